From an optimization exercise on the open Yosys and OpenROAD flow, aimed at small area and a short achievable clock period; shortcuts taken in it are not production practice. Where RTL was checked, it was by simulation tests only, not by an equivalence proof against the original. The runs stand in the order in which they began. Some may have run side by side, so a run need not build on the results above it, and the first need not be the original design. Some runs may be left out. An edit can pass the tests and still lose a function that they never use. No functional check of the RTL was part of runs 1 to 10, 18 and 19.

--- design/flow/config.mk ---
export PLATFORM = sky130hd
export DESIGN_NAME = bubble_sort
export DESIGN_NICKNAME = bubble_sort
export VERILOG_FILES = /design/flow/design.v
export SDC_FILE = /design/flow/constraint.sdc
export NUM_CORES = 4
export LEC_CHECK = 0
export CAP_MARGIN = 20
export CORE_MARGIN = 2
export CORE_UTILIZATION = 40
export SLEW_MARGIN = 20
--- design/flow/constraint.sdc ---
create_clock -name core_clock -period 45.0 [get_ports {clk}]
set_input_delay 9.0000 -clock core_clock [delete_from_list [all_inputs] [get_ports {clk}]]
set_output_delay 9.0000 -clock core_clock [all_outputs]
set_load 0.01 [all_outputs]
--- design/flow/design.v ---
module bubble_sort (
    input  logic         clk,
    input  logic         rst_n,
    input  logic         in_vld,
    input  logic [255:0] data_in,
    output logic         out_vld,
    output logic [255:0] data_o
);
    logic [0:0] vld_q;
    always_ff @(posedge clk or negedge rst_n)
        if (!rst_n) vld_q <= '0;
        else vld_q <= in_vld;
    assign out_vld = vld_q[0];
    logic c_l1_0_13;
    logic [15:0] hi_l1_0_13, lo_l1_0_13;
    assign c_l1_0_13 = data_in[15:0] < data_in[223:208];
    assign hi_l1_0_13 = c_l1_0_13 ? data_in[223:208] : data_in[15:0];
    assign lo_l1_0_13 = c_l1_0_13 ? data_in[15:0] : data_in[223:208];
    logic c_l1_1_12;
    logic [15:0] hi_l1_1_12, lo_l1_1_12;
    assign c_l1_1_12 = data_in[31:16] < data_in[207:192];
    assign hi_l1_1_12 = c_l1_1_12 ? data_in[207:192] : data_in[31:16];
    assign lo_l1_1_12 = c_l1_1_12 ? data_in[31:16] : data_in[207:192];
    logic c_l1_2_15;
    logic [15:0] hi_l1_2_15, lo_l1_2_15;
    assign c_l1_2_15 = data_in[47:32] < data_in[255:240];
    assign hi_l1_2_15 = c_l1_2_15 ? data_in[255:240] : data_in[47:32];
    assign lo_l1_2_15 = c_l1_2_15 ? data_in[47:32] : data_in[255:240];
    logic c_l1_3_14;
    logic [15:0] hi_l1_3_14, lo_l1_3_14;
    assign c_l1_3_14 = data_in[63:48] < data_in[239:224];
    assign hi_l1_3_14 = c_l1_3_14 ? data_in[239:224] : data_in[63:48];
    assign lo_l1_3_14 = c_l1_3_14 ? data_in[63:48] : data_in[239:224];
    logic c_l1_4_8;
    logic [15:0] hi_l1_4_8, lo_l1_4_8;
    assign c_l1_4_8 = data_in[79:64] < data_in[143:128];
    assign hi_l1_4_8 = c_l1_4_8 ? data_in[143:128] : data_in[79:64];
    assign lo_l1_4_8 = c_l1_4_8 ? data_in[79:64] : data_in[143:128];
    logic c_l1_5_6;
    logic [15:0] hi_l1_5_6, lo_l1_5_6;
    assign c_l1_5_6 = data_in[95:80] < data_in[111:96];
    assign hi_l1_5_6 = c_l1_5_6 ? data_in[111:96] : data_in[95:80];
    assign lo_l1_5_6 = c_l1_5_6 ? data_in[95:80] : data_in[111:96];
    logic c_l1_7_11;
    logic [15:0] hi_l1_7_11, lo_l1_7_11;
    assign c_l1_7_11 = data_in[127:112] < data_in[191:176];
    assign hi_l1_7_11 = c_l1_7_11 ? data_in[191:176] : data_in[127:112];
    assign lo_l1_7_11 = c_l1_7_11 ? data_in[127:112] : data_in[191:176];
    logic c_l1_9_10;
    logic [15:0] hi_l1_9_10, lo_l1_9_10;
    assign c_l1_9_10 = data_in[159:144] < data_in[175:160];
    assign hi_l1_9_10 = c_l1_9_10 ? data_in[175:160] : data_in[159:144];
    assign lo_l1_9_10 = c_l1_9_10 ? data_in[159:144] : data_in[175:160];
    logic c_l2_0_5;
    logic [15:0] hi_l2_0_5, lo_l2_0_5;
    assign c_l2_0_5 = hi_l1_0_13 < hi_l1_5_6;
    assign hi_l2_0_5 = c_l2_0_5 ? hi_l1_5_6 : hi_l1_0_13;
    assign lo_l2_0_5 = c_l2_0_5 ? hi_l1_0_13 : hi_l1_5_6;
    logic c_l2_1_7;
    logic [15:0] hi_l2_1_7, lo_l2_1_7;
    assign c_l2_1_7 = hi_l1_1_12 < hi_l1_7_11;
    assign hi_l2_1_7 = c_l2_1_7 ? hi_l1_7_11 : hi_l1_1_12;
    assign lo_l2_1_7 = c_l2_1_7 ? hi_l1_1_12 : hi_l1_7_11;
    logic c_l2_2_9;
    logic [15:0] hi_l2_2_9, lo_l2_2_9;
    assign c_l2_2_9 = hi_l1_2_15 < hi_l1_9_10;
    assign hi_l2_2_9 = c_l2_2_9 ? hi_l1_9_10 : hi_l1_2_15;
    assign lo_l2_2_9 = c_l2_2_9 ? hi_l1_2_15 : hi_l1_9_10;
    logic c_l2_3_4;
    logic [15:0] hi_l2_3_4, lo_l2_3_4;
    assign c_l2_3_4 = hi_l1_3_14 < hi_l1_4_8;
    assign hi_l2_3_4 = c_l2_3_4 ? hi_l1_4_8 : hi_l1_3_14;
    assign lo_l2_3_4 = c_l2_3_4 ? hi_l1_3_14 : hi_l1_4_8;
    logic c_l2_6_13;
    logic [15:0] hi_l2_6_13, lo_l2_6_13;
    assign c_l2_6_13 = lo_l1_5_6 < lo_l1_0_13;
    assign hi_l2_6_13 = c_l2_6_13 ? lo_l1_0_13 : lo_l1_5_6;
    assign lo_l2_6_13 = c_l2_6_13 ? lo_l1_5_6 : lo_l1_0_13;
    logic c_l2_8_14;
    logic [15:0] hi_l2_8_14, lo_l2_8_14;
    assign c_l2_8_14 = lo_l1_4_8 < lo_l1_3_14;
    assign hi_l2_8_14 = c_l2_8_14 ? lo_l1_3_14 : lo_l1_4_8;
    assign lo_l2_8_14 = c_l2_8_14 ? lo_l1_4_8 : lo_l1_3_14;
    logic c_l2_10_15;
    logic [15:0] hi_l2_10_15, lo_l2_10_15;
    assign c_l2_10_15 = lo_l1_9_10 < lo_l1_2_15;
    assign hi_l2_10_15 = c_l2_10_15 ? lo_l1_2_15 : lo_l1_9_10;
    assign lo_l2_10_15 = c_l2_10_15 ? lo_l1_9_10 : lo_l1_2_15;
    logic c_l2_11_12;
    logic [15:0] hi_l2_11_12, lo_l2_11_12;
    assign c_l2_11_12 = lo_l1_7_11 < lo_l1_1_12;
    assign hi_l2_11_12 = c_l2_11_12 ? lo_l1_1_12 : lo_l1_7_11;
    assign lo_l2_11_12 = c_l2_11_12 ? lo_l1_7_11 : lo_l1_1_12;
    logic c_l3_0_1;
    logic [15:0] hi_l3_0_1, lo_l3_0_1;
    assign c_l3_0_1 = hi_l2_0_5 < hi_l2_1_7;
    assign hi_l3_0_1 = c_l3_0_1 ? hi_l2_1_7 : hi_l2_0_5;
    assign lo_l3_0_1 = c_l3_0_1 ? hi_l2_0_5 : hi_l2_1_7;
    logic c_l3_2_3;
    logic [15:0] hi_l3_2_3, lo_l3_2_3;
    assign c_l3_2_3 = hi_l2_2_9 < hi_l2_3_4;
    assign hi_l3_2_3 = c_l3_2_3 ? hi_l2_3_4 : hi_l2_2_9;
    assign lo_l3_2_3 = c_l3_2_3 ? hi_l2_2_9 : hi_l2_3_4;
    logic c_l3_4_5;
    logic [15:0] hi_l3_4_5, lo_l3_4_5;
    assign c_l3_4_5 = lo_l2_3_4 < lo_l2_0_5;
    assign hi_l3_4_5 = c_l3_4_5 ? lo_l2_0_5 : lo_l2_3_4;
    assign lo_l3_4_5 = c_l3_4_5 ? lo_l2_3_4 : lo_l2_0_5;
    logic c_l3_6_8;
    logic [15:0] hi_l3_6_8, lo_l3_6_8;
    assign c_l3_6_8 = hi_l2_6_13 < hi_l2_8_14;
    assign hi_l3_6_8 = c_l3_6_8 ? hi_l2_8_14 : hi_l2_6_13;
    assign lo_l3_6_8 = c_l3_6_8 ? hi_l2_6_13 : hi_l2_8_14;
    logic c_l3_7_9;
    logic [15:0] hi_l3_7_9, lo_l3_7_9;
    assign c_l3_7_9 = lo_l2_1_7 < lo_l2_2_9;
    assign hi_l3_7_9 = c_l3_7_9 ? lo_l2_2_9 : lo_l2_1_7;
    assign lo_l3_7_9 = c_l3_7_9 ? lo_l2_1_7 : lo_l2_2_9;
    logic c_l3_10_11;
    logic [15:0] hi_l3_10_11, lo_l3_10_11;
    assign c_l3_10_11 = hi_l2_10_15 < hi_l2_11_12;
    assign hi_l3_10_11 = c_l3_10_11 ? hi_l2_11_12 : hi_l2_10_15;
    assign lo_l3_10_11 = c_l3_10_11 ? hi_l2_10_15 : hi_l2_11_12;
    logic c_l3_12_13;
    logic [15:0] hi_l3_12_13, lo_l3_12_13;
    assign c_l3_12_13 = lo_l2_11_12 < lo_l2_6_13;
    assign hi_l3_12_13 = c_l3_12_13 ? lo_l2_6_13 : lo_l2_11_12;
    assign lo_l3_12_13 = c_l3_12_13 ? lo_l2_11_12 : lo_l2_6_13;
    logic c_l3_14_15;
    logic [15:0] hi_l3_14_15, lo_l3_14_15;
    assign c_l3_14_15 = lo_l2_8_14 < lo_l2_10_15;
    assign hi_l3_14_15 = c_l3_14_15 ? lo_l2_10_15 : lo_l2_8_14;
    assign lo_l3_14_15 = c_l3_14_15 ? lo_l2_8_14 : lo_l2_10_15;
    logic c_l4_0_2;
    logic [15:0] hi_l4_0_2, lo_l4_0_2;
    assign c_l4_0_2 = hi_l3_0_1 < hi_l3_2_3;
    assign hi_l4_0_2 = c_l4_0_2 ? hi_l3_2_3 : hi_l3_0_1;
    assign lo_l4_0_2 = c_l4_0_2 ? hi_l3_0_1 : hi_l3_2_3;
    logic c_l4_1_3;
    logic [15:0] hi_l4_1_3, lo_l4_1_3;
    assign c_l4_1_3 = lo_l3_0_1 < lo_l3_2_3;
    assign hi_l4_1_3 = c_l4_1_3 ? lo_l3_2_3 : lo_l3_0_1;
    assign lo_l4_1_3 = c_l4_1_3 ? lo_l3_0_1 : lo_l3_2_3;
    logic c_l4_4_10;
    logic [15:0] hi_l4_4_10, lo_l4_4_10;
    assign c_l4_4_10 = hi_l3_4_5 < hi_l3_10_11;
    assign hi_l4_4_10 = c_l4_4_10 ? hi_l3_10_11 : hi_l3_4_5;
    assign lo_l4_4_10 = c_l4_4_10 ? hi_l3_4_5 : hi_l3_10_11;
    logic c_l4_5_11;
    logic [15:0] hi_l4_5_11, lo_l4_5_11;
    assign c_l4_5_11 = lo_l3_4_5 < lo_l3_10_11;
    assign hi_l4_5_11 = c_l4_5_11 ? lo_l3_10_11 : lo_l3_4_5;
    assign lo_l4_5_11 = c_l4_5_11 ? lo_l3_4_5 : lo_l3_10_11;
    logic c_l4_6_7;
    logic [15:0] hi_l4_6_7, lo_l4_6_7;
    assign c_l4_6_7 = hi_l3_6_8 < hi_l3_7_9;
    assign hi_l4_6_7 = c_l4_6_7 ? hi_l3_7_9 : hi_l3_6_8;
    assign lo_l4_6_7 = c_l4_6_7 ? hi_l3_6_8 : hi_l3_7_9;
    logic c_l4_8_9;
    logic [15:0] hi_l4_8_9, lo_l4_8_9;
    assign c_l4_8_9 = lo_l3_6_8 < lo_l3_7_9;
    assign hi_l4_8_9 = c_l4_8_9 ? lo_l3_7_9 : lo_l3_6_8;
    assign lo_l4_8_9 = c_l4_8_9 ? lo_l3_6_8 : lo_l3_7_9;
    logic c_l4_12_14;
    logic [15:0] hi_l4_12_14, lo_l4_12_14;
    assign c_l4_12_14 = hi_l3_12_13 < hi_l3_14_15;
    assign hi_l4_12_14 = c_l4_12_14 ? hi_l3_14_15 : hi_l3_12_13;
    assign lo_l4_12_14 = c_l4_12_14 ? hi_l3_12_13 : hi_l3_14_15;
    logic c_l4_13_15;
    logic [15:0] hi_l4_13_15, lo_l4_13_15;
    assign c_l4_13_15 = lo_l3_12_13 < lo_l3_14_15;
    assign hi_l4_13_15 = c_l4_13_15 ? lo_l3_14_15 : lo_l3_12_13;
    assign lo_l4_13_15 = c_l4_13_15 ? lo_l3_12_13 : lo_l3_14_15;
    logic c_l5_1_2;
    logic [15:0] hi_l5_1_2, lo_l5_1_2;
    assign c_l5_1_2 = hi_l4_1_3 < lo_l4_0_2;
    assign hi_l5_1_2 = c_l5_1_2 ? lo_l4_0_2 : hi_l4_1_3;
    assign lo_l5_1_2 = c_l5_1_2 ? hi_l4_1_3 : lo_l4_0_2;
    logic c_l5_3_12;
    logic [15:0] hi_l5_3_12, lo_l5_3_12;
    assign c_l5_3_12 = lo_l4_1_3 < hi_l4_12_14;
    assign hi_l5_3_12 = c_l5_3_12 ? hi_l4_12_14 : lo_l4_1_3;
    assign lo_l5_3_12 = c_l5_3_12 ? lo_l4_1_3 : hi_l4_12_14;
    logic c_l5_4_6;
    logic [15:0] hi_l5_4_6, lo_l5_4_6;
    assign c_l5_4_6 = hi_l4_4_10 < hi_l4_6_7;
    assign hi_l5_4_6 = c_l5_4_6 ? hi_l4_6_7 : hi_l4_4_10;
    assign lo_l5_4_6 = c_l5_4_6 ? hi_l4_4_10 : hi_l4_6_7;
    logic c_l5_5_7;
    logic [15:0] hi_l5_5_7, lo_l5_5_7;
    assign c_l5_5_7 = hi_l4_5_11 < lo_l4_6_7;
    assign hi_l5_5_7 = c_l5_5_7 ? lo_l4_6_7 : hi_l4_5_11;
    assign lo_l5_5_7 = c_l5_5_7 ? hi_l4_5_11 : lo_l4_6_7;
    logic c_l5_8_10;
    logic [15:0] hi_l5_8_10, lo_l5_8_10;
    assign c_l5_8_10 = hi_l4_8_9 < lo_l4_4_10;
    assign hi_l5_8_10 = c_l5_8_10 ? lo_l4_4_10 : hi_l4_8_9;
    assign lo_l5_8_10 = c_l5_8_10 ? hi_l4_8_9 : lo_l4_4_10;
    logic c_l5_9_11;
    logic [15:0] hi_l5_9_11, lo_l5_9_11;
    assign c_l5_9_11 = lo_l4_8_9 < lo_l4_5_11;
    assign hi_l5_9_11 = c_l5_9_11 ? lo_l4_5_11 : lo_l4_8_9;
    assign lo_l5_9_11 = c_l5_9_11 ? lo_l4_8_9 : lo_l4_5_11;
    logic c_l5_13_14;
    logic [15:0] hi_l5_13_14, lo_l5_13_14;
    assign c_l5_13_14 = hi_l4_13_15 < lo_l4_12_14;
    assign hi_l5_13_14 = c_l5_13_14 ? lo_l4_12_14 : hi_l4_13_15;
    assign lo_l5_13_14 = c_l5_13_14 ? hi_l4_13_15 : lo_l4_12_14;
    logic [15:0] r0_0;
    logic [15:0] r0_1;
    logic [15:0] r0_2;
    logic [15:0] r0_3;
    logic [15:0] r0_4;
    logic [15:0] r0_5;
    logic [15:0] r0_6;
    logic [15:0] r0_7;
    logic [15:0] r0_8;
    logic [15:0] r0_9;
    logic [15:0] r0_10;
    logic [15:0] r0_11;
    logic [15:0] r0_12;
    logic [15:0] r0_13;
    logic [15:0] r0_14;
    logic [15:0] r0_15;
    always_ff @(posedge clk) begin
        r0_0 <= hi_l4_0_2;
        r0_1 <= hi_l5_1_2;
        r0_2 <= lo_l5_1_2;
        r0_3 <= hi_l5_3_12;
        r0_4 <= hi_l5_4_6;
        r0_5 <= hi_l5_5_7;
        r0_6 <= lo_l5_4_6;
        r0_7 <= lo_l5_5_7;
        r0_8 <= hi_l5_8_10;
        r0_9 <= hi_l5_9_11;
        r0_10 <= lo_l5_8_10;
        r0_11 <= lo_l5_9_11;
        r0_12 <= lo_l5_3_12;
        r0_13 <= hi_l5_13_14;
        r0_14 <= lo_l5_13_14;
        r0_15 <= lo_l4_13_15;
    end
    logic c_l6_1_4;
    logic [15:0] hi_l6_1_4, lo_l6_1_4;
    assign c_l6_1_4 = r0_1 < r0_4;
    assign hi_l6_1_4 = c_l6_1_4 ? r0_4 : r0_1;
    assign lo_l6_1_4 = c_l6_1_4 ? r0_1 : r0_4;
    logic c_l6_2_6;
    logic [15:0] hi_l6_2_6, lo_l6_2_6;
    assign c_l6_2_6 = r0_2 < r0_6;
    assign hi_l6_2_6 = c_l6_2_6 ? r0_6 : r0_2;
    assign lo_l6_2_6 = c_l6_2_6 ? r0_2 : r0_6;
    logic c_l6_5_8;
    logic [15:0] hi_l6_5_8, lo_l6_5_8;
    assign c_l6_5_8 = r0_5 < r0_8;
    assign hi_l6_5_8 = c_l6_5_8 ? r0_8 : r0_5;
    assign lo_l6_5_8 = c_l6_5_8 ? r0_5 : r0_8;
    logic c_l6_7_10;
    logic [15:0] hi_l6_7_10, lo_l6_7_10;
    assign c_l6_7_10 = r0_7 < r0_10;
    assign hi_l6_7_10 = c_l6_7_10 ? r0_10 : r0_7;
    assign lo_l6_7_10 = c_l6_7_10 ? r0_7 : r0_10;
    logic c_l6_9_13;
    logic [15:0] hi_l6_9_13, lo_l6_9_13;
    assign c_l6_9_13 = r0_9 < r0_13;
    assign hi_l6_9_13 = c_l6_9_13 ? r0_13 : r0_9;
    assign lo_l6_9_13 = c_l6_9_13 ? r0_9 : r0_13;
    logic c_l6_11_14;
    logic [15:0] hi_l6_11_14, lo_l6_11_14;
    assign c_l6_11_14 = r0_11 < r0_14;
    assign hi_l6_11_14 = c_l6_11_14 ? r0_14 : r0_11;
    assign lo_l6_11_14 = c_l6_11_14 ? r0_11 : r0_14;
    logic c_l7_2_4;
    logic [15:0] hi_l7_2_4, lo_l7_2_4;
    assign c_l7_2_4 = hi_l6_2_6 < lo_l6_1_4;
    assign hi_l7_2_4 = c_l7_2_4 ? lo_l6_1_4 : hi_l6_2_6;
    assign lo_l7_2_4 = c_l7_2_4 ? hi_l6_2_6 : lo_l6_1_4;
    logic c_l7_3_6;
    logic [15:0] hi_l7_3_6, lo_l7_3_6;
    assign c_l7_3_6 = r0_3 < lo_l6_2_6;
    assign hi_l7_3_6 = c_l7_3_6 ? lo_l6_2_6 : r0_3;
    assign lo_l7_3_6 = c_l7_3_6 ? r0_3 : lo_l6_2_6;
    logic c_l7_9_12;
    logic [15:0] hi_l7_9_12, lo_l7_9_12;
    assign c_l7_9_12 = hi_l6_9_13 < r0_12;
    assign hi_l7_9_12 = c_l7_9_12 ? r0_12 : hi_l6_9_13;
    assign lo_l7_9_12 = c_l7_9_12 ? hi_l6_9_13 : r0_12;
    logic c_l7_11_13;
    logic [15:0] hi_l7_11_13, lo_l7_11_13;
    assign c_l7_11_13 = hi_l6_11_14 < lo_l6_9_13;
    assign hi_l7_11_13 = c_l7_11_13 ? lo_l6_9_13 : hi_l6_11_14;
    assign lo_l7_11_13 = c_l7_11_13 ? hi_l6_11_14 : lo_l6_9_13;
    logic c_l8_3_5;
    logic [15:0] hi_l8_3_5, lo_l8_3_5;
    assign c_l8_3_5 = hi_l7_3_6 < hi_l6_5_8;
    assign hi_l8_3_5 = c_l8_3_5 ? hi_l6_5_8 : hi_l7_3_6;
    assign lo_l8_3_5 = c_l8_3_5 ? hi_l7_3_6 : hi_l6_5_8;
    logic c_l8_6_8;
    logic [15:0] hi_l8_6_8, lo_l8_6_8;
    assign c_l8_6_8 = lo_l7_3_6 < lo_l6_5_8;
    assign hi_l8_6_8 = c_l8_6_8 ? lo_l6_5_8 : lo_l7_3_6;
    assign lo_l8_6_8 = c_l8_6_8 ? lo_l7_3_6 : lo_l6_5_8;
    logic c_l8_7_9;
    logic [15:0] hi_l8_7_9, lo_l8_7_9;
    assign c_l8_7_9 = hi_l6_7_10 < hi_l7_9_12;
    assign hi_l8_7_9 = c_l8_7_9 ? hi_l7_9_12 : hi_l6_7_10;
    assign lo_l8_7_9 = c_l8_7_9 ? hi_l6_7_10 : hi_l7_9_12;
    logic c_l8_10_12;
    logic [15:0] hi_l8_10_12, lo_l8_10_12;
    assign c_l8_10_12 = lo_l6_7_10 < lo_l7_9_12;
    assign hi_l8_10_12 = c_l8_10_12 ? lo_l7_9_12 : lo_l6_7_10;
    assign lo_l8_10_12 = c_l8_10_12 ? lo_l6_7_10 : lo_l7_9_12;
    logic c_l9_3_4;
    logic [15:0] hi_l9_3_4, lo_l9_3_4;
    assign c_l9_3_4 = hi_l8_3_5 < lo_l7_2_4;
    assign hi_l9_3_4 = c_l9_3_4 ? lo_l7_2_4 : hi_l8_3_5;
    assign lo_l9_3_4 = c_l9_3_4 ? hi_l8_3_5 : lo_l7_2_4;
    logic c_l9_5_6;
    logic [15:0] hi_l9_5_6, lo_l9_5_6;
    assign c_l9_5_6 = lo_l8_3_5 < hi_l8_6_8;
    assign hi_l9_5_6 = c_l9_5_6 ? hi_l8_6_8 : lo_l8_3_5;
    assign lo_l9_5_6 = c_l9_5_6 ? lo_l8_3_5 : hi_l8_6_8;
    logic c_l9_7_8;
    logic [15:0] hi_l9_7_8, lo_l9_7_8;
    assign c_l9_7_8 = hi_l8_7_9 < lo_l8_6_8;
    assign hi_l9_7_8 = c_l9_7_8 ? lo_l8_6_8 : hi_l8_7_9;
    assign lo_l9_7_8 = c_l9_7_8 ? hi_l8_7_9 : lo_l8_6_8;
    logic c_l9_9_10;
    logic [15:0] hi_l9_9_10, lo_l9_9_10;
    assign c_l9_9_10 = lo_l8_7_9 < hi_l8_10_12;
    assign hi_l9_9_10 = c_l9_9_10 ? hi_l8_10_12 : lo_l8_7_9;
    assign lo_l9_9_10 = c_l9_9_10 ? lo_l8_7_9 : hi_l8_10_12;
    logic c_l9_11_12;
    logic [15:0] hi_l9_11_12, lo_l9_11_12;
    assign c_l9_11_12 = hi_l7_11_13 < lo_l8_10_12;
    assign hi_l9_11_12 = c_l9_11_12 ? lo_l8_10_12 : hi_l7_11_13;
    assign lo_l9_11_12 = c_l9_11_12 ? hi_l7_11_13 : lo_l8_10_12;
    logic c_l10_6_7;
    logic [15:0] hi_l10_6_7, lo_l10_6_7;
    assign c_l10_6_7 = lo_l9_5_6 < hi_l9_7_8;
    assign hi_l10_6_7 = c_l10_6_7 ? hi_l9_7_8 : lo_l9_5_6;
    assign lo_l10_6_7 = c_l10_6_7 ? lo_l9_5_6 : hi_l9_7_8;
    logic c_l10_8_9;
    logic [15:0] hi_l10_8_9, lo_l10_8_9;
    assign c_l10_8_9 = lo_l9_7_8 < hi_l9_9_10;
    assign hi_l10_8_9 = c_l10_8_9 ? hi_l9_9_10 : lo_l9_7_8;
    assign lo_l10_8_9 = c_l10_8_9 ? lo_l9_7_8 : hi_l9_9_10;
    assign data_o[15:0] = r0_0;
    assign data_o[31:16] = hi_l6_1_4;
    assign data_o[47:32] = hi_l7_2_4;
    assign data_o[63:48] = hi_l9_3_4;
    assign data_o[79:64] = lo_l9_3_4;
    assign data_o[95:80] = hi_l9_5_6;
    assign data_o[111:96] = hi_l10_6_7;
    assign data_o[127:112] = lo_l10_6_7;
    assign data_o[143:128] = hi_l10_8_9;
    assign data_o[159:144] = lo_l10_8_9;
    assign data_o[175:160] = lo_l9_9_10;
    assign data_o[191:176] = hi_l9_11_12;
    assign data_o[207:192] = lo_l9_11_12;
    assign data_o[223:208] = lo_l7_11_13;
    assign data_o[239:224] = lo_l6_11_14;
    assign data_o[255:240] = r0_15;
endmodule
--- design/flow/run.sh ---
#!/bin/bash
# synth_recipe.tcl (not shown) runs the flow's synth.tcl, then flattens the netlist and writes it again
# the make line also repeats each setting of config.mk as NAME=value (left out here)
make -C /OpenROAD-flow-scripts/flow DESIGN_CONFIG=/design/flow/config.mk WORK_HOME=/design/flow/orfs CLKGATE_MAP_FILE= SYNTH_SCRIPT=/design/flow/synth_recipe.tcl finish
==> results of run 1 <==
==> critical path: cells and delay by family <==
kind,cells,cell delay (ps)
adder cells (fa/ha/maj),5,1670
AND/OR/NAND/NOR,13,1690
AO/OA/AOI/OAI,26,6730
multiplexers,5,2540
buffers and inverters,8,2450
==> how the worst max path moves through the flow <==
stage / from / to / slack, ps / depth (start not counted)
2_1_floorplan: data_in[238] / r0_14[10] / 23350 / 58
3_3_place_gp: data_in[237] / r0_12[3] / 21420 / 57
3_5_place_dp: data_in[237] / r0_12[3] / 21090 / 57
4_1_cts: data_in[237] / r0_12[15] / 21690 / 57
5_1_grt: data_in[237] / r0_14[7] / 20620 / 57
6_report: data_in[237] / r0_12[15] / 21350 / 57
==> cell usage after synthesis, types with 6 or more instances <==
master                      instances  area share (%)
sky130_fd_sc_hd__a2111oi_0          9            0.16
sky130_fd_sc_hd__a211o_1           17            0.30
sky130_fd_sc_hd__a211oi_1          27            0.41
sky130_fd_sc_hd__a21boi_0          12            0.18
sky130_fd_sc_hd__a21o_1           224             3.4
sky130_fd_sc_hd__a21oi_1          669             6.8
sky130_fd_sc_hd__a221o_1            7            0.14
sky130_fd_sc_hd__a221oi_1          11            0.19
sky130_fd_sc_hd__a22oi_1            6           0.091
sky130_fd_sc_hd__a31oi_1           25            0.32
sky130_fd_sc_hd__and2_1            21            0.27
sky130_fd_sc_hd__and3_1            19            0.24
sky130_fd_sc_hd__and4_1            26            0.46
sky130_fd_sc_hd__buf_1             54            0.41
sky130_fd_sc_hd__buf_2             36            0.36
sky130_fd_sc_hd__buf_4             16            0.24
sky130_fd_sc_hd__clkbuf_1         136             1.0
sky130_fd_sc_hd__dfxtp_1          256              10
sky130_fd_sc_hd__ha_1             854              22
sky130_fd_sc_hd__inv_1            869             6.6
sky130_fd_sc_hd__maj3_1             9            0.18
sky130_fd_sc_hd__mux2_1           132             3.0
sky130_fd_sc_hd__mux2_2           170             3.9
sky130_fd_sc_hd__mux2i_1         1032              21
sky130_fd_sc_hd__nand2_1          268             2.0
sky130_fd_sc_hd__nand2b_1          75            0.95
sky130_fd_sc_hd__nand3_1           52            0.53
sky130_fd_sc_hd__nand4_1          137             1.7
sky130_fd_sc_hd__nor2_1           536             4.1
sky130_fd_sc_hd__nor2b_1           86             1.1
sky130_fd_sc_hd__nor3_1            36            0.36
sky130_fd_sc_hd__nor4_1            17            0.21
sky130_fd_sc_hd__o211ai_1          35            0.53
sky130_fd_sc_hd__o21a_1            26            0.39
sky130_fd_sc_hd__o21ai_0          283             2.9
sky130_fd_sc_hd__o21ai_1           46            0.47
sky130_fd_sc_hd__o21bai_1           6           0.091
sky130_fd_sc_hd__o221ai_1          12            0.21
sky130_fd_sc_hd__o22a_1             6            0.11
sky130_fd_sc_hd__o22ai_1           18            0.23
sky130_fd_sc_hd__o31a_1            10            0.18
sky130_fd_sc_hd__o31ai_1           11            0.17
sky130_fd_sc_hd__or2_2             13            0.16
sky130_fd_sc_hd__or3_1             12            0.15
==> layout make-up <==
type | count | area [um2]
clock inverters | 15 | 223
diodes | 8 | 20.0
multi-input cells | 5053 | 40400
well taps | 1637 | 2050
inverters | 871 | 3270
flip-flops and latches | 257 | 5150
fillers | 12300 | 65700
repair buffers | 576 | 5650
clock buffers | 40 | 840
==> through the flow <==
| stage | util (%) | instances | hold slack [ps] |
|---|---|---|---|
| 2_1_floorplan | - | 6424 | 8700 |
| 3_5_place_dp | 45.8 | 8392 | 9150 |
| 4_1_cts | 46.6 | 8447 | 8500 |
| 6_report | 46.7 | 8457 | 8530 |
| 3_3_place_gp | 45.8 | 8392 | 9150 |
| 5_1_grt | 46.7 | 8450 | 8530 |
==> per-layer routing <==
layer | vias to the layer above | global-route usage [%] | part of all wire (%)
met4 | 24 | 11.4 | 4.2
li1 | 23700 | - | -
met5 | - | 0 | 0.13
met1 | 23100 | 40.9 | 43
met3 | 314 | 4.66 | 6.6
met2 | 1599 | 54.2 | 46
==> cell families after synthesis <==
family / Yosys count / synth area share (%)
AO/OA/AOI/OAI: 1539 / 18.8
adder cells (fa/ha/maj): 863 / 21.8
buffers and inverters: 1114 / 8.67
flip-flops: 257 / 10.4
multiplexers: 1336 / 27.8
AND/OR/NAND/NOR: 1315 / 12.5
==> summary.txt, run 1 <==
The count of yosys warnings during synthesis came out at 1. The distinct cell type count of the synthesized netlist is 97. The mean instance size in the synthesized netlist is 7.71 um2. Setup repair after global routing left no endpoint under its margin. The worst hold path belongs to the class in2async. The library cells used most frequently in the layout, excluding fill and tap cells, are 1026 x sky130_fd_sc_hd__mux2i_1, 869 x sky130_fd_sc_hd__inv_1, 854 x sky130_fd_sc_hd__ha_1. Clock-pin slew was measured on the worst setup and hold paths at 80 ps.

The initial utilization of the core area, before any placement, comes to 40.1%. For this run, the slowest stage of the critical path takes 940 ps. Post-CTS timing repair inserted 0 buffers for setup. The portion of the post-synthesis area used by sequential elements is a little over a tenth. The maximum clock frequency is 42.3 MHz. The number of buffers created by CTS came out at 30. CTS built an H-tree with a depth of 1. The number of failing hold endpoints at the final stage is 0. The fraction of registers with async set/reset came out at 0.389%. The tree built by TritonCTS fans out to 257 sinks. The worst endpoint data arrival time came out at 24130 ps.

The count of state elements after synthesis came out at 257. The aggregate routed wire length is around 210000 um. The number of maximum-capacitance constraint violations is 0. The endpoint class of the critical path is a flop. The number of antenna violations at the first check in global routing is 16. For this block, the via count after detailed routing is 48.8k. The post-placement setup slack is 21090 ps. The DRC violation count after routing is 0. The number of rows in the core area came out at approximately 130. The post-synthesis cell count is between 6k and 7k.

The worst-path maximum fanout is 45. The per-cell via count in the routed design is slightly below 6. In this run the cell area of the synthesized design comes to 0.0495 mm2. The transition time at the pin with the least slew margin came out at 1330 ps. Summing all placed instances gives a cell area of between 0.05 and 0.06 mm2. Relative to the synthesized area, the layout overhead comes to 16.4%. For the worst setup path, the data required time is 45470 ps. The area of the die came out at 0.127 mm2. The total overflow reported by the global router came out at 0. The number of pins with negative max-slew slack in the final report came out at 0.

TritonCTS built the clock tree. The HPWL reported at the end of detailed placement is 186000 um. The die extent in y came out at 356 um. The start-to-end type of the worst setup path is in2reg. The number of synthesized flops with an enable pin is 0. The number of nets in the synthesized netlist is 7537.

In the finished design, the share of the clock period the worst path needs comes to around 53%. The cell sitting at the root of the clock tree is a sky130_fd_sc_hd__clkbuf_16. In this run the remaining antenna-violating nets after routing total 0. The largest buffer count on any clock path came out at 3. The final critical-path required period came out at 23650 ps. The sum of negative setup slack is 0 ps. The maximum number of pins on one net before global-route repair came out at 61. Hold repair after CTS inserted 0 buffers.

STA classifies the critical path startpoint as an input port. From left edge to right edge, the die measures 356 um. In the synthesized netlist the dominant register cell turns out to be sky130_fd_sc_hd__dfxtp_1. The detailed router's first-iteration violation count is 4432. The tightest slew margin relative to the limit is 8.78%. Buffers placed on the I/O ports in this run total 515. The number of primary I/O pins is 516. The run finished with no timing, DRC or antenna violations. The final weighted congestion of routability-driven global placement is between 1 and 1.5. The first-pass GRT wire length is 301000 um. After detailed routing, the average wire length per cell comes to 24.9 um. The post-route standard cell area excluding fillers is 0.0576 mm2. Leaving out fill and tap cells, the most frequent cell in the layout is sky130_fd_sc_hd__mux2i_1. Setup slack on the critical path of the routed design comes to between 20000 and 25000 ps. The slowest stage of the critical path is the sky130_fd_sc_hd__a2bb2oi_4 cell. The core region is between 0.1 and 0.15 mm2. Setup violations remaining at the end of the flow were counted as 0. The share of cells above drive strength 1 came out at 5.23%.

For this run, the total global-route usage over all layers was measured as about a third. The net count reported at finish came out at 7902. The number of global-route vias before repair was 45.6k. The first detailed-routing pass took 5 iterations. The count of instances resized after the clock tree is built came out at 0.
Power of run 1 is not shown: default switching activity piles up to over one toggle a cycle in this logic, so the estimate is an artifact.
==> run 2: changes to the inputs <==
--- a/design/flow/design.v
+++ b/design/flow/design.v
@@ -6,11 +6,11 @@
     output logic         out_vld,
     output logic [255:0] data_o
 );
-    logic [0:0] vld_q;
+    logic [1:0] vld_q;
     always_ff @(posedge clk or negedge rst_n)
         if (!rst_n) vld_q <= '0;
-        else vld_q <= in_vld;
-    assign out_vld = vld_q[0];
+        else vld_q <= {vld_q[0:0], in_vld};
+    assign out_vld = vld_q[1];
     logic c_l1_0_13;
     logic [15:0] hi_l1_0_13, lo_l1_0_13;
     assign c_l1_0_13 = data_in[15:0] < data_in[223:208];
@@ -131,46 +131,80 @@
     assign c_l3_14_15 = lo_l2_8_14 < lo_l2_10_15;
     assign hi_l3_14_15 = c_l3_14_15 ? lo_l2_10_15 : lo_l2_8_14;
     assign lo_l3_14_15 = c_l3_14_15 ? lo_l2_8_14 : lo_l2_10_15;
+    logic [15:0] r0_0;
+    logic [15:0] r0_1;
+    logic [15:0] r0_2;
+    logic [15:0] r0_3;
+    logic [15:0] r0_4;
+    logic [15:0] r0_5;
+    logic [15:0] r0_6;
+    logic [15:0] r0_7;
+    logic [15:0] r0_8;
+    logic [15:0] r0_9;
+    logic [15:0] r0_10;
+    logic [15:0] r0_11;
+    logic [15:0] r0_12;
+    logic [15:0] r0_13;
+    logic [15:0] r0_14;
+    logic [15:0] r0_15;
+    always_ff @(posedge clk) begin
+        r0_0 <= hi_l3_0_1;
+        r0_1 <= lo_l3_0_1;
+        r0_2 <= hi_l3_2_3;
+        r0_3 <= lo_l3_2_3;
+        r0_4 <= hi_l3_4_5;
+        r0_5 <= lo_l3_4_5;
+        r0_6 <= hi_l3_6_8;
+        r0_7 <= hi_l3_7_9;
+        r0_8 <= lo_l3_6_8;
+        r0_9 <= lo_l3_7_9;
+        r0_10 <= hi_l3_10_11;
+        r0_11 <= lo_l3_10_11;
+        r0_12 <= hi_l3_12_13;
+        r0_13 <= lo_l3_12_13;
+        r0_14 <= hi_l3_14_15;
+        r0_15 <= lo_l3_14_15;
+    end
     logic c_l4_0_2;
     logic [15:0] hi_l4_0_2, lo_l4_0_2;
-    assign c_l4_0_2 = hi_l3_0_1 < hi_l3_2_3;
-    assign hi_l4_0_2 = c_l4_0_2 ? hi_l3_2_3 : hi_l3_0_1;
-    assign lo_l4_0_2 = c_l4_0_2 ? hi_l3_0_1 : hi_l3_2_3;
+    assign c_l4_0_2 = r0_0 < r0_2;
+    assign hi_l4_0_2 = c_l4_0_2 ? r0_2 : r0_0;
+    assign lo_l4_0_2 = c_l4_0_2 ? r0_0 : r0_2;
     logic c_l4_1_3;
     logic [15:0] hi_l4_1_3, lo_l4_1_3;
-    assign c_l4_1_3 = lo_l3_0_1 < lo_l3_2_3;
-    assign hi_l4_1_3 = c_l4_1_3 ? lo_l3_2_3 : lo_l3_0_1;
-    assign lo_l4_1_3 = c_l4_1_3 ? lo_l3_0_1 : lo_l3_2_3;
+    assign c_l4_1_3 = r0_1 < r0_3;
+    assign hi_l4_1_3 = c_l4_1_3 ? r0_3 : r0_1;
+    assign lo_l4_1_3 = c_l4_1_3 ? r0_1 : r0_3;
     logic c_l4_4_10;
     logic [15:0] hi_l4_4_10, lo_l4_4_10;
-    assign c_l4_4_10 = hi_l3_4_5 < hi_l3_10_11;
-    assign hi_l4_4_10 = c_l4_4_10 ? hi_l3_10_11 : hi_l3_4_5;
-    assign lo_l4_4_10 = c_l4_4_10 ? hi_l3_4_5 : hi_l3_10_11;
+    assign c_l4_4_10 = r0_4 < r0_10;
+    assign hi_l4_4_10 = c_l4_4_10 ? r0_10 : r0_4;
+    assign lo_l4_4_10 = c_l4_4_10 ? r0_4 : r0_10;
     logic c_l4_5_11;
     logic [15:0] hi_l4_5_11, lo_l4_5_11;
-    assign c_l4_5_11 = lo_l3_4_5 < lo_l3_10_11;
-    assign hi_l4_5_11 = c_l4_5_11 ? lo_l3_10_11 : lo_l3_4_5;
-    assign lo_l4_5_11 = c_l4_5_11 ? lo_l3_4_5 : lo_l3_10_11;
+    assign c_l4_5_11 = r0_5 < r0_11;
+    assign hi_l4_5_11 = c_l4_5_11 ? r0_11 : r0_5;
+    assign lo_l4_5_11 = c_l4_5_11 ? r0_5 : r0_11;
     logic c_l4_6_7;
     logic [15:0] hi_l4_6_7, lo_l4_6_7;
-    assign c_l4_6_7 = hi_l3_6_8 < hi_l3_7_9;
-    assign hi_l4_6_7 = c_l4_6_7 ? hi_l3_7_9 : hi_l3_6_8;
-    assign lo_l4_6_7 = c_l4_6_7 ? hi_l3_6_8 : hi_l3_7_9;
+    assign c_l4_6_7 = r0_6 < r0_7;
+    assign hi_l4_6_7 = c_l4_6_7 ? r0_7 : r0_6;
+    assign lo_l4_6_7 = c_l4_6_7 ? r0_6 : r0_7;
     logic c_l4_8_9;
     logic [15:0] hi_l4_8_9, lo_l4_8_9;
-    assign c_l4_8_9 = lo_l3_6_8 < lo_l3_7_9;
-    assign hi_l4_8_9 = c_l4_8_9 ? lo_l3_7_9 : lo_l3_6_8;
-    assign lo_l4_8_9 = c_l4_8_9 ? lo_l3_6_8 : lo_l3_7_9;
+    assign c_l4_8_9 = r0_8 < r0_9;
+    assign hi_l4_8_9 = c_l4_8_9 ? r0_9 : r0_8;
+    assign lo_l4_8_9 = c_l4_8_9 ? r0_8 : r0_9;
     logic c_l4_12_14;
     logic [15:0] hi_l4_12_14, lo_l4_12_14;
-    assign c_l4_12_14 = hi_l3_12_13 < hi_l3_14_15;
-    assign hi_l4_12_14 = c_l4_12_14 ? hi_l3_14_15 : hi_l3_12_13;
-    assign lo_l4_12_14 = c_l4_12_14 ? hi_l3_12_13 : hi_l3_14_15;
+    assign c_l4_12_14 = r0_12 < r0_14;
+    assign hi_l4_12_14 = c_l4_12_14 ? r0_14 : r0_12;
+    assign lo_l4_12_14 = c_l4_12_14 ? r0_12 : r0_14;
     logic c_l4_13_15;
     logic [15:0] hi_l4_13_15, lo_l4_13_15;
-    assign c_l4_13_15 = lo_l3_12_13 < lo_l3_14_15;
-    assign hi_l4_13_15 = c_l4_13_15 ? lo_l3_14_15 : lo_l3_12_13;
-    assign lo_l4_13_15 = c_l4_13_15 ? lo_l3_12_13 : lo_l3_14_15;
+    assign c_l4_13_15 = r0_13 < r0_15;
+    assign hi_l4_13_15 = c_l4_13_15 ? r0_15 : r0_13;
+    assign lo_l4_13_15 = c_l4_13_15 ? r0_13 : r0_15;
     logic c_l5_1_2;
     logic [15:0] hi_l5_1_2, lo_l5_1_2;
     assign c_l5_1_2 = hi_l4_1_3 < lo_l4_0_2;
@@ -206,70 +240,36 @@
     assign c_l5_13_14 = hi_l4_13_15 < lo_l4_12_14;
     assign hi_l5_13_14 = c_l5_13_14 ? lo_l4_12_14 : hi_l4_13_15;
     assign lo_l5_13_14 = c_l5_13_14 ? hi_l4_13_15 : lo_l4_12_14;
-    logic [15:0] r0_0;
-    logic [15:0] r0_1;
-    logic [15:0] r0_2;
-    logic [15:0] r0_3;
-    logic [15:0] r0_4;
-    logic [15:0] r0_5;
-    logic [15:0] r0_6;
-    logic [15:0] r0_7;
-    logic [15:0] r0_8;
-    logic [15:0] r0_9;
-    logic [15:0] r0_10;
-    logic [15:0] r0_11;
-    logic [15:0] r0_12;
-    logic [15:0] r0_13;
-    logic [15:0] r0_14;
-    logic [15:0] r0_15;
-    always_ff @(posedge clk) begin
-        r0_0 <= hi_l4_0_2;
-        r0_1 <= hi_l5_1_2;
-        r0_2 <= lo_l5_1_2;
-        r0_3 <= hi_l5_3_12;
-        r0_4 <= hi_l5_4_6;
-        r0_5 <= hi_l5_5_7;
-        r0_6 <= lo_l5_4_6;
-        r0_7 <= lo_l5_5_7;
-        r0_8 <= hi_l5_8_10;
-        r0_9 <= hi_l5_9_11;
-        r0_10 <= lo_l5_8_10;
-        r0_11 <= lo_l5_9_11;
-        r0_12 <= lo_l5_3_12;
-        r0_13 <= hi_l5_13_14;
-        r0_14 <= lo_l5_13_14;
-        r0_15 <= lo_l4_13_15;
-    end
     logic c_l6_1_4;
     logic [15:0] hi_l6_1_4, lo_l6_1_4;
-    assign c_l6_1_4 = r0_1 < r0_4;
-    assign hi_l6_1_4 = c_l6_1_4 ? r0_4 : r0_1;
-    assign lo_l6_1_4 = c_l6_1_4 ? r0_1 : r0_4;
+    assign c_l6_1_4 = hi_l5_1_2 < hi_l5_4_6;
+    assign hi_l6_1_4 = c_l6_1_4 ? hi_l5_4_6 : hi_l5_1_2;
+    assign lo_l6_1_4 = c_l6_1_4 ? hi_l5_1_2 : hi_l5_4_6;
     logic c_l6_2_6;
     logic [15:0] hi_l6_2_6, lo_l6_2_6;
-    assign c_l6_2_6 = r0_2 < r0_6;
-    assign hi_l6_2_6 = c_l6_2_6 ? r0_6 : r0_2;
-    assign lo_l6_2_6 = c_l6_2_6 ? r0_2 : r0_6;
+    assign c_l6_2_6 = lo_l5_1_2 < lo_l5_4_6;
+    assign hi_l6_2_6 = c_l6_2_6 ? lo_l5_4_6 : lo_l5_1_2;
+    assign lo_l6_2_6 = c_l6_2_6 ? lo_l5_1_2 : lo_l5_4_6;
     logic c_l6_5_8;
     logic [15:0] hi_l6_5_8, lo_l6_5_8;
-    assign c_l6_5_8 = r0_5 < r0_8;
-    assign hi_l6_5_8 = c_l6_5_8 ? r0_8 : r0_5;
-    assign lo_l6_5_8 = c_l6_5_8 ? r0_5 : r0_8;
+    assign c_l6_5_8 = hi_l5_5_7 < hi_l5_8_10;
+    assign hi_l6_5_8 = c_l6_5_8 ? hi_l5_8_10 : hi_l5_5_7;
+    assign lo_l6_5_8 = c_l6_5_8 ? hi_l5_5_7 : hi_l5_8_10;
     logic c_l6_7_10;
     logic [15:0] hi_l6_7_10, lo_l6_7_10;
-    assign c_l6_7_10 = r0_7 < r0_10;
-    assign hi_l6_7_10 = c_l6_7_10 ? r0_10 : r0_7;
-    assign lo_l6_7_10 = c_l6_7_10 ? r0_7 : r0_10;
+    assign c_l6_7_10 = lo_l5_5_7 < lo_l5_8_10;
+    assign hi_l6_7_10 = c_l6_7_10 ? lo_l5_8_10 : lo_l5_5_7;
+    assign lo_l6_7_10 = c_l6_7_10 ? lo_l5_5_7 : lo_l5_8_10;
     logic c_l6_9_13;
     logic [15:0] hi_l6_9_13, lo_l6_9_13;
-    assign c_l6_9_13 = r0_9 < r0_13;
-    assign hi_l6_9_13 = c_l6_9_13 ? r0_13 : r0_9;
-    assign lo_l6_9_13 = c_l6_9_13 ? r0_9 : r0_13;
+    assign c_l6_9_13 = hi_l5_9_11 < hi_l5_13_14;
+    assign hi_l6_9_13 = c_l6_9_13 ? hi_l5_13_14 : hi_l5_9_11;
+    assign lo_l6_9_13 = c_l6_9_13 ? hi_l5_9_11 : hi_l5_13_14;
     logic c_l6_11_14;
     logic [15:0] hi_l6_11_14, lo_l6_11_14;
-    assign c_l6_11_14 = r0_11 < r0_14;
-    assign hi_l6_11_14 = c_l6_11_14 ? r0_14 : r0_11;
-    assign lo_l6_11_14 = c_l6_11_14 ? r0_11 : r0_14;
+    assign c_l6_11_14 = lo_l5_9_11 < lo_l5_13_14;
+    assign hi_l6_11_14 = c_l6_11_14 ? lo_l5_13_14 : lo_l5_9_11;
+    assign lo_l6_11_14 = c_l6_11_14 ? lo_l5_9_11 : lo_l5_13_14;
     logic c_l7_2_4;
     logic [15:0] hi_l7_2_4, lo_l7_2_4;
     assign c_l7_2_4 = hi_l6_2_6 < lo_l6_1_4;
@@ -277,44 +277,78 @@
     assign lo_l7_2_4 = c_l7_2_4 ? hi_l6_2_6 : lo_l6_1_4;
     logic c_l7_3_6;
     logic [15:0] hi_l7_3_6, lo_l7_3_6;
-    assign c_l7_3_6 = r0_3 < lo_l6_2_6;
-    assign hi_l7_3_6 = c_l7_3_6 ? lo_l6_2_6 : r0_3;
-    assign lo_l7_3_6 = c_l7_3_6 ? r0_3 : lo_l6_2_6;
+    assign c_l7_3_6 = hi_l5_3_12 < lo_l6_2_6;
+    assign hi_l7_3_6 = c_l7_3_6 ? lo_l6_2_6 : hi_l5_3_12;
+    assign lo_l7_3_6 = c_l7_3_6 ? hi_l5_3_12 : lo_l6_2_6;
     logic c_l7_9_12;
     logic [15:0] hi_l7_9_12, lo_l7_9_12;
-    assign c_l7_9_12 = hi_l6_9_13 < r0_12;
-    assign hi_l7_9_12 = c_l7_9_12 ? r0_12 : hi_l6_9_13;
-    assign lo_l7_9_12 = c_l7_9_12 ? hi_l6_9_13 : r0_12;
+    assign c_l7_9_12 = hi_l6_9_13 < lo_l5_3_12;
+    assign hi_l7_9_12 = c_l7_9_12 ? lo_l5_3_12 : hi_l6_9_13;
+    assign lo_l7_9_12 = c_l7_9_12 ? hi_l6_9_13 : lo_l5_3_12;
     logic c_l7_11_13;
     logic [15:0] hi_l7_11_13, lo_l7_11_13;
     assign c_l7_11_13 = hi_l6_11_14 < lo_l6_9_13;
     assign hi_l7_11_13 = c_l7_11_13 ? lo_l6_9_13 : hi_l6_11_14;
     assign lo_l7_11_13 = c_l7_11_13 ? hi_l6_11_14 : lo_l6_9_13;
+    logic [15:0] r1_0;
+    logic [15:0] r1_1;
+    logic [15:0] r1_2;
+    logic [15:0] r1_3;
+    logic [15:0] r1_4;
+    logic [15:0] r1_5;
+    logic [15:0] r1_6;
+    logic [15:0] r1_7;
+    logic [15:0] r1_8;
+    logic [15:0] r1_9;
+    logic [15:0] r1_10;
+    logic [15:0] r1_11;
+    logic [15:0] r1_12;
+    logic [15:0] r1_13;
+    logic [15:0] r1_14;
+    logic [15:0] r1_15;
+    always_ff @(posedge clk) begin
+        r1_0 <= hi_l4_0_2;
+        r1_1 <= hi_l6_1_4;
+        r1_2 <= hi_l7_2_4;
+        r1_3 <= hi_l7_3_6;
+        r1_4 <= lo_l7_2_4;
+        r1_5 <= hi_l6_5_8;
+        r1_6 <= lo_l7_3_6;
+        r1_7 <= hi_l6_7_10;
+        r1_8 <= lo_l6_5_8;
+        r1_9 <= hi_l7_9_12;
+        r1_10 <= lo_l6_7_10;
+        r1_11 <= hi_l7_11_13;
+        r1_12 <= lo_l7_9_12;
+        r1_13 <= lo_l7_11_13;
+        r1_14 <= lo_l6_11_14;
+        r1_15 <= lo_l4_13_15;
+    end
     logic c_l8_3_5;
     logic [15:0] hi_l8_3_5, lo_l8_3_5;
-    assign c_l8_3_5 = hi_l7_3_6 < hi_l6_5_8;
-    assign hi_l8_3_5 = c_l8_3_5 ? hi_l6_5_8 : hi_l7_3_6;
-    assign lo_l8_3_5 = c_l8_3_5 ? hi_l7_3_6 : hi_l6_5_8;
+    assign c_l8_3_5 = r1_3 < r1_5;
+    assign hi_l8_3_5 = c_l8_3_5 ? r1_5 : r1_3;
+    assign lo_l8_3_5 = c_l8_3_5 ? r1_3 : r1_5;
     logic c_l8_6_8;
     logic [15:0] hi_l8_6_8, lo_l8_6_8;
-    assign c_l8_6_8 = lo_l7_3_6 < lo_l6_5_8;
-    assign hi_l8_6_8 = c_l8_6_8 ? lo_l6_5_8 : lo_l7_3_6;
-    assign lo_l8_6_8 = c_l8_6_8 ? lo_l7_3_6 : lo_l6_5_8;
+    assign c_l8_6_8 = r1_6 < r1_8;
+    assign hi_l8_6_8 = c_l8_6_8 ? r1_8 : r1_6;
+    assign lo_l8_6_8 = c_l8_6_8 ? r1_6 : r1_8;
     logic c_l8_7_9;
     logic [15:0] hi_l8_7_9, lo_l8_7_9;
-    assign c_l8_7_9 = hi_l6_7_10 < hi_l7_9_12;
-    assign hi_l8_7_9 = c_l8_7_9 ? hi_l7_9_12 : hi_l6_7_10;
-    assign lo_l8_7_9 = c_l8_7_9 ? hi_l6_7_10 : hi_l7_9_12;
+    assign c_l8_7_9 = r1_7 < r1_9;
+    assign hi_l8_7_9 = c_l8_7_9 ? r1_9 : r1_7;
+    assign lo_l8_7_9 = c_l8_7_9 ? r1_7 : r1_9;
     logic c_l8_10_12;
     logic [15:0] hi_l8_10_12, lo_l8_10_12;
-    assign c_l8_10_12 = lo_l6_7_10 < lo_l7_9_12;
-    assign hi_l8_10_12 = c_l8_10_12 ? lo_l7_9_12 : lo_l6_7_10;
-    assign lo_l8_10_12 = c_l8_10_12 ? lo_l6_7_10 : lo_l7_9_12;
+    assign c_l8_10_12 = r1_10 < r1_12;
+    assign hi_l8_10_12 = c_l8_10_12 ? r1_12 : r1_10;
+    assign lo_l8_10_12 = c_l8_10_12 ? r1_10 : r1_12;
     logic c_l9_3_4;
     logic [15:0] hi_l9_3_4, lo_l9_3_4;
-    assign c_l9_3_4 = hi_l8_3_5 < lo_l7_2_4;
-    assign hi_l9_3_4 = c_l9_3_4 ? lo_l7_2_4 : hi_l8_3_5;
-    assign lo_l9_3_4 = c_l9_3_4 ? hi_l8_3_5 : lo_l7_2_4;
+    assign c_l9_3_4 = hi_l8_3_5 < r1_4;
+    assign hi_l9_3_4 = c_l9_3_4 ? r1_4 : hi_l8_3_5;
+    assign lo_l9_3_4 = c_l9_3_4 ? hi_l8_3_5 : r1_4;
     logic c_l9_5_6;
     logic [15:0] hi_l9_5_6, lo_l9_5_6;
     assign c_l9_5_6 = lo_l8_3_5 < hi_l8_6_8;
@@ -332,9 +366,9 @@
     assign lo_l9_9_10 = c_l9_9_10 ? lo_l8_7_9 : hi_l8_10_12;
     logic c_l9_11_12;
     logic [15:0] hi_l9_11_12, lo_l9_11_12;
-    assign c_l9_11_12 = hi_l7_11_13 < lo_l8_10_12;
-    assign hi_l9_11_12 = c_l9_11_12 ? lo_l8_10_12 : hi_l7_11_13;
-    assign lo_l9_11_12 = c_l9_11_12 ? hi_l7_11_13 : lo_l8_10_12;
+    assign c_l9_11_12 = r1_11 < lo_l8_10_12;
+    assign hi_l9_11_12 = c_l9_11_12 ? lo_l8_10_12 : r1_11;
+    assign lo_l9_11_12 = c_l9_11_12 ? r1_11 : lo_l8_10_12;
     logic c_l10_6_7;
     logic [15:0] hi_l10_6_7, lo_l10_6_7;
     assign c_l10_6_7 = lo_l9_5_6 < hi_l9_7_8;
@@ -345,9 +379,9 @@
     assign c_l10_8_9 = lo_l9_7_8 < hi_l9_9_10;
     assign hi_l10_8_9 = c_l10_8_9 ? hi_l9_9_10 : lo_l9_7_8;
     assign lo_l10_8_9 = c_l10_8_9 ? lo_l9_7_8 : hi_l9_9_10;
-    assign data_o[15:0] = r0_0;
-    assign data_o[31:16] = hi_l6_1_4;
-    assign data_o[47:32] = hi_l7_2_4;
+    assign data_o[15:0] = r1_0;
+    assign data_o[31:16] = r1_1;
+    assign data_o[47:32] = r1_2;
     assign data_o[63:48] = hi_l9_3_4;
     assign data_o[79:64] = lo_l9_3_4;
     assign data_o[95:80] = hi_l9_5_6;
@@ -358,7 +392,7 @@
     assign data_o[175:160] = lo_l9_9_10;
     assign data_o[191:176] = hi_l9_11_12;
     assign data_o[207:192] = lo_l9_11_12;
-    assign data_o[223:208] = lo_l7_11_13;
-    assign data_o[239:224] = lo_l6_11_14;
-    assign data_o[255:240] = r0_15;
+    assign data_o[223:208] = r1_13;
+    assign data_o[239:224] = r1_14;
+    assign data_o[255:240] = r1_15;
 endmodule
==> run 2 against run 1 <==
Effect of this change:
- still clean
- hold slack got worse by 8200 ps
- sequential share of layout area rose by 7.3 points
- utilization rose by 0.82 points
- via count fell by 0.39%
- non-clock buffer count fell by 4
- area after synthesis rose by 9.0%
- setup slack improved by 5000 ps
- final cell count rose by 2.7%
- maximum frequency rose by 27%
- global-route usage fell by 3.0 points
- largest cell class unchanged
==> summary.txt, run 2 <==
The flop-to-flop setup slack came out at 32860 ps. In this run the critical register-to-register path is captured at r1_3[1]. The per-cell via count in the routed design is 5.59 (was 5.77). The remaining antenna violation count after routing was 0 (unchanged). The area of the die came to 0.138 mm2 (was 0.127 mm2). The count of yosys warnings during synthesis is 1 (unchanged).

The worst-case hold slack came out at 353 ps (was 8530 ps). The startpoint identified for the worst hold timing path is vld_q[0]. The number of input and output port buffers inserted came to 515 (unchanged).

The clock-pin slew reported for the worst setup and hold paths after clock tree synthesis is 60 ps (was 80 ps). The number of antenna violations at the first check in global routing came out at 8 (was 16). The portion of the post-synthesis area used by sequential elements came out at 19.1% (was 10.4%).

The sum of negative setup slack came out at 0 ps (unchanged). The post-synthesis cell count is 6477 (was 6424). The transition time at the pin with the least slew margin is 1110 ps (was 1330 ps). The post-CTS repair timing setup buffer count came out at 0 (unchanged). The core footprint is 0.134 mm2 (was 0.123 mm2). The width of the die was 371 um (was 356 um). The final weighted congestion of routability-driven global placement is 1.03 (about the same). The net count reported at finish came out at 8020 (was 7902).

The library cell used as clock root buffer is sky130_fd_sc_hd__clkbuf_16 (unchanged). The number of rows in the core area came out at 134 (was 129). The worst endpoint data arrival time was 9660 ps (was 24130 ps).

The worst hold path passes through 0 cells. The area added between synthesis and finish came out at 17.7% (was 16.4%). The detailed router's first-iteration violation count came out at 3964 (was 4432). The via total after detailed routing was 48.6k (was 48.8k). The worst hold path terminates at vld_q[1]. The maximum clock frequency is 53.6 MHz (was 42.3 MHz). The fraction of registers with async set/reset came out at 0.389% (unchanged). The sink count of the clock tree came to 514 (was 257).

The largest buffer count on any clock path is 3 (unchanged). The number of hold buffers added after cts is 0 (unchanged). The number of failing hold endpoints at the final stage came out at 0 (unchanged). The flip-flop cell with the highest count after synthesis was sky130_fd_sc_hd__dfxtp_1 (unchanged). The number of buffers created by CTS came out at 60 (was 30). The first element of the critical path is r1_9[9] (was data_in[237]). The final critical-path required period came out at 18660 ps (was 23650 ps). Commonest cells after routing, fill and taps aside: 922 x sky130_fd_sc_hd__mux2i_1, 913 x sky130_fd_sc_hd__inv_1, 889 x sky130_fd_sc_hd__ha_1 (was 1026 x sky130_fd_sc_hd__mux2i_1, 869 x sky130_fd_sc_hd__inv_1, 854 x sky130_fd_sc_hd__ha_1). The delay contributed by the slowest stage of the critical path came out at 590 ps (was 940 ps). The worst-path maximum fanout is 33 (was 45). The number of nets in the synthesized netlist came out at 7625 (was 7537). The CTS tree is yes (unchanged). The kind of start point of the critical path is a flop (was input port). The distinct cell type count of the synthesized netlist came out at 78 (was 97).

The global-route usage over all layers is 28.9% (was 31.9%). The initial core utilization is 40.4% (was 40.1%). The total instance count after detailed placement is 8573 (was 8392). The total overflow reported by the global router is 0 (unchanged).

The final clock period utilization by the worst path is 41.5% (was 52.6%). The aggregate routed wire length came to 207000 um (was 211000 um). The post-synthesis instance area was 0.0540 mm2 (was 0.0495 mm2). The share of the synthesized area in the top cell type is 20.6% (was 21.6%). The tightest slew margin relative to the limit came to 25.9% (was 8.78%). The DRC violation count after routing came to 0 (unchanged). The clock latency of the later-clocked register in the worst-skew pair is roughly 700 ps.

Top post-synthesis cells by count: 922 x sky130_fd_sc_hd__mux2i_1, 913 x sky130_fd_sc_hd__inv_1, 889 x sky130_fd_sc_hd__ha_1, 609 x sky130_fd_sc_hd__a21oi_1, 512 x sky130_fd_sc_hd__dfxtp_1 (was 1032 x sky130_fd_sc_hd__mux2i_1, 869 x sky130_fd_sc_hd__inv_1, 854 x sky130_fd_sc_hd__ha_1, 669 x sky130_fd_sc_hd__a21oi_1, 536 x sky130_fd_sc_hd__nor2_1). The dominant cell by count in the synthesized netlist is sky130_fd_sc_hd__mux2i_1 (unchanged). The die extent in y came out at 371 um (was 356 um). Outcome: complete, no violations (unchanged). The number of global-route vias before repair came out at 45.2k (was 45.6k).

The maximum level of the CTS H-tree came out at 2 (was 1). The average wire per cell in the routed design is 23.9 um (was 24.9 um). The number of pins with negative max-slew slack in the final report came out at 0 (unchanged).

The first-pass GRT wire length came to 296000 um (was 301000 um). The start-to-end type of the worst setup path was reg2out (was in2reg). RSZ-0062 raised after global routing: false (unchanged). The type of the tightest min-delay check is reg2reg (was in2async). The biggest area consumer among synthesized cells is sky130_fd_sc_hd__ha_1 (unchanged). Top post-synthesis cells by area: sky130_fd_sc_hd__ha_1 21%, sky130_fd_sc_hd__dfxtp_1 19%, sky130_fd_sc_hd__mux2i_1 17% (was sky130_fd_sc_hd__ha_1 22%, sky130_fd_sc_hd__mux2i_1 21%, sky130_fd_sc_hd__dfxtp_1 10%). The count of TritonRoute iterations in the first routing pass is 6 (was 5). The maximum number of pins on one net before global-route repair is 49 (was 61).

The number of primary I/O pins is 516 (unchanged). The depth of the worst register-to-register path came out at 48. The number of setup violations in the final report came out at 0 (unchanged). The worst clock skew is 35.7 ps. The number of maximum-capacitance constraint violations is 0 (unchanged).

The count of instances resized after the clock tree is built is 0 (unchanged). The cell type of the slowest stage on the worst timing path is sky130_fd_sc_hd__clkdlybuf4s50_1 (was sky130_fd_sc_hd__a2bb2oi_4). The non-filler instance count after layout came out at 8689 (was 8457).

The number of antenna diodes is 0 (was 8). The share of cells above drive strength 1 is 10.2% (was 5.23%). The beginning of the worst register-to-register path is r0_7[7]. The most common cell after layout, fill and taps aside is sky130_fd_sc_hd__mux2i_1 (unchanged). The endpoint class of the critical path is an output port (was flop). The count of state elements after synthesis came to 514 (was 257).

The HPWL reported at the end of detailed placement is 180000 um (was 186000 um). The number of synthesized flops with an enable pin is 0 (unchanged). The required time of the critical path is 36000 ps (was 45470 ps). The mean instance size in the synthesized netlist is 8.33 um2 (was 7.71 um2).
==> run 2: cell types whose count changed in the layout (fill, tap and decap cells not counted), sizes merged, moves of 30 or more <==
| cell | delta |
|---|---|
| dfxtp | +256 |
| mux2 | +161 |
| mux2i | -111 |
| nor2 | -88 |
| a21oi | -60 |
| inv | +50 |
| ha | +35 |
| clkbuf | +30 |
==> run 2: worst max-delay path by stage <==
stage,slack [ps],cells after the start,end
floorplan,28530,40,data_o[100]
global placement,27250,34,r0_15[3]
detailed placement,27060,34,r0_15[4]
CTS,26340,35,data_o[149]
global route,25650,36,data_o[149]
finish,26340,36,data_o[149]
==> run 2: logic make-up (layout without fill, tap and decap cells) <==
kind of cell	count (synthesis)	count (layout)	synth area share, %
adders and majority gates	891	891	20.7
AOI/OAI and AO/OA	1408	1408	15.6
and+or+nand+nor	1126	1126	9.79
muxes	1386	1386	26.8
buffers and inverters	1152	1596	8.10
DFF	514	514	19.1
==> run 2: area by class of cell <==
cell class	instances	area (um2)
tap	1768	2210
multi-input combinational	4811	39800
sequential	514	10300
inverter	913	3430
timing repair buffer	572	5680
fill	12900	70100
clock buffer	70	1600
clock inverter	41	529
==> run 2: worst max-delay path: cells and delay by family, from the launching register on <==
| family | cells | cell delay [ps] |
|---|---|---|
| muxes | 2 | 510 |
| AOI/OAI and AO/OA | 16 | 4010 |
| buffers and inverters | 7 | 1820 |
| adders and majority gates | 3 | 930 |
| and+or+nand+nor | 8 | 1350 |
| DFF | 1 | 340 |
==> run 2: stage by stage <==
step	area [um2]	worst slack [ps]	utilization [%]
finish	63500	26340	47.5
global route	63500	25650	47.5
CTS	63400	26340	47.4
detailed placement	61200	27060	45.8
global placement	61200	27250	45.8
floorplan	54000	28530	-
==> run 2: layer usage <==
layer | wire length (um) | global-route usage, % | vias to the layer above
met5 | 0 | 0 | -
met4 | 9140 | 11.8 | 0
met3 | 12200 | 3.10 | 265
met2 | 93800 | 47.8 | 1570
met1 | 92400 | 38.3 | 23000
li1 | - | - | 23700
Power of run 2 is left out for the same reason.
==> run 3: too many edits to list; what changed since run 2 <==
design/flow/design.v: 398 -> 3312 lines; modules unchanged: 0
  bubble_sort: edited, 398 -> 3312 lines, shown in part
==> module bubble_sort, changes in run 3, first 55 of 3515 lines <==
@@ -6,393 +6,3307 @@
     output logic         out_vld,
     output logic [255:0] data_o
 );
-    logic [1:0] vld_q;
+    logic [2:0] vld_q;
     always_ff @(posedge clk or negedge rst_n)
         if (!rst_n) vld_q <= '0;
-        else vld_q <= {vld_q[0:0], in_vld};
-    assign out_vld = vld_q[1];
+        else vld_q <= {vld_q[1:0], in_vld};
+    assign out_vld = vld_q[2];
+    logic [15:0] r0_0;
+    logic [15:0] r0_1;
+    logic [15:0] r0_2;
+    logic [15:0] r0_3;
+    logic [15:0] r0_4;
+    logic [15:0] r0_5;
+    logic [15:0] r0_6;
+    logic [15:0] r0_7;
+    logic [15:0] r0_8;
+    logic [15:0] r0_9;
+    logic [15:0] r0_10;
+    logic [15:0] r0_11;
+    logic [15:0] r0_12;
+    logic [15:0] r0_13;
+    logic [15:0] r0_14;
+    logic [15:0] r0_15;
+    always_ff @(posedge clk) begin
+        r0_0 <= data_in[15:0];
+        r0_1 <= data_in[31:16];
+        r0_2 <= data_in[47:32];
+        r0_3 <= data_in[63:48];
+        r0_4 <= data_in[79:64];
+        r0_5 <= data_in[95:80];
+        r0_6 <= data_in[111:96];
+        r0_7 <= data_in[127:112];
+        r0_8 <= data_in[143:128];
+        r0_9 <= data_in[159:144];
+        r0_10 <= data_in[175:160];
+        r0_11 <= data_in[191:176];
+        r0_12 <= data_in[207:192];
+        r0_13 <= data_in[223:208];
+        r0_14 <= data_in[239:224];
+        r0_15 <= data_in[255:240];
+    end
     logic c_l1_0_13;
     logic [15:0] hi_l1_0_13, lo_l1_0_13;
-    assign c_l1_0_13 = data_in[15:0] < data_in[223:208];
-    assign hi_l1_0_13 = c_l1_0_13 ? data_in[223:208] : data_in[15:0];
-    assign lo_l1_0_13 = c_l1_0_13 ? data_in[15:0] : data_in[223:208];
+    logic [15:0] g_l1_0_13, e_l1_0_13;
+    assign g_l1_0_13 = r0_13 & ~r0_0;
+    assign e_l1_0_13 = ~(r0_0 ^ r0_13);
+    logic Gt0_0_l1_0_13, Et0_0_l1_0_13;
==> run 3 against run 2 <==
Effect of this change:
- maximum frequency up 26%
- highest routed layer is now met5
- critical path depth up 19
- area after synthesis up 12%
- final cell count up 8.9%
- critical endpoint is now r1_10[11]
- synthesized cell count up 7.4%
- die area up 12%
==> summary.txt, run 3 <==
The width of the die was 392 um (was 371 um). The share of the synthesized area in the top cell type is 25.5% (was 20.6%). The number of buffers created by CTS came out at 84 (was 60). The delay contributed by the slowest stage of the critical path came out at 940 ps (was 590 ps). The number of antenna diodes came out at 0 (unchanged). The clock latency of the later-clocked register in the worst-skew pair was 720 ps (was 690 ps). The fraction of registers with async set/reset came out at 0.389% (unchanged).

The dominant cell by count in the synthesized netlist is sky130_fd_sc_hd__mux2i_1 (unchanged). The flip-flop cell with the highest count after synthesis is sky130_fd_sc_hd__dfxtp_1 (unchanged). The cell type of the slowest stage on the worst timing path is sky130_fd_sc_hd__a31oi_4 (was sky130_fd_sc_hd__clkdlybuf4s50_1). The worst endpoint data arrival time is 15360 ps (was 9660 ps).

The via total after detailed routing is 52.9k (was 48.6k). The post-synthesis cell count came out at 6956 (was 6477). The worst clock skew came out at 39.2 ps (was 35.7 ps).

The number of antenna violations at the first check in global routing is 7 (was 8). The kind of start point of the critical path was a flop (unchanged). The number of input and output port buffers inserted came out at 515 (unchanged). RSZ-0062 raised after global routing: false (unchanged). Commonest cells after routing, fill and taps aside: 1073 x sky130_fd_sc_hd__mux2i_1, 898 x sky130_fd_sc_hd__inv_1, 855 x sky130_fd_sc_hd__ha_1 (was 922 x sky130_fd_sc_hd__mux2i_1, 913 x sky130_fd_sc_hd__inv_1, 889 x sky130_fd_sc_hd__ha_1).

The distinct cell type count of the synthesized netlist is 98 (was 78). The biggest area consumer among synthesized cells is sky130_fd_sc_hd__dfxtp_1 (was sky130_fd_sc_hd__ha_1). The start-to-end type of the worst setup path is reg2reg (was reg2out).

The CTS tree is yes (unchanged). The global-route usage over all layers came out at 28.4% (was 28.9%). The number of primary I/O pins came to 516 (unchanged). The number of failing hold endpoints at the final stage is 0 (unchanged). The core footprint is 0.150 mm2 (was 0.134 mm2). The final clock period utilization by the worst path came out at 32.8% (was 41.5%). The worst-path maximum fanout came to 49 (was 33). The share of cells above drive strength 1 came out at 7.16% (was 10.2%).

The count of yosys warnings during synthesis was 1 (unchanged). The number of hold buffers added after cts is 0 (unchanged). The die extent in y came out at 392 um (was 371 um). The number of buffers and inverters on the critical path is 5 (was 7). The number of setup violations in the final report was 0 (unchanged).

The portion of the post-synthesis area used by sequential elements was 25.6% (was 19.1%). The total overflow reported by the global router is 0 (unchanged). The count of instances resized after the clock tree is built is 0 (unchanged). The type of the tightest min-delay check is reg2reg (unchanged). The number of global-route vias before repair came out at 50.1k (was 45.2k). The average wire per cell in the routed design came out at 23.8 um (was 23.9 um). The most common cell after layout, fill and taps aside was sky130_fd_sc_hd__mux2i_1 (unchanged). The number of synthesized flops with an enable pin was 0 (unchanged). The maximum level of the CTS H-tree came out at 3 (was 2). The count of TritonRoute iterations in the first routing pass was 6 (unchanged). The most numerous cell type found on the critical path is sky130_fd_sc_hd__a21o_1.

The library cell used as clock root buffer is sky130_fd_sc_hd__clkbuf_16 (unchanged). The sink count of the clock tree came to 771 (was 514). The transition time at the pin with the least slew margin came out at 1100 ps (was 1110 ps).

The area of the die is 0.154 mm2 (was 0.138 mm2). The aggregate routed wire length came out at 225000 um (was 207000 um). Top post-synthesis cells by count: 1079 x sky130_fd_sc_hd__mux2i_1, 898 x sky130_fd_sc_hd__inv_1, 855 x sky130_fd_sc_hd__ha_1, 768 x sky130_fd_sc_hd__dfxtp_1, 586 x sky130_fd_sc_hd__a21oi_1 (was 922 x sky130_fd_sc_hd__mux2i_1, 913 x sky130_fd_sc_hd__inv_1, 889 x sky130_fd_sc_hd__ha_1, 609 x sky130_fd_sc_hd__a21oi_1, 512 x sky130_fd_sc_hd__dfxtp_1).

The HPWL reported at the end of detailed placement is 194000 um (was 180000 um). Top post-synthesis cells by area: sky130_fd_sc_hd__dfxtp_1 25%, sky130_fd_sc_hd__mux2i_1 18%, sky130_fd_sc_hd__ha_1 18% (was sky130_fd_sc_hd__ha_1 21%, sky130_fd_sc_hd__dfxtp_1 19%, sky130_fd_sc_hd__mux2i_1 17%). The number of maximum-capacitance constraint violations came out at 0 (unchanged). The sum of negative setup slack is 0 ps (unchanged). The largest buffer count on any clock path came out at 3 (unchanged). The DRC violation count after routing is 0 (unchanged). The endpoint class of the critical path is a flop (was output port). The clock-pin slew reported for the worst setup and hold paths after clock tree synthesis came out at 60 ps (about the same). The number of rows in the core area is 142 (was 134). The post-CTS repair timing setup buffer count came out at 0 (unchanged). The number of nets in the synthesized netlist came out at 8070 (was 7625). The maximum number of pins on one net before global-route repair was 62 (was 49). The final critical-path required period came out at 14770 ps (was 18660 ps). The first-pass GRT wire length is 322000 um (was 296000 um). The post-synthesis instance area came out at 0.0603 mm2 (was 0.0540 mm2). The per-cell via count in the routed design is 5.59 (about the same).

The number of pins with negative max-slew slack in the final report was 0 (unchanged). The net count reported at finish came to 8490 (was 8020). The tightest slew margin relative to the limit is 24.3% (was 25.9%). The required time of the critical path is 45590 ps (was 36000 ps). The detailed router's first-iteration violation count is 3989 (was 3964).

Outcome: complete, no violations (unchanged). The mean instance size in the synthesized netlist is 8.67 um2 (was 8.33 um2). The maximum clock frequency is 67.7 MHz (was 53.6 MHz). The initial core utilization came out at 40.3% (was 40.4%).

The area added between synthesis and finish came to 17.2% (was 17.7%). The remaining antenna violation count after routing was 0 (unchanged). The final weighted congestion of routability-driven global placement was 1.05 (was 1.03). The family with the most delay on the worst path is compound AO/OA/AOI/OAI gates (unchanged). The count of state elements after synthesis came out at 771 (was 514).
## run 3: cell types whose count changed after synthesis, moves of 34 or more
cell	previous run	this run
sky130_fd_sc_hd__clkbuf_1	175	131
sky130_fd_sc_hd__dfxtp_1	512	768
sky130_fd_sc_hd__ha_1	889	855
sky130_fd_sc_hd__mux2_1	3	45
sky130_fd_sc_hd__mux2_2	461	231
sky130_fd_sc_hd__mux2i_1	922	1079
sky130_fd_sc_hd__nand2_1	248	319
sky130_fd_sc_hd__o21ai_0	304	354
## run 3: worst paths after layout
| check | startpoint | to | slack (ps) | cells past startpoint |
|---|---|---|---|---|
| min in group asynchronous | rst_n | vld_q[0] | 8480 | 1 |
| max in group asynchronous | rst_n | vld_q[2] | 36380 | 1 |
| worst min register to register | r1_0[11] | r2_0[11] | 320 | 0 |
| worst max register to register | r0_3[9] | r1_10[11] | 30230 | 55 |
| worst max-delay path | r0_3[9] | r1_10[11] | 30230 | 55 |
| worst min-delay path | r1_0[11] | r2_0[11] | 320 | 0 |
## run 3: cell families (layout without fill, tap and decap cells)
logic type,count (synthesis),in the layout,share of synthesized area [%]
AOI/OAI and AO/OA,1541,1541,15.8
adders and majority gates,864,864,17.9
buffers and inverters,1141,1629,7.39
DFF,771,771,25.6
muxes,1357,1357,23.1
and+or+nand+nor,1282,1282,10.2
## run 3: metal layers
layer  vias to the layer above  wire [um]  global-route usage (%)
met2                      1835     101000                    46.4
met5                         -         16                       0
li1                      25600          -                       -
met1                     25000      98300                    36.8
met3                       406      14100                    3.76
met4                         2      11100                    13.3
## run 3: final cells by class
type                            count  area (um2)
Fill cell                       14400       79100
Multi-Input combinational cell   5044       40700
Sequential cell                   771       15400
Timing Repair Buffer              577        5700
Inverter                          898        3370
Tap cell                         2016        2520
Clock buffer                      109        2340
Clock inverter                     45         578
## run 3: through the flow
stage | instance area [um2] | util, % | cells | hold WS, ps | setup slack, ps
final | 70700 | 47.2 | 9460 | 325 | 30230
after global routing | 70700 | 47.2 | 9460 | 328 | 29260
after CTS | 70600 | 47.1 | 9455 | 326 | 30520
after detailed placement | 67600 | 45.2 | 9301 | 314 | 30570
after global placement | 67600 | 45.2 | 9301 | 312 | 30700
after floorplan | 60300 | - | 6956 | 310 | 32320
Power of run 3 is left out for the same reason.
==> run 4: changes to the inputs <==
--- a/design/flow/config.mk
+++ b/design/flow/config.mk
@@ -5,6 +5,7 @@
 export SDC_FILE = /design/flow/constraint.sdc
 export NUM_CORES = 4
 export LEC_CHECK = 0
+export ABC_CLOCK_PERIOD_IN_PS = 8000
 export CAP_MARGIN = 20
 export CORE_MARGIN = 2
 export CORE_UTILIZATION = 40
==> run 4 against run 3 <==
Effect of this change:
- register-to-register slack is essentially flat
- maximum frequency did not move
- hold slack unchanged
- area after synthesis did not move
- largest cell class unchanged
- still clean on timing, DRC and antenna
- critical path depth unchanged
- critical path type unchanged
- utilization unchanged
- flip-flop and latch count did not move
- setup slack is the same
- design area stayed put
==> summary.txt, run 4 <==
Outcome: complete, no violations (unchanged). The clock-pin slew reported for the worst setup and hold paths after clock tree synthesis is 60 ps (about the same). The biggest area consumer among synthesized cells is sky130_fd_sc_hd__dfxtp_1 (unchanged). The post-synthesis cell count is 6956 (unchanged).

Top post-synthesis cells by area: sky130_fd_sc_hd__dfxtp_1 25%, sky130_fd_sc_hd__mux2i_1 18%, sky130_fd_sc_hd__ha_1 18% (unchanged). RSZ-0062 raised after global routing: false (unchanged). The worst-case hold slack is 325 ps (unchanged). The number of antenna diodes is 0 (unchanged). The aggregate routed wire length came out at 225000 um (unchanged).

The final weighted congestion of routability-driven global placement is 1.05 (unchanged). The remaining antenna violation count after routing is 0 (unchanged). The number of primary I/O pins is 516 (unchanged). The final critical-path required period is 14770 ps (unchanged).

The number of global-route vias before repair was 50.1k (unchanged). The initial core utilization is 40.3% (unchanged). The maximum level of the CTS H-tree came out at 3 (unchanged). The library cell used as clock root buffer is sky130_fd_sc_hd__clkbuf_16 (unchanged).

The number of buffers created by CTS came out at 84 (unchanged). The largest buffer count on any clock path came out at 3 (unchanged). The flip-flop cell with the highest count after synthesis is sky130_fd_sc_hd__dfxtp_1 (unchanged). The number of antenna violations at the first check in global routing came to 7 (unchanged). The post-synthesis instance area came out at 0.0603 mm2 (unchanged).

The post-placement setup slack came out at 30570 ps (unchanged). The number of nets in the synthesized netlist is 8070 (unchanged). The first-pass GRT wire length was 322000 um (unchanged). The share of cells above drive strength 1 is 7.16% (unchanged). The worst clock skew is 39.2 ps (unchanged). The count of state elements after synthesis came out at 771 (unchanged). The distinct cell type count of the synthesized netlist was 98 (unchanged). The kind of start point of the critical path is a flop (unchanged). The total overflow reported by the global router came out at 0 (unchanged). The number of maximum-capacitance constraint violations came out at 0 (unchanged). The instance count along the most critical hold path is 0 (unchanged). The number of input and output port buffers inserted came out at 515 (unchanged). The worst endpoint data arrival time is 15360 ps (about the same). The cell type of the slowest stage on the worst timing path is sky130_fd_sc_hd__a31oi_4 (unchanged). The core footprint came out at 0.150 mm2 (unchanged). The count of instances resized after the clock tree is built is 0 (unchanged). The delay contributed by the slowest stage of the critical path is 940 ps (about the same). The worst-path maximum fanout came to 49 (unchanged). The count of yosys warnings during synthesis came to 1 (unchanged). The count of cell instances traversed by the critical path is 55 (unchanged). The start-to-end type of the worst setup path is reg2reg (unchanged).

The most common cell after layout, fill and taps aside is sky130_fd_sc_hd__mux2i_1 (unchanged). The number of failing hold endpoints at the final stage came out at 0 (unchanged). The detailed router's first-iteration violation count is 3989 (unchanged).

The per-cell via count in the routed design came out at 5.59 (unchanged). The area of the multi-input gates came to 0.0407 mm2 (unchanged). The global-route usage over all layers is 28.4% (unchanged). The number of rows in the core area is 142 (unchanged). The sum of negative setup slack came out at 0 ps (unchanged). The maximum clock frequency is 67.7 MHz (unchanged).

The share of the synthesized area in the top cell type is 25.5% (unchanged). The maximum number of pins on one net before global-route repair is 62 (unchanged). The most repeated library cell on the critical path is sky130_fd_sc_hd__a21o_1 (unchanged). The average wire per cell in the routed design was 23.8 um (unchanged). Commonest cells after routing, fill and taps aside: 1073 x sky130_fd_sc_hd__mux2i_1, 898 x sky130_fd_sc_hd__inv_1, 855 x sky130_fd_sc_hd__ha_1 (unchanged).

The register area is 0.0154 mm2 (unchanged). The fraction of registers with async set/reset came to 0.389% (unchanged). The count of TritonRoute iterations in the first routing pass is 6 (unchanged). The net count reported at finish is 8490 (unchanged).

The area of the die came out at 0.154 mm2 (unchanged). The width of the die came out at 392 um (unchanged). The total instance count after detailed placement came out at 9301 (unchanged). The HPWL reported at the end of detailed placement came out at 194000 um (unchanged). The non-filler instance count after layout came to 9460 (unchanged). The dominant cell by count in the synthesized netlist was sky130_fd_sc_hd__mux2i_1 (unchanged).

The required time of the critical path came to 45590 ps (about the same). The type of the tightest min-delay check is reg2reg (unchanged). The slack of the critical path is 30230 ps (unchanged). The number of pins with negative max-slew slack in the final report is 0 (unchanged). The post-CTS repair timing setup buffer count came to 0 (unchanged). The number of buffers and inverters on the critical path came out at 5 (unchanged). The clock latency of the later-clocked register in the worst-skew pair came out at 720 ps (about the same). The total of fill cells in the finished design came out at 14.4k (unchanged). The sink count of the clock tree is 771 (unchanged). The endpoint class of the critical path was a flop (unchanged). The portion of the post-synthesis area used by sequential elements is 25.6% (unchanged). The family with the most delay on the worst path is compound AO/OA/AOI/OAI gates (unchanged).

Top post-synthesis cells by count: 1079 x sky130_fd_sc_hd__mux2i_1, 898 x sky130_fd_sc_hd__inv_1, 855 x sky130_fd_sc_hd__ha_1, 768 x sky130_fd_sc_hd__dfxtp_1, 586 x sky130_fd_sc_hd__a21oi_1 (unchanged). The tightest slew margin relative to the limit was 24.3% (unchanged). The transition time at the pin with the least slew margin is 1100 ps (unchanged). The mean instance size in the synthesized netlist came out at 8.67 um2 (unchanged).

The CTS tree is yes (unchanged). The area added between synthesis and finish is 17.2% (unchanged). The via total after detailed routing came out at 52.9k (unchanged). The depth of the worst register-to-register path is 55 (unchanged). The number of hold buffers added after cts is 0 (unchanged).

The number of setup violations in the final report came out at 0 (unchanged). The die extent in y is 392 um (unchanged). The final clock period utilization by the worst path came out at 32.8% (unchanged). The DRC violation count after routing is 0 (unchanged). The number of synthesized flops with an enable pin was 0 (unchanged).
[run 4: cell counts after synthesis]
Identical to the previous run, type by type.
[run 4: metal layers]
layer  vias to the layer above  global-route usage [%]  wire (um)
li1                      25600                       -          -
met1                     25000                    36.8      98300
met2                      1835                    46.4     101000
met3                       406                    3.76      14100
met4                         2                    13.3      11100
met5                         -                       0         16
[run 4: per-stage QoR]
step | instance area, um2 | utilization [%]
global placement | 67600 | 45.2
detailed placement | 67600 | 45.2
floorplan | 60300 | -
global route | 70700 | 47.2
finish | 70700 | 47.2
CTS | 70600 | 47.1
[run 4: final cells by class]
cell class | count | share of cell area (%)
clock buffers | 109 | 3.31
clock inverters | 45 | 0.818
inverters | 898 | 4.77
multi-input cells | 5044 | 57.6
flip-flops and latches | 771 | 21.9
well taps | 2016 | 3.57
repair buffers | 577 | 8.06
[run 4: cell families (layout without fill, tap and decap cells)]
| group | Yosys count | in the layout | share of synthesized area [%] |
|---|---|---|---|
| flip-flops | 771 | 771 | 25.6 |
| AND/OR/NAND/NOR | 1282 | 1282 | 10.2 |
| AO/OA/AOI/OAI | 1541 | 1541 | 15.8 |
| adder cells (fa/ha/maj) | 864 | 864 | 17.9 |
| buffers and inverters | 1141 | 1629 | 7.39 |
| multiplexers | 1357 | 1357 | 23.1 |
[run 4: path summary, 6_finish.rpt]
kind,startpoint,endpoint,slack [ps]
worst max-delay path,r0_3[9],r1_10[11],30230
worst min-delay path,r1_0[11],r2_0[11],320
worst max register to register,r0_3[9],r1_10[11],30230
worst min register to register,r1_0[11],r2_0[11],320
max in group asynchronous,rst_n,vld_q[2],36380
min in group asynchronous,rst_n,vld_q[0],8480
Power of run 4 is left out for the same reason.
==> run 5: changes to the inputs <==
==> design/flow/design.v (replaced) <==
module bubble_sort (
    input  logic         clk,
    input  logic         rst_n,
    input  logic         in_vld,
    input  logic [255:0] data_in,
    output logic         out_vld,
    output logic [255:0] data_o
);
    logic [2:0] vld_q;
    always_ff @(posedge clk or negedge rst_n)
        if (!rst_n) vld_q <= '0;
        else vld_q <= {vld_q[1:0], in_vld};
    assign out_vld = vld_q[2];
    logic [15:0] r0_0;
    logic [15:0] r0_1;
    logic [15:0] r0_2;
    logic [15:0] r0_3;
    logic [15:0] r0_4;
    logic [15:0] r0_5;
    logic [15:0] r0_6;
    logic [15:0] r0_7;
    logic [15:0] r0_8;
    logic [15:0] r0_9;
    logic [15:0] r0_10;
    logic [15:0] r0_11;
    logic [15:0] r0_12;
    logic [15:0] r0_13;
    logic [15:0] r0_14;
    logic [15:0] r0_15;
    always_ff @(posedge clk) begin
        r0_0 <= data_in[15:0];
        r0_1 <= data_in[31:16];
        r0_2 <= data_in[47:32];
        r0_3 <= data_in[63:48];
        r0_4 <= data_in[79:64];
        r0_5 <= data_in[95:80];
        r0_6 <= data_in[111:96];
        r0_7 <= data_in[127:112];
        r0_8 <= data_in[143:128];
        r0_9 <= data_in[159:144];
        r0_10 <= data_in[175:160];
        r0_11 <= data_in[191:176];
        r0_12 <= data_in[207:192];
        r0_13 <= data_in[223:208];
        r0_14 <= data_in[239:224];
        r0_15 <= data_in[255:240];
    end
    logic s_1_0_13, sn_1_0_13;
    logic [15:0] hi_1_0_13, lo_1_0_13;
    sort_cmp u_c_1_0_13 (.x(r0_0), .y(r0_13), .lt(s_1_0_13));
    sort_inv u_i_1_0_13 (.a(s_1_0_13), .y(sn_1_0_13));
    sort_mux16 u_h_1_0_13 (.a(r0_13), .b(r0_0), .s(s_1_0_13), .sn(sn_1_0_13), .y(hi_1_0_13));
    sort_mux16 u_l_1_0_13 (.a(r0_0), .b(r0_13), .s(s_1_0_13), .sn(sn_1_0_13), .y(lo_1_0_13));
    logic s_1_1_12, sn_1_1_12;
    logic [15:0] hi_1_1_12, lo_1_1_12;
    sort_cmp u_c_1_1_12 (.x(r0_1), .y(r0_12), .lt(s_1_1_12));
    sort_inv u_i_1_1_12 (.a(s_1_1_12), .y(sn_1_1_12));
    sort_mux16 u_h_1_1_12 (.a(r0_12), .b(r0_1), .s(s_1_1_12), .sn(sn_1_1_12), .y(hi_1_1_12));
    sort_mux16 u_l_1_1_12 (.a(r0_1), .b(r0_12), .s(s_1_1_12), .sn(sn_1_1_12), .y(lo_1_1_12));
    logic s_1_2_15, sn_1_2_15;
    logic [15:0] hi_1_2_15, lo_1_2_15;
    sort_cmp u_c_1_2_15 (.x(r0_2), .y(r0_15), .lt(s_1_2_15));
    sort_inv u_i_1_2_15 (.a(s_1_2_15), .y(sn_1_2_15));
    sort_mux16 u_h_1_2_15 (.a(r0_15), .b(r0_2), .s(s_1_2_15), .sn(sn_1_2_15), .y(hi_1_2_15));
    sort_mux16 u_l_1_2_15 (.a(r0_2), .b(r0_15), .s(s_1_2_15), .sn(sn_1_2_15), .y(lo_1_2_15));
    logic s_1_3_14, sn_1_3_14;
    logic [15:0] hi_1_3_14, lo_1_3_14;
    sort_cmp u_c_1_3_14 (.x(r0_3), .y(r0_14), .lt(s_1_3_14));
    sort_inv u_i_1_3_14 (.a(s_1_3_14), .y(sn_1_3_14));
    sort_mux16 u_h_1_3_14 (.a(r0_14), .b(r0_3), .s(s_1_3_14), .sn(sn_1_3_14), .y(hi_1_3_14));
    sort_mux16 u_l_1_3_14 (.a(r0_3), .b(r0_14), .s(s_1_3_14), .sn(sn_1_3_14), .y(lo_1_3_14));
    logic s_1_4_8, sn_1_4_8;
    logic [15:0] hi_1_4_8, lo_1_4_8;
    sort_cmp u_c_1_4_8 (.x(r0_4), .y(r0_8), .lt(s_1_4_8));
    sort_inv u_i_1_4_8 (.a(s_1_4_8), .y(sn_1_4_8));
    sort_mux16 u_h_1_4_8 (.a(r0_8), .b(r0_4), .s(s_1_4_8), .sn(sn_1_4_8), .y(hi_1_4_8));
    sort_mux16 u_l_1_4_8 (.a(r0_4), .b(r0_8), .s(s_1_4_8), .sn(sn_1_4_8), .y(lo_1_4_8));
    logic s_1_5_6, sn_1_5_6;
    logic [15:0] hi_1_5_6, lo_1_5_6;
    sort_cmp u_c_1_5_6 (.x(r0_5), .y(r0_6), .lt(s_1_5_6));
    sort_inv u_i_1_5_6 (.a(s_1_5_6), .y(sn_1_5_6));
    sort_mux16 u_h_1_5_6 (.a(r0_6), .b(r0_5), .s(s_1_5_6), .sn(sn_1_5_6), .y(hi_1_5_6));
    sort_mux16 u_l_1_5_6 (.a(r0_5), .b(r0_6), .s(s_1_5_6), .sn(sn_1_5_6), .y(lo_1_5_6));
    logic s_1_7_11, sn_1_7_11;
    logic [15:0] hi_1_7_11, lo_1_7_11;
    sort_cmp u_c_1_7_11 (.x(r0_7), .y(r0_11), .lt(s_1_7_11));
    sort_inv u_i_1_7_11 (.a(s_1_7_11), .y(sn_1_7_11));
    sort_mux16 u_h_1_7_11 (.a(r0_11), .b(r0_7), .s(s_1_7_11), .sn(sn_1_7_11), .y(hi_1_7_11));
    sort_mux16 u_l_1_7_11 (.a(r0_7), .b(r0_11), .s(s_1_7_11), .sn(sn_1_7_11), .y(lo_1_7_11));
    logic s_1_9_10, sn_1_9_10;
    logic [15:0] hi_1_9_10, lo_1_9_10;
    sort_cmp u_c_1_9_10 (.x(r0_9), .y(r0_10), .lt(s_1_9_10));
    sort_inv u_i_1_9_10 (.a(s_1_9_10), .y(sn_1_9_10));
    sort_mux16 u_h_1_9_10 (.a(r0_10), .b(r0_9), .s(s_1_9_10), .sn(sn_1_9_10), .y(hi_1_9_10));
    sort_mux16 u_l_1_9_10 (.a(r0_9), .b(r0_10), .s(s_1_9_10), .sn(sn_1_9_10), .y(lo_1_9_10));
    logic s_2_0_5, sn_2_0_5;
    logic [15:0] hi_2_0_5, lo_2_0_5;
    sort_cmp u_c_2_0_5 (.x(hi_1_5_6), .y(hi_1_0_13), .lt(s_2_0_5));
    sort_inv u_i_2_0_5 (.a(s_2_0_5), .y(sn_2_0_5));
    sort_mux16 u_h_2_0_5 (.a(hi_1_5_6), .b(hi_1_0_13), .s(s_2_0_5), .sn(sn_2_0_5), .y(hi_2_0_5));
    sort_mux16 u_l_2_0_5 (.a(hi_1_0_13), .b(hi_1_5_6), .s(s_2_0_5), .sn(sn_2_0_5), .y(lo_2_0_5));
    logic s_2_1_7, sn_2_1_7;
    logic [15:0] hi_2_1_7, lo_2_1_7;
    sort_cmp u_c_2_1_7 (.x(hi_1_7_11), .y(hi_1_1_12), .lt(s_2_1_7));
    sort_inv u_i_2_1_7 (.a(s_2_1_7), .y(sn_2_1_7));
    sort_mux16 u_h_2_1_7 (.a(hi_1_7_11), .b(hi_1_1_12), .s(s_2_1_7), .sn(sn_2_1_7), .y(hi_2_1_7));
    sort_mux16 u_l_2_1_7 (.a(hi_1_1_12), .b(hi_1_7_11), .s(s_2_1_7), .sn(sn_2_1_7), .y(lo_2_1_7));
    logic s_2_2_9, sn_2_2_9;
    logic [15:0] hi_2_2_9, lo_2_2_9;
    sort_cmp u_c_2_2_9 (.x(hi_1_9_10), .y(hi_1_2_15), .lt(s_2_2_9));
    sort_inv u_i_2_2_9 (.a(s_2_2_9), .y(sn_2_2_9));
    sort_mux16 u_h_2_2_9 (.a(hi_1_9_10), .b(hi_1_2_15), .s(s_2_2_9), .sn(sn_2_2_9), .y(hi_2_2_9));
    sort_mux16 u_l_2_2_9 (.a(hi_1_2_15), .b(hi_1_9_10), .s(s_2_2_9), .sn(sn_2_2_9), .y(lo_2_2_9));
    logic s_2_3_4, sn_2_3_4;
    logic [15:0] hi_2_3_4, lo_2_3_4;
    sort_cmp u_c_2_3_4 (.x(hi_1_4_8), .y(hi_1_3_14), .lt(s_2_3_4));
    sort_inv u_i_2_3_4 (.a(s_2_3_4), .y(sn_2_3_4));
    sort_mux16 u_h_2_3_4 (.a(hi_1_4_8), .b(hi_1_3_14), .s(s_2_3_4), .sn(sn_2_3_4), .y(hi_2_3_4));
    sort_mux16 u_l_2_3_4 (.a(hi_1_3_14), .b(hi_1_4_8), .s(s_2_3_4), .sn(sn_2_3_4), .y(lo_2_3_4));
    logic s_2_6_13, sn_2_6_13;
    logic [15:0] hi_2_6_13, lo_2_6_13;
    sort_cmp u_c_2_6_13 (.x(lo_1_0_13), .y(lo_1_5_6), .lt(s_2_6_13));
    sort_inv u_i_2_6_13 (.a(s_2_6_13), .y(sn_2_6_13));
    sort_mux16 u_h_2_6_13 (.a(lo_1_0_13), .b(lo_1_5_6), .s(s_2_6_13), .sn(sn_2_6_13), .y(hi_2_6_13));
    sort_mux16 u_l_2_6_13 (.a(lo_1_5_6), .b(lo_1_0_13), .s(s_2_6_13), .sn(sn_2_6_13), .y(lo_2_6_13));
    logic s_2_8_14, sn_2_8_14;
    logic [15:0] hi_2_8_14, lo_2_8_14;
    sort_cmp u_c_2_8_14 (.x(lo_1_3_14), .y(lo_1_4_8), .lt(s_2_8_14));
    sort_inv u_i_2_8_14 (.a(s_2_8_14), .y(sn_2_8_14));
    sort_mux16 u_h_2_8_14 (.a(lo_1_3_14), .b(lo_1_4_8), .s(s_2_8_14), .sn(sn_2_8_14), .y(hi_2_8_14));
    sort_mux16 u_l_2_8_14 (.a(lo_1_4_8), .b(lo_1_3_14), .s(s_2_8_14), .sn(sn_2_8_14), .y(lo_2_8_14));
    logic s_2_10_15, sn_2_10_15;
    logic [15:0] hi_2_10_15, lo_2_10_15;
    sort_cmp u_c_2_10_15 (.x(lo_1_2_15), .y(lo_1_9_10), .lt(s_2_10_15));
    sort_inv u_i_2_10_15 (.a(s_2_10_15), .y(sn_2_10_15));
    sort_mux16 u_h_2_10_15 (.a(lo_1_2_15), .b(lo_1_9_10), .s(s_2_10_15), .sn(sn_2_10_15), .y(hi_2_10_15));
    sort_mux16 u_l_2_10_15 (.a(lo_1_9_10), .b(lo_1_2_15), .s(s_2_10_15), .sn(sn_2_10_15), .y(lo_2_10_15));
    logic s_2_11_12, sn_2_11_12;
    logic [15:0] hi_2_11_12, lo_2_11_12;
    sort_cmp u_c_2_11_12 (.x(lo_1_1_12), .y(lo_1_7_11), .lt(s_2_11_12));
    sort_inv u_i_2_11_12 (.a(s_2_11_12), .y(sn_2_11_12));
    sort_mux16 u_h_2_11_12 (.a(lo_1_1_12), .b(lo_1_7_11), .s(s_2_11_12), .sn(sn_2_11_12), .y(hi_2_11_12));
    sort_mux16 u_l_2_11_12 (.a(lo_1_7_11), .b(lo_1_1_12), .s(s_2_11_12), .sn(sn_2_11_12), .y(lo_2_11_12));
    logic s_3_0_1, sn_3_0_1;
    logic [15:0] hi_3_0_1, lo_3_0_1;
    sort_cmp u_c_3_0_1 (.x(hi_2_0_5), .y(hi_2_1_7), .lt(s_3_0_1));
    sort_inv u_i_3_0_1 (.a(s_3_0_1), .y(sn_3_0_1));
    sort_mux16 u_h_3_0_1 (.a(hi_2_1_7), .b(hi_2_0_5), .s(s_3_0_1), .sn(sn_3_0_1), .y(hi_3_0_1));
    sort_mux16 u_l_3_0_1 (.a(hi_2_0_5), .b(hi_2_1_7), .s(s_3_0_1), .sn(sn_3_0_1), .y(lo_3_0_1));
    logic s_3_2_3, sn_3_2_3;
    logic [15:0] hi_3_2_3, lo_3_2_3;
    sort_cmp u_c_3_2_3 (.x(hi_2_2_9), .y(hi_2_3_4), .lt(s_3_2_3));
    sort_inv u_i_3_2_3 (.a(s_3_2_3), .y(sn_3_2_3));
    sort_mux16 u_h_3_2_3 (.a(hi_2_3_4), .b(hi_2_2_9), .s(s_3_2_3), .sn(sn_3_2_3), .y(hi_3_2_3));
    sort_mux16 u_l_3_2_3 (.a(hi_2_2_9), .b(hi_2_3_4), .s(s_3_2_3), .sn(sn_3_2_3), .y(lo_3_2_3));
    logic s_3_4_5, sn_3_4_5;
    logic [15:0] hi_3_4_5, lo_3_4_5;
    sort_cmp u_c_3_4_5 (.x(lo_2_3_4), .y(lo_2_0_5), .lt(s_3_4_5));
    sort_inv u_i_3_4_5 (.a(s_3_4_5), .y(sn_3_4_5));
    sort_mux16 u_h_3_4_5 (.a(lo_2_0_5), .b(lo_2_3_4), .s(s_3_4_5), .sn(sn_3_4_5), .y(hi_3_4_5));
    sort_mux16 u_l_3_4_5 (.a(lo_2_3_4), .b(lo_2_0_5), .s(s_3_4_5), .sn(sn_3_4_5), .y(lo_3_4_5));
    logic s_3_6_8, sn_3_6_8;
    logic [15:0] hi_3_6_8, lo_3_6_8;
    sort_cmp u_c_3_6_8 (.x(hi_2_6_13), .y(hi_2_8_14), .lt(s_3_6_8));
    sort_inv u_i_3_6_8 (.a(s_3_6_8), .y(sn_3_6_8));
    sort_mux16 u_h_3_6_8 (.a(hi_2_8_14), .b(hi_2_6_13), .s(s_3_6_8), .sn(sn_3_6_8), .y(hi_3_6_8));
    sort_mux16 u_l_3_6_8 (.a(hi_2_6_13), .b(hi_2_8_14), .s(s_3_6_8), .sn(sn_3_6_8), .y(lo_3_6_8));
    logic s_3_7_9, sn_3_7_9;
    logic [15:0] hi_3_7_9, lo_3_7_9;
    sort_cmp u_c_3_7_9 (.x(lo_2_1_7), .y(lo_2_2_9), .lt(s_3_7_9));
    sort_inv u_i_3_7_9 (.a(s_3_7_9), .y(sn_3_7_9));
    sort_mux16 u_h_3_7_9 (.a(lo_2_2_9), .b(lo_2_1_7), .s(s_3_7_9), .sn(sn_3_7_9), .y(hi_3_7_9));
    sort_mux16 u_l_3_7_9 (.a(lo_2_1_7), .b(lo_2_2_9), .s(s_3_7_9), .sn(sn_3_7_9), .y(lo_3_7_9));
    logic s_3_10_11, sn_3_10_11;
    logic [15:0] hi_3_10_11, lo_3_10_11;
    sort_cmp u_c_3_10_11 (.x(hi_2_10_15), .y(hi_2_11_12), .lt(s_3_10_11));
    sort_inv u_i_3_10_11 (.a(s_3_10_11), .y(sn_3_10_11));
    sort_mux16 u_h_3_10_11 (.a(hi_2_11_12), .b(hi_2_10_15), .s(s_3_10_11), .sn(sn_3_10_11), .y(hi_3_10_11));
    sort_mux16 u_l_3_10_11 (.a(hi_2_10_15), .b(hi_2_11_12), .s(s_3_10_11), .sn(sn_3_10_11), .y(lo_3_10_11));
    logic s_3_12_13, sn_3_12_13;
    logic [15:0] hi_3_12_13, lo_3_12_13;
    sort_cmp u_c_3_12_13 (.x(lo_2_11_12), .y(lo_2_6_13), .lt(s_3_12_13));
    sort_inv u_i_3_12_13 (.a(s_3_12_13), .y(sn_3_12_13));
    sort_mux16 u_h_3_12_13 (.a(lo_2_6_13), .b(lo_2_11_12), .s(s_3_12_13), .sn(sn_3_12_13), .y(hi_3_12_13));
    sort_mux16 u_l_3_12_13 (.a(lo_2_11_12), .b(lo_2_6_13), .s(s_3_12_13), .sn(sn_3_12_13), .y(lo_3_12_13));
    logic s_3_14_15, sn_3_14_15;
    logic [15:0] hi_3_14_15, lo_3_14_15;
    sort_cmp u_c_3_14_15 (.x(lo_2_8_14), .y(lo_2_10_15), .lt(s_3_14_15));
    sort_inv u_i_3_14_15 (.a(s_3_14_15), .y(sn_3_14_15));
    sort_mux16 u_h_3_14_15 (.a(lo_2_10_15), .b(lo_2_8_14), .s(s_3_14_15), .sn(sn_3_14_15), .y(hi_3_14_15));
    sort_mux16 u_l_3_14_15 (.a(lo_2_8_14), .b(lo_2_10_15), .s(s_3_14_15), .sn(sn_3_14_15), .y(lo_3_14_15));
    logic s_4_0_2, sn_4_0_2;
    logic [15:0] hi_4_0_2, lo_4_0_2;
    sort_cmp u_c_4_0_2 (.x(hi_3_2_3), .y(hi_3_0_1), .lt(s_4_0_2));
    sort_inv u_i_4_0_2 (.a(s_4_0_2), .y(sn_4_0_2));
    sort_mux16 u_h_4_0_2 (.a(hi_3_2_3), .b(hi_3_0_1), .s(s_4_0_2), .sn(sn_4_0_2), .y(hi_4_0_2));
    sort_mux16 u_l_4_0_2 (.a(hi_3_0_1), .b(hi_3_2_3), .s(s_4_0_2), .sn(sn_4_0_2), .y(lo_4_0_2));
    logic s_4_1_3, sn_4_1_3;
    logic [15:0] hi_4_1_3, lo_4_1_3;
    sort_cmp u_c_4_1_3 (.x(lo_3_2_3), .y(lo_3_0_1), .lt(s_4_1_3));
    sort_inv u_i_4_1_3 (.a(s_4_1_3), .y(sn_4_1_3));
    sort_mux16 u_h_4_1_3 (.a(lo_3_2_3), .b(lo_3_0_1), .s(s_4_1_3), .sn(sn_4_1_3), .y(hi_4_1_3));
    sort_mux16 u_l_4_1_3 (.a(lo_3_0_1), .b(lo_3_2_3), .s(s_4_1_3), .sn(sn_4_1_3), .y(lo_4_1_3));
    logic s_4_4_10, sn_4_4_10;
    logic [15:0] hi_4_4_10, lo_4_4_10;
    sort_cmp u_c_4_4_10 (.x(hi_3_10_11), .y(hi_3_4_5), .lt(s_4_4_10));
    sort_inv u_i_4_4_10 (.a(s_4_4_10), .y(sn_4_4_10));
    sort_mux16 u_h_4_4_10 (.a(hi_3_10_11), .b(hi_3_4_5), .s(s_4_4_10), .sn(sn_4_4_10), .y(hi_4_4_10));
    sort_mux16 u_l_4_4_10 (.a(hi_3_4_5), .b(hi_3_10_11), .s(s_4_4_10), .sn(sn_4_4_10), .y(lo_4_4_10));
    logic s_4_5_11, sn_4_5_11;
    logic [15:0] hi_4_5_11, lo_4_5_11;
    sort_cmp u_c_4_5_11 (.x(lo_3_10_11), .y(lo_3_4_5), .lt(s_4_5_11));
    sort_inv u_i_4_5_11 (.a(s_4_5_11), .y(sn_4_5_11));
    sort_mux16 u_h_4_5_11 (.a(lo_3_10_11), .b(lo_3_4_5), .s(s_4_5_11), .sn(sn_4_5_11), .y(hi_4_5_11));
    sort_mux16 u_l_4_5_11 (.a(lo_3_4_5), .b(lo_3_10_11), .s(s_4_5_11), .sn(sn_4_5_11), .y(lo_4_5_11));
    logic s_4_6_7, sn_4_6_7;
    logic [15:0] hi_4_6_7, lo_4_6_7;
    sort_cmp u_c_4_6_7 (.x(hi_3_7_9), .y(hi_3_6_8), .lt(s_4_6_7));
    sort_inv u_i_4_6_7 (.a(s_4_6_7), .y(sn_4_6_7));
    sort_mux16 u_h_4_6_7 (.a(hi_3_7_9), .b(hi_3_6_8), .s(s_4_6_7), .sn(sn_4_6_7), .y(hi_4_6_7));
    sort_mux16 u_l_4_6_7 (.a(hi_3_6_8), .b(hi_3_7_9), .s(s_4_6_7), .sn(sn_4_6_7), .y(lo_4_6_7));
    logic s_4_8_9, sn_4_8_9;
    logic [15:0] hi_4_8_9, lo_4_8_9;
    sort_cmp u_c_4_8_9 (.x(lo_3_7_9), .y(lo_3_6_8), .lt(s_4_8_9));
    sort_inv u_i_4_8_9 (.a(s_4_8_9), .y(sn_4_8_9));
    sort_mux16 u_h_4_8_9 (.a(lo_3_7_9), .b(lo_3_6_8), .s(s_4_8_9), .sn(sn_4_8_9), .y(hi_4_8_9));
    sort_mux16 u_l_4_8_9 (.a(lo_3_6_8), .b(lo_3_7_9), .s(s_4_8_9), .sn(sn_4_8_9), .y(lo_4_8_9));
    logic s_4_12_14, sn_4_12_14;
    logic [15:0] hi_4_12_14, lo_4_12_14;
    sort_cmp u_c_4_12_14 (.x(hi_3_14_15), .y(hi_3_12_13), .lt(s_4_12_14));
    sort_inv u_i_4_12_14 (.a(s_4_12_14), .y(sn_4_12_14));
    sort_mux16 u_h_4_12_14 (.a(hi_3_14_15), .b(hi_3_12_13), .s(s_4_12_14), .sn(sn_4_12_14), .y(hi_4_12_14));
    sort_mux16 u_l_4_12_14 (.a(hi_3_12_13), .b(hi_3_14_15), .s(s_4_12_14), .sn(sn_4_12_14), .y(lo_4_12_14));
    logic s_4_13_15, sn_4_13_15;
    logic [15:0] hi_4_13_15, lo_4_13_15;
    sort_cmp u_c_4_13_15 (.x(lo_3_14_15), .y(lo_3_12_13), .lt(s_4_13_15));
    sort_inv u_i_4_13_15 (.a(s_4_13_15), .y(sn_4_13_15));
    sort_mux16 u_h_4_13_15 (.a(lo_3_14_15), .b(lo_3_12_13), .s(s_4_13_15), .sn(sn_4_13_15), .y(hi_4_13_15));
    sort_mux16 u_l_4_13_15 (.a(lo_3_12_13), .b(lo_3_14_15), .s(s_4_13_15), .sn(sn_4_13_15), .y(lo_4_13_15));
    logic s_5_1_2, sn_5_1_2;
    logic [15:0] hi_5_1_2, lo_5_1_2;
    sort_cmp u_c_5_1_2 (.x(hi_4_1_3), .y(lo_4_0_2), .lt(s_5_1_2));
    sort_inv u_i_5_1_2 (.a(s_5_1_2), .y(sn_5_1_2));
    sort_mux16 u_h_5_1_2 (.a(lo_4_0_2), .b(hi_4_1_3), .s(s_5_1_2), .sn(sn_5_1_2), .y(hi_5_1_2));
    sort_mux16 u_l_5_1_2 (.a(hi_4_1_3), .b(lo_4_0_2), .s(s_5_1_2), .sn(sn_5_1_2), .y(lo_5_1_2));
    logic s_5_3_12, sn_5_3_12;
    logic [15:0] hi_5_3_12, lo_5_3_12;
    sort_cmp u_c_5_3_12 (.x(lo_4_1_3), .y(hi_4_12_14), .lt(s_5_3_12));
    sort_inv u_i_5_3_12 (.a(s_5_3_12), .y(sn_5_3_12));
    sort_mux16 u_h_5_3_12 (.a(hi_4_12_14), .b(lo_4_1_3), .s(s_5_3_12), .sn(sn_5_3_12), .y(hi_5_3_12));
    sort_mux16 u_l_5_3_12 (.a(lo_4_1_3), .b(hi_4_12_14), .s(s_5_3_12), .sn(sn_5_3_12), .y(lo_5_3_12));
    logic s_5_4_6, sn_5_4_6;
    logic [15:0] hi_5_4_6, lo_5_4_6;
    sort_cmp u_c_5_4_6 (.x(hi_4_4_10), .y(hi_4_6_7), .lt(s_5_4_6));
    sort_inv u_i_5_4_6 (.a(s_5_4_6), .y(sn_5_4_6));
    sort_mux16 u_h_5_4_6 (.a(hi_4_6_7), .b(hi_4_4_10), .s(s_5_4_6), .sn(sn_5_4_6), .y(hi_5_4_6));
    sort_mux16 u_l_5_4_6 (.a(hi_4_4_10), .b(hi_4_6_7), .s(s_5_4_6), .sn(sn_5_4_6), .y(lo_5_4_6));
    logic s_5_5_7, sn_5_5_7;
    logic [15:0] hi_5_5_7, lo_5_5_7;
    sort_cmp u_c_5_5_7 (.x(hi_4_5_11), .y(lo_4_6_7), .lt(s_5_5_7));
    sort_inv u_i_5_5_7 (.a(s_5_5_7), .y(sn_5_5_7));
    sort_mux16 u_h_5_5_7 (.a(lo_4_6_7), .b(hi_4_5_11), .s(s_5_5_7), .sn(sn_5_5_7), .y(hi_5_5_7));
    sort_mux16 u_l_5_5_7 (.a(hi_4_5_11), .b(lo_4_6_7), .s(s_5_5_7), .sn(sn_5_5_7), .y(lo_5_5_7));
    logic s_5_8_10, sn_5_8_10;
    logic [15:0] hi_5_8_10, lo_5_8_10;
    sort_cmp u_c_5_8_10 (.x(hi_4_8_9), .y(lo_4_4_10), .lt(s_5_8_10));
    sort_inv u_i_5_8_10 (.a(s_5_8_10), .y(sn_5_8_10));
    sort_mux16 u_h_5_8_10 (.a(lo_4_4_10), .b(hi_4_8_9), .s(s_5_8_10), .sn(sn_5_8_10), .y(hi_5_8_10));
    sort_mux16 u_l_5_8_10 (.a(hi_4_8_9), .b(lo_4_4_10), .s(s_5_8_10), .sn(sn_5_8_10), .y(lo_5_8_10));
    logic s_5_9_11, sn_5_9_11;
    logic [15:0] hi_5_9_11, lo_5_9_11;
    sort_cmp u_c_5_9_11 (.x(lo_4_8_9), .y(lo_4_5_11), .lt(s_5_9_11));
    sort_inv u_i_5_9_11 (.a(s_5_9_11), .y(sn_5_9_11));
    sort_mux16 u_h_5_9_11 (.a(lo_4_5_11), .b(lo_4_8_9), .s(s_5_9_11), .sn(sn_5_9_11), .y(hi_5_9_11));
    sort_mux16 u_l_5_9_11 (.a(lo_4_8_9), .b(lo_4_5_11), .s(s_5_9_11), .sn(sn_5_9_11), .y(lo_5_9_11));
    logic s_5_13_14, sn_5_13_14;
    logic [15:0] hi_5_13_14, lo_5_13_14;
    sort_cmp u_c_5_13_14 (.x(hi_4_13_15), .y(lo_4_12_14), .lt(s_5_13_14));
    sort_inv u_i_5_13_14 (.a(s_5_13_14), .y(sn_5_13_14));
    sort_mux16 u_h_5_13_14 (.a(lo_4_12_14), .b(hi_4_13_15), .s(s_5_13_14), .sn(sn_5_13_14), .y(hi_5_13_14));
    sort_mux16 u_l_5_13_14 (.a(hi_4_13_15), .b(lo_4_12_14), .s(s_5_13_14), .sn(sn_5_13_14), .y(lo_5_13_14));
    logic [15:0] r1_0;
    logic [15:0] r1_1;
    logic [15:0] r1_2;
    logic [15:0] r1_3;
    logic [15:0] r1_4;
    logic [15:0] r1_5;
    logic [15:0] r1_6;
    logic [15:0] r1_7;
    logic [15:0] r1_8;
    logic [15:0] r1_9;
    logic [15:0] r1_10;
    logic [15:0] r1_11;
    logic [15:0] r1_12;
    logic [15:0] r1_13;
    logic [15:0] r1_14;
    logic [15:0] r1_15;
    always_ff @(posedge clk) begin
        r1_0 <= hi_4_0_2;
        r1_1 <= hi_5_1_2;
        r1_2 <= lo_5_1_2;
        r1_3 <= hi_5_3_12;
        r1_4 <= hi_5_4_6;
        r1_5 <= hi_5_5_7;
        r1_6 <= lo_5_4_6;
        r1_7 <= lo_5_5_7;
        r1_8 <= hi_5_8_10;
        r1_9 <= hi_5_9_11;
        r1_10 <= lo_5_8_10;
        r1_11 <= lo_5_9_11;
        r1_12 <= lo_5_3_12;
        r1_13 <= hi_5_13_14;
        r1_14 <= lo_5_13_14;
        r1_15 <= lo_4_13_15;
    end
    logic s_6_1_4, sn_6_1_4;
    logic [15:0] hi_6_1_4, lo_6_1_4;
    sort_cmp u_c_6_1_4 (.x(r1_4), .y(r1_1), .lt(s_6_1_4));
    sort_inv u_i_6_1_4 (.a(s_6_1_4), .y(sn_6_1_4));
    sort_mux16 u_h_6_1_4 (.a(r1_4), .b(r1_1), .s(s_6_1_4), .sn(sn_6_1_4), .y(hi_6_1_4));
    sort_mux16 u_l_6_1_4 (.a(r1_1), .b(r1_4), .s(s_6_1_4), .sn(sn_6_1_4), .y(lo_6_1_4));
    logic s_6_2_6, sn_6_2_6;
    logic [15:0] hi_6_2_6, lo_6_2_6;
    sort_cmp u_c_6_2_6 (.x(r1_6), .y(r1_2), .lt(s_6_2_6));
    sort_inv u_i_6_2_6 (.a(s_6_2_6), .y(sn_6_2_6));
    sort_mux16 u_h_6_2_6 (.a(r1_6), .b(r1_2), .s(s_6_2_6), .sn(sn_6_2_6), .y(hi_6_2_6));
    sort_mux16 u_l_6_2_6 (.a(r1_2), .b(r1_6), .s(s_6_2_6), .sn(sn_6_2_6), .y(lo_6_2_6));
    logic s_6_5_8, sn_6_5_8;
    logic [15:0] hi_6_5_8, lo_6_5_8;
    sort_cmp u_c_6_5_8 (.x(r1_8), .y(r1_5), .lt(s_6_5_8));
    sort_inv u_i_6_5_8 (.a(s_6_5_8), .y(sn_6_5_8));
    sort_mux16 u_h_6_5_8 (.a(r1_8), .b(r1_5), .s(s_6_5_8), .sn(sn_6_5_8), .y(hi_6_5_8));
    sort_mux16 u_l_6_5_8 (.a(r1_5), .b(r1_8), .s(s_6_5_8), .sn(sn_6_5_8), .y(lo_6_5_8));
    logic s_6_7_10, sn_6_7_10;
    logic [15:0] hi_6_7_10, lo_6_7_10;
    sort_cmp u_c_6_7_10 (.x(r1_10), .y(r1_7), .lt(s_6_7_10));
    sort_inv u_i_6_7_10 (.a(s_6_7_10), .y(sn_6_7_10));
    sort_mux16 u_h_6_7_10 (.a(r1_10), .b(r1_7), .s(s_6_7_10), .sn(sn_6_7_10), .y(hi_6_7_10));
    sort_mux16 u_l_6_7_10 (.a(r1_7), .b(r1_10), .s(s_6_7_10), .sn(sn_6_7_10), .y(lo_6_7_10));
    logic s_6_9_13, sn_6_9_13;
    logic [15:0] hi_6_9_13, lo_6_9_13;
    sort_cmp u_c_6_9_13 (.x(r1_13), .y(r1_9), .lt(s_6_9_13));
    sort_inv u_i_6_9_13 (.a(s_6_9_13), .y(sn_6_9_13));
    sort_mux16 u_h_6_9_13 (.a(r1_13), .b(r1_9), .s(s_6_9_13), .sn(sn_6_9_13), .y(hi_6_9_13));
    sort_mux16 u_l_6_9_13 (.a(r1_9), .b(r1_13), .s(s_6_9_13), .sn(sn_6_9_13), .y(lo_6_9_13));
    logic s_6_11_14, sn_6_11_14;
    logic [15:0] hi_6_11_14, lo_6_11_14;
    sort_cmp u_c_6_11_14 (.x(r1_14), .y(r1_11), .lt(s_6_11_14));
    sort_inv u_i_6_11_14 (.a(s_6_11_14), .y(sn_6_11_14));
    sort_mux16 u_h_6_11_14 (.a(r1_14), .b(r1_11), .s(s_6_11_14), .sn(sn_6_11_14), .y(hi_6_11_14));
    sort_mux16 u_l_6_11_14 (.a(r1_11), .b(r1_14), .s(s_6_11_14), .sn(sn_6_11_14), .y(lo_6_11_14));
    logic s_7_2_4, sn_7_2_4;
    logic [15:0] hi_7_2_4, lo_7_2_4;
    sort_cmp u_c_7_2_4 (.x(hi_6_2_6), .y(lo_6_1_4), .lt(s_7_2_4));
    sort_inv u_i_7_2_4 (.a(s_7_2_4), .y(sn_7_2_4));
    sort_mux16 u_h_7_2_4 (.a(lo_6_1_4), .b(hi_6_2_6), .s(s_7_2_4), .sn(sn_7_2_4), .y(hi_7_2_4));
    sort_mux16 u_l_7_2_4 (.a(hi_6_2_6), .b(lo_6_1_4), .s(s_7_2_4), .sn(sn_7_2_4), .y(lo_7_2_4));
    logic [15:0] iv0;
    sort_inv16 u_iv0 (.a(lo_6_2_6), .y(iv0));
    logic s_7_3_6, sn_7_3_6;
    logic [15:0] hi_7_3_6, lo_7_3_6;
    sort_cmp u_c_7_3_6 (.x(iv0), .y(r1_3), .lt(s_7_3_6));
    sort_inv u_i_7_3_6 (.a(s_7_3_6), .y(sn_7_3_6));
    sort_mux16 u_h_7_3_6 (.a(iv0), .b(r1_3), .s(s_7_3_6), .sn(sn_7_3_6), .y(hi_7_3_6));
    sort_mux16 u_l_7_3_6 (.a(r1_3), .b(iv0), .s(s_7_3_6), .sn(sn_7_3_6), .y(lo_7_3_6));
    logic [15:0] iv1;
    sort_inv16 u_iv1 (.a(r1_12), .y(iv1));
    logic s_7_9_12, sn_7_9_12;
    logic [15:0] hi_7_9_12, lo_7_9_12;
    sort_cmp u_c_7_9_12 (.x(hi_6_9_13), .y(iv1), .lt(s_7_9_12));
    sort_inv u_i_7_9_12 (.a(s_7_9_12), .y(sn_7_9_12));
    sort_mux16 u_h_7_9_12 (.a(iv1), .b(hi_6_9_13), .s(s_7_9_12), .sn(sn_7_9_12), .y(hi_7_9_12));
    sort_mux16 u_l_7_9_12 (.a(hi_6_9_13), .b(iv1), .s(s_7_9_12), .sn(sn_7_9_12), .y(lo_7_9_12));
    logic s_7_11_13, sn_7_11_13;
    logic [15:0] hi_7_11_13, lo_7_11_13;
    sort_cmp u_c_7_11_13 (.x(hi_6_11_14), .y(lo_6_9_13), .lt(s_7_11_13));
    sort_inv u_i_7_11_13 (.a(s_7_11_13), .y(sn_7_11_13));
    sort_mux16 u_h_7_11_13 (.a(lo_6_9_13), .b(hi_6_11_14), .s(s_7_11_13), .sn(sn_7_11_13), .y(hi_7_11_13));
    sort_mux16 u_l_7_11_13 (.a(hi_6_11_14), .b(lo_6_9_13), .s(s_7_11_13), .sn(sn_7_11_13), .y(lo_7_11_13));
    logic s_8_3_5, sn_8_3_5;
    logic [15:0] hi_8_3_5, lo_8_3_5;
    sort_cmp u_c_8_3_5 (.x(hi_7_3_6), .y(hi_6_5_8), .lt(s_8_3_5));
    sort_inv u_i_8_3_5 (.a(s_8_3_5), .y(sn_8_3_5));
    sort_mux16 u_h_8_3_5 (.a(hi_6_5_8), .b(hi_7_3_6), .s(s_8_3_5), .sn(sn_8_3_5), .y(hi_8_3_5));
    sort_mux16 u_l_8_3_5 (.a(hi_7_3_6), .b(hi_6_5_8), .s(s_8_3_5), .sn(sn_8_3_5), .y(lo_8_3_5));
    logic s_8_6_8, sn_8_6_8;
    logic [15:0] hi_8_6_8, lo_8_6_8;
    sort_cmp u_c_8_6_8 (.x(lo_7_3_6), .y(lo_6_5_8), .lt(s_8_6_8));
    sort_inv u_i_8_6_8 (.a(s_8_6_8), .y(sn_8_6_8));
    sort_mux16 u_h_8_6_8 (.a(lo_6_5_8), .b(lo_7_3_6), .s(s_8_6_8), .sn(sn_8_6_8), .y(hi_8_6_8));
    sort_mux16 u_l_8_6_8 (.a(lo_7_3_6), .b(lo_6_5_8), .s(s_8_6_8), .sn(sn_8_6_8), .y(lo_8_6_8));
    logic [15:0] iv2;
    sort_inv16 u_iv2 (.a(hi_7_9_12), .y(iv2));
    logic s_8_7_9, sn_8_7_9;
    logic [15:0] hi_8_7_9, lo_8_7_9;
    sort_cmp u_c_8_7_9 (.x(hi_6_7_10), .y(iv2), .lt(s_8_7_9));
    sort_inv u_i_8_7_9 (.a(s_8_7_9), .y(sn_8_7_9));
    sort_mux16 u_h_8_7_9 (.a(iv2), .b(hi_6_7_10), .s(s_8_7_9), .sn(sn_8_7_9), .y(hi_8_7_9));
    sort_mux16 u_l_8_7_9 (.a(hi_6_7_10), .b(iv2), .s(s_8_7_9), .sn(sn_8_7_9), .y(lo_8_7_9));
    logic [15:0] iv3;
    sort_inv16 u_iv3 (.a(lo_7_9_12), .y(iv3));
    logic s_8_10_12, sn_8_10_12;
    logic [15:0] hi_8_10_12, lo_8_10_12;
    sort_cmp u_c_8_10_12 (.x(lo_6_7_10), .y(iv3), .lt(s_8_10_12));
    sort_inv u_i_8_10_12 (.a(s_8_10_12), .y(sn_8_10_12));
    sort_mux16 u_h_8_10_12 (.a(iv3), .b(lo_6_7_10), .s(s_8_10_12), .sn(sn_8_10_12), .y(hi_8_10_12));
    sort_mux16 u_l_8_10_12 (.a(lo_6_7_10), .b(iv3), .s(s_8_10_12), .sn(sn_8_10_12), .y(lo_8_10_12));
    logic s_9_3_4, sn_9_3_4;
    logic [15:0] hi_9_3_4, lo_9_3_4;
    sort_cmp u_c_9_3_4 (.x(lo_7_2_4), .y(hi_8_3_5), .lt(s_9_3_4));
    sort_inv u_i_9_3_4 (.a(s_9_3_4), .y(sn_9_3_4));
    sort_mux16 u_h_9_3_4 (.a(lo_7_2_4), .b(hi_8_3_5), .s(s_9_3_4), .sn(sn_9_3_4), .y(hi_9_3_4));
    sort_mux16 u_l_9_3_4 (.a(hi_8_3_5), .b(lo_7_2_4), .s(s_9_3_4), .sn(sn_9_3_4), .y(lo_9_3_4));
    logic s_9_5_6, sn_9_5_6;
    logic [15:0] hi_9_5_6, lo_9_5_6;
    sort_cmp u_c_9_5_6 (.x(hi_8_6_8), .y(lo_8_3_5), .lt(s_9_5_6));
    sort_inv u_i_9_5_6 (.a(s_9_5_6), .y(sn_9_5_6));
    sort_mux16 u_h_9_5_6 (.a(hi_8_6_8), .b(lo_8_3_5), .s(s_9_5_6), .sn(sn_9_5_6), .y(hi_9_5_6));
    sort_mux16 u_l_9_5_6 (.a(lo_8_3_5), .b(hi_8_6_8), .s(s_9_5_6), .sn(sn_9_5_6), .y(lo_9_5_6));
    logic s_9_7_8, sn_9_7_8;
    logic [15:0] hi_9_7_8, lo_9_7_8;
    sort_cmp u_c_9_7_8 (.x(lo_8_6_8), .y(hi_8_7_9), .lt(s_9_7_8));
    sort_inv u_i_9_7_8 (.a(s_9_7_8), .y(sn_9_7_8));
    sort_mux16 u_h_9_7_8 (.a(lo_8_6_8), .b(hi_8_7_9), .s(s_9_7_8), .sn(sn_9_7_8), .y(hi_9_7_8));
    sort_mux16 u_l_9_7_8 (.a(hi_8_7_9), .b(lo_8_6_8), .s(s_9_7_8), .sn(sn_9_7_8), .y(lo_9_7_8));
    logic s_9_9_10, sn_9_9_10;
    logic [15:0] hi_9_9_10, lo_9_9_10;
    sort_cmp u_c_9_9_10 (.x(hi_8_10_12), .y(lo_8_7_9), .lt(s_9_9_10));
    sort_inv u_i_9_9_10 (.a(s_9_9_10), .y(sn_9_9_10));
    sort_mux16 u_h_9_9_10 (.a(hi_8_10_12), .b(lo_8_7_9), .s(s_9_9_10), .sn(sn_9_9_10), .y(hi_9_9_10));
    sort_mux16 u_l_9_9_10 (.a(lo_8_7_9), .b(hi_8_10_12), .s(s_9_9_10), .sn(sn_9_9_10), .y(lo_9_9_10));
    logic s_9_11_12, sn_9_11_12;
    logic [15:0] hi_9_11_12, lo_9_11_12;
    sort_cmp u_c_9_11_12 (.x(lo_8_10_12), .y(hi_7_11_13), .lt(s_9_11_12));
    sort_inv u_i_9_11_12 (.a(s_9_11_12), .y(sn_9_11_12));
    sort_mux16 u_h_9_11_12 (.a(lo_8_10_12), .b(hi_7_11_13), .s(s_9_11_12), .sn(sn_9_11_12), .y(hi_9_11_12));
    sort_mux16 u_l_9_11_12 (.a(hi_7_11_13), .b(lo_8_10_12), .s(s_9_11_12), .sn(sn_9_11_12), .y(lo_9_11_12));
    logic s_10_6_7, sn_10_6_7;
    logic [15:0] hi_10_6_7, lo_10_6_7;
    sort_cmp u_c_10_6_7 (.x(lo_9_5_6), .y(hi_9_7_8), .lt(s_10_6_7));
    sort_inv u_i_10_6_7 (.a(s_10_6_7), .y(sn_10_6_7));
    sort_mux16 u_h_10_6_7 (.a(hi_9_7_8), .b(lo_9_5_6), .s(s_10_6_7), .sn(sn_10_6_7), .y(hi_10_6_7));
    sort_mux16 u_l_10_6_7 (.a(lo_9_5_6), .b(hi_9_7_8), .s(s_10_6_7), .sn(sn_10_6_7), .y(lo_10_6_7));
    logic s_10_8_9, sn_10_8_9;
    logic [15:0] hi_10_8_9, lo_10_8_9;
    sort_cmp u_c_10_8_9 (.x(lo_9_7_8), .y(hi_9_9_10), .lt(s_10_8_9));
    sort_inv u_i_10_8_9 (.a(s_10_8_9), .y(sn_10_8_9));
    sort_mux16 u_h_10_8_9 (.a(hi_9_9_10), .b(lo_9_7_8), .s(s_10_8_9), .sn(sn_10_8_9), .y(hi_10_8_9));
    sort_mux16 u_l_10_8_9 (.a(lo_9_7_8), .b(hi_9_9_10), .s(s_10_8_9), .sn(sn_10_8_9), .y(lo_10_8_9));
    logic [15:0] iv4;
    sort_inv16 u_iv4 (.a(hi_7_2_4), .y(iv4));
    logic [15:0] iv5;
    sort_inv16 u_iv5 (.a(hi_10_6_7), .y(iv5));
    logic [15:0] iv6;
    sort_inv16 u_iv6 (.a(lo_10_6_7), .y(iv6));
    logic [15:0] iv7;
    sort_inv16 u_iv7 (.a(hi_10_8_9), .y(iv7));
    logic [15:0] iv8;
    sort_inv16 u_iv8 (.a(lo_10_8_9), .y(iv8));
    logic [15:0] iv9;
    sort_inv16 u_iv9 (.a(lo_7_11_13), .y(iv9));
    logic [15:0] r2_0;
    logic [15:0] r2_1;
    logic [15:0] r2_2;
    logic [15:0] r2_3;
    logic [15:0] r2_4;
    logic [15:0] r2_5;
    logic [15:0] r2_6;
    logic [15:0] r2_7;
    logic [15:0] r2_8;
    logic [15:0] r2_9;
    logic [15:0] r2_10;
    logic [15:0] r2_11;
    logic [15:0] r2_12;
    logic [15:0] r2_13;
    logic [15:0] r2_14;
    logic [15:0] r2_15;
    always_ff @(posedge clk) begin
        r2_0 <= r1_0;
        r2_1 <= hi_6_1_4;
        r2_2 <= iv4;
        r2_3 <= hi_9_3_4;
        r2_4 <= lo_9_3_4;
        r2_5 <= hi_9_5_6;
        r2_6 <= iv5;
        r2_7 <= iv6;
        r2_8 <= iv7;
        r2_9 <= iv8;
        r2_10 <= lo_9_9_10;
        r2_11 <= hi_9_11_12;
        r2_12 <= lo_9_11_12;
        r2_13 <= iv9;
        r2_14 <= lo_6_11_14;
        r2_15 <= r1_15;
    end
    assign data_o[15:0] = r2_0;
    assign data_o[31:16] = r2_1;
    assign data_o[47:32] = r2_2;
    assign data_o[63:48] = r2_3;
    assign data_o[79:64] = r2_4;
    assign data_o[95:80] = r2_5;
    assign data_o[111:96] = r2_6;
    assign data_o[127:112] = r2_7;
    assign data_o[143:128] = r2_8;
    assign data_o[159:144] = r2_9;
    assign data_o[175:160] = r2_10;
    assign data_o[191:176] = r2_11;
    assign data_o[207:192] = r2_12;
    assign data_o[223:208] = r2_13;
    assign data_o[239:224] = r2_14;
    assign data_o[255:240] = r2_15;
endmodule
module sort_mux16 (input logic [15:0] a, b, input logic s, sn, output logic [15:0] y);
    for (genvar k = 0; k < 16; k++) begin : g
        sort_mux1 u (.a(a[k]), .b(b[k]), .s(s), .sn(sn), .y(y[k]));
    end
endmodule
module sort_mux1 (input logic a, b, s, sn, output logic y);
    assign y = ~((a | sn) & (b | s));
endmodule
module sort_inv (input logic a, output logic y);
    assign y = ~a;
endmodule
module sort_inv16 (input logic [15:0] a, output logic [15:0] y);
    assign y = ~a;
endmodule
module sort_cmp (input logic [15:0] x, y, output logic lt);
    assign lt = x < y;
endmodule
--- a/design/flow/config.mk
+++ b/design/flow/config.mk
@@ -5,8 +5,9 @@
 export SDC_FILE = /design/flow/constraint.sdc
 export NUM_CORES = 4
 export LEC_CHECK = 0
-export ABC_CLOCK_PERIOD_IN_PS = 8000
 export CAP_MARGIN = 20
 export CORE_MARGIN = 2
 export CORE_UTILIZATION = 40
 export SLEW_MARGIN = 20
+export SYNTH_HIERARCHICAL = 1
+export SYNTH_MINIMUM_KEEP_SIZE = 0
==> run 5 against run 4 <==
Effect of this change:
- critical path type unchanged
- design area is 13% lower
- non-clock buffer count is 1 lower
- clock skew decreased by 11 ps
- register-to-register slack improved by 940 ps
- critical path depth is 13 lower
- area after synthesis shrank 16%
- via count decreased by 2.8%
- setup slack gained 940 ps
- flip-flop and latch count stayed put
- maximum frequency increased by 6.8%
- synthesized cell count fell by 13%
- still clean on timing, DRC and antenna
- first-iteration DRC count up 32%
==> summary.txt, run 5 <==
The worst clock skew came out at 28.6 ps (was 39.2 ps). The first-pass GRT wire length is 295000 um (was 322000 um). The core footprint came out at 0.126 mm2 (was 0.150 mm2). The via total after detailed routing is 51.4k (was 52.9k).

The register area is 0.0154 mm2 (unchanged). The endpoint class of the critical path was a flop (unchanged). The post-CTS repair timing setup buffer count is 0 (unchanged). The final weighted congestion of routability-driven global placement came out at 1.08 (was 1.05). The final critical-path required period came out at 13830 ps (was 14770 ps). The total overflow reported by the global router came to 0 (unchanged).

The aggregate routed wire length is 203000 um (was 225000 um). The portion of the post-synthesis area used by sequential elements is 30.4% (was 25.6%). The largest buffer count on any clock path came out at 3 (unchanged).

The initial core utilization is 40.4% (was 40.3%). The mean instance size in the synthesized netlist came out at 8.42 um2 (was 8.67 um2). The distinct cell type count of the synthesized netlist is 18 (was 98). The width of the die came to 360 um (was 392 um). The average wire per cell in the routed design is 24.2 um (was 23.8 um).

The met1 usage is 38.6% (was 36.8%). The HPWL reported at the end of detailed placement was 172000 um (was 194000 um). The type of the tightest min-delay check is reg2reg (unchanged). The most heavily used metal layer in global routing is met2 (unchanged). The post-route standard cell area excluding fillers came out at 0.0616 mm2 (was 0.0707 mm2). The fraction of registers with async set/reset is 0.389% (unchanged). The required time of the critical path was 45620 ps (was 45590 ps). The CTS tree is yes (unchanged).

Top post-synthesis cells by count: 1920 x sky130_fd_sc_hd__o22ai_1, 1240 x sky130_fd_sc_hd__inv_1, 900 x sky130_fd_sc_hd__ha_1, 768 x sky130_fd_sc_hd__dfxtp_1 (was 1079 x sky130_fd_sc_hd__mux2i_1, 898 x sky130_fd_sc_hd__inv_1, 855 x sky130_fd_sc_hd__ha_1, 768 x sky130_fd_sc_hd__dfxtp_1, 586 x sky130_fd_sc_hd__a21oi_1). The number of antenna violations at the first check in global routing is 3 (was 7). The count of state elements after synthesis came out at 771 (unchanged). The maximum clock frequency came out at 72.3 MHz (was 67.7 MHz). The number of synthesized flops with an enable pin came out at 0 (unchanged). The worst-path maximum fanout came out at 33 (was 49).

The remaining antenna violation count after routing was 0 (unchanged). The cell area after placement came out at 0.0587 mm2 (was 0.0676 mm2). The delay contributed by the slowest stage of the critical path is 810 ps (was 940 ps). The tightest slew margin relative to the limit came out at 31.5% (was 24.3%). The library cell used as clock root buffer is sky130_fd_sc_hd__clkbuf_16 (unchanged). Commonest cells after routing, fill and taps aside: 1920 x sky130_fd_sc_hd__o22ai_1, 1240 x sky130_fd_sc_hd__inv_1, 900 x sky130_fd_sc_hd__ha_1 (was 1073 x sky130_fd_sc_hd__mux2i_1, 898 x sky130_fd_sc_hd__inv_1, 855 x sky130_fd_sc_hd__ha_1). The share of cells above drive strength 1 is 3.85% (was 7.16%). The detailed router's first-iteration violation count came out at 5248 (was 3989).

The cell type of the slowest stage on the worst timing path is sky130_fd_sc_hd__o22ai_1 (was sky130_fd_sc_hd__a31oi_4). The count of TritonRoute iterations in the first routing pass is 6 (unchanged). The number of buffers created by CTS came out at 83 (was 84). The area of the multi-input gates came out at 0.0309 mm2 (was 0.0407 mm2). The share of the synthesized area in the top cell type is 30.3% (was 25.5%). The start-to-end type of the worst setup path is reg2reg (unchanged). The DRC violation count after routing came out at 0 (unchanged). The sum of negative setup slack is 0 ps (unchanged). The die extent in y was 360 um (was 392 um). The flip-flop cell with the highest count after synthesis is sky130_fd_sc_hd__dfxtp_1 (unchanged). The global-route usage over all layers came out at 30.0% (was 28.4%).

The per-cell via count in the routed design came out at 6.11 (was 5.59). The number of hold buffers added after cts came to 0 (unchanged). The count of instances resized after the clock tree is built came out at 0 (unchanged). The clock latency of the later-clocked register in the worst-skew pair is 720 ps (about the same).

The number of global-route vias before repair is 46.4k (was 50.1k). The kind of start point of the critical path is a flop (unchanged). The final clock period utilization by the worst path is 30.7% (was 32.8%). The number of setup violations in the final report came out at 0 (unchanged). The total of fill cells in the finished design is 12.2k (was 14.4k). The net count reported at finish came out at 7851 (was 8490). The number of maximum-capacitance constraint violations is 0 (unchanged). The global routing met3 resource utilization came out at 5.53% (was 3.76%).

The number of pins with negative max-slew slack in the final report came out at 0 (unchanged). The transition time at the pin with the least slew margin was 1030 ps (was 1100 ps). The clock-pin slew reported for the worst setup and hold paths after clock tree synthesis is 60 ps (about the same).

The most common cell after layout, fill and taps aside is sky130_fd_sc_hd__o22ai_1 (was sky130_fd_sc_hd__mux2i_1). The maximum number of pins on one net before global-route repair is 34 (was 62). The area of the die came out at 0.130 mm2 (was 0.154 mm2). The family with the most delay on the worst path is compound AO/OA/AOI/OAI gates (unchanged).

The sink count of the clock tree is 771 (unchanged). The met2 capacity usage during global routing is 48.2% (was 46.4%). The worst endpoint data arrival time is 14440 ps (was 15360 ps). The maximum level of the CTS H-tree is 3 (unchanged). The post-synthesis instance area came out at 0.0508 mm2 (was 0.0603 mm2). RSZ-0062 raised after global routing: false (unchanged). Outcome: complete, no violations (unchanged). The number of primary I/O pins came to 516 (unchanged). Top post-synthesis cells by area: sky130_fd_sc_hd__dfxtp_1 30%, sky130_fd_sc_hd__o22ai_1 24%, sky130_fd_sc_hd__ha_1 22% (was sky130_fd_sc_hd__dfxtp_1 25%, sky130_fd_sc_hd__mux2i_1 18%, sky130_fd_sc_hd__ha_1 18%). The number of nets in the synthesized netlist is 7190 (was 8070).

The biggest area consumer among synthesized cells is sky130_fd_sc_hd__dfxtp_1 (unchanged). The count of yosys warnings during synthesis came out at 7 (was 1). The number of rows in the core area came to 130 (was 142). The post-synthesis cell count is 6031 (was 6956).

The area added between synthesis and finish came out at 21.3% (was 17.2%). The number of input and output port buffers inserted is 515 (unchanged). The number of failing hold endpoints at the final stage came out at 0 (unchanged). The number of buffers and inverters on the critical path is 13 (was 5). The dominant cell by count in the synthesized netlist is sky130_fd_sc_hd__o22ai_1 (was sky130_fd_sc_hd__mux2i_1).
-- run 5: area by class of cell --
| type | instances | share of cell area (%) |
|---|---|---|
| Inverter | 1240 | 7.55 |
| Timing Repair Buffer | 576 | 9.11 |
| Multi-Input combinational cell | 4020 | 50.2 |
| Antenna cell | 1 | 0.00406 |
| Sequential cell | 771 | 25.1 |
| Clock buffer | 105 | 3.67 |
| Clock inverter | 47 | 1.05 |
| Tap cell | 1650 | 3.35 |
-- run 5: per-module statistics from Yosys, one instance, submodules excluded, a selection --
| module | flops+latches | area (um2) |
|---|---|---|
| sort_inv | 0 | 3.75 |
| sort_mux1 | 0 | 6.26 |
| sort_cmp | 0 | 375 |
| bubble_sort | 771 | 15400 |
| sort_inv16 | 0 | 60.1 |
-- run 5: layer usage --
metal	vias up	wire length (um)	part of all wire (%)
met5	-	31	0.015
li1	24700	-	-
met4	4	10800	5.3
met2	2217	90600	45
met1	24000	85800	42
met3	412	16100	7.9
-- run 5: final timing paths --
path                            slack [ps]  endpoint  startpoint  depth (start not counted)
worst min register to register         320   r2_0[8]     r1_0[8]                          0
worst max register to register       31170  r1_14[7]   r0_15[13]                         42
worst min-delay path                   320   r2_0[8]     r1_0[8]                          0
worst max-delay path                 31170  r1_14[7]   r0_15[13]                         42
min in group asynchronous             8480  vld_q[0]       rst_n                          1
max in group asynchronous            36370  vld_q[2]       rst_n                          1
-- run 5: logic make-up after synthesis --
kind of cell    count (synthesis)  synth area share [%]
flops                         771                  30.4
compound gates               2640                  33.4
fa+ha+maj                     900                  22.2
buf+inv                      1240                  9.16
simple gates                  480                  4.88
-- run 5: worst reg2reg max path: cells and delay by family (launching register included) --
family	cells	cell delay, ps
flip-flops	1	360
buffers and inverters	13	4060
AO/OA/AOI/OAI	24	7670
adder cells (fa/ha/maj)	5	1710
-- run 5: stage by stage --
stage	cells	setup slack (ps)	util (%)	hold slack, ps
2_1_floorplan	6031	27570	-	310
3_3_place_gp	8257	31320	46.6	312
3_5_place_dp	8257	31190	46.6	312
4_1_cts	8409	31190	48.9	318
5_1_grt	8410	30280	49.0	322
6_report	8410	31170	49.0	317
Power of run 5 is left out for the same reason.
==> run 6: changes to the inputs <==
--- a/design/flow/design.v
+++ b/design/flow/design.v
@@ -525,5 +525,22 @@
     assign y = ~a;
 endmodule
 module sort_cmp (input logic [15:0] x, y, output logic lt);
-    assign lt = x < y;
+    logic [15:0] e;
+    logic [7:0] g1, e1;
+    logic [3:0] g2, e2;
+    logic [1:0] g3, e3;
+    assign e = ~(x ^ y);
+    for (genvar i = 0; i < 8; i++) begin : l1
+        assign g1[i] = e[2*i+1] ? y[2*i] : y[2*i+1];
+        assign e1[i] = e[2*i+1] & e[2*i];
+    end
+    for (genvar i = 0; i < 4; i++) begin : l2
+        assign g2[i] = e1[2*i+1] ? g1[2*i] : g1[2*i+1];
+        assign e2[i] = e1[2*i+1] & e1[2*i];
+    end
+    for (genvar i = 0; i < 2; i++) begin : l3
+        assign g3[i] = e2[2*i+1] ? g2[2*i] : g2[2*i+1];
+        assign e3[i] = e2[2*i+1] & e2[2*i];
+    end
+    assign lt = e3[1] ? g3[0] : g3[1];
 endmodule
==> run 6 against run 5 <==
Effect of this change:
- first-iteration DRC count grew 7.6%
- final cell count decreased by 2.6%
- via count down 2.8%
- highest routed layer is now met4
==> summary.txt, run 6 <==
Outcome: complete, no violations (unchanged). The worst endpoint data arrival time is 14910 ps (was 14440 ps). The count of TritonRoute iterations in the first routing pass came out at 7 (was 6). The count of yosys warnings during synthesis is 7 (unchanged). The detailed router's first-iteration violation count is 5645 (was 5248). The number of antenna diodes is 0 (was 1). RSZ-0062 raised after global routing: false (unchanged). The portion of the post-synthesis area used by sequential elements is 32.0% (was 30.4%). The cell type of the slowest stage on the worst timing path is sky130_fd_sc_hd__o31ai_4 (was sky130_fd_sc_hd__o22ai_1).

The average wire per cell in the routed design is 24.4 um (was 24.2 um). The share of cells above drive strength 1 is 5.81% (was 3.85%). Top post-synthesis cells by area: sky130_fd_sc_hd__dfxtp_1 32%, sky130_fd_sc_hd__o22ai_1 26%, sky130_fd_sc_hd__xnor2_1 8.7% (was sky130_fd_sc_hd__dfxtp_1 30%, sky130_fd_sc_hd__o22ai_1 24%, sky130_fd_sc_hd__ha_1 22%). The final weighted congestion of routability-driven global placement was 1.07 (was 1.08). The total of fill cells in the finished design came out at 11.5k (was 12.2k). The via total after detailed routing came out at 49.9k (was 51.4k). The per-cell via count in the routed design came out at 6.10 (was 6.11). The core footprint came out at 0.120 mm2 (was 0.126 mm2). The DRC violation count after routing is 0 (unchanged).

The slack of the critical path came out at 30730 ps (was 31170 ps). The dominant cell by count in the synthesized netlist is sky130_fd_sc_hd__o22ai_1 (unchanged). The number of primary I/O pins is 516 (unchanged). The post-placement setup slack came out at 29480 ps (was 31190 ps). The worst clock skew came out at 45.0 ps (was 28.6 ps). The number of synthesized flops with an enable pin is 0 (unchanged).

The CTS tree was yes (unchanged). The adder and majority gate portion of the synthesized area came out at 9.01% (was 22.2%). The tightest slew margin relative to the limit came out at 13.5% (was 31.5%). The die extent in y is 352 um (was 360 um). The final clock period utilization by the worst path is 31.7% (was 30.7%). The post-synthesis instance area came to 0.0483 mm2 (was 0.0508 mm2). The number of failing hold endpoints at the final stage came to 0 (unchanged).

The post-CTS repair timing setup buffer count is 0 (unchanged). The aggregate routed wire length was 200000 um (was 203000 um). The fraction of synthesized cell area in xor and xnor cells is 13.0% (was 0%). The worst-case hold slack came out at 312 ps (was 317 ps). The post-synthesis cell count is 5851 (was 6031). The number of antenna violations at the first check in global routing is 0 (was 3).

The share of the synthesized area in compound gates (AO/OA/AOI/OAI) is 32.5% (was 33.4%). The dominant combinational cell family by area after synthesis is compound AO/OA/AOI/OAI gates (unchanged). The flip-flop cell with the highest count after synthesis is sky130_fd_sc_hd__dfxtp_1 (unchanged).

The family with the most delay on the worst path is compound AO/OA/AOI/OAI gates (unchanged). The delay contributed by the slowest stage of the critical path is 940 ps (was 810 ps). The global-route usage over all layers came out at 30.8% (was 30.0%).

The transition time at the pin with the least slew margin came out at 1300 ps (was 1030 ps). The number of global-route vias before repair came out at 44.2k (was 46.4k). The number of buffers created by CTS is 80 (was 83). The sink count of the clock tree was 771 (unchanged).

The clock-pin slew reported for the worst setup and hold paths after clock tree synthesis is 60 ps (about the same). The library cell used as clock root buffer was sky130_fd_sc_hd__clkbuf_16 (unchanged). Top post-synthesis cells by count: 1980 x sky130_fd_sc_hd__o22ai_1, 820 x sky130_fd_sc_hd__inv_1, 768 x sky130_fd_sc_hd__dfxtp_1, 480 x sky130_fd_sc_hd__xnor2_1, 300 x sky130_fd_sc_hd__maj3_1 (was 1920 x sky130_fd_sc_hd__o22ai_1, 1240 x sky130_fd_sc_hd__inv_1, 900 x sky130_fd_sc_hd__ha_1, 768 x sky130_fd_sc_hd__dfxtp_1). The largest buffer count on any clock path came to 3 (unchanged). The biggest area consumer among synthesized cells is sky130_fd_sc_hd__dfxtp_1 (unchanged).

The maximum number of pins on one net before global-route repair came out at 34 (unchanged). The area of the die is 0.124 mm2 (was 0.130 mm2). The kind of start point of the critical path was a flop (unchanged). The area added between synthesis and finish came out at 23.3% (was 21.3%).

Commonest cells after routing, fill and taps aside: 1979 x sky130_fd_sc_hd__o22ai_1, 820 x sky130_fd_sc_hd__inv_1, 768 x sky130_fd_sc_hd__dfxtp_1 (was 1920 x sky130_fd_sc_hd__o22ai_1, 1240 x sky130_fd_sc_hd__inv_1, 900 x sky130_fd_sc_hd__ha_1). The count of state elements after synthesis is 771 (unchanged). The clock latency of the later-clocked register in the worst-skew pair came to 730 ps (was 720 ps). The total overflow reported by the global router came out at 0 (unchanged). The required time of the critical path is 45640 ps (was 45620 ps). The mean instance size in the synthesized netlist came out at 8.26 um2 (was 8.42 um2). The number of input and output port buffers inserted is 515 (unchanged). The most common cell after layout, fill and taps aside is sky130_fd_sc_hd__o22ai_1 (unchanged).

The initial core utilization was 40.3% (was 40.4%). The endpoint class of the critical path was a flop (unchanged). The number of maximum-capacitance constraint violations came to 0 (unchanged). The number of nets in the synthesized netlist is 6110 (was 7190). The post-synthesis simple-gate area fraction is 7.15% (was 4.88%). The HPWL reported at the end of detailed placement came to 163000 um (was 172000 um).

The start-to-end type of the worst setup path is reg2reg (unchanged). The number of hold buffers added after cts is 0 (unchanged). The post-synthesis mux area share came to 0% (unchanged). The fraction of registers with async set/reset came out at 0.389% (unchanged). The maximum level of the CTS H-tree is 3 (unchanged). The number of rows in the core area came out at 127 (was 130). The maximum clock frequency was 70.1 MHz (was 72.3 MHz). The distinct cell type count of the synthesized netlist came to 21 (was 18). The number of pins with negative max-slew slack in the final report came out at 0 (unchanged).

The sum of negative setup slack is 0 ps (unchanged). The number of setup violations in the final report is 0 (unchanged). The remaining antenna violation count after routing is 0 (unchanged). The number of buffers and inverters on the critical path came out at 9 (was 13). The final critical-path required period is 14270 ps (was 13830 ps). The net count reported at finish came to 6770 (was 7851). The share of the synthesized area in the top cell type is 31.8% (was 30.3%). The count of instances resized after the clock tree is built is 0 (unchanged). The width of the die came to 352 um (was 360 um). The worst-path maximum fanout is 33 (unchanged). The type of the tightest min-delay check is reg2reg (unchanged). The first-pass GRT wire length came out at 289000 um (was 295000 um).
==> run 6: area by class of cell <==
type / instances / area, um2 / area share (%)
clock buffers: 99 / 2170 / 3.65
inverters: 820 / 3080 / 5.17
flip-flops and latches: 771 / 15400 / 25.9
multi-input cells: 4260 / 30300 / 50.9
clock inverters: 48 / 823 / 1.38
repair buffers: 578 / 5710 / 9.59
well taps: 1612 / 2020 / 3.38
==> run 6: path summary, 6_finish.rpt <==
check	startpoint	endpoint	slack (ps)	cells after the start
setup / recovery	r0_7[8]	r1_5[3]	30730	43
hold / removal	r1_0[7]	r2_0[7]	310	0
setup reg to reg	r0_7[8]	r1_5[3]	30730	43
hold reg to reg	r1_0[7]	r2_0[7]	310	0
max in group asynchronous	rst_n	vld_q[0]	36380	1
min in group asynchronous	rst_n	vld_q[2]	8490	1
==> run 6: kinds of logic after synthesis <==
family,after synthesis
AO/OA/AOI/OAI,2460
XOR/XNOR,720
adder cells (fa/ha/maj),420
buffers and inverters,820
flip-flops,771
AND/OR/NAND/NOR,660
==> run 6: worst register-to-register path, delay by kind of cell, from the launching register on <==
family | cells | cell delay (ps)
buffers and inverters | 9 | 3930
flip-flops | 1 | 340
AND/OR/NAND/NOR | 7 | 930
AO/OA/AOI/OAI | 18 | 6220
XOR/XNOR | 1 | 190
adder cells (fa/ha/maj) | 8 | 2610
==> run 6: Yosys stat by module, one instance, submodules excluded, excerpt <==
| module | flip-flops and latches | times used | cell area [um2] | cells |
|---|---|---|---|---|
| bubble_sort | 771 | 1 | 15400 | 771 |
| sort_cmp | 0 | 60 | 334 | 49 |
| sort_inv | 0 | 60 | 3.75 | 1 |
| sort_inv16 | 0 | 10 | 60.1 | 16 |
| sort_mux1 | 0 | 1920 | 6.26 | 1 |
==> run 6: per-stage QoR <==
step	cell area [um2]	util, %	std cells
floorplan	48300	-	5851
global placement	56400	47.0	8026
detailed placement	56400	47.0	8026
CTS	59400	49.5	8173
global route	59600	49.7	8188
finish	59600	49.7	8188
==> run 6: metal layers <==
metal	track usage, %	share of wire [%]	up-vias
met5	0	0	-
met3	5.15	7.6	444
met2	50.3	45	2292
met4	15.0	5.5	0
li1	-	-	23700
met1	39.4	41	23400
Power of run 6 is left out for the same reason.
==> run 7: changes to the inputs <==
--- a/design/flow/config.mk
+++ b/design/flow/config.mk
@@ -5,9 +5,9 @@
 export SDC_FILE = /design/flow/constraint.sdc
 export NUM_CORES = 4
 export LEC_CHECK = 0
-export CAP_MARGIN = 20
+export CAP_MARGIN = 70
 export CORE_MARGIN = 2
 export CORE_UTILIZATION = 40
-export SLEW_MARGIN = 20
+export SLEW_MARGIN = 70
 export SYNTH_HIERARCHICAL = 1
 export SYNTH_MINIMUM_KEEP_SIZE = 0
==> run 7 against run 6 <==
Effect of this change:
- count of clock-buffer cells in the layout did not move
- maximum frequency rose by 9.0%
- non-clock buffer count rose by 228
- flip-flop and latch count did not move
- design area rose by 21%
- setup slack improved by 1200 ps
- hold slack got worse by 0.90 ps
- clock skew fell by 9.7 ps
- global-route usage rose by 1.7 points
- critical path type unchanged
==> summary.txt, run 7 <==
The initial core utilization is 40.3% (unchanged). The post-synthesis instance area came out at 0.0483 mm2 (unchanged). The worst clock skew is 35.3 ps (was 45.0 ps). The post-synthesis cell count was 5851 (unchanged). The core footprint is 0.120 mm2 (unchanged).

The most numerous cell type found on the critical path is sky130_fd_sc_hd__buf_2. The tightest slew margin relative to the limit came to 66.6% (was 13.5%). The fraction of registers with async set/reset came out at 0.389% (unchanged). The area added between synthesis and finish came to 48.8% (was 23.3%). The number of failing hold endpoints at the final stage came out at 0 (unchanged).

The most common cell after layout, fill and taps aside is sky130_fd_sc_hd__o22ai_1 (unchanged). The area of the die is 0.124 mm2 (unchanged). The kind of start point of the critical path is a flop (unchanged). The type of the tightest min-delay check is reg2reg (unchanged). The total of fill cells in the finished design is 10.0k (was 11.5k). The net count reported at finish is 6998 (was 6770).

The number of maximum-capacitance constraint violations is 0 (unchanged). The clock latency of the later-clocked register in the worst-skew pair is 740 ps (was 730 ps). The number of setup violations in the final report came out at 0 (unchanged). The biggest area consumer among synthesized cells is sky130_fd_sc_hd__dfxtp_1 (unchanged). The final critical-path required period is 13100 ps (was 14270 ps). The sink count of the clock tree was 771 (unchanged). The final weighted congestion of routability-driven global placement was 1.07 (unchanged).

The width of the die came out at 352 um (unchanged). The endpoint class of the critical path is a flop (unchanged). The count of instances resized after the clock tree is built came out at 0 (unchanged).

Commonest cells after routing, fill and taps aside: 797 x sky130_fd_sc_hd__o22ai_1, 766 x sky130_fd_sc_hd__dfxtp_1, 762 x sky130_fd_sc_hd__o22ai_2 (was 1979 x sky130_fd_sc_hd__o22ai_1, 820 x sky130_fd_sc_hd__inv_1, 768 x sky130_fd_sc_hd__dfxtp_1). The CTS tree is yes (unchanged). The distinct cell type count of the synthesized netlist came to 21 (unchanged).

The global routing met3 resource utilization came to 5.90% (was 5.15%). The mean instance size in the synthesized netlist is 8.26 um2 (unchanged). The aggregate routed wire length came out at 209000 um (was 200000 um).

The number of pins with negative max-slew slack in the final report came out at 0 (unchanged). The die extent in y came out at 352 um (unchanged). The beginning of the worst register-to-register path is r0_14[9] (was r0_7[8]). The first element of the critical path is r0_14[9] (was r0_7[8]). The DRC violation count after routing came out at 0 (unchanged). The average wire per cell in the routed design is 24.9 um (was 24.4 um). The count of TritonRoute iterations in the first routing pass came to 6 (was 7). The most heavily used metal layer in global routing is met2 (unchanged). The maximum clock frequency came out at 76.3 MHz (was 70.1 MHz). The dominant cell by count in the synthesized netlist is sky130_fd_sc_hd__o22ai_1 (unchanged).

The flip-flop cell with the highest count after synthesis is sky130_fd_sc_hd__dfxtp_1 (unchanged). The required time of the critical path is 45610 ps (was 45640 ps). The worst-path maximum fanout came out at 33 (unchanged). The number of input and output port buffers inserted is 515 (unchanged). The worst-case hold slack came to 311 ps (was 312 ps). The clock-pin slew reported for the worst setup and hold paths after clock tree synthesis came out at 70 ps (was 60 ps). The number of buffers created by CTS is 80 (unchanged). Outcome: complete, no violations (unchanged).

The share of cells above drive strength 1 came out at 27.0% (was 5.81%). The worst endpoint data arrival time came to 13710 ps (was 14910 ps). The sum of negative setup slack was 0 ps (unchanged). The number of primary I/O pins is 516 (unchanged). The critical path endpoint was r1_14[1] (was r1_5[3]).

The number of global-route vias before repair is 47.9k (was 44.2k). The count of state elements after synthesis came out at 771 (unchanged). Top post-synthesis cells by area: sky130_fd_sc_hd__dfxtp_1 32%, sky130_fd_sc_hd__o22ai_1 26%, sky130_fd_sc_hd__xnor2_1 8.7% (unchanged).

The portion of the post-synthesis area used by sequential elements came to 32.0% (unchanged). The largest buffer count on any clock path is 3 (unchanged). The post-CTS repair timing setup buffer count is 0 (unchanged). The number of hold buffers added after cts is 0 (unchanged). The HPWL reported at the end of detailed placement is 171000 um (was 163000 um). The maximum number of pins on one net before global-route repair is 34 (unchanged). The endpoint of the lowest-slack register-to-register path is r1_14[1] (was r1_5[3]). The maximum level of the CTS H-tree is 3 (unchanged).

The number of antenna diodes is 0 (unchanged). The number of synthesized flops with an enable pin was 0 (unchanged). The delay contributed by the slowest stage of the critical path is 530 ps (was 940 ps).

The detailed router's first-iteration violation count came to 4929 (was 5645). The flop-to-flop setup slack is 31900 ps (was 30730 ps). The met2 capacity usage during global routing was 52.8% (was 50.3%). The cell type of the slowest stage on the worst timing path is sky130_fd_sc_hd__dfxtp_1 (was sky130_fd_sc_hd__o31ai_4). The library cell used as clock root buffer is sky130_fd_sc_hd__clkbuf_16 (unchanged). The met1 usage came out at 40.6% (was 39.4%).

The total overflow reported by the global router came to 0 (unchanged). The total instance count after detailed placement is 8248 (was 8026). The final clock period utilization by the worst path was 29.1% (was 31.7%). The non-filler instance count after layout came to 8419 (was 8188). The per-cell via count in the routed design came out at 6.20 (was 6.10).

The depth of the worst register-to-register path came out at 54 (was 43). Top post-synthesis cells by count: 1980 x sky130_fd_sc_hd__o22ai_1, 820 x sky130_fd_sc_hd__inv_1, 768 x sky130_fd_sc_hd__dfxtp_1, 480 x sky130_fd_sc_hd__xnor2_1, 300 x sky130_fd_sc_hd__maj3_1 (unchanged). The start-to-end type of the worst setup path was reg2reg (unchanged). The remaining antenna violation count after routing came out at 0 (unchanged). The count of yosys warnings during synthesis is 7 (unchanged). The number of rows in the core area is 127 (unchanged). The number of antenna violations at the first check in global routing came to 1 (was 0). RSZ-0062 raised after global routing: false (unchanged). The first-pass GRT wire length was 307000 um (was 289000 um). The number of nets in the synthesized netlist is 6110 (unchanged). The share of the synthesized area in the top cell type came out at 31.8% (unchanged).

The via total after detailed routing came out at 52.2k (was 49.9k). The transition time at the pin with the least slew margin was 501 ps (was 1300 ps). The global-route usage over all layers is 32.6% (was 30.8%).
==> run 7: per-module statistics from Yosys (local to each module, per instance), excerpt <==
module,flip-flops and latches,cells
bubble_sort,771,771
sort_cmp,0,49
sort_inv16,0,16
sort_mux1,0,1
sort_inv,0,1
==> run 7: worst min path at each step <==
stage                  start  endpoint  slack (ps)  cells past startpoint
floorplan            r1_0[0]   r2_0[0]         310                      0
global placement    r1_0[10]  r2_0[10]         310                      0
detailed placement   r1_0[8]   r2_0[8]         310                      0
CTS                  r1_0[1]   r2_0[1]         310                      0
global route         r1_0[1]   r2_0[1]         320                      0
finish               r1_0[1]   r2_0[1]         310                      0
==> run 7: cells by family after synthesis <==
| group | Yosys count | share of synthesized area, % |
|---|---|---|
| buffers and inverters | 820 | 6.37 |
| flip-flops | 771 | 32.0 |
| AND/OR/NAND/NOR | 660 | 7.15 |
| AO/OA/AOI/OAI | 2460 | 32.5 |
| XOR/XNOR | 720 | 13.0 |
| adder cells (fa/ha/maj) | 420 | 9.01 |
==> run 7: worst max-delay path: cells and delay by family (launching register included) <==
kind	cells	cell delay (ps)
AOI/OAI and AO/OA	17	3950
buffers and inverters	22	4720
xor gates and xnor gates	1	120
and+or+nand+nor	6	890
adders and majority gates	8	2660
DFF	1	530
==> run 7: layer usage <==
layer	vias up	share of wire [%]	wire [um]
met5	-	0.020	41
met1	25100	40	84500
met4	2	6.4	13500
met3	542	7.0	14700
li1	24300	-	-
met2	2211	46	96700
==> run 7: final cells by class <==
type	count	area, um2	area share, %
Sequential cell	771	15500	21.5
Tap cell	1612	2020	2.80
Timing Repair Buffer	806	7160	9.96
Clock inverter	51	821	1.14
Inverter	820	3370	4.69
Multi-Input combinational cell	4260	40900	56.9
Clock buffer	99	2200	3.07
==> run 7: per-stage QoR <==
| step | setup slack [ps] | utilization, % | instance area [um2] |
|---|---|---|---|
| 2_1_floorplan | 28310 | - | 48300 |
| 3_3_place_gp | 29750 | 47.0 | 56400 |
| 3_5_place_dp | 32180 | 56.5 | 67700 |
| 4_1_cts | 32170 | 59.0 | 70800 |
| 5_1_grt | 31370 | 59.9 | 71900 |
| 6_report | 31900 | 59.9 | 71900 |
Power of run 7 is left out for the same reason.
==> run 8: changes to the inputs <==
==> design/flow/design.v (replaced) <==
module bubble_sort (
    input  logic         clk,
    input  logic         rst_n,
    input  logic         in_vld,
    input  logic [255:0] data_in,
    output logic         out_vld,
    output logic [255:0] data_o
);
    logic [3:0] vld_q;
    always_ff @(posedge clk or negedge rst_n)
        if (!rst_n) vld_q <= '0;
        else vld_q <= {vld_q[2:0], in_vld};
    assign out_vld = vld_q[3];
    logic s_1_0_13;
    sort_cmp u_c_1_0_13 (.x(data_in[15:0]), .y(data_in[223:208]), .lt(s_1_0_13));
    logic s_1_1_12;
    sort_cmp u_c_1_1_12 (.x(data_in[31:16]), .y(data_in[207:192]), .lt(s_1_1_12));
    logic s_1_2_15;
    sort_cmp u_c_1_2_15 (.x(data_in[47:32]), .y(data_in[255:240]), .lt(s_1_2_15));
    logic s_1_3_14;
    sort_cmp u_c_1_3_14 (.x(data_in[63:48]), .y(data_in[239:224]), .lt(s_1_3_14));
    logic s_1_4_8;
    sort_cmp u_c_1_4_8 (.x(data_in[79:64]), .y(data_in[143:128]), .lt(s_1_4_8));
    logic s_1_5_6;
    sort_cmp u_c_1_5_6 (.x(data_in[95:80]), .y(data_in[111:96]), .lt(s_1_5_6));
    logic s_1_7_11;
    sort_cmp u_c_1_7_11 (.x(data_in[127:112]), .y(data_in[191:176]), .lt(s_1_7_11));
    logic s_1_9_10;
    sort_cmp u_c_1_9_10 (.x(data_in[159:144]), .y(data_in[175:160]), .lt(s_1_9_10));
    logic [15:0] r0_0;
    logic [15:0] r0_1;
    logic [15:0] r0_2;
    logic [15:0] r0_3;
    logic [15:0] r0_4;
    logic [15:0] r0_5;
    logic [15:0] r0_6;
    logic [15:0] r0_7;
    logic [15:0] r0_8;
    logic [15:0] r0_9;
    logic [15:0] r0_10;
    logic [15:0] r0_11;
    logic [15:0] r0_12;
    logic [15:0] r0_13;
    logic [15:0] r0_14;
    logic [15:0] r0_15;
    logic s_1_0_13_q;
    logic s_1_1_12_q;
    logic s_1_2_15_q;
    logic s_1_3_14_q;
    logic s_1_4_8_q;
    logic s_1_5_6_q;
    logic s_1_7_11_q;
    logic s_1_9_10_q;
    always_ff @(posedge clk) begin
        r0_0 <= data_in[15:0];
        r0_1 <= data_in[31:16];
        r0_2 <= data_in[47:32];
        r0_3 <= data_in[63:48];
        r0_4 <= data_in[79:64];
        r0_5 <= data_in[95:80];
        r0_6 <= data_in[111:96];
        r0_7 <= data_in[127:112];
        r0_8 <= data_in[143:128];
        r0_9 <= data_in[159:144];
        r0_10 <= data_in[175:160];
        r0_11 <= data_in[191:176];
        r0_12 <= data_in[207:192];
        r0_13 <= data_in[223:208];
        r0_14 <= data_in[239:224];
        r0_15 <= data_in[255:240];
        s_1_0_13_q <= s_1_0_13;
        s_1_1_12_q <= s_1_1_12;
        s_1_2_15_q <= s_1_2_15;
        s_1_3_14_q <= s_1_3_14;
        s_1_4_8_q <= s_1_4_8;
        s_1_5_6_q <= s_1_5_6;
        s_1_7_11_q <= s_1_7_11;
        s_1_9_10_q <= s_1_9_10;
    end
    logic [15:0] hi_1_0_13, lo_1_0_13;
    logic sn_1_0_13;
    sort_inv u_i_1_0_13 (.a(s_1_0_13_q), .y(sn_1_0_13));
    sort_mux16 u_h_1_0_13 (.a(r0_13), .b(r0_0), .s(s_1_0_13_q), .sn(sn_1_0_13), .y(hi_1_0_13));
    sort_mux16 u_l_1_0_13 (.a(r0_0), .b(r0_13), .s(s_1_0_13_q), .sn(sn_1_0_13), .y(lo_1_0_13));
    logic [15:0] hi_1_1_12, lo_1_1_12;
    logic sn_1_1_12;
    sort_inv u_i_1_1_12 (.a(s_1_1_12_q), .y(sn_1_1_12));
    sort_mux16 u_h_1_1_12 (.a(r0_12), .b(r0_1), .s(s_1_1_12_q), .sn(sn_1_1_12), .y(hi_1_1_12));
    sort_mux16 u_l_1_1_12 (.a(r0_1), .b(r0_12), .s(s_1_1_12_q), .sn(sn_1_1_12), .y(lo_1_1_12));
    logic [15:0] hi_1_2_15, lo_1_2_15;
    logic sn_1_2_15;
    sort_inv u_i_1_2_15 (.a(s_1_2_15_q), .y(sn_1_2_15));
    sort_mux16 u_h_1_2_15 (.a(r0_15), .b(r0_2), .s(s_1_2_15_q), .sn(sn_1_2_15), .y(hi_1_2_15));
    sort_mux16 u_l_1_2_15 (.a(r0_2), .b(r0_15), .s(s_1_2_15_q), .sn(sn_1_2_15), .y(lo_1_2_15));
    logic [15:0] hi_1_3_14, lo_1_3_14;
    logic sn_1_3_14;
    sort_inv u_i_1_3_14 (.a(s_1_3_14_q), .y(sn_1_3_14));
    sort_mux16 u_h_1_3_14 (.a(r0_14), .b(r0_3), .s(s_1_3_14_q), .sn(sn_1_3_14), .y(hi_1_3_14));
    sort_mux16 u_l_1_3_14 (.a(r0_3), .b(r0_14), .s(s_1_3_14_q), .sn(sn_1_3_14), .y(lo_1_3_14));
    logic [15:0] hi_1_4_8, lo_1_4_8;
    logic sn_1_4_8;
    sort_inv u_i_1_4_8 (.a(s_1_4_8_q), .y(sn_1_4_8));
    sort_mux16 u_h_1_4_8 (.a(r0_8), .b(r0_4), .s(s_1_4_8_q), .sn(sn_1_4_8), .y(hi_1_4_8));
    sort_mux16 u_l_1_4_8 (.a(r0_4), .b(r0_8), .s(s_1_4_8_q), .sn(sn_1_4_8), .y(lo_1_4_8));
    logic [15:0] hi_1_5_6, lo_1_5_6;
    logic sn_1_5_6;
    sort_inv u_i_1_5_6 (.a(s_1_5_6_q), .y(sn_1_5_6));
    sort_mux16 u_h_1_5_6 (.a(r0_6), .b(r0_5), .s(s_1_5_6_q), .sn(sn_1_5_6), .y(hi_1_5_6));
    sort_mux16 u_l_1_5_6 (.a(r0_5), .b(r0_6), .s(s_1_5_6_q), .sn(sn_1_5_6), .y(lo_1_5_6));
    logic [15:0] hi_1_7_11, lo_1_7_11;
    logic sn_1_7_11;
    sort_inv u_i_1_7_11 (.a(s_1_7_11_q), .y(sn_1_7_11));
    sort_mux16 u_h_1_7_11 (.a(r0_11), .b(r0_7), .s(s_1_7_11_q), .sn(sn_1_7_11), .y(hi_1_7_11));
    sort_mux16 u_l_1_7_11 (.a(r0_7), .b(r0_11), .s(s_1_7_11_q), .sn(sn_1_7_11), .y(lo_1_7_11));
    logic [15:0] hi_1_9_10, lo_1_9_10;
    logic sn_1_9_10;
    sort_inv u_i_1_9_10 (.a(s_1_9_10_q), .y(sn_1_9_10));
    sort_mux16 u_h_1_9_10 (.a(r0_10), .b(r0_9), .s(s_1_9_10_q), .sn(sn_1_9_10), .y(hi_1_9_10));
    sort_mux16 u_l_1_9_10 (.a(r0_9), .b(r0_10), .s(s_1_9_10_q), .sn(sn_1_9_10), .y(lo_1_9_10));
    logic s_2_0_5;
    sort_cmp u_c_2_0_5 (.x(hi_1_5_6), .y(hi_1_0_13), .lt(s_2_0_5));
    logic s_2_1_7;
    sort_cmp u_c_2_1_7 (.x(hi_1_7_11), .y(hi_1_1_12), .lt(s_2_1_7));
    logic s_2_2_9;
    sort_cmp u_c_2_2_9 (.x(hi_1_9_10), .y(hi_1_2_15), .lt(s_2_2_9));
    logic s_2_3_4;
    sort_cmp u_c_2_3_4 (.x(hi_1_4_8), .y(hi_1_3_14), .lt(s_2_3_4));
    logic s_2_6_13;
    sort_cmp u_c_2_6_13 (.x(lo_1_0_13), .y(lo_1_5_6), .lt(s_2_6_13));
    logic s_2_8_14;
    sort_cmp u_c_2_8_14 (.x(lo_1_3_14), .y(lo_1_4_8), .lt(s_2_8_14));
    logic s_2_10_15;
    sort_cmp u_c_2_10_15 (.x(lo_1_2_15), .y(lo_1_9_10), .lt(s_2_10_15));
    logic s_2_11_12;
    sort_cmp u_c_2_11_12 (.x(lo_1_1_12), .y(lo_1_7_11), .lt(s_2_11_12));
    logic [15:0] hi_2_0_5, lo_2_0_5;
    logic sn_2_0_5;
    sort_inv u_i_2_0_5 (.a(s_2_0_5), .y(sn_2_0_5));
    sort_mux16 u_h_2_0_5 (.a(hi_1_5_6), .b(hi_1_0_13), .s(s_2_0_5), .sn(sn_2_0_5), .y(hi_2_0_5));
    sort_mux16 u_l_2_0_5 (.a(hi_1_0_13), .b(hi_1_5_6), .s(s_2_0_5), .sn(sn_2_0_5), .y(lo_2_0_5));
    logic [15:0] hi_2_1_7, lo_2_1_7;
    logic sn_2_1_7;
    sort_inv u_i_2_1_7 (.a(s_2_1_7), .y(sn_2_1_7));
    sort_mux16 u_h_2_1_7 (.a(hi_1_7_11), .b(hi_1_1_12), .s(s_2_1_7), .sn(sn_2_1_7), .y(hi_2_1_7));
    sort_mux16 u_l_2_1_7 (.a(hi_1_1_12), .b(hi_1_7_11), .s(s_2_1_7), .sn(sn_2_1_7), .y(lo_2_1_7));
    logic [15:0] hi_2_2_9, lo_2_2_9;
    logic sn_2_2_9;
    sort_inv u_i_2_2_9 (.a(s_2_2_9), .y(sn_2_2_9));
    sort_mux16 u_h_2_2_9 (.a(hi_1_9_10), .b(hi_1_2_15), .s(s_2_2_9), .sn(sn_2_2_9), .y(hi_2_2_9));
    sort_mux16 u_l_2_2_9 (.a(hi_1_2_15), .b(hi_1_9_10), .s(s_2_2_9), .sn(sn_2_2_9), .y(lo_2_2_9));
    logic [15:0] hi_2_3_4, lo_2_3_4;
    logic sn_2_3_4;
    sort_inv u_i_2_3_4 (.a(s_2_3_4), .y(sn_2_3_4));
    sort_mux16 u_h_2_3_4 (.a(hi_1_4_8), .b(hi_1_3_14), .s(s_2_3_4), .sn(sn_2_3_4), .y(hi_2_3_4));
    sort_mux16 u_l_2_3_4 (.a(hi_1_3_14), .b(hi_1_4_8), .s(s_2_3_4), .sn(sn_2_3_4), .y(lo_2_3_4));
    logic [15:0] hi_2_6_13, lo_2_6_13;
    logic sn_2_6_13;
    sort_inv u_i_2_6_13 (.a(s_2_6_13), .y(sn_2_6_13));
    sort_mux16 u_h_2_6_13 (.a(lo_1_0_13), .b(lo_1_5_6), .s(s_2_6_13), .sn(sn_2_6_13), .y(hi_2_6_13));
    sort_mux16 u_l_2_6_13 (.a(lo_1_5_6), .b(lo_1_0_13), .s(s_2_6_13), .sn(sn_2_6_13), .y(lo_2_6_13));
    logic [15:0] hi_2_8_14, lo_2_8_14;
    logic sn_2_8_14;
    sort_inv u_i_2_8_14 (.a(s_2_8_14), .y(sn_2_8_14));
    sort_mux16 u_h_2_8_14 (.a(lo_1_3_14), .b(lo_1_4_8), .s(s_2_8_14), .sn(sn_2_8_14), .y(hi_2_8_14));
    sort_mux16 u_l_2_8_14 (.a(lo_1_4_8), .b(lo_1_3_14), .s(s_2_8_14), .sn(sn_2_8_14), .y(lo_2_8_14));
    logic [15:0] hi_2_10_15, lo_2_10_15;
    logic sn_2_10_15;
    sort_inv u_i_2_10_15 (.a(s_2_10_15), .y(sn_2_10_15));
    sort_mux16 u_h_2_10_15 (.a(lo_1_2_15), .b(lo_1_9_10), .s(s_2_10_15), .sn(sn_2_10_15), .y(hi_2_10_15));
    sort_mux16 u_l_2_10_15 (.a(lo_1_9_10), .b(lo_1_2_15), .s(s_2_10_15), .sn(sn_2_10_15), .y(lo_2_10_15));
    logic [15:0] hi_2_11_12, lo_2_11_12;
    logic sn_2_11_12;
    sort_inv u_i_2_11_12 (.a(s_2_11_12), .y(sn_2_11_12));
    sort_mux16 u_h_2_11_12 (.a(lo_1_1_12), .b(lo_1_7_11), .s(s_2_11_12), .sn(sn_2_11_12), .y(hi_2_11_12));
    sort_mux16 u_l_2_11_12 (.a(lo_1_7_11), .b(lo_1_1_12), .s(s_2_11_12), .sn(sn_2_11_12), .y(lo_2_11_12));
    logic s_3_0_1;
    sort_cmp u_c_3_0_1 (.x(hi_2_0_5), .y(hi_2_1_7), .lt(s_3_0_1));
    logic s_3_2_3;
    sort_cmp u_c_3_2_3 (.x(hi_2_2_9), .y(hi_2_3_4), .lt(s_3_2_3));
    logic s_3_4_5;
    sort_cmp u_c_3_4_5 (.x(lo_2_3_4), .y(lo_2_0_5), .lt(s_3_4_5));
    logic s_3_6_8;
    sort_cmp u_c_3_6_8 (.x(hi_2_6_13), .y(hi_2_8_14), .lt(s_3_6_8));
    logic s_3_7_9;
    sort_cmp u_c_3_7_9 (.x(lo_2_1_7), .y(lo_2_2_9), .lt(s_3_7_9));
    logic s_3_10_11;
    sort_cmp u_c_3_10_11 (.x(hi_2_10_15), .y(hi_2_11_12), .lt(s_3_10_11));
    logic s_3_12_13;
    sort_cmp u_c_3_12_13 (.x(lo_2_11_12), .y(lo_2_6_13), .lt(s_3_12_13));
    logic s_3_14_15;
    sort_cmp u_c_3_14_15 (.x(lo_2_8_14), .y(lo_2_10_15), .lt(s_3_14_15));
    logic [15:0] hi_3_0_1, lo_3_0_1;
    logic sn_3_0_1;
    sort_inv u_i_3_0_1 (.a(s_3_0_1), .y(sn_3_0_1));
    sort_mux16 u_h_3_0_1 (.a(hi_2_1_7), .b(hi_2_0_5), .s(s_3_0_1), .sn(sn_3_0_1), .y(hi_3_0_1));
    sort_mux16 u_l_3_0_1 (.a(hi_2_0_5), .b(hi_2_1_7), .s(s_3_0_1), .sn(sn_3_0_1), .y(lo_3_0_1));
    logic [15:0] hi_3_2_3, lo_3_2_3;
    logic sn_3_2_3;
    sort_inv u_i_3_2_3 (.a(s_3_2_3), .y(sn_3_2_3));
    sort_mux16 u_h_3_2_3 (.a(hi_2_3_4), .b(hi_2_2_9), .s(s_3_2_3), .sn(sn_3_2_3), .y(hi_3_2_3));
    sort_mux16 u_l_3_2_3 (.a(hi_2_2_9), .b(hi_2_3_4), .s(s_3_2_3), .sn(sn_3_2_3), .y(lo_3_2_3));
    logic [15:0] hi_3_4_5, lo_3_4_5;
    logic sn_3_4_5;
    sort_inv u_i_3_4_5 (.a(s_3_4_5), .y(sn_3_4_5));
    sort_mux16 u_h_3_4_5 (.a(lo_2_0_5), .b(lo_2_3_4), .s(s_3_4_5), .sn(sn_3_4_5), .y(hi_3_4_5));
    sort_mux16 u_l_3_4_5 (.a(lo_2_3_4), .b(lo_2_0_5), .s(s_3_4_5), .sn(sn_3_4_5), .y(lo_3_4_5));
    logic [15:0] hi_3_6_8, lo_3_6_8;
    logic sn_3_6_8;
    sort_inv u_i_3_6_8 (.a(s_3_6_8), .y(sn_3_6_8));
    sort_mux16 u_h_3_6_8 (.a(hi_2_8_14), .b(hi_2_6_13), .s(s_3_6_8), .sn(sn_3_6_8), .y(hi_3_6_8));
    sort_mux16 u_l_3_6_8 (.a(hi_2_6_13), .b(hi_2_8_14), .s(s_3_6_8), .sn(sn_3_6_8), .y(lo_3_6_8));
    logic [15:0] hi_3_7_9, lo_3_7_9;
    logic sn_3_7_9;
    sort_inv u_i_3_7_9 (.a(s_3_7_9), .y(sn_3_7_9));
    sort_mux16 u_h_3_7_9 (.a(lo_2_2_9), .b(lo_2_1_7), .s(s_3_7_9), .sn(sn_3_7_9), .y(hi_3_7_9));
    sort_mux16 u_l_3_7_9 (.a(lo_2_1_7), .b(lo_2_2_9), .s(s_3_7_9), .sn(sn_3_7_9), .y(lo_3_7_9));
    logic [15:0] hi_3_10_11, lo_3_10_11;
    logic sn_3_10_11;
    sort_inv u_i_3_10_11 (.a(s_3_10_11), .y(sn_3_10_11));
    sort_mux16 u_h_3_10_11 (.a(hi_2_11_12), .b(hi_2_10_15), .s(s_3_10_11), .sn(sn_3_10_11), .y(hi_3_10_11));
    sort_mux16 u_l_3_10_11 (.a(hi_2_10_15), .b(hi_2_11_12), .s(s_3_10_11), .sn(sn_3_10_11), .y(lo_3_10_11));
    logic [15:0] hi_3_12_13, lo_3_12_13;
    logic sn_3_12_13;
    sort_inv u_i_3_12_13 (.a(s_3_12_13), .y(sn_3_12_13));
    sort_mux16 u_h_3_12_13 (.a(lo_2_6_13), .b(lo_2_11_12), .s(s_3_12_13), .sn(sn_3_12_13), .y(hi_3_12_13));
    sort_mux16 u_l_3_12_13 (.a(lo_2_11_12), .b(lo_2_6_13), .s(s_3_12_13), .sn(sn_3_12_13), .y(lo_3_12_13));
    logic [15:0] hi_3_14_15, lo_3_14_15;
    logic sn_3_14_15;
    sort_inv u_i_3_14_15 (.a(s_3_14_15), .y(sn_3_14_15));
    sort_mux16 u_h_3_14_15 (.a(lo_2_10_15), .b(lo_2_8_14), .s(s_3_14_15), .sn(sn_3_14_15), .y(hi_3_14_15));
    sort_mux16 u_l_3_14_15 (.a(lo_2_8_14), .b(lo_2_10_15), .s(s_3_14_15), .sn(sn_3_14_15), .y(lo_3_14_15));
    logic s_4_0_2;
    sort_cmp u_c_4_0_2 (.x(hi_3_2_3), .y(hi_3_0_1), .lt(s_4_0_2));
    logic s_4_1_3;
    sort_cmp u_c_4_1_3 (.x(lo_3_2_3), .y(lo_3_0_1), .lt(s_4_1_3));
    logic s_4_4_10;
    sort_cmp u_c_4_4_10 (.x(hi_3_10_11), .y(hi_3_4_5), .lt(s_4_4_10));
    logic s_4_5_11;
    sort_cmp u_c_4_5_11 (.x(lo_3_10_11), .y(lo_3_4_5), .lt(s_4_5_11));
    logic s_4_6_7;
    sort_cmp u_c_4_6_7 (.x(hi_3_7_9), .y(hi_3_6_8), .lt(s_4_6_7));
    logic s_4_8_9;
    sort_cmp u_c_4_8_9 (.x(lo_3_7_9), .y(lo_3_6_8), .lt(s_4_8_9));
    logic s_4_12_14;
    sort_cmp u_c_4_12_14 (.x(hi_3_14_15), .y(hi_3_12_13), .lt(s_4_12_14));
    logic s_4_13_15;
    sort_cmp u_c_4_13_15 (.x(lo_3_14_15), .y(lo_3_12_13), .lt(s_4_13_15));
    logic [15:0] r1_0;
    logic [15:0] r1_1;
    logic [15:0] r1_2;
    logic [15:0] r1_3;
    logic [15:0] r1_4;
    logic [15:0] r1_5;
    logic [15:0] r1_6;
    logic [15:0] r1_7;
    logic [15:0] r1_8;
    logic [15:0] r1_9;
    logic [15:0] r1_10;
    logic [15:0] r1_11;
    logic [15:0] r1_12;
    logic [15:0] r1_13;
    logic [15:0] r1_14;
    logic [15:0] r1_15;
    logic s_4_0_2_q;
    logic s_4_1_3_q;
    logic s_4_4_10_q;
    logic s_4_5_11_q;
    logic s_4_6_7_q;
    logic s_4_8_9_q;
    logic s_4_12_14_q;
    logic s_4_13_15_q;
    always_ff @(posedge clk) begin
        r1_0 <= hi_3_0_1;
        r1_1 <= lo_3_0_1;
        r1_2 <= hi_3_2_3;
        r1_3 <= lo_3_2_3;
        r1_4 <= hi_3_4_5;
        r1_5 <= lo_3_4_5;
        r1_6 <= hi_3_6_8;
        r1_7 <= hi_3_7_9;
        r1_8 <= lo_3_6_8;
        r1_9 <= lo_3_7_9;
        r1_10 <= hi_3_10_11;
        r1_11 <= lo_3_10_11;
        r1_12 <= hi_3_12_13;
        r1_13 <= lo_3_12_13;
        r1_14 <= hi_3_14_15;
        r1_15 <= lo_3_14_15;
        s_4_0_2_q <= s_4_0_2;
        s_4_1_3_q <= s_4_1_3;
        s_4_4_10_q <= s_4_4_10;
        s_4_5_11_q <= s_4_5_11;
        s_4_6_7_q <= s_4_6_7;
        s_4_8_9_q <= s_4_8_9;
        s_4_12_14_q <= s_4_12_14;
        s_4_13_15_q <= s_4_13_15;
    end
    logic [15:0] hi_4_0_2, lo_4_0_2;
    logic sn_4_0_2;
    sort_inv u_i_4_0_2 (.a(s_4_0_2_q), .y(sn_4_0_2));
    sort_mux16 u_h_4_0_2 (.a(r1_2), .b(r1_0), .s(s_4_0_2_q), .sn(sn_4_0_2), .y(hi_4_0_2));
    sort_mux16 u_l_4_0_2 (.a(r1_0), .b(r1_2), .s(s_4_0_2_q), .sn(sn_4_0_2), .y(lo_4_0_2));
    logic [15:0] hi_4_1_3, lo_4_1_3;
    logic sn_4_1_3;
    sort_inv u_i_4_1_3 (.a(s_4_1_3_q), .y(sn_4_1_3));
    sort_mux16 u_h_4_1_3 (.a(r1_3), .b(r1_1), .s(s_4_1_3_q), .sn(sn_4_1_3), .y(hi_4_1_3));
    sort_mux16 u_l_4_1_3 (.a(r1_1), .b(r1_3), .s(s_4_1_3_q), .sn(sn_4_1_3), .y(lo_4_1_3));
    logic [15:0] hi_4_4_10, lo_4_4_10;
    logic sn_4_4_10;
    sort_inv u_i_4_4_10 (.a(s_4_4_10_q), .y(sn_4_4_10));
    sort_mux16 u_h_4_4_10 (.a(r1_10), .b(r1_4), .s(s_4_4_10_q), .sn(sn_4_4_10), .y(hi_4_4_10));
    sort_mux16 u_l_4_4_10 (.a(r1_4), .b(r1_10), .s(s_4_4_10_q), .sn(sn_4_4_10), .y(lo_4_4_10));
    logic [15:0] hi_4_5_11, lo_4_5_11;
    logic sn_4_5_11;
    sort_inv u_i_4_5_11 (.a(s_4_5_11_q), .y(sn_4_5_11));
    sort_mux16 u_h_4_5_11 (.a(r1_11), .b(r1_5), .s(s_4_5_11_q), .sn(sn_4_5_11), .y(hi_4_5_11));
    sort_mux16 u_l_4_5_11 (.a(r1_5), .b(r1_11), .s(s_4_5_11_q), .sn(sn_4_5_11), .y(lo_4_5_11));
    logic [15:0] hi_4_6_7, lo_4_6_7;
    logic sn_4_6_7;
    sort_inv u_i_4_6_7 (.a(s_4_6_7_q), .y(sn_4_6_7));
    sort_mux16 u_h_4_6_7 (.a(r1_7), .b(r1_6), .s(s_4_6_7_q), .sn(sn_4_6_7), .y(hi_4_6_7));
    sort_mux16 u_l_4_6_7 (.a(r1_6), .b(r1_7), .s(s_4_6_7_q), .sn(sn_4_6_7), .y(lo_4_6_7));
    logic [15:0] hi_4_8_9, lo_4_8_9;
    logic sn_4_8_9;
    sort_inv u_i_4_8_9 (.a(s_4_8_9_q), .y(sn_4_8_9));
    sort_mux16 u_h_4_8_9 (.a(r1_9), .b(r1_8), .s(s_4_8_9_q), .sn(sn_4_8_9), .y(hi_4_8_9));
    sort_mux16 u_l_4_8_9 (.a(r1_8), .b(r1_9), .s(s_4_8_9_q), .sn(sn_4_8_9), .y(lo_4_8_9));
    logic [15:0] hi_4_12_14, lo_4_12_14;
    logic sn_4_12_14;
    sort_inv u_i_4_12_14 (.a(s_4_12_14_q), .y(sn_4_12_14));
    sort_mux16 u_h_4_12_14 (.a(r1_14), .b(r1_12), .s(s_4_12_14_q), .sn(sn_4_12_14), .y(hi_4_12_14));
    sort_mux16 u_l_4_12_14 (.a(r1_12), .b(r1_14), .s(s_4_12_14_q), .sn(sn_4_12_14), .y(lo_4_12_14));
    logic [15:0] hi_4_13_15, lo_4_13_15;
    logic sn_4_13_15;
    sort_inv u_i_4_13_15 (.a(s_4_13_15_q), .y(sn_4_13_15));
    sort_mux16 u_h_4_13_15 (.a(r1_15), .b(r1_13), .s(s_4_13_15_q), .sn(sn_4_13_15), .y(hi_4_13_15));
    sort_mux16 u_l_4_13_15 (.a(r1_13), .b(r1_15), .s(s_4_13_15_q), .sn(sn_4_13_15), .y(lo_4_13_15));
    logic s_5_1_2;
    sort_cmp u_c_5_1_2 (.x(hi_4_1_3), .y(lo_4_0_2), .lt(s_5_1_2));
    logic s_5_3_12;
    sort_cmp u_c_5_3_12 (.x(lo_4_1_3), .y(hi_4_12_14), .lt(s_5_3_12));
    logic s_5_4_6;
    sort_cmp u_c_5_4_6 (.x(hi_4_4_10), .y(hi_4_6_7), .lt(s_5_4_6));
    logic s_5_5_7;
    sort_cmp u_c_5_5_7 (.x(hi_4_5_11), .y(lo_4_6_7), .lt(s_5_5_7));
    logic s_5_8_10;
    sort_cmp u_c_5_8_10 (.x(hi_4_8_9), .y(lo_4_4_10), .lt(s_5_8_10));
    logic s_5_9_11;
    sort_cmp u_c_5_9_11 (.x(lo_4_8_9), .y(lo_4_5_11), .lt(s_5_9_11));
    logic s_5_13_14;
    sort_cmp u_c_5_13_14 (.x(hi_4_13_15), .y(lo_4_12_14), .lt(s_5_13_14));
    logic [15:0] hi_5_1_2, lo_5_1_2;
    logic sn_5_1_2;
    sort_inv u_i_5_1_2 (.a(s_5_1_2), .y(sn_5_1_2));
    sort_mux16 u_h_5_1_2 (.a(lo_4_0_2), .b(hi_4_1_3), .s(s_5_1_2), .sn(sn_5_1_2), .y(hi_5_1_2));
    sort_mux16 u_l_5_1_2 (.a(hi_4_1_3), .b(lo_4_0_2), .s(s_5_1_2), .sn(sn_5_1_2), .y(lo_5_1_2));
    logic [15:0] hi_5_3_12, lo_5_3_12;
    logic sn_5_3_12;
    sort_inv u_i_5_3_12 (.a(s_5_3_12), .y(sn_5_3_12));
    sort_mux16 u_h_5_3_12 (.a(hi_4_12_14), .b(lo_4_1_3), .s(s_5_3_12), .sn(sn_5_3_12), .y(hi_5_3_12));
    sort_mux16 u_l_5_3_12 (.a(lo_4_1_3), .b(hi_4_12_14), .s(s_5_3_12), .sn(sn_5_3_12), .y(lo_5_3_12));
    logic [15:0] hi_5_4_6, lo_5_4_6;
    logic sn_5_4_6;
    sort_inv u_i_5_4_6 (.a(s_5_4_6), .y(sn_5_4_6));
    sort_mux16 u_h_5_4_6 (.a(hi_4_6_7), .b(hi_4_4_10), .s(s_5_4_6), .sn(sn_5_4_6), .y(hi_5_4_6));
    sort_mux16 u_l_5_4_6 (.a(hi_4_4_10), .b(hi_4_6_7), .s(s_5_4_6), .sn(sn_5_4_6), .y(lo_5_4_6));
    logic [15:0] hi_5_5_7, lo_5_5_7;
    logic sn_5_5_7;
    sort_inv u_i_5_5_7 (.a(s_5_5_7), .y(sn_5_5_7));
    sort_mux16 u_h_5_5_7 (.a(lo_4_6_7), .b(hi_4_5_11), .s(s_5_5_7), .sn(sn_5_5_7), .y(hi_5_5_7));
    sort_mux16 u_l_5_5_7 (.a(hi_4_5_11), .b(lo_4_6_7), .s(s_5_5_7), .sn(sn_5_5_7), .y(lo_5_5_7));
    logic [15:0] hi_5_8_10, lo_5_8_10;
    logic sn_5_8_10;
    sort_inv u_i_5_8_10 (.a(s_5_8_10), .y(sn_5_8_10));
    sort_mux16 u_h_5_8_10 (.a(lo_4_4_10), .b(hi_4_8_9), .s(s_5_8_10), .sn(sn_5_8_10), .y(hi_5_8_10));
    sort_mux16 u_l_5_8_10 (.a(hi_4_8_9), .b(lo_4_4_10), .s(s_5_8_10), .sn(sn_5_8_10), .y(lo_5_8_10));
    logic [15:0] hi_5_9_11, lo_5_9_11;
    logic sn_5_9_11;
    sort_inv u_i_5_9_11 (.a(s_5_9_11), .y(sn_5_9_11));
    sort_mux16 u_h_5_9_11 (.a(lo_4_5_11), .b(lo_4_8_9), .s(s_5_9_11), .sn(sn_5_9_11), .y(hi_5_9_11));
    sort_mux16 u_l_5_9_11 (.a(lo_4_8_9), .b(lo_4_5_11), .s(s_5_9_11), .sn(sn_5_9_11), .y(lo_5_9_11));
    logic [15:0] hi_5_13_14, lo_5_13_14;
    logic sn_5_13_14;
    sort_inv u_i_5_13_14 (.a(s_5_13_14), .y(sn_5_13_14));
    sort_mux16 u_h_5_13_14 (.a(lo_4_12_14), .b(hi_4_13_15), .s(s_5_13_14), .sn(sn_5_13_14), .y(hi_5_13_14));
    sort_mux16 u_l_5_13_14 (.a(hi_4_13_15), .b(lo_4_12_14), .s(s_5_13_14), .sn(sn_5_13_14), .y(lo_5_13_14));
    logic s_6_1_4;
    sort_cmp u_c_6_1_4 (.x(hi_5_4_6), .y(hi_5_1_2), .lt(s_6_1_4));
    logic s_6_2_6;
    sort_cmp u_c_6_2_6 (.x(lo_5_4_6), .y(lo_5_1_2), .lt(s_6_2_6));
    logic s_6_5_8;
    sort_cmp u_c_6_5_8 (.x(hi_5_8_10), .y(hi_5_5_7), .lt(s_6_5_8));
    logic s_6_7_10;
    sort_cmp u_c_6_7_10 (.x(lo_5_8_10), .y(lo_5_5_7), .lt(s_6_7_10));
    logic s_6_9_13;
    sort_cmp u_c_6_9_13 (.x(hi_5_13_14), .y(hi_5_9_11), .lt(s_6_9_13));
    logic s_6_11_14;
    sort_cmp u_c_6_11_14 (.x(lo_5_13_14), .y(lo_5_9_11), .lt(s_6_11_14));
    logic [15:0] hi_6_1_4, lo_6_1_4;
    logic sn_6_1_4;
    sort_inv u_i_6_1_4 (.a(s_6_1_4), .y(sn_6_1_4));
    sort_mux16 u_h_6_1_4 (.a(hi_5_4_6), .b(hi_5_1_2), .s(s_6_1_4), .sn(sn_6_1_4), .y(hi_6_1_4));
    sort_mux16 u_l_6_1_4 (.a(hi_5_1_2), .b(hi_5_4_6), .s(s_6_1_4), .sn(sn_6_1_4), .y(lo_6_1_4));
    logic [15:0] hi_6_2_6, lo_6_2_6;
    logic sn_6_2_6;
    sort_inv u_i_6_2_6 (.a(s_6_2_6), .y(sn_6_2_6));
    sort_mux16 u_h_6_2_6 (.a(lo_5_4_6), .b(lo_5_1_2), .s(s_6_2_6), .sn(sn_6_2_6), .y(hi_6_2_6));
    sort_mux16 u_l_6_2_6 (.a(lo_5_1_2), .b(lo_5_4_6), .s(s_6_2_6), .sn(sn_6_2_6), .y(lo_6_2_6));
    logic [15:0] hi_6_5_8, lo_6_5_8;
    logic sn_6_5_8;
    sort_inv u_i_6_5_8 (.a(s_6_5_8), .y(sn_6_5_8));
    sort_mux16 u_h_6_5_8 (.a(hi_5_8_10), .b(hi_5_5_7), .s(s_6_5_8), .sn(sn_6_5_8), .y(hi_6_5_8));
    sort_mux16 u_l_6_5_8 (.a(hi_5_5_7), .b(hi_5_8_10), .s(s_6_5_8), .sn(sn_6_5_8), .y(lo_6_5_8));
    logic [15:0] hi_6_7_10, lo_6_7_10;
    logic sn_6_7_10;
    sort_inv u_i_6_7_10 (.a(s_6_7_10), .y(sn_6_7_10));
    sort_mux16 u_h_6_7_10 (.a(lo_5_8_10), .b(lo_5_5_7), .s(s_6_7_10), .sn(sn_6_7_10), .y(hi_6_7_10));
    sort_mux16 u_l_6_7_10 (.a(lo_5_5_7), .b(lo_5_8_10), .s(s_6_7_10), .sn(sn_6_7_10), .y(lo_6_7_10));
    logic [15:0] hi_6_9_13, lo_6_9_13;
    logic sn_6_9_13;
    sort_inv u_i_6_9_13 (.a(s_6_9_13), .y(sn_6_9_13));
    sort_mux16 u_h_6_9_13 (.a(hi_5_13_14), .b(hi_5_9_11), .s(s_6_9_13), .sn(sn_6_9_13), .y(hi_6_9_13));
    sort_mux16 u_l_6_9_13 (.a(hi_5_9_11), .b(hi_5_13_14), .s(s_6_9_13), .sn(sn_6_9_13), .y(lo_6_9_13));
    logic [15:0] hi_6_11_14, lo_6_11_14;
    logic sn_6_11_14;
    sort_inv u_i_6_11_14 (.a(s_6_11_14), .y(sn_6_11_14));
    sort_mux16 u_h_6_11_14 (.a(lo_5_13_14), .b(lo_5_9_11), .s(s_6_11_14), .sn(sn_6_11_14), .y(hi_6_11_14));
    sort_mux16 u_l_6_11_14 (.a(lo_5_9_11), .b(lo_5_13_14), .s(s_6_11_14), .sn(sn_6_11_14), .y(lo_6_11_14));
    logic s_7_2_4;
    sort_cmp u_c_7_2_4 (.x(hi_6_2_6), .y(lo_6_1_4), .lt(s_7_2_4));
    logic [15:0] iv0;
    sort_inv16 u_iv0 (.a(lo_6_2_6), .y(iv0));
    logic s_7_3_6;
    sort_cmp u_c_7_3_6 (.x(iv0), .y(hi_5_3_12), .lt(s_7_3_6));
    logic [15:0] iv1;
    sort_inv16 u_iv1 (.a(lo_5_3_12), .y(iv1));
    logic s_7_9_12;
    sort_cmp u_c_7_9_12 (.x(hi_6_9_13), .y(iv1), .lt(s_7_9_12));
    logic s_7_11_13;
    sort_cmp u_c_7_11_13 (.x(hi_6_11_14), .y(lo_6_9_13), .lt(s_7_11_13));
    logic [15:0] r2_0;
    logic [15:0] r2_1;
    logic [15:0] r2_2;
    logic [15:0] r2_3;
    logic [15:0] r2_4;
    logic [15:0] r2_5;
    logic [15:0] r2_6;
    logic [15:0] r2_7;
    logic [15:0] r2_8;
    logic [15:0] r2_9;
    logic [15:0] r2_10;
    logic [15:0] r2_11;
    logic [15:0] r2_12;
    logic [15:0] r2_13;
    logic [15:0] r2_14;
    logic [15:0] r2_15;
    logic s_7_2_4_q;
    logic s_7_3_6_q;
    logic s_7_9_12_q;
    logic s_7_11_13_q;
    always_ff @(posedge clk) begin
        r2_0 <= hi_4_0_2;
        r2_1 <= hi_6_1_4;
        r2_2 <= hi_6_2_6;
        r2_3 <= hi_5_3_12;
        r2_4 <= lo_6_1_4;
        r2_5 <= hi_6_5_8;
        r2_6 <= iv0;
        r2_7 <= hi_6_7_10;
        r2_8 <= lo_6_5_8;
        r2_9 <= hi_6_9_13;
        r2_10 <= lo_6_7_10;
        r2_11 <= hi_6_11_14;
        r2_12 <= iv1;
        r2_13 <= lo_6_9_13;
        r2_14 <= lo_6_11_14;
        r2_15 <= lo_4_13_15;
        s_7_2_4_q <= s_7_2_4;
        s_7_3_6_q <= s_7_3_6;
        s_7_9_12_q <= s_7_9_12;
        s_7_11_13_q <= s_7_11_13;
    end
    logic [15:0] hi_7_2_4, lo_7_2_4;
    logic sn_7_2_4;
    sort_inv u_i_7_2_4 (.a(s_7_2_4_q), .y(sn_7_2_4));
    sort_mux16 u_h_7_2_4 (.a(r2_4), .b(r2_2), .s(s_7_2_4_q), .sn(sn_7_2_4), .y(hi_7_2_4));
    sort_mux16 u_l_7_2_4 (.a(r2_2), .b(r2_4), .s(s_7_2_4_q), .sn(sn_7_2_4), .y(lo_7_2_4));
    logic [15:0] hi_7_3_6, lo_7_3_6;
    logic sn_7_3_6;
    sort_inv u_i_7_3_6 (.a(s_7_3_6_q), .y(sn_7_3_6));
    sort_mux16 u_h_7_3_6 (.a(r2_6), .b(r2_3), .s(s_7_3_6_q), .sn(sn_7_3_6), .y(hi_7_3_6));
    sort_mux16 u_l_7_3_6 (.a(r2_3), .b(r2_6), .s(s_7_3_6_q), .sn(sn_7_3_6), .y(lo_7_3_6));
    logic [15:0] hi_7_9_12, lo_7_9_12;
    logic sn_7_9_12;
    sort_inv u_i_7_9_12 (.a(s_7_9_12_q), .y(sn_7_9_12));
    sort_mux16 u_h_7_9_12 (.a(r2_12), .b(r2_9), .s(s_7_9_12_q), .sn(sn_7_9_12), .y(hi_7_9_12));
    sort_mux16 u_l_7_9_12 (.a(r2_9), .b(r2_12), .s(s_7_9_12_q), .sn(sn_7_9_12), .y(lo_7_9_12));
    logic [15:0] hi_7_11_13, lo_7_11_13;
    logic sn_7_11_13;
    sort_inv u_i_7_11_13 (.a(s_7_11_13_q), .y(sn_7_11_13));
    sort_mux16 u_h_7_11_13 (.a(r2_13), .b(r2_11), .s(s_7_11_13_q), .sn(sn_7_11_13), .y(hi_7_11_13));
    sort_mux16 u_l_7_11_13 (.a(r2_11), .b(r2_13), .s(s_7_11_13_q), .sn(sn_7_11_13), .y(lo_7_11_13));
    logic s_8_3_5;
    sort_cmp u_c_8_3_5 (.x(hi_7_3_6), .y(r2_5), .lt(s_8_3_5));
    logic s_8_6_8;
    sort_cmp u_c_8_6_8 (.x(lo_7_3_6), .y(r2_8), .lt(s_8_6_8));
    logic [15:0] iv2;
    sort_inv16 u_iv2 (.a(hi_7_9_12), .y(iv2));
    logic s_8_7_9;
    sort_cmp u_c_8_7_9 (.x(r2_7), .y(iv2), .lt(s_8_7_9));
    logic [15:0] iv3;
    sort_inv16 u_iv3 (.a(lo_7_9_12), .y(iv3));
    logic s_8_10_12;
    sort_cmp u_c_8_10_12 (.x(r2_10), .y(iv3), .lt(s_8_10_12));
    logic [15:0] hi_8_3_5, lo_8_3_5;
    logic sn_8_3_5;
    sort_inv u_i_8_3_5 (.a(s_8_3_5), .y(sn_8_3_5));
    sort_mux16 u_h_8_3_5 (.a(r2_5), .b(hi_7_3_6), .s(s_8_3_5), .sn(sn_8_3_5), .y(hi_8_3_5));
    sort_mux16 u_l_8_3_5 (.a(hi_7_3_6), .b(r2_5), .s(s_8_3_5), .sn(sn_8_3_5), .y(lo_8_3_5));
    logic [15:0] hi_8_6_8, lo_8_6_8;
    logic sn_8_6_8;
    sort_inv u_i_8_6_8 (.a(s_8_6_8), .y(sn_8_6_8));
    sort_mux16 u_h_8_6_8 (.a(r2_8), .b(lo_7_3_6), .s(s_8_6_8), .sn(sn_8_6_8), .y(hi_8_6_8));
    sort_mux16 u_l_8_6_8 (.a(lo_7_3_6), .b(r2_8), .s(s_8_6_8), .sn(sn_8_6_8), .y(lo_8_6_8));
    logic [15:0] hi_8_7_9, lo_8_7_9;
    logic sn_8_7_9;
    sort_inv u_i_8_7_9 (.a(s_8_7_9), .y(sn_8_7_9));
    sort_mux16 u_h_8_7_9 (.a(iv2), .b(r2_7), .s(s_8_7_9), .sn(sn_8_7_9), .y(hi_8_7_9));
    sort_mux16 u_l_8_7_9 (.a(r2_7), .b(iv2), .s(s_8_7_9), .sn(sn_8_7_9), .y(lo_8_7_9));
    logic [15:0] hi_8_10_12, lo_8_10_12;
    logic sn_8_10_12;
    sort_inv u_i_8_10_12 (.a(s_8_10_12), .y(sn_8_10_12));
    sort_mux16 u_h_8_10_12 (.a(iv3), .b(r2_10), .s(s_8_10_12), .sn(sn_8_10_12), .y(hi_8_10_12));
    sort_mux16 u_l_8_10_12 (.a(r2_10), .b(iv3), .s(s_8_10_12), .sn(sn_8_10_12), .y(lo_8_10_12));
    logic s_9_3_4;
    sort_cmp u_c_9_3_4 (.x(lo_7_2_4), .y(hi_8_3_5), .lt(s_9_3_4));
    logic s_9_5_6;
    sort_cmp u_c_9_5_6 (.x(hi_8_6_8), .y(lo_8_3_5), .lt(s_9_5_6));
    logic s_9_7_8;
    sort_cmp u_c_9_7_8 (.x(lo_8_6_8), .y(hi_8_7_9), .lt(s_9_7_8));
    logic s_9_9_10;
    sort_cmp u_c_9_9_10 (.x(hi_8_10_12), .y(lo_8_7_9), .lt(s_9_9_10));
    logic s_9_11_12;
    sort_cmp u_c_9_11_12 (.x(lo_8_10_12), .y(hi_7_11_13), .lt(s_9_11_12));
    logic [15:0] hi_9_3_4, lo_9_3_4;
    logic sn_9_3_4;
    sort_inv u_i_9_3_4 (.a(s_9_3_4), .y(sn_9_3_4));
    sort_mux16 u_h_9_3_4 (.a(lo_7_2_4), .b(hi_8_3_5), .s(s_9_3_4), .sn(sn_9_3_4), .y(hi_9_3_4));
    sort_mux16 u_l_9_3_4 (.a(hi_8_3_5), .b(lo_7_2_4), .s(s_9_3_4), .sn(sn_9_3_4), .y(lo_9_3_4));
    logic [15:0] hi_9_5_6, lo_9_5_6;
    logic sn_9_5_6;
    sort_inv u_i_9_5_6 (.a(s_9_5_6), .y(sn_9_5_6));
    sort_mux16 u_h_9_5_6 (.a(hi_8_6_8), .b(lo_8_3_5), .s(s_9_5_6), .sn(sn_9_5_6), .y(hi_9_5_6));
    sort_mux16 u_l_9_5_6 (.a(lo_8_3_5), .b(hi_8_6_8), .s(s_9_5_6), .sn(sn_9_5_6), .y(lo_9_5_6));
    logic [15:0] hi_9_7_8, lo_9_7_8;
    logic sn_9_7_8;
    sort_inv u_i_9_7_8 (.a(s_9_7_8), .y(sn_9_7_8));
    sort_mux16 u_h_9_7_8 (.a(lo_8_6_8), .b(hi_8_7_9), .s(s_9_7_8), .sn(sn_9_7_8), .y(hi_9_7_8));
    sort_mux16 u_l_9_7_8 (.a(hi_8_7_9), .b(lo_8_6_8), .s(s_9_7_8), .sn(sn_9_7_8), .y(lo_9_7_8));
    logic [15:0] hi_9_9_10, lo_9_9_10;
    logic sn_9_9_10;
    sort_inv u_i_9_9_10 (.a(s_9_9_10), .y(sn_9_9_10));
    sort_mux16 u_h_9_9_10 (.a(hi_8_10_12), .b(lo_8_7_9), .s(s_9_9_10), .sn(sn_9_9_10), .y(hi_9_9_10));
    sort_mux16 u_l_9_9_10 (.a(lo_8_7_9), .b(hi_8_10_12), .s(s_9_9_10), .sn(sn_9_9_10), .y(lo_9_9_10));
    logic [15:0] hi_9_11_12, lo_9_11_12;
    logic sn_9_11_12;
    sort_inv u_i_9_11_12 (.a(s_9_11_12), .y(sn_9_11_12));
    sort_mux16 u_h_9_11_12 (.a(lo_8_10_12), .b(hi_7_11_13), .s(s_9_11_12), .sn(sn_9_11_12), .y(hi_9_11_12));
    sort_mux16 u_l_9_11_12 (.a(hi_7_11_13), .b(lo_8_10_12), .s(s_9_11_12), .sn(sn_9_11_12), .y(lo_9_11_12));
    logic s_10_6_7;
    sort_cmp u_c_10_6_7 (.x(lo_9_5_6), .y(hi_9_7_8), .lt(s_10_6_7));
    logic s_10_8_9;
    sort_cmp u_c_10_8_9 (.x(lo_9_7_8), .y(hi_9_9_10), .lt(s_10_8_9));
    logic [15:0] hi_10_6_7, lo_10_6_7;
    logic sn_10_6_7;
    sort_inv u_i_10_6_7 (.a(s_10_6_7), .y(sn_10_6_7));
    sort_mux16 u_h_10_6_7 (.a(hi_9_7_8), .b(lo_9_5_6), .s(s_10_6_7), .sn(sn_10_6_7), .y(hi_10_6_7));
    sort_mux16 u_l_10_6_7 (.a(lo_9_5_6), .b(hi_9_7_8), .s(s_10_6_7), .sn(sn_10_6_7), .y(lo_10_6_7));
    logic [15:0] hi_10_8_9, lo_10_8_9;
    logic sn_10_8_9;
    sort_inv u_i_10_8_9 (.a(s_10_8_9), .y(sn_10_8_9));
    sort_mux16 u_h_10_8_9 (.a(hi_9_9_10), .b(lo_9_7_8), .s(s_10_8_9), .sn(sn_10_8_9), .y(hi_10_8_9));
    sort_mux16 u_l_10_8_9 (.a(lo_9_7_8), .b(hi_9_9_10), .s(s_10_8_9), .sn(sn_10_8_9), .y(lo_10_8_9));
    logic [15:0] iv4;
    sort_inv16 u_iv4 (.a(hi_7_2_4), .y(iv4));
    logic [15:0] iv5;
    sort_inv16 u_iv5 (.a(hi_10_6_7), .y(iv5));
    logic [15:0] iv6;
    sort_inv16 u_iv6 (.a(lo_10_6_7), .y(iv6));
    logic [15:0] iv7;
    sort_inv16 u_iv7 (.a(hi_10_8_9), .y(iv7));
    logic [15:0] iv8;
    sort_inv16 u_iv8 (.a(lo_10_8_9), .y(iv8));
    logic [15:0] iv9;
    sort_inv16 u_iv9 (.a(lo_7_11_13), .y(iv9));
    logic [15:0] r3_0;
    logic [15:0] r3_1;
    logic [15:0] r3_2;
    logic [15:0] r3_3;
    logic [15:0] r3_4;
    logic [15:0] r3_5;
    logic [15:0] r3_6;
    logic [15:0] r3_7;
    logic [15:0] r3_8;
    logic [15:0] r3_9;
    logic [15:0] r3_10;
    logic [15:0] r3_11;
    logic [15:0] r3_12;
    logic [15:0] r3_13;
    logic [15:0] r3_14;
    logic [15:0] r3_15;
    always_ff @(posedge clk) begin
        r3_0 <= r2_0;
        r3_1 <= r2_1;
        r3_2 <= iv4;
        r3_3 <= hi_9_3_4;
        r3_4 <= lo_9_3_4;
        r3_5 <= hi_9_5_6;
        r3_6 <= iv5;
        r3_7 <= iv6;
        r3_8 <= iv7;
        r3_9 <= iv8;
        r3_10 <= lo_9_9_10;
        r3_11 <= hi_9_11_12;
        r3_12 <= lo_9_11_12;
        r3_13 <= iv9;
        r3_14 <= r2_14;
        r3_15 <= r2_15;
    end
    assign data_o[15:0] = r3_0;
    assign data_o[31:16] = r3_1;
    assign data_o[47:32] = r3_2;
    assign data_o[63:48] = r3_3;
    assign data_o[79:64] = r3_4;
    assign data_o[95:80] = r3_5;
    assign data_o[111:96] = r3_6;
    assign data_o[127:112] = r3_7;
    assign data_o[143:128] = r3_8;
    assign data_o[159:144] = r3_9;
    assign data_o[175:160] = r3_10;
    assign data_o[191:176] = r3_11;
    assign data_o[207:192] = r3_12;
    assign data_o[223:208] = r3_13;
    assign data_o[239:224] = r3_14;
    assign data_o[255:240] = r3_15;
endmodule
module sort_mux16 (input logic [15:0] a, b, input logic s, sn, output logic [15:0] y);
    for (genvar k = 0; k < 16; k++) begin : g
        sort_mux1 u (.a(a[k]), .b(b[k]), .s(s), .sn(sn), .y(y[k]));
    end
endmodule
module sort_mux1 (input logic a, b, s, sn, output logic y);
    assign y = ~((a | sn) & (b | s));
endmodule
module sort_inv (input logic a, output logic y);
    assign y = ~a;
endmodule
module sort_inv16 (input logic [15:0] a, output logic [15:0] y);
    assign y = ~a;
endmodule
module sort_cmp (input logic [15:0] x, y, output logic lt);
    logic [15:0] e;
    logic [7:0] g1, e1;
    logic [3:0] g2, e2;
    logic [1:0] g3, e3;
    assign e = ~(x ^ y);
    for (genvar i = 0; i < 8; i++) begin : l1
        assign g1[i] = e[2*i+1] ? y[2*i] : y[2*i+1];
        assign e1[i] = e[2*i+1] & e[2*i];
    end
    for (genvar i = 0; i < 4; i++) begin : l2
        assign g2[i] = e1[2*i+1] ? g1[2*i] : g1[2*i+1];
        assign e2[i] = e1[2*i+1] & e1[2*i];
    end
    for (genvar i = 0; i < 2; i++) begin : l3
        assign g3[i] = e2[2*i+1] ? g2[2*i] : g2[2*i+1];
        assign e3[i] = e2[2*i+1] & e2[2*i];
    end
    assign lt = e3[1] ? g3[0] : g3[1];
endmodule
--- a/design/flow/config.mk
+++ b/design/flow/config.mk
@@ -5,9 +5,9 @@
 export SDC_FILE = /design/flow/constraint.sdc
 export NUM_CORES = 4
 export LEC_CHECK = 0
-export CAP_MARGIN = 70
+export CAP_MARGIN = 20
 export CORE_MARGIN = 2
 export CORE_UTILIZATION = 40
-export SLEW_MARGIN = 70
+export SLEW_MARGIN = 20
 export SYNTH_HIERARCHICAL = 1
 export SYNTH_MINIMUM_KEEP_SIZE = 0
==> run 8 against run 7 <==
Effect of this change:
- still clean on timing, DRC and antenna
- highest routed layer is now met4
- hold slack got worse by 10 ps
- routed wire length rose by 2.1%
- setup slack improved by 2400 ps
==> summary.txt, run 8 <==
Outcome: complete, no violations (unchanged). The delay contributed by the slowest stage of the critical path is 600 ps (was 530 ps). The worst endpoint data arrival time came out at 1680 ps (was 13710 ps). The count of yosys warnings during synthesis is 7 (unchanged). The worst-path maximum fanout is 1 (was 33). RSZ-0062 raised after global routing: false (unchanged). The start-to-end type of the worst setup path was reg2out (was reg2reg). The number of global-route vias before repair was 46.5k (was 47.9k).

Top post-synthesis cells by area: sky130_fd_sc_hd__dfxtp_1 39%, sky130_fd_sc_hd__o22ai_1 23%, sky130_fd_sc_hd__xnor2_1 7.8% (was sky130_fd_sc_hd__dfxtp_1 32%, sky130_fd_sc_hd__o22ai_1 26%, sky130_fd_sc_hd__xnor2_1 8.7%). The number of buffers created by CTS is 107 (was 80). The aggregate routed wire length came out at 214000 um (was 209000 um).

The largest buffer count on any clock path was 3 (unchanged). The flip-flop cell with the highest count after synthesis is sky130_fd_sc_hd__dfxtp_1 (unchanged). The HPWL reported at the end of detailed placement was 175000 um (was 171000 um).

The number of setup violations in the final report is 0 (unchanged). The number of antenna violations at the first check in global routing is 2 (was 1). The total of fill cells in the finished design is 12.6k (was 10.0k). The post-CTS repair timing setup buffer count was 0 (unchanged). The sink count of the clock tree came out at 1048 (was 771). Top post-synthesis cells by count: 1980 x sky130_fd_sc_hd__o22ai_1, 1044 x sky130_fd_sc_hd__dfxtp_1, 820 x sky130_fd_sc_hd__inv_1, 480 x sky130_fd_sc_hd__xnor2_1, 300 x sky130_fd_sc_hd__maj3_1 (was 1980 x sky130_fd_sc_hd__o22ai_1, 820 x sky130_fd_sc_hd__inv_1, 768 x sky130_fd_sc_hd__dfxtp_1, 480 x sky130_fd_sc_hd__xnor2_1, 300 x sky130_fd_sc_hd__maj3_1). The maximum level of the CTS H-tree came out at 3 (unchanged).

The required time of the critical path is 36000 ps (was 45610 ps). The die extent in y is 371 um (was 352 um). The detailed router's first-iteration violation count came to 4737 (was 4929). The total instance count after detailed placement is 8485 (was 8248). The post-synthesis instance area came out at 0.0539 mm2 (was 0.0483 mm2). The final core utilization is 49.5% (was 59.9%). The number of maximum-capacitance constraint violations is 0 (unchanged). Commonest cells after routing, fill and taps aside: 1975 x sky130_fd_sc_hd__o22ai_1, 1044 x sky130_fd_sc_hd__dfxtp_1, 820 x sky130_fd_sc_hd__inv_1 (was 797 x sky130_fd_sc_hd__o22ai_1, 766 x sky130_fd_sc_hd__dfxtp_1, 762 x sky130_fd_sc_hd__o22ai_2). The number of buffers and inverters on the critical path is 1 (was 22).

The average wire per cell in the routed design was 24.6 um (was 24.9 um). The share of the synthesized area in the top cell type is 38.8% (was 31.8%). The global-route usage over all layers came out at 29.8% (was 32.6%). The most common cell after layout, fill and taps aside is sky130_fd_sc_hd__o22ai_1 (unchanged). The initial core utilization was 40.3% (about the same). The non-filler instance count after layout is 8693 (was 8419).

The tightest slew margin relative to the limit came to 17.2% (was 66.6%). The total overflow reported by the global router is 0 (unchanged). The clock latency of the later-clocked register in the worst-skew pair is 750 ps (was 740 ps). The kind of start point of the critical path is a flop (unchanged). The count of state elements after synthesis is 1048 (was 771). The distinct cell type count of the synthesized netlist is 21 (unchanged). The biggest area consumer among synthesized cells is sky130_fd_sc_hd__dfxtp_1 (unchanged). The number of rows in the core area came out at 134 (was 127). The sum of negative setup slack is 0 ps (unchanged). The final clock period utilization by the worst path was 23.7% (was 29.1%). The worst clock skew is 52.9 ps (was 35.3 ps). The family with the most delay on the worst path is buffers and inverters (unchanged). The number of input and output port buffers inserted came out at 515 (unchanged). The area added between synthesis and finish is 22.8% (was 48.8%). The clock-pin slew reported for the worst setup and hold paths after clock tree synthesis was 70 ps (about the same). Traced cell by cell, the critical path runs through clkdlybuf4s50_1. The cell type of the slowest stage on the worst timing path was sky130_fd_sc_hd__clkdlybuf4s50_1 (was sky130_fd_sc_hd__dfxtp_1). The remaining antenna violation count after routing came to 0 (unchanged). The library cell used as clock root buffer is sky130_fd_sc_hd__clkbuf_16 (unchanged).

The fraction of registers with async set/reset came out at 0.382% (was 0.389%). The maximum clock frequency came to 93.6 MHz (was 76.3 MHz). The count of TritonRoute iterations in the first routing pass is 7 (was 6). The per-cell via count in the routed design was 5.94 (was 6.20). The number of primary I/O pins is 516 (unchanged). The type of the tightest min-delay check is reg2reg (unchanged). The CTS tree is yes (unchanged). The maximum number of pins on one net before global-route repair was 34 (unchanged). The dominant cell by count in the synthesized netlist was sky130_fd_sc_hd__o22ai_1 (unchanged). The core footprint is 0.134 mm2 (was 0.120 mm2). The share of cells above drive strength 1 came out at 6.60% (was 27.0%).

The via total after detailed routing came out at 51.7k (was 52.2k). The endpoint class of the critical path is an output port (was flop). The final weighted congestion of routability-driven global placement came out at 1.01 (was 1.07).

The net count reported at finish came out at 7092 (was 6998). The portion of the post-synthesis area used by sequential elements came to 39.0% (was 32.0%). The mean instance size in the synthesized netlist came to 8.79 um2 (was 8.26 um2). The number of pins with negative max-slew slack in the final report is 0 (unchanged).

The number of synthesized flops with an enable pin came to 0 (unchanged). The post-synthesis cell count is 6128 (was 5851). The number of failing hold endpoints at the final stage is 0 (unchanged). The width of the die is 371 um (was 352 um). The DRC violation count after routing is 0 (unchanged). The number of antenna diodes is 0 (unchanged).

The final critical-path required period came out at 10680 ps (was 13100 ps). The transition time at the pin with the least slew margin is 1240 ps (was 501 ps). The number of nets in the synthesized netlist came out at 6387 (was 6110).

The area of the die came out at 0.138 mm2 (was 0.124 mm2). The first-pass GRT wire length came to 307000 um (about the same). The count of instances resized after the clock tree is built came out at 0 (unchanged). The number of hold buffers added after cts is 0 (unchanged).
## run 8: cell count changes after synthesis
cell                      before   now
sky130_fd_sc_hd__dfrtp_1       3     4
sky130_fd_sc_hd__dfxtp_1     768  1044
## run 8: kinds of logic (layout without fill, tap and decap cells)
logic type | after synthesis | count (layout) | synth area share (%)
compound gates | 2460 | 2460 | 29.1
buf+inv | 820 | 1617 | 5.71
simple gates | 660 | 660 | 6.41
xor+xnor | 720 | 720 | 11.7
fa+ha+maj | 420 | 420 | 8.08
flops | 1048 | 1048 | 39.0
## run 8: Yosys stat by module (local to each module, per instance), a selection
module / flops+latches / cells inside / times used / area [um2]
sort_inv: 0 / 1 / 60 / 3.75
sort_inv16: 0 / 16 / 10 / 60.1
bubble_sort: 1048 / 1048 / 1 / 21000
sort_cmp: 0 / 49 / 60 / 334
sort_mux1: 0 / 1 / 1920 / 6.26
## run 8: routing by layer
layer / part of all wire, % / global-route usage (%) / vias to the layer above
li1: - / - / 24700
met1: 41 / 37.5 / 24400
met2: 45 / 48.1 / 2093
met3: 6.8 / 4.69 / 445
met4: 6.4 / 18.0 / 0
met5: 0 / 0 / -
## run 8: worst paths after layout
check	start	endpoint	slack (ps)	cells past startpoint
setup / recovery	r3_15[0]	data_o[240]	34320	1
hold / removal	r2_0[6]	r3_0[6]	300	0
setup reg to reg	s_7_9_12_q	r3_7[13]	35060	27
hold reg to reg	r2_0[6]	r3_0[6]	300	0
max in group asynchronous	rst_n	vld_q[3]	36390	1
min in group asynchronous	rst_n	vld_q[0]	8450	1
## run 8: cell type report
class / count / area, um2 / share of cell area (%)
multi-input combinational: 4260 / 30200 / 45.6
sequential: 1048 / 21000 / 31.7
timing repair buffer: 596 / 5800 / 8.77
inverter: 820 / 3080 / 4.65
clock buffer: 141 / 3070 / 4.64
tap: 1768 / 2210 / 3.34
clock inverter: 60 / 833 / 1.26
## run 8: per-stage QoR
stage,worst slack (ps),cell area [um2],hold WS [ps]
floorplan,33700,53900,310
global placement,34230,62200,312
detailed placement,34170,62200,313
CTS,34130,66100,300
global route,34200,66200,302
finish,34320,66200,301
Power of run 8 is left out for the same reason.
==> run 9: changes to the inputs <==
--- a/design/flow/design.v
+++ b/design/flow/design.v
@@ -659,22 +659,40 @@
     assign y = ~a;
 endmodule
 module sort_cmp (input logic [15:0] x, y, output logic lt);
-    logic [15:0] e;
-    logic [7:0] g1, e1;
+    logic [15:1] e;
+    logic [7:0] g1n, e1n;
     logic [3:0] g2, e2;
-    logic [1:0] g3, e3;
-    assign e = ~(x ^ y);
+    logic [1:0] g3n, e3n;
+    for (genvar i = 1; i < 16; i++) begin : l0
+        sort_xnor u (.a(x[i]), .b(y[i]), .y(e[i]));
+    end
     for (genvar i = 0; i < 8; i++) begin : l1
-        assign g1[i] = e[2*i+1] ? y[2*i] : y[2*i+1];
-        assign e1[i] = e[2*i+1] & e[2*i];
+        sort_mux2i um (.s(e[2*i+1]), .a(y[2*i]), .b(y[2*i+1]), .y(g1n[i]));
+        if (i > 0) begin : ge
+            sort_nand2 ua (.a(e[2*i+1]), .b(e[2*i]), .y(e1n[i]));
+        end else begin : gz
+            assign e1n[i] = 1'b0;
+        end
     end
     for (genvar i = 0; i < 4; i++) begin : l2
-        assign g2[i] = e1[2*i+1] ? g1[2*i] : g1[2*i+1];
-        assign e2[i] = e1[2*i+1] & e1[2*i];
+        sort_mux2i um (.s(e1n[2*i+1]), .a(g1n[2*i+1]), .b(g1n[2*i]), .y(g2[i]));
+        sort_nor2 ua (.a(e1n[2*i+1]), .b(e1n[2*i]), .y(e2[i]));
     end
     for (genvar i = 0; i < 2; i++) begin : l3
-        assign g3[i] = e2[2*i+1] ? g2[2*i] : g2[2*i+1];
-        assign e3[i] = e2[2*i+1] & e2[2*i];
+        sort_mux2i um (.s(e2[2*i+1]), .a(g2[2*i]), .b(g2[2*i+1]), .y(g3n[i]));
+        sort_nand2 ua (.a(e2[2*i+1]), .b(e2[2*i]), .y(e3n[i]));
     end
-    assign lt = e3[1] ? g3[0] : g3[1];
+    sort_mux2i ur (.s(e3n[1]), .a(g3n[1]), .b(g3n[0]), .y(lt));
+endmodule
+module sort_xnor (input logic a, b, output logic y);
+    assign y = ~(a ^ b);
+endmodule
+module sort_mux2i (input logic s, a, b, output logic y);
+    assign y = ~(s ? a : b);
+endmodule
+module sort_nand2 (input logic a, b, output logic y);
+    assign y = ~(a & b);
+endmodule
+module sort_nor2 (input logic a, b, output logic y);
+    assign y = ~(a | b);
 endmodule
==> run 9 against run 8 <==
Effect of this change:
- highest routed layer unchanged
- largest cell class unchanged
- flip-flop and latch count unchanged
- hold slack better by 12 ps
- register-to-register slack better by 850 ps
- still clean
- non-clock buffer count down 33
- critical path type unchanged
==> summary.txt, run 9 <==
Commonest cells after routing, fill and taps aside: 1917 x sky130_fd_sc_hd__o22ai_1, 1044 x sky130_fd_sc_hd__dfxtp_1, 900 x sky130_fd_sc_hd__xnor2_1 (was 1975 x sky130_fd_sc_hd__o22ai_1, 1044 x sky130_fd_sc_hd__dfxtp_1, 820 x sky130_fd_sc_hd__inv_1). The number of setup violations in the final report came to 0 (unchanged). The count of instances resized after the clock tree is built is 0 (unchanged). The share of the synthesized area in the top cell type is 39.3% (was 38.8%). The number of input and output port buffers inserted came to 515 (unchanged). The family with the most delay on the worst path is buffers and inverters (unchanged). The post-CTS repair timing setup buffer count came out at 0 (unchanged). The launch instance of the worst min-delay path is r2_14[13] (was r2_0[6]).

The mean instance size in the synthesized netlist came to 9.42 um2 (was 8.79 um2). The aggregate routed wire length came out at 203000 um (was 214000 um). The CTS tree is yes (unchanged). The net count reported at finish came out at 6581 (was 7092). The distinct cell type count of the synthesized netlist is 8 (was 21). The final critical-path required period came out at 10670 ps (was 10680 ps). The post-synthesis instance area came to 0.0532 mm2 (was 0.0539 mm2).

The final clock period utilization by the worst path is 23.7% (about the same). The largest buffer count on any clock path came out at 3 (unchanged). The final weighted congestion of routability-driven global placement is 1.06 (was 1.01). The remaining antenna violation count after routing is 0 (unchanged). The most common cell after layout, fill and taps aside is sky130_fd_sc_hd__o22ai_1 (unchanged).

The number of nets in the synthesized netlist is 5907 (was 6387). The average wire per cell in the routed design was 24.8 um (was 24.6 um). Top post-synthesis cells by area: sky130_fd_sc_hd__dfxtp_1 39%, sky130_fd_sc_hd__o22ai_1 23%, sky130_fd_sc_hd__mux2i_1 17% (was sky130_fd_sc_hd__dfxtp_1 39%, sky130_fd_sc_hd__o22ai_1 23%, sky130_fd_sc_hd__xnor2_1 7.8%).

The depth of the worst register-to-register path came out at 27 (unchanged). Top post-synthesis cells by count: 1920 x sky130_fd_sc_hd__o22ai_1, 1044 x sky130_fd_sc_hd__dfxtp_1, 900 x sky130_fd_sc_hd__mux2i_1, 900 x sky130_fd_sc_hd__xnor2_1, 480 x sky130_fd_sc_hd__nand2_1 (was 1980 x sky130_fd_sc_hd__o22ai_1, 1044 x sky130_fd_sc_hd__dfxtp_1, 820 x sky130_fd_sc_hd__inv_1, 480 x sky130_fd_sc_hd__xnor2_1, 300 x sky130_fd_sc_hd__maj3_1). The number of hold buffers added after cts came out at 0 (unchanged). The area added between synthesis and finish is 22.1% (was 22.8%). The instance count along the most critical hold path came out at 0 (unchanged). The fraction of registers with async set/reset came out at 0.382% (unchanged). The total overflow reported by the global router is 0 (unchanged). The dominant cell by count in the synthesized netlist is sky130_fd_sc_hd__o22ai_1 (unchanged). The cell type of the slowest stage on the worst timing path is sky130_fd_sc_hd__clkdlybuf4s50_1 (unchanged). The number of buffers created by CTS is 109 (was 107).

The kind of start point of the critical path is a flop (unchanged). The count of TritonRoute iterations in the first routing pass came out at 6 (was 7). The sum of negative setup slack is 0 ps (unchanged). The number of primary I/O pins came out at 516 (unchanged). The start-to-end type of the worst setup path was reg2out (unchanged). The initial core utilization is 40.4% (was 40.3%).

The portion of the post-synthesis area used by sequential elements came out at 39.5% (was 39.0%). The HPWL reported at the end of detailed placement came out at 167000 um (was 175000 um). The sink count of the clock tree came out at 1048 (unchanged). The core footprint is 0.132 mm2 (was 0.134 mm2).

The endpoint class of the critical path is an output port (unchanged). The type of the tightest min-delay check is reg2reg (unchanged). The number of synthesized flops with an enable pin was 0 (unchanged).

The flip-flop cell with the highest count after synthesis is sky130_fd_sc_hd__dfxtp_1 (unchanged). List of cells traversed by the critical path: clkdlybuf4s50_1 (unchanged). The worst endpoint data arrival time is 1670 ps (was 1680 ps). The area of the die came to 0.136 mm2 (was 0.138 mm2).

The via total after detailed routing was 48.7k (was 51.7k). The biggest area consumer among synthesized cells is sky130_fd_sc_hd__dfxtp_1 (unchanged). The beginning of the worst register-to-register path is s_7_3_6_q (was s_7_9_12_q). The number of pins with negative max-slew slack in the final report is 0 (unchanged). The worst-path maximum fanout came out at 1 (unchanged). The clock-pin slew reported for the worst setup and hold paths after clock tree synthesis is 60 ps (was 70 ps).

The required time of the critical path came out at 36000 ps (about the same). Outcome: complete, no violations (unchanged). The global-route usage over all layers came out at 28.3% (was 29.8%). The delay contributed by the slowest stage of the critical path came out at 570 ps (was 600 ps).

The tightest slew margin relative to the limit is 8.73% (was 17.2%). The clock latency of the later-clocked register in the worst-skew pair is 750 ps (about the same). The detailed router's first-iteration violation count came out at 4588 (was 4737).

The count of yosys warnings during synthesis is 7 (unchanged). The number of rows in the core area came to 133 (was 134). The DRC violation count after routing was 0 (unchanged). The maximum level of the CTS H-tree is 3 (unchanged). The number of maximum-capacitance constraint violations came out at 0 (unchanged).

The maximum number of pins on one net before global-route repair was 34 (unchanged). The die extent in y came out at 369 um (was 371 um). The first element of the critical path is r3_2[3] (was r3_15[0]). The number of buffers and inverters on the critical path was 1 (unchanged). The library cell used as clock root buffer is sky130_fd_sc_hd__clkbuf_16 (unchanged). The per-cell via count in the routed design is 5.96 (was 5.94).

The worst clock skew is 48.5 ps (was 52.9 ps). The count of cell instances traversed by the critical path was 1 (unchanged). The number of global-route vias before repair came out at 43.4k (was 46.5k). The transition time at the pin with the least slew margin came to 1370 ps (was 1240 ps). The number of antenna violations at the first check in global routing is 1 (was 2). The post-synthesis cell count is 5648 (was 6128).

The share of cells above drive strength 1 was 4.26% (was 6.60%). The width of the die came out at 369 um (was 371 um). The count of state elements after synthesis is 1048 (unchanged). The first-pass GRT wire length came out at 287000 um (was 307000 um). RSZ-0062 raised after global routing: false (unchanged). The maximum clock frequency came to 93.7 MHz (was 93.6 MHz). The number of failing hold endpoints at the final stage was 0 (unchanged).
==> run 9: final timing paths <==
check,slack [ps],to
max reg2reg,35910,r3_7[15]
max in group asynchronous,36330,vld_q[0]
max,34330,data_o[35]
min reg2reg,310,r3_14[13]
min in group asynchronous,8490,vld_q[3]
min,310,r3_14[13]
==> run 9: final cells by class <==
type / count / area, um2
Fill cell: 12400 / 66800
Multi-Input combinational cell: 4380 / 31500
Sequential cell: 1048 / 21000
Timing Repair Buffer: 563 / 5520
Clock buffer: 144 / 2990
Tap cell: 1755 / 2200
Clock inverter: 60 / 870
Inverter: 220 / 826
Antenna cell: 2 / 5.00
==> run 9: layer usage <==
layer	GRT usage, %	up-vias	share of wire [%]
li1	-	23200	-
met1	36.0	23000	42
met2	45.9	2090	45
met3	3.68	423	6.7
met4	16.9	0	6.5
met5	0	-	0
==> run 9: per-module statistics from Yosys, one instance, submodules excluded, excerpt <==
module	copies in the design	cells inside	area (um2)
bubble_sort	1	1048	21000
sort_inv16	10	16	60.1
sort_mux2i	900	1	10.0
sort_xnor	900	1	8.76
sort_mux1	1920	1	6.26
sort_inv	60	1	3.75
sort_nand2	480	1	3.75
sort_nor2	180	1	3.75
==> run 9: per-stage QoR <==
step,setup WS (ps),instances,hold WS [ps],cell area (um2),util [%]
after global routing,34300,8170,327,64900,49.3
after detailed placement,34350,7966,312,61100,46.3
after floorplan,33870,5648,310,53200,-
after CTS,34300,8170,317,64900,49.3
after global placement,34420,7966,313,61100,46.3
final,34330,8172,313,64900,49.3
==> run 9: cells by family (layout without fill, tap and decap cells) <==
logic type | count (synthesis) | count (layout) | share of synthesized area, %
buffers and inverters | 220 | 987 | 1.55
flip-flops | 1048 | 1048 | 39.5
multiplexers | 900 | 900 | 16.9
other | 0 | 2 | 0
XOR/XNOR | 900 | 900 | 14.8
AND/OR/NAND/NOR | 660 | 660 | 4.66
AO/OA/AOI/OAI | 1920 | 1920 | 22.6
Power of run 9 is left out for the same reason.
==> run 10: changes to the inputs <==
--- a/design/flow/design.v
+++ b/design/flow/design.v
@@ -6,11 +6,11 @@
     output logic         out_vld,
     output logic [255:0] data_o
 );
-    logic [3:0] vld_q;
+    logic [2:0] vld_q;
     always_ff @(posedge clk or negedge rst_n)
         if (!rst_n) vld_q <= '0;
-        else vld_q <= {vld_q[2:0], in_vld};
-    assign out_vld = vld_q[3];
+        else vld_q <= {vld_q[1:0], in_vld};
+    assign out_vld = vld_q[2];
     logic s_1_0_13;
     sort_cmp u_c_1_0_13 (.x(data_in[15:0]), .y(data_in[223:208]), .lt(s_1_0_13));
     logic s_1_1_12;
@@ -245,96 +245,46 @@
     sort_cmp u_c_4_12_14 (.x(hi_3_14_15), .y(hi_3_12_13), .lt(s_4_12_14));
     logic s_4_13_15;
     sort_cmp u_c_4_13_15 (.x(lo_3_14_15), .y(lo_3_12_13), .lt(s_4_13_15));
-    logic [15:0] r1_0;
-    logic [15:0] r1_1;
-    logic [15:0] r1_2;
-    logic [15:0] r1_3;
-    logic [15:0] r1_4;
-    logic [15:0] r1_5;
-    logic [15:0] r1_6;
-    logic [15:0] r1_7;
-    logic [15:0] r1_8;
-    logic [15:0] r1_9;
-    logic [15:0] r1_10;
-    logic [15:0] r1_11;
-    logic [15:0] r1_12;
-    logic [15:0] r1_13;
-    logic [15:0] r1_14;
-    logic [15:0] r1_15;
-    logic s_4_0_2_q;
-    logic s_4_1_3_q;
-    logic s_4_4_10_q;
-    logic s_4_5_11_q;
-    logic s_4_6_7_q;
-    logic s_4_8_9_q;
-    logic s_4_12_14_q;
-    logic s_4_13_15_q;
-    always_ff @(posedge clk) begin
-        r1_0 <= hi_3_0_1;
-        r1_1 <= lo_3_0_1;
-        r1_2 <= hi_3_2_3;
-        r1_3 <= lo_3_2_3;
-        r1_4 <= hi_3_4_5;
-        r1_5 <= lo_3_4_5;
-        r1_6 <= hi_3_6_8;
-        r1_7 <= hi_3_7_9;
-        r1_8 <= lo_3_6_8;
-        r1_9 <= lo_3_7_9;
-        r1_10 <= hi_3_10_11;
-        r1_11 <= lo_3_10_11;
-        r1_12 <= hi_3_12_13;
-        r1_13 <= lo_3_12_13;
-        r1_14 <= hi_3_14_15;
-        r1_15 <= lo_3_14_15;
-        s_4_0_2_q <= s_4_0_2;
-        s_4_1_3_q <= s_4_1_3;
-        s_4_4_10_q <= s_4_4_10;
-        s_4_5_11_q <= s_4_5_11;
-        s_4_6_7_q <= s_4_6_7;
-        s_4_8_9_q <= s_4_8_9;
-        s_4_12_14_q <= s_4_12_14;
-        s_4_13_15_q <= s_4_13_15;
-    end
     logic [15:0] hi_4_0_2, lo_4_0_2;
     logic sn_4_0_2;
-    sort_inv u_i_4_0_2 (.a(s_4_0_2_q), .y(sn_4_0_2));
-    sort_mux16 u_h_4_0_2 (.a(r1_2), .b(r1_0), .s(s_4_0_2_q), .sn(sn_4_0_2), .y(hi_4_0_2));
-    sort_mux16 u_l_4_0_2 (.a(r1_0), .b(r1_2), .s(s_4_0_2_q), .sn(sn_4_0_2), .y(lo_4_0_2));
+    sort_inv u_i_4_0_2 (.a(s_4_0_2), .y(sn_4_0_2));
+    sort_mux16 u_h_4_0_2 (.a(hi_3_2_3), .b(hi_3_0_1), .s(s_4_0_2), .sn(sn_4_0_2), .y(hi_4_0_2));
+    sort_mux16 u_l_4_0_2 (.a(hi_3_0_1), .b(hi_3_2_3), .s(s_4_0_2), .sn(sn_4_0_2), .y(lo_4_0_2));
     logic [15:0] hi_4_1_3, lo_4_1_3;
     logic sn_4_1_3;
-    sort_inv u_i_4_1_3 (.a(s_4_1_3_q), .y(sn_4_1_3));
-    sort_mux16 u_h_4_1_3 (.a(r1_3), .b(r1_1), .s(s_4_1_3_q), .sn(sn_4_1_3), .y(hi_4_1_3));
-    sort_mux16 u_l_4_1_3 (.a(r1_1), .b(r1_3), .s(s_4_1_3_q), .sn(sn_4_1_3), .y(lo_4_1_3));
+    sort_inv u_i_4_1_3 (.a(s_4_1_3), .y(sn_4_1_3));
+    sort_mux16 u_h_4_1_3 (.a(lo_3_2_3), .b(lo_3_0_1), .s(s_4_1_3), .sn(sn_4_1_3), .y(hi_4_1_3));
+    sort_mux16 u_l_4_1_3 (.a(lo_3_0_1), .b(lo_3_2_3), .s(s_4_1_3), .sn(sn_4_1_3), .y(lo_4_1_3));
     logic [15:0] hi_4_4_10, lo_4_4_10;
     logic sn_4_4_10;
-    sort_inv u_i_4_4_10 (.a(s_4_4_10_q), .y(sn_4_4_10));
-    sort_mux16 u_h_4_4_10 (.a(r1_10), .b(r1_4), .s(s_4_4_10_q), .sn(sn_4_4_10), .y(hi_4_4_10));
-    sort_mux16 u_l_4_4_10 (.a(r1_4), .b(r1_10), .s(s_4_4_10_q), .sn(sn_4_4_10), .y(lo_4_4_10));
+    sort_inv u_i_4_4_10 (.a(s_4_4_10), .y(sn_4_4_10));
+    sort_mux16 u_h_4_4_10 (.a(hi_3_10_11), .b(hi_3_4_5), .s(s_4_4_10), .sn(sn_4_4_10), .y(hi_4_4_10));
+    sort_mux16 u_l_4_4_10 (.a(hi_3_4_5), .b(hi_3_10_11), .s(s_4_4_10), .sn(sn_4_4_10), .y(lo_4_4_10));
     logic [15:0] hi_4_5_11, lo_4_5_11;
     logic sn_4_5_11;
-    sort_inv u_i_4_5_11 (.a(s_4_5_11_q), .y(sn_4_5_11));
-    sort_mux16 u_h_4_5_11 (.a(r1_11), .b(r1_5), .s(s_4_5_11_q), .sn(sn_4_5_11), .y(hi_4_5_11));
-    sort_mux16 u_l_4_5_11 (.a(r1_5), .b(r1_11), .s(s_4_5_11_q), .sn(sn_4_5_11), .y(lo_4_5_11));
+    sort_inv u_i_4_5_11 (.a(s_4_5_11), .y(sn_4_5_11));
+    sort_mux16 u_h_4_5_11 (.a(lo_3_10_11), .b(lo_3_4_5), .s(s_4_5_11), .sn(sn_4_5_11), .y(hi_4_5_11));
+    sort_mux16 u_l_4_5_11 (.a(lo_3_4_5), .b(lo_3_10_11), .s(s_4_5_11), .sn(sn_4_5_11), .y(lo_4_5_11));
     logic [15:0] hi_4_6_7, lo_4_6_7;
     logic sn_4_6_7;
-    sort_inv u_i_4_6_7 (.a(s_4_6_7_q), .y(sn_4_6_7));
-    sort_mux16 u_h_4_6_7 (.a(r1_7), .b(r1_6), .s(s_4_6_7_q), .sn(sn_4_6_7), .y(hi_4_6_7));
-    sort_mux16 u_l_4_6_7 (.a(r1_6), .b(r1_7), .s(s_4_6_7_q), .sn(sn_4_6_7), .y(lo_4_6_7));
+    sort_inv u_i_4_6_7 (.a(s_4_6_7), .y(sn_4_6_7));
+    sort_mux16 u_h_4_6_7 (.a(hi_3_7_9), .b(hi_3_6_8), .s(s_4_6_7), .sn(sn_4_6_7), .y(hi_4_6_7));
+    sort_mux16 u_l_4_6_7 (.a(hi_3_6_8), .b(hi_3_7_9), .s(s_4_6_7), .sn(sn_4_6_7), .y(lo_4_6_7));
     logic [15:0] hi_4_8_9, lo_4_8_9;
     logic sn_4_8_9;
-    sort_inv u_i_4_8_9 (.a(s_4_8_9_q), .y(sn_4_8_9));
-    sort_mux16 u_h_4_8_9 (.a(r1_9), .b(r1_8), .s(s_4_8_9_q), .sn(sn_4_8_9), .y(hi_4_8_9));
-    sort_mux16 u_l_4_8_9 (.a(r1_8), .b(r1_9), .s(s_4_8_9_q), .sn(sn_4_8_9), .y(lo_4_8_9));
+    sort_inv u_i_4_8_9 (.a(s_4_8_9), .y(sn_4_8_9));
+    sort_mux16 u_h_4_8_9 (.a(lo_3_7_9), .b(lo_3_6_8), .s(s_4_8_9), .sn(sn_4_8_9), .y(hi_4_8_9));
+    sort_mux16 u_l_4_8_9 (.a(lo_3_6_8), .b(lo_3_7_9), .s(s_4_8_9), .sn(sn_4_8_9), .y(lo_4_8_9));
     logic [15:0] hi_4_12_14, lo_4_12_14;
     logic sn_4_12_14;
-    sort_inv u_i_4_12_14 (.a(s_4_12_14_q), .y(sn_4_12_14));
-    sort_mux16 u_h_4_12_14 (.a(r1_14), .b(r1_12), .s(s_4_12_14_q), .sn(sn_4_12_14), .y(hi_4_12_14));
-    sort_mux16 u_l_4_12_14 (.a(r1_12), .b(r1_14), .s(s_4_12_14_q), .sn(sn_4_12_14), .y(lo_4_12_14));
+    sort_inv u_i_4_12_14 (.a(s_4_12_14), .y(sn_4_12_14));
+    sort_mux16 u_h_4_12_14 (.a(hi_3_14_15), .b(hi_3_12_13), .s(s_4_12_14), .sn(sn_4_12_14), .y(hi_4_12_14));
+    sort_mux16 u_l_4_12_14 (.a(hi_3_12_13), .b(hi_3_14_15), .s(s_4_12_14), .sn(sn_4_12_14), .y(lo_4_12_14));
     logic [15:0] hi_4_13_15, lo_4_13_15;
     logic sn_4_13_15;
-    sort_inv u_i_4_13_15 (.a(s_4_13_15_q), .y(sn_4_13_15));
-    sort_mux16 u_h_4_13_15 (.a(r1_15), .b(r1_13), .s(s_4_13_15_q), .sn(sn_4_13_15), .y(hi_4_13_15));
-    sort_mux16 u_l_4_13_15 (.a(r1_13), .b(r1_15), .s(s_4_13_15_q), .sn(sn_4_13_15), .y(lo_4_13_15));
+    sort_inv u_i_4_13_15 (.a(s_4_13_15), .y(sn_4_13_15));
+    sort_mux16 u_h_4_13_15 (.a(lo_3_14_15), .b(lo_3_12_13), .s(s_4_13_15), .sn(sn_4_13_15), .y(hi_4_13_15));
+    sort_mux16 u_l_4_13_15 (.a(lo_3_12_13), .b(lo_3_14_15), .s(s_4_13_15), .sn(sn_4_13_15), .y(lo_4_13_15));
     logic s_5_1_2;
     sort_cmp u_c_5_1_2 (.x(hi_4_1_3), .y(lo_4_0_2), .lt(s_5_1_2));
     logic s_5_3_12;
@@ -396,142 +346,146 @@
     sort_cmp u_c_6_9_13 (.x(hi_5_13_14), .y(hi_5_9_11), .lt(s_6_9_13));
     logic s_6_11_14;
     sort_cmp u_c_6_11_14 (.x(lo_5_13_14), .y(lo_5_9_11), .lt(s_6_11_14));
+    logic [15:0] r1_0;
+    logic [15:0] r1_1;
+    logic [15:0] r1_2;
+    logic [15:0] r1_3;
+    logic [15:0] r1_4;
+    logic [15:0] r1_5;
+    logic [15:0] r1_6;
+    logic [15:0] r1_7;
+    logic [15:0] r1_8;
+    logic [15:0] r1_9;
+    logic [15:0] r1_10;
+    logic [15:0] r1_11;
+    logic [15:0] r1_12;
+    logic [15:0] r1_13;
+    logic [15:0] r1_14;
+    logic [15:0] r1_15;
+    logic s_6_1_4_q;
+    logic s_6_2_6_q;
+    logic s_6_5_8_q;
+    logic s_6_7_10_q;
+    logic s_6_9_13_q;
+    logic s_6_11_14_q;
+    always_ff @(posedge clk) begin
+        r1_0 <= hi_4_0_2;
+        r1_1 <= hi_5_1_2;
+        r1_2 <= lo_5_1_2;
+        r1_3 <= hi_5_3_12;
+        r1_4 <= hi_5_4_6;
+        r1_5 <= hi_5_5_7;
+        r1_6 <= lo_5_4_6;
+        r1_7 <= lo_5_5_7;
+        r1_8 <= hi_5_8_10;
+        r1_9 <= hi_5_9_11;
+        r1_10 <= lo_5_8_10;
+        r1_11 <= lo_5_9_11;
+        r1_12 <= lo_5_3_12;
+        r1_13 <= hi_5_13_14;
+        r1_14 <= lo_5_13_14;
+        r1_15 <= lo_4_13_15;
+        s_6_1_4_q <= s_6_1_4;
+        s_6_2_6_q <= s_6_2_6;
+        s_6_5_8_q <= s_6_5_8;
+        s_6_7_10_q <= s_6_7_10;
+        s_6_9_13_q <= s_6_9_13;
+        s_6_11_14_q <= s_6_11_14;
+    end
     logic [15:0] hi_6_1_4, lo_6_1_4;
     logic sn_6_1_4;
-    sort_inv u_i_6_1_4 (.a(s_6_1_4), .y(sn_6_1_4));
-    sort_mux16 u_h_6_1_4 (.a(hi_5_4_6), .b(hi_5_1_2), .s(s_6_1_4), .sn(sn_6_1_4), .y(hi_6_1_4));
-    sort_mux16 u_l_6_1_4 (.a(hi_5_1_2), .b(hi_5_4_6), .s(s_6_1_4), .sn(sn_6_1_4), .y(lo_6_1_4));
+    sort_inv u_i_6_1_4 (.a(s_6_1_4_q), .y(sn_6_1_4));
+    sort_mux16 u_h_6_1_4 (.a(r1_4), .b(r1_1), .s(s_6_1_4_q), .sn(sn_6_1_4), .y(hi_6_1_4));
+    sort_mux16 u_l_6_1_4 (.a(r1_1), .b(r1_4), .s(s_6_1_4_q), .sn(sn_6_1_4), .y(lo_6_1_4));
     logic [15:0] hi_6_2_6, lo_6_2_6;
     logic sn_6_2_6;
-    sort_inv u_i_6_2_6 (.a(s_6_2_6), .y(sn_6_2_6));
-    sort_mux16 u_h_6_2_6 (.a(lo_5_4_6), .b(lo_5_1_2), .s(s_6_2_6), .sn(sn_6_2_6), .y(hi_6_2_6));
-    sort_mux16 u_l_6_2_6 (.a(lo_5_1_2), .b(lo_5_4_6), .s(s_6_2_6), .sn(sn_6_2_6), .y(lo_6_2_6));
+    sort_inv u_i_6_2_6 (.a(s_6_2_6_q), .y(sn_6_2_6));
+    sort_mux16 u_h_6_2_6 (.a(r1_6), .b(r1_2), .s(s_6_2_6_q), .sn(sn_6_2_6), .y(hi_6_2_6));
+    sort_mux16 u_l_6_2_6 (.a(r1_2), .b(r1_6), .s(s_6_2_6_q), .sn(sn_6_2_6), .y(lo_6_2_6));
     logic [15:0] hi_6_5_8, lo_6_5_8;
     logic sn_6_5_8;
-    sort_inv u_i_6_5_8 (.a(s_6_5_8), .y(sn_6_5_8));
-    sort_mux16 u_h_6_5_8 (.a(hi_5_8_10), .b(hi_5_5_7), .s(s_6_5_8), .sn(sn_6_5_8), .y(hi_6_5_8));
-    sort_mux16 u_l_6_5_8 (.a(hi_5_5_7), .b(hi_5_8_10), .s(s_6_5_8), .sn(sn_6_5_8), .y(lo_6_5_8));
+    sort_inv u_i_6_5_8 (.a(s_6_5_8_q), .y(sn_6_5_8));
+    sort_mux16 u_h_6_5_8 (.a(r1_8), .b(r1_5), .s(s_6_5_8_q), .sn(sn_6_5_8), .y(hi_6_5_8));
+    sort_mux16 u_l_6_5_8 (.a(r1_5), .b(r1_8), .s(s_6_5_8_q), .sn(sn_6_5_8), .y(lo_6_5_8));
     logic [15:0] hi_6_7_10, lo_6_7_10;
     logic sn_6_7_10;
-    sort_inv u_i_6_7_10 (.a(s_6_7_10), .y(sn_6_7_10));
-    sort_mux16 u_h_6_7_10 (.a(lo_5_8_10), .b(lo_5_5_7), .s(s_6_7_10), .sn(sn_6_7_10), .y(hi_6_7_10));
-    sort_mux16 u_l_6_7_10 (.a(lo_5_5_7), .b(lo_5_8_10), .s(s_6_7_10), .sn(sn_6_7_10), .y(lo_6_7_10));
+    sort_inv u_i_6_7_10 (.a(s_6_7_10_q), .y(sn_6_7_10));
+    sort_mux16 u_h_6_7_10 (.a(r1_10), .b(r1_7), .s(s_6_7_10_q), .sn(sn_6_7_10), .y(hi_6_7_10));
+    sort_mux16 u_l_6_7_10 (.a(r1_7), .b(r1_10), .s(s_6_7_10_q), .sn(sn_6_7_10), .y(lo_6_7_10));
     logic [15:0] hi_6_9_13, lo_6_9_13;
     logic sn_6_9_13;
-    sort_inv u_i_6_9_13 (.a(s_6_9_13), .y(sn_6_9_13));
-    sort_mux16 u_h_6_9_13 (.a(hi_5_13_14), .b(hi_5_9_11), .s(s_6_9_13), .sn(sn_6_9_13), .y(hi_6_9_13));
-    sort_mux16 u_l_6_9_13 (.a(hi_5_9_11), .b(hi_5_13_14), .s(s_6_9_13), .sn(sn_6_9_13), .y(lo_6_9_13));
+    sort_inv u_i_6_9_13 (.a(s_6_9_13_q), .y(sn_6_9_13));
+    sort_mux16 u_h_6_9_13 (.a(r1_13), .b(r1_9), .s(s_6_9_13_q), .sn(sn_6_9_13), .y(hi_6_9_13));
+    sort_mux16 u_l_6_9_13 (.a(r1_9), .b(r1_13), .s(s_6_9_13_q), .sn(sn_6_9_13), .y(lo_6_9_13));
     logic [15:0] hi_6_11_14, lo_6_11_14;
     logic sn_6_11_14;
-    sort_inv u_i_6_11_14 (.a(s_6_11_14), .y(sn_6_11_14));
-    sort_mux16 u_h_6_11_14 (.a(lo_5_13_14), .b(lo_5_9_11), .s(s_6_11_14), .sn(sn_6_11_14), .y(hi_6_11_14));
-    sort_mux16 u_l_6_11_14 (.a(lo_5_9_11), .b(lo_5_13_14), .s(s_6_11_14), .sn(sn_6_11_14), .y(lo_6_11_14));
+    sort_inv u_i_6_11_14 (.a(s_6_11_14_q), .y(sn_6_11_14));
+    sort_mux16 u_h_6_11_14 (.a(r1_14), .b(r1_11), .s(s_6_11_14_q), .sn(sn_6_11_14), .y(hi_6_11_14));
+    sort_mux16 u_l_6_11_14 (.a(r1_11), .b(r1_14), .s(s_6_11_14_q), .sn(sn_6_11_14), .y(lo_6_11_14));
     logic s_7_2_4;
     sort_cmp u_c_7_2_4 (.x(hi_6_2_6), .y(lo_6_1_4), .lt(s_7_2_4));
     logic [15:0] iv0;
     sort_inv16 u_iv0 (.a(lo_6_2_6), .y(iv0));
     logic s_7_3_6;
-    sort_cmp u_c_7_3_6 (.x(iv0), .y(hi_5_3_12), .lt(s_7_3_6));
+    sort_cmp u_c_7_3_6 (.x(iv0), .y(r1_3), .lt(s_7_3_6));
     logic [15:0] iv1;
-    sort_inv16 u_iv1 (.a(lo_5_3_12), .y(iv1));
+    sort_inv16 u_iv1 (.a(r1_12), .y(iv1));
     logic s_7_9_12;
     sort_cmp u_c_7_9_12 (.x(hi_6_9_13), .y(iv1), .lt(s_7_9_12));
     logic s_7_11_13;
     sort_cmp u_c_7_11_13 (.x(hi_6_11_14), .y(lo_6_9_13), .lt(s_7_11_13));
-    logic [15:0] r2_0;
-    logic [15:0] r2_1;
-    logic [15:0] r2_2;
-    logic [15:0] r2_3;
-    logic [15:0] r2_4;
-    logic [15:0] r2_5;
-    logic [15:0] r2_6;
-    logic [15:0] r2_7;
-    logic [15:0] r2_8;
-    logic [15:0] r2_9;
-    logic [15:0] r2_10;
-    logic [15:0] r2_11;
-    logic [15:0] r2_12;
-    logic [15:0] r2_13;
-    logic [15:0] r2_14;
-    logic [15:0] r2_15;
-    logic s_7_2_4_q;
-    logic s_7_3_6_q;
-    logic s_7_9_12_q;
-    logic s_7_11_13_q;
-    always_ff @(posedge clk) begin
-        r2_0 <= hi_4_0_2;
-        r2_1 <= hi_6_1_4;
-        r2_2 <= hi_6_2_6;
-        r2_3 <= hi_5_3_12;
-        r2_4 <= lo_6_1_4;
-        r2_5 <= hi_6_5_8;
-        r2_6 <= iv0;
-        r2_7 <= hi_6_7_10;
-        r2_8 <= lo_6_5_8;
-        r2_9 <= hi_6_9_13;
-        r2_10 <= lo_6_7_10;
-        r2_11 <= hi_6_11_14;
-        r2_12 <= iv1;
-        r2_13 <= lo_6_9_13;
-        r2_14 <= lo_6_11_14;
-        r2_15 <= lo_4_13_15;
-        s_7_2_4_q <= s_7_2_4;
-        s_7_3_6_q <= s_7_3_6;
-        s_7_9_12_q <= s_7_9_12;
-        s_7_11_13_q <= s_7_11_13;
-    end
     logic [15:0] hi_7_2_4, lo_7_2_4;
     logic sn_7_2_4;
-    sort_inv u_i_7_2_4 (.a(s_7_2_4_q), .y(sn_7_2_4));
-    sort_mux16 u_h_7_2_4 (.a(r2_4), .b(r2_2), .s(s_7_2_4_q), .sn(sn_7_2_4), .y(hi_7_2_4));
-    sort_mux16 u_l_7_2_4 (.a(r2_2), .b(r2_4), .s(s_7_2_4_q), .sn(sn_7_2_4), .y(lo_7_2_4));
+    sort_inv u_i_7_2_4 (.a(s_7_2_4), .y(sn_7_2_4));
+    sort_mux16 u_h_7_2_4 (.a(lo_6_1_4), .b(hi_6_2_6), .s(s_7_2_4), .sn(sn_7_2_4), .y(hi_7_2_4));
+    sort_mux16 u_l_7_2_4 (.a(hi_6_2_6), .b(lo_6_1_4), .s(s_7_2_4), .sn(sn_7_2_4), .y(lo_7_2_4));
     logic [15:0] hi_7_3_6, lo_7_3_6;
     logic sn_7_3_6;
-    sort_inv u_i_7_3_6 (.a(s_7_3_6_q), .y(sn_7_3_6));
-    sort_mux16 u_h_7_3_6 (.a(r2_6), .b(r2_3), .s(s_7_3_6_q), .sn(sn_7_3_6), .y(hi_7_3_6));
-    sort_mux16 u_l_7_3_6 (.a(r2_3), .b(r2_6), .s(s_7_3_6_q), .sn(sn_7_3_6), .y(lo_7_3_6));
+    sort_inv u_i_7_3_6 (.a(s_7_3_6), .y(sn_7_3_6));
+    sort_mux16 u_h_7_3_6 (.a(iv0), .b(r1_3), .s(s_7_3_6), .sn(sn_7_3_6), .y(hi_7_3_6));
+    sort_mux16 u_l_7_3_6 (.a(r1_3), .b(iv0), .s(s_7_3_6), .sn(sn_7_3_6), .y(lo_7_3_6));
     logic [15:0] hi_7_9_12, lo_7_9_12;
     logic sn_7_9_12;
-    sort_inv u_i_7_9_12 (.a(s_7_9_12_q), .y(sn_7_9_12));
-    sort_mux16 u_h_7_9_12 (.a(r2_12), .b(r2_9), .s(s_7_9_12_q), .sn(sn_7_9_12), .y(hi_7_9_12));
-    sort_mux16 u_l_7_9_12 (.a(r2_9), .b(r2_12), .s(s_7_9_12_q), .sn(sn_7_9_12), .y(lo_7_9_12));
+    sort_inv u_i_7_9_12 (.a(s_7_9_12), .y(sn_7_9_12));
+    sort_mux16 u_h_7_9_12 (.a(iv1), .b(hi_6_9_13), .s(s_7_9_12), .sn(sn_7_9_12), .y(hi_7_9_12));
+    sort_mux16 u_l_7_9_12 (.a(hi_6_9_13), .b(iv1), .s(s_7_9_12), .sn(sn_7_9_12), .y(lo_7_9_12));
     logic [15:0] hi_7_11_13, lo_7_11_13;
     logic sn_7_11_13;
-    sort_inv u_i_7_11_13 (.a(s_7_11_13_q), .y(sn_7_11_13));
-    sort_mux16 u_h_7_11_13 (.a(r2_13), .b(r2_11), .s(s_7_11_13_q), .sn(sn_7_11_13), .y(hi_7_11_13));
-    sort_mux16 u_l_7_11_13 (.a(r2_11), .b(r2_13), .s(s_7_11_13_q), .sn(sn_7_11_13), .y(lo_7_11_13));
+    sort_inv u_i_7_11_13 (.a(s_7_11_13), .y(sn_7_11_13));
+    sort_mux16 u_h_7_11_13 (.a(lo_6_9_13), .b(hi_6_11_14), .s(s_7_11_13), .sn(sn_7_11_13), .y(hi_7_11_13));
+    sort_mux16 u_l_7_11_13 (.a(hi_6_11_14), .b(lo_6_9_13), .s(s_7_11_13), .sn(sn_7_11_13), .y(lo_7_11_13));
     logic s_8_3_5;
-    sort_cmp u_c_8_3_5 (.x(hi_7_3_6), .y(r2_5), .lt(s_8_3_5));
+    sort_cmp u_c_8_3_5 (.x(hi_7_3_6), .y(hi_6_5_8), .lt(s_8_3_5));
     logic s_8_6_8;
-    sort_cmp u_c_8_6_8 (.x(lo_7_3_6), .y(r2_8), .lt(s_8_6_8));
+    sort_cmp u_c_8_6_8 (.x(lo_7_3_6), .y(lo_6_5_8), .lt(s_8_6_8));
     logic [15:0] iv2;
     sort_inv16 u_iv2 (.a(hi_7_9_12), .y(iv2));
     logic s_8_7_9;
-    sort_cmp u_c_8_7_9 (.x(r2_7), .y(iv2), .lt(s_8_7_9));
+    sort_cmp u_c_8_7_9 (.x(hi_6_7_10), .y(iv2), .lt(s_8_7_9));
     logic [15:0] iv3;
     sort_inv16 u_iv3 (.a(lo_7_9_12), .y(iv3));
     logic s_8_10_12;
-    sort_cmp u_c_8_10_12 (.x(r2_10), .y(iv3), .lt(s_8_10_12));
+    sort_cmp u_c_8_10_12 (.x(lo_6_7_10), .y(iv3), .lt(s_8_10_12));
     logic [15:0] hi_8_3_5, lo_8_3_5;
     logic sn_8_3_5;
     sort_inv u_i_8_3_5 (.a(s_8_3_5), .y(sn_8_3_5));
-    sort_mux16 u_h_8_3_5 (.a(r2_5), .b(hi_7_3_6), .s(s_8_3_5), .sn(sn_8_3_5), .y(hi_8_3_5));
-    sort_mux16 u_l_8_3_5 (.a(hi_7_3_6), .b(r2_5), .s(s_8_3_5), .sn(sn_8_3_5), .y(lo_8_3_5));
+    sort_mux16 u_h_8_3_5 (.a(hi_6_5_8), .b(hi_7_3_6), .s(s_8_3_5), .sn(sn_8_3_5), .y(hi_8_3_5));
+    sort_mux16 u_l_8_3_5 (.a(hi_7_3_6), .b(hi_6_5_8), .s(s_8_3_5), .sn(sn_8_3_5), .y(lo_8_3_5));
     logic [15:0] hi_8_6_8, lo_8_6_8;
     logic sn_8_6_8;
     sort_inv u_i_8_6_8 (.a(s_8_6_8), .y(sn_8_6_8));
-    sort_mux16 u_h_8_6_8 (.a(r2_8), .b(lo_7_3_6), .s(s_8_6_8), .sn(sn_8_6_8), .y(hi_8_6_8));
-    sort_mux16 u_l_8_6_8 (.a(lo_7_3_6), .b(r2_8), .s(s_8_6_8), .sn(sn_8_6_8), .y(lo_8_6_8));
+    sort_mux16 u_h_8_6_8 (.a(lo_6_5_8), .b(lo_7_3_6), .s(s_8_6_8), .sn(sn_8_6_8), .y(hi_8_6_8));
+    sort_mux16 u_l_8_6_8 (.a(lo_7_3_6), .b(lo_6_5_8), .s(s_8_6_8), .sn(sn_8_6_8), .y(lo_8_6_8));
     logic [15:0] hi_8_7_9, lo_8_7_9;
     logic sn_8_7_9;
     sort_inv u_i_8_7_9 (.a(s_8_7_9), .y(sn_8_7_9));
-    sort_mux16 u_h_8_7_9 (.a(iv2), .b(r2_7), .s(s_8_7_9), .sn(sn_8_7_9), .y(hi_8_7_9));
-    sort_mux16 u_l_8_7_9 (.a(r2_7), .b(iv2), .s(s_8_7_9), .sn(sn_8_7_9), .y(lo_8_7_9));
+    sort_mux16 u_h_8_7_9 (.a(iv2), .b(hi_6_7_10), .s(s_8_7_9), .sn(sn_8_7_9), .y(hi_8_7_9));
+    sort_mux16 u_l_8_7_9 (.a(hi_6_7_10), .b(iv2), .s(s_8_7_9), .sn(sn_8_7_9), .y(lo_8_7_9));
     logic [15:0] hi_8_10_12, lo_8_10_12;
     logic sn_8_10_12;
     sort_inv u_i_8_10_12 (.a(s_8_10_12), .y(sn_8_10_12));
-    sort_mux16 u_h_8_10_12 (.a(iv3), .b(r2_10), .s(s_8_10_12), .sn(sn_8_10_12), .y(hi_8_10_12));
-    sort_mux16 u_l_8_10_12 (.a(r2_10), .b(iv3), .s(s_8_10_12), .sn(sn_8_10_12), .y(lo_8_10_12));
+    sort_mux16 u_h_8_10_12 (.a(iv3), .b(lo_6_7_10), .s(s_8_10_12), .sn(sn_8_10_12), .y(hi_8_10_12));
+    sort_mux16 u_l_8_10_12 (.a(lo_6_7_10), .b(iv3), .s(s_8_10_12), .sn(sn_8_10_12), .y(lo_8_10_12));
     logic s_9_3_4;
     sort_cmp u_c_9_3_4 (.x(lo_7_2_4), .y(hi_8_3_5), .lt(s_9_3_4));
     logic s_9_5_6;
@@ -593,56 +547,56 @@
     sort_inv16 u_iv8 (.a(lo_10_8_9), .y(iv8));
     logic [15:0] iv9;
     sort_inv16 u_iv9 (.a(lo_7_11_13), .y(iv9));
-    logic [15:0] r3_0;
-    logic [15:0] r3_1;
-    logic [15:0] r3_2;
-    logic [15:0] r3_3;
-    logic [15:0] r3_4;
-    logic [15:0] r3_5;
-    logic [15:0] r3_6;
-    logic [15:0] r3_7;
-    logic [15:0] r3_8;
-    logic [15:0] r3_9;
-    logic [15:0] r3_10;
-    logic [15:0] r3_11;
-    logic [15:0] r3_12;
-    logic [15:0] r3_13;
-    logic [15:0] r3_14;
-    logic [15:0] r3_15;
+    logic [15:0] r2_0;
+    logic [15:0] r2_1;
+    logic [15:0] r2_2;
+    logic [15:0] r2_3;
+    logic [15:0] r2_4;
+    logic [15:0] r2_5;
+    logic [15:0] r2_6;
+    logic [15:0] r2_7;
+    logic [15:0] r2_8;
+    logic [15:0] r2_9;
+    logic [15:0] r2_10;
+    logic [15:0] r2_11;
+    logic [15:0] r2_12;
+    logic [15:0] r2_13;
+    logic [15:0] r2_14;
+    logic [15:0] r2_15;
     always_ff @(posedge clk) begin
-        r3_0 <= r2_0;
-        r3_1 <= r2_1;
-        r3_2 <= iv4;
-        r3_3 <= hi_9_3_4;
-        r3_4 <= lo_9_3_4;
-        r3_5 <= hi_9_5_6;
-        r3_6 <= iv5;
-        r3_7 <= iv6;
-        r3_8 <= iv7;
-        r3_9 <= iv8;
-        r3_10 <= lo_9_9_10;
-        r3_11 <= hi_9_11_12;
-        r3_12 <= lo_9_11_12;
-        r3_13 <= iv9;
-        r3_14 <= r2_14;
-        r3_15 <= r2_15;
+        r2_0 <= r1_0;
+        r2_1 <= hi_6_1_4;
+        r2_2 <= iv4;
+        r2_3 <= hi_9_3_4;
+        r2_4 <= lo_9_3_4;
+        r2_5 <= hi_9_5_6;
+        r2_6 <= iv5;
+        r2_7 <= iv6;
+        r2_8 <= iv7;
+        r2_9 <= iv8;
+        r2_10 <= lo_9_9_10;
+        r2_11 <= hi_9_11_12;
+        r2_12 <= lo_9_11_12;
+        r2_13 <= iv9;
+        r2_14 <= lo_6_11_14;
+        r2_15 <= r1_15;
     end
-    assign data_o[15:0] = r3_0;
-    assign data_o[31:16] = r3_1;
-    assign data_o[47:32] = r3_2;
-    assign data_o[63:48] = r3_3;
-    assign data_o[79:64] = r3_4;
-    assign data_o[95:80] = r3_5;
-    assign data_o[111:96] = r3_6;
-    assign data_o[127:112] = r3_7;
-    assign data_o[143:128] = r3_8;
-    assign data_o[159:144] = r3_9;
-    assign data_o[175:160] = r3_10;
-    assign data_o[191:176] = r3_11;
-    assign data_o[207:192] = r3_12;
-    assign data_o[223:208] = r3_13;
-    assign data_o[239:224] = r3_14;
-    assign data_o[255:240] = r3_15;
+    assign data_o[15:0] = r2_0;
+    assign data_o[31:16] = r2_1;
+    assign data_o[47:32] = r2_2;
+    assign data_o[63:48] = r2_3;
+    assign data_o[79:64] = r2_4;
+    assign data_o[95:80] = r2_5;
+    assign data_o[111:96] = r2_6;
+    assign data_o[127:112] = r2_7;
+    assign data_o[143:128] = r2_8;
+    assign data_o[159:144] = r2_9;
+    assign data_o[175:160] = r2_10;
+    assign data_o[191:176] = r2_11;
+    assign data_o[207:192] = r2_12;
+    assign data_o[223:208] = r2_13;
+    assign data_o[239:224] = r2_14;
+    assign data_o[255:240] = r2_15;
 endmodule
 module sort_mux16 (input logic [15:0] a, b, input logic s, sn, output logic [15:0] y);
     for (genvar k = 0; k < 16; k++) begin : g
==> run 10 against run 9 <==
Effect of this change:
- non-clock buffer count up 10
- sequential share of layout area down 5.6 points
- die area down 9.8%
- via count down 2.3%
- flip-flop and latch count down 263
- still clean
- critical path type is now reg2reg
- first-iteration DRC count up 3.6%
- design area down 9.5%
- global-route usage up 2.4 points
- critical endpoint is now s_6_7_10_q
- critical path depth up 37
==> summary.txt, run 10 <==
The family with the most delay on the worst path is multiplexers (was buffers and inverters). The flip-flop cell with the highest count after synthesis is sky130_fd_sc_hd__dfxtp_1 (unchanged). The start-to-end type of the worst setup path was reg2reg (was reg2out). The beginning of the worst register-to-register path is s_1_0_13_q (was s_7_3_6_q). The instance count along the most critical hold path was 0 (unchanged).

The cell that appears most often on the critical path is sky130_fd_sc_hd__mux2i_1. The DRC violation count after routing was 0 (unchanged). Top post-synthesis cells by area: sky130_fd_sc_hd__dfxtp_1 33%, sky130_fd_sc_hd__o22ai_1 25%, sky130_fd_sc_hd__mux2i_1 19% (was sky130_fd_sc_hd__dfxtp_1 39%, sky130_fd_sc_hd__o22ai_1 23%, sky130_fd_sc_hd__mux2i_1 17%). The endpoint of the lowest-slack register-to-register path was s_6_7_10_q (was r3_7[15]). The post-placement setup slack is 32260 ps (was 34350 ps). The maximum number of pins on one net before global-route repair is 34 (unchanged).

RSZ-0062 raised after global routing: false (unchanged). The number of antenna violations at the first check in global routing was 1 (unchanged). The worst clock skew came out at 51.6 ps (was 48.5 ps). The largest buffer count on any clock path came out at 3 (unchanged).

The kind of start point of the critical path is a flop (unchanged). The number of hold buffers added after cts came out at 0 (unchanged). The initial core utilization is 40.2% (was 40.4%).

The transition time at the pin with the least slew margin came out at 1330 ps (was 1370 ps). The launch instance of the worst min-delay path is r1_0[12] (was r2_14[13]). The area added between synthesis and finish is 22.6% (was 22.1%). The distinct cell type count of the synthesized netlist is 8 (unchanged).

The most common cell after layout, fill and taps aside is sky130_fd_sc_hd__o22ai_1 (unchanged). The count of state elements after synthesis is 785 (was 1048). The clock latency of the later-clocked register in the worst-skew pair came out at 700 ps (was 750 ps).

The number of primary I/O pins came out at 516 (unchanged). The final critical-path required period is 13750 ps (was 10670 ps). The number of antenna diodes came to 0 (was 2). The number of rows in the core area is 127 (was 133). The non-filler instance count after layout came to 7723 (was 8172).

The number of nets in the synthesized netlist is 5644 (was 5907). The share of the synthesized area in compound gates (AO/OA/AOI/OAI) is 25.1% (was 22.6%). The core footprint is 0.119 mm2 (was 0.132 mm2). The post-synthesis cell count is 5385 (was 5648).

The delay contributed by the slowest stage of the critical path came out at 990 ps (was 570 ps). The fraction of synthesized cell area in xor and xnor cells came out at 16.4% (was 14.8%). The global-route usage over all layers came to 30.7% (was 28.3%).

Top post-synthesis cells by count: 1920 x sky130_fd_sc_hd__o22ai_1, 900 x sky130_fd_sc_hd__mux2i_1, 900 x sky130_fd_sc_hd__xnor2_1, 782 x sky130_fd_sc_hd__dfxtp_1, 480 x sky130_fd_sc_hd__nand2_1 (was 1920 x sky130_fd_sc_hd__o22ai_1, 1044 x sky130_fd_sc_hd__dfxtp_1, 900 x sky130_fd_sc_hd__mux2i_1, 900 x sky130_fd_sc_hd__xnor2_1, 480 x sky130_fd_sc_hd__nand2_1). The tightest slew margin relative to the limit came out at 11.1% (was 8.73%). The endpoint class of the critical path is a flop (was output port).

The post-synthesis mux area share is 18.8% (was 16.9%). The HPWL reported at the end of detailed placement is 164000 um (was 167000 um). The worst endpoint data arrival time was 14310 ps (was 1670 ps). The required time of the critical path came to 45560 ps (was 36000 ps). The first-pass GRT wire length came out at 281000 um (was 287000 um). The count of cell instances traversed by the critical path is 38 (was 1).

The flop-to-flop setup slack came out at 31250 ps (was 35910 ps). The count of instances resized after the clock tree is built is 0 (unchanged). The via total after detailed routing came out at 47.6k (was 48.7k). Commonest cells after routing, fill and taps aside: 1919 x sky130_fd_sc_hd__o22ai_1, 900 x sky130_fd_sc_hd__xnor2_1, 854 x sky130_fd_sc_hd__mux2i_1 (was 1917 x sky130_fd_sc_hd__o22ai_1, 1044 x sky130_fd_sc_hd__dfxtp_1, 900 x sky130_fd_sc_hd__xnor2_1). The per-cell via count in the routed design came out at 6.16 (was 5.96). The slack of the critical path came out at 31250 ps (was 34330 ps). The number of buffers and inverters on the critical path came out at 8 (was 1). The number of failing hold endpoints at the final stage is 0 (unchanged). The post-synthesis instance area was 0.0479 mm2 (was 0.0532 mm2). The maximum level of the CTS H-tree came out at 3 (unchanged). The number of input and output port buffers inserted came out at 515 (unchanged). The count of TritonRoute iterations in the first routing pass is 6 (unchanged).

The number of maximum-capacitance constraint violations was 0 (unchanged). The detailed router's first-iteration violation count is 4752 (was 4588). The net count reported at finish is 6303 (was 6581). The average wire per cell in the routed design came to 25.7 um (was 24.8 um). The adder and majority gate portion of the synthesized area came out at 0% (unchanged). The dominant cell by count in the synthesized netlist is sky130_fd_sc_hd__o22ai_1 (unchanged). The CTS tree is yes (unchanged). The width of the die is 350 um (was 369 um). The area of the die came out at 0.123 mm2 (was 0.136 mm2).

The depth of the worst register-to-register path came to 38 (was 27). The library cell used as clock root buffer was sky130_fd_sc_hd__clkbuf_16 (unchanged). The hold path endpoint is r2_0[12] (was r3_14[13]).

The remaining antenna violation count after routing was 0 (unchanged). The worst-path maximum fanout is 33 (was 1). The final clock period utilization by the worst path was 30.6% (was 23.7%). The clock-pin slew reported for the worst setup and hold paths after clock tree synthesis came out at 60 ps (about the same).

The total instance count after detailed placement is 7570 (was 7966). The cell type of the slowest stage on the worst timing path is sky130_fd_sc_hd__dfxtp_1 (was sky130_fd_sc_hd__clkdlybuf4s50_1). The number of global-route vias before repair came out at 42.4k (was 43.4k).

The sink count of the clock tree is 785 (was 1048). The number of synthesized flops with an enable pin is 0 (unchanged). The share of the synthesized area in the top cell type is 32.7% (was 39.3%). The post-CTS repair timing setup buffer count was 0 (unchanged). The maximum clock frequency is 72.7 MHz (was 93.7 MHz).

The biggest area consumer among synthesized cells was sky130_fd_sc_hd__dfxtp_1 (unchanged). The mean instance size in the synthesized netlist came out at 8.90 um2 (was 9.42 um2). The total overflow reported by the global router came out at 0 (unchanged). The share of cells above drive strength 1 is 4.07% (was 4.26%). The number of setup violations in the final report came out at 0 (unchanged). The number of pins with negative max-slew slack in the final report came out at 0 (unchanged).

The final weighted congestion of routability-driven global placement is 1.14 (was 1.06). The dominant combinational cell family by area after synthesis is compound AO/OA/AOI/OAI gates (unchanged). The post-synthesis simple-gate area fraction is 5.17% (was 4.66%). The total of fill cells in the finished design is 11.4k (was 12.4k). Outcome: complete, no violations (unchanged). The count of yosys warnings during synthesis is 7 (unchanged). The type of the tightest min-delay check is reg2reg (unchanged). The aggregate routed wire length is 199000 um (was 203000 um). The fraction of registers with async set/reset came to 0.382% (about the same). The number of buffers created by CTS is 84 (was 109). The die extent in y came to 350 um (was 369 um). The final core utilization came out at 49.3% (about the same). The portion of the post-synthesis area used by sequential elements came out at 32.8% (was 39.5%). The sum of negative setup slack came out at 0 ps (unchanged).
==> run 10: worst max path at each step <==
| stage | slack, ps | from | endpoint |
|---|---|---|---|
| floorplan | 29960 | s_1_0_13_q | s_6_11_14_q |
| global placement | 32320 | s_1_9_10_q | s_6_5_8_q |
| detailed placement | 32260 | s_1_3_14_q | s_6_5_8_q |
| CTS | 32250 | s_1_0_13_q | s_6_5_8_q |
| global route | 30550 | s_1_0_13_q | s_6_5_8_q |
| finish | 31250 | s_1_0_13_q | s_6_7_10_q |
==> run 10: metrics by stage <==
step	hold slack, ps	cell area [um2]
after global routing	330	58800
after CTS	326	58800
after floorplan	310	47900
after global placement	312	55700
after detailed placement	312	55700
final	325	58800
==> run 10: modules after synthesis, one instance, submodules excluded, excerpt <==
module	copies in the design	flops+latches	area, um2	cells inside
sort_inv	60	0	3.75	1
sort_inv16	10	0	60.1	16
sort_mux1	1920	0	6.26	1
sort_nor2	180	0	3.75	1
sort_xnor	900	0	8.76	1
sort_nand2	480	0	3.75	1
bubble_sort	1	785	15700	785
sort_mux2i	900	0	10.0	1
==> run 10: logic make-up (layout without fill, tap and decap cells) <==
kind of cell	Yosys count	after routing
AO/OA/AOI/OAI	1920	1920
XOR/XNOR	900	900
buffers and inverters	220	946
flip-flops	785	785
multiplexers	900	900
AND/OR/NAND/NOR	660	660
==> run 10: area by class of cell <==
class                           instances  area, um2  share of cell area [%]
Tap cell                             1612       2020                    3.43
Inverter                              220        826                    1.40
Timing Repair Buffer                  573       5590                    9.51
Sequential cell                       785      15700                    26.8
Clock inverter                         40        609                    1.04
Clock buffer                          113       2430                    4.14
Multi-Input combinational cell       4380      31600                    53.7
==> run 10: worst register-to-register path, delay by kind of cell, from the launching register on <==
kind | cells | cell delay [ps]
AO/OA/AOI/OAI | 5 | 3650
AND/OR/NAND/NOR | 1 | 170
multiplexers | 19 | 3930
flip-flops | 1 | 990
buffers and inverters | 8 | 3790
XOR/XNOR | 5 | 1120
==> run 10: metal layers <==
layer	track usage (%)	share of wire, %	routed length [um]
met1	38.4	40	80400
met2	50.0	45	90100
met3	5.37	8.0	15800
met4	17.4	6.3	12400
met5	0	0.0040	8
Power of run 10 is left out for the same reason.
==> run 11: changes to the inputs <==
==> design/flow/design.v (replaced) <==
module bubble_sort (
    input  logic         clk,
    input  logic         rst_n,
    input  logic         in_vld,
    input  logic [255:0] data_in,
    output logic         out_vld,
    output logic [255:0] data_o
);
    logic [2:0] vld_q;
    always_ff @(posedge clk or negedge rst_n)
        if (!rst_n) vld_q <= '0;
        else vld_q <= {vld_q[1:0], in_vld};
    assign out_vld = vld_q[2];
    logic s_1_0_13;
    logic t_1_0_13;
    sort_cmp u_c_1_0_13 (.x(data_in[15:0]), .y(data_in[223:208]), .lt(s_1_0_13), .ltn(t_1_0_13));
    logic s_1_1_12;
    logic t_1_1_12;
    sort_cmp u_c_1_1_12 (.x(data_in[31:16]), .y(data_in[207:192]), .lt(s_1_1_12), .ltn(t_1_1_12));
    logic s_1_2_15;
    logic t_1_2_15;
    sort_cmp u_c_1_2_15 (.x(data_in[47:32]), .y(data_in[255:240]), .lt(s_1_2_15), .ltn(t_1_2_15));
    logic s_1_3_14;
    logic t_1_3_14;
    sort_cmp u_c_1_3_14 (.x(data_in[63:48]), .y(data_in[239:224]), .lt(s_1_3_14), .ltn(t_1_3_14));
    logic s_1_4_8;
    logic t_1_4_8;
    sort_cmp u_c_1_4_8 (.x(data_in[79:64]), .y(data_in[143:128]), .lt(s_1_4_8), .ltn(t_1_4_8));
    logic s_1_5_6;
    logic t_1_5_6;
    sort_cmp u_c_1_5_6 (.x(data_in[95:80]), .y(data_in[111:96]), .lt(s_1_5_6), .ltn(t_1_5_6));
    logic s_1_7_11;
    logic t_1_7_11;
    sort_cmp u_c_1_7_11 (.x(data_in[127:112]), .y(data_in[191:176]), .lt(s_1_7_11), .ltn(t_1_7_11));
    logic s_1_9_10;
    logic t_1_9_10;
    sort_cmp u_c_1_9_10 (.x(data_in[159:144]), .y(data_in[175:160]), .lt(s_1_9_10), .ltn(t_1_9_10));
    logic [15:0] r0_0;
    logic [15:0] r0_1;
    logic [15:0] r0_2;
    logic [15:0] r0_3;
    logic [15:0] r0_4;
    logic [15:0] r0_5;
    logic [15:0] r0_6;
    logic [15:0] r0_7;
    logic [15:0] r0_8;
    logic [15:0] r0_9;
    logic [15:0] r0_10;
    logic [15:0] r0_11;
    logic [15:0] r0_12;
    logic [15:0] r0_13;
    logic [15:0] r0_14;
    logic [15:0] r0_15;
    logic s_1_0_13_q;
    logic s_1_1_12_q;
    logic s_1_2_15_q;
    logic s_1_3_14_q;
    logic s_1_4_8_q;
    logic s_1_5_6_q;
    logic s_1_7_11_q;
    logic s_1_9_10_q;
    logic t_1_0_13_q;
    logic t_1_1_12_q;
    logic t_1_2_15_q;
    logic t_1_3_14_q;
    logic t_1_4_8_q;
    logic t_1_5_6_q;
    logic t_1_7_11_q;
    logic t_1_9_10_q;
    always_ff @(posedge clk) begin
        r0_0 <= data_in[15:0];
        r0_1 <= data_in[31:16];
        r0_2 <= data_in[47:32];
        r0_3 <= data_in[63:48];
        r0_4 <= data_in[79:64];
        r0_5 <= data_in[95:80];
        r0_6 <= data_in[111:96];
        r0_7 <= data_in[127:112];
        r0_8 <= data_in[143:128];
        r0_9 <= data_in[159:144];
        r0_10 <= data_in[175:160];
        r0_11 <= data_in[191:176];
        r0_12 <= data_in[207:192];
        r0_13 <= data_in[223:208];
        r0_14 <= data_in[239:224];
        r0_15 <= data_in[255:240];
        s_1_0_13_q <= s_1_0_13;
        s_1_1_12_q <= s_1_1_12;
        s_1_2_15_q <= s_1_2_15;
        s_1_3_14_q <= s_1_3_14;
        s_1_4_8_q <= s_1_4_8;
        s_1_5_6_q <= s_1_5_6;
        s_1_7_11_q <= s_1_7_11;
        s_1_9_10_q <= s_1_9_10;
        t_1_0_13_q <= t_1_0_13;
        t_1_1_12_q <= t_1_1_12;
        t_1_2_15_q <= t_1_2_15;
        t_1_3_14_q <= t_1_3_14;
        t_1_4_8_q <= t_1_4_8;
        t_1_5_6_q <= t_1_5_6;
        t_1_7_11_q <= t_1_7_11;
        t_1_9_10_q <= t_1_9_10;
    end
    logic [15:0] hi_1_0_13, lo_1_0_13;
    logic snh_1_0_13, snl_1_0_13, sh_1_0_13, sl_1_0_13;
    sort_inv u_ih_1_0_13 (.a(s_1_0_13_q), .y(snh_1_0_13));
    sort_inv u_il_1_0_13 (.a(s_1_0_13_q), .y(snl_1_0_13));
    sort_inv u_jh_1_0_13 (.a(t_1_0_13_q), .y(sh_1_0_13));
    sort_inv u_jl_1_0_13 (.a(t_1_0_13_q), .y(sl_1_0_13));
    sort_mux16 u_h_1_0_13 (.a(r0_13), .b(r0_0), .s(sh_1_0_13), .sn(snh_1_0_13), .y(hi_1_0_13));
    sort_mux16 u_l_1_0_13 (.a(r0_0), .b(r0_13), .s(sl_1_0_13), .sn(snl_1_0_13), .y(lo_1_0_13));
    logic [15:0] hi_1_1_12, lo_1_1_12;
    logic snh_1_1_12, snl_1_1_12, sh_1_1_12, sl_1_1_12;
    sort_inv u_ih_1_1_12 (.a(s_1_1_12_q), .y(snh_1_1_12));
    sort_inv u_il_1_1_12 (.a(s_1_1_12_q), .y(snl_1_1_12));
    sort_inv u_jh_1_1_12 (.a(t_1_1_12_q), .y(sh_1_1_12));
    sort_inv u_jl_1_1_12 (.a(t_1_1_12_q), .y(sl_1_1_12));
    sort_mux16 u_h_1_1_12 (.a(r0_12), .b(r0_1), .s(sh_1_1_12), .sn(snh_1_1_12), .y(hi_1_1_12));
    sort_mux16 u_l_1_1_12 (.a(r0_1), .b(r0_12), .s(sl_1_1_12), .sn(snl_1_1_12), .y(lo_1_1_12));
    logic [15:0] hi_1_2_15, lo_1_2_15;
    logic snh_1_2_15, snl_1_2_15, sh_1_2_15, sl_1_2_15;
    sort_inv u_ih_1_2_15 (.a(s_1_2_15_q), .y(snh_1_2_15));
    sort_inv u_il_1_2_15 (.a(s_1_2_15_q), .y(snl_1_2_15));
    sort_inv u_jh_1_2_15 (.a(t_1_2_15_q), .y(sh_1_2_15));
    sort_inv u_jl_1_2_15 (.a(t_1_2_15_q), .y(sl_1_2_15));
    sort_mux16 u_h_1_2_15 (.a(r0_15), .b(r0_2), .s(sh_1_2_15), .sn(snh_1_2_15), .y(hi_1_2_15));
    sort_mux16 u_l_1_2_15 (.a(r0_2), .b(r0_15), .s(sl_1_2_15), .sn(snl_1_2_15), .y(lo_1_2_15));
    logic [15:0] hi_1_3_14, lo_1_3_14;
    logic snh_1_3_14, snl_1_3_14, sh_1_3_14, sl_1_3_14;
    sort_inv u_ih_1_3_14 (.a(s_1_3_14_q), .y(snh_1_3_14));
    sort_inv u_il_1_3_14 (.a(s_1_3_14_q), .y(snl_1_3_14));
    sort_inv u_jh_1_3_14 (.a(t_1_3_14_q), .y(sh_1_3_14));
    sort_inv u_jl_1_3_14 (.a(t_1_3_14_q), .y(sl_1_3_14));
    sort_mux16 u_h_1_3_14 (.a(r0_14), .b(r0_3), .s(sh_1_3_14), .sn(snh_1_3_14), .y(hi_1_3_14));
    sort_mux16 u_l_1_3_14 (.a(r0_3), .b(r0_14), .s(sl_1_3_14), .sn(snl_1_3_14), .y(lo_1_3_14));
    logic [15:0] hi_1_4_8, lo_1_4_8;
    logic snh_1_4_8, snl_1_4_8, sh_1_4_8, sl_1_4_8;
    sort_inv u_ih_1_4_8 (.a(s_1_4_8_q), .y(snh_1_4_8));
    sort_inv u_il_1_4_8 (.a(s_1_4_8_q), .y(snl_1_4_8));
    sort_inv u_jh_1_4_8 (.a(t_1_4_8_q), .y(sh_1_4_8));
    sort_inv u_jl_1_4_8 (.a(t_1_4_8_q), .y(sl_1_4_8));
    sort_mux16 u_h_1_4_8 (.a(r0_8), .b(r0_4), .s(sh_1_4_8), .sn(snh_1_4_8), .y(hi_1_4_8));
    sort_mux16 u_l_1_4_8 (.a(r0_4), .b(r0_8), .s(sl_1_4_8), .sn(snl_1_4_8), .y(lo_1_4_8));
    logic [15:0] hi_1_5_6, lo_1_5_6;
    logic snh_1_5_6, snl_1_5_6, sh_1_5_6, sl_1_5_6;
    sort_inv u_ih_1_5_6 (.a(s_1_5_6_q), .y(snh_1_5_6));
    sort_inv u_il_1_5_6 (.a(s_1_5_6_q), .y(snl_1_5_6));
    sort_inv u_jh_1_5_6 (.a(t_1_5_6_q), .y(sh_1_5_6));
    sort_inv u_jl_1_5_6 (.a(t_1_5_6_q), .y(sl_1_5_6));
    sort_mux16 u_h_1_5_6 (.a(r0_6), .b(r0_5), .s(sh_1_5_6), .sn(snh_1_5_6), .y(hi_1_5_6));
    sort_mux16 u_l_1_5_6 (.a(r0_5), .b(r0_6), .s(sl_1_5_6), .sn(snl_1_5_6), .y(lo_1_5_6));
    logic [15:0] hi_1_7_11, lo_1_7_11;
    logic snh_1_7_11, snl_1_7_11, sh_1_7_11, sl_1_7_11;
    sort_inv u_ih_1_7_11 (.a(s_1_7_11_q), .y(snh_1_7_11));
    sort_inv u_il_1_7_11 (.a(s_1_7_11_q), .y(snl_1_7_11));
    sort_inv u_jh_1_7_11 (.a(t_1_7_11_q), .y(sh_1_7_11));
    sort_inv u_jl_1_7_11 (.a(t_1_7_11_q), .y(sl_1_7_11));
    sort_mux16 u_h_1_7_11 (.a(r0_11), .b(r0_7), .s(sh_1_7_11), .sn(snh_1_7_11), .y(hi_1_7_11));
    sort_mux16 u_l_1_7_11 (.a(r0_7), .b(r0_11), .s(sl_1_7_11), .sn(snl_1_7_11), .y(lo_1_7_11));
    logic [15:0] hi_1_9_10, lo_1_9_10;
    logic snh_1_9_10, snl_1_9_10, sh_1_9_10, sl_1_9_10;
    sort_inv u_ih_1_9_10 (.a(s_1_9_10_q), .y(snh_1_9_10));
    sort_inv u_il_1_9_10 (.a(s_1_9_10_q), .y(snl_1_9_10));
    sort_inv u_jh_1_9_10 (.a(t_1_9_10_q), .y(sh_1_9_10));
    sort_inv u_jl_1_9_10 (.a(t_1_9_10_q), .y(sl_1_9_10));
    sort_mux16 u_h_1_9_10 (.a(r0_10), .b(r0_9), .s(sh_1_9_10), .sn(snh_1_9_10), .y(hi_1_9_10));
    sort_mux16 u_l_1_9_10 (.a(r0_9), .b(r0_10), .s(sl_1_9_10), .sn(snl_1_9_10), .y(lo_1_9_10));
    logic s_2_0_5;
    logic t_2_0_5;
    sort_cmp u_c_2_0_5 (.x(hi_1_5_6), .y(hi_1_0_13), .lt(s_2_0_5), .ltn(t_2_0_5));
    logic s_2_1_7;
    logic t_2_1_7;
    sort_cmp u_c_2_1_7 (.x(hi_1_7_11), .y(hi_1_1_12), .lt(s_2_1_7), .ltn(t_2_1_7));
    logic s_2_2_9;
    logic t_2_2_9;
    sort_cmp u_c_2_2_9 (.x(hi_1_9_10), .y(hi_1_2_15), .lt(s_2_2_9), .ltn(t_2_2_9));
    logic s_2_3_4;
    logic t_2_3_4;
    sort_cmp u_c_2_3_4 (.x(hi_1_4_8), .y(hi_1_3_14), .lt(s_2_3_4), .ltn(t_2_3_4));
    logic s_2_6_13;
    logic t_2_6_13;
    sort_cmp u_c_2_6_13 (.x(lo_1_0_13), .y(lo_1_5_6), .lt(s_2_6_13), .ltn(t_2_6_13));
    logic s_2_8_14;
    logic t_2_8_14;
    sort_cmp u_c_2_8_14 (.x(lo_1_3_14), .y(lo_1_4_8), .lt(s_2_8_14), .ltn(t_2_8_14));
    logic s_2_10_15;
    logic t_2_10_15;
    sort_cmp u_c_2_10_15 (.x(lo_1_2_15), .y(lo_1_9_10), .lt(s_2_10_15), .ltn(t_2_10_15));
    logic s_2_11_12;
    logic t_2_11_12;
    sort_cmp u_c_2_11_12 (.x(lo_1_1_12), .y(lo_1_7_11), .lt(s_2_11_12), .ltn(t_2_11_12));
    logic [15:0] hi_2_0_5, lo_2_0_5;
    logic snh_2_0_5, snl_2_0_5, sh_2_0_5, sl_2_0_5;
    sort_inv u_ih_2_0_5 (.a(s_2_0_5), .y(snh_2_0_5));
    sort_inv u_il_2_0_5 (.a(s_2_0_5), .y(snl_2_0_5));
    sort_inv u_jh_2_0_5 (.a(t_2_0_5), .y(sh_2_0_5));
    sort_inv u_jl_2_0_5 (.a(t_2_0_5), .y(sl_2_0_5));
    sort_mux16 u_h_2_0_5 (.a(hi_1_5_6), .b(hi_1_0_13), .s(sh_2_0_5), .sn(snh_2_0_5), .y(hi_2_0_5));
    sort_mux16 u_l_2_0_5 (.a(hi_1_0_13), .b(hi_1_5_6), .s(sl_2_0_5), .sn(snl_2_0_5), .y(lo_2_0_5));
    logic [15:0] hi_2_1_7, lo_2_1_7;
    logic snh_2_1_7, snl_2_1_7, sh_2_1_7, sl_2_1_7;
    sort_inv u_ih_2_1_7 (.a(s_2_1_7), .y(snh_2_1_7));
    sort_inv u_il_2_1_7 (.a(s_2_1_7), .y(snl_2_1_7));
    sort_inv u_jh_2_1_7 (.a(t_2_1_7), .y(sh_2_1_7));
    sort_inv u_jl_2_1_7 (.a(t_2_1_7), .y(sl_2_1_7));
    sort_mux16 u_h_2_1_7 (.a(hi_1_7_11), .b(hi_1_1_12), .s(sh_2_1_7), .sn(snh_2_1_7), .y(hi_2_1_7));
    sort_mux16 u_l_2_1_7 (.a(hi_1_1_12), .b(hi_1_7_11), .s(sl_2_1_7), .sn(snl_2_1_7), .y(lo_2_1_7));
    logic [15:0] hi_2_2_9, lo_2_2_9;
    logic snh_2_2_9, snl_2_2_9, sh_2_2_9, sl_2_2_9;
    sort_inv u_ih_2_2_9 (.a(s_2_2_9), .y(snh_2_2_9));
    sort_inv u_il_2_2_9 (.a(s_2_2_9), .y(snl_2_2_9));
    sort_inv u_jh_2_2_9 (.a(t_2_2_9), .y(sh_2_2_9));
    sort_inv u_jl_2_2_9 (.a(t_2_2_9), .y(sl_2_2_9));
    sort_mux16 u_h_2_2_9 (.a(hi_1_9_10), .b(hi_1_2_15), .s(sh_2_2_9), .sn(snh_2_2_9), .y(hi_2_2_9));
    sort_mux16 u_l_2_2_9 (.a(hi_1_2_15), .b(hi_1_9_10), .s(sl_2_2_9), .sn(snl_2_2_9), .y(lo_2_2_9));
    logic [15:0] hi_2_3_4, lo_2_3_4;
    logic snh_2_3_4, snl_2_3_4, sh_2_3_4, sl_2_3_4;
    sort_inv u_ih_2_3_4 (.a(s_2_3_4), .y(snh_2_3_4));
    sort_inv u_il_2_3_4 (.a(s_2_3_4), .y(snl_2_3_4));
    sort_inv u_jh_2_3_4 (.a(t_2_3_4), .y(sh_2_3_4));
    sort_inv u_jl_2_3_4 (.a(t_2_3_4), .y(sl_2_3_4));
    sort_mux16 u_h_2_3_4 (.a(hi_1_4_8), .b(hi_1_3_14), .s(sh_2_3_4), .sn(snh_2_3_4), .y(hi_2_3_4));
    sort_mux16 u_l_2_3_4 (.a(hi_1_3_14), .b(hi_1_4_8), .s(sl_2_3_4), .sn(snl_2_3_4), .y(lo_2_3_4));
    logic [15:0] hi_2_6_13, lo_2_6_13;
    logic snh_2_6_13, snl_2_6_13, sh_2_6_13, sl_2_6_13;
    sort_inv u_ih_2_6_13 (.a(s_2_6_13), .y(snh_2_6_13));
    sort_inv u_il_2_6_13 (.a(s_2_6_13), .y(snl_2_6_13));
    sort_inv u_jh_2_6_13 (.a(t_2_6_13), .y(sh_2_6_13));
    sort_inv u_jl_2_6_13 (.a(t_2_6_13), .y(sl_2_6_13));
    sort_mux16 u_h_2_6_13 (.a(lo_1_0_13), .b(lo_1_5_6), .s(sh_2_6_13), .sn(snh_2_6_13), .y(hi_2_6_13));
    sort_mux16 u_l_2_6_13 (.a(lo_1_5_6), .b(lo_1_0_13), .s(sl_2_6_13), .sn(snl_2_6_13), .y(lo_2_6_13));
    logic [15:0] hi_2_8_14, lo_2_8_14;
    logic snh_2_8_14, snl_2_8_14, sh_2_8_14, sl_2_8_14;
    sort_inv u_ih_2_8_14 (.a(s_2_8_14), .y(snh_2_8_14));
    sort_inv u_il_2_8_14 (.a(s_2_8_14), .y(snl_2_8_14));
    sort_inv u_jh_2_8_14 (.a(t_2_8_14), .y(sh_2_8_14));
    sort_inv u_jl_2_8_14 (.a(t_2_8_14), .y(sl_2_8_14));
    sort_mux16 u_h_2_8_14 (.a(lo_1_3_14), .b(lo_1_4_8), .s(sh_2_8_14), .sn(snh_2_8_14), .y(hi_2_8_14));
    sort_mux16 u_l_2_8_14 (.a(lo_1_4_8), .b(lo_1_3_14), .s(sl_2_8_14), .sn(snl_2_8_14), .y(lo_2_8_14));
    logic [15:0] hi_2_10_15, lo_2_10_15;
    logic snh_2_10_15, snl_2_10_15, sh_2_10_15, sl_2_10_15;
    sort_inv u_ih_2_10_15 (.a(s_2_10_15), .y(snh_2_10_15));
    sort_inv u_il_2_10_15 (.a(s_2_10_15), .y(snl_2_10_15));
    sort_inv u_jh_2_10_15 (.a(t_2_10_15), .y(sh_2_10_15));
    sort_inv u_jl_2_10_15 (.a(t_2_10_15), .y(sl_2_10_15));
    sort_mux16 u_h_2_10_15 (.a(lo_1_2_15), .b(lo_1_9_10), .s(sh_2_10_15), .sn(snh_2_10_15), .y(hi_2_10_15));
    sort_mux16 u_l_2_10_15 (.a(lo_1_9_10), .b(lo_1_2_15), .s(sl_2_10_15), .sn(snl_2_10_15), .y(lo_2_10_15));
    logic [15:0] hi_2_11_12, lo_2_11_12;
    logic snh_2_11_12, snl_2_11_12, sh_2_11_12, sl_2_11_12;
    sort_inv u_ih_2_11_12 (.a(s_2_11_12), .y(snh_2_11_12));
    sort_inv u_il_2_11_12 (.a(s_2_11_12), .y(snl_2_11_12));
    sort_inv u_jh_2_11_12 (.a(t_2_11_12), .y(sh_2_11_12));
    sort_inv u_jl_2_11_12 (.a(t_2_11_12), .y(sl_2_11_12));
    sort_mux16 u_h_2_11_12 (.a(lo_1_1_12), .b(lo_1_7_11), .s(sh_2_11_12), .sn(snh_2_11_12), .y(hi_2_11_12));
    sort_mux16 u_l_2_11_12 (.a(lo_1_7_11), .b(lo_1_1_12), .s(sl_2_11_12), .sn(snl_2_11_12), .y(lo_2_11_12));
    logic s_3_0_1;
    logic t_3_0_1;
    sort_cmp u_c_3_0_1 (.x(hi_2_0_5), .y(hi_2_1_7), .lt(s_3_0_1), .ltn(t_3_0_1));
    logic s_3_2_3;
    logic t_3_2_3;
    sort_cmp u_c_3_2_3 (.x(hi_2_2_9), .y(hi_2_3_4), .lt(s_3_2_3), .ltn(t_3_2_3));
    logic s_3_4_5;
    logic t_3_4_5;
    sort_cmp u_c_3_4_5 (.x(lo_2_3_4), .y(lo_2_0_5), .lt(s_3_4_5), .ltn(t_3_4_5));
    logic s_3_6_8;
    logic t_3_6_8;
    sort_cmp u_c_3_6_8 (.x(hi_2_6_13), .y(hi_2_8_14), .lt(s_3_6_8), .ltn(t_3_6_8));
    logic s_3_7_9;
    logic t_3_7_9;
    sort_cmp u_c_3_7_9 (.x(lo_2_1_7), .y(lo_2_2_9), .lt(s_3_7_9), .ltn(t_3_7_9));
    logic s_3_10_11;
    logic t_3_10_11;
    sort_cmp u_c_3_10_11 (.x(hi_2_10_15), .y(hi_2_11_12), .lt(s_3_10_11), .ltn(t_3_10_11));
    logic s_3_12_13;
    logic t_3_12_13;
    sort_cmp u_c_3_12_13 (.x(lo_2_11_12), .y(lo_2_6_13), .lt(s_3_12_13), .ltn(t_3_12_13));
    logic s_3_14_15;
    logic t_3_14_15;
    sort_cmp u_c_3_14_15 (.x(lo_2_8_14), .y(lo_2_10_15), .lt(s_3_14_15), .ltn(t_3_14_15));
    logic [15:0] hi_3_0_1, lo_3_0_1;
    logic snh_3_0_1, snl_3_0_1, sh_3_0_1, sl_3_0_1;
    sort_inv u_ih_3_0_1 (.a(s_3_0_1), .y(snh_3_0_1));
    sort_inv u_il_3_0_1 (.a(s_3_0_1), .y(snl_3_0_1));
    sort_inv u_jh_3_0_1 (.a(t_3_0_1), .y(sh_3_0_1));
    sort_inv u_jl_3_0_1 (.a(t_3_0_1), .y(sl_3_0_1));
    sort_mux16 u_h_3_0_1 (.a(hi_2_1_7), .b(hi_2_0_5), .s(sh_3_0_1), .sn(snh_3_0_1), .y(hi_3_0_1));
    sort_mux16 u_l_3_0_1 (.a(hi_2_0_5), .b(hi_2_1_7), .s(sl_3_0_1), .sn(snl_3_0_1), .y(lo_3_0_1));
    logic [15:0] hi_3_2_3, lo_3_2_3;
    logic snh_3_2_3, snl_3_2_3, sh_3_2_3, sl_3_2_3;
    sort_inv u_ih_3_2_3 (.a(s_3_2_3), .y(snh_3_2_3));
    sort_inv u_il_3_2_3 (.a(s_3_2_3), .y(snl_3_2_3));
    sort_inv u_jh_3_2_3 (.a(t_3_2_3), .y(sh_3_2_3));
    sort_inv u_jl_3_2_3 (.a(t_3_2_3), .y(sl_3_2_3));
    sort_mux16 u_h_3_2_3 (.a(hi_2_3_4), .b(hi_2_2_9), .s(sh_3_2_3), .sn(snh_3_2_3), .y(hi_3_2_3));
    sort_mux16 u_l_3_2_3 (.a(hi_2_2_9), .b(hi_2_3_4), .s(sl_3_2_3), .sn(snl_3_2_3), .y(lo_3_2_3));
    logic [15:0] hi_3_4_5, lo_3_4_5;
    logic snh_3_4_5, snl_3_4_5, sh_3_4_5, sl_3_4_5;
    sort_inv u_ih_3_4_5 (.a(s_3_4_5), .y(snh_3_4_5));
    sort_inv u_il_3_4_5 (.a(s_3_4_5), .y(snl_3_4_5));
    sort_inv u_jh_3_4_5 (.a(t_3_4_5), .y(sh_3_4_5));
    sort_inv u_jl_3_4_5 (.a(t_3_4_5), .y(sl_3_4_5));
    sort_mux16 u_h_3_4_5 (.a(lo_2_0_5), .b(lo_2_3_4), .s(sh_3_4_5), .sn(snh_3_4_5), .y(hi_3_4_5));
    sort_mux16 u_l_3_4_5 (.a(lo_2_3_4), .b(lo_2_0_5), .s(sl_3_4_5), .sn(snl_3_4_5), .y(lo_3_4_5));
    logic [15:0] hi_3_6_8, lo_3_6_8;
    logic snh_3_6_8, snl_3_6_8, sh_3_6_8, sl_3_6_8;
    sort_inv u_ih_3_6_8 (.a(s_3_6_8), .y(snh_3_6_8));
    sort_inv u_il_3_6_8 (.a(s_3_6_8), .y(snl_3_6_8));
    sort_inv u_jh_3_6_8 (.a(t_3_6_8), .y(sh_3_6_8));
    sort_inv u_jl_3_6_8 (.a(t_3_6_8), .y(sl_3_6_8));
    sort_mux16 u_h_3_6_8 (.a(hi_2_8_14), .b(hi_2_6_13), .s(sh_3_6_8), .sn(snh_3_6_8), .y(hi_3_6_8));
    sort_mux16 u_l_3_6_8 (.a(hi_2_6_13), .b(hi_2_8_14), .s(sl_3_6_8), .sn(snl_3_6_8), .y(lo_3_6_8));
    logic [15:0] hi_3_7_9, lo_3_7_9;
    logic snh_3_7_9, snl_3_7_9, sh_3_7_9, sl_3_7_9;
    sort_inv u_ih_3_7_9 (.a(s_3_7_9), .y(snh_3_7_9));
    sort_inv u_il_3_7_9 (.a(s_3_7_9), .y(snl_3_7_9));
    sort_inv u_jh_3_7_9 (.a(t_3_7_9), .y(sh_3_7_9));
    sort_inv u_jl_3_7_9 (.a(t_3_7_9), .y(sl_3_7_9));
    sort_mux16 u_h_3_7_9 (.a(lo_2_2_9), .b(lo_2_1_7), .s(sh_3_7_9), .sn(snh_3_7_9), .y(hi_3_7_9));
    sort_mux16 u_l_3_7_9 (.a(lo_2_1_7), .b(lo_2_2_9), .s(sl_3_7_9), .sn(snl_3_7_9), .y(lo_3_7_9));
    logic [15:0] hi_3_10_11, lo_3_10_11;
    logic snh_3_10_11, snl_3_10_11, sh_3_10_11, sl_3_10_11;
    sort_inv u_ih_3_10_11 (.a(s_3_10_11), .y(snh_3_10_11));
    sort_inv u_il_3_10_11 (.a(s_3_10_11), .y(snl_3_10_11));
    sort_inv u_jh_3_10_11 (.a(t_3_10_11), .y(sh_3_10_11));
    sort_inv u_jl_3_10_11 (.a(t_3_10_11), .y(sl_3_10_11));
    sort_mux16 u_h_3_10_11 (.a(hi_2_11_12), .b(hi_2_10_15), .s(sh_3_10_11), .sn(snh_3_10_11), .y(hi_3_10_11));
    sort_mux16 u_l_3_10_11 (.a(hi_2_10_15), .b(hi_2_11_12), .s(sl_3_10_11), .sn(snl_3_10_11), .y(lo_3_10_11));
    logic [15:0] hi_3_12_13, lo_3_12_13;
    logic snh_3_12_13, snl_3_12_13, sh_3_12_13, sl_3_12_13;
    sort_inv u_ih_3_12_13 (.a(s_3_12_13), .y(snh_3_12_13));
    sort_inv u_il_3_12_13 (.a(s_3_12_13), .y(snl_3_12_13));
    sort_inv u_jh_3_12_13 (.a(t_3_12_13), .y(sh_3_12_13));
    sort_inv u_jl_3_12_13 (.a(t_3_12_13), .y(sl_3_12_13));
    sort_mux16 u_h_3_12_13 (.a(lo_2_6_13), .b(lo_2_11_12), .s(sh_3_12_13), .sn(snh_3_12_13), .y(hi_3_12_13));
    sort_mux16 u_l_3_12_13 (.a(lo_2_11_12), .b(lo_2_6_13), .s(sl_3_12_13), .sn(snl_3_12_13), .y(lo_3_12_13));
    logic [15:0] hi_3_14_15, lo_3_14_15;
    logic snh_3_14_15, snl_3_14_15, sh_3_14_15, sl_3_14_15;
    sort_inv u_ih_3_14_15 (.a(s_3_14_15), .y(snh_3_14_15));
    sort_inv u_il_3_14_15 (.a(s_3_14_15), .y(snl_3_14_15));
    sort_inv u_jh_3_14_15 (.a(t_3_14_15), .y(sh_3_14_15));
    sort_inv u_jl_3_14_15 (.a(t_3_14_15), .y(sl_3_14_15));
    sort_mux16 u_h_3_14_15 (.a(lo_2_10_15), .b(lo_2_8_14), .s(sh_3_14_15), .sn(snh_3_14_15), .y(hi_3_14_15));
    sort_mux16 u_l_3_14_15 (.a(lo_2_8_14), .b(lo_2_10_15), .s(sl_3_14_15), .sn(snl_3_14_15), .y(lo_3_14_15));
    logic s_4_0_2;
    logic t_4_0_2;
    sort_cmp u_c_4_0_2 (.x(hi_3_2_3), .y(hi_3_0_1), .lt(s_4_0_2), .ltn(t_4_0_2));
    logic s_4_1_3;
    logic t_4_1_3;
    sort_cmp u_c_4_1_3 (.x(lo_3_2_3), .y(lo_3_0_1), .lt(s_4_1_3), .ltn(t_4_1_3));
    logic s_4_4_10;
    logic t_4_4_10;
    sort_cmp u_c_4_4_10 (.x(hi_3_10_11), .y(hi_3_4_5), .lt(s_4_4_10), .ltn(t_4_4_10));
    logic s_4_5_11;
    logic t_4_5_11;
    sort_cmp u_c_4_5_11 (.x(lo_3_10_11), .y(lo_3_4_5), .lt(s_4_5_11), .ltn(t_4_5_11));
    logic s_4_6_7;
    logic t_4_6_7;
    sort_cmp u_c_4_6_7 (.x(hi_3_7_9), .y(hi_3_6_8), .lt(s_4_6_7), .ltn(t_4_6_7));
    logic s_4_8_9;
    logic t_4_8_9;
    sort_cmp u_c_4_8_9 (.x(lo_3_7_9), .y(lo_3_6_8), .lt(s_4_8_9), .ltn(t_4_8_9));
    logic s_4_12_14;
    logic t_4_12_14;
    sort_cmp u_c_4_12_14 (.x(hi_3_14_15), .y(hi_3_12_13), .lt(s_4_12_14), .ltn(t_4_12_14));
    logic s_4_13_15;
    logic t_4_13_15;
    sort_cmp u_c_4_13_15 (.x(lo_3_14_15), .y(lo_3_12_13), .lt(s_4_13_15), .ltn(t_4_13_15));
    logic [15:0] hi_4_0_2, lo_4_0_2;
    logic snh_4_0_2, snl_4_0_2, sh_4_0_2, sl_4_0_2;
    sort_inv u_ih_4_0_2 (.a(s_4_0_2), .y(snh_4_0_2));
    sort_inv u_il_4_0_2 (.a(s_4_0_2), .y(snl_4_0_2));
    sort_inv u_jh_4_0_2 (.a(t_4_0_2), .y(sh_4_0_2));
    sort_inv u_jl_4_0_2 (.a(t_4_0_2), .y(sl_4_0_2));
    sort_mux16 u_h_4_0_2 (.a(hi_3_2_3), .b(hi_3_0_1), .s(sh_4_0_2), .sn(snh_4_0_2), .y(hi_4_0_2));
    sort_mux16 u_l_4_0_2 (.a(hi_3_0_1), .b(hi_3_2_3), .s(sl_4_0_2), .sn(snl_4_0_2), .y(lo_4_0_2));
    logic [15:0] hi_4_1_3, lo_4_1_3;
    logic snh_4_1_3, snl_4_1_3, sh_4_1_3, sl_4_1_3;
    sort_inv u_ih_4_1_3 (.a(s_4_1_3), .y(snh_4_1_3));
    sort_inv u_il_4_1_3 (.a(s_4_1_3), .y(snl_4_1_3));
    sort_inv u_jh_4_1_3 (.a(t_4_1_3), .y(sh_4_1_3));
    sort_inv u_jl_4_1_3 (.a(t_4_1_3), .y(sl_4_1_3));
    sort_mux16 u_h_4_1_3 (.a(lo_3_2_3), .b(lo_3_0_1), .s(sh_4_1_3), .sn(snh_4_1_3), .y(hi_4_1_3));
    sort_mux16 u_l_4_1_3 (.a(lo_3_0_1), .b(lo_3_2_3), .s(sl_4_1_3), .sn(snl_4_1_3), .y(lo_4_1_3));
    logic [15:0] hi_4_4_10, lo_4_4_10;
    logic snh_4_4_10, snl_4_4_10, sh_4_4_10, sl_4_4_10;
    sort_inv u_ih_4_4_10 (.a(s_4_4_10), .y(snh_4_4_10));
    sort_inv u_il_4_4_10 (.a(s_4_4_10), .y(snl_4_4_10));
    sort_inv u_jh_4_4_10 (.a(t_4_4_10), .y(sh_4_4_10));
    sort_inv u_jl_4_4_10 (.a(t_4_4_10), .y(sl_4_4_10));
    sort_mux16 u_h_4_4_10 (.a(hi_3_10_11), .b(hi_3_4_5), .s(sh_4_4_10), .sn(snh_4_4_10), .y(hi_4_4_10));
    sort_mux16 u_l_4_4_10 (.a(hi_3_4_5), .b(hi_3_10_11), .s(sl_4_4_10), .sn(snl_4_4_10), .y(lo_4_4_10));
    logic [15:0] hi_4_5_11, lo_4_5_11;
    logic snh_4_5_11, snl_4_5_11, sh_4_5_11, sl_4_5_11;
    sort_inv u_ih_4_5_11 (.a(s_4_5_11), .y(snh_4_5_11));
    sort_inv u_il_4_5_11 (.a(s_4_5_11), .y(snl_4_5_11));
    sort_inv u_jh_4_5_11 (.a(t_4_5_11), .y(sh_4_5_11));
    sort_inv u_jl_4_5_11 (.a(t_4_5_11), .y(sl_4_5_11));
    sort_mux16 u_h_4_5_11 (.a(lo_3_10_11), .b(lo_3_4_5), .s(sh_4_5_11), .sn(snh_4_5_11), .y(hi_4_5_11));
    sort_mux16 u_l_4_5_11 (.a(lo_3_4_5), .b(lo_3_10_11), .s(sl_4_5_11), .sn(snl_4_5_11), .y(lo_4_5_11));
    logic [15:0] hi_4_6_7, lo_4_6_7;
    logic snh_4_6_7, snl_4_6_7, sh_4_6_7, sl_4_6_7;
    sort_inv u_ih_4_6_7 (.a(s_4_6_7), .y(snh_4_6_7));
    sort_inv u_il_4_6_7 (.a(s_4_6_7), .y(snl_4_6_7));
    sort_inv u_jh_4_6_7 (.a(t_4_6_7), .y(sh_4_6_7));
    sort_inv u_jl_4_6_7 (.a(t_4_6_7), .y(sl_4_6_7));
    sort_mux16 u_h_4_6_7 (.a(hi_3_7_9), .b(hi_3_6_8), .s(sh_4_6_7), .sn(snh_4_6_7), .y(hi_4_6_7));
    sort_mux16 u_l_4_6_7 (.a(hi_3_6_8), .b(hi_3_7_9), .s(sl_4_6_7), .sn(snl_4_6_7), .y(lo_4_6_7));
    logic [15:0] hi_4_8_9, lo_4_8_9;
    logic snh_4_8_9, snl_4_8_9, sh_4_8_9, sl_4_8_9;
    sort_inv u_ih_4_8_9 (.a(s_4_8_9), .y(snh_4_8_9));
    sort_inv u_il_4_8_9 (.a(s_4_8_9), .y(snl_4_8_9));
    sort_inv u_jh_4_8_9 (.a(t_4_8_9), .y(sh_4_8_9));
    sort_inv u_jl_4_8_9 (.a(t_4_8_9), .y(sl_4_8_9));
    sort_mux16 u_h_4_8_9 (.a(lo_3_7_9), .b(lo_3_6_8), .s(sh_4_8_9), .sn(snh_4_8_9), .y(hi_4_8_9));
    sort_mux16 u_l_4_8_9 (.a(lo_3_6_8), .b(lo_3_7_9), .s(sl_4_8_9), .sn(snl_4_8_9), .y(lo_4_8_9));
    logic [15:0] hi_4_12_14, lo_4_12_14;
    logic snh_4_12_14, snl_4_12_14, sh_4_12_14, sl_4_12_14;
    sort_inv u_ih_4_12_14 (.a(s_4_12_14), .y(snh_4_12_14));
    sort_inv u_il_4_12_14 (.a(s_4_12_14), .y(snl_4_12_14));
    sort_inv u_jh_4_12_14 (.a(t_4_12_14), .y(sh_4_12_14));
    sort_inv u_jl_4_12_14 (.a(t_4_12_14), .y(sl_4_12_14));
    sort_mux16 u_h_4_12_14 (.a(hi_3_14_15), .b(hi_3_12_13), .s(sh_4_12_14), .sn(snh_4_12_14), .y(hi_4_12_14));
    sort_mux16 u_l_4_12_14 (.a(hi_3_12_13), .b(hi_3_14_15), .s(sl_4_12_14), .sn(snl_4_12_14), .y(lo_4_12_14));
    logic [15:0] hi_4_13_15, lo_4_13_15;
    logic snh_4_13_15, snl_4_13_15, sh_4_13_15, sl_4_13_15;
    sort_inv u_ih_4_13_15 (.a(s_4_13_15), .y(snh_4_13_15));
    sort_inv u_il_4_13_15 (.a(s_4_13_15), .y(snl_4_13_15));
    sort_inv u_jh_4_13_15 (.a(t_4_13_15), .y(sh_4_13_15));
    sort_inv u_jl_4_13_15 (.a(t_4_13_15), .y(sl_4_13_15));
    sort_mux16 u_h_4_13_15 (.a(lo_3_14_15), .b(lo_3_12_13), .s(sh_4_13_15), .sn(snh_4_13_15), .y(hi_4_13_15));
    sort_mux16 u_l_4_13_15 (.a(lo_3_12_13), .b(lo_3_14_15), .s(sl_4_13_15), .sn(snl_4_13_15), .y(lo_4_13_15));
    logic s_5_1_2;
    logic t_5_1_2;
    sort_cmp u_c_5_1_2 (.x(hi_4_1_3), .y(lo_4_0_2), .lt(s_5_1_2), .ltn(t_5_1_2));
    logic s_5_3_12;
    logic t_5_3_12;
    sort_cmp u_c_5_3_12 (.x(lo_4_1_3), .y(hi_4_12_14), .lt(s_5_3_12), .ltn(t_5_3_12));
    logic s_5_4_6;
    logic t_5_4_6;
    sort_cmp u_c_5_4_6 (.x(hi_4_4_10), .y(hi_4_6_7), .lt(s_5_4_6), .ltn(t_5_4_6));
    logic s_5_5_7;
    logic t_5_5_7;
    sort_cmp u_c_5_5_7 (.x(hi_4_5_11), .y(lo_4_6_7), .lt(s_5_5_7), .ltn(t_5_5_7));
    logic s_5_8_10;
    logic t_5_8_10;
    sort_cmp u_c_5_8_10 (.x(hi_4_8_9), .y(lo_4_4_10), .lt(s_5_8_10), .ltn(t_5_8_10));
    logic s_5_9_11;
    logic t_5_9_11;
    sort_cmp u_c_5_9_11 (.x(lo_4_8_9), .y(lo_4_5_11), .lt(s_5_9_11), .ltn(t_5_9_11));
    logic s_5_13_14;
    logic t_5_13_14;
    sort_cmp u_c_5_13_14 (.x(hi_4_13_15), .y(lo_4_12_14), .lt(s_5_13_14), .ltn(t_5_13_14));
    logic [15:0] hi_5_1_2, lo_5_1_2;
    logic snh_5_1_2, snl_5_1_2, sh_5_1_2, sl_5_1_2;
    sort_inv u_ih_5_1_2 (.a(s_5_1_2), .y(snh_5_1_2));
    sort_inv u_il_5_1_2 (.a(s_5_1_2), .y(snl_5_1_2));
    sort_inv u_jh_5_1_2 (.a(t_5_1_2), .y(sh_5_1_2));
    sort_inv u_jl_5_1_2 (.a(t_5_1_2), .y(sl_5_1_2));
    sort_mux16 u_h_5_1_2 (.a(lo_4_0_2), .b(hi_4_1_3), .s(sh_5_1_2), .sn(snh_5_1_2), .y(hi_5_1_2));
    sort_mux16 u_l_5_1_2 (.a(hi_4_1_3), .b(lo_4_0_2), .s(sl_5_1_2), .sn(snl_5_1_2), .y(lo_5_1_2));
    logic [15:0] hi_5_3_12, lo_5_3_12;
    logic snh_5_3_12, snl_5_3_12, sh_5_3_12, sl_5_3_12;
    sort_inv u_ih_5_3_12 (.a(s_5_3_12), .y(snh_5_3_12));
    sort_inv u_il_5_3_12 (.a(s_5_3_12), .y(snl_5_3_12));
    sort_inv u_jh_5_3_12 (.a(t_5_3_12), .y(sh_5_3_12));
    sort_inv u_jl_5_3_12 (.a(t_5_3_12), .y(sl_5_3_12));
    sort_mux16 u_h_5_3_12 (.a(hi_4_12_14), .b(lo_4_1_3), .s(sh_5_3_12), .sn(snh_5_3_12), .y(hi_5_3_12));
    sort_mux16 u_l_5_3_12 (.a(lo_4_1_3), .b(hi_4_12_14), .s(sl_5_3_12), .sn(snl_5_3_12), .y(lo_5_3_12));
    logic [15:0] hi_5_4_6, lo_5_4_6;
    logic snh_5_4_6, snl_5_4_6, sh_5_4_6, sl_5_4_6;
    sort_inv u_ih_5_4_6 (.a(s_5_4_6), .y(snh_5_4_6));
    sort_inv u_il_5_4_6 (.a(s_5_4_6), .y(snl_5_4_6));
    sort_inv u_jh_5_4_6 (.a(t_5_4_6), .y(sh_5_4_6));
    sort_inv u_jl_5_4_6 (.a(t_5_4_6), .y(sl_5_4_6));
    sort_mux16 u_h_5_4_6 (.a(hi_4_6_7), .b(hi_4_4_10), .s(sh_5_4_6), .sn(snh_5_4_6), .y(hi_5_4_6));
    sort_mux16 u_l_5_4_6 (.a(hi_4_4_10), .b(hi_4_6_7), .s(sl_5_4_6), .sn(snl_5_4_6), .y(lo_5_4_6));
    logic [15:0] hi_5_5_7, lo_5_5_7;
    logic snh_5_5_7, snl_5_5_7, sh_5_5_7, sl_5_5_7;
    sort_inv u_ih_5_5_7 (.a(s_5_5_7), .y(snh_5_5_7));
    sort_inv u_il_5_5_7 (.a(s_5_5_7), .y(snl_5_5_7));
    sort_inv u_jh_5_5_7 (.a(t_5_5_7), .y(sh_5_5_7));
    sort_inv u_jl_5_5_7 (.a(t_5_5_7), .y(sl_5_5_7));
    sort_mux16 u_h_5_5_7 (.a(lo_4_6_7), .b(hi_4_5_11), .s(sh_5_5_7), .sn(snh_5_5_7), .y(hi_5_5_7));
    sort_mux16 u_l_5_5_7 (.a(hi_4_5_11), .b(lo_4_6_7), .s(sl_5_5_7), .sn(snl_5_5_7), .y(lo_5_5_7));
    logic [15:0] hi_5_8_10, lo_5_8_10;
    logic snh_5_8_10, snl_5_8_10, sh_5_8_10, sl_5_8_10;
    sort_inv u_ih_5_8_10 (.a(s_5_8_10), .y(snh_5_8_10));
    sort_inv u_il_5_8_10 (.a(s_5_8_10), .y(snl_5_8_10));
    sort_inv u_jh_5_8_10 (.a(t_5_8_10), .y(sh_5_8_10));
    sort_inv u_jl_5_8_10 (.a(t_5_8_10), .y(sl_5_8_10));
    sort_mux16 u_h_5_8_10 (.a(lo_4_4_10), .b(hi_4_8_9), .s(sh_5_8_10), .sn(snh_5_8_10), .y(hi_5_8_10));
    sort_mux16 u_l_5_8_10 (.a(hi_4_8_9), .b(lo_4_4_10), .s(sl_5_8_10), .sn(snl_5_8_10), .y(lo_5_8_10));
    logic [15:0] hi_5_9_11, lo_5_9_11;
    logic snh_5_9_11, snl_5_9_11, sh_5_9_11, sl_5_9_11;
    sort_inv u_ih_5_9_11 (.a(s_5_9_11), .y(snh_5_9_11));
    sort_inv u_il_5_9_11 (.a(s_5_9_11), .y(snl_5_9_11));
    sort_inv u_jh_5_9_11 (.a(t_5_9_11), .y(sh_5_9_11));
    sort_inv u_jl_5_9_11 (.a(t_5_9_11), .y(sl_5_9_11));
    sort_mux16 u_h_5_9_11 (.a(lo_4_5_11), .b(lo_4_8_9), .s(sh_5_9_11), .sn(snh_5_9_11), .y(hi_5_9_11));
    sort_mux16 u_l_5_9_11 (.a(lo_4_8_9), .b(lo_4_5_11), .s(sl_5_9_11), .sn(snl_5_9_11), .y(lo_5_9_11));
    logic [15:0] hi_5_13_14, lo_5_13_14;
    logic snh_5_13_14, snl_5_13_14, sh_5_13_14, sl_5_13_14;
    sort_inv u_ih_5_13_14 (.a(s_5_13_14), .y(snh_5_13_14));
    sort_inv u_il_5_13_14 (.a(s_5_13_14), .y(snl_5_13_14));
    sort_inv u_jh_5_13_14 (.a(t_5_13_14), .y(sh_5_13_14));
    sort_inv u_jl_5_13_14 (.a(t_5_13_14), .y(sl_5_13_14));
    sort_mux16 u_h_5_13_14 (.a(lo_4_12_14), .b(hi_4_13_15), .s(sh_5_13_14), .sn(snh_5_13_14), .y(hi_5_13_14));
    sort_mux16 u_l_5_13_14 (.a(hi_4_13_15), .b(lo_4_12_14), .s(sl_5_13_14), .sn(snl_5_13_14), .y(lo_5_13_14));
    logic s_6_1_4;
    logic t_6_1_4;
    sort_cmp u_c_6_1_4 (.x(hi_5_4_6), .y(hi_5_1_2), .lt(s_6_1_4), .ltn(t_6_1_4));
    logic s_6_2_6;
    logic t_6_2_6;
    sort_cmp u_c_6_2_6 (.x(lo_5_4_6), .y(lo_5_1_2), .lt(s_6_2_6), .ltn(t_6_2_6));
    logic s_6_5_8;
    logic t_6_5_8;
    sort_cmp u_c_6_5_8 (.x(hi_5_8_10), .y(hi_5_5_7), .lt(s_6_5_8), .ltn(t_6_5_8));
    logic s_6_7_10;
    logic t_6_7_10;
    sort_cmp u_c_6_7_10 (.x(lo_5_8_10), .y(lo_5_5_7), .lt(s_6_7_10), .ltn(t_6_7_10));
    logic s_6_9_13;
    logic t_6_9_13;
    sort_cmp u_c_6_9_13 (.x(hi_5_13_14), .y(hi_5_9_11), .lt(s_6_9_13), .ltn(t_6_9_13));
    logic s_6_11_14;
    logic t_6_11_14;
    sort_cmp u_c_6_11_14 (.x(lo_5_13_14), .y(lo_5_9_11), .lt(s_6_11_14), .ltn(t_6_11_14));
    logic [15:0] r1_0;
    logic [15:0] r1_1;
    logic [15:0] r1_2;
    logic [15:0] r1_3;
    logic [15:0] r1_4;
    logic [15:0] r1_5;
    logic [15:0] r1_6;
    logic [15:0] r1_7;
    logic [15:0] r1_8;
    logic [15:0] r1_9;
    logic [15:0] r1_10;
    logic [15:0] r1_11;
    logic [15:0] r1_12;
    logic [15:0] r1_13;
    logic [15:0] r1_14;
    logic [15:0] r1_15;
    logic s_6_1_4_q;
    logic s_6_2_6_q;
    logic s_6_5_8_q;
    logic s_6_7_10_q;
    logic s_6_9_13_q;
    logic s_6_11_14_q;
    logic t_6_1_4_q;
    logic t_6_2_6_q;
    logic t_6_5_8_q;
    logic t_6_7_10_q;
    logic t_6_9_13_q;
    logic t_6_11_14_q;
    always_ff @(posedge clk) begin
        r1_0 <= hi_4_0_2;
        r1_1 <= hi_5_1_2;
        r1_2 <= lo_5_1_2;
        r1_3 <= hi_5_3_12;
        r1_4 <= hi_5_4_6;
        r1_5 <= hi_5_5_7;
        r1_6 <= lo_5_4_6;
        r1_7 <= lo_5_5_7;
        r1_8 <= hi_5_8_10;
        r1_9 <= hi_5_9_11;
        r1_10 <= lo_5_8_10;
        r1_11 <= lo_5_9_11;
        r1_12 <= lo_5_3_12;
        r1_13 <= hi_5_13_14;
        r1_14 <= lo_5_13_14;
        r1_15 <= lo_4_13_15;
        s_6_1_4_q <= s_6_1_4;
        s_6_2_6_q <= s_6_2_6;
        s_6_5_8_q <= s_6_5_8;
        s_6_7_10_q <= s_6_7_10;
        s_6_9_13_q <= s_6_9_13;
        s_6_11_14_q <= s_6_11_14;
        t_6_1_4_q <= t_6_1_4;
        t_6_2_6_q <= t_6_2_6;
        t_6_5_8_q <= t_6_5_8;
        t_6_7_10_q <= t_6_7_10;
        t_6_9_13_q <= t_6_9_13;
        t_6_11_14_q <= t_6_11_14;
    end
    logic [15:0] hi_6_1_4, lo_6_1_4;
    logic snh_6_1_4, snl_6_1_4, sh_6_1_4, sl_6_1_4;
    sort_inv u_ih_6_1_4 (.a(s_6_1_4_q), .y(snh_6_1_4));
    sort_inv u_il_6_1_4 (.a(s_6_1_4_q), .y(snl_6_1_4));
    sort_inv u_jh_6_1_4 (.a(t_6_1_4_q), .y(sh_6_1_4));
    sort_inv u_jl_6_1_4 (.a(t_6_1_4_q), .y(sl_6_1_4));
    sort_mux16 u_h_6_1_4 (.a(r1_4), .b(r1_1), .s(sh_6_1_4), .sn(snh_6_1_4), .y(hi_6_1_4));
    sort_mux16 u_l_6_1_4 (.a(r1_1), .b(r1_4), .s(sl_6_1_4), .sn(snl_6_1_4), .y(lo_6_1_4));
    logic [15:0] hi_6_2_6, lo_6_2_6;
    logic snh_6_2_6, snl_6_2_6, sh_6_2_6, sl_6_2_6;
    sort_inv u_ih_6_2_6 (.a(s_6_2_6_q), .y(snh_6_2_6));
    sort_inv u_il_6_2_6 (.a(s_6_2_6_q), .y(snl_6_2_6));
    sort_inv u_jh_6_2_6 (.a(t_6_2_6_q), .y(sh_6_2_6));
    sort_inv u_jl_6_2_6 (.a(t_6_2_6_q), .y(sl_6_2_6));
    sort_mux16 u_h_6_2_6 (.a(r1_6), .b(r1_2), .s(sh_6_2_6), .sn(snh_6_2_6), .y(hi_6_2_6));
    sort_mux16 u_l_6_2_6 (.a(r1_2), .b(r1_6), .s(sl_6_2_6), .sn(snl_6_2_6), .y(lo_6_2_6));
    logic [15:0] hi_6_5_8, lo_6_5_8;
    logic snh_6_5_8, snl_6_5_8, sh_6_5_8, sl_6_5_8;
    sort_inv u_ih_6_5_8 (.a(s_6_5_8_q), .y(snh_6_5_8));
    sort_inv u_il_6_5_8 (.a(s_6_5_8_q), .y(snl_6_5_8));
    sort_inv u_jh_6_5_8 (.a(t_6_5_8_q), .y(sh_6_5_8));
    sort_inv u_jl_6_5_8 (.a(t_6_5_8_q), .y(sl_6_5_8));
    sort_mux16 u_h_6_5_8 (.a(r1_8), .b(r1_5), .s(sh_6_5_8), .sn(snh_6_5_8), .y(hi_6_5_8));
    sort_mux16 u_l_6_5_8 (.a(r1_5), .b(r1_8), .s(sl_6_5_8), .sn(snl_6_5_8), .y(lo_6_5_8));
    logic [15:0] hi_6_7_10, lo_6_7_10;
    logic snh_6_7_10, snl_6_7_10, sh_6_7_10, sl_6_7_10;
    sort_inv u_ih_6_7_10 (.a(s_6_7_10_q), .y(snh_6_7_10));
    sort_inv u_il_6_7_10 (.a(s_6_7_10_q), .y(snl_6_7_10));
    sort_inv u_jh_6_7_10 (.a(t_6_7_10_q), .y(sh_6_7_10));
    sort_inv u_jl_6_7_10 (.a(t_6_7_10_q), .y(sl_6_7_10));
    sort_mux16 u_h_6_7_10 (.a(r1_10), .b(r1_7), .s(sh_6_7_10), .sn(snh_6_7_10), .y(hi_6_7_10));
    sort_mux16 u_l_6_7_10 (.a(r1_7), .b(r1_10), .s(sl_6_7_10), .sn(snl_6_7_10), .y(lo_6_7_10));
    logic [15:0] hi_6_9_13, lo_6_9_13;
    logic snh_6_9_13, snl_6_9_13, sh_6_9_13, sl_6_9_13;
    sort_inv u_ih_6_9_13 (.a(s_6_9_13_q), .y(snh_6_9_13));
    sort_inv u_il_6_9_13 (.a(s_6_9_13_q), .y(snl_6_9_13));
    sort_inv u_jh_6_9_13 (.a(t_6_9_13_q), .y(sh_6_9_13));
    sort_inv u_jl_6_9_13 (.a(t_6_9_13_q), .y(sl_6_9_13));
    sort_mux16 u_h_6_9_13 (.a(r1_13), .b(r1_9), .s(sh_6_9_13), .sn(snh_6_9_13), .y(hi_6_9_13));
    sort_mux16 u_l_6_9_13 (.a(r1_9), .b(r1_13), .s(sl_6_9_13), .sn(snl_6_9_13), .y(lo_6_9_13));
    logic [15:0] hi_6_11_14, lo_6_11_14;
    logic snh_6_11_14, snl_6_11_14, sh_6_11_14, sl_6_11_14;
    sort_inv u_ih_6_11_14 (.a(s_6_11_14_q), .y(snh_6_11_14));
    sort_inv u_il_6_11_14 (.a(s_6_11_14_q), .y(snl_6_11_14));
    sort_inv u_jh_6_11_14 (.a(t_6_11_14_q), .y(sh_6_11_14));
    sort_inv u_jl_6_11_14 (.a(t_6_11_14_q), .y(sl_6_11_14));
    sort_mux16 u_h_6_11_14 (.a(r1_14), .b(r1_11), .s(sh_6_11_14), .sn(snh_6_11_14), .y(hi_6_11_14));
    sort_mux16 u_l_6_11_14 (.a(r1_11), .b(r1_14), .s(sl_6_11_14), .sn(snl_6_11_14), .y(lo_6_11_14));
    logic s_7_2_4;
    logic t_7_2_4;
    sort_cmp u_c_7_2_4 (.x(hi_6_2_6), .y(lo_6_1_4), .lt(s_7_2_4), .ltn(t_7_2_4));
    logic [15:0] iv0;
    sort_inv16 u_iv0 (.a(lo_6_2_6), .y(iv0));
    logic s_7_3_6;
    logic t_7_3_6;
    sort_cmp u_c_7_3_6 (.x(iv0), .y(r1_3), .lt(s_7_3_6), .ltn(t_7_3_6));
    logic [15:0] iv1;
    sort_inv16 u_iv1 (.a(r1_12), .y(iv1));
    logic s_7_9_12;
    logic t_7_9_12;
    sort_cmp u_c_7_9_12 (.x(hi_6_9_13), .y(iv1), .lt(s_7_9_12), .ltn(t_7_9_12));
    logic s_7_11_13;
    logic t_7_11_13;
    sort_cmp u_c_7_11_13 (.x(hi_6_11_14), .y(lo_6_9_13), .lt(s_7_11_13), .ltn(t_7_11_13));
    logic [15:0] hi_7_2_4, lo_7_2_4;
    logic snh_7_2_4, snl_7_2_4, sh_7_2_4, sl_7_2_4;
    sort_inv u_ih_7_2_4 (.a(s_7_2_4), .y(snh_7_2_4));
    sort_inv u_il_7_2_4 (.a(s_7_2_4), .y(snl_7_2_4));
    sort_inv u_jh_7_2_4 (.a(t_7_2_4), .y(sh_7_2_4));
    sort_inv u_jl_7_2_4 (.a(t_7_2_4), .y(sl_7_2_4));
    sort_mux16 u_h_7_2_4 (.a(lo_6_1_4), .b(hi_6_2_6), .s(sh_7_2_4), .sn(snh_7_2_4), .y(hi_7_2_4));
    sort_mux16 u_l_7_2_4 (.a(hi_6_2_6), .b(lo_6_1_4), .s(sl_7_2_4), .sn(snl_7_2_4), .y(lo_7_2_4));
    logic [15:0] hi_7_3_6, lo_7_3_6;
    logic snh_7_3_6, snl_7_3_6, sh_7_3_6, sl_7_3_6;
    sort_inv u_ih_7_3_6 (.a(s_7_3_6), .y(snh_7_3_6));
    sort_inv u_il_7_3_6 (.a(s_7_3_6), .y(snl_7_3_6));
    sort_inv u_jh_7_3_6 (.a(t_7_3_6), .y(sh_7_3_6));
    sort_inv u_jl_7_3_6 (.a(t_7_3_6), .y(sl_7_3_6));
    sort_mux16 u_h_7_3_6 (.a(iv0), .b(r1_3), .s(sh_7_3_6), .sn(snh_7_3_6), .y(hi_7_3_6));
    sort_mux16 u_l_7_3_6 (.a(r1_3), .b(iv0), .s(sl_7_3_6), .sn(snl_7_3_6), .y(lo_7_3_6));
    logic [15:0] hi_7_9_12, lo_7_9_12;
    logic snh_7_9_12, snl_7_9_12, sh_7_9_12, sl_7_9_12;
    sort_inv u_ih_7_9_12 (.a(s_7_9_12), .y(snh_7_9_12));
    sort_inv u_il_7_9_12 (.a(s_7_9_12), .y(snl_7_9_12));
    sort_inv u_jh_7_9_12 (.a(t_7_9_12), .y(sh_7_9_12));
    sort_inv u_jl_7_9_12 (.a(t_7_9_12), .y(sl_7_9_12));
    sort_mux16 u_h_7_9_12 (.a(iv1), .b(hi_6_9_13), .s(sh_7_9_12), .sn(snh_7_9_12), .y(hi_7_9_12));
    sort_mux16 u_l_7_9_12 (.a(hi_6_9_13), .b(iv1), .s(sl_7_9_12), .sn(snl_7_9_12), .y(lo_7_9_12));
    logic [15:0] hi_7_11_13, lo_7_11_13;
    logic snh_7_11_13, snl_7_11_13, sh_7_11_13, sl_7_11_13;
    sort_inv u_ih_7_11_13 (.a(s_7_11_13), .y(snh_7_11_13));
    sort_inv u_il_7_11_13 (.a(s_7_11_13), .y(snl_7_11_13));
    sort_inv u_jh_7_11_13 (.a(t_7_11_13), .y(sh_7_11_13));
    sort_inv u_jl_7_11_13 (.a(t_7_11_13), .y(sl_7_11_13));
    sort_mux16 u_h_7_11_13 (.a(lo_6_9_13), .b(hi_6_11_14), .s(sh_7_11_13), .sn(snh_7_11_13), .y(hi_7_11_13));
    sort_mux16 u_l_7_11_13 (.a(hi_6_11_14), .b(lo_6_9_13), .s(sl_7_11_13), .sn(snl_7_11_13), .y(lo_7_11_13));
    logic s_8_3_5;
    logic t_8_3_5;
    sort_cmp u_c_8_3_5 (.x(hi_7_3_6), .y(hi_6_5_8), .lt(s_8_3_5), .ltn(t_8_3_5));
    logic s_8_6_8;
    logic t_8_6_8;
    sort_cmp u_c_8_6_8 (.x(lo_7_3_6), .y(lo_6_5_8), .lt(s_8_6_8), .ltn(t_8_6_8));
    logic [15:0] iv2;
    sort_inv16 u_iv2 (.a(hi_7_9_12), .y(iv2));
    logic s_8_7_9;
    logic t_8_7_9;
    sort_cmp u_c_8_7_9 (.x(hi_6_7_10), .y(iv2), .lt(s_8_7_9), .ltn(t_8_7_9));
    logic [15:0] iv3;
    sort_inv16 u_iv3 (.a(lo_7_9_12), .y(iv3));
    logic s_8_10_12;
    logic t_8_10_12;
    sort_cmp u_c_8_10_12 (.x(lo_6_7_10), .y(iv3), .lt(s_8_10_12), .ltn(t_8_10_12));
    logic [15:0] hi_8_3_5, lo_8_3_5;
    logic snh_8_3_5, snl_8_3_5, sh_8_3_5, sl_8_3_5;
    sort_inv u_ih_8_3_5 (.a(s_8_3_5), .y(snh_8_3_5));
    sort_inv u_il_8_3_5 (.a(s_8_3_5), .y(snl_8_3_5));
    sort_inv u_jh_8_3_5 (.a(t_8_3_5), .y(sh_8_3_5));
    sort_inv u_jl_8_3_5 (.a(t_8_3_5), .y(sl_8_3_5));
    sort_mux16 u_h_8_3_5 (.a(hi_6_5_8), .b(hi_7_3_6), .s(sh_8_3_5), .sn(snh_8_3_5), .y(hi_8_3_5));
    sort_mux16 u_l_8_3_5 (.a(hi_7_3_6), .b(hi_6_5_8), .s(sl_8_3_5), .sn(snl_8_3_5), .y(lo_8_3_5));
    logic [15:0] hi_8_6_8, lo_8_6_8;
    logic snh_8_6_8, snl_8_6_8, sh_8_6_8, sl_8_6_8;
    sort_inv u_ih_8_6_8 (.a(s_8_6_8), .y(snh_8_6_8));
    sort_inv u_il_8_6_8 (.a(s_8_6_8), .y(snl_8_6_8));
    sort_inv u_jh_8_6_8 (.a(t_8_6_8), .y(sh_8_6_8));
    sort_inv u_jl_8_6_8 (.a(t_8_6_8), .y(sl_8_6_8));
    sort_mux16 u_h_8_6_8 (.a(lo_6_5_8), .b(lo_7_3_6), .s(sh_8_6_8), .sn(snh_8_6_8), .y(hi_8_6_8));
    sort_mux16 u_l_8_6_8 (.a(lo_7_3_6), .b(lo_6_5_8), .s(sl_8_6_8), .sn(snl_8_6_8), .y(lo_8_6_8));
    logic [15:0] hi_8_7_9, lo_8_7_9;
    logic snh_8_7_9, snl_8_7_9, sh_8_7_9, sl_8_7_9;
    sort_inv u_ih_8_7_9 (.a(s_8_7_9), .y(snh_8_7_9));
    sort_inv u_il_8_7_9 (.a(s_8_7_9), .y(snl_8_7_9));
    sort_inv u_jh_8_7_9 (.a(t_8_7_9), .y(sh_8_7_9));
    sort_inv u_jl_8_7_9 (.a(t_8_7_9), .y(sl_8_7_9));
    sort_mux16 u_h_8_7_9 (.a(iv2), .b(hi_6_7_10), .s(sh_8_7_9), .sn(snh_8_7_9), .y(hi_8_7_9));
    sort_mux16 u_l_8_7_9 (.a(hi_6_7_10), .b(iv2), .s(sl_8_7_9), .sn(snl_8_7_9), .y(lo_8_7_9));
    logic [15:0] hi_8_10_12, lo_8_10_12;
    logic snh_8_10_12, snl_8_10_12, sh_8_10_12, sl_8_10_12;
    sort_inv u_ih_8_10_12 (.a(s_8_10_12), .y(snh_8_10_12));
    sort_inv u_il_8_10_12 (.a(s_8_10_12), .y(snl_8_10_12));
    sort_inv u_jh_8_10_12 (.a(t_8_10_12), .y(sh_8_10_12));
    sort_inv u_jl_8_10_12 (.a(t_8_10_12), .y(sl_8_10_12));
    sort_mux16 u_h_8_10_12 (.a(iv3), .b(lo_6_7_10), .s(sh_8_10_12), .sn(snh_8_10_12), .y(hi_8_10_12));
    sort_mux16 u_l_8_10_12 (.a(lo_6_7_10), .b(iv3), .s(sl_8_10_12), .sn(snl_8_10_12), .y(lo_8_10_12));
    logic s_9_3_4;
    logic t_9_3_4;
    sort_cmp u_c_9_3_4 (.x(lo_7_2_4), .y(hi_8_3_5), .lt(s_9_3_4), .ltn(t_9_3_4));
    logic s_9_5_6;
    logic t_9_5_6;
    sort_cmp u_c_9_5_6 (.x(hi_8_6_8), .y(lo_8_3_5), .lt(s_9_5_6), .ltn(t_9_5_6));
    logic s_9_7_8;
    logic t_9_7_8;
    sort_cmp u_c_9_7_8 (.x(lo_8_6_8), .y(hi_8_7_9), .lt(s_9_7_8), .ltn(t_9_7_8));
    logic s_9_9_10;
    logic t_9_9_10;
    sort_cmp u_c_9_9_10 (.x(hi_8_10_12), .y(lo_8_7_9), .lt(s_9_9_10), .ltn(t_9_9_10));
    logic s_9_11_12;
    logic t_9_11_12;
    sort_cmp u_c_9_11_12 (.x(lo_8_10_12), .y(hi_7_11_13), .lt(s_9_11_12), .ltn(t_9_11_12));
    logic [15:0] hi_9_3_4, lo_9_3_4;
    logic snh_9_3_4, snl_9_3_4, sh_9_3_4, sl_9_3_4;
    sort_inv u_ih_9_3_4 (.a(s_9_3_4), .y(snh_9_3_4));
    sort_inv u_il_9_3_4 (.a(s_9_3_4), .y(snl_9_3_4));
    sort_inv u_jh_9_3_4 (.a(t_9_3_4), .y(sh_9_3_4));
    sort_inv u_jl_9_3_4 (.a(t_9_3_4), .y(sl_9_3_4));
    sort_mux16 u_h_9_3_4 (.a(lo_7_2_4), .b(hi_8_3_5), .s(sh_9_3_4), .sn(snh_9_3_4), .y(hi_9_3_4));
    sort_mux16 u_l_9_3_4 (.a(hi_8_3_5), .b(lo_7_2_4), .s(sl_9_3_4), .sn(snl_9_3_4), .y(lo_9_3_4));
    logic [15:0] hi_9_5_6, lo_9_5_6;
    logic snh_9_5_6, snl_9_5_6, sh_9_5_6, sl_9_5_6;
    sort_inv u_ih_9_5_6 (.a(s_9_5_6), .y(snh_9_5_6));
    sort_inv u_il_9_5_6 (.a(s_9_5_6), .y(snl_9_5_6));
    sort_inv u_jh_9_5_6 (.a(t_9_5_6), .y(sh_9_5_6));
    sort_inv u_jl_9_5_6 (.a(t_9_5_6), .y(sl_9_5_6));
    sort_mux16 u_h_9_5_6 (.a(hi_8_6_8), .b(lo_8_3_5), .s(sh_9_5_6), .sn(snh_9_5_6), .y(hi_9_5_6));
    sort_mux16 u_l_9_5_6 (.a(lo_8_3_5), .b(hi_8_6_8), .s(sl_9_5_6), .sn(snl_9_5_6), .y(lo_9_5_6));
    logic [15:0] hi_9_7_8, lo_9_7_8;
    logic snh_9_7_8, snl_9_7_8, sh_9_7_8, sl_9_7_8;
    sort_inv u_ih_9_7_8 (.a(s_9_7_8), .y(snh_9_7_8));
    sort_inv u_il_9_7_8 (.a(s_9_7_8), .y(snl_9_7_8));
    sort_inv u_jh_9_7_8 (.a(t_9_7_8), .y(sh_9_7_8));
    sort_inv u_jl_9_7_8 (.a(t_9_7_8), .y(sl_9_7_8));
    sort_mux16 u_h_9_7_8 (.a(lo_8_6_8), .b(hi_8_7_9), .s(sh_9_7_8), .sn(snh_9_7_8), .y(hi_9_7_8));
    sort_mux16 u_l_9_7_8 (.a(hi_8_7_9), .b(lo_8_6_8), .s(sl_9_7_8), .sn(snl_9_7_8), .y(lo_9_7_8));
    logic [15:0] hi_9_9_10, lo_9_9_10;
    logic snh_9_9_10, snl_9_9_10, sh_9_9_10, sl_9_9_10;
    sort_inv u_ih_9_9_10 (.a(s_9_9_10), .y(snh_9_9_10));
    sort_inv u_il_9_9_10 (.a(s_9_9_10), .y(snl_9_9_10));
    sort_inv u_jh_9_9_10 (.a(t_9_9_10), .y(sh_9_9_10));
    sort_inv u_jl_9_9_10 (.a(t_9_9_10), .y(sl_9_9_10));
    sort_mux16 u_h_9_9_10 (.a(hi_8_10_12), .b(lo_8_7_9), .s(sh_9_9_10), .sn(snh_9_9_10), .y(hi_9_9_10));
    sort_mux16 u_l_9_9_10 (.a(lo_8_7_9), .b(hi_8_10_12), .s(sl_9_9_10), .sn(snl_9_9_10), .y(lo_9_9_10));
    logic [15:0] hi_9_11_12, lo_9_11_12;
    logic snh_9_11_12, snl_9_11_12, sh_9_11_12, sl_9_11_12;
    sort_inv u_ih_9_11_12 (.a(s_9_11_12), .y(snh_9_11_12));
    sort_inv u_il_9_11_12 (.a(s_9_11_12), .y(snl_9_11_12));
    sort_inv u_jh_9_11_12 (.a(t_9_11_12), .y(sh_9_11_12));
    sort_inv u_jl_9_11_12 (.a(t_9_11_12), .y(sl_9_11_12));
    sort_mux16 u_h_9_11_12 (.a(lo_8_10_12), .b(hi_7_11_13), .s(sh_9_11_12), .sn(snh_9_11_12), .y(hi_9_11_12));
    sort_mux16 u_l_9_11_12 (.a(hi_7_11_13), .b(lo_8_10_12), .s(sl_9_11_12), .sn(snl_9_11_12), .y(lo_9_11_12));
    logic s_10_6_7;
    logic t_10_6_7;
    sort_cmp u_c_10_6_7 (.x(lo_9_5_6), .y(hi_9_7_8), .lt(s_10_6_7), .ltn(t_10_6_7));
    logic s_10_8_9;
    logic t_10_8_9;
    sort_cmp u_c_10_8_9 (.x(lo_9_7_8), .y(hi_9_9_10), .lt(s_10_8_9), .ltn(t_10_8_9));
    logic [15:0] hi_10_6_7, lo_10_6_7;
    logic snh_10_6_7, snl_10_6_7, sh_10_6_7, sl_10_6_7;
    sort_inv u_ih_10_6_7 (.a(s_10_6_7), .y(snh_10_6_7));
    sort_inv u_il_10_6_7 (.a(s_10_6_7), .y(snl_10_6_7));
    sort_inv u_jh_10_6_7 (.a(t_10_6_7), .y(sh_10_6_7));
    sort_inv u_jl_10_6_7 (.a(t_10_6_7), .y(sl_10_6_7));
    sort_mux16 u_h_10_6_7 (.a(hi_9_7_8), .b(lo_9_5_6), .s(sh_10_6_7), .sn(snh_10_6_7), .y(hi_10_6_7));
    sort_mux16 u_l_10_6_7 (.a(lo_9_5_6), .b(hi_9_7_8), .s(sl_10_6_7), .sn(snl_10_6_7), .y(lo_10_6_7));
    logic [15:0] hi_10_8_9, lo_10_8_9;
    logic snh_10_8_9, snl_10_8_9, sh_10_8_9, sl_10_8_9;
    sort_inv u_ih_10_8_9 (.a(s_10_8_9), .y(snh_10_8_9));
    sort_inv u_il_10_8_9 (.a(s_10_8_9), .y(snl_10_8_9));
    sort_inv u_jh_10_8_9 (.a(t_10_8_9), .y(sh_10_8_9));
    sort_inv u_jl_10_8_9 (.a(t_10_8_9), .y(sl_10_8_9));
    sort_mux16 u_h_10_8_9 (.a(hi_9_9_10), .b(lo_9_7_8), .s(sh_10_8_9), .sn(snh_10_8_9), .y(hi_10_8_9));
    sort_mux16 u_l_10_8_9 (.a(lo_9_7_8), .b(hi_9_9_10), .s(sl_10_8_9), .sn(snl_10_8_9), .y(lo_10_8_9));
    logic [15:0] iv4;
    sort_inv16 u_iv4 (.a(hi_7_2_4), .y(iv4));
    logic [15:0] iv5;
    sort_inv16 u_iv5 (.a(hi_10_6_7), .y(iv5));
    logic [15:0] iv6;
    sort_inv16 u_iv6 (.a(lo_10_6_7), .y(iv6));
    logic [15:0] iv7;
    sort_inv16 u_iv7 (.a(hi_10_8_9), .y(iv7));
    logic [15:0] iv8;
    sort_inv16 u_iv8 (.a(lo_10_8_9), .y(iv8));
    logic [15:0] iv9;
    sort_inv16 u_iv9 (.a(lo_7_11_13), .y(iv9));
    logic [15:0] r2_0;
    logic [15:0] r2_1;
    logic [15:0] r2_2;
    logic [15:0] r2_3;
    logic [15:0] r2_4;
    logic [15:0] r2_5;
    logic [15:0] r2_6;
    logic [15:0] r2_7;
    logic [15:0] r2_8;
    logic [15:0] r2_9;
    logic [15:0] r2_10;
    logic [15:0] r2_11;
    logic [15:0] r2_12;
    logic [15:0] r2_13;
    logic [15:0] r2_14;
    logic [15:0] r2_15;
    always_ff @(posedge clk) begin
        r2_0 <= r1_0;
        r2_1 <= hi_6_1_4;
        r2_2 <= iv4;
        r2_3 <= hi_9_3_4;
        r2_4 <= lo_9_3_4;
        r2_5 <= hi_9_5_6;
        r2_6 <= iv5;
        r2_7 <= iv6;
        r2_8 <= iv7;
        r2_9 <= iv8;
        r2_10 <= lo_9_9_10;
        r2_11 <= hi_9_11_12;
        r2_12 <= lo_9_11_12;
        r2_13 <= iv9;
        r2_14 <= lo_6_11_14;
        r2_15 <= r1_15;
    end
    assign data_o[15:0] = r2_0;
    assign data_o[31:16] = r2_1;
    assign data_o[47:32] = r2_2;
    assign data_o[63:48] = r2_3;
    assign data_o[79:64] = r2_4;
    assign data_o[95:80] = r2_5;
    assign data_o[111:96] = r2_6;
    assign data_o[127:112] = r2_7;
    assign data_o[143:128] = r2_8;
    assign data_o[159:144] = r2_9;
    assign data_o[175:160] = r2_10;
    assign data_o[191:176] = r2_11;
    assign data_o[207:192] = r2_12;
    assign data_o[223:208] = r2_13;
    assign data_o[239:224] = r2_14;
    assign data_o[255:240] = r2_15;
endmodule
module sort_mux16 (input logic [15:0] a, b, input logic s, sn, output logic [15:0] y);
    for (genvar k = 0; k < 16; k++) begin : g
        sort_mux1 u (.a(a[k]), .b(b[k]), .s(s), .sn(sn), .y(y[k]));
    end
endmodule
module sort_mux1 (input logic a, b, s, sn, output logic y);
    assign y = ~((a | sn) & (b | s));
endmodule
module sort_inv (input logic a, output logic y);
    assign y = ~a;
endmodule
module sort_inv16 (input logic [15:0] a, output logic [15:0] y);
    assign y = ~a;
endmodule
module sort_cmp (input logic [15:0] x, y, output logic lt, ltn);
    logic [15:1] e;
    logic [7:0] g1n, e1n;
    logic [3:0] g2, e2;
    logic [1:0] g3n, e3n;
    for (genvar i = 1; i < 16; i++) begin : l0
        sort_xnor u (.a(x[i]), .b(y[i]), .y(e[i]));
    end
    for (genvar i = 0; i < 8; i++) begin : l1
        sort_mux2i um (.s(e[2*i+1]), .a(y[2*i]), .b(y[2*i+1]), .y(g1n[i]));
        if (i > 0) begin : ge
            sort_nand2 ua (.a(e[2*i+1]), .b(e[2*i]), .y(e1n[i]));
        end else begin : gz
            assign e1n[i] = 1'b0;
        end
    end
    for (genvar i = 0; i < 4; i++) begin : l2
        sort_mux2i um (.s(e1n[2*i+1]), .a(g1n[2*i+1]), .b(g1n[2*i]), .y(g2[i]));
        sort_nor2 ua (.a(e1n[2*i+1]), .b(e1n[2*i]), .y(e2[i]));
    end
    for (genvar i = 0; i < 2; i++) begin : l3
        sort_mux2i um (.s(e2[2*i+1]), .a(g2[2*i]), .b(g2[2*i+1]), .y(g3n[i]));
        sort_nand2 ua (.a(e2[2*i+1]), .b(e2[2*i]), .y(e3n[i]));
    end
    sort_mux2i ur (.s(e3n[1]), .a(g3n[1]), .b(g3n[0]), .y(lt));
    sort_mux2 urn (.s(e3n[1]), .a(g3n[1]), .b(g3n[0]), .y(ltn));
endmodule
module sort_xnor (input logic a, b, output logic y);
    assign y = ~(a ^ b);
endmodule
module sort_mux2i (input logic s, a, b, output logic y);
    assign y = ~(s ? a : b);
endmodule
module sort_mux2 (input logic s, a, b, output logic y);
    assign y = s ? a : b;
endmodule
module sort_nand2 (input logic a, b, output logic y);
    assign y = ~(a & b);
endmodule
module sort_nor2 (input logic a, b, output logic y);
    assign y = ~(a | b);
endmodule
==> run 11 against run 10 <==
Effect of this change:
- critical path depth shrank 37
- sequential share of layout area shrank 0.096 points
- design area grew 2.1%
- routed wire length grew 1.7%
- count of clock-buffer cells in the layout shrank 1
- setup slack gained 3100 ps
- utilization shrank 0.70 points
- maximum frequency grew 30%
==> summary.txt, run 11 <==
The number of input and output port buffers inserted is 515 (unchanged). The die extent in y came to 357 um (was 350 um). The remaining antenna violation count after routing is 0 (unchanged).

The flip-flop cell with the highest count after synthesis is sky130_fd_sc_hd__dfxtp_1 (unchanged). The number of maximum-capacitance constraint violations came to 0 (unchanged). The count of instances resized after the clock tree is built is 0 (unchanged). The mean instance size in the synthesized netlist is 8.83 um2 (was 8.90 um2). The number of synthesized flops with an enable pin came out at 0 (unchanged). The signal on the critical path passes through clkdlybuf4s50_1. The share of cells above drive strength 1 came out at 3.25% (was 4.07%).

The number of global-route vias before repair was 45.5k (was 42.4k). The critical path endpoint was data_o[179] (was s_6_7_10_q). The final clock period utilization by the worst path came out at 23.6% (was 30.6%). RSZ-0062 raised after global routing: false (unchanged). The worst-case hold slack was 325 ps (about the same). The number of buffers and inverters on the critical path is 1 (was 8). The clock-pin slew reported for the worst setup and hold paths after clock tree synthesis came out at 60 ps (about the same). The type of the tightest min-delay check is reg2reg (unchanged). The first-pass GRT wire length came out at 290000 um (was 281000 um). The via total after detailed routing came to 49.4k (was 47.6k). The first element of the critical path is r2_11[3] (was s_1_0_13_q). The fraction of registers with async set/reset is 0.375% (was 0.382%). Outcome: complete, no violations (unchanged). The family with the most delay on the worst path is buffers and inverters (was multiplexers). The dominant cell by count in the synthesized netlist is sky130_fd_sc_hd__o22ai_1 (unchanged). The count of yosys warnings during synthesis came out at 7 (unchanged).

The delay contributed by the slowest stage of the critical path came out at 550 ps (was 990 ps). The aggregate routed wire length came out at 202000 um (was 199000 um). The required time of the critical path came out at 36000 ps (was 45560 ps). The endpoint of the lowest-slack register-to-register path is t_6_2_6_q (was s_6_7_10_q). The start-to-end type of the worst setup path is reg2out (was reg2reg). The number of primary I/O pins is 516 (unchanged).

The maximum number of pins on one net before global-route repair is 17 (was 34). Top post-synthesis cells by area: sky130_fd_sc_hd__dfxtp_1 32%, sky130_fd_sc_hd__o22ai_1 24%, sky130_fd_sc_hd__mux2i_1 18% (was sky130_fd_sc_hd__dfxtp_1 33%, sky130_fd_sc_hd__o22ai_1 25%, sky130_fd_sc_hd__mux2i_1 19%). The kind of start point of the critical path is a flop (unchanged). The flop-to-flop setup slack came to 35290 ps (was 31250 ps). The count of TritonRoute iterations in the first routing pass is 6 (unchanged). The number of rows in the core area is 129 (was 127). Commonest cells after routing, fill and taps aside: 1920 x sky130_fd_sc_hd__o22ai_1, 900 x sky130_fd_sc_hd__xnor2_1, 900 x sky130_fd_sc_hd__mux2i_1 (was 1919 x sky130_fd_sc_hd__o22ai_1, 900 x sky130_fd_sc_hd__xnor2_1, 854 x sky130_fd_sc_hd__mux2i_1). The depth of the worst register-to-register path is 35 (was 38). The biggest area consumer among synthesized cells is sky130_fd_sc_hd__dfxtp_1 (unchanged). The DRC violation count after routing is 0 (unchanged). The area added between synthesis and finish is 20.6% (was 22.6%). The tightest slew margin relative to the limit came out at 21.3% (was 11.1%). The number of pins with negative max-slew slack in the final report is 0 (unchanged). The per-cell via count in the routed design is 6.21 (was 6.16). The transition time at the pin with the least slew margin is 1180 ps (was 1330 ps). The post-synthesis instance area is 0.0498 mm2 (was 0.0479 mm2). The share of the synthesized area in the top cell type is 32.0% (was 32.7%).

The post-synthesis cell count is 5639 (was 5385). The post-CTS repair timing setup buffer count came out at 0 (unchanged). The number of setup violations in the final report is 0 (unchanged).

The number of failing hold endpoints at the final stage is 0 (unchanged). The global-route usage over all layers came to 30.1% (was 30.7%). The CTS tree is yes (unchanged). The endpoint class of the critical path is an output port (was flop). The number of antenna violations at the first check in global routing is 2 (was 1). The maximum clock frequency is 94.3 MHz (was 72.7 MHz).

The net count reported at finish came out at 6506 (was 6303). The library cell used as clock root buffer was sky130_fd_sc_hd__clkbuf_16 (unchanged). Top post-synthesis cells by count: 1920 x sky130_fd_sc_hd__o22ai_1, 900 x sky130_fd_sc_hd__mux2i_1, 900 x sky130_fd_sc_hd__xnor2_1, 796 x sky130_fd_sc_hd__dfxtp_1, 480 x sky130_fd_sc_hd__nand2_1 (was 1920 x sky130_fd_sc_hd__o22ai_1, 900 x sky130_fd_sc_hd__mux2i_1, 900 x sky130_fd_sc_hd__xnor2_1, 782 x sky130_fd_sc_hd__dfxtp_1, 480 x sky130_fd_sc_hd__nand2_1). The cell type of the slowest stage on the worst timing path is sky130_fd_sc_hd__clkdlybuf4s50_1 (was sky130_fd_sc_hd__dfxtp_1).

The clock latency of the later-clocked register in the worst-skew pair is 690 ps (was 700 ps). The sum of negative setup slack came out at 0 ps (unchanged). The worst-path maximum fanout is 1 (was 33).

The total overflow reported by the global router came out at 0 (unchanged). The average wire per cell in the routed design came out at 25.4 um (was 25.7 um). The width of the die is 357 um (was 350 um). The count of state elements after synthesis came out at 799 (was 785). The initial core utilization came out at 40.3% (was 40.2%). The core footprint came out at 0.124 mm2 (was 0.119 mm2).

The final critical-path required period is 10610 ps (was 13750 ps). The beginning of the worst register-to-register path was t_1_4_8_q (was s_1_0_13_q). The most common cell after layout, fill and taps aside is sky130_fd_sc_hd__o22ai_1 (unchanged). The number of hold buffers added after cts is 0 (unchanged).

The area of the die came out at 0.127 mm2 (was 0.123 mm2). The HPWL reported at the end of detailed placement is 166000 um (was 164000 um). The number of buffers created by CTS is 83 (was 84). The worst clock skew came to 29.6 ps (was 51.6 ps). The worst endpoint data arrival time came out at 1610 ps (was 14310 ps).

The largest buffer count on any clock path is 3 (unchanged). The detailed router's first-iteration violation count is 5440 (was 4752). The final weighted congestion of routability-driven global placement is 1.07 (was 1.14). The count of cell instances traversed by the critical path came to 1 (was 38).

The sink count of the clock tree is 799 (was 785). The portion of the post-synthesis area used by sequential elements came to 32.2% (was 32.8%). The maximum level of the CTS H-tree came out at 3 (unchanged). The distinct cell type count of the synthesized netlist is 9 (was 8). The number of nets in the synthesized netlist came out at 5898 (was 5644).
run 11: cell types whose count changed after synthesis:
cell | previous run | this run
sky130_fd_sc_hd__inv_1 | 220 | 400
sky130_fd_sc_hd__mux2_4 | 0 | 60
sky130_fd_sc_hd__dfxtp_1 | 782 | 796
run 11: how the worst min path moves through the flow:
stage,from,endpoint,cells after the start
floorplan,r1_0[0],r2_0[0],0
global placement,r1_15[2],r2_15[2],0
detailed placement,r1_15[3],r2_15[3],0
CTS,r1_15[3],r2_15[3],0
global route,r1_15[15],r2_15[15],0
finish,r1_0[11],r2_0[11],0
run 11: through the flow:
| stage | setup WS, ps | cell area (um2) | cells | util [%] |
|---|---|---|---|---|
| global route | 34350 | 60000 | 7951 | 48.6 |
| CTS | 34330 | 60000 | 7950 | 48.6 |
| detailed placement | 34390 | 57000 | 7798 | 46.1 |
| global placement | 34370 | 57000 | 7798 | 46.1 |
| finish | 34390 | 60000 | 7953 | 48.6 |
| floorplan | 35020 | 49800 | 5639 | - |
run 11: modules after synthesis, one instance, submodules excluded, excerpt:
module	area, um2	times used
bubble_sort	16000	1
sort_mux2i	10.0	900
sort_inv16	60.1	10
sort_inv	3.75	240
sort_nor2	3.75	180
sort_mux2	15.0	60
sort_nand2	3.75	480
sort_xnor	8.76	900
sort_mux1	6.26	1920
run 11: cell type report:
class / count / area (um2)
Multi-Input combinational cell: 4440 / 32300
Inverter: 400 / 1500
Clock inverter: 40 / 633
Clock buffer: 112 / 2350
Sequential cell: 799 / 16000
Antenna cell: 2 / 5.00
Timing Repair Buffer: 523 / 5220
Tap cell: 1637 / 2050
Fill cell: 12000 / 63600
run 11: per-layer routing:
| layer | GRT usage (%) | wire, um | vias up |
|---|---|---|---|
| li1 | - | - | 22800 |
| met1 | 37.3 | 81100 | 23400 |
| met2 | 49.7 | 92900 | 2607 |
| met3 | 4.44 | 15400 | 541 |
| met4 | 17.3 | 12600 | 4 |
| met5 | 0.333 | 71 | - |
run 11: kinds of logic after synthesis:
group	synth area share, %
buf+inv	3.02
flops	32.2
xor+xnor	15.8
simple gates	4.98
compound gates	24.1
mux	19.9
Power of run 11 is left out for the same reason.
==> run 12: changes to the inputs <==
--- a/design/flow/config.mk
+++ b/design/flow/config.mk
@@ -7,7 +7,7 @@
 export LEC_CHECK = 0
 export CAP_MARGIN = 20
 export CORE_MARGIN = 2
-export CORE_UTILIZATION = 40
+export CORE_UTILIZATION = 50
 export SLEW_MARGIN = 20
 export SYNTH_HIERARCHICAL = 1
 export SYNTH_MINIMUM_KEEP_SIZE = 0
==> run 12 against run 11 <==
Effect of this change:
- setup slack better by 27 ps
- critical path depth stayed put
- still clean
- utilization is 12 points higher
- flip-flop and latch count stayed put
- sequential share of layout area is 0.33 points higher
- critical path type unchanged
- global-route usage is 6.6 points higher
==> summary.txt, run 12 <==
The family with the most delay on the worst path is buffers and inverters (unchanged). The width of the die came to 320 um (was 357 um). The distinct cell type count of the synthesized netlist is 9 (unchanged). The core footprint came out at 0.0986 mm2 (was 0.124 mm2).

The share of the synthesized area in the top cell type came out at 32.0% (unchanged). The maximum level of the CTS H-tree is 3 (unchanged). The share of cells above drive strength 1 came out at 3.16% (was 3.25%). The sum of negative setup slack came to 0 ps (unchanged).

The worst-path maximum fanout came out at 1 (unchanged). The biggest area consumer among synthesized cells is sky130_fd_sc_hd__dfxtp_1 (unchanged). The global-route usage over all layers is 36.7% (was 30.1%). The per-cell via count in the routed design came out at 6.59 (was 6.21). The net count reported at finish was 6505 (was 6506). The flip-flop cell with the highest count after synthesis is sky130_fd_sc_hd__dfxtp_1 (unchanged). The initial core utilization is 50.5% (was 40.3%). The dominant cell by count in the synthesized netlist is sky130_fd_sc_hd__o22ai_1 (unchanged). RSZ-0062 raised after global routing: false (unchanged). The post-synthesis instance area came to 0.0498 mm2 (unchanged).

The delay contributed by the slowest stage of the critical path came out at 570 ps (was 550 ps). The post-synthesis cell count is 5639 (unchanged). Outcome: complete, no violations (unchanged). The post-CTS repair timing setup buffer count came out at 0 (unchanged). The number of hold buffers added after cts is 0 (unchanged). The clock-pin slew reported for the worst setup and hold paths after clock tree synthesis is 60 ps (about the same). The number of input and output port buffers inserted is 515 (unchanged). The largest buffer count on any clock path is 3 (unchanged). The number of primary I/O pins was 516 (unchanged). The tightest slew margin relative to the limit is 13.2% (was 21.3%).

The via total after detailed routing is 50.0k (was 49.4k). The aggregate routed wire length is 199000 um (was 202000 um). The worst endpoint data arrival time came out at 1580 ps (was 1610 ps). The type of the tightest min-delay check was reg2reg (unchanged). The total overflow reported by the global router is 0 (unchanged). The number of pins with negative max-slew slack in the final report came out at 0 (unchanged). The fraction of registers with async set/reset is 0.375% (unchanged).

Top post-synthesis cells by count: 1920 x sky130_fd_sc_hd__o22ai_1, 900 x sky130_fd_sc_hd__mux2i_1, 900 x sky130_fd_sc_hd__xnor2_1, 796 x sky130_fd_sc_hd__dfxtp_1, 480 x sky130_fd_sc_hd__nand2_1 (unchanged). The final clock period utilization by the worst path came to 23.5% (was 23.6%). Top post-synthesis cells by area: sky130_fd_sc_hd__dfxtp_1 32%, sky130_fd_sc_hd__o22ai_1 24%, sky130_fd_sc_hd__mux2i_1 18% (unchanged).

The number of rows in the core area came out at 115 (was 129). The portion of the post-synthesis area used by sequential elements came to 32.2% (unchanged). The area of the die came out at 0.102 mm2 (was 0.127 mm2). The worst clock skew is 33.2 ps (was 29.6 ps). The count of TritonRoute iterations in the first routing pass came out at 7 (was 6). The count of instances resized after the clock tree is built came out at 0 (unchanged). Commonest cells after routing, fill and taps aside: 1920 x sky130_fd_sc_hd__o22ai_1, 900 x sky130_fd_sc_hd__xnor2_1, 900 x sky130_fd_sc_hd__mux2i_1 (unchanged). The clock latency of the later-clocked register in the worst-skew pair came out at 680 ps (was 690 ps). The first-pass GRT wire length is 286000 um (was 290000 um). The most common cell after layout, fill and taps aside is sky130_fd_sc_hd__o22ai_1 (unchanged). The number of synthesized flops with an enable pin was 0 (unchanged). The area added between synthesis and finish is 19.1% (was 20.6%).

The CTS tree was yes (unchanged). The number of antenna violations at the first check in global routing was 0 (was 2). The DRC violation count after routing is 0 (unchanged). The final critical-path required period is 10580 ps (was 10610 ps). The mean instance size in the synthesized netlist is 8.83 um2 (unchanged). The transition time at the pin with the least slew margin is 1300 ps (was 1180 ps). The sink count of the clock tree was 799 (unchanged). The maximum clock frequency came out at 94.5 MHz (was 94.3 MHz). List of cells traversed by the critical path: clkdlybuf4s50_1 (unchanged). The kind of start point of the critical path was a flop (unchanged).

The average wire per cell in the routed design was 26.2 um (was 25.4 um). The die extent in y is 320 um (was 357 um). The count of yosys warnings during synthesis is 7 (unchanged). The remaining antenna violation count after routing is 0 (unchanged). The library cell used as clock root buffer is sky130_fd_sc_hd__clkbuf_16 (unchanged). The number of nets in the synthesized netlist is 5898 (unchanged). The number of buffers and inverters on the critical path came to 1 (unchanged). The number of global-route vias before repair was 45.2k (was 45.5k).

The number of buffers created by CTS is 79 (was 83). The detailed router's first-iteration violation count came out at 6417 (was 5440). The HPWL reported at the end of detailed placement came to 162000 um (was 166000 um). The maximum number of pins on one net before global-route repair came to 17 (unchanged).

The required time of the critical path is 36000 ps (about the same). The count of state elements after synthesis is 799 (unchanged). The number of maximum-capacitance constraint violations came out at 0 (unchanged). The cell type of the slowest stage on the worst timing path was sky130_fd_sc_hd__clkdlybuf4s50_1 (unchanged). The start-to-end type of the worst setup path was reg2out (unchanged). The final weighted congestion of routability-driven global placement is 1.11 (was 1.07). The number of setup violations in the final report is 0 (unchanged).

The endpoint class of the critical path is an output port (unchanged). The number of failing hold endpoints at the final stage is 0 (unchanged).
run 12: changes by cell type in the layout (fill, tap and decap cells not counted), sizes merged:
cell      change
clkinv        +4
bufinv        -6
clkbuf        -9
clkinvlp      -4
inv           +2
buf           +3
run 12: worst paths after layout:
check / end / cells past startpoint / start / slack [ps]
worst max-delay path: data_o[67] / 1 / r2_4[3] / 34420
worst min register to register: r2_15[6] / 0 / r1_15[6] / 320
worst max register to register: t_6_2_6_q / 35 / s_1_7_11_q / 35180
min in group asynchronous: vld_q[0] / 1 / rst_n / 8510
worst min-delay path: r2_15[6] / 0 / r1_15[6] / 320
max in group asynchronous: vld_q[2] / 1 / rst_n / 36340
run 12: metal layers:
| layer | share of wire (%) | up-vias | track usage [%] |
|---|---|---|---|
| li1 | - | 22800 | - |
| met1 | 40 | 23600 | 46.5 |
| met2 | 44 | 2996 | 58.3 |
| met3 | 8.8 | 603 | 5.77 |
| met4 | 7.1 | 0 | 23.4 |
| met5 | 0 | - | 0 |
run 12: modules after synthesis (local to each module, per instance), excerpt:
module / flops+latches / cell area [um2]
sort_inv: 0 / 3.75
sort_nor2: 0 / 3.75
sort_mux1: 0 / 6.26
bubble_sort: 799 / 16000
sort_nand2: 0 / 3.75
sort_mux2: 0 / 15.0
sort_xnor: 0 / 8.76
sort_mux2i: 0 / 10.0
sort_inv16: 0 / 60.1
run 12: area by class of cell:
| cell class | count | area (um2) |
|---|---|---|
| antenna | 2 | 5.00 |
| clock buffer | 103 | 2200 |
| clock inverter | 36 | 475 |
| fill | 8817 | 39200 |
| inverter | 400 | 1500 |
| multi-input combinational | 4440 | 32300 |
| sequential | 799 | 16000 |
| tap | 1287 | 1610 |
| timing repair buffer | 526 | 5240 |
run 12: cells by family (layout without fill, tap and decap cells):
family                 after synthesis  count (layout)  share of synthesized area (%)
other                                0               2                              0
flip-flops                         799             799                           32.2
AO/OA/AOI/OAI                     1920            1920                           24.1
buffers and inverters              400            1065                           3.02
XOR/XNOR                           900             900                           15.8
multiplexers                       960             960                           19.9
AND/OR/NAND/NOR                    660             660                           4.98
run 12: through the flow:
stage	std cells	util, %	worst slack, ps	hold slack, ps	cell area (um2)
6_report	7593	60.2	34420	324	59300
5_1_grt	7591	60.2	34400	325	59300
4_1_cts	7590	60.2	34360	324	59300
3_5_place_dp	7451	57.5	34330	312	56600
3_3_place_gp	7450	57.5	34350	312	56600
2_1_floorplan	5639	-	35020	310	49800
Power of run 12 is left out for the same reason.
==> run 13: changes to the inputs <==
--- a/design/flow/config.mk
+++ b/design/flow/config.mk
@@ -8,6 +8,7 @@
 export CAP_MARGIN = 20
 export CORE_MARGIN = 2
 export CORE_UTILIZATION = 50
+export CTS_BUF_LIST = sky130_fd_sc_hd__clkbuf_2 sky130_fd_sc_hd__clkbuf_4 sky130_fd_sc_hd__clkbuf_8
 export SLEW_MARGIN = 20
 export SYNTH_HIERARCHICAL = 1
 export SYNTH_MINIMUM_KEEP_SIZE = 0
==> run 13 against run 12 <==
Effect of this change:
- still clean
- global-route usage grew 0.18 points
- design area up 0.36%
- synthesized cell count stayed put
- maximum frequency is 1.6% lower
- utilization increased by 0.22 points
- critical endpoint is now data_o[62]
==> summary.txt, run 13 <==
Outcome: complete, no violations (unchanged). The share of the synthesized area in the top cell type is 32.0% (unchanged). The transition time at the pin with the least slew margin is 1350 ps (was 1300 ps). The fraction of registers with async set/reset is 0.375% (unchanged). The net count reported at finish came out at 6556 (was 6505).

The total of fill cells in the finished design is 8841 (was 8817). The first-pass GRT wire length was 286000 um (about the same). Top post-synthesis cells by area: sky130_fd_sc_hd__dfxtp_1 32%, sky130_fd_sc_hd__o22ai_1 24%, sky130_fd_sc_hd__mux2i_1 18% (unchanged). The post-synthesis cell count came out at 5639 (unchanged). The largest buffer count on any clock path came out at 3 (unchanged). The library cell used as clock root buffer is sky130_fd_sc_hd__clkbuf_8 (was sky130_fd_sc_hd__clkbuf_16). The number of input and output port buffers inserted was 515 (unchanged).

The distinct cell type count of the synthesized netlist came out at 9 (unchanged). The number of buffers created by CTS came out at 131 (was 79). The average wire per cell in the routed design is 26.0 um (was 26.2 um). The DRC violation count after routing is 0 (unchanged). The delay contributed by the slowest stage of the critical path came to 550 ps (was 570 ps). The kind of start point of the critical path is a flop (unchanged). The global-route usage over all layers came out at 36.9% (was 36.7%). The post-CTS repair timing setup buffer count came out at 0 (unchanged). The sink count of the clock tree came out at 799 (unchanged). The final critical-path required period came out at 10750 ps (was 10580 ps). The flop-to-flop setup slack was 35090 ps (was 35180 ps). The area of the die came to 0.102 mm2 (unchanged).

The beginning of the worst register-to-register path is s_1_7_11_q (unchanged). The number of hold buffers added after cts is 0 (unchanged). The family with the most delay on the worst path is buffers and inverters (unchanged). The number of synthesized flops with an enable pin is 0 (unchanged). The depth of the worst register-to-register path is 35 (unchanged). Top post-synthesis cells by count: 1920 x sky130_fd_sc_hd__o22ai_1, 900 x sky130_fd_sc_hd__mux2i_1, 900 x sky130_fd_sc_hd__xnor2_1, 796 x sky130_fd_sc_hd__dfxtp_1, 480 x sky130_fd_sc_hd__nand2_1 (unchanged). The share of cells above drive strength 1 is 4.69% (was 3.16%).

The number of global-route vias before repair came to 45.6k (was 45.2k). The required time of the critical path came to 36000 ps (about the same). The critical path endpoint was data_o[62] (was data_o[67]). The most common cell after layout, fill and taps aside is sky130_fd_sc_hd__o22ai_1 (unchanged). The count of instances resized after the clock tree is built came out at 0 (unchanged). The flip-flop cell with the highest count after synthesis is sky130_fd_sc_hd__dfxtp_1 (unchanged). The number of pins with negative max-slew slack in the final report is 0 (unchanged).

The start-to-end type of the worst setup path was reg2out (unchanged). The number of maximum-capacitance constraint violations was 0 (unchanged). The number of nets in the synthesized netlist came out at 5898 (unchanged). The worst clock skew is 50.7 ps (was 33.2 ps). The sum of negative setup slack is 0 ps (unchanged). The tightest slew margin relative to the limit is 9.88% (was 13.2%). The endpoint class of the critical path was an output port (unchanged). The clock-pin slew reported for the worst setup and hold paths after clock tree synthesis is 60 ps (about the same). List of cells traversed by the critical path: clkdlybuf4s50_1 (unchanged). The die extent in y was 320 um (unchanged). The CTS tree is yes (unchanged).

The aggregate routed wire length came out at 200000 um (was 199000 um). The endpoint of the lowest-slack register-to-register path is s_6_2_6_q (was t_6_2_6_q). The maximum number of pins on one net before global-route repair was 17 (unchanged). The number of failing hold endpoints at the final stage came out at 0 (unchanged). The initial core utilization is 50.5% (unchanged).

The count of state elements after synthesis came out at 799 (unchanged). The first element of the critical path is r2_3[14] (was r2_4[3]). The final clock period utilization by the worst path was 23.9% (was 23.5%). The number of setup violations in the final report was 0 (unchanged).

The HPWL reported at the end of detailed placement is 162000 um (unchanged). The count of cell instances traversed by the critical path was 1 (unchanged). The slack of the critical path came out at 34250 ps (was 34420 ps). The maximum level of the CTS H-tree is 4 (was 3).

The cell type of the slowest stage on the worst timing path was sky130_fd_sc_hd__clkdlybuf4s50_1 (unchanged). The biggest area consumer among synthesized cells is sky130_fd_sc_hd__dfxtp_1 (unchanged). The mean instance size in the synthesized netlist is 8.83 um2 (unchanged). The core footprint came out at 0.0986 mm2 (unchanged). The type of the tightest min-delay check is reg2reg (unchanged). The remaining antenna violation count after routing came out at 0 (unchanged). RSZ-0062 raised after global routing: false (unchanged).

The area added between synthesis and finish came to 19.6% (was 19.1%). The number of buffers and inverters on the critical path came out at 1 (unchanged). The total overflow reported by the global router was 0 (unchanged).

The count of TritonRoute iterations in the first routing pass was 9 (was 7). The detailed router's first-iteration violation count came out at 6603 (was 6417). The dominant cell by count in the synthesized netlist was sky130_fd_sc_hd__o22ai_1 (unchanged). The post-synthesis instance area came out at 0.0498 mm2 (unchanged). The number of primary I/O pins is 516 (unchanged). The portion of the post-synthesis area used by sequential elements is 32.2% (unchanged).

The number of antenna violations at the first check in global routing came out at 3 (was 0). The maximum clock frequency is 93.0 MHz (was 94.5 MHz). The via total after detailed routing is 50.2k (was 50.0k).

The count of yosys warnings during synthesis came out at 7 (unchanged). The per-cell via count in the routed design came out at 6.53 (was 6.59). The clock latency of the later-clocked register in the worst-skew pair came out at 860 ps (was 680 ps). Commonest cells after routing, fill and taps aside: 1919 x sky130_fd_sc_hd__o22ai_1, 900 x sky130_fd_sc_hd__xnor2_1, 900 x sky130_fd_sc_hd__mux2i_1 (was 1920 x sky130_fd_sc_hd__o22ai_1, 900 x sky130_fd_sc_hd__xnor2_1, 900 x sky130_fd_sc_hd__mux2i_1). The worst endpoint data arrival time was 1750 ps (was 1580 ps).

The number of rows in the core area was 115 (unchanged). The worst-path maximum fanout was 1 (unchanged). The post-placement setup slack is 34330 ps (unchanged). The width of the die came out at 320 um (unchanged).

The final weighted congestion of routability-driven global placement came out at 1.11 (unchanged).
==> run 13: cell count changes in the layout (fill, tap and decap cells not counted), moves of 3 or more <==
cell / delta
sky130_fd_sc_hd__bufinv_16: -3
sky130_fd_sc_hd__clkbuf_8: +147
sky130_fd_sc_hd__clkbuf_4: +34
sky130_fd_sc_hd__clkbuf_1: -11
sky130_fd_sc_hd__clkbuf_16: -79
sky130_fd_sc_hd__diode_2: +3
sky130_fd_sc_hd__clkinv_8: +4
sky130_fd_sc_hd__inv_8: +4
==> run 13: cells by family after synthesis <==
logic type	synth area share [%]
compound gates	24.1
xor+xnor	15.8
buf+inv	3.02
flops	32.2
mux	19.9
simple gates	4.98
==> run 13: cell type report <==
class                   instances  area (um2)  share of cell area [%]
flip-flops and latches        799       16000                    26.9
well taps                    1287        1610                    2.70
inverters                     400        1500                    2.52
clock buffers                 195        2460                    4.14
diodes                          5        12.5                  0.0210
multi-input cells            4440       32300                    54.2
clock inverters                34         417                   0.700
repair buffers                525        5230                    8.79
==> run 13: per-stage QoR <==
stage               cell area, um2  util (%)  instances  hold slack (ps)
floorplan                    49800         -       5639              310
global placement             56600      57.5       7450              312
detailed placement           56600      57.5       7451              312
CTS                          59500      60.4       7680              305
global route                 59500      60.4       7683              316
finish                       59500      60.4       7685              313
==> run 13: modules after synthesis (local to each module, per instance), a selection <==
| module | cells | cell area, um2 |
|---|---|---|
| bubble_sort | 799 | 16000 |
| sort_inv16 | 16 | 60.1 |
| sort_mux2 | 1 | 15.0 |
| sort_mux2i | 1 | 10.0 |
| sort_xnor | 1 | 8.76 |
| sort_mux1 | 1 | 6.26 |
| sort_inv | 1 | 3.75 |
| sort_nand2 | 1 | 3.75 |
| sort_nor2 | 1 | 3.75 |
==> run 13: worst min path at each step <==
stage	from	endpoint	slack, ps	depth (start not counted)
after global routing	r1_0[3]	r2_0[3]	320	0
final	r1_0[3]	r2_0[3]	310	0
after floorplan	r1_0[0]	r2_0[0]	310	0
after global placement	r1_0[8]	r2_0[8]	310	0
after detailed placement	r1_15[2]	r2_15[2]	310	0
after CTS	r1_0[3]	r2_0[3]	300	0
==> run 13: per-layer routing <==
layer	global-route usage [%]	share of wire [%]	vias to the layer above
li1	-	-	23000
met2	58.4	44	2914
met3	6.79	8.7	604
met1	46.1	40	23700
met4	23.9	7.0	2
met5	0	0.0045	-
Power of run 13 is left out for the same reason.
## Run 14: large edit since run 13, in outline
design/flow/design.v: 924 -> 952 lines; modules unchanged: 8
  bubble_sort: edited, 868 -> 900 lines, shown in part
  sort_cmp: edited, 27 -> 26 lines
  removed: sort_mux2
==> module bubble_sort, changes in run 14, first 33 of 888 lines <==
@@ -12,29 +12,21 @@
         else vld_q <= {vld_q[1:0], in_vld};
     assign out_vld = vld_q[2];
     logic s_1_0_13;
-    logic t_1_0_13;
-    sort_cmp u_c_1_0_13 (.x(data_in[15:0]), .y(data_in[223:208]), .lt(s_1_0_13), .ltn(t_1_0_13));
+    sort_cmp u_c_1_0_13 (.x(data_in[15:0]), .y(data_in[223:208]), .lt(s_1_0_13));
     logic s_1_1_12;
-    logic t_1_1_12;
-    sort_cmp u_c_1_1_12 (.x(data_in[31:16]), .y(data_in[207:192]), .lt(s_1_1_12), .ltn(t_1_1_12));
+    sort_cmp u_c_1_1_12 (.x(data_in[31:16]), .y(data_in[207:192]), .lt(s_1_1_12));
     logic s_1_2_15;
-    logic t_1_2_15;
-    sort_cmp u_c_1_2_15 (.x(data_in[47:32]), .y(data_in[255:240]), .lt(s_1_2_15), .ltn(t_1_2_15));
+    sort_cmp u_c_1_2_15 (.x(data_in[47:32]), .y(data_in[255:240]), .lt(s_1_2_15));
     logic s_1_3_14;
-    logic t_1_3_14;
-    sort_cmp u_c_1_3_14 (.x(data_in[63:48]), .y(data_in[239:224]), .lt(s_1_3_14), .ltn(t_1_3_14));
+    sort_cmp u_c_1_3_14 (.x(data_in[63:48]), .y(data_in[239:224]), .lt(s_1_3_14));
     logic s_1_4_8;
-    logic t_1_4_8;
-    sort_cmp u_c_1_4_8 (.x(data_in[79:64]), .y(data_in[143:128]), .lt(s_1_4_8), .ltn(t_1_4_8));
+    sort_cmp u_c_1_4_8 (.x(data_in[79:64]), .y(data_in[143:128]), .lt(s_1_4_8));
     logic s_1_5_6;
-    logic t_1_5_6;
-    sort_cmp u_c_1_5_6 (.x(data_in[95:80]), .y(data_in[111:96]), .lt(s_1_5_6), .ltn(t_1_5_6));
+    sort_cmp u_c_1_5_6 (.x(data_in[95:80]), .y(data_in[111:96]), .lt(s_1_5_6));
     logic s_1_7_11;
-    logic t_1_7_11;
-    sort_cmp u_c_1_7_11 (.x(data_in[127:112]), .y(data_in[191:176]), .lt(s_1_7_11), .ltn(t_1_7_11));
+    sort_cmp u_c_1_7_11 (.x(data_in[127:112]), .y(data_in[191:176]), .lt(s_1_7_11));
     logic s_1_9_10;
-    logic t_1_9_10;
==> module sort_cmp, changes in run 14 <==
@@ -1,4 +1,4 @@
-module sort_cmp (input logic [15:0] x, y, output logic lt, ltn);
+module sort_cmp (input logic [15:0] x, y, output logic lt);
     logic [15:1] e;
     logic [7:0] g1n, e1n;
     logic [3:0] g2, e2;
@@ -23,5 +23,4 @@
         sort_nand2 ua (.a(e2[2*i+1]), .b(e2[2*i]), .y(e3n[i]));
     end
     sort_mux2i ur (.s(e3n[1]), .a(g3n[1]), .b(g3n[0]), .y(lt));
-    sort_mux2 urn (.s(e3n[1]), .a(g3n[1]), .b(g3n[0]), .y(ltn));
 endmodule
removed: design/flow/run.sh
==> design/flow/flow/run.sh (new file) <==
#!/bin/bash
# The standard layout (standard.sh: the standard synthesis and ORFS steps
# unchanged), except that the buffer ORFS puts on every input and output port
# is a sky130_fd_sc_hd__buf_1 instead of the cell buffer_ports picks by default.
set -euo pipefail
bash standard.sh "BUFFER_PORTS_ARGS=-buffer_cell sky130_fd_sc_hd__buf_1" finish > standard.log 2>&1
==> design/flow/standard.sh (new file) <==
#!/bin/bash
# synth_recipe.tcl (not shown) runs the flow's synth.tcl, then flattens the netlist and writes it again
# the make line also repeats each setting of config.mk as NAME=value (left out here)
make -C /OpenROAD-flow-scripts/flow DESIGN_CONFIG=/design/flow/config.mk WORK_HOME=/design/flow/orfs CLKGATE_MAP_FILE= SYNTH_SCRIPT=/design/flow/synth_recipe.tcl "${@:-finish}"
--- a/design/flow/config.mk
+++ b/design/flow/config.mk
@@ -8,7 +8,6 @@
 export CAP_MARGIN = 20
 export CORE_MARGIN = 2
 export CORE_UTILIZATION = 50
-export CTS_BUF_LIST = sky130_fd_sc_hd__clkbuf_2 sky130_fd_sc_hd__clkbuf_4 sky130_fd_sc_hd__clkbuf_8
 export SLEW_MARGIN = 20
 export SYNTH_HIERARCHICAL = 1
 export SYNTH_MINIMUM_KEEP_SIZE = 0
==> run 14 against run 13 <==
Effect of this change:
- die area is 1.9% lower
- global-route usage is 0.80 points higher
- critical path depth stayed put
- count of clock-buffer cells in the layout is 91 lower
- synthesized cell count is 0.25% lower
- critical path type unchanged
- critical endpoint is now data_o[72]
==> summary.txt, run 14 <==
Outcome: complete, no violations (unchanged). The number of nets in the synthesized netlist came to 5884 (was 5898). The fraction of registers with async set/reset came out at 0.382% (was 0.375%).

The number of buffers created by CTS was 79 (was 131). The maximum clock frequency came out at 97.9 MHz (was 93.0 MHz). The start-to-end type of the worst setup path is reg2out (unchanged). The worst-path maximum fanout is 1 (unchanged). The count of TritonRoute iterations in the first routing pass came to 8 (was 9). The slack of the critical path came out at 34790 ps (was 34250 ps). The count of cell instances traversed by the critical path is 1 (unchanged). The final clock period utilization by the worst path came out at 22.7% (was 23.9%). The count of instances resized after the clock tree is built came out at 0 (unchanged).

The maximum number of pins on one net before global-route repair was 17 (unchanged). The register area is 0.0157 mm2 (was 0.0160 mm2). The HPWL reported at the end of detailed placement came out at 161000 um (was 162000 um). The number of input and output port buffers inserted came out at 515 (unchanged). The endpoint class of the critical path is an output port (unchanged). The largest buffer count on any clock path is 3 (unchanged). The via total after detailed routing came out at 49.8k (was 50.2k). The number of maximum-capacitance constraint violations is 0 (unchanged). The post-synthesis mux area share is 18.4% (was 19.9%). The width of the die came out at 317 um (was 320 um). The number of pins with negative max-slew slack in the final report came out at 0 (unchanged). RSZ-0062 raised after global routing: false (unchanged).

The detailed router's first-iteration violation count came to 5981 (was 6603). The clock latency of the later-clocked register in the worst-skew pair came out at 690 ps (was 860 ps). The share of the synthesized area in the top cell type came out at 32.1% (was 32.0%).

The required time of the critical path came out at 36000 ps (about the same). The CTS tree is yes (unchanged). The portion of the post-synthesis area used by sequential elements came to 32.2% (about the same). The tightest slew margin relative to the limit is 10.4% (was 9.88%). The distinct cell type count of the synthesized netlist is 8 (was 9). The DRC violation count after routing came out at 0 (unchanged). The clock-pin slew reported for the worst setup and hold paths after clock tree synthesis was 60 ps (about the same). The number of setup violations in the final report came out at 0 (unchanged). Top post-synthesis cells by area: sky130_fd_sc_hd__dfxtp_1 32%, sky130_fd_sc_hd__o22ai_1 25%, sky130_fd_sc_hd__mux2i_1 18% (was sky130_fd_sc_hd__dfxtp_1 32%, sky130_fd_sc_hd__o22ai_1 24%, sky130_fd_sc_hd__mux2i_1 18%).

The number of antenna diodes is 0 (was 5). The global-route usage over all layers came out at 37.7% (was 36.9%). The number of synthesized flops with an enable pin is 0 (unchanged).

The share of cells above drive strength 1 was 2.55% (was 4.69%). The aggregate routed wire length was 199000 um (was 200000 um). The count of yosys warnings during synthesis came out at 7 (unchanged).

The core footprint is 0.0967 mm2 (was 0.0986 mm2). The number of failing hold endpoints at the final stage is 0 (unchanged). The initial core utilization is 50.5% (about the same). The dominant combinational cell family by area after synthesis was compound AO/OA/AOI/OAI gates (unchanged). The number of global-route vias before repair is 45.0k (was 45.6k). List of cells traversed by the critical path: buf_1 (was clkdlybuf4s50_1). The worst endpoint data arrival time is 1210 ps (was 1750 ps). Top post-synthesis cells by count: 1920 x sky130_fd_sc_hd__o22ai_1, 900 x sky130_fd_sc_hd__mux2i_1, 900 x sky130_fd_sc_hd__xnor2_1, 782 x sky130_fd_sc_hd__dfxtp_1, 480 x sky130_fd_sc_hd__nand2_1 (was 1920 x sky130_fd_sc_hd__o22ai_1, 900 x sky130_fd_sc_hd__mux2i_1, 900 x sky130_fd_sc_hd__xnor2_1, 796 x sky130_fd_sc_hd__dfxtp_1, 480 x sky130_fd_sc_hd__nand2_1). The final critical-path required period came out at 10210 ps (was 10750 ps). The total overflow reported by the global router is 0 (unchanged).

The maximum level of the CTS H-tree is 3 (was 4). The post-CTS repair timing setup buffer count came to 0 (unchanged). The post-synthesis simple-gate area fraction is 5.07% (was 4.98%). The fraction of synthesized cell area in xor and xnor cells came out at 16.1% (was 15.8%). The remaining antenna violation count after routing is 0 (unchanged). The number of buffers and inverters on the critical path came out at 1 (unchanged). The sum of negative setup slack was 0 ps (unchanged).

The first-pass GRT wire length came to 285000 um (was 286000 um). The final weighted congestion of routability-driven global placement is 1.10 (was 1.11). The total of fill cells in the finished design is 9068 (was 8841). The delay contributed by the slowest stage of the critical path is 320 ps (was 550 ps). The transition time at the pin with the least slew margin is 1340 ps (was 1350 ps). The biggest area consumer among synthesized cells is sky130_fd_sc_hd__dfxtp_1 (unchanged). The depth of the worst register-to-register path is 40 (was 35). The die extent in y is 317 um (was 320 um). The flip-flop cell with the highest count after synthesis is sky130_fd_sc_hd__dfxtp_1 (unchanged). The average wire per cell in the routed design was 26.2 um (was 26.0 um). The cell type of the slowest stage on the worst timing path is sky130_fd_sc_hd__dfxtp_1 (was sky130_fd_sc_hd__clkdlybuf4s50_1). The net count reported at finish is 6503 (was 6556). The area of the multi-input gates was 0.0314 mm2 (was 0.0323 mm2). The most common cell after layout, fill and taps aside is sky130_fd_sc_hd__o22ai_1 (unchanged). The sink count of the clock tree came out at 785 (was 799). The number of hold buffers added after cts came out at 0 (unchanged). The per-cell via count in the routed design came out at 6.56 (was 6.53). The library cell used as clock root buffer is sky130_fd_sc_hd__clkbuf_16 (was sky130_fd_sc_hd__clkbuf_8). The area added between synthesis and finish came to 13.4% (was 19.6%).

The dominant cell by count in the synthesized netlist is sky130_fd_sc_hd__o22ai_1 (unchanged). The mean instance size in the synthesized netlist is 8.68 um2 (was 8.83 um2). The count of state elements after synthesis came out at 785 (was 799). The post-synthesis cell count was 5625 (was 5639). The kind of start point of the critical path is a flop (unchanged). The post-placement setup slack was 34880 ps (was 34330 ps). The post-synthesis instance area was 0.0488 mm2 (was 0.0498 mm2). The type of the tightest min-delay check is reg2reg (unchanged). The area of the die is 0.100 mm2 (was 0.102 mm2). The share of the synthesized area in compound gates (AO/OA/AOI/OAI) is 24.6% (was 24.1%). The number of primary I/O pins came to 516 (unchanged). The family with the most delay on the worst path was flip-flops (was buffers and inverters). The worst clock skew is 42.2 ps (was 50.7 ps). The number of antenna violations at the first check in global routing came to 0 (was 3). The adder and majority gate portion of the synthesized area was 0% (unchanged). The instance count along the most critical hold path was 0 (unchanged). Commonest cells after routing, fill and taps aside: 1920 x sky130_fd_sc_hd__o22ai_1, 900 x sky130_fd_sc_hd__xnor2_1, 900 x sky130_fd_sc_hd__mux2i_1 (was 1919 x sky130_fd_sc_hd__o22ai_1, 900 x sky130_fd_sc_hd__xnor2_1, 900 x sky130_fd_sc_hd__mux2i_1). The number of rows in the core area came out at 114 (was 115).
-- run 14: worst register-to-register path: cells and delay by family (launching register included) --
family | cells | cell delay (ps)
muxes | 13 | 2220
DFF | 1 | 350
buffers and inverters | 10 | 2080
xor gates and xnor gates | 5 | 1550
AOI/OAI and AO/OA | 5 | 2350
and+or+nand+nor | 7 | 1030
-- run 14: final timing paths --
kind	from	to	slack, ps
min reg2reg	r1_15[15]	r2_15[15]	320
max	r2_4[8]	data_o[72]	34790
min in group asynchronous	rst_n	vld_q[2]	8100
max reg2reg	s_1_7_11_q	s_6_2_6_q	35280
max in group asynchronous	rst_n	vld_q[1]	36750
min	r1_15[15]	r2_15[15]	320
-- run 14: logic make-up (layout without fill, tap and decap cells) --
family | after synthesis | in the layout
AOI/OAI and AO/OA | 1920 | 1920
xor gates and xnor gates | 900 | 900
buffers and inverters | 460 | 1145
DFF | 785 | 785
muxes | 900 | 900
and+or+nand+nor | 660 | 660
-- run 14: per-layer routing --
| layer | GRT usage (%) | vias up | part of all wire [%] |
|---|---|---|---|
| met5 | 0 | - | 0 |
| met4 | 24.0 | 0 | 7.2 |
| met3 | 7.00 | 601 | 9.0 |
| met2 | 58.9 | 2888 | 44 |
| met1 | 47.8 | 23600 | 40 |
| li1 | - | 22700 | - |
-- run 14: stage by stage --
step           utilization [%]  area (um2)  instances  hold WS (ps)
3_3_place_gp              54.3       52500       7436           311
6_report                  57.3       55400       7586           324
2_1_floorplan                -       48800       5625           310
3_5_place_dp              54.3       52500       7438           312
4_1_cts                   57.3       55400       7585           323
5_1_grt                   57.3       55400       7586           329
-- run 14: per-module statistics from Yosys (local to each module, per instance), excerpt --
module,cells inside,flops+latches
bubble_sort,785,785
sort_inv,1,0
sort_inv16,16,0
sort_mux1,1,0
sort_mux2i,1,0
sort_nand2,1,0
sort_nor2,1,0
sort_xnor,1,0
-- run 14: cell type report --
class | instances | area share [%]
clock inverters | 43 | 1.08
clock buffers | 104 | 4.05
flip-flops and latches | 785 | 28.4
inverters | 460 | 3.12
repair buffers | 538 | 3.80
multi-input cells | 4380 | 56.7
well taps | 1276 | 2.88
Power of run 14 is left out for the same reason.
==> run 15: changes to the inputs <==
==> design/flow/run.sh (new file) <==
#!/bin/bash
# synth_recipe.tcl (not shown) runs the flow's synth.tcl, then flattens the netlist and writes it again
# the make line also repeats each setting of config.mk as NAME=value (left out here)
make -C /OpenROAD-flow-scripts/flow DESIGN_CONFIG=/design/flow/config.mk WORK_HOME=/design/flow/orfs CLKGATE_MAP_FILE= SYNTH_SCRIPT=/design/flow/synth_recipe.tcl finish
removed: design/flow/flow/run.sh
removed: design/flow/standard.sh
==> run 15 against run 14 <==
Effect of this change:
- area after synthesis is the same
- largest cell class unchanged
- hold slack is essentially flat
- critical path type unchanged
- synthesized cell count is the same
- via count is essentially flat
- final cell count shrank 0.17%
==> summary.txt, run 15 <==
The number of input and output port buffers inserted is 515 (unchanged). The worst endpoint data arrival time was 1580 ps (was 1210 ps). The maximum level of the CTS H-tree came out at 3 (unchanged).

The kind of start point of the critical path is a flop (unchanged). The number of setup violations in the final report was 0 (unchanged). The post-placement setup slack is 34530 ps (was 34880 ps). The non-filler instance count after layout is 7573 (was 7586). The type of the tightest min-delay check is reg2reg (unchanged). The post-CTS repair timing setup buffer count came out at 0 (unchanged). The clock latency of the later-clocked register in the worst-skew pair was 680 ps (was 690 ps). Outcome: complete, no violations (unchanged). The number of antenna violations at the first check in global routing is 0 (unchanged). The CTS tree is yes (unchanged). The sink count of the clock tree is 785 (unchanged). The required time of the critical path is 36000 ps (about the same).

The instance count along the most critical hold path came out at 0 (unchanged). The total overflow reported by the global router is 0 (unchanged). The number of failing hold endpoints at the final stage came out at 0 (unchanged). The total instance count after detailed placement is 7431 (was 7438). The maximum number of pins on one net before global-route repair is 17 (unchanged). The cell area after placement is 0.0557 mm2 (was 0.0525 mm2). The worst clock skew was 35.4 ps (was 42.2 ps). The area of the die was 0.100 mm2 (unchanged). The width of the die came out at 317 um (unchanged).

The number of hold buffers added after cts is 0 (unchanged). RSZ-0062 raised after global routing: false (unchanged). The initial core utilization is 50.5% (unchanged). The remaining antenna violation count after routing is 0 (unchanged). The portion of the post-synthesis area used by sequential elements came out at 32.2% (unchanged). The area added between synthesis and finish is 19.7% (was 13.4%). The cell type of the slowest stage on the worst timing path is sky130_fd_sc_hd__clkdlybuf4s50_1 (was sky130_fd_sc_hd__dfxtp_1). The number of pins with negative max-slew slack in the final report is 0 (unchanged). The distinct cell type count of the synthesized netlist came to 8 (unchanged). The number of nets in the synthesized netlist came out at 5884 (unchanged). The DRC violation count after routing is 0 (unchanged). The core footprint came out at 0.0967 mm2 (unchanged). The number of rows in the core area came out at 114 (unchanged). The number of global-route vias before repair came out at 44.8k (was 45.0k).

The number of primary I/O pins came out at 516 (unchanged). The first-pass GRT wire length is 281000 um (was 285000 um). The transition time at the pin with the least slew margin is 1290 ps (was 1340 ps). The count of state elements after synthesis came out at 785 (unchanged).

The launch instance of the worst min-delay path is r1_15[4] (was r1_15[15]). The aggregate routed wire length came out at 195000 um (was 199000 um). Top post-synthesis cells by area: sky130_fd_sc_hd__dfxtp_1 32%, sky130_fd_sc_hd__o22ai_1 25%, sky130_fd_sc_hd__mux2i_1 18% (unchanged). The die extent in y came out at 317 um (unchanged).

The number of maximum-capacitance constraint violations came out at 0 (unchanged). The count of yosys warnings during synthesis was 7 (unchanged). The flop-to-flop setup slack is 35220 ps (was 35280 ps). The slack of the critical path came out at 34420 ps (was 34790 ps).

The sum of negative setup slack is 0 ps (unchanged). The final clock period utilization by the worst path is 23.5% (was 22.7%). The start-to-end type of the worst setup path is reg2out (unchanged).

The worst-path maximum fanout was 1 (unchanged). List of cells traversed by the critical path: clkdlybuf4s50_1 (was buf_1). The share of cells above drive strength 1 was 2.37% (was 2.55%).

The biggest area consumer among synthesized cells was sky130_fd_sc_hd__dfxtp_1 (unchanged). The beginning of the worst register-to-register path is s_1_7_11_q (unchanged). The delay contributed by the slowest stage of the critical path is 560 ps (was 320 ps). The share of the synthesized area in the top cell type came out at 32.1% (unchanged). The most common cell after layout, fill and taps aside is sky130_fd_sc_hd__o22ai_1 (unchanged). The fraction of registers with async set/reset came out at 0.382% (unchanged). The average wire per cell in the routed design came out at 25.7 um (was 26.2 um). The endpoint class of the critical path was an output port (unchanged). Top post-synthesis cells by count: 1920 x sky130_fd_sc_hd__o22ai_1, 900 x sky130_fd_sc_hd__mux2i_1, 900 x sky130_fd_sc_hd__xnor2_1, 782 x sky130_fd_sc_hd__dfxtp_1, 480 x sky130_fd_sc_hd__nand2_1 (unchanged).

The detailed router's first-iteration violation count is 6414 (was 5981). The endpoint of the lowest-slack register-to-register path was s_6_2_6_q (unchanged). The number of buffers created by CTS was 78 (was 79).

The largest buffer count on any clock path is 3 (unchanged). The HPWL reported at the end of detailed placement is 158000 um (was 161000 um). The post-synthesis cell count came out at 5625 (unchanged).

The dominant cell by count in the synthesized netlist is sky130_fd_sc_hd__o22ai_1 (unchanged). The post-route standard cell area excluding fillers was 0.0584 mm2 (was 0.0554 mm2). The number of synthesized flops with an enable pin is 0 (unchanged). Commonest cells after routing, fill and taps aside: 1916 x sky130_fd_sc_hd__o22ai_1, 900 x sky130_fd_sc_hd__xnor2_1, 900 x sky130_fd_sc_hd__mux2i_1 (was 1920 x sky130_fd_sc_hd__o22ai_1, 900 x sky130_fd_sc_hd__xnor2_1, 900 x sky130_fd_sc_hd__mux2i_1).

The mean instance size in the synthesized netlist is 8.68 um2 (unchanged). The count of TritonRoute iterations in the first routing pass is 7 (was 8). The tightest slew margin relative to the limit came to 14.0% (was 10.4%). The family with the most delay on the worst path is buffers and inverters (was flip-flops). The number of antenna diodes came out at 0 (unchanged). The library cell used as clock root buffer is sky130_fd_sc_hd__clkbuf_16 (unchanged). The hold path endpoint is r2_15[4] (was r2_15[15]). The per-cell via count in the routed design came out at 6.57 (was 6.56). The flip-flop cell with the highest count after synthesis is sky130_fd_sc_hd__dfxtp_1 (unchanged). The net count reported at finish came out at 6495 (was 6503). The via total after detailed routing came out at 49.7k (was 49.8k). The maximum clock frequency is 94.6 MHz (was 97.9 MHz). The clock-pin slew reported for the worst setup and hold paths after clock tree synthesis is 60 ps (about the same). The final weighted congestion of routability-driven global placement came out at 1.18 (was 1.10). The depth of the worst register-to-register path is 40 (unchanged). The final critical-path required period is 10580 ps (was 10210 ps).

The number of buffers and inverters on the critical path is 1 (unchanged). The post-synthesis instance area is 0.0488 mm2 (unchanged). The count of instances resized after the clock tree is built is 0 (unchanged). The global-route usage over all layers is 37.0% (was 37.7%).
run 15: kinds of logic (layout without fill, tap and decap cells):
group | Yosys count | in the layout | synth area share [%]
multiplexers | 900 | 900 | 18.4
AO/OA/AOI/OAI | 1920 | 1920 | 24.6
buffers and inverters | 460 | 1132 | 3.54
XOR/XNOR | 900 | 900 | 16.1
AND/OR/NAND/NOR | 660 | 660 | 5.07
flip-flops | 785 | 785 | 32.2
run 15: worst register-to-register path, delay by kind of cell, from the launching register on:
family / cells / cell delay, ps
compound gates: 5 / 2370
buf+inv: 10 / 2120
xor+xnor: 5 / 1570
flops: 1 / 360
mux: 14 / 2330
simple gates: 6 / 900
run 15: cell type report:
| type | instances | area (um2) |
|---|---|---|
| Clock buffer | 103 | 2180 |
| Tap cell | 1276 | 1600 |
| Fill cell | 8699 | 38300 |
| Inverter | 460 | 1730 |
| Timing Repair Buffer | 531 | 5280 |
| Sequential cell | 785 | 15700 |
| Multi-Input combinational cell | 4380 | 31400 |
| Clock inverter | 38 | 533 |
run 15: worst max path at each step:
stage,startpoint,endpoint,cells after the start
finish,r2_4[7],data_o[71],1
floorplan,data_in[223],s_1_0_13_q,5
CTS,r2_11[3],data_o[179],1
global placement,data_in[247],s_1_2_15_q,6
detailed placement,data_in[207],s_1_1_12_q,6
global route,r2_3[8],data_o[56],1
run 15: Yosys stat by module (local to each module, per instance), a selection:
module	cells inside	times used	flops+latches	cell area, um2
sort_xnor	1	900	0	8.76
sort_inv	1	300	0	3.75
sort_inv16	16	10	0	60.1
sort_mux1	1	1920	0	6.26
sort_nor2	1	180	0	3.75
bubble_sort	785	1	785	15700
sort_nand2	1	480	0	3.75
sort_mux2i	1	900	0	10.0
run 15: metal layers:
metal	vias to the layer above	share of wire, %	GRT usage [%]
li1	22700	-	-
met1	23400	39	46.7
met2	2990	44	58.1
met3	667	9.6	7.31
met4	0	7.2	23.0
met5	-	0	0
run 15: metrics by stage:
| stage | hold WS, ps | util [%] |
|---|---|---|
| 6_report | 324 | 60.4 |
| 5_1_grt | 329 | 60.4 |
| 4_1_cts | 326 | 60.4 |
| 3_5_place_dp | 312 | 57.6 |
| 3_3_place_gp | 312 | 57.6 |
| 2_1_floorplan | 310 | - |
Power of run 15 is left out for the same reason.
==> run 16: changes to the inputs <==
==> design/flow/flow/run.sh (new file) <==
#!/bin/bash
# The standard layout (standard.sh: the standard synthesis and ORFS steps
# unchanged), except that the buffer ORFS puts on every input and output port
# is a sky130_fd_sc_hd__buf_1 instead of the cell buffer_ports picks by default.
set -euo pipefail
bash standard.sh "BUFFER_PORTS_ARGS=-buffer_cell sky130_fd_sc_hd__buf_1" finish > standard.log 2>&1
==> design/flow/standard.sh (new file) <==
#!/bin/bash
# synth_recipe.tcl (not shown) runs the flow's synth.tcl, then flattens the netlist and writes it again
# the make line also repeats each setting of config.mk as NAME=value (left out here)
make -C /OpenROAD-flow-scripts/flow DESIGN_CONFIG=/design/flow/config.mk WORK_HOME=/design/flow/orfs CLKGATE_MAP_FILE= SYNTH_SCRIPT=/design/flow/synth_recipe.tcl "${@:-finish}"
--- a/design/flow/config.mk
+++ b/design/flow/config.mk
@@ -8,6 +8,8 @@
 export CAP_MARGIN = 20
 export CORE_MARGIN = 2
 export CORE_UTILIZATION = 50
+export CTS_CLUSTER_DIAMETER = 80
+export CTS_CLUSTER_SIZE = 30
 export SLEW_MARGIN = 20
 export SYNTH_HIERARCHICAL = 1
 export SYNTH_MINIMUM_KEEP_SIZE = 0
removed: design/flow/run.sh
==> run 16 against run 15 <==
Effect of this change:
- still clean on timing, DRC and antenna
- routed wire length grew 0.78%
- highest routed layer unchanged
- via count shrank 1.1%
- maximum frequency grew 3.8%
- hold slack gained 6.2 ps
==> summary.txt, run 16 <==
Outcome: complete, no violations (unchanged). The number of buffers and inverters on the critical path is 1 (unchanged). The transition time at the pin with the least slew margin was 1320 ps (was 1290 ps). The share of the synthesized area in the top cell type came out at 32.1% (unchanged). Commonest cells after routing, fill and taps aside: 1919 x sky130_fd_sc_hd__o22ai_1, 900 x sky130_fd_sc_hd__xnor2_1, 900 x sky130_fd_sc_hd__mux2i_1 (was 1916 x sky130_fd_sc_hd__o22ai_1, 900 x sky130_fd_sc_hd__xnor2_1, 900 x sky130_fd_sc_hd__mux2i_1). The number of hold buffers added after cts came out at 0 (unchanged). The non-filler instance count after layout came to 7495 (was 7573). The HPWL reported at the end of detailed placement came out at 161000 um (was 158000 um).

The post-synthesis instance area is 0.0488 mm2 (unchanged). The die extent in y came out at 317 um (unchanged). The net count reported at finish is 6460 (was 6495). The final critical-path required period is 10190 ps (was 10580 ps). The register area was 0.0157 mm2 (unchanged). List of cells traversed by the critical path: buf_1 (was clkdlybuf4s50_1). The start-to-end type of the worst setup path is reg2out (unchanged). The maximum level of the CTS H-tree came to 2 (was 3). The number of antenna diodes came out at 0 (unchanged).

The mean instance size in the synthesized netlist came out at 8.68 um2 (unchanged). Top post-synthesis cells by area: sky130_fd_sc_hd__dfxtp_1 32%, sky130_fd_sc_hd__o22ai_1 25%, sky130_fd_sc_hd__mux2i_1 18% (unchanged). Top post-synthesis cells by count: 1920 x sky130_fd_sc_hd__o22ai_1, 900 x sky130_fd_sc_hd__mux2i_1, 900 x sky130_fd_sc_hd__xnor2_1, 782 x sky130_fd_sc_hd__dfxtp_1, 480 x sky130_fd_sc_hd__nand2_1 (unchanged). The number of maximum-capacitance constraint violations is 0 (unchanged). The sink count of the clock tree came out at 785 (unchanged).

The tightest slew margin relative to the limit came out at 11.8% (was 14.0%). The worst-path maximum fanout is 1 (unchanged). The total of fill cells in the finished design came out at 9256 (was 8699). The number of buffers created by CTS is 36 (was 78). The required time of the critical path is 36000 ps (about the same). The beginning of the worst register-to-register path is s_1_7_11_q (unchanged).

The depth of the worst register-to-register path came out at 40 (unchanged). The initial core utilization is 50.5% (unchanged). The final weighted congestion of routability-driven global placement came to 1.10 (was 1.18).

The total overflow reported by the global router is 0 (unchanged). The first-pass GRT wire length was 282000 um (was 281000 um). The flip-flop cell with the highest count after synthesis is sky130_fd_sc_hd__dfxtp_1 (unchanged). The count of cell instances traversed by the critical path came out at 1 (unchanged). The distinct cell type count of the synthesized netlist came out at 8 (unchanged).

RSZ-0062 raised after global routing: false (unchanged). The count of TritonRoute iterations in the first routing pass is 6 (was 7). The global-route usage over all layers is 37.2% (was 37.0%).

The critical path endpoint was data_o[55] (was data_o[71]). The share of cells above drive strength 1 came out at 1.24% (was 2.37%). The number of synthesized flops with an enable pin is 0 (unchanged). The number of input and output port buffers inserted is 515 (unchanged).

The flop-to-flop setup slack came to 35260 ps (was 35220 ps). The final clock period utilization by the worst path was 22.6% (was 23.5%). The clock latency of the later-clocked register in the worst-skew pair is 650 ps (was 680 ps). The count of yosys warnings during synthesis was 7 (unchanged). The area of the die is 0.100 mm2 (unchanged).

The number of pins with negative max-slew slack in the final report was 0 (unchanged). The remaining antenna violation count after routing was 0 (unchanged). The number of antenna violations at the first check in global routing was 0 (unchanged). The maximum clock frequency was 98.2 MHz (was 94.6 MHz). The total instance count after detailed placement is 7438 (was 7431). The aggregate routed wire length is 196000 um (was 195000 um). The clock-pin slew reported for the worst setup and hold paths after clock tree synthesis is 110 ps (was 60 ps). The maximum number of pins on one net before global-route repair is 32 (was 17). The largest buffer count on any clock path came to 3 (unchanged).

The post-synthesis cell count came out at 5625 (unchanged). The average wire per cell in the routed design was 26.2 um (was 25.7 um). The sum of negative setup slack came out at 0 ps (unchanged). The worst clock skew is 33.7 ps (was 35.4 ps).

The count of instances resized after the clock tree is built came out at 0 (unchanged). The cell type of the slowest stage on the worst timing path is sky130_fd_sc_hd__dfxtp_1 (was sky130_fd_sc_hd__clkdlybuf4s50_1). The area added between synthesis and finish came out at 9.91% (was 19.7%). The kind of start point of the critical path was a flop (unchanged). The slack of the critical path came out at 34810 ps (was 34420 ps).

The number of primary I/O pins came out at 516 (unchanged). The post-CTS repair timing setup buffer count came to 0 (unchanged). The number of nets in the synthesized netlist is 5884 (unchanged). The endpoint of the lowest-slack register-to-register path is s_6_2_6_q (unchanged). The fraction of registers with async set/reset came out at 0.382% (unchanged). The area of the multi-input gates was 0.0314 mm2 (about the same).

The via total after detailed routing came out at 49.2k (was 49.7k). The detailed router's first-iteration violation count was 5960 (was 6414). The biggest area consumer among synthesized cells was sky130_fd_sc_hd__dfxtp_1 (unchanged). The number of failing hold endpoints at the final stage is 0 (unchanged). The portion of the post-synthesis area used by sequential elements came to 32.2% (unchanged). The worst endpoint data arrival time is 1190 ps (was 1580 ps). The count of state elements after synthesis came out at 785 (unchanged). The delay contributed by the slowest stage of the critical path came out at 360 ps (was 560 ps). The endpoint class of the critical path is an output port (unchanged). The width of the die came out at 317 um (unchanged). The dominant cell by count in the synthesized netlist is sky130_fd_sc_hd__o22ai_1 (unchanged).

The per-cell via count in the routed design is 6.57 (about the same). The number of rows in the core area came out at 114 (unchanged). The core footprint is 0.0967 mm2 (unchanged).

The family with the most delay on the worst path is flip-flops (was buffers and inverters). The CTS tree is yes (unchanged). The DRC violation count after routing is 0 (unchanged). The first element of the critical path is r2_3[7] (was r2_4[7]). The most common cell after layout, fill and taps aside is sky130_fd_sc_hd__o22ai_1 (unchanged). The number of setup violations in the final report came out at 0 (unchanged). The library cell used as clock root buffer is sky130_fd_sc_hd__clkbuf_16 (unchanged). The post-placement setup slack came to 34880 ps (was 34530 ps). The number of global-route vias before repair came out at 44.3k (was 44.8k). The type of the tightest min-delay check is reg2reg (unchanged).
==> run 16: cell counts after synthesis <==
No cell type changed its count.
==> run 16: logic make-up (layout without fill, tap and decap cells) <==
logic type      Yosys count  count (layout)  share of synthesized area (%)
compound gates         1920            1920                           24.6
buf+inv                 460            1054                           3.54
simple gates            660             660                           5.07
xor+xnor                900             900                           16.1
flops                   785             785                           32.2
mux                     900             900                           18.4
==> run 16: metrics by stage <==
step	hold WS [ps]	cell area, um2	util, %
6_report	330	53700	55.5
5_1_grt	337	53700	55.5
4_1_cts	328	53700	55.5
3_5_place_dp	312	52500	54.3
3_3_place_gp	311	52500	54.3
2_1_floorplan	310	48800	-
==> run 16: per-layer routing <==
metal / wire, um / part of all wire, % / track usage, %
met5: 0 / 0 / 0
met4: 14400 / 7.3 / 24.2
met3: 17300 / 8.8 / 6.27
met2: 86100 / 44 / 58.1
met1: 78600 / 40 / 47.5
==> run 16: per-module statistics from Yosys (local to each module, per instance), excerpt <==
module	area [um2]	flops+latches
sort_xnor	8.76	0
sort_inv16	60.1	0
sort_nor2	3.75	0
sort_mux2i	10.0	0
sort_inv	3.75	0
sort_nand2	3.75	0
bubble_sort	15700	785
sort_mux1	6.26	0
==> run 16: worst min path at each step <==
stage / from / endpoint / slack [ps] / cells past startpoint
floorplan: r1_0[0] / r2_0[0] / 310 / 0
global placement: r1_0[3] / r2_0[3] / 310 / 0
detailed placement: r1_0[11] / r2_0[11] / 310 / 0
CTS: r1_0[5] / r2_0[5] / 330 / 0
global route: r1_0[5] / r2_0[5] / 340 / 0
finish: r1_0[5] / r2_0[5] / 330 / 0
==> run 16: cell type report <==
class	instances	area share [%]
sequential	785	29.3
inverter	460	3.22
multi-input combinational	4380	58.5
clock inverter	16	0.364
clock buffer	40	1.75
tap	1276	2.97
timing repair buffer	538	3.92
Power of run 16 is left out for the same reason.
==> run 17: changes to the inputs <==
--- a/design/flow/config.mk
+++ b/design/flow/config.mk
@@ -8,7 +8,7 @@
 export CAP_MARGIN = 20
 export CORE_MARGIN = 2
 export CORE_UTILIZATION = 50
-export CTS_CLUSTER_DIAMETER = 80
+export CTS_CLUSTER_DIAMETER = 120
 export CTS_CLUSTER_SIZE = 30
 export SLEW_MARGIN = 20
 export SYNTH_HIERARCHICAL = 1
==> run 17 against run 16 <==
Effect of this change:
- non-clock buffer count unchanged
- routed wire length about the same
- sequential share of layout area grew 0.14 points
- synthesized cell count is the same
- count of clock-buffer cells in the layout decreased by 6
- clock skew shrank 9.2 ps
- design area down 0.47%
- critical path type unchanged
- largest cell class unchanged
==> summary.txt, run 17 <==
The clock latency of the later-clocked register in the worst-skew pair is 670 ps (was 650 ps). The cell area after placement is 0.0525 mm2 (unchanged). The kind of start point of the critical path was a flop (unchanged). Top post-synthesis cells by count: 1920 x sky130_fd_sc_hd__o22ai_1, 900 x sky130_fd_sc_hd__mux2i_1, 900 x sky130_fd_sc_hd__xnor2_1, 782 x sky130_fd_sc_hd__dfxtp_1, 480 x sky130_fd_sc_hd__nand2_1 (unchanged).

The width of the die came out at 317 um (unchanged). The sum of negative setup slack came out at 0 ps (unchanged). The final critical-path required period came out at 10220 ps (was 10190 ps).

The library cell used as clock root buffer was sky130_fd_sc_hd__clkbuf_16 (unchanged). The portion of the post-synthesis area used by sequential elements came to 32.2% (unchanged). The share of the synthesized area in the top cell type is 32.1% (unchanged). The share of cells above drive strength 1 is 0.984% (was 1.24%).

The count of instances resized after the clock tree is built is 0 (unchanged). The maximum number of pins on one net before global-route repair was 32 (unchanged). The via total after detailed routing is 49.2k (about the same). The endpoint of the lowest-slack register-to-register path was s_6_11_14_q (was s_6_2_6_q). The dominant cell by count in the synthesized netlist is sky130_fd_sc_hd__o22ai_1 (unchanged). The tightest slew margin relative to the limit came out at 12.1% (was 11.8%). The area of the die is 0.100 mm2 (unchanged).

The transition time at the pin with the least slew margin is 1320 ps (about the same). The depth of the worst register-to-register path came to 39 (was 40). The DRC violation count after routing is 0 (unchanged). The aggregate routed wire length is 196000 um (about the same). The start-to-end type of the worst setup path is reg2out (unchanged). The total instance count after detailed placement is 7438 (unchanged).

The non-filler instance count after layout came out at 7478 (was 7495). The total of fill cells in the finished design came out at 9288 (was 9256). The largest buffer count on any clock path came out at 3 (unchanged). The count of state elements after synthesis came out at 785 (unchanged). The most common cell after layout, fill and taps aside is sky130_fd_sc_hd__o22ai_1 (unchanged). The instance count along the most critical hold path is 0 (unchanged). The count of yosys warnings during synthesis is 7 (unchanged).

The total overflow reported by the global router came to 0 (unchanged). The worst clock skew came out at 24.5 ps (was 33.7 ps). The number of hold buffers added after cts came out at 0 (unchanged). Top post-synthesis cells by area: sky130_fd_sc_hd__dfxtp_1 32%, sky130_fd_sc_hd__o22ai_1 25%, sky130_fd_sc_hd__mux2i_1 18% (unchanged).

The final clock period utilization by the worst path came out at 22.7% (was 22.6%). The register area came out at 0.0157 mm2 (unchanged). The number of nets in the synthesized netlist was 5884 (unchanged).

The net count reported at finish is 6455 (was 6460). The number of buffers and inverters on the critical path came out at 1 (unchanged). The per-cell via count in the routed design is 6.58 (was 6.57). The area of the multi-input gates came to 0.0314 mm2 (unchanged). The number of input and output port buffers inserted is 515 (unchanged).

The global-route usage over all layers is 37.0% (was 37.2%). The delay contributed by the slowest stage of the critical path was 370 ps (was 360 ps). The hold path endpoint is r2_15[9] (was r2_0[5]). The post-CTS repair timing setup buffer count is 0 (unchanged).

The fraction of registers with async set/reset is 0.382% (unchanged). The final weighted congestion of routability-driven global placement came out at 1.10 (unchanged). The number of failing hold endpoints at the final stage is 0 (unchanged). The endpoint class of the critical path was an output port (unchanged).

The required time of the critical path is 36000 ps (about the same). The mean instance size in the synthesized netlist is 8.68 um2 (unchanged). The initial core utilization was 50.5% (unchanged). The number of global-route vias before repair came out at 44.2k (was 44.3k). The core footprint is 0.0967 mm2 (unchanged). The cell type of the slowest stage on the worst timing path is sky130_fd_sc_hd__dfxtp_1 (unchanged).

The post-synthesis instance area is 0.0488 mm2 (unchanged). The area added between synthesis and finish is 9.40% (was 9.91%). The count of TritonRoute iterations in the first routing pass came out at 9 (was 6). The number of buffers created by CTS came out at 31 (was 36). The average wire per cell in the routed design is 26.2 um (about the same). The worst endpoint data arrival time is 1220 ps (was 1190 ps).

RSZ-0062 raised after global routing: false (unchanged). The flip-flop cell with the highest count after synthesis is sky130_fd_sc_hd__dfxtp_1 (unchanged). The number of pins with negative max-slew slack in the final report is 0 (unchanged). The biggest area consumer among synthesized cells is sky130_fd_sc_hd__dfxtp_1 (unchanged). The maximum level of the CTS H-tree is 1 (was 2). Outcome: complete, no violations (unchanged).

The distinct cell type count of the synthesized netlist came out at 8 (unchanged). The number of synthesized flops with an enable pin is 0 (unchanged). The detailed router's first-iteration violation count is 5845 (was 5960). The family with the most delay on the worst path is flip-flops (unchanged). The number of antenna diodes is 0 (unchanged). The type of the tightest min-delay check is reg2reg (unchanged). The number of rows in the core area is 114 (unchanged). The worst-path maximum fanout was 1 (unchanged). The HPWL reported at the end of detailed placement came out at 161000 um (unchanged).

The CTS tree is yes (unchanged). Commonest cells after routing, fill and taps aside: 1919 x sky130_fd_sc_hd__o22ai_1, 900 x sky130_fd_sc_hd__xnor2_1, 900 x sky130_fd_sc_hd__mux2i_1 (unchanged). The sink count of the clock tree came out at 785 (unchanged). The number of primary I/O pins is 516 (unchanged). The beginning of the worst register-to-register path is s_1_0_13_q (was s_1_7_11_q). The remaining antenna violation count after routing was 0 (unchanged). The launch instance of the worst min-delay path was r1_15[9] (was r1_0[5]). The number of setup violations in the final report is 0 (unchanged).

List of cells traversed by the critical path: buf_1 (unchanged). The post-synthesis cell count came out at 5625 (unchanged). The clock-pin slew reported for the worst setup and hold paths after clock tree synthesis came to 110 ps (about the same). The flop-to-flop setup slack was 35280 ps (was 35260 ps).

The post-route standard cell area excluding fillers was 0.0534 mm2 (was 0.0537 mm2). The die extent in y came to 317 um (unchanged). The maximum clock frequency came out at 97.8 MHz (was 98.2 MHz). The number of maximum-capacitance constraint violations came out at 0 (unchanged). The first-pass GRT wire length is 281000 um (was 282000 um). The number of antenna violations at the first check in global routing came out at 0 (unchanged).
[run 17: cell counts after synthesis]
Identical to the previous run, type by type.
[run 17: worst register-to-register path, delay by kind of cell, from the launching register on]
family / cells / cell delay (ps)
flops: 1 / 360
mux: 19 / 3250
simple gates: 1 / 140
compound gates: 5 / 2230
buf+inv: 9 / 2070
xor+xnor: 5 / 1530
[run 17: area by class of cell]
cell class / instances / share of cell area (%)
repair buffers: 538 / 3.94
clock inverters: 5 / 0.157
well taps: 1276 / 2.99
flip-flops and latches: 785 / 29.4
inverters: 460 / 3.23
clock buffers: 34 / 1.49
multi-input cells: 4380 / 58.7
[run 17: worst max-delay path by stage]
stage / from / endpoint / depth (start not counted)
detailed placement: data_in[243] / s_1_2_15_q / 6
global route: s_1_2_15_q / s_6_1_4_q / 40
CTS: r2_3[7] / data_o[55] / 1
finish: r2_3[7] / data_o[55] / 1
floorplan: data_in[223] / s_1_0_13_q / 5
global placement: data_in[247] / s_1_2_15_q / 6
[run 17: logic make-up (layout without fill, tap and decap cells)]
kind of cell              after synthesis  in the layout  synth area share, %
buffers and inverters                 460           1037                 3.54
DFF                                   785            785                 32.2
and+or+nand+nor                       660            660                 5.07
AOI/OAI and AO/OA                    1920           1920                 24.6
muxes                                 900            900                 18.4
xor gates and xnor gates              900            900                 16.1
[run 17: Yosys stat by module (local to each module, per instance), a selection]
module,flops+latches,copies in the design,cell area (um2)
bubble_sort,785,1,15700
sort_inv16,0,10,60.1
sort_mux2i,0,900,10.0
sort_xnor,0,900,8.76
sort_mux1,0,1920,6.26
sort_inv,0,300,3.75
sort_nand2,0,480,3.75
sort_nor2,0,180,3.75
[run 17: per-stage QoR]
stage / worst slack (ps) / hold slack (ps) / util [%]
after global placement: 34940 / 311 / 54.3
after global routing: 34490 / 340 / 55.2
after floorplan: 35170 / 310 / -
final: 34780 / 335 / 55.2
after CTS: 34750 / 337 / 55.2
after detailed placement: 34880 / 312 / 54.3
[run 17: metal layers]
layer / track usage, % / vias to the layer above / routed length [um]
met5: 0 / - / 0
met4: 23.0 / 0 / 13900
met3: 5.42 / 560 / 17200
met2: 58.3 / 2784 / 86300
met1: 47.7 / 23300 / 78800
li1: - / 22500 / -
Power of run 17 is left out for the same reason.
==> run 18: changes to the inputs <==
--- a/design/flow/design.v
+++ b/design/flow/design.v
@@ -654,9 +654,9 @@
     logic s_7_3_6;
     sort_cmp u_c_7_3_6 (.x(iv0), .y(r1_3), .lt(s_7_3_6));
     logic [15:0] iv1;
-    sort_inv16 u_iv1 (.a(r1_12), .y(iv1));
+    sort_inv16 u_iv1 (.a(hi_6_9_13), .y(iv1));
     logic s_7_9_12;
-    sort_cmp u_c_7_9_12 (.x(hi_6_9_13), .y(iv1), .lt(s_7_9_12));
+    sort_cmp u_c_7_9_12 (.x(r1_12), .y(iv1), .lt(s_7_9_12));
     logic s_7_11_13;
     sort_cmp u_c_7_11_13 (.x(hi_6_11_14), .y(lo_6_9_13), .lt(s_7_11_13));
     logic [15:0] hi_7_2_4, lo_7_2_4;
@@ -687,8 +687,8 @@
     sort_inv u_il_7_9_12 (.a(s_7_9_12), .y(snl_7_9_12));
     sort_inv u_jh_7_9_12 (.a(t_7_9_12), .y(sh_7_9_12));
     sort_inv u_jl_7_9_12 (.a(t_7_9_12), .y(sl_7_9_12));
-    sort_mux16 u_h_7_9_12 (.a(iv1), .b(hi_6_9_13), .s(sh_7_9_12), .sn(snh_7_9_12), .y(hi_7_9_12));
-    sort_mux16 u_l_7_9_12 (.a(hi_6_9_13), .b(iv1), .s(sl_7_9_12), .sn(snl_7_9_12), .y(lo_7_9_12));
+    sort_mux16 u_h_7_9_12 (.a(r1_12), .b(iv1), .s(sh_7_9_12), .sn(snh_7_9_12), .y(hi_7_9_12));
+    sort_mux16 u_l_7_9_12 (.a(iv1), .b(r1_12), .s(sl_7_9_12), .sn(snl_7_9_12), .y(lo_7_9_12));
     logic [15:0] hi_7_11_13, lo_7_11_13;
     logic t_7_11_13;
     sort_inv u_it_7_11_13 (.a(s_7_11_13), .y(t_7_11_13));
@@ -703,14 +703,10 @@
     sort_cmp u_c_8_3_5 (.x(hi_7_3_6), .y(hi_6_5_8), .lt(s_8_3_5));
     logic s_8_6_8;
     sort_cmp u_c_8_6_8 (.x(lo_7_3_6), .y(lo_6_5_8), .lt(s_8_6_8));
-    logic [15:0] iv2;
-    sort_inv16 u_iv2 (.a(hi_7_9_12), .y(iv2));
     logic s_8_7_9;
-    sort_cmp u_c_8_7_9 (.x(hi_6_7_10), .y(iv2), .lt(s_8_7_9));
-    logic [15:0] iv3;
-    sort_inv16 u_iv3 (.a(lo_7_9_12), .y(iv3));
+    sort_cmp u_c_8_7_9 (.x(hi_6_7_10), .y(hi_7_9_12), .lt(s_8_7_9));
     logic s_8_10_12;
-    sort_cmp u_c_8_10_12 (.x(lo_6_7_10), .y(iv3), .lt(s_8_10_12));
+    sort_cmp u_c_8_10_12 (.x(lo_6_7_10), .y(lo_7_9_12), .lt(s_8_10_12));
     logic [15:0] hi_8_3_5, lo_8_3_5;
     logic t_8_3_5;
     sort_inv u_it_8_3_5 (.a(s_8_3_5), .y(t_8_3_5));
@@ -739,8 +735,8 @@
     sort_inv u_il_8_7_9 (.a(s_8_7_9), .y(snl_8_7_9));
     sort_inv u_jh_8_7_9 (.a(t_8_7_9), .y(sh_8_7_9));
     sort_inv u_jl_8_7_9 (.a(t_8_7_9), .y(sl_8_7_9));
-    sort_mux16 u_h_8_7_9 (.a(iv2), .b(hi_6_7_10), .s(sh_8_7_9), .sn(snh_8_7_9), .y(hi_8_7_9));
-    sort_mux16 u_l_8_7_9 (.a(hi_6_7_10), .b(iv2), .s(sl_8_7_9), .sn(snl_8_7_9), .y(lo_8_7_9));
+    sort_mux16 u_h_8_7_9 (.a(hi_7_9_12), .b(hi_6_7_10), .s(sh_8_7_9), .sn(snh_8_7_9), .y(hi_8_7_9));
+    sort_mux16 u_l_8_7_9 (.a(hi_6_7_10), .b(hi_7_9_12), .s(sl_8_7_9), .sn(snl_8_7_9), .y(lo_8_7_9));
     logic [15:0] hi_8_10_12, lo_8_10_12;
     logic t_8_10_12;
     sort_inv u_it_8_10_12 (.a(s_8_10_12), .y(t_8_10_12));
@@ -749,8 +745,8 @@
     sort_inv u_il_8_10_12 (.a(s_8_10_12), .y(snl_8_10_12));
     sort_inv u_jh_8_10_12 (.a(t_8_10_12), .y(sh_8_10_12));
     sort_inv u_jl_8_10_12 (.a(t_8_10_12), .y(sl_8_10_12));
-    sort_mux16 u_h_8_10_12 (.a(iv3), .b(lo_6_7_10), .s(sh_8_10_12), .sn(snh_8_10_12), .y(hi_8_10_12));
-    sort_mux16 u_l_8_10_12 (.a(lo_6_7_10), .b(iv3), .s(sl_8_10_12), .sn(snl_8_10_12), .y(lo_8_10_12));
+    sort_mux16 u_h_8_10_12 (.a(lo_7_9_12), .b(lo_6_7_10), .s(sh_8_10_12), .sn(snh_8_10_12), .y(hi_8_10_12));
+    sort_mux16 u_l_8_10_12 (.a(lo_6_7_10), .b(lo_7_9_12), .s(sl_8_10_12), .sn(snl_8_10_12), .y(lo_8_10_12));
     logic s_9_3_4;
     sort_cmp u_c_9_3_4 (.x(lo_7_2_4), .y(hi_8_3_5), .lt(s_9_3_4));
     logic s_9_5_6;
@@ -811,10 +807,18 @@
     sort_inv u_jl_9_11_12 (.a(t_9_11_12), .y(sl_9_11_12));
     sort_mux16 u_h_9_11_12 (.a(lo_8_10_12), .b(hi_7_11_13), .s(sh_9_11_12), .sn(snh_9_11_12), .y(hi_9_11_12));
     sort_mux16 u_l_9_11_12 (.a(hi_7_11_13), .b(lo_8_10_12), .s(sl_9_11_12), .sn(snl_9_11_12), .y(lo_9_11_12));
+    logic [15:0] iv2;
+    sort_inv16 u_iv2 (.a(lo_9_5_6), .y(iv2));
+    logic [15:0] iv3;
+    sort_inv16 u_iv3 (.a(hi_9_7_8), .y(iv3));
     logic s_10_6_7;
-    sort_cmp u_c_10_6_7 (.x(lo_9_5_6), .y(hi_9_7_8), .lt(s_10_6_7));
+    sort_cmp u_c_10_6_7 (.x(iv3), .y(iv2), .lt(s_10_6_7));
+    logic [15:0] iv4;
+    sort_inv16 u_iv4 (.a(lo_9_7_8), .y(iv4));
+    logic [15:0] iv5;
+    sort_inv16 u_iv5 (.a(hi_9_9_10), .y(iv5));
     logic s_10_8_9;
-    sort_cmp u_c_10_8_9 (.x(lo_9_7_8), .y(hi_9_9_10), .lt(s_10_8_9));
+    sort_cmp u_c_10_8_9 (.x(iv5), .y(iv4), .lt(s_10_8_9));
     logic [15:0] hi_10_6_7, lo_10_6_7;
     logic t_10_6_7;
     sort_inv u_it_10_6_7 (.a(s_10_6_7), .y(t_10_6_7));
@@ -823,8 +827,8 @@
     sort_inv u_il_10_6_7 (.a(s_10_6_7), .y(snl_10_6_7));
     sort_inv u_jh_10_6_7 (.a(t_10_6_7), .y(sh_10_6_7));
     sort_inv u_jl_10_6_7 (.a(t_10_6_7), .y(sl_10_6_7));
-    sort_mux16 u_h_10_6_7 (.a(hi_9_7_8), .b(lo_9_5_6), .s(sh_10_6_7), .sn(snh_10_6_7), .y(hi_10_6_7));
-    sort_mux16 u_l_10_6_7 (.a(lo_9_5_6), .b(hi_9_7_8), .s(sl_10_6_7), .sn(snl_10_6_7), .y(lo_10_6_7));
+    sort_mux16 u_h_10_6_7 (.a(iv3), .b(iv2), .s(sh_10_6_7), .sn(snh_10_6_7), .y(hi_10_6_7));
+    sort_mux16 u_l_10_6_7 (.a(iv2), .b(iv3), .s(sl_10_6_7), .sn(snl_10_6_7), .y(lo_10_6_7));
     logic [15:0] hi_10_8_9, lo_10_8_9;
     logic t_10_8_9;
     sort_inv u_it_10_8_9 (.a(s_10_8_9), .y(t_10_8_9));
@@ -833,20 +837,12 @@
     sort_inv u_il_10_8_9 (.a(s_10_8_9), .y(snl_10_8_9));
     sort_inv u_jh_10_8_9 (.a(t_10_8_9), .y(sh_10_8_9));
     sort_inv u_jl_10_8_9 (.a(t_10_8_9), .y(sl_10_8_9));
-    sort_mux16 u_h_10_8_9 (.a(hi_9_9_10), .b(lo_9_7_8), .s(sh_10_8_9), .sn(snh_10_8_9), .y(hi_10_8_9));
-    sort_mux16 u_l_10_8_9 (.a(lo_9_7_8), .b(hi_9_9_10), .s(sl_10_8_9), .sn(snl_10_8_9), .y(lo_10_8_9));
-    logic [15:0] iv4;
-    sort_inv16 u_iv4 (.a(hi_7_2_4), .y(iv4));
-    logic [15:0] iv5;
-    sort_inv16 u_iv5 (.a(hi_10_6_7), .y(iv5));
+    sort_mux16 u_h_10_8_9 (.a(iv5), .b(iv4), .s(sh_10_8_9), .sn(snh_10_8_9), .y(hi_10_8_9));
+    sort_mux16 u_l_10_8_9 (.a(iv4), .b(iv5), .s(sl_10_8_9), .sn(snl_10_8_9), .y(lo_10_8_9));
     logic [15:0] iv6;
-    sort_inv16 u_iv6 (.a(lo_10_6_7), .y(iv6));
+    sort_inv16 u_iv6 (.a(hi_7_2_4), .y(iv6));
     logic [15:0] iv7;
-    sort_inv16 u_iv7 (.a(hi_10_8_9), .y(iv7));
-    logic [15:0] iv8;
-    sort_inv16 u_iv8 (.a(lo_10_8_9), .y(iv8));
-    logic [15:0] iv9;
-    sort_inv16 u_iv9 (.a(lo_7_11_13), .y(iv9));
+    sort_inv16 u_iv7 (.a(lo_7_11_13), .y(iv7));
     logic [15:0] r2_0;
     logic [15:0] r2_1;
     logic [15:0] r2_2;
@@ -866,18 +862,18 @@
     always_ff @(posedge clk) begin
         r2_0 <= r1_0;
         r2_1 <= hi_6_1_4;
-        r2_2 <= iv4;
+        r2_2 <= iv6;
         r2_3 <= hi_9_3_4;
         r2_4 <= lo_9_3_4;
         r2_5 <= hi_9_5_6;
-        r2_6 <= iv5;
-        r2_7 <= iv6;
-        r2_8 <= iv7;
-        r2_9 <= iv8;
+        r2_6 <= hi_10_6_7;
+        r2_7 <= lo_10_6_7;
+        r2_8 <= hi_10_8_9;
+        r2_9 <= lo_10_8_9;
         r2_10 <= lo_9_9_10;
         r2_11 <= hi_9_11_12;
         r2_12 <= lo_9_11_12;
-        r2_13 <= iv9;
+        r2_13 <= iv7;
         r2_14 <= lo_6_11_14;
         r2_15 <= r1_15;
     end
==> run 18 against run 17 <==
Effect of this change:
- hold slack got worse by 2.2 ps
- largest cell class unchanged
- setup slack did not move
- final cell count fell by 0.74%
- critical path type unchanged
- sequential share of layout area rose by 0.17 points
- still clean on timing, DRC and antenna
==> summary.txt, run 18 <==
RSZ-0062 raised after global routing: false (unchanged). The worst endpoint data arrival time came to 1220 ps (about the same). The number of setup violations in the final report is 0 (unchanged). The maximum level of the CTS H-tree is 1 (unchanged). The core footprint came out at 0.0966 mm2 (was 0.0967 mm2). The distinct cell type count of the synthesized netlist is 8 (unchanged). The first-pass GRT wire length is 280000 um (was 281000 um). The number of input and output port buffers inserted is 515 (unchanged). The clock latency of the later-clocked register in the worst-skew pair is 690 ps (was 670 ps). The total overflow reported by the global router came out at 0 (unchanged). The largest buffer count on any clock path was 3 (unchanged). The die extent in y is 316 um (was 317 um). The final clock period utilization by the worst path came out at 22.7% (unchanged). The number of maximum-capacitance constraint violations is 0 (unchanged). The worst-case hold slack was 333 ps (was 335 ps). The sink count of the clock tree is 785 (unchanged). The worst-path maximum fanout came out at 1 (unchanged). The number of hold buffers added after cts is 0 (unchanged).

Top post-synthesis cells by count: 1920 x sky130_fd_sc_hd__o22ai_1, 900 x sky130_fd_sc_hd__mux2i_1, 900 x sky130_fd_sc_hd__xnor2_1, 782 x sky130_fd_sc_hd__dfxtp_1, 480 x sky130_fd_sc_hd__nand2_1 (unchanged). The CTS tree is yes (unchanged). List of cells traversed by the critical path: buf_1 (unchanged). The share of cells above drive strength 1 is 0.618% (was 0.984%). The number of antenna violations at the first check in global routing came to 0 (unchanged). The number of failing hold endpoints at the final stage came to 0 (unchanged). The endpoint class of the critical path is an output port (unchanged). The number of rows in the core area came out at 114 (unchanged). The required time of the critical path is 36000 ps (about the same).

The tightest slew margin relative to the limit came out at 14.1% (was 12.1%). The biggest area consumer among synthesized cells was sky130_fd_sc_hd__dfxtp_1 (unchanged). The aggregate routed wire length is 197000 um (was 196000 um). The number of synthesized flops with an enable pin is 0 (unchanged). The net count reported at finish came out at 6400 (was 6455). The flip-flop cell with the highest count after synthesis was sky130_fd_sc_hd__dfxtp_1 (unchanged).

The final critical-path required period is 10220 ps (unchanged). The transition time at the pin with the least slew margin was 1290 ps (was 1320 ps). The kind of start point of the critical path was a flop (unchanged).

The width of the die came out at 316 um (was 317 um). The number of primary I/O pins was 516 (unchanged). The count of yosys warnings during synthesis is 7 (unchanged). The area added between synthesis and finish is 9.02% (was 9.40%). The portion of the post-synthesis area used by sequential elements is 32.3% (was 32.2%).

The per-cell via count in the routed design was 6.57 (was 6.58). The HPWL reported at the end of detailed placement is 162000 um (was 161000 um). The DRC violation count after routing came out at 0 (unchanged). The fraction of registers with async set/reset came to 0.382% (unchanged). The mean instance size in the synthesized netlist is 8.71 um2 (was 8.68 um2). The initial core utilization came to 50.4% (was 50.5%).

The worst clock skew came out at 38.1 ps (was 24.5 ps). The clock-pin slew reported for the worst setup and hold paths after clock tree synthesis is 110 ps (about the same). The remaining antenna violation count after routing is 0 (unchanged). The via total after detailed routing was 48.7k (was 49.2k). The start-to-end type of the worst setup path was reg2out (unchanged). The count of TritonRoute iterations in the first routing pass came out at 8 (was 9).

The global-route usage over all layers came out at 37.1% (was 37.0%). The number of pins with negative max-slew slack in the final report came out at 0 (unchanged). The number of global-route vias before repair is 43.7k (was 44.2k). The count of instances resized after the clock tree is built came out at 0 (unchanged).

The area of the die was 0.0999 mm2 (was 0.100 mm2). The average wire per cell in the routed design came out at 26.5 um (was 26.2 um). The post-synthesis cell count came out at 5593 (was 5625). The post-CTS repair timing setup buffer count was 0 (unchanged).

The final weighted congestion of routability-driven global placement came out at 1.06 (was 1.10). The sum of negative setup slack is 0 ps (unchanged). The cell type of the slowest stage on the worst timing path is sky130_fd_sc_hd__dfxtp_1 (unchanged). The maximum number of pins on one net before global-route repair is 32 (unchanged). The share of the synthesized area in the top cell type is 32.1% (about the same). The detailed router's first-iteration violation count is 6598 (was 5845). The number of nets in the synthesized netlist was 5852 (was 5884). Commonest cells after routing, fill and taps aside: 1918 x sky130_fd_sc_hd__o22ai_1, 900 x sky130_fd_sc_hd__xnor2_1, 900 x sky130_fd_sc_hd__mux2i_1 (was 1919 x sky130_fd_sc_hd__o22ai_1, 900 x sky130_fd_sc_hd__xnor2_1, 900 x sky130_fd_sc_hd__mux2i_1). The number of buffers and inverters on the critical path came out at 1 (unchanged). The library cell used as clock root buffer was sky130_fd_sc_hd__clkbuf_16 (unchanged). Outcome: complete, no violations (unchanged). The family with the most delay on the worst path is flip-flops (unchanged). The delay contributed by the slowest stage of the critical path is 330 ps (was 370 ps). The post-synthesis instance area is 0.0487 mm2 (was 0.0488 mm2). Top post-synthesis cells by area: sky130_fd_sc_hd__dfxtp_1 32%, sky130_fd_sc_hd__o22ai_1 25%, sky130_fd_sc_hd__mux2i_1 18% (unchanged).

The number of buffers created by CTS is 31 (unchanged). The dominant cell by count in the synthesized netlist is sky130_fd_sc_hd__o22ai_1 (unchanged). The most common cell after layout, fill and taps aside is sky130_fd_sc_hd__o22ai_1 (unchanged). The type of the tightest min-delay check is reg2reg (unchanged). The count of state elements after synthesis came out at 785 (unchanged).

The maximum clock frequency is 97.8 MHz (about the same).
[run 18: cell count changes in the layout (fill, tap and decap cells not counted), sizes merged]
cell,change
buf,-23
bufinv,-1
clkbuf,-2
clkinv,+2
clkinvlp,+1
diode,+2
inv,-34
[run 18: routing by layer]
layer / GRT usage [%] / wire (um)
met1: 48.2 / 79600
met2: 59.8 / 88400
met3: 5.19 / 16900
met4: 19.3 / 11700
met5: 0 / 0
[run 18: Yosys stat by module, one instance, submodules excluded, excerpt]
module	copies in the design	cells	flops+latches	cell area (um2)
sort_nand2	480	1	0	3.75
bubble_sort	1	785	785	15700
sort_inv	300	1	0	3.75
sort_nor2	180	1	0	3.75
sort_inv16	8	16	0	60.1
sort_mux1	1920	1	0	6.26
sort_xnor	900	1	0	8.76
sort_mux2i	900	1	0	10.0
[run 18: cell families after synthesis]
group	Yosys count	share of synthesized area, %
and+or+nand+nor	660	5.09
AOI/OAI and AO/OA	1920	24.7
buffers and inverters	428	3.30
muxes	900	18.5
xor gates and xnor gates	900	16.2
DFF	785	32.3
[run 18: cell type report]
| cell class | instances | area (um2) |
|---|---|---|
| Clock inverter | 5 | 68.8 |
| Tap cell | 1276 | 1600 |
| Fill cell | 9157 | 43500 |
| Antenna cell | 2 | 5.00 |
| Sequential cell | 785 | 15700 |
| Timing Repair Buffer | 515 | 1930 |
| Clock buffer | 32 | 779 |
| Inverter | 428 | 1610 |
| Multi-Input combinational cell | 4380 | 31400 |
[run 18: stage by stage]
stage | util [%] | instances | setup WS, ps | cell area [um2]
3_5_place_dp | 54.1 | 7384 | 34880 | 52200
2_1_floorplan | - | 5593 | 35170 | 48700
4_1_cts | 55.0 | 7421 | 34750 | 53100
3_3_place_gp | 54.1 | 7384 | 34900 | 52200
6_report | 55.0 | 7423 | 34780 | 53100
5_1_grt | 55.0 | 7421 | 34240 | 53100
[run 18: path summary, 6_finish.rpt]
check	start	end	slack, ps	cells past startpoint
worst max-delay path	r2_4[11]	data_o[75]	34780	1
max in group asynchronous	rst_n	vld_q[2]	36740	1
worst min register to register	r1_0[5]	r2_0[5]	330	0
min in group asynchronous	rst_n	vld_q[0]	8120	1
worst min-delay path	r1_0[5]	r2_0[5]	330	0
worst max register to register	s_1_2_15_q	s_6_1_4_q	34900	39
Power of run 18 is left out for the same reason.
==> run 19: changes to the inputs <==
--- a/design/flow/design.v
+++ b/design/flow/design.v
@@ -529,18 +529,6 @@
     sort_inv u_jl_5_13_14 (.a(t_5_13_14), .y(sl_5_13_14));
     sort_mux16 u_h_5_13_14 (.a(lo_4_12_14), .b(hi_4_13_15), .s(sh_5_13_14), .sn(snh_5_13_14), .y(hi_5_13_14));
     sort_mux16 u_l_5_13_14 (.a(hi_4_13_15), .b(lo_4_12_14), .s(sl_5_13_14), .sn(snl_5_13_14), .y(lo_5_13_14));
-    logic s_6_1_4;
-    sort_cmp u_c_6_1_4 (.x(hi_5_4_6), .y(hi_5_1_2), .lt(s_6_1_4));
-    logic s_6_2_6;
-    sort_cmp u_c_6_2_6 (.x(lo_5_4_6), .y(lo_5_1_2), .lt(s_6_2_6));
-    logic s_6_5_8;
-    sort_cmp u_c_6_5_8 (.x(hi_5_8_10), .y(hi_5_5_7), .lt(s_6_5_8));
-    logic s_6_7_10;
-    sort_cmp u_c_6_7_10 (.x(lo_5_8_10), .y(lo_5_5_7), .lt(s_6_7_10));
-    logic s_6_9_13;
-    sort_cmp u_c_6_9_13 (.x(hi_5_13_14), .y(hi_5_9_11), .lt(s_6_9_13));
-    logic s_6_11_14;
-    sort_cmp u_c_6_11_14 (.x(lo_5_13_14), .y(lo_5_9_11), .lt(s_6_11_14));
     logic [15:0] r1_0;
     logic [15:0] r1_1;
     logic [15:0] r1_2;
@@ -557,12 +545,6 @@
     logic [15:0] r1_13;
     logic [15:0] r1_14;
     logic [15:0] r1_15;
-    logic s_6_1_4_q;
-    logic s_6_2_6_q;
-    logic s_6_5_8_q;
-    logic s_6_7_10_q;
-    logic s_6_9_13_q;
-    logic s_6_11_14_q;
     always_ff @(posedge clk) begin
         r1_0 <= hi_4_0_2;
         r1_1 <= hi_5_1_2;
@@ -580,69 +562,75 @@
         r1_13 <= hi_5_13_14;
         r1_14 <= lo_5_13_14;
         r1_15 <= lo_4_13_15;
-        s_6_1_4_q <= s_6_1_4;
-        s_6_2_6_q <= s_6_2_6;
-        s_6_5_8_q <= s_6_5_8;
-        s_6_7_10_q <= s_6_7_10;
-        s_6_9_13_q <= s_6_9_13;
-        s_6_11_14_q <= s_6_11_14;
     end
+    logic s_6_1_4;
+    sort_cmp u_c_6_1_4 (.x(r1_4), .y(r1_1), .lt(s_6_1_4));
+    logic s_6_2_6;
+    sort_cmp u_c_6_2_6 (.x(r1_6), .y(r1_2), .lt(s_6_2_6));
+    logic s_6_5_8;
+    sort_cmp u_c_6_5_8 (.x(r1_8), .y(r1_5), .lt(s_6_5_8));
+    logic s_6_7_10;
+    sort_cmp u_c_6_7_10 (.x(r1_10), .y(r1_7), .lt(s_6_7_10));
+    logic s_6_9_13;
+    sort_cmp u_c_6_9_13 (.x(r1_13), .y(r1_9), .lt(s_6_9_13));
+    logic s_6_11_14;
+    sort_cmp u_c_6_11_14 (.x(r1_14), .y(r1_11), .lt(s_6_11_14));
     logic [15:0] hi_6_1_4, lo_6_1_4;
     logic t_6_1_4;
-    sort_inv u_it_6_1_4 (.a(s_6_1_4_q), .y(t_6_1_4));
+    sort_inv u_it_6_1_4 (.a(s_6_1_4), .y(t_6_1_4));
     logic snh_6_1_4, snl_6_1_4, sh_6_1_4, sl_6_1_4;
-    sort_inv u_ih_6_1_4 (.a(s_6_1_4_q), .y(snh_6_1_4));
-    sort_inv u_il_6_1_4 (.a(s_6_1_4_q), .y(snl_6_1_4));
+    sort_inv u_ih_6_1_4 (.a(s_6_1_4), .y(snh_6_1_4));
+    sort_inv u_il_6_1_4 (.a(s_6_1_4), .y(snl_6_1_4));
     sort_inv u_jh_6_1_4 (.a(t_6_1_4), .y(sh_6_1_4));
     sort_inv u_jl_6_1_4 (.a(t_6_1_4), .y(sl_6_1_4));
     sort_mux16 u_h_6_1_4 (.a(r1_4), .b(r1_1), .s(sh_6_1_4), .sn(snh_6_1_4), .y(hi_6_1_4));
     sort_mux16 u_l_6_1_4 (.a(r1_1), .b(r1_4), .s(sl_6_1_4), .sn(snl_6_1_4), .y(lo_6_1_4));
     logic [15:0] hi_6_2_6, lo_6_2_6;
     logic t_6_2_6;
-    sort_inv u_it_6_2_6 (.a(s_6_2_6_q), .y(t_6_2_6));
+    sort_inv u_it_6_2_6 (.a(s_6_2_6), .y(t_6_2_6));
     logic snh_6_2_6, snl_6_2_6, sh_6_2_6, sl_6_2_6;
-    sort_inv u_ih_6_2_6 (.a(s_6_2_6_q), .y(snh_6_2_6));
-    sort_inv u_il_6_2_6 (.a(s_6_2_6_q), .y(snl_6_2_6));
+    sort_inv u_ih_6_2_6 (.a(s_6_2_6), .y(snh_6_2_6));
+    sort_inv u_il_6_2_6 (.a(s_6_2_6), .y(snl_6_2_6));
     sort_inv u_jh_6_2_6 (.a(t_6_2_6), .y(sh_6_2_6));
     sort_inv u_jl_6_2_6 (.a(t_6_2_6), .y(sl_6_2_6));
     sort_mux16 u_h_6_2_6 (.a(r1_6), .b(r1_2), .s(sh_6_2_6), .sn(snh_6_2_6), .y(hi_6_2_6));
     sort_mux16 u_l_6_2_6 (.a(r1_2), .b(r1_6), .s(sl_6_2_6), .sn(snl_6_2_6), .y(lo_6_2_6));
     logic [15:0] hi_6_5_8, lo_6_5_8;
     logic t_6_5_8;
-    sort_inv u_it_6_5_8 (.a(s_6_5_8_q), .y(t_6_5_8));
+    sort_inv u_it_6_5_8 (.a(s_6_5_8), .y(t_6_5_8));
     logic snh_6_5_8, snl_6_5_8, sh_6_5_8, sl_6_5_8;
-    sort_inv u_ih_6_5_8 (.a(s_6_5_8_q), .y(snh_6_5_8));
-    sort_inv u_il_6_5_8 (.a(s_6_5_8_q), .y(snl_6_5_8));
+    sort_inv u_ih_6_5_8 (.a(s_6_5_8), .y(snh_6_5_8));
+    sort_inv u_il_6_5_8 (.a(s_6_5_8), .y(snl_6_5_8));
     sort_inv u_jh_6_5_8 (.a(t_6_5_8), .y(sh_6_5_8));
     sort_inv u_jl_6_5_8 (.a(t_6_5_8), .y(sl_6_5_8));
     sort_mux16 u_h_6_5_8 (.a(r1_8), .b(r1_5), .s(sh_6_5_8), .sn(snh_6_5_8), .y(hi_6_5_8));
     sort_mux16 u_l_6_5_8 (.a(r1_5), .b(r1_8), .s(sl_6_5_8), .sn(snl_6_5_8), .y(lo_6_5_8));
     logic [15:0] hi_6_7_10, lo_6_7_10;
     logic t_6_7_10;
-    sort_inv u_it_6_7_10 (.a(s_6_7_10_q), .y(t_6_7_10));
+    sort_inv u_it_6_7_10 (.a(s_6_7_10), .y(t_6_7_10));
     logic snh_6_7_10, snl_6_7_10, sh_6_7_10, sl_6_7_10;
-    sort_inv u_ih_6_7_10 (.a(s_6_7_10_q), .y(snh_6_7_10));
-    sort_inv u_il_6_7_10 (.a(s_6_7_10_q), .y(snl_6_7_10));
+    sort_inv u_ih_6_7_10 (.a(s_6_7_10), .y(snh_6_7_10));
+    sort_inv u_il_6_7_10 (.a(s_6_7_10), .y(snl_6_7_10));
     sort_inv u_jh_6_7_10 (.a(t_6_7_10), .y(sh_6_7_10));
     sort_inv u_jl_6_7_10 (.a(t_6_7_10), .y(sl_6_7_10));
     sort_mux16 u_h_6_7_10 (.a(r1_10), .b(r1_7), .s(sh_6_7_10), .sn(snh_6_7_10), .y(hi_6_7_10));
     sort_mux16 u_l_6_7_10 (.a(r1_7), .b(r1_10), .s(sl_6_7_10), .sn(snl_6_7_10), .y(lo_6_7_10));
     logic [15:0] hi_6_9_13, lo_6_9_13;
     logic t_6_9_13;
-    sort_inv u_it_6_9_13 (.a(s_6_9_13_q), .y(t_6_9_13));
+    sort_inv u_it_6_9_13 (.a(s_6_9_13), .y(t_6_9_13));
     logic snh_6_9_13, snl_6_9_13, sh_6_9_13, sl_6_9_13;
-    sort_inv u_ih_6_9_13 (.a(s_6_9_13_q), .y(snh_6_9_13));
-    sort_inv u_il_6_9_13 (.a(s_6_9_13_q), .y(snl_6_9_13));
+    sort_inv u_ih_6_9_13 (.a(s_6_9_13), .y(snh_6_9_13));
+    sort_inv u_il_6_9_13 (.a(s_6_9_13), .y(snl_6_9_13));
     sort_inv u_jh_6_9_13 (.a(t_6_9_13), .y(sh_6_9_13));
     sort_inv u_jl_6_9_13 (.a(t_6_9_13), .y(sl_6_9_13));
     sort_mux16 u_h_6_9_13 (.a(r1_13), .b(r1_9), .s(sh_6_9_13), .sn(snh_6_9_13), .y(hi_6_9_13));
     sort_mux16 u_l_6_9_13 (.a(r1_9), .b(r1_13), .s(sl_6_9_13), .sn(snl_6_9_13), .y(lo_6_9_13));
     logic [15:0] hi_6_11_14, lo_6_11_14;
     logic t_6_11_14;
-    sort_inv u_it_6_11_14 (.a(s_6_11_14_q), .y(t_6_11_14));
+    sort_inv u_it_6_11_14 (.a(s_6_11_14), .y(t_6_11_14));
     logic snh_6_11_14, snl_6_11_14, sh_6_11_14, sl_6_11_14;
-    sort_inv u_ih_6_11_14 (.a(s_6_11_14_q), .y(snh_6_11_14));
-    sort_inv u_il_6_11_14 (.a(s_6_11_14_q), .y(snl_6_11_14));
+    sort_inv u_ih_6_11_14 (.a(s_6_11_14), .y(snh_6_11_14));
+    sort_inv u_il_6_11_14 (.a(s_6_11_14), .y(snl_6_11_14));
     sort_inv u_jh_6_11_14 (.a(t_6_11_14), .y(sh_6_11_14));
     sort_inv u_jl_6_11_14 (.a(t_6_11_14), .y(sl_6_11_14));
     sort_mux16 u_h_6_11_14 (.a(r1_14), .b(r1_11), .s(sh_6_11_14), .sn(snh_6_11_14), .y(hi_6_11_14));
==> run 19 against run 18 <==
Effect of this change:
- still clean
- maximum frequency down 0.12%
- flip-flop and latch count down 6
- via count up 0.59%
- critical path type unchanged
- critical endpoint is now data_o[77]
==> summary.txt, run 19 <==
The number of primary I/O pins is 516 (unchanged). The DRC violation count after routing is 0 (unchanged). The worst-case hold slack is 308 ps (was 333 ps). The number of setup violations in the final report is 0 (unchanged). Outcome: complete, no violations (unchanged).

The average wire per cell in the routed design is 27.0 um (was 26.5 um). The post-synthesis instance area was 0.0486 mm2 (was 0.0487 mm2). The per-cell via count in the routed design came out at 6.59 (was 6.57). The number of hold buffers added after cts is 0 (unchanged). The number of input and output port buffers inserted came out at 515 (unchanged). The most common cell after layout, fill and taps aside was sky130_fd_sc_hd__o22ai_1 (unchanged). The count of state elements after synthesis was 779 (was 785). The post-synthesis cell count was 5587 (was 5593). The initial core utilization is 50.3% (was 50.4%). The tightest slew margin relative to the limit was 15.6% (was 14.1%). The portion of the post-synthesis area used by sequential elements came out at 32.1% (was 32.3%).

The count of TritonRoute iterations in the first routing pass is 12 (was 8). The number of buffers created by CTS is 31 (unchanged). The share of cells above drive strength 1 came out at 1.04% (was 0.618%).

The die extent in y came to 316 um (about the same). The count of instances resized after the clock tree is built is 0 (unchanged). The number of global-route vias before repair is 44.0k (was 43.7k).

The library cell used as clock root buffer was sky130_fd_sc_hd__clkbuf_16 (unchanged). The kind of start point of the critical path is a flop (unchanged). The post-route standard cell area excluding fillers is 0.0532 mm2 (was 0.0531 mm2). The number of synthesized flops with an enable pin came to 0 (unchanged). The count of yosys warnings during synthesis is 7 (unchanged).

The worst clock skew came out at 47.1 ps (was 38.1 ps). The area added between synthesis and finish came to 9.52% (was 9.02%). The number of antenna violations at the first check in global routing is 1 (was 0). The total overflow reported by the global router is 0 (unchanged). The biggest area consumer among synthesized cells was sky130_fd_sc_hd__dfxtp_1 (unchanged). The flip-flop cell with the highest count after synthesis is sky130_fd_sc_hd__dfxtp_1 (unchanged).

The via total after detailed routing came to 49.0k (was 48.7k). The worst endpoint data arrival time is 1230 ps (was 1220 ps). The number of nets in the synthesized netlist is 5846 (was 5852). The instance count along the most critical hold path is 0 (unchanged). The number of failing hold endpoints at the final stage is 0 (unchanged).

The HPWL reported at the end of detailed placement is 164000 um (was 162000 um). The endpoint of the lowest-slack register-to-register path is r1_3[1] (was s_6_1_4_q). The first-pass GRT wire length came out at 285000 um (was 280000 um). The delay contributed by the slowest stage of the critical path came out at 350 ps (was 330 ps). The number of pins with negative max-slew slack in the final report is 0 (unchanged).

The remaining antenna violation count after routing is 0 (unchanged). The flop-to-flop setup slack was 35370 ps (was 34900 ps). The number of buffers and inverters on the critical path came out at 1 (unchanged). The depth of the worst register-to-register path is 33 (was 39). The number of maximum-capacitance constraint violations is 0 (unchanged).

The distinct cell type count of the synthesized netlist was 8 (unchanged). The maximum clock frequency is 97.7 MHz (was 97.8 MHz). The area of the die is 0.0997 mm2 (was 0.0999 mm2). The required time of the critical path came out at 36000 ps (about the same). The launch instance of the worst min-delay path is r1_0[11] (was r1_0[5]). The core footprint is 0.0966 mm2 (unchanged). The hold path endpoint was r2_0[11] (was r2_0[5]). The clock-pin slew reported for the worst setup and hold paths after clock tree synthesis is 110 ps (about the same). The final weighted congestion of routability-driven global placement was 1.11 (was 1.06). The cell area after placement is 0.0523 mm2 (was 0.0522 mm2).

The dominant cell by count in the synthesized netlist was sky130_fd_sc_hd__o22ai_1 (unchanged). The net count reported at finish is 6419 (was 6400). The aggregate routed wire length came out at 201000 um (was 197000 um). The type of the tightest min-delay check is reg2reg (unchanged).

The global-route usage over all layers is 37.9% (was 37.1%). Top post-synthesis cells by count: 1920 x sky130_fd_sc_hd__o22ai_1, 900 x sky130_fd_sc_hd__mux2i_1, 900 x sky130_fd_sc_hd__xnor2_1, 776 x sky130_fd_sc_hd__dfxtp_1, 480 x sky130_fd_sc_hd__nand2_1 (was 1920 x sky130_fd_sc_hd__o22ai_1, 900 x sky130_fd_sc_hd__mux2i_1, 900 x sky130_fd_sc_hd__xnor2_1, 782 x sky130_fd_sc_hd__dfxtp_1, 480 x sky130_fd_sc_hd__nand2_1). The CTS tree is yes (unchanged).

The final critical-path required period is 10230 ps (was 10220 ps). The start-to-end type of the worst setup path is reg2out (unchanged). The detailed router's first-iteration violation count is 6642 (was 6598). The sum of negative setup slack came out at 0 ps (unchanged). The number of rows in the core area is 114 (unchanged). The final core utilization came to 55.1% (was 55.0%). The fraction of registers with async set/reset came out at 0.385% (was 0.382%). The clock latency of the later-clocked register in the worst-skew pair is 710 ps (was 690 ps). The width of the die came to 316 um (about the same). The largest buffer count on any clock path came to 3 (unchanged). The sink count of the clock tree came out at 779 (was 785). List of cells traversed by the critical path: buf_1 (unchanged). The family with the most delay on the worst path is flip-flops (unchanged).

The worst-path maximum fanout is 1 (unchanged). The maximum level of the CTS H-tree is 1 (unchanged). The maximum number of pins on one net before global-route repair came out at 32 (unchanged). The total of fill cells in the finished design was 9125 (was 9157). Top post-synthesis cells by area: sky130_fd_sc_hd__dfxtp_1 32%, sky130_fd_sc_hd__o22ai_1 25%, sky130_fd_sc_hd__mux2i_1 19% (was sky130_fd_sc_hd__dfxtp_1 32%, sky130_fd_sc_hd__o22ai_1 25%, sky130_fd_sc_hd__mux2i_1 18%).

Commonest cells after routing, fill and taps aside: 1920 x sky130_fd_sc_hd__o22ai_1, 900 x sky130_fd_sc_hd__xnor2_1, 900 x sky130_fd_sc_hd__mux2i_1 (was 1918 x sky130_fd_sc_hd__o22ai_1, 900 x sky130_fd_sc_hd__xnor2_1, 900 x sky130_fd_sc_hd__mux2i_1). The beginning of the worst register-to-register path is s_1_0_13_q (was s_1_2_15_q). The cell type of the slowest stage on the worst timing path is sky130_fd_sc_hd__dfxtp_1 (unchanged). The share of the synthesized area in the top cell type is 32.0% (was 32.1%).

RSZ-0062 raised after global routing: false (unchanged). The post-CTS repair timing setup buffer count is 0 (unchanged). The mean instance size in the synthesized netlist is 8.70 um2 (was 8.71 um2). The final clock period utilization by the worst path came out at 22.7% (about the same). The endpoint class of the critical path is an output port (unchanged). The transition time at the pin with the least slew margin came out at 1270 ps (was 1290 ps).
-- run 19: changes by cell type after synthesis --
cell / before / now
sky130_fd_sc_hd__dfxtp_1: 782 / 776
-- run 19: layer usage --
layer	track usage [%]	part of all wire [%]	vias to the layer above
met4	20.7	6.4	0
met5	0	0	-
met1	48.9	40	23300
met3	5.12	8.2	534
li1	-	-	22400
met2	61.5	45	2745
-- run 19: area by class of cell --
type                       instances  area (um2)  share of cell area, %
timing repair buffer             540        2120                   3.98
tap                             1276        1600                   3.00
clock buffer                      35         811                   1.52
sequential                       779       15600                   29.3
clock inverter                     6        96.3                  0.181
multi-input combinational       4380       31400                   59.0
inverter                         428        1610                   3.02
antenna                            1        2.50                0.00470
-- run 19: logic make-up (layout without fill, tap and decap cells) --
family	after synthesis	in the layout	synth area share, %
AO/OA/AOI/OAI	1920	1920	24.7
XOR/XNOR	900	900	16.2
multiplexers	900	900	18.5
flip-flops	779	779	32.1
AND/OR/NAND/NOR	660	660	5.10
buffers and inverters	428	1009	3.31
other	0	1	0
-- run 19: worst max-delay path by stage --
| stage | cells after the start | from | endpoint | slack [ps] |
|---|---|---|---|---|
| after floorplan | 5 | data_in[223] | s_1_0_13_q | 35170 |
| after global placement | 6 | data_in[191] | s_1_7_11_q | 34860 |
| after detailed placement | 6 | data_in[167] | s_1_9_10_q | 34820 |
| after CTS | 1 | r2_4[13] | data_o[77] | 34730 |
| after global routing | 1 | r2_9[4] | data_o[148] | 34700 |
| final | 1 | r2_4[13] | data_o[77] | 34770 |
-- run 19: per-module statistics from Yosys (local to each module, per instance), a selection --
module,cell area (um2),cells inside,times used
bubble_sort,15600,779,1
sort_inv,3.75,1,300
sort_inv16,60.1,16,8
sort_mux1,6.26,1,1920
sort_mux2i,10.0,1,900
sort_nand2,3.75,1,480
sort_nor2,3.75,1,180
sort_xnor,8.76,1,900
-- run 19: metrics by stage --
stage / setup slack, ps / cells
4_1_cts: 34730 / 7443
5_1_grt: 34700 / 7444
2_1_floorplan: 35170 / 5587
3_5_place_dp: 34820 / 7402
3_3_place_gp: 34860 / 7402
6_report: 34770 / 7445
Power of run 19 is left out for the same reason.
==> run 20: changes to the inputs <==
--- a/design/flow/design.v
+++ b/design/flow/design.v
@@ -642,9 +642,9 @@
     logic s_7_3_6;
     sort_cmp u_c_7_3_6 (.x(iv0), .y(r1_3), .lt(s_7_3_6));
     logic [15:0] iv1;
-    sort_inv16 u_iv1 (.a(hi_6_9_13), .y(iv1));
+    sort_inv16 u_iv1 (.a(r1_12), .y(iv1));
     logic s_7_9_12;
-    sort_cmp u_c_7_9_12 (.x(r1_12), .y(iv1), .lt(s_7_9_12));
+    sort_cmp u_c_7_9_12 (.x(hi_6_9_13), .y(iv1), .lt(s_7_9_12));
     logic s_7_11_13;
     sort_cmp u_c_7_11_13 (.x(hi_6_11_14), .y(lo_6_9_13), .lt(s_7_11_13));
     logic [15:0] hi_7_2_4, lo_7_2_4;
@@ -675,8 +675,8 @@
     sort_inv u_il_7_9_12 (.a(s_7_9_12), .y(snl_7_9_12));
     sort_inv u_jh_7_9_12 (.a(t_7_9_12), .y(sh_7_9_12));
     sort_inv u_jl_7_9_12 (.a(t_7_9_12), .y(sl_7_9_12));
-    sort_mux16 u_h_7_9_12 (.a(r1_12), .b(iv1), .s(sh_7_9_12), .sn(snh_7_9_12), .y(hi_7_9_12));
-    sort_mux16 u_l_7_9_12 (.a(iv1), .b(r1_12), .s(sl_7_9_12), .sn(snl_7_9_12), .y(lo_7_9_12));
+    sort_mux16 u_h_7_9_12 (.a(iv1), .b(hi_6_9_13), .s(sh_7_9_12), .sn(snh_7_9_12), .y(hi_7_9_12));
+    sort_mux16 u_l_7_9_12 (.a(hi_6_9_13), .b(iv1), .s(sl_7_9_12), .sn(snl_7_9_12), .y(lo_7_9_12));
     logic [15:0] hi_7_11_13, lo_7_11_13;
     logic t_7_11_13;
     sort_inv u_it_7_11_13 (.a(s_7_11_13), .y(t_7_11_13));
@@ -691,10 +691,14 @@
     sort_cmp u_c_8_3_5 (.x(hi_7_3_6), .y(hi_6_5_8), .lt(s_8_3_5));
     logic s_8_6_8;
     sort_cmp u_c_8_6_8 (.x(lo_7_3_6), .y(lo_6_5_8), .lt(s_8_6_8));
+    logic [15:0] iv2;
+    sort_inv16 u_iv2 (.a(hi_7_9_12), .y(iv2));
     logic s_8_7_9;
-    sort_cmp u_c_8_7_9 (.x(hi_6_7_10), .y(hi_7_9_12), .lt(s_8_7_9));
+    sort_cmp u_c_8_7_9 (.x(hi_6_7_10), .y(iv2), .lt(s_8_7_9));
+    logic [15:0] iv3;
+    sort_inv16 u_iv3 (.a(lo_7_9_12), .y(iv3));
     logic s_8_10_12;
-    sort_cmp u_c_8_10_12 (.x(lo_6_7_10), .y(lo_7_9_12), .lt(s_8_10_12));
+    sort_cmp u_c_8_10_12 (.x(lo_6_7_10), .y(iv3), .lt(s_8_10_12));
     logic [15:0] hi_8_3_5, lo_8_3_5;
     logic t_8_3_5;
     sort_inv u_it_8_3_5 (.a(s_8_3_5), .y(t_8_3_5));
@@ -723,8 +727,8 @@
     sort_inv u_il_8_7_9 (.a(s_8_7_9), .y(snl_8_7_9));
     sort_inv u_jh_8_7_9 (.a(t_8_7_9), .y(sh_8_7_9));
     sort_inv u_jl_8_7_9 (.a(t_8_7_9), .y(sl_8_7_9));
-    sort_mux16 u_h_8_7_9 (.a(hi_7_9_12), .b(hi_6_7_10), .s(sh_8_7_9), .sn(snh_8_7_9), .y(hi_8_7_9));
-    sort_mux16 u_l_8_7_9 (.a(hi_6_7_10), .b(hi_7_9_12), .s(sl_8_7_9), .sn(snl_8_7_9), .y(lo_8_7_9));
+    sort_mux16 u_h_8_7_9 (.a(iv2), .b(hi_6_7_10), .s(sh_8_7_9), .sn(snh_8_7_9), .y(hi_8_7_9));
+    sort_mux16 u_l_8_7_9 (.a(hi_6_7_10), .b(iv2), .s(sl_8_7_9), .sn(snl_8_7_9), .y(lo_8_7_9));
     logic [15:0] hi_8_10_12, lo_8_10_12;
     logic t_8_10_12;
     sort_inv u_it_8_10_12 (.a(s_8_10_12), .y(t_8_10_12));
@@ -733,8 +737,8 @@
     sort_inv u_il_8_10_12 (.a(s_8_10_12), .y(snl_8_10_12));
     sort_inv u_jh_8_10_12 (.a(t_8_10_12), .y(sh_8_10_12));
     sort_inv u_jl_8_10_12 (.a(t_8_10_12), .y(sl_8_10_12));
-    sort_mux16 u_h_8_10_12 (.a(lo_7_9_12), .b(lo_6_7_10), .s(sh_8_10_12), .sn(snh_8_10_12), .y(hi_8_10_12));
-    sort_mux16 u_l_8_10_12 (.a(lo_6_7_10), .b(lo_7_9_12), .s(sl_8_10_12), .sn(snl_8_10_12), .y(lo_8_10_12));
+    sort_mux16 u_h_8_10_12 (.a(iv3), .b(lo_6_7_10), .s(sh_8_10_12), .sn(snh_8_10_12), .y(hi_8_10_12));
+    sort_mux16 u_l_8_10_12 (.a(lo_6_7_10), .b(iv3), .s(sl_8_10_12), .sn(snl_8_10_12), .y(lo_8_10_12));
     logic s_9_3_4;
     sort_cmp u_c_9_3_4 (.x(lo_7_2_4), .y(hi_8_3_5), .lt(s_9_3_4));
     logic s_9_5_6;
@@ -795,18 +799,10 @@
     sort_inv u_jl_9_11_12 (.a(t_9_11_12), .y(sl_9_11_12));
     sort_mux16 u_h_9_11_12 (.a(lo_8_10_12), .b(hi_7_11_13), .s(sh_9_11_12), .sn(snh_9_11_12), .y(hi_9_11_12));
     sort_mux16 u_l_9_11_12 (.a(hi_7_11_13), .b(lo_8_10_12), .s(sl_9_11_12), .sn(snl_9_11_12), .y(lo_9_11_12));
-    logic [15:0] iv2;
-    sort_inv16 u_iv2 (.a(lo_9_5_6), .y(iv2));
-    logic [15:0] iv3;
-    sort_inv16 u_iv3 (.a(hi_9_7_8), .y(iv3));
     logic s_10_6_7;
-    sort_cmp u_c_10_6_7 (.x(iv3), .y(iv2), .lt(s_10_6_7));
-    logic [15:0] iv4;
-    sort_inv16 u_iv4 (.a(lo_9_7_8), .y(iv4));
-    logic [15:0] iv5;
-    sort_inv16 u_iv5 (.a(hi_9_9_10), .y(iv5));
+    sort_cmp u_c_10_6_7 (.x(lo_9_5_6), .y(hi_9_7_8), .lt(s_10_6_7));
     logic s_10_8_9;
-    sort_cmp u_c_10_8_9 (.x(iv5), .y(iv4), .lt(s_10_8_9));
+    sort_cmp u_c_10_8_9 (.x(lo_9_7_8), .y(hi_9_9_10), .lt(s_10_8_9));
     logic [15:0] hi_10_6_7, lo_10_6_7;
     logic t_10_6_7;
     sort_inv u_it_10_6_7 (.a(s_10_6_7), .y(t_10_6_7));
@@ -815,8 +811,8 @@
     sort_inv u_il_10_6_7 (.a(s_10_6_7), .y(snl_10_6_7));
     sort_inv u_jh_10_6_7 (.a(t_10_6_7), .y(sh_10_6_7));
     sort_inv u_jl_10_6_7 (.a(t_10_6_7), .y(sl_10_6_7));
-    sort_mux16 u_h_10_6_7 (.a(iv3), .b(iv2), .s(sh_10_6_7), .sn(snh_10_6_7), .y(hi_10_6_7));
-    sort_mux16 u_l_10_6_7 (.a(iv2), .b(iv3), .s(sl_10_6_7), .sn(snl_10_6_7), .y(lo_10_6_7));
+    sort_mux16 u_h_10_6_7 (.a(hi_9_7_8), .b(lo_9_5_6), .s(sh_10_6_7), .sn(snh_10_6_7), .y(hi_10_6_7));
+    sort_mux16 u_l_10_6_7 (.a(lo_9_5_6), .b(hi_9_7_8), .s(sl_10_6_7), .sn(snl_10_6_7), .y(lo_10_6_7));
     logic [15:0] hi_10_8_9, lo_10_8_9;
     logic t_10_8_9;
     sort_inv u_it_10_8_9 (.a(s_10_8_9), .y(t_10_8_9));
@@ -825,12 +821,20 @@
     sort_inv u_il_10_8_9 (.a(s_10_8_9), .y(snl_10_8_9));
     sort_inv u_jh_10_8_9 (.a(t_10_8_9), .y(sh_10_8_9));
     sort_inv u_jl_10_8_9 (.a(t_10_8_9), .y(sl_10_8_9));
-    sort_mux16 u_h_10_8_9 (.a(iv5), .b(iv4), .s(sh_10_8_9), .sn(snh_10_8_9), .y(hi_10_8_9));
-    sort_mux16 u_l_10_8_9 (.a(iv4), .b(iv5), .s(sl_10_8_9), .sn(snl_10_8_9), .y(lo_10_8_9));
+    sort_mux16 u_h_10_8_9 (.a(hi_9_9_10), .b(lo_9_7_8), .s(sh_10_8_9), .sn(snh_10_8_9), .y(hi_10_8_9));
+    sort_mux16 u_l_10_8_9 (.a(lo_9_7_8), .b(hi_9_9_10), .s(sl_10_8_9), .sn(snl_10_8_9), .y(lo_10_8_9));
+    logic [15:0] iv4;
+    sort_inv16 u_iv4 (.a(hi_7_2_4), .y(iv4));
+    logic [15:0] iv5;
+    sort_inv16 u_iv5 (.a(hi_10_6_7), .y(iv5));
     logic [15:0] iv6;
-    sort_inv16 u_iv6 (.a(hi_7_2_4), .y(iv6));
+    sort_inv16 u_iv6 (.a(lo_10_6_7), .y(iv6));
     logic [15:0] iv7;
-    sort_inv16 u_iv7 (.a(lo_7_11_13), .y(iv7));
+    sort_inv16 u_iv7 (.a(hi_10_8_9), .y(iv7));
+    logic [15:0] iv8;
+    sort_inv16 u_iv8 (.a(lo_10_8_9), .y(iv8));
+    logic [15:0] iv9;
+    sort_inv16 u_iv9 (.a(lo_7_11_13), .y(iv9));
     logic [15:0] r2_0;
     logic [15:0] r2_1;
     logic [15:0] r2_2;
@@ -850,18 +854,18 @@
     always_ff @(posedge clk) begin
         r2_0 <= r1_0;
         r2_1 <= hi_6_1_4;
-        r2_2 <= iv6;
+        r2_2 <= iv4;
         r2_3 <= hi_9_3_4;
         r2_4 <= lo_9_3_4;
         r2_5 <= hi_9_5_6;
-        r2_6 <= hi_10_6_7;
-        r2_7 <= lo_10_6_7;
-        r2_8 <= hi_10_8_9;
-        r2_9 <= lo_10_8_9;
+        r2_6 <= iv5;
+        r2_7 <= iv6;
+        r2_8 <= iv7;
+        r2_9 <= iv8;
         r2_10 <= lo_9_9_10;
         r2_11 <= hi_9_11_12;
         r2_12 <= lo_9_11_12;
-        r2_13 <= iv7;
+        r2_13 <= iv9;
         r2_14 <= lo_6_11_14;
         r2_15 <= r1_15;
     end
==> run 20 against run 19 <==
Effect of this change:
- critical endpoint is now data_o[65]
- count of clock-buffer cells in the layout fell by 3
- critical path depth did not move
- clock skew fell by 13 ps
- die area rose by 0.24%
- hold slack improved by 11 ps
- setup slack improved by 2.7 ps
- area after synthesis rose by 0.25%
- design area barely moved
- synthesized cell count rose by 0.57%
- maximum frequency barely moved
- final cell count rose by 0.24%
- routed wire length fell by 3.8%
==> summary.txt, run 20 <==
The area of the die is 0.0999 mm2 (was 0.0997 mm2). The via total after detailed routing came out at 48.8k (was 49.0k). The number of setup violations in the final report came to 0 (unchanged).

The portion of the post-synthesis area used by sequential elements came to 32.0% (was 32.1%). The final weighted congestion of routability-driven global placement came to 1.12 (was 1.11). The number of maximum-capacitance constraint violations came out at 0 (unchanged). The width of the die is 316 um (about the same). Top post-synthesis cells by count: 1920 x sky130_fd_sc_hd__o22ai_1, 900 x sky130_fd_sc_hd__mux2i_1, 900 x sky130_fd_sc_hd__xnor2_1, 776 x sky130_fd_sc_hd__dfxtp_1, 480 x sky130_fd_sc_hd__nand2_1 (unchanged). The number of hold buffers added after cts is 0 (unchanged).

The distinct cell type count of the synthesized netlist came out at 8 (unchanged). The CTS tree is yes (unchanged). The maximum clock frequency came out at 97.7 MHz (about the same). The number of antenna violations at the first check in global routing came to 1 (unchanged). The global-route usage over all layers came to 36.3% (was 37.9%).

The die extent in y came out at 316 um (about the same). The number of global-route vias before repair is 43.2k (was 44.0k). The share of cells above drive strength 1 came to 0.857% (was 1.04%). The flop-to-flop setup slack is 35670 ps (was 35370 ps). The flip-flop cell with the highest count after synthesis is sky130_fd_sc_hd__dfxtp_1 (unchanged). The critical path endpoint is data_o[65] (was data_o[77]). The final clock period utilization by the worst path is 22.7% (about the same).

The number of failing hold endpoints at the final stage was 0 (unchanged). The clock latency of the later-clocked register in the worst-skew pair came out at 700 ps (was 710 ps). The dominant cell by count in the synthesized netlist was sky130_fd_sc_hd__o22ai_1 (unchanged). The launch instance of the worst min-delay path was r1_0[10] (was r1_0[11]). The required time of the critical path is 36000 ps (about the same). The total of fill cells in the finished design came out at 9300 (was 9125). The beginning of the worst register-to-register path is s_1_0_13_q (unchanged). The library cell used as clock root buffer is sky130_fd_sc_hd__clkbuf_16 (unchanged). The cell type of the slowest stage on the worst timing path is sky130_fd_sc_hd__dfxtp_1 (unchanged). The family with the most delay on the worst path was flip-flops (unchanged).

The mean instance size in the synthesized netlist is 8.67 um2 (was 8.70 um2). The number of rows in the core area came out at 114 (unchanged). The largest buffer count on any clock path is 3 (unchanged). The worst endpoint data arrival time was 1230 ps (about the same).

The number of primary I/O pins came out at 516 (unchanged). The area added between synthesis and finish came out at 9.21% (was 9.52%). Commonest cells after routing, fill and taps aside: 1919 x sky130_fd_sc_hd__o22ai_1, 900 x sky130_fd_sc_hd__xnor2_1, 900 x sky130_fd_sc_hd__mux2i_1 (was 1920 x sky130_fd_sc_hd__o22ai_1, 900 x sky130_fd_sc_hd__xnor2_1, 900 x sky130_fd_sc_hd__mux2i_1). The number of antenna diodes came to 0 (was 1). The count of TritonRoute iterations in the first routing pass came out at 7 (was 12).

The total instance count after detailed placement came out at 7428 (was 7402). The per-cell via count in the routed design was 6.54 (was 6.59). The number of synthesized flops with an enable pin came to 0 (unchanged).

The post-CTS repair timing setup buffer count was 0 (unchanged). The number of pins with negative max-slew slack in the final report came out at 0 (unchanged). The worst clock skew is 34.4 ps (was 47.1 ps). The number of nets in the synthesized netlist is 5878 (was 5846). The clock-pin slew reported for the worst setup and hold paths after clock tree synthesis is 110 ps (about the same). RSZ-0062 raised after global routing: false (unchanged). The count of yosys warnings during synthesis came out at 7 (unchanged). The core footprint is 0.0966 mm2 (unchanged). The initial core utilization is 50.4% (was 50.3%).

The non-filler instance count after layout came out at 7463 (was 7445). The most common cell after layout, fill and taps aside is sky130_fd_sc_hd__o22ai_1 (unchanged). The net count reported at finish came out at 6443 (was 6419). The depth of the worst register-to-register path is 35 (was 33).

The average wire per cell in the routed design is 25.9 um (was 27.0 um). The worst-case hold slack is 319 ps (was 308 ps). The total overflow reported by the global router is 0 (unchanged). The start-to-end type of the worst setup path was reg2out (unchanged). The delay contributed by the slowest stage of the critical path came out at 360 ps (was 350 ps). The tightest slew margin relative to the limit was 9.72% (was 15.6%). The number of buffers and inverters on the critical path is 1 (unchanged). The fraction of registers with async set/reset came out at 0.385% (unchanged). The share of the synthesized area in the top cell type is 31.9% (was 32.0%).

The transition time at the pin with the least slew margin came out at 1350 ps (was 1270 ps). The detailed router's first-iteration violation count came out at 6336 (was 6642). The count of state elements after synthesis is 779 (unchanged). The number of input and output port buffers inserted is 515 (unchanged). The worst-path maximum fanout came out at 1 (unchanged). The number of buffers created by CTS is 30 (was 31). Top post-synthesis cells by area: sky130_fd_sc_hd__dfxtp_1 32%, sky130_fd_sc_hd__o22ai_1 25%, sky130_fd_sc_hd__mux2i_1 18% (was sky130_fd_sc_hd__dfxtp_1 32%, sky130_fd_sc_hd__o22ai_1 25%, sky130_fd_sc_hd__mux2i_1 19%).

The count of instances resized after the clock tree is built is 0 (unchanged). The count of cell instances traversed by the critical path is 1 (unchanged). The endpoint of the lowest-slack register-to-register path is r1_12[11] (was r1_3[1]). The first element of the critical path was r2_4[1] (was r2_4[13]). The kind of start point of the critical path was a flop (unchanged). The first-pass GRT wire length is 276000 um (was 285000 um).

The maximum level of the CTS H-tree is 1 (unchanged). The aggregate routed wire length is 193000 um (was 201000 um). The sink count of the clock tree came out at 779 (unchanged). The post-synthesis instance area is 0.0487 mm2 (was 0.0486 mm2). The post-synthesis cell count came out at 5619 (was 5587). The biggest area consumer among synthesized cells is sky130_fd_sc_hd__dfxtp_1 (unchanged). The remaining antenna violation count after routing came out at 0 (unchanged).

List of cells traversed by the critical path: buf_1 (unchanged). The final critical-path required period is 10230 ps (about the same). The maximum number of pins on one net before global-route repair came out at 32 (unchanged). The DRC violation count after routing came out at 0 (unchanged).

Outcome: complete, no violations (unchanged). The sum of negative setup slack is 0 ps (unchanged). The endpoint class of the critical path is an output port (unchanged). The HPWL reported at the end of detailed placement is 158000 um (was 164000 um). The type of the tightest min-delay check is reg2reg (unchanged).
run 20: logic make-up after synthesis:
group           count (synthesis)  share of synthesized area (%)
simple gates                  660                           5.09
flops                         779                           32.0
compound gates               1920                           24.7
xor+xnor                      900                           16.2
buf+inv                       460                           3.54
mux                           900                           18.5
run 20: how the worst min path moves through the flow:
stage,end,slack [ps],cells after the start
global route,r2_0[10],320,0
CTS,r2_0[10],320,0
finish,r2_0[10],320,0
global placement,r2_0[6],310,0
floorplan,r2_0[0],310,0
detailed placement,r2_0[13],310,0
run 20: metal layers:
metal	wire length, um	GRT usage (%)	vias to the layer above	share of wire, %
met5	13	0	-	0.0067
met1	78400	47.8	23200	41
li1	-	-	22500	-
met2	85700	57.4	2631	44
met3	16600	5.19	503	8.6
met4	12200	19.9	2	6.3
run 20: stage by stage:
stage / area [um2] / util (%) / worst slack (ps)
after floorplan: 48700 / - / 35170
after global placement: 52400 / 54.2 / 34910
after detailed placement: 52400 / 54.2 / 34850
after CTS: 53200 / 55.1 / 34720
after global routing: 53200 / 55.1 / 34700
final: 53200 / 55.1 / 34770
run 20: layout make-up:
type,instances,area [um2],share of cell area [%]
sequential,779,15600,29.3
clock buffer,32,768,1.44
clock inverter,3,47.5,0.0894
tap,1276,1600,3.00
timing repair buffer,533,2070,3.89
multi-input combinational,4380,31400,59.0
inverter,460,1730,3.25
run 20: Yosys stat by module, one instance, submodules excluded, excerpt:
| module | cells | area, um2 | times used |
|---|---|---|---|
| sort_inv16 | 16 | 60.1 | 10 |
| bubble_sort | 779 | 15600 | 1 |
| sort_nor2 | 1 | 3.75 | 180 |
| sort_nand2 | 1 | 3.75 | 480 |
| sort_mux1 | 1 | 6.26 | 1920 |
| sort_mux2i | 1 | 10.0 | 900 |
| sort_inv | 1 | 3.75 | 300 |
| sort_xnor | 1 | 8.76 | 900 |
Power of run 20 is left out for the same reason.
==> run 21: changes to the inputs <==
--- a/design/flow/config.mk
+++ b/design/flow/config.mk
@@ -7,7 +7,7 @@
 export LEC_CHECK = 0
 export CAP_MARGIN = 20
 export CORE_MARGIN = 2
-export CORE_UTILIZATION = 50
+export CORE_UTILIZATION = 60
 export CTS_CLUSTER_DIAMETER = 120
 export CTS_CLUSTER_SIZE = 30
 export SLEW_MARGIN = 20
==> run 21 against run 20 <==
Effect of this change:
- register-to-register slack better by 180 ps
- count of clock-buffer cells in the layout unchanged
- area after synthesis unchanged
- via count increased by 2.1%
- flip-flop and latch count did not move
- global-route usage is 5.8 points higher
- critical path depth stayed put
- routed wire length shrank 3.0%
- maximum frequency grew 0.21%
- hold slack lost 24 ps
==> summary.txt, run 21 <==
The CTS tree is yes (unchanged). The count of yosys warnings during synthesis came out at 7 (unchanged). The count of instances resized after the clock tree is built came out at 0 (unchanged). The remaining antenna violation count after routing came out at 0 (unchanged). The fraction of registers with async set/reset is 0.385% (unchanged). The number of antenna diodes came out at 0 (unchanged).

The maximum level of the CTS H-tree is 1 (unchanged). The start-to-end type of the worst setup path was reg2out (unchanged). The share of cells above drive strength 1 is 0.664% (was 0.857%). The count of state elements after synthesis is 779 (unchanged).

The family with the most delay on the worst path was flip-flops (unchanged). The worst endpoint data arrival time is 1210 ps (was 1230 ps). RSZ-0062 raised after global routing: false (unchanged). The number of maximum-capacitance constraint violations was 0 (unchanged). The flop-to-flop setup slack is 35850 ps (was 35670 ps).

The most common cell after layout, fill and taps aside is sky130_fd_sc_hd__o22ai_1 (unchanged). The initial core utilization is 60.6% (was 50.4%). The global-route usage over all layers came out at 42.1% (was 36.3%). The register area was 0.0156 mm2 (unchanged). The final clock period utilization by the worst path is 22.7% (about the same).

Top post-synthesis cells by count: 1920 x sky130_fd_sc_hd__o22ai_1, 900 x sky130_fd_sc_hd__mux2i_1, 900 x sky130_fd_sc_hd__xnor2_1, 776 x sky130_fd_sc_hd__dfxtp_1, 480 x sky130_fd_sc_hd__nand2_1 (unchanged). The width of the die came out at 289 um (was 316 um). The number of setup violations in the final report is 0 (unchanged).

The total overflow reported by the global router came to 0 (unchanged). The sum of negative setup slack came out at 0 ps (unchanged). The clock-pin slew reported for the worst setup and hold paths after clock tree synthesis is 110 ps (about the same). The share of the synthesized area in the top cell type is 31.9% (unchanged). The count of TritonRoute iterations in the first routing pass is 9 (was 7).

The number of failing hold endpoints at the final stage came out at 0 (unchanged). The final core utilization is 65.7% (was 55.1%). The number of antenna violations at the first check in global routing came out at 1 (unchanged). The core footprint is 0.0804 mm2 (was 0.0966 mm2).

The per-cell via count in the routed design was 6.89 (was 6.54). The first-pass GRT wire length is 270000 um (was 276000 um). The largest buffer count on any clock path is 3 (unchanged). The dominant cell by count in the synthesized netlist is sky130_fd_sc_hd__o22ai_1 (unchanged). List of cells traversed by the critical path: buf_1 (unchanged). The type of the tightest min-delay check is reg2reg (unchanged). Top post-synthesis cells by area: sky130_fd_sc_hd__dfxtp_1 32%, sky130_fd_sc_hd__o22ai_1 25%, sky130_fd_sc_hd__mux2i_1 18% (unchanged). The number of global-route vias before repair is 43.8k (was 43.2k).

The aggregate routed wire length came out at 187000 um (was 193000 um). The biggest area consumer among synthesized cells is sky130_fd_sc_hd__dfxtp_1 (unchanged). The first element of the critical path was r2_13[7] (was r2_4[1]).

The distinct cell type count of the synthesized netlist is 8 (unchanged). The beginning of the worst register-to-register path is s_1_1_12_q (was s_1_0_13_q). The total of fill cells in the finished design came out at 6955 (was 9300). The flip-flop cell with the highest count after synthesis was sky130_fd_sc_hd__dfxtp_1 (unchanged). The die extent in y was 289 um (was 316 um).

The average wire per cell in the routed design was 25.9 um (about the same). The net count reported at finish came out at 6429 (was 6443). The number of buffers and inverters on the critical path came out at 1 (unchanged).

The worst-path maximum fanout came to 1 (unchanged). The endpoint class of the critical path was an output port (unchanged). The number of pins with negative max-slew slack in the final report is 0 (unchanged). The post-synthesis instance area is 0.0487 mm2 (unchanged). The worst-case hold slack came out at 295 ps (was 319 ps). The number of synthesized flops with an enable pin is 0 (unchanged). The portion of the post-synthesis area used by sequential elements came out at 32.0% (unchanged).

The number of buffers created by CTS came out at 30 (unchanged). The required time of the critical path is 36000 ps (about the same). The detailed router's first-iteration violation count came out at 7286 (was 6336). The worst clock skew is 71.7 ps (was 34.4 ps). The sink count of the clock tree came out at 779 (unchanged). The maximum clock frequency is 97.9 MHz (was 97.7 MHz). The area added between synthesis and finish came out at 8.48% (was 9.21%). The area of the multi-input gates came out at 0.0314 mm2 (about the same). The transition time at the pin with the least slew margin is 1310 ps (was 1350 ps). The number of hold buffers added after cts was 0 (unchanged).

The final critical-path required period came out at 10210 ps (was 10230 ps). The tightest slew margin relative to the limit came to 12.7% (was 9.72%). The number of primary I/O pins is 516 (unchanged). The kind of start point of the critical path is a flop (unchanged). Outcome: complete, no violations (unchanged). The DRC violation count after routing came out at 0 (unchanged). The number of nets in the synthesized netlist is 5878 (unchanged). The via total after detailed routing came out at 49.8k (was 48.8k). The number of rows in the core area is 104 (was 114). The cell type of the slowest stage on the worst timing path is sky130_fd_sc_hd__dfxtp_1 (unchanged). The delay contributed by the slowest stage of the critical path was 360 ps (about the same). The post-CTS repair timing setup buffer count is 0 (unchanged).

The clock latency of the later-clocked register in the worst-skew pair is 680 ps (was 700 ps). The final weighted congestion of routability-driven global placement came out at 1.15 (was 1.12). The maximum number of pins on one net before global-route repair is 32 (unchanged). The post-synthesis cell count is 5619 (unchanged). The area of the die is 0.0835 mm2 (was 0.0999 mm2). The number of input and output port buffers inserted is 515 (unchanged).

Commonest cells after routing, fill and taps aside: 1916 x sky130_fd_sc_hd__o22ai_1, 900 x sky130_fd_sc_hd__xnor2_1, 900 x sky130_fd_sc_hd__mux2i_1 (was 1919 x sky130_fd_sc_hd__o22ai_1, 900 x sky130_fd_sc_hd__xnor2_1, 900 x sky130_fd_sc_hd__mux2i_1). The library cell used as clock root buffer was sky130_fd_sc_hd__clkbuf_16 (unchanged). The mean instance size in the synthesized netlist came out at 8.67 um2 (unchanged).

The HPWL reported at the end of detailed placement came out at 152000 um (was 158000 um). The launch instance of the worst min-delay path is r1_0[0] (was r1_0[10]).
## run 21: cell counts after synthesis
No cell type changed its count.
## run 21: cell type report
cell class / instances / area share, %
well taps: 1060 / 2.51
repair buffers: 519 / 3.71
multi-input cells: 4380 / 59.4
clock buffers: 32 / 1.47
flip-flops and latches: 779 / 29.5
clock inverters: 2 / 0.0734
inverters: 460 / 3.27
## run 21: cell families after synthesis
kind of cell	Yosys count	share of synthesized area, %
AO/OA/AOI/OAI	1920	24.7
multiplexers	900	18.5
buffers and inverters	460	3.54
flip-flops	779	32.0
AND/OR/NAND/NOR	660	5.09
XOR/XNOR	900	16.2
## run 21: per-stage QoR
step                setup WS [ps]  instances  area [um2]
CTS                         34770       7232       52800
detailed placement          34770       7198       52000
global route                34750       7232       52800
global placement            34800       7198       52000
floorplan                   35170       5619       48700
finish                      34790       7232       52800
## run 21: modules after synthesis, one instance, submodules excluded, excerpt
module | flip-flops and latches | copies in the design | cells inside
bubble_sort | 779 | 1 | 779
sort_inv16 | 0 | 10 | 16
sort_mux2i | 0 | 900 | 1
sort_xnor | 0 | 900 | 1
sort_mux1 | 0 | 1920 | 1
sort_inv | 0 | 300 | 1
sort_nand2 | 0 | 480 | 1
sort_nor2 | 0 | 180 | 1
## run 21: layer usage
layer  GRT usage (%)  wire length, um  vias up
met2            66.2            82300     3479
met4            25.9            13700        0
met1            53.5            70500    23300
li1                -                -    22500
met5               0                0        -
met3            7.88            20700      648
## run 21: final timing paths
check | to | depth (start not counted)
max | data_o[215] | 1
min | r2_0[0] | 0
max reg2reg | r1_3[8] | 33
min reg2reg | r2_0[0] | 0
max in group asynchronous | vld_q[0] | 1
min in group asynchronous | vld_q[2] | 1
Power of run 21 is left out for the same reason.
==> run 22: changes to the inputs <==
--- a/design/flow/config.mk
+++ b/design/flow/config.mk
@@ -7,7 +7,7 @@
 export LEC_CHECK = 0
 export CAP_MARGIN = 20
 export CORE_MARGIN = 2
-export CORE_UTILIZATION = 60
+export CORE_UTILIZATION = 55
 export CTS_CLUSTER_DIAMETER = 120
 export CTS_CLUSTER_SIZE = 30
 export SLEW_MARGIN = 20
==> run 22 against run 21 <==
Effect of this change:
- synthesized cell count unchanged
- die area increased by 9.0%
- critical endpoint is now data_o[49]
- setup slack improved by 13 ps
- hold slack improved by 42 ps
- critical path type unchanged
- critical path depth unchanged
- sequential share of layout area decreased by 0.098 points
- maximum frequency increased by 0.13%
- flip-flop and latch count unchanged
- first-iteration DRC count decreased by 7.5%
- register-to-register slack got worse by 160 ps
- area after synthesis unchanged
==> summary.txt, run 22 <==
Outcome: complete, no violations (unchanged). The most common cell after layout, fill and taps aside is sky130_fd_sc_hd__o22ai_1 (unchanged). The mean instance size in the synthesized netlist is 8.67 um2 (unchanged). The worst endpoint data arrival time came out at 1200 ps (was 1210 ps).

The flip-flop cell with the highest count after synthesis was sky130_fd_sc_hd__dfxtp_1 (unchanged). The total routed wire length on the met1 layer was 75400 um (was 70500 um). RSZ-0062 raised after global routing: false (unchanged). The final weighted congestion of routability-driven global placement is 1.11 (was 1.15). The instance count along the most critical hold path was 0 (unchanged). The required time of the critical path is 36000 ps (about the same). The distinct cell type count of the synthesized netlist is 8 (unchanged). The clock latency of the later-clocked register in the worst-skew pair is 680 ps (about the same). The number of hold buffers added after cts came out at 0 (unchanged). The sink count of the clock tree came to 779 (unchanged). The family with the most delay on the worst path is flip-flops (unchanged). The number of input and output port buffers inserted came out at 515 (unchanged). The number of buffers created by CTS came out at 30 (unchanged). The number of buffers and inverters on the critical path came to 1 (unchanged). The share of cells above drive strength 1 came to 0.776% (was 0.664%). The tightest slew margin relative to the limit is 13.3% (was 12.7%). The first-pass GRT wire length came to 276000 um (was 270000 um). The global-route usage over all layers came to 39.7% (was 42.1%). The area added between synthesis and finish is 8.84% (was 8.48%). The average wire per cell in the routed design is 26.1 um (was 25.9 um). List of cells traversed by the critical path: buf_1 (unchanged).

The delay contributed by the slowest stage of the critical path is 360 ps (about the same). The start-to-end type of the worst setup path is reg2out (unchanged). The number of primary I/O pins is 516 (unchanged).

The number of rows in the core area is 109 (was 104). The number of nets in the synthesized netlist is 5878 (unchanged). The maximum clock frequency was 98.1 MHz (was 97.9 MHz). The width of the die came out at 302 um (was 289 um).

Commonest cells after routing, fill and taps aside: 1919 x sky130_fd_sc_hd__o22ai_1, 900 x sky130_fd_sc_hd__xnor2_1, 900 x sky130_fd_sc_hd__mux2i_1 (was 1916 x sky130_fd_sc_hd__o22ai_1, 900 x sky130_fd_sc_hd__xnor2_1, 900 x sky130_fd_sc_hd__mux2i_1). The number of global-route vias before repair came out at 43.9k (was 43.8k). The per-cell via count in the routed design is 6.74 (was 6.89). The area of the die was 0.0910 mm2 (was 0.0835 mm2). The sum of negative setup slack was 0 ps (unchanged). The endpoint class of the critical path is an output port (unchanged).

The remaining antenna violation count after routing came to 0 (unchanged). Top post-synthesis cells by area: sky130_fd_sc_hd__dfxtp_1 32%, sky130_fd_sc_hd__o22ai_1 25%, sky130_fd_sc_hd__mux2i_1 18% (unchanged). The DRC violation count after routing is 0 (unchanged). The detailed router's first-iteration violation count came out at 6737 (was 7286). The kind of start point of the critical path is a flop (unchanged). The worst clock skew came to 35.6 ps (was 71.7 ps). The maximum number of pins on one net before global-route repair came out at 32 (unchanged). The met3 wirelength from detailed routing came to 17800 um (was 20700 um).

The type of the tightest min-delay check is reg2reg (unchanged). The biggest area consumer among synthesized cells is sky130_fd_sc_hd__dfxtp_1 (unchanged). The die extent in y came out at 302 um (was 289 um). The number of antenna violations at the first check in global routing came out at 3 (was 1). The post-synthesis instance area is 0.0487 mm2 (unchanged). The number of failing hold endpoints at the final stage was 0 (unchanged). The worst-path maximum fanout was 1 (unchanged).

The initial core utilization came to 55.3% (was 60.6%). The count of TritonRoute iterations in the first routing pass is 9 (unchanged). The number of synthesized flops with an enable pin was 0 (unchanged). The largest buffer count on any clock path is 3 (unchanged). The total instance count after detailed placement was 7311 (was 7198).

The routed length on met2 is 85200 um (was 82300 um). The count of state elements after synthesis is 779 (unchanged). The via total after detailed routing is 49.6k (was 49.8k).

The maximum level of the CTS H-tree is 1 (unchanged). The fraction of registers with async set/reset came out at 0.385% (unchanged). The HPWL reported at the end of detailed placement came out at 157000 um (was 152000 um).

The share of the synthesized area in the top cell type is 31.9% (unchanged). Top post-synthesis cells by count: 1920 x sky130_fd_sc_hd__o22ai_1, 900 x sky130_fd_sc_hd__mux2i_1, 900 x sky130_fd_sc_hd__xnor2_1, 776 x sky130_fd_sc_hd__dfxtp_1, 480 x sky130_fd_sc_hd__nand2_1 (unchanged). The CTS tree is yes (unchanged). The final clock period utilization by the worst path came to 22.7% (about the same). The final critical-path required period came out at 10200 ps (was 10210 ps).

The portion of the post-synthesis area used by sequential elements came out at 32.0% (unchanged). The aggregate routed wire length was 192000 um (was 187000 um). The dominant cell by count in the synthesized netlist is sky130_fd_sc_hd__o22ai_1 (unchanged). The core footprint came to 0.0881 mm2 (was 0.0804 mm2). The depth of the worst register-to-register path is 35 (was 33). The post-synthesis cell count is 5619 (unchanged). The net count reported at finish is 6437 (was 6429). The top layer used by detailed routing is met4 (unchanged). The number of setup violations in the final report came out at 0 (unchanged). The count of instances resized after the clock tree is built came out at 0 (unchanged).

The number of maximum-capacitance constraint violations came out at 0 (unchanged). The count of cell instances traversed by the critical path came out at 1 (unchanged). The library cell used as clock root buffer is sky130_fd_sc_hd__clkbuf_16 (unchanged). The total overflow reported by the global router was 0 (unchanged).

The non-filler instance count after layout is 7348 (was 7232). The count of yosys warnings during synthesis is 7 (unchanged). The clock-pin slew reported for the worst setup and hold paths after clock tree synthesis is 110 ps (about the same). The cell type of the slowest stage on the worst timing path is sky130_fd_sc_hd__dfxtp_1 (unchanged). The post-CTS repair timing setup buffer count is 0 (unchanged). The number of pins with negative max-slew slack in the final report came out at 0 (unchanged).

The transition time at the pin with the least slew margin is 1300 ps (was 1310 ps).
==> run 22: changes by cell type in the layout (fill, tap and decap cells not counted), moves of 2 or more <==
cell / previous run / this run
sky130_fd_sc_hd__o22ai_1: 1916 / 1919
sky130_fd_sc_hd__inv_8: 0 / 2
sky130_fd_sc_hd__buf_4: 4 / 12
sky130_fd_sc_hd__o22ai_2: 4 / 1
==> run 22: through the flow <==
stage	cell area [um2]	worst slack, ps	hold WS (ps)	utilization, %
2_1_floorplan	48700	35170	310	-
3_3_place_gp	52200	34840	311	59.2
3_5_place_dp	52200	34790	312	59.2
4_1_cts	53000	34770	337	60.2
5_1_grt	53000	34750	342	60.2
6_report	53000	34800	336	60.2
==> run 22: layout make-up <==
type | instances | area, um2
clock buffer | 32 | 779
sequential | 779 | 15600
clock inverter | 4 | 38.8
inverter | 460 | 1730
tap | 1165 | 1460
antenna | 1 | 2.50
fill | 7950 | 35100
timing repair buffer | 527 | 2020
multi-input combinational | 4380 | 31400
==> run 22: final timing paths <==
path,start,endpoint,slack [ps]
min,r1_15[6],r2_15[6],340
min in group asynchronous,rst_n,vld_q[0],8100
max reg2reg,s_1_1_12_q,r1_3[12],35690
max,r2_3[1],data_o[49],34800
min reg2reg,r1_15[6],r2_15[6],340
max in group asynchronous,rst_n,vld_q[2],36760
==> run 22: cell families (layout without fill, tap and decap cells) <==
logic type                Yosys count  count (layout)  synth area share (%)
muxes                             900             900                  18.5
other                               0               1                     0
and+or+nand+nor                   660             660                  5.09
buffers and inverters             460            1023                  3.54
xor gates and xnor gates          900             900                  16.2
DFF                               779             779                  32.0
AOI/OAI and AO/OA                1920            1920                  24.7
==> run 22: per-layer routing <==
layer / vias to the layer above / global-route usage (%)
met5: - / 0
met4: 0 / 24.0
met3: 545 / 5.33
met2: 3080 / 63.2
met1: 23400 / 51.2
li1: 22500 / -
==> run 22: per-module statistics from Yosys, one instance, submodules excluded, a selection <==
module | cells inside | flops+latches
sort_inv | 1 | 0
sort_mux2i | 1 | 0
sort_mux1 | 1 | 0
bubble_sort | 779 | 779
sort_nor2 | 1 | 0
sort_nand2 | 1 | 0
sort_xnor | 1 | 0
sort_inv16 | 16 | 0
Power of run 22 is left out for the same reason.

-- port drivers added, routing unchanged --
The results above use ideal ports. As a check the final layouts listed here were re-extracted and re-timed, cells and wires unchanged. Step 1 sets driving cells, clkbuf_16 on the clock port and buf_2 on the other inputs (assumed; they add their load-dependent delay and slew). Step 2, shift: input delay + t, output delay - t, t = (earliest + latest rising clock arrival at the registers) / 2. This alone moves slack from input paths to output paths. Three values: ideal, step 1, step 2; two values: the first two.
run | shift t [ns] | slack for setup (ns) | slew at the worst register clock pin (ns) | worst slew at a driven data input, ns
run 1 | 0.667 | 21.346 / 21.403 / 20.736 | 0.08 / 0.08 | 0.10
run 2 | 0.753 | 26.336 / 26.257 / 27.010 | 0.07 / 0.07 | 0.06
run 3 | 0.782 | 30.229 / 30.229 / 30.229 | 0.08 / 0.08 | 0.08
run 4 | 0.782 | 30.229 / 30.229 / 30.229 | 0.08 / 0.08 | 0.08
run 5 | 0.786 | 31.174 / 31.174 / 31.174 | 0.07 / 0.07 | 0.05
run 6 | 0.786 | 30.728 / 30.728 / 30.728 | 0.07 / 0.07 | 0.06
run 7 | 0.797 | 31.901 / 31.901 / 31.901 | 0.07 / 0.07 | 0.06
run 8 | 0.806 | 34.316 / 34.237 / 34.243 | 0.07 / 0.07 | 0.10
run 9 | 0.798 | 34.332 / 34.255 / 34.384 | 0.08 / 0.08 | 0.07
run 10 | 0.756 | 31.250 / 31.250 / 31.250 | 0.07 / 0.07 | 0.08
run 11 | 0.760 | 34.392 / 34.312 / 34.331 | 0.07 / 0.07 | 0.06
run 12 | 0.744 | 34.419 / 34.340 / 34.295 | 0.07 / 0.07 | 0.06
run 13 | 0.910 | 34.251 / 34.176 / 34.316 | 0.07 / 0.07 | 0.06
run 14 | 0.750 | 34.787 / 34.708 / 34.890 | 0.07 / 0.07 | 0.08
run 15 | 0.740 | 34.425 / 34.348 / 34.453 | 0.06 / 0.06 | 0.08
run 16 | 0.716 | 34.812 / 34.733 / 34.842 | 0.11 / 0.11 | 0.09
run 17 | 0.734 | 34.778 / 34.703 / 34.900 | 0.11 / 0.11 | 0.08
run 18 | 0.748 | 34.778 / 34.701 / 34.838 | 0.11 / 0.11 | 0.07
run 19 | 0.768 | 34.766 / 34.688 / 34.794 | 0.12 / 0.12 | 0.09
run 20 | 0.764 | 34.768 / 34.692 / 34.857 | 0.12 / 0.12 | 0.06
run 21 | 0.716 | 34.790 / 34.722 / 34.727 | 0.12 / 0.12 | 0.06
run 22 | 0.743 | 34.803 / 34.724 / 34.764 | 0.12 / 0.12 | 0.06
After both steps setup and hold are still met in every run listed. The setup slack of run 1, which loses most, moves by +0.057 ns with the drivers and by -0.610 ns with both steps.
